Source: an optimization exercise on an open RTL-to-GDS flow (aim: small area and a short achievable clock period). Production flows keep margins and buffers that such runs may drop.
RTL that was checked went through simulation tests only; none was proved equivalent to the original.
Order is by start time. A run may have started before the one above it ended, and the first run may already hold edits.
Some runs may be left out. An edit can pass the tests and still lose a function that they never use.
No functional check of the RTL was part of runs 2 to 14, 21 to 23, 29, 30, 35, 36, 39 and 42 to 45.
Power figures rest on the tool's default switching activity, not on a simulated workload.

===== flow/design.v =====
module array_multiplier_product_row #(
    parameter DATA_WIDTH = 32
) (
    input  logic [DATA_WIDTH - 1:0] and_product_i,
    input  logic [DATA_WIDTH - 2:0] partial_product_i,
    input  logic                    prev_carry_i,
    output logic [DATA_WIDTH - 2:0] result_o,
    output logic                    product_bit_o,
    output logic                    carry_o
);
    logic carry;
    assign {carry, result_o[DATA_WIDTH - 3:0], product_bit_o} = and_product_i[DATA_WIDTH - 2:0] + partial_product_i[DATA_WIDTH - 2:0];
    assign {carry_o, result_o[DATA_WIDTH - 2]} = prev_carry_i + carry + and_product_i[DATA_WIDTH - 1];
endmodule
module pipelined_array_multiplier_stage #(
    parameter DATA_WIDTH = 8,
    parameter PRODUCT_PER_STAGE = 4
) (
    input  logic  [DATA_WIDTH - 1:0]        operand_A_i,
    input  logic  [PRODUCT_PER_STAGE - 1:0] operand_B_i,
    input  logic  [DATA_WIDTH - 2:0]        last_partial_prod_i,
    input  logic                            carry_i,
    output logic                            carry_o,
    output logic [DATA_WIDTH - 2:0]         partial_product_o,
    output logic [PRODUCT_PER_STAGE - 1:0]  final_result_bits_o
);
    logic [PRODUCT_PER_STAGE - 1:0][DATA_WIDTH - 1:0] and_product;
        always_comb begin : and_product_generation
            for (int i = 0; i < PRODUCT_PER_STAGE; ++i) begin 
                for (int j = 0; j < DATA_WIDTH; ++j) begin
                    and_product[i][j] = operand_A_i[j] & operand_B_i[i];
                end              
            end
        end : and_product_generation
    logic [PRODUCT_PER_STAGE - 1:0][DATA_WIDTH - 1:0] partial_product;
    logic [PRODUCT_PER_STAGE - 1:0] carry_next;
    genvar i;
    generate
        for (i = 0; i < PRODUCT_PER_STAGE; ++i) begin 
            if (i == 0) begin
                array_multiplier_product_row #(DATA_WIDTH) multiplier_row (
                    .and_product_i     ( and_product[0][DATA_WIDTH - 1:0]     ),
                    .partial_product_i ( last_partial_prod_i                  ),
                    .prev_carry_i      ( carry_i                              ),
                    .result_o          ( partial_product[0][DATA_WIDTH - 1:1] ),
                    .product_bit_o     ( final_result_bits_o[0]               ),
                    .carry_o           ( carry_next[0]                        ) 
                );
            end else begin
                array_multiplier_product_row #(DATA_WIDTH) multiplier_row (
                    .and_product_i     ( and_product[i]                           ),
                    .partial_product_i ( partial_product[i - 1][DATA_WIDTH - 1:1] ),
                    .prev_carry_i      ( carry_next[i - 1]                        ),
                    .result_o          ( partial_product[i][DATA_WIDTH - 1:1]     ),
                    .product_bit_o     ( final_result_bits_o[i]                   ),
                    .carry_o           ( carry_next[i]                            ) 
                );      
            end
        end
    endgenerate
    assign carry_o = carry_next[PRODUCT_PER_STAGE - 1];
    assign partial_product_o = partial_product[PRODUCT_PER_STAGE - 1][DATA_WIDTH - 1:1];
endmodule
module pipelined_array_multiplier #(
    parameter DATA_WIDTH = 32,
    parameter PIPELINE_DEPTH = 8
) (
    input  logic                          clk_i,
    input  logic                          clk_en_i,
    input  logic                          rst_n_i,
    input  logic [DATA_WIDTH - 1:0]       multiplicand_i,
    input  logic [DATA_WIDTH - 1:0]       multiplier_i,
    input  logic                          data_valid_i,
    output logic [(2 * DATA_WIDTH) - 1:0] product_o,
    output logic                          data_valid_o
);
    localparam PRODUCT_PER_STAGE = DATA_WIDTH / PIPELINE_DEPTH;
    localparam PIPELINE_REG = PIPELINE_DEPTH - 1;
    localparam RESULT_WIDTH = 2 * DATA_WIDTH;
    logic [PIPELINE_REG - 1:0][DATA_WIDTH - 1:0] multiplicand_stage, multiplier_stage;
    logic [PIPELINE_REG - 1:0] data_valid_stage;
        always_ff @(posedge clk_i      ) begin : inputs_pipeline_registers
            if (!rst_n_i) begin
                for (int i = 0; i < PIPELINE_REG; ++i) begin 
                    multiplicand_stage[i] <= 'b0;
                    multiplier_stage[i] <= 'b0;
                    data_valid_stage[i] <= 1'b0;
                end
            end else if (clk_en_i) begin
                for (int i = 0; i < PIPELINE_REG; ++i) begin 
                    if (i == 0) begin 
                        multiplicand_stage[i] <= multiplicand_i;
                        multiplier_stage[i] <= multiplier_i;
                        data_valid_stage[i] <= data_valid_i;
                    end else begin 
                        multiplicand_stage[i] <= multiplicand_stage[i - 1];
                        multiplier_stage[i] <= multiplier_stage[i - 1];
                        data_valid_stage[i] <= data_valid_stage[i - 1];
                    end
                end  
            end
        end : inputs_pipeline_registers
    logic [PIPELINE_REG - 1:0] carry_stage_in, carry_stage_out;
    logic [PIPELINE_REG - 1:0][DATA_WIDTH - 2:0] partial_product_stage_in, partial_product_stage_out;
    logic [PIPELINE_REG - 1:0][PRODUCT_PER_STAGE - 1:0] result_bits; 
    logic [PIPELINE_REG - 1:0][PIPELINE_REG - 1:0][PRODUCT_PER_STAGE - 1:0] result_bits_stage;
        always_ff @(posedge clk_i      ) begin
            if (!rst_n_i) begin
                for (int i = 0; i < PIPELINE_REG; ++i) begin 
                    carry_stage_out[i] <= 1'b0;
                    partial_product_stage_out[i] <= 'b0;
                end
            end else if (clk_en_i) begin
                for (int i = 0; i < PIPELINE_REG; ++i) begin 
                    carry_stage_out[i] <= carry_stage_in[i];
                    partial_product_stage_out[i] <= partial_product_stage_in[i];
                end
            end
        end
        always_ff @(posedge clk_i      ) begin : final_bits_pipeline_network
            if (!rst_n_i) begin
                for (int i = 0; i < PIPELINE_REG; ++i) begin
                    for (int j = i; j < PIPELINE_REG; ++j) begin
                        result_bits_stage[i][j] <= 'b0;
                    end
                end
            end else if (clk_en_i) begin
                for (int i = 0; i < PIPELINE_REG; ++i) begin
                    for (int j = i; j < PIPELINE_REG; ++j) begin
                        if (i == j) begin 
                            result_bits_stage[i][j] <= result_bits[i];
                        end else begin 
                            result_bits_stage[i][j] <= result_bits_stage[i][j - 1];
                        end
                    end
                end
            end
        end : final_bits_pipeline_network
    genvar i;
    generate 
        for (i = 0; i < PIPELINE_DEPTH; ++i) begin
            if (i == 0) begin 
                pipelined_array_multiplier_stage #(DATA_WIDTH, PRODUCT_PER_STAGE) pipeline_stage (
                    .operand_A_i         ( multiplicand_i                        ),
                    .operand_B_i         ( multiplier_i[PRODUCT_PER_STAGE - 1:0] ),
                    .last_partial_prod_i ( 'b0                                   ),
                    .carry_i             ( 1'b0                                  ),
                    .carry_o             ( carry_stage_in[0]                     ),
                    .partial_product_o   ( partial_product_stage_in[0]           ),
                    .final_result_bits_o ( result_bits[0]                        )
                );
            end else if (i == (PIPELINE_DEPTH - 1)) begin
                pipelined_array_multiplier_stage #(DATA_WIDTH, PRODUCT_PER_STAGE) pipeline_stage (
                    .operand_A_i         ( multiplicand_stage[i - 1]                                             ),
                    .operand_B_i         ( multiplier_stage[i - 1][(PRODUCT_PER_STAGE * i) +: PRODUCT_PER_STAGE] ),
                    .last_partial_prod_i ( partial_product_stage_out[i - 1]                                      ),
                    .carry_i             ( carry_stage_out[i - 1]                                                ),
                    .carry_o             ( product_o[RESULT_WIDTH - 1]                                           ),
                    .partial_product_o   ( product_o[RESULT_WIDTH - 2:DATA_WIDTH]                                ),
                    .final_result_bits_o ( product_o[DATA_WIDTH - 1:DATA_WIDTH - PRODUCT_PER_STAGE]              )
                );     
            end else begin
                pipelined_array_multiplier_stage #(DATA_WIDTH, PRODUCT_PER_STAGE) pipeline_stage (
                    .operand_A_i         ( multiplicand_stage[i - 1]                                             ),
                    .operand_B_i         ( multiplier_stage[i - 1][(PRODUCT_PER_STAGE * i) +: PRODUCT_PER_STAGE] ),
                    .last_partial_prod_i ( partial_product_stage_out[i - 1]                                      ),
                    .carry_i             ( carry_stage_out[i - 1]                                                ),
                    .carry_o             ( carry_stage_in[i]                                                     ),
                    .partial_product_o   ( partial_product_stage_in[i]                                           ),
                    .final_result_bits_o ( result_bits[i]                                                        )
                );
            end
        end
    endgenerate
    assign data_valid_o = data_valid_stage[PIPELINE_REG - 1];
    logic [DATA_WIDTH - PRODUCT_PER_STAGE - 1:0] result;
        always_comb begin 
            for (int i = 0; i < PIPELINE_REG; ++i) begin 
                result[i * PRODUCT_PER_STAGE +: PRODUCT_PER_STAGE] = result_bits_stage[i][PIPELINE_REG - 1];
            end
        end
    assign product_o[DATA_WIDTH - PRODUCT_PER_STAGE - 1:0] = result;
endmodule

===== flow/constraint.sdc =====
create_clock -name core_clock -period 11.0 [get_ports {clk_i}]
set_input_delay 2.2000 -clock core_clock [delete_from_list [all_inputs] [get_ports {clk_i}]]
set_output_delay 2.2000 -clock core_clock [all_outputs]
set_load 0.01 [all_outputs]

===== flow/run.sh =====
#!/bin/bash
# synth_recipe.tcl (not shown) runs the flow's synth.tcl, then flattens the netlist and writes it again
# the make line also repeats each setting of config.mk as NAME=value (left out here)
make -C /OpenROAD-flow-scripts/flow DESIGN_CONFIG=/design/flow/config.mk WORK_HOME=/design/flow/orfs CLKGATE_MAP_FILE= SYNTH_SCRIPT=/design/flow/synth_recipe.tcl finish

===== flow/config.mk =====
export PLATFORM = sky130hd
export DESIGN_NAME = pipelined_array_multiplier
export DESIGN_NICKNAME = pipelined_array_multiplier
export VERILOG_FILES = /design/flow/design.v
export SDC_FILE = /design/flow/constraint.sdc
export NUM_CORES = 4
export LEC_CHECK = 0
export CAP_MARGIN = 20
export CORE_MARGIN = 2
export CORE_UTILIZATION = 40
export SLEW_MARGIN = 20

==> key figures, run 1 <==
Power
  • Power, Total: slightly above 0.007 W
  • Net Sw Frac: 0.308
  • Power Density: 87.3 mW/mm²
  • Power Internal: about 0.0050 W
  • Net switching power figure: 0.00221 W
  • Reg power frac: 0.366
  • Worst vdd ir: ~0.11 mV
  • Gate power share: 0.215
  • Clk network pwr share: 0.419
  • Pleak: 42.0 nW

Routing
  • Routed vias/inst: 5.44
  • Post-Route WL: 194000 µm
  • DRC viols: 0
  • Post-route ant nets: 0
  • Wire per inst: between 15 and 20 µm
  • Detailed Routing Iterations Pass 1: 6
  • DR vias: between 60000 and 70000
  • Initial DRC count: between 3000 and 4000

Cells and area
  • FF/Latch Area: around 0.014 mm²
  • Fillers: 18900
  • Share of cells above drive strength 1: 0.0363
  • Most common cell after layout, fill and taps aside: nor2_1
  • Final nets: between 10000 and 15000
  • Finished Core Util: 0.440
  • Final std cells w/o fill: 12100
  • Multi-input gate area: ~0.059 mm²
  • Commonest non-fill, non-tap cells in the layout: nor2_1, and2_1, ha_1, a21oi_1, dfxtp_1
  • Layout overhead on the synthesized area: 9.48%

CTS
  • Clock Latency Late Sink: approximately 0.74 ns
  • Cts hold-fix bufs: 0
  • CTS tree: yes
  • Max clock buf depth: 3
  • CTS Root Buffer Type: clkbuf_16
  • Clk pin slew, worst setup/hold paths: 0.06 ns
  • Htree depth: 3
  • CTS buffer count: 84
  • Clock sink count: 679

STA
  • Final WS setup: 0.354 ns
  • RSZ-0062 raised after global routing: yes
  • Clock skew: 0.0618 ns
  • Final Cycle Share: 0.968
  • Pins Over Slew Limit: 0
  • Hold WS: 0.463 ns
  • Final Hold Viols: 0
  • Slew headroom: 0.327
  • Fmax: 93.9 MHz
  • Setup-failing EPs final: 0
  • Fin crit period: 10.65 ns
  • Worst-Margin Slew: 1.01 ns

Yosys
  • Largest family of logic cells by synthesized area: simple AND/OR/NAND/NOR gates
  • Post-synth top flop: dfxtp_1
  • Post-synth top area cell: dfxtp_1
  • Simple-Gate Fraction of Synth Area: 0.225
  • Seq cells post-synth: 679
  • Complex-gate fraction of the synthesized area: 0.212
  • Synth unique cells: 80
  • Synth top area share: 0.181
  • Yosys warns: 2
  • Mux cell area share after synthesis: 0.0751
  • Post-synth EDFFs: 0
  • Synthesized-area fraction occupied by adder cells: 0.182
  • Cells after Synth: between 9000 and 10000
  • Seq/Total Area, Yosys: 0.181
  • Ys async rst share: 0
  • Synth Area per Inst: 7.88 µm²
  • Synth Area in XOR/XNOR: 0.0933
  • Mapped Area: around 0.075 mm²
  • Top cells by area, synth: dfxtp_1, ha_1, and2_1

Status
  • Status: timing/DRC/antenna clean

Floorplanning
  • # IOs: 133
  • Total die area: about 0.19 mm²
  • CORE AREA: between 0.15 and 0.2 mm²
  • Horiz. Die Dim: 437 µm
  • Starting Density: 0.401
  • # rows: 159
  • Die height: 437 µm

Placement
  • Port Buf Inserts: 132
  • Gpl congestion: 0.896
  • Post-DP HPWL: around 150000 µm
  • Post-place setup slack: -0.0185 ns
  • Placed Instances: 11900

Global route
  • Largest net degree at the start of global routing: 109
  • Grt ovf: 0
  • Initial antenna violation count: 9
  • Vias in the first global route: 62600
  • First-pass GRT wire length: between 300000 and 400000 µm
  • Tot GR Track Use: 0.196

Setup path
  • Depth of the worst register-to-register path: 36
  • Cell family with most CP delay: compound AO/OA/AOI/OAI gates
  • CP Max Fanout: 26
  • Worst setup path class: reg -> out
  • Critical path depth in cells: 40
  • CP max stage delay: ~0.53 ns
  • CP Capture Type: output pin
  • WP buf/inv: 3
  • Max stage delay cell, worst path: fa_1
  • Startpoint types: flop
  • CP Data Required Time: 8.80 ns
  • WP data arrival: 8.45 ns

Worst hold path
  • WHS Path Cells: 2
  • Min-Delay Path Class: reg -> reg

Flow run
  • MaxCap Viol Count: 0
-- layout make-up --
cell class / count / area share
multi-input cells: 8250 / 0.722
clock inverters: 51 / 0.00923
diodes: 5 / 0.000152
well taps: 2495 / 0.0379
repair buffers: 214 / 0.0241
clock buffers: 103 / 0.0279
flip-flops and latches: 679 / 0.165
inverters: 287 / 0.0132
-- repair_timing --
action / in CTS / in global routing
setup endpoints to repair: 7 / 9
pin swaps: 23 / 40
gates resized for setup: 37 / 48
hold endpoints to repair: 0 / 0
setup buffers: 16 / 10
-- final timing paths --
kind / startpoint / endpoint / slack [ns]
min reg2reg: partial_product_stage_out[183] / partial_product_stage_out[183] / 0.46
max: multiplier_stage[220] / product_o[62] / 0.35
min: partial_product_stage_out[183] / partial_product_stage_out[183] / 0.46
max reg2reg: multiplier_stage[76] / partial_product_stage_out[123] / 1.35
-- metal layers --
metal / global-route usage / up-vias / part of all wire
li1: - / 33800 / -
met1: 0.253 / 30800 / 0.46
met2: 0.342 / 947 / 0.47
met3: 0.0179 / 253 / 0.031
met4: 0.0662 / 2 / 0.033
met5: 0 / - / 0.000067
-- power groups by stage --
stage	Combinational, W	Clock (W)	Sequential [W]
after floorplan	0.00124	0	0.00264
after global placement	0.00152	0	0.00268
after detailed placement	0.00154	0	0.00269
after CTS	0.00155	0.00310	0.00263
after global routing	0.00174	0.00319	0.00264
final	0.00155	0.00301	0.00263
-- cell usage after synthesis (41+ instances only) --
cell type / number
ha_1: 997
o31ai_1: 46
o21bai_1: 90
xor2_1: 262
inv_1: 286
nand4_1: 73
buf_1: 55
nor2b_1: 116
a211oi_1: 84
nand2_1: 497
and3_1: 70
nand2b_1: 124
a21oi_1: 752
fa_1: 61
nor3_1: 112
nand3_1: 154
mux2i_1: 564
xnor2_1: 539
o21ai_0: 465
nor2_1: 1035
a21o_1: 484
and2_1: 1015
o21a_1: 113
dfxtp_1: 679
o211ai_1: 44
or3_1: 41
a31oi_1: 87
clkbuf_1: 229
-- per-stage QoR --
stage / TNS [ns] / area [µm²]
after floorplan: 0 / 75200
after detailed placement: -0.0185 / 78800
final: 0 / 82300
after global routing: -0.135 / 82300
after global placement: 0 / 78800
after CTS: 0 / 82000
-- flip-flops by register name, indices dropped and copies added, names as in the netlist --
signal / flops
carry_stage_out: 7
multiplicand_stage: 224
data_valid_stage: 7
multiplier_stage: 112
result_bits_stage: 112
partial_product_stage_out: 217
-- worst reg2reg max path: cells and delay by family, from the launching register on --
family | cells | cell delay (ns)
AND/OR/NAND/NOR | 9 | 1.60
buffers and inverters | 1 | 0.35
flip-flops | 1 | 0.49
adder cells (fa/ha/maj) | 5 | 2.03
AO/OA/AOI/OAI | 17 | 4.45
XOR/XNOR | 3 | 0.47
multiplexers | 1 | 0.14
-- kinds of logic (layout without fill, tap and decap cells) --
family | Yosys count | in the layout
muxes | 564 | 564
DFF | 679 | 679
other | 0 | 5
and+or+nand+nor | 3346 | 3346
adders and majority gates | 1058 | 1058
xor gates and xnor gates | 801 | 801
AOI/OAI and AO/OA | 2481 | 2481
buffers and inverters | 604 | 655
## Run 2: large edit since run 1, in outline
flow/design.v: 183 -> 2986 lines; modules unchanged: 0
  pipelined_array_multiplier: edited, 120 -> 2958 lines, shown in part
  mul_fa: new, 10 lines
  mul_ha: new, 9 lines
  mul_ha_n: new, 9 lines
  removed: array_multiplier_product_row, pipelined_array_multiplier_stage
==> module pipelined_array_multiplier, changes in run 2, first 25 of 3074 lines <==
@@ -1,120 +1,2958 @@
-module pipelined_array_multiplier #(
-    parameter DATA_WIDTH = 32,
-    parameter PIPELINE_DEPTH = 8
-) (
-    input  logic                          clk_i,
-    input  logic                          clk_en_i,
-    input  logic                          rst_n_i,
-    input  logic [DATA_WIDTH - 1:0]       multiplicand_i,
-    input  logic [DATA_WIDTH - 1:0]       multiplier_i,
-    input  logic                          data_valid_i,
-    output logic [(2 * DATA_WIDTH) - 1:0] product_o,
-    output logic                          data_valid_o
+module pipelined_array_multiplier (
+    input  logic        clk_i,
+    input  logic        clk_en_i,
+    input  logic        rst_n_i,
+    input  logic [31:0] multiplicand_i,
+    input  logic [31:0] multiplier_i,
+    input  logic        data_valid_i,
+    output logic [63:0] product_o,
+    output logic        data_valid_o
 );
-    localparam PRODUCT_PER_STAGE = DATA_WIDTH / PIPELINE_DEPTH;
-    localparam PIPELINE_REG = PIPELINE_DEPTH - 1;
==> module mul_fa as of run 2 <==
module mul_fa (
    input  logic a_i,
    input  logic b_i,
    input  logic c_i,
    output logic s_o,
    output logic c_o
);
    assign s_o = a_i ^ b_i ^ c_i;
    assign c_o = (a_i & b_i) | (a_i & c_i) | (b_i & c_i);
endmodule
==> module mul_ha as of run 2 <==
module mul_ha (
    input  logic a_i,
    input  logic b_i,
    output logic s_o,
    output logic c_o
);
    assign s_o = a_i ^ b_i;
    assign c_o = a_i & b_i;
endmodule
==> module mul_ha_n as of run 2 <==
module mul_ha_n (
    input  logic a_i,
    input  logic b_i,
    output logic s_o,
    output logic c_o
);
    assign s_o = ~(a_i ^ b_i);
    assign c_o = a_i | b_i;
endmodule
--- a/flow/config.mk
+++ b/flow/config.mk
@@ -9,3 +9,5 @@
 export CORE_MARGIN = 2
 export CORE_UTILIZATION = 40
 export SLEW_MARGIN = 20
+export SYNTH_HIERARCHICAL = 1
+export SYNTH_MINIMUM_KEEP_SIZE = 0
==> run 2 against run 1 <==
Still clean on timing, DRC and antenna. Register-to-register slack better by 4.2 ns. Clock skew down 0.023 ns. Flip-flop and latch count is 423 lower. Count of clock-buffer cells in the layout shrank 57.
==> key figures, run 2 <==
Setup path
  • CP Max Fanout: 32 (+23%)
  • CP Data Required Time: 11.32 ns (+2.52 ns)
  • CP max stage delay: 0.55 ns (+0.02 ns)
  • WP data arrival: 5.81 ns (-2.64 ns)
  • CP startpoint: b_q[20]
  • WP buf/inv: 1 (-2)
  • Crit Reg-Reg Startpoint: b_q[20]
  • Startpoint types: flop
  • Cell family with most CP delay: adder cells
  • Cells along the critical path: buf_4, nand2_1, fa_1, fa_1, fa_1, fa_1, fa_1, fa_1, fa_1, fa_1
  • Max stage delay cell, worst path: fa_1
  • Capturing point of the worst reg2reg path: y_q[36]
  • Worst path most repeated cell: fa_1
  • Worst setup path class: reg -> reg
  • CP Capture Type: flop
  • Crit path capture: y_q[36]
  • Depth of the worst register-to-register path: 10 (-72%)
  • Critical path depth in cells: 10 (-75%)
  • FF-to-FF setup slack: 5.51 ns (+4.16 ns)

CTS
  • CTS tree: yes
  • Clock Latency Late Sink: 0.58 ns (-0.16 ns)
  • Clk pin slew, worst setup/hold paths: 0.06 ns (about the same)
  • Post-CTS Setup Inserts: 0 (-16)
  • PostCTS Resize Cnt: 0 (-100%)
  • CTS buffer count: 34 (-60%)
  • Htree depth: 2 (-1)
  • Clock sink count: 256 (-62%)
  • Max clock buf depth: 3 (unchanged)
  • CTS Root Buffer Type: clkbuf_16
  • Cts hold-fix bufs: 0 (unchanged)

Routing
  • DR vias: 24300 (-63%)
  • DRC viols: 0 (unchanged)
  • Post-Route WL: 110000 µm (-43%)
  • Detailed Routing Iterations Pass 1: 5 (-1)
  • Post-route ant nets: 0 (unchanged)
  • Routed vias/inst: 5.68 (+4.4%)
  • Wire per inst: 25.7 µm (+60%)
  • Initial DRC count: 2615 (-29%)

Yosys
  • Mux cell area share after synthesis: 0.000864 (-0.0743)
  • Most common cell in the netlist: nand2_1
  • Synth unique cells: 55 (-31%)
  • Seq/Total Area, Yosys: 0.220 (+0.0394)
  • Cells after Synth: 3071 (-68%)
  • Mapped Area: 0.0348 mm² (-54%)
  • Synthesized-area fraction occupied by adder cells: 0.552 (+0.370)
  • Largest family of logic cells by synthesized area: adder cells
  • Seq cells post-synth: 256 (-62%)
  • Post-synth top area cell: fa_1
  • Synth Area in XOR/XNOR: 0.0144 (-0.0790)
  • Ys async rst share: 0 (unchanged)
  • Top post-synthesis cells by count: nand2_1, fa_1, edfxtp_1
  • Simple-Gate Fraction of Synth Area: 0.132 (-0.0928)
  • Top cells by area, synth: fa_1, edfxtp_1, nand2_1
  • Yosys warns: 7 (+5)
  • Synth top area share: 0.518 (+0.337)
  • Complex-gate fraction of the synthesized area: 0.0413 (-0.171)
  • Post-synth EDFFs: 253 (+253)
  • Synth Area per Inst: 11.3 µm² (+44%)
  • Post-synth top flop: edfxtp_1

STA
  • Pins Over Slew Limit: 0 (unchanged)
  • Fmax: 182 MHz (+94%)
  • RSZ-0062 raised after global routing: no
  • Final Hold Viols: 0 (unchanged)
  • Fin crit period: 5.49 ns (-5.16 ns)
  • Final Cycle Share: 0.499 (-0.469)
  • Worst-Margin Slew: 1.05 ns (+0.0441 ns)
  • Slew headroom: 0.298 (-0.0294)
  • Setup tns final: 0 ns (unchanged)
  • Clock skew: 0.0385 ns (-0.0233 ns)
  • Setup-failing EPs final: 0 (unchanged)

Floorplanning
  • # rows: 108 (-32%)
  • Total die area: 0.0893 mm² (-53%)
  • Horiz. Die Dim: 299 µm (-32%)
  • # IOs: 133 (unchanged)
  • Starting Density: 0.402 (+0.000437)
  • CORE AREA: 0.0865 mm² (-54%)
  • Die height: 299 µm (-32%)

Global route
  • First-pass GRT wire length: 165000 µm (-48%)
  • Initial antenna violation count: 0 (-9)
  • Largest net degree at the start of global routing: 83 (-24%)
  • Tot GR Track Use: 0.249 (+0.0527)
  • Grt ovf: 0 (unchanged)
  • Vias in the first global route: 26500 (-58%)

Cells and area
  • Max reg flops: 64 (-71%)
  • Most flop-heavy register: p_q
  • Share of cells above drive strength 1: 0.0414 (+0.00508)
  • Most common cell after layout, fill and taps aside: nand2_1
  • Layout overhead on the synthesized area: 10.5%
  • Commonest non-fill, non-tap cells in the layout: nand2_1, fa_1, edfxtp_1, inv_1, clkdlybuf4s50_1
  • Leading registers by flop count: p_q x64, x_q x63, y_q x62
  • Fillers: 8000 (-58%)
  • Final nets: 4152 (-61%)
  • Antenna diodes: 0 (-5)

Flow run
  • MaxCap Viol Count: 0 (unchanged)

Placement
  • Port Buf Inserts: 132 (unchanged)
  • Post-DP HPWL: 73000 µm (-52%)
  • Gpl congestion: 0.908 (+1.4%)

Status
  • Status: timing/DRC/antenna clean

Worst hold path
  • Min-Delay Path Class: reg -> reg
run 2: cell types whose count changed in the layout (fill, tap and decap cells not counted), moves of 581 or more:
cell / delta
fa_1: +840
nor2_1: -995
dfxtp_1: -674
ha_1: -895
a21oi_1: -670
nand2_1: +581
and2_1: -1011
run 2: metrics by stage:
step                      instance area (µm²)   util  cells  hold slack (ns)  setup slack, ns
after global routing                    38400  0.444   4272            0.551             5.51
after global placement                  37200  0.431   4210            0.501             5.70
after floorplan                         34800      -   3071            0.482             6.27
after detailed placement                37200  0.431   4210            0.510             5.72
final                                   38400  0.444   4272            0.520             5.51
after CTS                               38400  0.444   4272            0.526             5.69
run 2: worst reg2reg max path: cells and delay by family (launching register included):
kind,cells,cell delay [ns]
adders and majority gates,8,4.00
DFF,1,0.32
buffers and inverters,1,0.54
and+or+nand+nor,1,0.38
run 2: routing by layer:
layer,part of all wire,global-route usage,routed length (µm),up-vias
met4,0.039,0.0895,4280,0
li1,-,-,-,9679
met5,0,0,0,-
met3,0.12,0.0710,12800,286
met1,0.39,0.334,42600,12600
met2,0.46,0.388,50200,1649
run 2: worst min path at each step:
stage,start,end,cells past startpoint
6_report,v_q[2],v_q[2],2
5_1_grt,x_q[0],p_q[0],1
4_1_cts,v_q[2],v_q[2],2
3_5_place_dp,x_q[0],p_q[0],1
3_3_place_gp,v_q[2],v_q[2],2
2_1_floorplan,v_q[0],v_q[0],2
run 2: modules after synthesis, one instance, submodules excluded:
module / flops+latches / area [µm²]
pipelined_array_multiplier: 256 / 15900
mul_fa: 0 / 20.0
mul_ha_n: 0 / 27.5
run 2: cell families (layout without fill, tap and decap cells):
logic type | Yosys count | count (layout)
xor+xnor | 57 | 57
mux | 3 | 3
buf+inv | 363 | 409
fa+ha+maj | 993 | 993
simple gates | 1182 | 1182
compound gates | 217 | 217
flops | 256 | 256
run 2: layout make-up:
class	count	area [µm²]	area share
Clock inverter	16	228	0.00593
Sequential cell	256	7660	0.199
Multi-Input combinational cell	2452	25700	0.670
Inverter	145	544	0.0142
Clock buffer	46	937	0.0244
Tap cell	1155	1450	0.0376
Timing Repair Buffer	202	1850	0.0482
Power of run 2 is not shown: the default activity estimate is doubtful for this run.
## Run 3: large edit since run 2, in outline
flow/design.v: 2986 -> 1860 lines; modules unchanged: 2
  pipelined_array_multiplier: edited, 2958 -> 1817 lines, shown in part
  mul_bpp: new, 10 lines
  mul_xnor: new, 7 lines
  mul_or: new, 7 lines
  removed: mul_ha_n
==> module pipelined_array_multiplier, changes in run 3, first 40 of 2641 lines <==
@@ -8,27 +8,48 @@
     output logic [63:0] product_o,
     output logic        data_valid_o
 );
-    logic [31:0] a_q, b_q;
-    logic [63:0] x_q, y_q;
-    logic        v0_q, v1_q;
     logic [2:0] v_q;
     always_ff @(posedge clk_i) begin
         if (!rst_n_i) v_q <= '0;
         else if (clk_en_i) v_q <= {v_q[1:0], data_valid_i};
     end
     assign data_valid_o = v_q[2];
+    logic [31:0] a_q, b_q;
     always_ff @(posedge clk_i) begin
         if (clk_en_i) begin
             a_q <= multiplicand_i;
             b_q <= multiplier_i;
         end
     end
-    logic [31:0][31:0] pp;
-    for (genvar i = 0; i < 32; i++) begin : g_pp_row
-        for (genvar j = 0; j < 32; j++) begin : g_pp_bit
-            assign pp[i][j] = ~(a_q[j] & b_q[i]);
+    logic [33:0] bx;
+    assign bx = {2'b00, b_q};
+    logic [15:0] neg, one, two;
+    logic [32:0] ax;
+    assign ax = {a_q, 1'b0};
+    logic [15:0][32:0] ppn;   
+    for (genvar i = 0; i < 16; i++) begin : g_booth
+        logic b_lo;
+        if (i == 0) begin : g_first
+            assign b_lo = 1'b0;
+        end else begin : g_next
+            assign b_lo = bx[2*i-1];
+        end
+        assign neg[i] = bx[2*i+1];
+        assign one[i] = bx[2*i] ^ b_lo;
+        assign two[i] = (bx[2*i+1] & ~bx[2*i] & ~b_lo) | (~bx[2*i+1] & bx[2*i] & b_lo);
==> module mul_bpp as of run 3 <==
module mul_bpp (
    input  logic a_i,
    input  logic a1_i,
    input  logic one_i,
    input  logic two_i,
    input  logic neg_i,
    output logic ppn_o
);
    assign ppn_o = ~(((a_i & one_i) | (a1_i & two_i)) ^ neg_i);
endmodule
==> module mul_xnor as of run 3 <==
module mul_xnor (
    input  logic a_i,
    input  logic b_i,
    output logic y_o
);
    assign y_o = ~(a_i ^ b_i);
endmodule
==> module mul_or as of run 3 <==
module mul_or (
    input  logic a_i,
    input  logic b_i,
    output logic y_o
);
    assign y_o = a_i | b_i;
endmodule
==> run 3 against run 2 <==
Die area shrank 3.8%. Area after synthesis shrank 3.9%. Sequential share of layout area grew 0.16 points. Flip-flop and latch count grew 2. Core utilization grew 1.8 points. Critical path depth grew 4. Still clean. Worst hold slack gained 0.0040 ns. Fmax shrank 16%.
==> key figures, run 3 <==
Floorplanning
  • Starting Density: 0.402 (about the same)
  • # IOs: 133 (unchanged)
  • CORE AREA: 0.0832 mm² (-3.8%)
  • Horiz. Die Dim: 293 µm (-1.9%)
  • Total die area: 0.0859 mm² (-3.8%)
  • Die height: 293 µm (-1.9%)
  • # rows: 106 (-1.9%)

Routing
  • Wire per inst: 30.0 µm (+17%)
  • Post-Route WL: 118000 µm (+7.1%)
  • Routed vias/inst: 6.15 (+8.2%)
  • Detailed Routing Iterations Pass 1: 7 (+2)
  • Post-route ant nets: 0 (unchanged)
  • Initial DRC count: 1838 (-30%)
  • DR vias: 24100 (-0.59%)
  • DRC viols: 0 (unchanged)

CTS
  • Post-CTS Setup Inserts: 0 (unchanged)
  • Clock Latency Late Sink: 0.59 ns (about the same)
  • CTS tree: yes
  • Clk pin slew, worst setup/hold paths: 0.06 ns (about the same)
  • CTS Root Buffer Type: clkbuf_16
  • PostCTS Resize Cnt: 0 (unchanged)
  • Htree depth: 2 (unchanged)
  • Max clock buf depth: 3 (unchanged)
  • Clock sink count: 258 (+0.78%)
  • Cts hold-fix bufs: 0 (unchanged)
  • CTS buffer count: 37 (+8.8%)

Setup path
  • Depth of the worst register-to-register path: 14 (+4)
  • CP max stage delay: 0.91 ns (+0.36 ns)
  • Crit Reg-Reg Startpoint: b_q[29]
  • FF-to-FF setup slack: 4.46 ns (-1.05 ns)
  • CP Data Required Time: 11.31 ns (about the same)
  • WP data arrival: 6.85 ns (+1.04 ns)
  • Startpoint types: flop
  • Capturing point of the worst reg2reg path: cs_q[98]
  • Worst setup path class: reg -> reg
  • Max stage delay cell, worst path: edfxtp_1
  • Cells along the critical path: buf_4, inv_1, or3_1, o21ai_4, buf_4, a22oi_2, xor2_1, fa_1, fa_1, fa_1, fa_1, fa_1, fa_1, fa_1
  • Worst path most repeated cell: fa_1
  • CP Capture Type: flop
  • CP Max Fanout: 32 (unchanged)

STA
  • Setup-failing EPs final: 0 (unchanged)
  • Final Hold Viols: 0 (unchanged)
  • Setup tns final: 0 ns (unchanged)
  • Pins Over Slew Limit: 0 (unchanged)
  • Fmax: 153 MHz (-16%)
  • RSZ-0062 raised after global routing: no
  • Worst-Margin Slew: 1.13 ns (+0.0775 ns)
  • Slew headroom: 0.245 (-0.0529)
  • Final Cycle Share: 0.595 (+0.0958)
  • Fin crit period: 6.54 ns (+1.05 ns)
  • Clock skew: 0.0531 ns (+0.0145 ns)

Yosys
  • Synth Area per Inst: 13.0 µm² (+15%)
  • Top cells by area, synth: fa_1, edfxtp_1, a22oi_2
  • Post-synth top flop: edfxtp_1
  • Mapped Area: 0.0334 mm² (-3.9%)
  • Post-synth top area cell: fa_1
  • Cells after Synth: 2575 (-16%)
  • Ys async rst share: 0 (unchanged)
  • Synth top area share: 0.278 (-0.240)
  • Yosys warns: 7 (unchanged)
  • Post-synth EDFFs: 255 (+0.79%)
  • Seq/Total Area, Yosys: 0.231 (+0.0106)
  • Most common cell in the netlist: xor2_1
  • Seq cells post-synth: 258 (+0.78%)
  • Synth unique cells: 65 (+18%)
  • Top post-synthesis cells by count: xor2_1, a22oi_2, fa_1

Flow run
  • MaxCap Viol Count: 0 (unchanged)

Global route
  • Tot GR Track Use: 0.275 (+0.0264)
  • Grt ovf: 0 (unchanged)
  • Largest net degree at the start of global routing: 152 (+83%)
  • Vias in the first global route: 26100 (-1.4%)
  • First-pass GRT wire length: 175000 µm (+5.9%)
  • Initial antenna violation count: 1 (+1)

Cells and area
  • Antenna diodes: 0 (unchanged)
  • Most common cell after layout, fill and taps aside: xor2_1
  • Final nets: 3427 (-17%)
  • Layout overhead on the synthesized area: 14.9%
  • Leading registers by flop count: cs_q x127, p_q x64
  • Share of cells above drive strength 1: 0.250 (+0.209)
  • Max reg flops: 127 (+98%)
  • Most flop-heavy register: cs_q
  • Commonest non-fill, non-tap cells in the layout: xor2_1, a22oi_2, fa_1, edfxtp_1, clkdlybuf4s50_1

Worst hold path
  • WHS Path Cells: 2 (unchanged)
  • WHS Endpoint: v_q[2]
  • Min-Delay Path Class: reg -> reg
  • HP Start: v_q[2]

Placement
  • Post-DP HPWL: 78200 µm (+7.2%)
  • Port Buf Inserts: 132 (unchanged)
  • Gpl congestion: 0.929 (+2.3%)

Status
  • Status: timing/DRC/antenna clean
run 3: cell type report:
type	count	area, µm²
flip-flops and latches	258	7720
clock buffers	41	941
multi-input cells	2271	26000
repair buffers	217	2000
clock inverters	26	287
well taps	1080	1350
fillers	7451	44800
inverters	31	116
run 3: through the flow:
step                 util  hold slack (ns)  instances  setup WS, ns  area (µm²)
global placement    0.447            0.494       3856          4.54       37100
CTS                 0.462            0.537       3924          4.46       38400
global route        0.462            0.560       3924          4.28       38400
finish              0.462            0.524       3924          4.46       38400
detailed placement  0.447            0.521       3857          4.48       37200
floorplan               -            0.482       2590          2.69       33500
run 3: Yosys stat by module, one instance, submodules excluded:
module                      flip-flops and latches  times used  cell area [µm²]  cells
pipelined_array_multiplier                     258           1            12300    979
mul_bpp                                          0         512             21.3      2
mul_fa                                           0         464             20.0      1
mul_ha                                           0          16             12.5      1
mul_xnor                                         0          46             8.76      1
mul_or                                           0          46             6.26      1
run 3: per-layer routing:
layer	routed length, µm	vias to the layer above	global-route usage
met1	48700	12600	0.367
li1	-	9984	-
met3	9400	271	0.0526
met4	6040	2	0.128
met5	13	-	0
met2	53600	1241	0.434
run 3: cell families after synthesis:
logic type,Yosys count,synth area share
other cells,1,0.000112
mux,4,0.00120
fa+ha+maj,543,0.308
flops,258,0.231
compound gates,789,0.245
buf+inv,61,0.00700
xor+xnor,633,0.166
simple gates,286,0.0424
run 3: worst max path at each step:
stage	cells after the start	slack [ns]	start	to
2_1_floorplan	12	2.69	b_q[31]	cs_q[98]
3_3_place_gp	14	4.54	b_q[29]	cs_q[98]
3_5_place_dp	14	4.48	b_q[29]	cs_q[98]
4_1_cts	14	4.46	b_q[29]	cs_q[98]
5_1_grt	14	4.28	b_q[29]	cs_q[98]
6_report	14	4.46	b_q[29]	cs_q[98]
run 3: worst max-delay path, delay by kind of cell, from the launching register on:
family / cells / cell delay [ns]
DFF: 1 / 0.91
AOI/OAI and AO/OA: 2 / 0.17
xor gates and xnor gates: 1 / 0.19
adders and majority gates: 7 / 3.24
and+or+nand+nor: 1 / 0.45
buffers and inverters: 3 / 1.26
Power of run 3 is not shown: the default activity estimate is doubtful for this run.
==> run 4: too many edits to list; what changed since run 3 <==
flow/design.v: 1860 -> 3033 lines; modules unchanged: 5
  pipelined_array_multiplier: edited, 1817 -> 2990 lines, shown in part
==> module pipelined_array_multiplier, changes in run 4, first 49 of 2649 lines <==
@@ -21,35 +21,13 @@
             b_q <= multiplier_i;
         end
     end
-    logic [33:0] bx;
-    assign bx = {2'b00, b_q};
-    logic [15:0] neg, one, two;
-    logic [32:0] ax;
-    assign ax = {a_q, 1'b0};
-    logic [15:0][32:0] ppn;   
-    for (genvar i = 0; i < 16; i++) begin : g_booth
-        logic b_lo;
-        if (i == 0) begin : g_first
-            assign b_lo = 1'b0;
-        end else begin : g_next
-            assign b_lo = bx[2*i-1];
-        end
-        assign neg[i] = bx[2*i+1];
-        assign one[i] = bx[2*i] ^ b_lo;
-        assign two[i] = (bx[2*i+1] & ~bx[2*i] & ~b_lo) | (~bx[2*i+1] & bx[2*i] & b_lo);
-        for (genvar j = 0; j < 33; j++) begin : g_bit
-            if (j == 32) begin : g_top
-                assign ppn[i][j] = ~((ax[j] & two[i]) ^ neg[i]);
-            end else begin : g_mid
-                mul_bpp u_bpp (.a_i(a_q[j]), .a1_i(ax[j]), .one_i(one[i]), .two_i(two[i]), .neg_i(neg[i]), .ppn_o(ppn[i][j]));
-            end
+    logic [31:0][31:0] ppn;
+    for (genvar i = 0; i < 32; i++) begin : g_pp_row
+        for (genvar j = 0; j < 32; j++) begin : g_pp_bit
+            assign ppn[i][j] = ~(a_q[j] & b_q[i]);
         end
     end
-    logic [31:0] ppn16;
-    assign ppn16 = ~(a_q & {32{b_q[31]}});
-    logic [15:0] negn;
-    assign negn = ~neg;
-    logic [126:0] cs_q;
+    logic [124:0] cs_q;
     logic s1;
     logic c2;
     logic s3;
@@ -1102,712 +1080,1907 @@
     logic c1050;
     logic s1051;
     logic c1052;
-    mul_xnor u_hans1 (.a_i(negn[1]), .b_i(ppn[0][2]), .y_o(s1));
-    mul_or u_hanc1 (.a_i(negn[1]), .b_i(ppn[0][2]), .y_o(c2));
-    mul_xnor u_hans2 (.a_i(ppn[0][3]), .b_i(ppn[1][1]), .y_o(s3));
-    mul_or u_hanc2 (.a_i(ppn[0][3]), .b_i(ppn[1][1]), .y_o(c4));
==> run 4 against run 3 <==
Flip-flop and latch count fell by 2. Register-to-register slack improved by 1.3 ns. Die area rose by 2.8%. Critical endpoint is now cs_q[95]. Final cell count rose by 6.1%. Critical path type unchanged.
==> key figures, run 4 <==
Routing
  • Detailed Routing Iterations Pass 1: 6 (-1)
  • DRC viols: 0 (unchanged)
  • Post-route ant nets: 0 (unchanged)
  • Routed wl met2: 49200 µm (-8.3%)
  • Post-Route WL: 108000 µm (-8.1%)
  • Met3 wire len: 12500 µm (+33%)
  • Wire per inst: 26.0 µm (-13%)
  • Initial DRC count: 2478 (+35%)
  • Highest routed layer: met5
  • DRT met1 WL: 42300 µm (-13%)
  • DR vias: 24000 (-0.53%)
  • Routed vias/inst: 5.76 (-6.3%)

STA
  • Setup tns final: 0 ns (unchanged)
  • Clock skew: 0.0364 ns (-0.0167 ns)
  • Fin crit period: 5.20 ns (-1.34 ns)
  • Final Hold Viols: 0 (unchanged)
  • Final Cycle Share: 0.473 (-0.122)
  • RSZ-0062 raised after global routing: no
  • Worst-Margin Slew: 1.00 ns (-0.128 ns)
  • Slew headroom: 0.328 (+0.0826)
  • Fmax: 192 MHz (+26%)
  • Hold WS: 0.512 ns (-0.0119 ns)
  • Setup-failing EPs final: 0 (unchanged)
  • Pins Over Slew Limit: 0 (unchanged)

Worst hold path
  • WHS Path Cells: 2 (unchanged)
  • HP Start: v_q[2]
  • Min-Delay Path Class: reg -> reg
  • WHS Endpoint: v_q[2]

Setup path
  • CP Max Fanout: 32 (unchanged)
  • Capturing point of the worst reg2reg path: cs_q[95]
  • Crit Reg-Reg Startpoint: a_q[26]
  • CP startpoint: a_q[26]
  • CP Capture Type: flop
  • Startpoint types: flop
  • FF-to-FF setup slack: 5.80 ns (+1.34 ns)
  • CP Data Required Time: 11.28 ns (-0.03 ns)
  • Worst setup path class: reg -> reg
  • Depth of the worst register-to-register path: 10 (-4)
  • WP data arrival: 5.49 ns (-1.36 ns)

Global route
  • Vias in the first global route: 26100 (-0.18%)
  • Largest net degree at the start of global routing: 78 (-49%)
  • Grt ovf: 0 (unchanged)
  • Tot GR Track Use: 0.247 (-0.0287)
  • First-pass GRT wire length: 163000 µm (-6.9%)
  • Initial antenna violation count: 3 (+2)

CTS
  • CTS tree: yes
  • CTS Root Buffer Type: clkbuf_16
  • PostCTS Resize Cnt: 0 (unchanged)
  • Clock sink count: 256 (-0.78%)
  • Post-CTS Setup Inserts: 0 (unchanged)
  • Max clock buf depth: 3 (unchanged)
  • Clock Latency Late Sink: 0.58 ns (about the same)
  • CTS buffer count: 34 (-8.1%)
  • Htree depth: 2 (unchanged)
  • Clk pin slew, worst setup/hold paths: 0.06 ns (about the same)
  • Cts hold-fix bufs: 0 (unchanged)

Cells and area
  • Most common cell after layout, fill and taps aside: nand2_1
  • Most flop-heavy register: cs_q
  • Multi-input gate area: 0.0258 mm² (-0.65%)
  • Leading registers by flop count: cs_q x125, p_q x64
  • Commonest non-fill, non-tap cells in the layout: nand2_1, fa_1, edfxtp_1, clkdlybuf4s50_1
  • Final std cells w/o fill: 4165 (+6.1%)
  • Fillers: 7837 (+5.2%)
  • FF/Latch Area: 0.00766 mm² (-0.78%)
  • Final nets: 4027 (+18%)
  • Max reg flops: 125 (-1.6%)
  • Layout overhead on the synthesized area: 10.3%
  • Share of cells above drive strength 1: 0.0421 (-0.208)

Floorplanning
  • # IOs: 133 (unchanged)
  • # rows: 107 (+0.94%)
  • Die height: 297 µm (+1.4%)
  • Total die area: 0.0883 mm² (+2.8%)
  • CORE AREA: 0.0851 mm² (+2.4%)
  • Starting Density: 0.404 (+0.00179)
  • Horiz. Die Dim: 297 µm (+1.4%)

Yosys
  • Synth unique cells: 56 (-14%)
  • Seq/Total Area, Yosys: 0.223 (-0.00814)
  • Post-synth top area cell: fa_1
  • Synth top area share: 0.524 (+0.246)
  • Top post-synthesis cells by count: nand2_1, fa_1, edfxtp_1
  • Yosys warns: 7 (unchanged)
  • Most common cell in the netlist: nand2_1
  • Synth Area per Inst: 11.5 µm² (-11%)
  • Post-synth top flop: edfxtp_1
  • Cells after Synth: 2978 (+16%)
  • Ys async rst share: 0 (unchanged)
  • Mapped Area: 0.0344 mm² (+2.8%)
  • Top cells by area, synth: fa_1, edfxtp_1, nand2_1
  • Post-synth EDFFs: 253 (-0.78%)
  • Seq cells post-synth: 256 (-0.78%)

Placement
  • Post-DP HPWL: 71500 µm (-8.6%)
  • Placed Instances: 4105 (+6.4%)
  • Gpl congestion: 0.911 (-1.9%)
  • Port Buf Inserts: 132 (unchanged)

Status
  • Status: timing/DRC/antenna clean

Flow run
  • MaxCap Viol Count: 0 (unchanged)
run 4: cell count changes after synthesis, moves of 17 or more:
cell      previous run  this run
clkbuf_1            26       214
a22oi_2            512         0
xor2_1             553        24
ha_1                79        62
nand2_1             96      1075
o21ai_0             70        35
fa_1               464       900
a21oi_1             91        69
run 4: per-layer routing:
| metal | track usage | up-vias |
|---|---|---|
| met5 | 0 | - |
| met4 | 0.0853 | 4 |
| met3 | 0.0670 | 301 |
| met2 | 0.386 | 1587 |
| met1 | 0.333 | 12600 |
| li1 | - | 9483 |
run 4: final cells by class:
class                           instances  area share
Clock inverter                         18     0.00587
Clock buffer                           40      0.0230
Timing Repair Buffer                  201      0.0486
Sequential cell                       256       0.202
Tap cell                             1144      0.0377
Inverter                               21     0.00208
Antenna cell                            2    0.000132
Multi-Input combinational cell       2483       0.681
run 4: worst max path at each step:
stage,slack [ns],to
3_5_place_dp,5.88,cs_q[95]
5_1_grt,5.64,cs_q[95]
6_report,5.80,cs_q[95]
2_1_floorplan,6.31,cs_q[95]
3_3_place_gp,6.00,cs_q[98]
4_1_cts,5.82,cs_q[95]
run 4: modules after synthesis, one instance, submodules excluded:
module,area (µm²),flip-flops and latches
mul_fa,20.0,0
pipelined_array_multiplier,15900,256
mul_or,6.26,0
mul_xnor,8.76,0
run 4: cell families (layout without fill, tap and decap cells):
family,Yosys count,in the layout,share of synthesized area
and+or+nand+nor,1213,1213,0.139
adders and majority gates,962,962,0.547
DFF,256,256,0.223
buffers and inverters,239,280,0.0262
AOI/OAI and AO/OA,217,217,0.0418
xor gates and xnor gates,88,88,0.0224
muxes,3,3,0.000874
other,0,2,0
run 4: worst max-delay path, stage by stage, from the launching register on:
cell and delay [ns]:
edfxtp_1 0.33, buf_4 0.52, nand2_1 0.17, fa_1 0.53
fa_1 0.53, fa_1 0.48, fa_1 0.44, fa_1 0.45
fa_1 0.49, fa_1 0.47, fa_1 0.47
run 4: metrics by stage:
stage	setup WS [ns]	area [µm²]	util
after floorplan	6.31	34400	-
after global placement	6.00	36800	0.432
after detailed placement	5.88	36800	0.432
after CTS	5.82	37900	0.445
after global routing	5.64	37900	0.445
final	5.80	37900	0.445
Power of run 4 is not shown: the default activity estimate is doubtful for this run.
==> run 5: changes to the inputs <==
==> flow/design.v: back to that of run 3 <==
==> flow/flow/run.sh (new file) <==
#!/bin/bash
# Layout flow: the standard ORFS flow (standard.sh, unchanged synthesis),
# with timing repair asked to leave 7.0 ns of setup slack at the design's
# clock period, so that it sizes and buffers the critical paths.
set -euo pipefail
cd "$(dirname "$0")/.."
bash standard.sh synth > flow_synth.log 2>&1
bash standard.sh SETUP_SLACK_MARGIN=7.0  finish > flow_layout.log 2>&1
==> flow/standard.sh (new file) <==
#!/bin/bash
# synth_recipe.tcl (not shown) runs the flow's synth.tcl, then flattens the netlist and writes it again
# the make line also repeats each setting of config.mk as NAME=value (left out here)
make -C /OpenROAD-flow-scripts/flow DESIGN_CONFIG=/design/flow/config.mk WORK_HOME=/design/flow/orfs CLKGATE_MAP_FILE= SYNTH_SCRIPT=/design/flow/synth_recipe.tcl "${@:-finish}"
removed: flow/run.sh
==> run 5 against run 4 <==
Via count grew 9.2%. Die area is 2.7% lower. Count of clock-buffer cells in the layout down 1. Fmax up 4.0%. Sequential share of layout area shrank 2.6 points. Synthesized cell count down 14%. Global-route usage increased by 6.1 points. Critical path depth grew 5. Design area is 16% higher.
==> key figures, run 5 <==
CTS
  • CTS buffer count: 35 (+2.9%)
  • Clock Latency Late Sink: 0.58 ns (about the same)
  • Max clock buf depth: 3 (unchanged)
  • Clk pin slew, worst setup/hold paths: 0.06 ns (about the same)
  • Htree depth: 2 (unchanged)
  • CTS Root Buffer Type: clkbuf_16
  • Cts hold-fix bufs: 0 (unchanged)
  • Clock sink count: 258 (+0.78%)
  • CTS tree: yes

Cells and area
  • Most common cell after layout, fill and taps aside: a22oi_2
  • Share of cells above drive strength 1: 0.417 (+0.375)
  • Layout overhead on the synthesized area: 31.1%
  • Max reg flops: 127 (+1.6%)
  • Commonest non-fill, non-tap cells in the layout: a22oi_2, xor2_1, edfxtp_1, fa_1, fa_2
  • Final nets: 3716 (-7.7%)
  • Leading registers by flop count: cs_q x127, p_q x64
  • Fillers: 6923 (-12%)
  • Most flop-heavy register: cs_q
  • Final std cells w/o fill: 4211 (+1.1%)

Yosys
  • Synth Area in XOR/XNOR: 0.166 (+0.143)
  • Simple-Gate Fraction of Synth Area: 0.0424 (-0.0968)
  • Top post-synthesis cells by count: xor2_1, a22oi_2, fa_1
  • Yosys warns: 7 (unchanged)
  • Post-synth top flop: edfxtp_1
  • Mapped Area: 0.0334 mm² (-2.8%)
  • Complex-gate fraction of the synthesized area: 0.245 (+0.203)
  • Most common cell in the netlist: xor2_1
  • Seq cells post-synth: 258 (+0.78%)
  • Cells after Synth: 2575 (-14%)
  • Synth unique cells: 65 (+16%)
  • Ys async rst share: 0 (unchanged)
  • Post-synth top area cell: fa_1
  • Top cells by area, synth: fa_1, edfxtp_1, a22oi_2
  • Synth top area share: 0.278 (-0.246)
  • Seq/Total Area, Yosys: 0.231 (+0.00814)
  • Post-synth EDFFs: 255 (+0.79%)
  • Synthesized-area fraction occupied by adder cells: 0.308 (-0.239)
  • Largest family of logic cells by synthesized area: adder cells
  • Synth Area per Inst: 13.0 µm² (+12%)
  • Mux cell area share after synthesis: 0.00120 (+0.000324)

Global route
  • Vias in the first global route: 27500 (+5.5%)
  • Initial antenna violation count: 3 (unchanged)
  • First-pass GRT wire length: 193000 µm (+18%)
  • Grt ovf: 0 (unchanged)
  • Tot GR Track Use: 0.308 (+0.0615)
  • Largest net degree at the start of global routing: 135 (+73%)

Status
  • Status: timing/DRC/antenna clean

Routing
  • Routed vias/inst: 6.22 (+8.0%)
  • Detailed Routing Iterations Pass 1: 5 (-1)
  • DR vias: 26200 (+9.2%)
  • DRC viols: 0 (unchanged)
  • Post-Route WL: 133000 µm (+23%)
  • Wire per inst: 31.5 µm (+21%)
  • Post-route ant nets: 0 (unchanged)
  • Initial DRC count: 2840 (+15%)

Setup path
  • WP data arrival: 5.27 ns (-0.22 ns)
  • CP Data Required Time: 11.27 ns (about the same)
  • Worst path most repeated cell: fa_2
  • Cells along the critical path: buf_12, buf_12, or3_4, o21ai_4, buf_12, buf_16, a22oi_2, xor2_1, fa_2, fa_2, fa_2, fa_2, fa_1, fa_2, fa_2
  • Crit Reg-Reg Startpoint: b_q[27]
  • Max stage delay cell, worst path: fa_2
  • Worst setup path class: reg -> reg
  • FF-to-FF setup slack: 5.99 ns (+0.20 ns)
  • CP startpoint: b_q[27]
  • CP Capture Type: flop
  • CP Max Fanout: 7 (-78%)
  • Startpoint types: flop
  • CP max stage delay: 0.48 ns (-0.05 ns)

STA
  • Setup tns final: 0 ns (unchanged)
  • Final Hold Viols: 0 (unchanged)
  • RSZ-0062 raised after global routing: yes
  • Slew headroom: 0.405 (+0.0769)
  • Pins Over Slew Limit: 0 (unchanged)
  • Final Cycle Share: 0.455 (-0.0180)
  • Worst-Margin Slew: 0.893 ns (-0.109 ns)
  • Clock skew: 0.0404 ns (+0.00395 ns)
  • Setup-failing EPs final: 0 (unchanged)
  • Fmax: 200 MHz (+4.0%)
  • Fin crit period: 5.01 ns (-0.198 ns)

Worst hold path
  • Min-Delay Path Class: reg -> reg
  • HP Start: v_q[0]

Placement
  • Placed Instances: 3861 (-5.9%)
  • Gpl congestion: 0.922 (+1.2%)
  • Post-DP HPWL: 78400 µm (+9.7%)
  • Port Buf Inserts: 132 (unchanged)

Floorplanning
  • CORE AREA: 0.0832 mm² (-2.3%)
  • Horiz. Die Dim: 293 µm (-1.4%)
  • Total die area: 0.0859 mm² (-2.7%)
  • # IOs: 133 (unchanged)
  • Starting Density: 0.402 (-0.00179)
  • Die height: 293 µm (-1.4%)
  • # rows: 106 (-0.93%)

Flow run
  • MaxCap Viol Count: 0 (unchanged)
-- run 5: repair_timing --
action | CTS | global route
pin swaps | 133 | 103
buffers inserted | 181 | 56
setup endpoints to repair | 106 | 192
gates resized for setup | 277 | 98
cloned | 47 | 3
-- run 5: layer usage --
layer	wire length (µm)	track usage	up-vias	share of wire
li1	-	-	10600	-
met1	51900	0.401	13400	0.39
met2	56900	0.456	1739	0.43
met3	14400	0.0857	478	0.11
met4	9410	0.188	0	0.071
met5	0	0	-	0
-- run 5: cells by family after synthesis --
logic type | after synthesis
compound gates | 789
xor+xnor | 633
fa+ha+maj | 543
simple gates | 286
flops | 258
buf+inv | 61
mux | 4
other cells | 1
-- run 5: critical path, delay by kind of cell, from the launching register on --
kind | cells | cell delay, ns
XOR/XNOR | 1 | 0.21
buffers and inverters | 4 | 0.62
AO/OA/AOI/OAI | 2 | 0.18
adder cells (fa/ha/maj) | 7 | 2.89
AND/OR/NAND/NOR | 1 | 0.37
flip-flops | 1 | 0.43
-- run 5: final cells by class --
type                       count  area [µm²]  share of cell area
clock inverter                23         236             0.00540
timing repair buffer         508        6410               0.146
multi-input combinational   2271       27000               0.617
antenna                        1        2.50           0.0000571
clock buffer                  39         912              0.0208
tap                         1080        1350              0.0308
sequential                   258        7720               0.176
inverter                      31         145             0.00331
-- run 5: final timing paths --
kind / to / cells after the start
worst max-delay path: cs_q[101] / 15
worst min-delay path: v_q[1] / 2
worst max register to register: cs_q[101] / 15
worst min register to register: v_q[1] / 2
-- run 5: per-stage QoR --
| step | cell area (µm²) | utilization | hold WS (ns) | setup WS, ns |
|---|---|---|---|---|
| after floorplan | 33800 | - | 0.482 | 3.87 |
| after global placement | 37500 | 0.451 | 0.495 | 4.93 |
| after detailed placement | 37500 | 0.451 | 0.514 | 4.86 |
| after CTS | 42800 | 0.515 | 0.526 | 6.05 |
| after global routing | 43800 | 0.527 | 0.556 | 5.94 |
| final | 43800 | 0.527 | 0.516 | 5.99 |
-- run 5: Yosys stat by module (local to each module, per instance) --
module / flip-flops and latches / cells
mul_xnor: 0 / 1
mul_fa: 0 / 1
mul_bpp: 0 / 2
mul_or: 0 / 1
pipelined_array_multiplier: 258 / 979
mul_ha: 0 / 1
Power of run 5 is not shown: the default activity estimate is doubtful for this run.
==> run 6: changes to the inputs <==
==> flow/design.v: back to that of run 4 <==
==> run 6 against run 5 <==
Final cell count up 7.8%. Fmax rose by 5.5%. Core utilization rose by 0.080 points. Count of clock-buffer cells in the layout rose by 2. Register-to-register slack better by 0.26 ns. Die area is 2.8% higher. Critical path depth fell by 4. Critical path type unchanged.
==> key figures, run 6 <==
Routing
  • Post-Route WL: 138000 µm (+3.9%)
  • Wire per inst: 30.4 µm (-3.6%)
  • Post-route ant nets: 0 (unchanged)
  • Initial DRC count: 4059 (+43%)
  • Detailed Routing Iterations Pass 1: 8 (+3)
  • DR vias: 27300 (+4.3%)
  • Routed vias/inst: 6.02 (-3.2%)
  • DRC viols: 0 (unchanged)

STA
  • Final Cycle Share: 0.431 (-0.0238)
  • Setup tns final: 0 ns (unchanged)
  • Final Hold Viols: 0 (unchanged)
  • Slew headroom: 0.318 (-0.0861)
  • Setup-failing EPs final: 0 (unchanged)
  • Worst-Margin Slew: 1.02 ns (+0.129 ns)
  • Fmax: 211 MHz (+5.5%)
  • Fin crit period: 4.74 ns (-0.262 ns)
  • RSZ-0062 raised after global routing: yes
  • Clock skew: 0.0244 ns (-0.0159 ns)
  • Pins Over Slew Limit: 0 (unchanged)

Cells and area
  • Final nets: 4394 (+18%)
  • Leading registers by flop count: cs_q x125, p_q x64
  • Max reg flops: 125 (-1.6%)
  • Most flop-heavy register: cs_q
  • Commonest non-fill, non-tap cells in the layout: nand2_1, fa_1, fa_2, edfxtp_1, buf_4
  • Share of cells above drive strength 1: 0.268 (-0.150)
  • Layout overhead on the synthesized area: 30.7%
  • Most common cell after layout, fill and taps aside: nand2_1

CTS
  • Cts hold-fix bufs: 0 (unchanged)
  • Clock sink count: 256 (-0.78%)
  • Max clock buf depth: 3 (unchanged)
  • Clk pin slew, worst setup/hold paths: 0.06 ns (about the same)
  • CTS buffer count: 37 (+5.7%)
  • CTS tree: yes
  • Clock Latency Late Sink: 0.59 ns (about the same)
  • Htree depth: 2 (unchanged)
  • CTS Root Buffer Type: clkbuf_16

Setup path
  • Crit path capture: cs_q[28]
  • Capturing point of the worst reg2reg path: cs_q[28]
  • Max stage delay cell, worst path: fa_1
  • CP Data Required Time: 11.33 ns (+0.06 ns)
  • CP startpoint: a_q[15]
  • CP max stage delay: 0.56 ns (+0.08 ns)
  • Cell family with most CP delay: adder cells
  • WP buf/inv: 2 (-2)
  • CP Capture Type: flop
  • Cells along the critical path: buf_12, buf_12, nand2_1, fa_2, fa_1, fa_1, fa_2, fa_2, fa_2, fa_2, or2_1
  • FF-to-FF setup slack: 6.26 ns (+0.26 ns)
  • WP data arrival: 5.07 ns (-0.20 ns)
  • Startpoint types: flop
  • Worst path most repeated cell: fa_2
  • Worst setup path class: reg -> reg
  • CP Max Fanout: 9 (+2)
  • Critical path depth in cells: 11 (-4)
  • Crit Reg-Reg Startpoint: a_q[15]
  • Depth of the worst register-to-register path: 11 (-4)

Yosys
  • Synth Area in XOR/XNOR: 0.0224 (-0.143)
  • Synth unique cells: 56 (-14%)
  • Seq cells post-synth: 256 (-0.78%)
  • Synth top area share: 0.524 (+0.246)
  • Synthesized-area fraction occupied by adder cells: 0.547 (+0.239)
  • Ys async rst share: 0 (unchanged)
  • Seq/Total Area, Yosys: 0.223 (-0.00814)
  • Simple-Gate Fraction of Synth Area: 0.139 (+0.0968)
  • Complex-gate fraction of the synthesized area: 0.0418 (-0.203)
  • Post-synth top flop: edfxtp_1
  • Largest family of logic cells by synthesized area: adder cells
  • Yosys warns: 7 (unchanged)
  • Post-synth top area cell: fa_1
  • Mux cell area share after synthesis: 0.000874 (-0.000324)
  • Cells after Synth: 2978 (+16%)
  • Synth Area per Inst: 11.5 µm² (-11%)
  • Top post-synthesis cells by count: nand2_1, fa_1, edfxtp_1
  • Most common cell in the netlist: nand2_1
  • Mapped Area: 0.0344 mm² (+2.8%)
  • Post-synth EDFFs: 253 (-0.78%)
  • Top cells by area, synth: fa_1, edfxtp_1, nand2_1

Placement
  • Post-DP HPWL: 72200 µm (-7.9%)
  • Port Buf Inserts: 132 (unchanged)
  • Gpl congestion: 0.907 (-1.6%)

Global route
  • Tot GR Track Use: 0.304 (-0.00407)
  • Initial antenna violation count: 1 (-2)
  • Vias in the first global route: 29000 (+5.2%)
  • First-pass GRT wire length: 194000 µm (+0.58%)
  • Grt ovf: 0 (unchanged)
  • Largest net degree at the start of global routing: 74 (-45%)

Flow run
  • MaxCap Viol Count: 0 (unchanged)

Floorplanning
  • Starting Density: 0.404 (+0.00179)
  • # rows: 107 (+0.94%)
  • Horiz. Die Dim: 297 µm (+1.4%)
  • # IOs: 133 (unchanged)
  • Total die area: 0.0883 mm² (+2.8%)
  • CORE AREA: 0.0851 mm² (+2.4%)
  • Die height: 297 µm (+1.4%)

Worst hold path
  • Min-Delay Path Class: reg -> reg

Status
  • Status: timing/DRC/antenna clean
-- run 6: cell types whose count changed after synthesis, moves of 16 or more --
cell	previous run	this run
a21oi_1	91	69
or2_1	47	31
xor2_1	553	24
fa_1	464	900
nand2_1	96	1075
clkbuf_1	26	214
o21ai_0	70	35
a22oi_2	512	0
xnor2_1	80	64
ha_1	79	62
-- run 6: how the worst min path moves through the flow --
stage	start	endpoint	slack, ns	depth (start not counted)
floorplan	v_q[0]	v_q[0]	0.48	2
global placement	v_q[2]	v_q[2]	0.50	2
detailed placement	v_q[1]	v_q[1]	0.51	2
CTS	v_q[1]	v_q[1]	0.53	2
global route	v_q[1]	v_q[1]	0.56	2
finish	v_q[0]	v_q[0]	0.51	2
-- run 6: logic make-up after synthesis --
kind of cell             after synthesis
AND/OR/NAND/NOR                     1213
adder cells (fa/ha/maj)              962
flip-flops                           256
buffers and inverters                239
AO/OA/AOI/OAI                        217
XOR/XNOR                              88
multiplexers                           3
-- run 6: cell type report --
cell class                 instances  area, µm²
fill                            7157      40200
multi-input combinational       2483      27000
sequential                       256       7660
timing repair buffer             565       7550
tap                             1144       1430
clock buffer                      41        941
clock inverter                    27        269
inverter                          21       78.8
antenna                            2       5.00
-- run 6: metrics by stage --
step                      area (µm²)  setup WS, ns  instances  hold slack, ns  utilization
final                          44900          6.26       4539           0.515        0.528
after global routing           44900          6.23       4537           0.559        0.528
after CTS                      43600          6.32       4460           0.526        0.512
after detailed placement       37000          5.68       4104           0.509        0.434
after global placement         37000          5.73       4104           0.503        0.434
after floorplan                35200          6.56       2978           0.482            -
-- run 6: modules after synthesis (local to each module, per instance) --
module / cells inside / copies in the design
mul_xnor: 1 / 31
mul_fa: 1 / 899
pipelined_array_multiplier: 2017 / 1
mul_or: 1 / 31
-- run 6: what timing repair did --
action                     in CTS  in global routing
gates resized for setup       470                196
pin swaps                      83                121
setup endpoints to repair     167                 87
gates cloned                   62                  5
setup buffers                 226                 72
-- run 6: worst register-to-register path, cell delays in order, from the launching register on --
cell and delay [ns]:
edfxtp_1 0.45, buf_12 0.19, buf_12 0.16, nand2_1 0.14
fa_2 0.50, fa_1 0.56, fa_1 0.44, fa_2 0.36
fa_2 0.40, fa_2 0.56, fa_2 0.47, or2_1 0.25
-- run 6: metal layers --
layer	part of all wire	wire [µm]	global-route usage	up-vias
met5	0	0	0.00325	-
met4	0.082	11300	0.205	0
met3	0.15	20700	0.125	738
met2	0.43	58600	0.440	2495
met1	0.34	47200	0.373	13800
li1	-	-	-	10300
Power of run 6 is not shown: the default activity estimate is doubtful for this run.
## Run 7: large edit since run 6, in outline
flow/design.v: 3033 -> 1918 lines; modules unchanged: 5
  pipelined_array_multiplier: edited, 2990 -> 1867 lines, shown in part
  mul_bpp0: new, 8 lines
==> module pipelined_array_multiplier, changes in run 7, first 41 of 2710 lines <==
@@ -14,20 +14,47 @@
         else if (clk_en_i) v_q <= {v_q[1:0], data_valid_i};
     end
     assign data_valid_o = v_q[2];
-    logic [31:0] a_q, b_q;
+    logic [33:0] bx;
+    assign bx = {2'b00, multiplier_i};
+    logic [15:0] neg, one, two;
+    for (genvar i = 0; i < 16; i++) begin : g_enc
+        logic b_lo;
+        if (i == 0) begin : g_first
+            assign b_lo = 1'b0;
+        end else begin : g_next
+            assign b_lo = bx[2*i-1];
+        end
+        assign neg[i] = bx[2*i+1];
+        assign one[i] = bx[2*i] ^ b_lo;
+        assign two[i] = (bx[2*i+1] & ~bx[2*i] & ~b_lo) | (~bx[2*i+1] & bx[2*i] & b_lo);
+    end
+    logic [31:0] a_q;
+    logic [15:0] neg_q, one_q, two_q;
+    logic        b31_q;
     always_ff @(posedge clk_i) begin
         if (clk_en_i) begin
-            a_q <= multiplicand_i;
-            b_q <= multiplier_i;
+            a_q   <= multiplicand_i;
+            neg_q <= neg;
+            one_q <= one;
+            two_q <= two;
+            b31_q <= multiplier_i[31];
         end
     end
-    logic [31:0][31:0] ppn;
-    for (genvar i = 0; i < 32; i++) begin : g_pp_row
-        for (genvar j = 0; j < 32; j++) begin : g_pp_bit
-            assign ppn[i][j] = ~(a_q[j] & b_q[i]);
+    logic [32:0] ax;
+    assign ax = {a_q, 1'b0};
+    logic [15:0][32:0] ppn;
+    for (genvar i = 0; i < 16; i++) begin : g_booth
==> module mul_bpp0 as of run 7 <==
module mul_bpp0 (
    input  logic a_i,
    input  logic one_i,
    input  logic neg_i,
    output logic ppn_o
);
    assign ppn_o = ~((a_i & one_i) ^ neg_i);
endmodule
removed: flow/flow/run.sh
removed: flow/standard.sh
==> flow/run.sh (new file) <==
#!/bin/bash
# synth_recipe.tcl (not shown) runs the flow's synth.tcl, then flattens the netlist and writes it again
# the make line also repeats each setting of config.mk as NAME=value (left out here)
make -C /OpenROAD-flow-scripts/flow DESIGN_CONFIG=/design/flow/config.mk WORK_HOME=/design/flow/orfs CLKGATE_MAP_FILE= SYNTH_SCRIPT=/design/flow/synth_recipe.tcl finish
==> run 7 against run 6 <==
Still clean. Design area down 11%. Worst hold slack better by 0.020 ns. First-iteration DRC count is 47% lower. Sequential share of layout area grew 7.2 points. Synthesized cell count fell by 11%. Non-clock buffer count decreased by 348. Area after synthesis increased by 2.8%. Routed wire length is 12% lower.
==> key figures, run 7 <==
STA
  • Final Cycle Share: 0.451 (+0.0196)
  • Setup-failing EPs final: 0 (unchanged)
  • Setup tns final: 0 ns (unchanged)
  • Worst-Margin Slew: 1.00 ns (-0.0212 ns)
  • Fmax: 202 MHz (-4.3%)
  • Final Hold Viols: 0 (unchanged)
  • Slew headroom: 0.333 (+0.0141)
  • Fin crit period: 4.96 ns (+0.215 ns)
  • RSZ-0062 raised after global routing: no
  • Pins Over Slew Limit: 0 (unchanged)
  • Final WS setup: 6.04 ns (-0.215 ns)
  • Clock skew: 0.0386 ns (+0.0142 ns)

CTS
  • CTS Root Buffer Type: clkbuf_16
  • PostCTS Resize Cnt: 0 (-100%)
  • Htree depth: 2 (unchanged)
  • Clock sink count: 324 (+27%)
  • CTS tree: yes
  • CTS buffer count: 42 (+14%)
  • Clk pin slew, worst setup/hold paths: 0.06 ns (about the same)
  • Post-CTS Setup Inserts: 0 (-100%)
  • Max clock buf depth: 3 (unchanged)
  • Cts hold-fix bufs: 0 (unchanged)
  • Clock Latency Late Sink: 0.61 ns (+0.02 ns)

Routing
  • Initial DRC count: 2154 (-47%)
  • Detailed Routing Iterations Pass 1: 6 (-2)
  • Routed vias/inst: 6.19 (+2.8%)
  • DR vias: 25100 (-8.2%)
  • Post-route ant nets: 0 (unchanged)
  • DRC viols: 0 (unchanged)
  • Post-Route WL: 121000 µm (-12%)
  • Wire per inst: 29.9 µm (-1.4%)

Floorplanning
  • # rows: 108 (+0.93%)
  • CORE AREA: 0.0872 mm² (+2.4%)
  • Starting Density: 0.405 (+0.00169)
  • Horiz. Die Dim: 301 µm (+1.4%)
  • Die height: 301 µm (+1.4%)
  • Total die area: 0.0907 mm² (+2.8%)
  • # IOs: 133 (unchanged)

Worst hold path
  • Min-Delay Path Class: reg -> reg

Placement
  • Gpl congestion: 0.870 (-4.2%)
  • Post-place setup slack: 6.09 ns (+0.411 ns)
  • Port Buf Inserts: 132 (unchanged)
  • Post-DP HPWL: 72900 µm (+0.90%)

Yosys
  • Synth Area per Inst: 13.4 µm² (+16%)
  • Top cells by area, synth: edfxtp_1, fa_1, a22oi_2
  • Cells after Synth: 2636 (-11%)
  • Seq cells post-synth: 324 (+27%)
  • Ys async rst share: 0 (unchanged)
  • Seq/Total Area, Yosys: 0.275 (+0.0517)
  • Synth top area share: 0.273 (-0.251)
  • Post-synth top flop: edfxtp_1
  • Synth unique cells: 63 (+13%)
  • Yosys warns: 7 (unchanged)
  • Mapped Area: 0.0353 mm² (+2.8%)
  • Post-synth EDFFs: 321 (+27%)
  • Top post-synthesis cells by count: xor2_1, a22oi_2, fa_1
  • Post-synth top area cell: edfxtp_1
  • Most common cell in the netlist: xor2_1

Status
  • Status: timing/DRC/antenna clean

Cells and area
  • Max reg flops: 177 (+42%)
  • Fillers: 7820 (+9.3%)
  • Most flop-heavy register: r0_q
  • Leading registers by flop count: r0_q x177, p_q x64, a_q x32
  • Antenna diodes: 0 (-2)
  • Share of cells above drive strength 1: 0.230 (-0.0376)
  • Most common cell after layout, fill and taps aside: xor2_1
  • Commonest non-fill, non-tap cells in the layout: xor2_1, a22oi_2, fa_1, edfxtp_1, clkdlybuf4s50_1
  • Final nets: 3474 (-21%)
  • Layout overhead on the synthesized area: 13.4%

Global route
  • Largest net degree at the start of global routing: 78 (+5.4%)
  • Initial antenna violation count: 4 (+3)
  • Vias in the first global route: 27300 (-5.7%)
  • Grt ovf: 0 (unchanged)
  • Tot GR Track Use: 0.268 (-0.0364)
  • First-pass GRT wire length: 180000 µm (-7.0%)

Setup path
  • Max stage delay cell, worst path: a2111oi_0
  • WP buf/inv: 0 (-2)
  • CP Data Required Time: 11.32 ns (about the same)
  • Startpoint types: flop
  • CP max stage delay: 0.65 ns (+0.09 ns)
  • WP data arrival: 5.28 ns (+0.21 ns)
  • Worst setup path class: reg -> reg
  • CP Max Fanout: 7 (-2)
  • FF-to-FF setup slack: 6.04 ns (-0.22 ns)
  • CP Capture Type: flop
  • Cells along the critical path: fa_1, or2_1, or2_1, xnor2_1, ha_1, nand2_1, nor4_1, o311a_1, o21ai_0, a2111oi_0, o21ai_0, a21oi_1, a21boi_0, xor2_1
  • Cell family with most CP delay: compound AO/OA/AOI/OAI gates

Flow run
  • MaxCap Viol Count: 0 (unchanged)
run 7: cell types whose count changed in the layout (fill, tap and decap cells not counted), sizes merged, moves of 68 or more:
cell    before  now
nand2     1075  112
buf        418   86
fa         900  469
edfxtp     253  321
xor2        24  566
a22oi        2  496
run 7: layout make-up:
cell class | count | area (µm²) | share of cell area
clock buffers | 50 | 1100 | 0.0275
clock inverters | 27 | 354 | 0.00884
inverters | 34 | 128 | 0.00319
multi-input cells | 2244 | 25400 | 0.633
flip-flops and latches | 324 | 9700 | 0.242
well taps | 1155 | 1450 | 0.0361
repair buffers | 217 | 1960 | 0.0490
run 7: final timing paths:
check                 end  depth (start not counted)  startpoint
setup / recovery  p_q[54]                         14    r0_q[60]
hold / removal     v_q[1]                          2      v_q[1]
setup reg to reg  p_q[54]                         14    r0_q[60]
hold reg to reg    v_q[1]                          2      v_q[1]
run 7: cells by family (layout without fill, tap and decap cells):
logic type,after synthesis,after routing,share of synthesized area
mux,5,5,0.00142
buf+inv,68,328,0.00740
fa+ha+maj,543,543,0.292
flops,324,324,0.275
xor+xnor,643,643,0.159
simple gates,326,326,0.0475
compound gates,727,727,0.218
run 7: worst register-to-register path, delay by kind of cell (launching register included):
kind                       cells  cell delay (ns)
AOI/OAI and AO/OA              6             2.10
xor gates and xnor gates       2             0.32
adders and majority gates      2             0.91
DFF                            1             0.41
and+or+nand+nor                4             0.96
run 7: Yosys stat by module, one instance, submodules excluded:
module / times used / cell area, µm²
mul_xnor: 41 / 8.76
mul_bpp: 496 / 21.3
mul_fa: 469 / 20.0
mul_bpp0: 32 / 12.5
mul_or: 41 / 6.26
pipelined_array_multiplier: 1 / 14200
mul_ha: 16 / 12.5
run 7: routing by layer:
metal | global-route usage | routed length [µm] | part of all wire | vias up
li1 | - | - | - | 10200
met1 | 0.352 | 48800 | 0.40 | 13000
met2 | 0.418 | 54800 | 0.45 | 1506
met3 | 0.0707 | 12200 | 0.10 | 414
met4 | 0.113 | 5360 | 0.044 | 2
met5 | 0 | 13 | 0.00011 | -
run 7: per-stage QoR:
step / instances / hold WS, ns / area, µm² / util
after floorplan: 2636 / 0.482 / 35300 / -
after global placement: 3974 / 0.495 / 38600 / 0.443
after detailed placement: 3974 / 0.513 / 38600 / 0.443
after CTS: 4051 / 0.538 / 40100 / 0.460
after global routing: 4051 / 0.553 / 40100 / 0.460
final: 4051 / 0.535 / 40100 / 0.460
Power of run 7 is not shown: the default activity estimate is doubtful for this run.
## Run 8: large edit since run 7, in outline
flow/design.v: 1918 -> 1873 lines; modules unchanged: 6
  pipelined_array_multiplier: edited, 1867 -> 1822 lines, shown in part
==> module pipelined_array_multiplier as of run 8, first 50 of 1822 lines <==
module pipelined_array_multiplier (
    input  logic        clk_i,
    input  logic        clk_en_i,
    input  logic        rst_n_i,
    input  logic [31:0] multiplicand_i,
    input  logic [31:0] multiplier_i,
    input  logic        data_valid_i,
    output logic [63:0] product_o,
    output logic        data_valid_o
);
    logic [2:0] v_q;
    always_ff @(posedge clk_i) begin
        if (!rst_n_i) v_q <= '0;
        else if (clk_en_i) v_q <= {v_q[1:0], data_valid_i};
    end
    assign data_valid_o = v_q[2];
    logic [33:0] bx;
    assign bx = {2'b00, multiplier_i};
    logic [15:0] neg, one, two;
    for (genvar i = 0; i < 16; i++) begin : g_enc
        logic b_lo;
        if (i == 0) begin : g_first
            assign b_lo = 1'b0;
        end else begin : g_next
            assign b_lo = bx[2*i-1];
        end
        assign neg[i] = bx[2*i+1];
        assign one[i] = bx[2*i] ^ b_lo;
        assign two[i] = (bx[2*i+1] & ~bx[2*i] & ~b_lo) | (~bx[2*i+1] & bx[2*i] & b_lo);
    end
    logic [31:0] a_q;
    logic [15:0] neg_q, one_q, two_q;
    logic        b31_q;
    always_ff @(posedge clk_i) begin
        if (clk_en_i) begin
            a_q   <= multiplicand_i;
            neg_q <= neg;
            one_q <= one;
            two_q <= two;
            b31_q <= multiplier_i[31];
        end
    end
    logic [32:0] ax;
    assign ax = {a_q, 1'b0};
    logic [15:0][32:0] ppn;
    for (genvar i = 0; i < 16; i++) begin : g_booth
        mul_bpp0 u_bpp0 (.a_i(a_q[0]), .one_i(one_q[i]), .neg_i(neg_q[i]), .ppn_o(ppn[i][0]));
        for (genvar j = 1; j < 32; j++) begin : g_bit
            mul_bpp u_bpp (.a_i(a_q[j]), .a1_i(a_q[j-1]), .one_i(one_q[i]), .two_i(two_q[i]), .neg_i(neg_q[i]), .ppn_o(ppn[i][j]));
        end
==> run 8 against run 7 <==
Still clean on timing, DRC and antenna. Clock skew is 0.017 ns lower. Highest routed layer is now met4. Routed wire length is 7.5% lower. Global-route usage is 1.0 points lower. Critical endpoint is now cs_q[98]. Core utilization down 0.61 points. Die area decreased by 3.2%. Worst hold slack got worse by 0.0097 ns. Largest cell class unchanged.
==> key figures, run 8 <==
Status
  • Status: timing/DRC/antenna clean

Placement
  • Post-DP Area: 0.0374 mm² (-3.2%)
  • Port Buf Inserts: 132 (unchanged)
  • Gpl congestion: 0.908 (+4.4%)
  • Placed Instances: 3976 (+0.050%)
  • Post-DP HPWL: 72200 µm (-0.88%)

Yosys
  • Post-synth top area cell: fa_1
  • Cells after Synth: 2649 (+0.49%)
  • Most common cell in the netlist: xor2_1
  • Synth unique cells: 76 (+21%)
  • Ys async rst share: 0 (unchanged)
  • Synth top area share: 0.272 (-0.000972)
  • Post-synth top flop: edfxtp_1
  • Post-synth EDFFs: 271 (-16%)
  • Seq/Total Area, Yosys: 0.240 (-0.0346)
  • Seq cells post-synth: 274 (-15%)
  • Top post-synthesis cells by count: xor2_1, a22oi_2, fa_1
  • Synth Area per Inst: 12.9 µm² (-3.8%)
  • Top cells by area, synth: fa_1, edfxtp_1, a22oi_2
  • Yosys warns: 7 (unchanged)
  • Mapped Area: 0.0342 mm² (-3.3%)

STA
  • Clock skew: 0.0213 ns (-0.0173 ns)
  • RSZ-0062 raised after global routing: no
  • Pins Over Slew Limit: 0 (unchanged)
  • Slew headroom: 0.431 (+0.0983)
  • Fin crit period: 4.85 ns (-0.112 ns)
  • Setup-failing EPs final: 0 (unchanged)
  • Fmax: 206 MHz (+2.3%)
  • Setup tns final: 0 ns (unchanged)
  • Final Hold Viols: 0 (unchanged)
  • Final Cycle Share: 0.441 (-0.0102)
  • Worst-Margin Slew: 0.854 ns (-0.147 ns)

Setup path
  • CP max stage delay: 0.55 ns (-0.10 ns)
  • Capturing point of the worst reg2reg path: cs_q[98]
  • Max stage delay cell, worst path: buf_4
  • CP Capture Type: flop
  • Crit Reg-Reg Startpoint: b31_q
  • Startpoint types: flop
  • CP Data Required Time: 11.29 ns (-0.03 ns)
  • WP data arrival: 5.14 ns (-0.14 ns)
  • CP Max Fanout: 39 (+32)
  • Crit path capture: cs_q[98]
  • FF-to-FF setup slack: 6.15 ns (+0.11 ns)
  • CP startpoint: b31_q
  • Cells along the critical path: buf_4, buf_4, xor2_1, fa_1, fa_1, fa_1, fa_1, fa_1, fa_1, fa_1
  • Depth of the worst register-to-register path: 10 (-4)
  • Worst path most repeated cell: fa_1
  • Worst setup path class: reg -> reg

Floorplanning
  • CORE AREA: 0.0849 mm² (-2.6%)
  • Horiz. Die Dim: 296 µm (-1.6%)
  • Starting Density: 0.403 (-0.00281)
  • Die height: 296 µm (-1.6%)
  • Total die area: 0.0878 mm² (-3.2%)
  • # rows: 107 (-0.93%)
  • # IOs: 133 (unchanged)

Flow run
  • MaxCap Viol Count: 0 (unchanged)

Routing
  • DR vias: 24200 (-3.6%)
  • Routed vias/inst: 5.99 (-3.3%)
  • Wire per inst: 27.8 µm (-7.3%)
  • Initial DRC count: 2072 (-3.8%)
  • Post-Route WL: 112000 µm (-7.5%)
  • Detailed Routing Iterations Pass 1: 5 (-1)
  • DRC viols: 0 (unchanged)
  • Post-route ant nets: 0 (unchanged)

CTS
  • CTS tree: yes
  • Cts hold-fix bufs: 0 (unchanged)
  • CTS buffer count: 34 (-19%)
  • Post-CTS Setup Inserts: 0 (unchanged)
  • Htree depth: 2 (unchanged)
  • Clock sink count: 274 (-15%)
  • Clk pin slew, worst setup/hold paths: 0.06 ns (about the same)
  • CTS Root Buffer Type: clkbuf_16
  • PostCTS Resize Cnt: 0 (unchanged)
  • Max clock buf depth: 3 (unchanged)
  • Clock Latency Late Sink: 0.56 ns (-0.05 ns)

Worst hold path
  • HP Start: v_q[0]
  • Min-Delay Path Class: reg -> reg

Cells and area
  • Leading registers by flop count: cs_q x127, p_q x64, a_q x32
  • Commonest non-fill, non-tap cells in the layout: xor2_1, a22oi_2, fa_1, edfxtp_1, clkdlybuf4s50_1
  • Share of cells above drive strength 1: 0.225 (-0.00502)
  • Layout overhead on the synthesized area: 12.7%
  • Fillers: 7786 (-0.43%)
  • Max reg flops: 127 (-28%)
  • Fin area: 0.0385 mm² (-3.9%)
  • Final nets: 3479 (+0.14%)
  • Most common cell after layout, fill and taps aside: xor2_1
  • Finished Core Util: 0.454 (-0.00605)
  • Most flop-heavy register: cs_q
  • Final std cells w/o fill: 4039 (-0.30%)

Global route
  • Met2 Usage GRT: 0.410 (-0.00767)
  • Initial antenna violation count: 0 (-4)
  • Grt ovf: 0 (unchanged)
  • First-pass GRT wire length: 169000 µm (-6.2%)
  • Vias in the first global route: 26200 (-4.2%)
  • GR peak layer: met2
  • Met3 GRT Util: 0.0501 (-0.0206)
  • Met1 Usage GRT: 0.351 (-0.00133)
  • Tot GR Track Use: 0.258 (-0.0101)
  • Largest net degree at the start of global routing: 88 (+13%)
## run 8: changes by cell type in the layout (fill, tap and decap cells not counted), sizes merged, moves of 9 or more
cell    before  now
a21oi       76   87
clkbuf      50   40
edfxtp     321  271
nand2      112  129
nor2        39   50
o21ai       55   64
## run 8: layout make-up
| class | count | area (µm²) | share of cell area |
|---|---|---|---|
| Timing Repair Buffer | 217 | 1960 | 0.0510 |
| Clock inverter | 22 | 225 | 0.00585 |
| Inverter | 34 | 128 | 0.00331 |
| Clock buffer | 40 | 895 | 0.0232 |
| Multi-Input combinational cell | 2307 | 25700 | 0.666 |
| Sequential cell | 274 | 8200 | 0.213 |
| Antenna cell | 1 | 2.50 | 0.0000650 |
| Tap cell | 1144 | 1430 | 0.0372 |
## run 8: worst min path at each step
stage,to,cells past startpoint,slack (ns)
3_5_place_dp,v_q[0],2,0.52
3_3_place_gp,v_q[0],2,0.50
5_1_grt,v_q[0],2,0.54
4_1_cts,v_q[0],2,0.53
2_1_floorplan,v_q[0],2,0.48
6_report,v_q[0],2,0.53
## run 8: modules after synthesis (local to each module, per instance)
module                      flops+latches  times used  cell area, µm²  cells
pipelined_array_multiplier            274           1           13000   1021
mul_bpp0                                0          32            12.5      2
mul_or                                  0          46            6.26      1
mul_ha                                  0          16            12.5      1
mul_bpp                                 0         496            21.3      2
mul_xnor                                0          46            8.76      1
mul_fa                                  0         464            20.0      1
## run 8: metal layers
metal	share of wire	wire length, µm
met1	0.43	47800
met5	0	0
met2	0.46	51400
met3	0.080	9000
met4	0.034	3870
## run 8: cell families after synthesis
logic type               share of synthesized area
AO/OA/AOI/OAI                                0.229
XOR/XNOR                                     0.165
adder cells (fa/ha/maj)                      0.301
buffers and inverters                      0.00915
flip-flops                                   0.240
multiplexers                               0.00205
AND/OR/NAND/NOR                             0.0540
## run 8: worst max-delay path, delay by kind of cell, from the launching register on
family / cells / cell delay, ns
buffers and inverters: 2 / 0.95
flip-flops: 1 / 0.34
adder cells (fa/ha/maj): 7 / 3.10
XOR/XNOR: 1 / 0.17
## run 8: per-stage QoR
stage / setup WS (ns) / hold WS (ns)
3_3_place_gp: 6.17 / 0.496
6_report: 6.15 / 0.526
2_1_floorplan: 5.83 / 0.482
4_1_cts: 6.17 / 0.531
5_1_grt: 6.01 / 0.541
3_5_place_dp: 6.19 / 0.523
Power of run 8 is not shown: the default activity estimate is doubtful for this run.
==> run 9: changes to the inputs <==
==> flow/flow/run.sh (new file) <==
#!/bin/bash
# Layout flow: the standard ORFS flow (standard.sh) with the standard
# synthesis unchanged, plus
#  - after floorplan, combinational cells downsized to their smallest drive
#    strength (flow/downsize.tcl), so that area is only spent where timing
#    repair asks for it;
#  - optionally a chosen buffer cell for the port buffers.
# Settings are in flow/settings.sh. Each tool's output goes to a log here.
set -euo pipefail
cd "$(dirname "$0")/.."
W=$PWD
source flow/settings.sh
args=()
if [[ "$DOWNSIZE" != "none" ]]; then
  args+=("POST_FLOORPLAN_TCL=$W/flow/downsize.tcl" "DOWNSIZE_FAMILIES=$DOWNSIZE")
fi
args+=("SETUP_SLACK_MARGIN=$SETUP_MARGIN")
if [[ -n "$PORT_BUFFER" ]]; then
  args+=("BUFFER_PORTS_ARGS=-buffer_cell $PORT_BUFFER")
fi
args+=($EXTRA)
bash standard.sh synth > flow_synth.log 2>&1
bash standard.sh "${args[@]}" finish > flow_layout.log 2>&1
==> flow/flow/downsize.tcl (new file) <==
# Downsize combinational cells to the smallest drive strength of their
# family (same function and footprint). Timing repair later sizes the
# critical ones back up. Registers and clock cells are left alone.
# DOWNSIZE_FAMILIES: space-separated family names (e.g. a22oi), or "all".
set families [expr {[info exists ::env(DOWNSIZE_FAMILIES)] ? $::env(DOWNSIZE_FAMILIES) : "all"}]
set skip {^(dfxtp|dfxbp|dfrtp|dfrbp|dfstp|dfbbp|dfsbp|dfrtn|dfbbn|edfxtp|edfxbp|sdf.*|sedf.*|dl.*|clk.*|conb|tap.*|fill.*|decap.*|diode.*|probe.*|lpflow.*)$}
set smallest [dict create]
set count 0
foreach inst [get_cells *] {
  set ref [get_property $inst ref_name]
  if {![regexp {^sky130_fd_sc_hd__(.+)_(\d+)$} $ref -> fam drive]} { continue }
  if {[regexp $skip $fam]} { continue }
  if {$families ne "all" && [lsearch -exact $families $fam] < 0} { continue }
  if {![dict exists $smallest $fam]} {
    set best ""
    set best_area 1e9
    foreach lc [get_lib_cells sky130_fd_sc_hd__${fam}_*] {
      set name [get_property $lc name]
      if {![regexp "^sky130_fd_sc_hd__${fam}_\\d+\$" $name]} { continue }
      if {[get_property $lc dont_use]} { continue }
      set a [get_property $lc area]
      if {$a < $best_area} { set best $name; set best_area $a }
    }
    dict set smallest $fam $best
  }
  set to [dict get $smallest $fam]
  if {$to ne "" && $to ne $ref} {
    replace_cell $inst $to
    incr count
  }
}
puts "downsize: replaced $count cells"
==> flow/flow/settings.sh (new file) <==
SETUP_MARGIN=0
DOWNSIZE="a22oi"
PORT_BUFFER=
EXTRA=""
==> flow/standard.sh (new file) <==
#!/bin/bash
# synth_recipe.tcl (not shown) runs the flow's synth.tcl, then flattens the netlist and writes it again
# the make line also repeats each setting of config.mk as NAME=value (left out here)
make -C /OpenROAD-flow-scripts/flow DESIGN_CONFIG=/design/flow/config.mk WORK_HOME=/design/flow/orfs CLKGATE_MAP_FILE= SYNTH_SCRIPT=/design/flow/synth_recipe.tcl "${@:-finish}"
removed: flow/run.sh
==> run 9 against run 8 <==
Worst setup slack worse by 0.059 ns. Clock skew is 0.0024 ns lower. Final cell count is 0.20% lower. Critical endpoint unchanged. Non-clock buffer count is 1 lower. Count of clock-buffer cells in the layout stayed put. Register-to-register slack worse by 0.06 ns. Still clean on timing, DRC and antenna. Highest routed layer is now met5.
==> key figures, run 9 <==
Routing
  • Post-Route WL: 112000 µm (-0.33%)
  • Detailed Routing Iterations Pass 1: 7 (+2)
  • DR vias: 24600 (+1.7%)
  • Wire per inst: 27.7 µm (-0.13%)
  • DRC viols: 0 (unchanged)
  • Routed vias/inst: 6.10 (+1.9%)
  • Post-route ant nets: 0 (unchanged)
  • Initial DRC count: 2768 (+34%)

STA
  • Clock skew: 0.0189 ns (-0.00244 ns)
  • Final Cycle Share: 0.446 (+0.00533)
  • Setup tns final: 0 ns (unchanged)
  • RSZ-0062 raised after global routing: no
  • Worst-Margin Slew: 0.841 ns (-0.0129 ns)
  • Pins Over Slew Limit: 0 (unchanged)
  • Slew headroom: 0.432 (+0.000673)
  • Final Hold Viols: 0 (unchanged)
  • Fmax: 204 MHz (-1.2%)
  • Fin crit period: 4.91 ns (+0.0586 ns)
  • Setup-failing EPs final: 0 (unchanged)

Setup path
  • CP max stage delay: 0.56 ns (about the same)
  • Depth of the worst register-to-register path: 10 (unchanged)
  • Worst path most repeated cell: fa_1
  • WP data arrival: 5.24 ns (+0.10 ns)
  • FF-to-FF setup slack: 6.09 ns (-0.06 ns)
  • CP startpoint: b31_q
  • Cells along the critical path: buf_4, buf_4, nand2_1, fa_1, fa_1, fa_1, fa_1, fa_1, fa_1, fa_1
  • Capturing point of the worst reg2reg path: cs_q[98]
  • Worst setup path class: reg -> reg
  • CP Data Required Time: 11.33 ns (+0.04 ns)
  • Crit Reg-Reg Startpoint: b31_q
  • CP Capture Type: flop
  • Crit path capture: cs_q[98]
  • Startpoint types: flop
  • CP Max Fanout: 42 (+7.7%)
  • Max stage delay cell, worst path: buf_4

Cells and area
  • Layout overhead on the synthesized area: 4.99%
  • Antenna diodes: 0 (-1)
  • Most flop-heavy register: cs_q
  • FF/Latch Area: 0.00820 mm² (unchanged)
  • Most common cell after layout, fill and taps aside: xor2_1
  • Multi-input gate area: 0.0232 mm² (-9.7%)
  • Commonest non-fill, non-tap cells in the layout: xor2_1, a22oi_1, fa_1, edfxtp_1, clkdlybuf4s50_1
  • Final nets: 3475 (-0.11%)
  • Leading registers by flop count: cs_q x127, p_q x64, a_q x32
  • Share of cells above drive strength 1: 0.0513 (-0.174)
  • Max reg flops: 127 (unchanged)
  • Fillers: 8088 (+3.9%)

Yosys
  • Cells after Synth: 2649 (unchanged)
  • Top post-synthesis cells by count: xor2_1, a22oi_2, fa_1
  • Most common cell in the netlist: xor2_1
  • Top cells by area, synth: fa_1, edfxtp_1, a22oi_2
  • Seq/Total Area, Yosys: 0.240 (unchanged)
  • Synth unique cells: 76 (unchanged)
  • Post-synth top flop: edfxtp_1
  • Seq cells post-synth: 274 (unchanged)
  • Mapped Area: 0.0342 mm² (unchanged)
  • Synth top area share: 0.272 (unchanged)
  • Synth Area per Inst: 12.9 µm² (unchanged)
  • Post-synth top area cell: fa_1
  • Ys async rst share: 0 (unchanged)
  • Post-synth EDFFs: 271 (unchanged)
  • Yosys warns: 7 (unchanged)

Floorplanning
  • # IOs: 133 (unchanged)
  • CORE AREA: 0.0849 mm² (unchanged)
  • # rows: 107 (unchanged)
  • Die height: 296 µm (unchanged)
  • Total die area: 0.0878 mm² (unchanged)
  • Horiz. Die Dim: 296 µm (unchanged)
  • Starting Density: 0.403 (unchanged)

Worst hold path
  • WHS Path Cells: 2 (unchanged)
  • Min-Delay Path Class: reg -> reg

CTS
  • Clk pin slew, worst setup/hold paths: 0.07 ns (about the same)
  • Clock sink count: 274 (unchanged)
  • Clock Latency Late Sink: 0.61 ns (+0.05 ns)
  • CTS Root Buffer Type: clkbuf_16
  • Post-CTS Setup Inserts: 0 (unchanged)
  • CTS tree: yes
  • Htree depth: 1 (-1)
  • PostCTS Resize Cnt: 0 (unchanged)
  • Cts hold-fix bufs: 0 (unchanged)
  • Max clock buf depth: 3 (unchanged)
  • CTS buffer count: 31 (-8.8%)

Flow run
  • MaxCap Viol Count: 0 (unchanged)

Global route
  • Vias in the first global route: 26600 (+1.8%)
  • Largest net degree at the start of global routing: 91 (+3.4%)
  • First-pass GRT wire length: 169000 µm (+0.27%)
  • Tot GR Track Use: 0.256 (-0.00125)
  • Initial antenna violation count: 1 (+1)
  • Grt ovf: 0 (unchanged)

Status
  • Status: timing/DRC/antenna clean

Placement
  • Port Buf Inserts: 132 (unchanged)
  • Gpl congestion: 0.906 (-0.26%)
  • Post-DP HPWL: 70600 µm (-2.3%)
## run 9: cell counts after synthesis
No cell type changed its count.
## run 9: cell families after synthesis
logic type / share of synthesized area
buf+inv: 0.00915
flops: 0.240
simple gates: 0.0540
xor+xnor: 0.165
mux: 0.00205
fa+ha+maj: 0.301
compound gates: 0.229
## run 9: worst min path at each step
stage	start	slack (ns)	endpoint
after global routing	v_q[1]	0.55	v_q[1]
after detailed placement	v_q[1]	0.51	v_q[1]
after floorplan	v_q[0]	0.48	v_q[0]
after CTS	v_q[1]	0.52	v_q[1]
final	v_q[1]	0.52	v_q[1]
after global placement	v_q[1]	0.50	v_q[1]
## run 9: layer usage
metal,up-vias,global-route usage,part of all wire
met3,401,0.0806,0.12
met2,1706,0.404,0.45
li1,10200,-,-
met5,-,0,0.00012
met1,12300,0.327,0.38
met4,2,0.105,0.045
## run 9: metrics by stage
stage / utilization / worst slack (ns) / hold slack, ns / instances / instance area [µm²]
floorplan: - / 5.83 / 0.482 / 2649 / 34200
global placement: 0.411 / 6.11 / 0.497 / 3975 / 34900
detailed placement: 0.411 / 6.14 / 0.511 / 3975 / 34900
CTS: 0.423 / 6.12 / 0.525 / 4031 / 35900
global route: 0.423 / 5.91 / 0.545 / 4031 / 35900
finish: 0.423 / 6.09 / 0.520 / 4031 / 35900
## run 9: cell type report
cell class / count / share of cell area
Clock inverter: 16 / 0.00499
Timing Repair Buffer: 216 / 0.0546
Clock buffer: 40 / 0.0226
Sequential cell: 274 / 0.229
Multi-Input combinational cell: 2307 / 0.646
Tap cell: 1144 / 0.0399
Inverter: 34 / 0.00356
## run 9: critical path, delay by kind of cell (launching register included)
family	cells	cell delay (ns)
adders and majority gates	7	3.19
buffers and inverters	2	0.92
DFF	1	0.32
and+or+nand+nor	1	0.16
## run 9: per-module statistics from Yosys, one instance, submodules excluded
module / flops+latches / cells inside
pipelined_array_multiplier: 274 / 1021
mul_bpp: 0 / 2
mul_fa: 0 / 1
mul_bpp0: 0 / 2
mul_ha: 0 / 1
mul_xnor: 0 / 1
mul_or: 0 / 1
Power of run 9 is not shown: the default activity estimate is doubtful for this run.
==> run 10: changes to the inputs <==
==> flow/flow/settings.sh (replaced) <==
SETUP_MARGIN=6.6
DOWNSIZE="all"
PORT_BUFFER=
EXTRA=""
==> run 10 against run 9 <==
Final cell count grew 2.1%. Critical path type unchanged. Design area grew 7.9%. Count of clock-buffer cells in the layout grew 1. Die area is the same. Register-to-register slack gained 0.46 ns. Largest cell class unchanged.
==> key figures, run 10 <==
Status
  • Status: timing/DRC/antenna clean

Floorplanning
  • # IOs: 133 (unchanged)
  • CORE AREA: 0.0849 mm² (unchanged)
  • Horiz. Die Dim: 296 µm (unchanged)
  • Total die area: 0.0878 mm² (unchanged)
  • Die height: 296 µm (unchanged)
  • Starting Density: 0.403 (unchanged)
  • # rows: 107 (unchanged)

Setup path
  • Depth of the worst register-to-register path: 9 (-1)
  • Crit Reg-Reg Startpoint: a_q[8]
  • Worst setup path class: reg -> reg
  • CP startpoint: a_q[8]
  • Startpoint types: flop
  • Capturing point of the worst reg2reg path: cs_q[98]
  • FF-to-FF setup slack: 6.55 ns (+0.46 ns)
  • WP data arrival: 4.74 ns (-0.50 ns)
  • CP Max Fanout: 17 (-60%)
  • CP Capture Type: flop
  • CP Data Required Time: 11.29 ns (-0.04 ns)

Routing
  • Wire per inst: 30.5 µm (+10%)
  • DR vias: 25700 (+4.3%)
  • Post-Route WL: 126000 µm (+12%)
  • Routed vias/inst: 6.23 (+2.1%)
  • DRC viols: 0 (unchanged)
  • Post-route ant nets: 0 (unchanged)
  • Initial DRC count: 3302 (+19%)
  • Detailed Routing Iterations Pass 1: 7 (unchanged)

STA
  • Worst-Margin Slew: 1.07 ns (+0.224 ns)
  • Slew headroom: 0.290 (-0.142)
  • Clock skew: 0.0243 ns (+0.00545 ns)
  • Hold WS: 0.529 ns (+0.00953 ns)
  • Fin crit period: 4.45 ns (-0.456 ns)
  • Pins Over Slew Limit: 0 (unchanged)
  • Final Hold Viols: 0 (unchanged)
  • RSZ-0062 raised after global routing: yes
  • Setup-failing EPs final: 0 (unchanged)
  • Final Cycle Share: 0.405 (-0.0414)
  • Fmax: 225 MHz (+10%)
  • Setup tns final: 0 ns (unchanged)

Flow run
  • MaxCap Viol Count: 0 (unchanged)

CTS
  • Htree depth: 2 (+1)
  • CTS Root Buffer Type: clkbuf_16
  • Clock sink count: 274 (unchanged)
  • Clock Latency Late Sink: 0.56 ns (-0.05 ns)
  • CTS buffer count: 35 (+13%)
  • Clk pin slew, worst setup/hold paths: 0.06 ns (about the same)
  • Cts hold-fix bufs: 0 (unchanged)
  • Max clock buf depth: 3 (unchanged)
  • CTS tree: yes

Cells and area
  • Antenna diodes: 0 (unchanged)
  • Most common cell after layout, fill and taps aside: xor2_1
  • Fin area: 0.0387 mm² (+7.9%)
  • Layout overhead on the synthesized area: 13.2%
  • Final nets: 3557 (+2.4%)
  • Share of cells above drive strength 1: 0.124 (+0.0729)
  • Fillers: 7665 (-5.2%)
  • Commonest non-fill, non-tap cells in the layout: xor2_1, a22oi_1, fa_1, edfxtp_1, clkdlybuf4s50_1
  • Max reg flops: 127 (unchanged)
  • Finished Core Util: 0.456 (+0.0332)
  • Leading registers by flop count: cs_q x127, p_q x64, a_q x32
  • Most flop-heavy register: cs_q

Yosys
  • Ys async rst share: 0 (unchanged)
  • Most common cell in the netlist: xor2_1
  • Synth Area per Inst: 12.9 µm² (unchanged)
  • Seq cells post-synth: 274 (unchanged)
  • Yosys warns: 7 (unchanged)
  • Post-synth top area cell: fa_1
  • Synth unique cells: 76 (unchanged)
  • Synth top area share: 0.272 (unchanged)
  • Top cells by area, synth: fa_1, edfxtp_1, a22oi_2
  • Top post-synthesis cells by count: xor2_1, a22oi_2, fa_1
  • Seq/Total Area, Yosys: 0.240 (unchanged)
  • Post-synth top flop: edfxtp_1
  • Cells after Synth: 2649 (unchanged)
  • Post-synth EDFFs: 271 (unchanged)
  • Mapped Area: 0.0342 mm² (unchanged)

Global route
  • Initial antenna violation count: 2 (+1)
  • Grt ovf: 0 (unchanged)
  • Vias in the first global route: 27100 (+1.8%)
  • First-pass GRT wire length: 182000 µm (+7.6%)
  • Tot GR Track Use: 0.283 (+0.0267)
  • Largest net degree at the start of global routing: 82 (-9.9%)

Placement
  • Post-DP Area: 0.0348 mm² (-0.16%)
  • Port Buf Inserts: 132 (unchanged)
  • Post-DP HPWL: 72900 µm (+3.3%)
  • Gpl congestion: 0.939 (+3.7%)

Worst hold path
  • HP Start: v_q[1]
  • Min-Delay Path Class: reg -> reg
  • WHS Path Cells: 2 (unchanged)
  • WHS Endpoint: v_q[1]
-- run 10: cell counts after synthesis --
Identical to the previous run, type by type.
-- run 10: logic make-up after synthesis --
group,Yosys count,share of synthesized area
xor gates and xnor gates,642,0.165
and+or+nand+nor,359,0.0540
adders and majority gates,543,0.301
AOI/OAI and AO/OA,756,0.229
muxes,7,0.00205
DFF,274,0.240
buffers and inverters,68,0.00915
-- run 10: worst max-delay path by stage --
stage / to / cells after the start
final: cs_q[98] / 9
after global routing: cs_q[98] / 9
after CTS: cs_q[102] / 10
after detailed placement: cs_q[102] / 9
after global placement: cs_q[102] / 9
after floorplan: cs_q[98] / 9
-- run 10: stage by stage --
stage / instances / worst slack, ns
after floorplan: 2649 / 6.07
after global placement: 3975 / 6.21
after detailed placement: 3975 / 6.11
after CTS: 4093 / 6.56
after global routing: 4116 / 6.49
final: 4116 / 6.55
-- run 10: layer usage --
metal	GRT usage	vias up	wire length (µm)
li1	-	10400	-
met1	0.358	12800	46600
met2	0.427	1953	55000
met3	0.107	499	16700
met4	0.132	4	7180
met5	0.00443	-	27
-- run 10: area by class of cell --
| class | count | area (µm²) | area share |
|---|---|---|---|
| Tap cell | 1144 | 1430 | 0.0370 |
| Clock inverter | 22 | 246 | 0.00637 |
| Clock buffer | 41 | 920 | 0.0238 |
| Timing Repair Buffer | 294 | 4100 | 0.106 |
| Inverter | 34 | 128 | 0.00330 |
| Sequential cell | 274 | 8200 | 0.212 |
| Multi-Input combinational cell | 2307 | 23700 | 0.612 |
-- run 10: critical path, cell delays in order (launching register included) --
cell	delay (ns)
edfxtp_1	0.44
buf_12	0.20
a22oi_1	0.22
xor2_1	0.25
fa_2	0.49
fa_1	0.53
fa_1	0.45
fa_1	0.51
fa_2	0.62
fa_1	0.44
-- run 10: Yosys stat by module (local to each module, per instance) --
module                      flops+latches  cells
pipelined_array_multiplier            274   1021
mul_bpp                                 0      2
mul_fa                                  0      1
mul_bpp0                                0      2
mul_ha                                  0      1
mul_xnor                                0      1
mul_or                                  0      1
-- run 10: timing repair --
action,4_1_cts,5_1_grt
resized for setup,236,135
pin swaps,13,49
setup endpoints to repair,44,34
gates cloned,24,5
buffers inserted,31,18
Power of run 10 is not shown: the default activity estimate is doubtful for this run.
==> run 11: too many edits to list; what changed since run 10 <==
flow/design.v: 1873 -> 1863 lines; modules unchanged: 6
  pipelined_array_multiplier: edited, 1822 -> 1812 lines, shown in part
==> module pipelined_array_multiplier as of run 11, first 47 of 1812 lines <==
module pipelined_array_multiplier (
    input  logic        clk_i,
    input  logic        clk_en_i,
    input  logic        rst_n_i,
    input  logic [31:0] multiplicand_i,
    input  logic [31:0] multiplier_i,
    input  logic        data_valid_i,
    output logic [63:0] product_o,
    output logic        data_valid_o
);
    logic [2:0] v_q;
    always_ff @(posedge clk_i) begin
        if (!rst_n_i) v_q <= '0;
        else if (clk_en_i) v_q <= {v_q[1:0], data_valid_i};
    end
    assign data_valid_o = v_q[2];
    logic [33:0] bx;
    assign bx = {2'b00, multiplier_i};
    logic [15:0] neg, one, two;
    for (genvar i = 0; i < 16; i++) begin : g_enc
        logic b_lo;
        if (i == 0) begin : g_first
            assign b_lo = 1'b0;
        end else begin : g_next
            assign b_lo = bx[2*i-1];
        end
        assign neg[i] = bx[2*i+1];
        assign one[i] = bx[2*i] ^ b_lo;
        assign two[i] = (bx[2*i+1] & ~bx[2*i] & ~b_lo) | (~bx[2*i+1] & bx[2*i] & b_lo);
    end
    logic [31:0] a_q;
    logic [15:0] neg_q, one_q, two_q;
    logic        b31_q;
    always_ff @(posedge clk_i) begin
        if (clk_en_i) begin
            a_q   <= multiplicand_i;
            neg_q <= neg;
            one_q <= one;
            two_q <= two;
            b31_q <= multiplier_i[31];
        end
    end
    logic [32:0] ax;
    assign ax = {a_q, 1'b0};
    logic [15:0][32:0] ppn;
    for (genvar i = 0; i < 16; i++) begin : g_booth
        mul_bpp0 u_bpp0 (.a_i(a_q[0]), .one_i(one_q[i]), .neg_i(neg_q[i]), .ppn_o(ppn[i][0]));
removed: flow/flow/run.sh
removed: flow/flow/downsize.tcl
removed: flow/flow/settings.sh
removed: flow/standard.sh
==> flow/run.sh (new file) <==
#!/bin/bash
# synth_recipe.tcl (not shown) runs the flow's synth.tcl, then flattens the netlist and writes it again
# the make line also repeats each setting of config.mk as NAME=value (left out here)
make -C /OpenROAD-flow-scripts/flow DESIGN_CONFIG=/design/flow/config.mk WORK_HOME=/design/flow/orfs CLKGATE_MAP_FILE= SYNTH_SCRIPT=/design/flow/synth_recipe.tcl finish
==> run 11 against run 10 <==
Worst setup slack got worse by 0.18 ns. Fmax fell by 3.8%. Still clean. Worst hold slack improved by 0.0097 ns. Via count fell by 5.2%. First-iteration DRC count fell by 32%. Non-clock buffer count fell by 78.
==> key figures, run 11 <==
Routing
  • Initial DRC count: 2250 (-32%)
  • DR vias: 24300 (-5.2%)
  • DRC viols: 0 (unchanged)
  • Post-Route WL: 113000 µm (-9.7%)
  • Wire per inst: 28.1 µm (-7.8%)
  • Post-route ant nets: 0 (unchanged)
  • Detailed Routing Iterations Pass 1: 5 (-2)
  • Routed vias/inst: 6.04 (-3.1%)

Yosys
  • Seq cells post-synth: 274 (unchanged)
  • Post-synth top area cell: fa_1
  • Seq/Total Area, Yosys: 0.240 (about the same)
  • Synth unique cells: 76 (unchanged)
  • Ys async rst share: 0 (unchanged)
  • Synth top area share: 0.275 (+0.00305)
  • Cells after Synth: 2644 (-0.19%)
  • Top cells by area, synth: fa_1, edfxtp_1, a22oi_2
  • Synth Area per Inst: 12.9 µm² (+0.15%)
  • Most common cell in the netlist: xor2_1
  • Post-synth EDFFs: 271 (unchanged)
  • Yosys warns: 7 (unchanged)
  • Post-synth top flop: edfxtp_1
  • Top post-synthesis cells by count: xor2_1, a22oi_2, fa_1
  • Mapped Area: 0.0342 mm² (about the same)

Global route
  • Largest net degree at the start of global routing: 80 (-2.4%)
  • Initial antenna violation count: 1 (-1)
  • Vias in the first global route: 26200 (-3.3%)
  • Grt ovf: 0 (unchanged)
  • Tot GR Track Use: 0.260 (-0.0232)
  • First-pass GRT wire length: 170000 µm (-6.9%)

Flow run
  • MaxCap Viol Count: 0 (unchanged)

Cells and area
  • Leading registers by flop count: cs_q x127, p_q x64, a_q x32
  • Final nets: 3473 (-2.4%)
  • Max reg flops: 127 (unchanged)
  • Layout overhead on the synthesized area: 12.6%
  • Commonest non-fill, non-tap cells in the layout: xor2_1, a22oi_2, fa_1, edfxtp_1, clkdlybuf4s50_1
  • Share of cells above drive strength 1: 0.225 (+0.101)
  • Most flop-heavy register: cs_q
  • Most common cell after layout, fill and taps aside: xor2_1
  • Antenna diodes: 0 (unchanged)

Floorplanning
  • Starting Density: 0.402 (about the same)
  • Die height: 296 µm (about the same)
  • Total die area: 0.0877 mm² (about the same)
  • # IOs: 133 (unchanged)
  • Horiz. Die Dim: 296 µm (about the same)
  • # rows: 107 (unchanged)
  • CORE AREA: 0.0849 mm² (unchanged)

Setup path
  • Cells along the critical path: buf_4, a22oi_2, xor2_1, fa_1, fa_1, fa_1, fa_1, fa_1, fa_1
  • Worst path most repeated cell: fa_1
  • CP max stage delay: 0.61 ns (about the same)
  • CP Max Fanout: 33 (+16)
  • CP Data Required Time: 11.26 ns (-0.03 ns)
  • CP Capture Type: flop
  • Max stage delay cell, worst path: buf_4
  • Worst setup path class: reg -> reg
  • Startpoint types: flop
  • WP data arrival: 4.89 ns (+0.15 ns)

CTS
  • Clock Latency Late Sink: 0.58 ns (+0.02 ns)
  • Post-CTS Setup Inserts: 0 (-100%)
  • Clk pin slew, worst setup/hold paths: 0.06 ns (about the same)
  • CTS buffer count: 34 (-2.9%)
  • Cts hold-fix bufs: 0 (unchanged)
  • Htree depth: 2 (unchanged)
  • Clock sink count: 274 (unchanged)
  • PostCTS Resize Cnt: 0 (-100%)
  • CTS tree: yes
  • Max clock buf depth: 3 (unchanged)
  • CTS Root Buffer Type: clkbuf_16

STA
  • Clock skew: 0.0364 ns (+0.0121 ns)
  • Pins Over Slew Limit: 0 (unchanged)
  • Fin crit period: 4.63 ns (+0.177 ns)
  • Setup tns final: 0 ns (unchanged)
  • RSZ-0062 raised after global routing: no
  • Setup-failing EPs final: 0 (unchanged)
  • Final Hold Viols: 0 (unchanged)
  • Slew headroom: 0.330 (+0.0403)
  • Fmax: 216 MHz (-3.8%)
  • Final Cycle Share: 0.421 (+0.0161)
  • Worst-Margin Slew: 1.00 ns (-0.0605 ns)

Worst hold path
  • Min-Delay Path Class: reg -> reg

Placement
  • Port Buf Inserts: 132 (unchanged)
  • Gpl congestion: 0.916 (-2.5%)
  • Post-DP HPWL: 71600 µm (-1.8%)

Status
  • Status: timing/DRC/antenna clean
==> run 11: changes by cell type after synthesis, moves of 5 or more <==
cell     previous run  this run
xnor2_1            79        74
fa_1              464       469
or2_1              47        42
ha_1               79        74
inv_1              34        39
==> run 11: cell type report <==
class / instances / area [µm²]
clock inverters: 15 / 191
repair buffers: 216 / 1960
well taps: 1144 / 1430
clock buffers: 44 / 908
multi-input cells: 2297 / 25600
flip-flops and latches: 274 / 8200
fillers: 7747 / 46400
inverters: 39 / 146
==> run 11: cell families (layout without fill, tap and decap cells) <==
logic type,Yosys count,after routing,synth area share
buffers and inverters,73,314,0.00978
AOI/OAI and AO/OA,756,756,0.230
and+or+nand+nor,354,354,0.0532
DFF,274,274,0.240
muxes,7,7,0.00205
xor gates and xnor gates,637,637,0.163
adders and majority gates,543,543,0.302
==> run 11: Yosys stat by module, one instance, submodules excluded <==
module,flops+latches,copies in the design
mul_ha,0,11
mul_bpp,0,496
mul_fa,0,469
mul_xnor,0,41
mul_or,0,41
pipelined_array_multiplier,274,1
mul_bpp0,0,32
==> run 11: per-layer routing <==
metal | wire [µm] | GRT usage | up-vias
li1 | - | - | 10200
met5 | 12 | 0 | -
met2 | 50700 | 0.404 | 1266
met1 | 48200 | 0.357 | 12600
met3 | 10600 | 0.0617 | 259
met4 | 3780 | 0.0861 | 2
==> run 11: stage by stage <==
stage | hold WS (ns) | instances | instance area [µm²] | setup slack [ns] | utilization
final | 0.539 | 4029 | 38500 | 6.37 | 0.453
after global routing | 0.572 | 4029 | 38500 | 6.30 | 0.453
after CTS | 0.544 | 4029 | 38500 | 6.45 | 0.453
after detailed placement | 0.526 | 3970 | 37400 | 6.24 | 0.440
after global placement | 0.499 | 3970 | 37400 | 6.33 | 0.440
after floorplan | 0.482 | 2644 | 34200 | 6.03 | -
==> run 11: critical path: cells and delay by family (launching register included) <==
| kind | cells | cell delay, ns |
|---|---|---|
| flip-flops | 1 | 0.33 |
| adder cells (fa/ha/maj) | 6 | 2.96 |
| AO/OA/AOI/OAI | 1 | 0.18 |
| XOR/XNOR | 1 | 0.20 |
| buffers and inverters | 1 | 0.61 |
==> run 11: worst paths after layout <==
path	startpoint	end	slack (ns)	cells after the start
worst max register to register	a_q[8]	cs_q[101]	6.37	9
worst min-delay path	v_q[0]	v_q[0]	0.54	2
worst min register to register	v_q[0]	v_q[0]	0.54	2
worst max-delay path	a_q[8]	cs_q[101]	6.37	9
Power of run 11 is not shown: the default activity estimate is doubtful for this run.
==> run 12: changes to the inputs <==
==> flow/flow/run.sh (new file) <==
#!/bin/bash
# Layout flow: the standard ORFS flow (standard.sh) with the standard
# synthesis unchanged, plus
#  - after floorplan, combinational cells downsized to their smallest drive
#    strength (flow/downsize.tcl), so that area is only spent where timing
#    repair asks for it;
#  - optionally a chosen buffer cell for the port buffers.
# Settings are in flow/settings.sh. Each tool's output goes to a log here.
set -euo pipefail
cd "$(dirname "$0")/.."
W=$PWD
source flow/settings.sh
args=()
if [[ "$DOWNSIZE" != "none" ]]; then
  args+=("POST_FLOORPLAN_TCL=$W/flow/downsize.tcl" "DOWNSIZE_FAMILIES=$DOWNSIZE")
fi
args+=("SETUP_SLACK_MARGIN=$SETUP_MARGIN")
if [[ -n "$PORT_BUFFER" ]]; then
  args+=("BUFFER_PORTS_ARGS=-buffer_cell $PORT_BUFFER")
fi
args+=($EXTRA)
bash standard.sh synth > flow_synth.log 2>&1
bash standard.sh "${args[@]}" finish > flow_layout.log 2>&1
==> flow/flow/downsize.tcl (new file) <==
# Downsize combinational cells to the smallest drive strength of their
# family (same function and footprint). Timing repair later sizes the
# critical ones back up. Registers and clock cells are left alone.
# DOWNSIZE_FAMILIES: space-separated family names (e.g. a22oi), or "all".
set families [expr {[info exists ::env(DOWNSIZE_FAMILIES)] ? $::env(DOWNSIZE_FAMILIES) : "all"}]
set skip {^(dfxtp|dfxbp|dfrtp|dfrbp|dfstp|dfbbp|dfsbp|dfrtn|dfbbn|edfxtp|edfxbp|sdf.*|sedf.*|dl.*|clk.*|conb|tap.*|fill.*|decap.*|diode.*|probe.*|lpflow.*)$}
set smallest [dict create]
set count 0
foreach inst [get_cells *] {
  set ref [get_property $inst ref_name]
  if {![regexp {^sky130_fd_sc_hd__(.+)_(\d+)$} $ref -> fam drive]} { continue }
  if {[regexp $skip $fam]} { continue }
  if {$families ne "all" && [lsearch -exact $families $fam] < 0} { continue }
  if {![dict exists $smallest $fam]} {
    set best ""
    set best_area 1e9
    foreach lc [get_lib_cells sky130_fd_sc_hd__${fam}_*] {
      set name [get_property $lc name]
      if {![regexp "^sky130_fd_sc_hd__${fam}_\\d+\$" $name]} { continue }
      if {[get_property $lc dont_use]} { continue }
      set a [get_property $lc area]
      if {$a < $best_area} { set best $name; set best_area $a }
    }
    dict set smallest $fam $best
  }
  set to [dict get $smallest $fam]
  if {$to ne "" && $to ne $ref} {
    replace_cell $inst $to
    incr count
  }
}
puts "downsize: replaced $count cells"
==> flow/flow/settings.sh (new file) <==
SETUP_MARGIN=7.0
DOWNSIZE="all"
PORT_BUFFER=
EXTRA=""
==> flow/standard.sh (new file) <==
#!/bin/bash
# synth_recipe.tcl (not shown) runs the flow's synth.tcl, then flattens the netlist and writes it again
# the make line also repeats each setting of config.mk as NAME=value (left out here)
make -C /OpenROAD-flow-scripts/flow DESIGN_CONFIG=/design/flow/config.mk WORK_HOME=/design/flow/orfs CLKGATE_MAP_FILE= SYNTH_SCRIPT=/design/flow/synth_recipe.tcl "${@:-finish}"
removed: flow/run.sh
==> run 12 against run 11 <==
Clock skew shrank 0.015 ns. Count of clock-buffer cells in the layout shrank 6. Critical endpoint unchanged. Area after synthesis stayed put. Fmax grew 11%. Highest routed layer unchanged. Design area rose by 1.3%. Synthesized cell count unchanged. Worst setup slack improved by 0.47 ns. Largest cell class unchanged. Via count is 4.8% higher. Critical path depth unchanged.
==> key figures, run 12 <==
Routing
  • Wire per inst: 29.1 µm (+3.6%)
  • DRC viols: 0 (unchanged)
  • Post-route ant nets: 0 (unchanged)
  • Routed vias/inst: 6.17 (+2.2%)
  • Post-Route WL: 120000 µm (+6.2%)
  • Detailed Routing Iterations Pass 1: 6 (+1)
  • DR vias: 25500 (+4.8%)
  • Initial DRC count: 3312 (+47%)

Setup path
  • Max stage delay cell, worst path: fa_1
  • Worst path most repeated cell: fa_1
  • Worst setup path class: reg -> reg
  • CP max stage delay: 0.53 ns (-0.08 ns)
  • CP Max Fanout: 17 (-48%)
  • WP data arrival: 4.45 ns (-0.44 ns)
  • Cells along the critical path: buf_12, a22oi_1, xor2_1, fa_1, fa_1, fa_1, fa_1, fa_1, fa_1
  • WP buf/inv: 1 (unchanged)
  • Cell family with most CP delay: adder cells
  • Startpoint types: flop
  • CP Data Required Time: 11.30 ns (+0.04 ns)
  • CP Capture Type: flop

Cells and area
  • Final nets: 3570 (+2.8%)
  • Commonest non-fill, non-tap cells in the layout: xor2_1, a22oi_1, fa_1, edfxtp_1, clkdlybuf4s50_1
  • Share of cells above drive strength 1: 0.140 (-0.0857)
  • Leading registers by flop count: cs_q x127, p_q x64, a_q x32
  • Most flop-heavy register: cs_q
  • FF/Latch Area: 0.00820 mm² (unchanged)
  • Finished Core Util: 0.459 (+0.00578)
  • Multi-input gate area: 0.0239 mm² (-6.9%)
  • Layout overhead on the synthesized area: 14.0%
  • Fillers: 7642 (-1.4%)
  • Most common cell after layout, fill and taps aside: xor2_1
  • Max reg flops: 127 (unchanged)

Yosys
  • Yosys warns: 7 (unchanged)
  • Synth Area per Inst: 12.9 µm² (unchanged)
  • Ys async rst share: 0 (unchanged)
  • Mapped Area: 0.0342 mm² (unchanged)
  • Post-synth top area cell: fa_1
  • Top post-synthesis cells by count: xor2_1, a22oi_2, fa_1
  • Seq/Total Area, Yosys: 0.240 (unchanged)
  • Top cells by area, synth: fa_1, edfxtp_1, a22oi_2
  • Post-synth EDFFs: 271 (unchanged)
  • Cells after Synth: 2644 (unchanged)
  • Synth top area share: 0.275 (unchanged)
  • Synth unique cells: 76 (unchanged)
  • Most common cell in the netlist: xor2_1
  • Seq cells post-synth: 274 (unchanged)
  • Post-synth top flop: edfxtp_1

Placement
  • Post-DP HPWL: 70700 µm (-1.3%)
  • Port Buf Inserts: 132 (unchanged)
  • Gpl congestion: 0.912 (-0.35%)

Floorplanning
  • Die height: 296 µm (unchanged)
  • # IOs: 133 (unchanged)
  • # rows: 107 (unchanged)
  • Horiz. Die Dim: 296 µm (unchanged)
  • Total die area: 0.0877 mm² (unchanged)
  • Starting Density: 0.402 (unchanged)
  • CORE AREA: 0.0849 mm² (unchanged)

CTS
  • Clock sink count: 274 (unchanged)
  • CTS Root Buffer Type: clkbuf_16
  • Max clock buf depth: 3 (unchanged)
  • CTS buffer count: 35 (+2.9%)
  • Clk pin slew, worst setup/hold paths: 0.06 ns (about the same)
  • Clock Latency Late Sink: 0.57 ns (about the same)
  • Cts hold-fix bufs: 0 (unchanged)
  • CTS tree: yes
  • Htree depth: 2 (unchanged)

STA
  • Fmax: 241 MHz (+11%)
  • Final Hold Viols: 0 (unchanged)
  • RSZ-0062 raised after global routing: yes
  • Final Cycle Share: 0.378 (-0.0430)
  • Slew headroom: 0.303 (-0.0271)
  • Worst-Margin Slew: 1.05 ns (+0.0406 ns)
  • Pins Over Slew Limit: 0 (unchanged)
  • Clock skew: 0.0211 ns (-0.0153 ns)
  • Setup-failing EPs final: 0 (unchanged)
  • Setup tns final: 0 ns (unchanged)
  • Fin crit period: 4.15 ns (-0.474 ns)

Global route
  • Initial antenna violation count: 4 (+3)
  • First-pass GRT wire length: 178000 µm (+4.7%)
  • Largest net degree at the start of global routing: 83 (+3.8%)
  • Grt ovf: 0 (unchanged)
  • Tot GR Track Use: 0.274 (+0.0139)
  • Vias in the first global route: 27100 (+3.3%)

Flow run
  • MaxCap Viol Count: 0 (unchanged)

Worst hold path
  • Min-Delay Path Class: reg -> reg

Status
  • Status: timing/DRC/antenna clean
==> run 12: logic make-up (layout without fill, tap and decap cells) <==
| group | Yosys count | in the layout | share of synthesized area |
|---|---|---|---|
| flops | 274 | 274 | 0.240 |
| mux | 7 | 7 | 0.00205 |
| other cells | 0 | 2 | 0 |
| compound gates | 756 | 756 | 0.230 |
| fa+ha+maj | 543 | 543 | 0.302 |
| buf+inv | 73 | 415 | 0.00978 |
| xor+xnor | 637 | 637 | 0.163 |
| simple gates | 354 | 354 | 0.0532 |
==> run 12: Yosys stat by module (local to each module, per instance) <==
module,flops+latches,copies in the design,cells inside,cell area (µm²)
pipelined_array_multiplier,274,1,1026,13100
mul_bpp,0,496,2,21.3
mul_fa,0,469,1,20.0
mul_bpp0,0,32,2,12.5
mul_ha,0,11,1,12.5
mul_xnor,0,41,1,8.76
mul_or,0,41,1,6.26
==> run 12: worst paths after layout <==
kind	startpoint	endpoint	slack [ns]	depth (start not counted)
max	a_q[17]	cs_q[101]	6.85	9
min	v_q[0]	v_q[1]	0.54	2
max reg2reg	a_q[17]	cs_q[101]	6.85	9
min reg2reg	v_q[0]	v_q[1]	0.54	2
==> run 12: worst register-to-register path, cell delays in order (launching register included) <==
cell      delay [ns]
edfxtp_1        0.44
buf_12          0.21
a22oi_1         0.23
xor2_1          0.21
fa_1            0.46
fa_1            0.52
fa_1            0.45
fa_1            0.40
fa_1            0.53
fa_1            0.43
==> run 12: cell type report <==
class,count,area share
diodes,2,0.000129
clock inverters,26,0.00729
clock buffers,38,0.0233
multi-input cells,2297,0.613
inverters,39,0.00376
well taps,1144,0.0368
repair buffers,312,0.105
flip-flops and latches,274,0.211
==> run 12: metrics by stage <==
stage / area, µm² / hold slack, ns / instances / setup slack (ns)
final: 38900 / 0.539 / 4132 / 6.85
after global routing: 38900 / 0.567 / 4130 / 6.78
after CTS: 38200 / 0.539 / 4115 / 6.87
after global placement: 34800 / 0.499 / 3970 / 6.49
after floorplan: 34400 / 0.482 / 2644 / 6.21
after detailed placement: 34800 / 0.525 / 3970 / 6.47
==> run 12: routing by layer <==
layer	GRT usage	vias to the layer above	wire [µm]
met4	0.130	4	5790
met1	0.351	12800	46200
met5	0	-	80
li1	-	10400	-
met3	0.0827	411	14700
met2	0.423	1864	53700
==> run 12: repair_timing <==
item                                    CTS  global route
endpoints found under the setup margin   45            54
pin swaps                                55            58
buffers inserted                         57            12
gates cloned                             24             3
hold endpoints to repair                  0             0
gates resized for setup                 267           117
Power of run 12 is not shown: the default activity estimate is doubtful for this run.
==> run 13: changes to the inputs <==
--- a/flow/design.v
+++ b/flow/design.v
@@ -54,7 +54,7 @@
     assign ppn16 = ~(a_q & {32{b31_q}});
     logic [15:0] negn;
     assign negn = ~neg_q;
-    logic [126:0] cs_q;
+    logic [242:0] r0_q;
     logic s1;
     logic c2;
     logic s3;
@@ -1544,265 +1544,381 @@
     mul_or u_hanc37 (.a_i(ppn[14][30]), .b_i(ppn[15][28]), .y_o(c803));
     mul_fa u_fa353 (.a_i(neg_q[13]), .b_i(ppn16[27]), .c_i(ppn[14][31]), .s_o(s804), .c_o(c805));
     assign s806 = ~ppn16[28];
-    mul_xnor u_hans38 (.a_i(negn[2]), .b_i(ppn[0][4]), .y_o(s807));
-    mul_or u_hanc38 (.a_i(negn[2]), .b_i(ppn[0][4]), .y_o(c808));
-    mul_xnor u_hans39 (.a_i(ppn[0][5]), .b_i(ppn[1][3]), .y_o(s809));
-    mul_or u_hanc39 (.a_i(ppn[0][5]), .b_i(ppn[1][3]), .y_o(c810));
-    mul_fa u_fa354 (.a_i(ppn[1][4]), .b_i(ppn[2][2]), .c_i(ppn[3][0]), .s_o(s811), .c_o(c812));
-    mul_fa u_fa355 (.a_i(ppn[2][3]), .b_i(ppn[3][1]), .c_i(c597), .s_o(s813), .c_o(c814));
-    mul_fa u_fa356 (.a_i(ppn[4][0]), .b_i(c599), .c_i(s602), .s_o(s815), .c_o(c816));
-    mul_fa u_fa357 (.a_i(c603), .b_i(s606), .c_i(c601), .s_o(s817), .c_o(c818));
-    mul_fa u_fa358 (.a_i(c607), .b_i(c605), .c_i(s608), .s_o(s819), .c_o(c820));
-    mul_fa u_fa359 (.a_i(c609), .b_i(s612), .c_i(c611), .s_o(s821), .c_o(c822));
-    mul_fa u_fa360 (.a_i(c613), .b_i(s616), .c_i(c615), .s_o(s823), .c_o(c824));
-    mul_fa u_fa361 (.a_i(c617), .b_i(s620), .c_i(c619), .s_o(s825), .c_o(c826));
-    mul_fa u_fa362 (.a_i(c621), .b_i(s624), .c_i(c623), .s_o(s827), .c_o(c828));
-    mul_fa u_fa363 (.a_i(c625), .b_i(s628), .c_i(c627), .s_o(s829), .c_o(c830));
-    mul_fa u_fa364 (.a_i(c629), .b_i(s632), .c_i(c631), .s_o(s831), .c_o(c832));
-    mul_fa u_fa365 (.a_i(c633), .b_i(s636), .c_i(c635), .s_o(s833), .c_o(c834));
-    mul_fa u_fa366 (.a_i(c637), .b_i(s640), .c_i(c639), .s_o(s835), .c_o(c836));
-    mul_fa u_fa367 (.a_i(c641), .b_i(s644), .c_i(c643), .s_o(s837), .c_o(c838));
-    mul_fa u_fa368 (.a_i(c645), .b_i(s648), .c_i(c647), .s_o(s839), .c_o(c840));
-    mul_fa u_fa369 (.a_i(c649), .b_i(s652), .c_i(c651), .s_o(s841), .c_o(c842));
-    mul_fa u_fa370 (.a_i(c653), .b_i(s656), .c_i(c655), .s_o(s843), .c_o(c844));
-    mul_fa u_fa371 (.a_i(c657), .b_i(s660), .c_i(c659), .s_o(s845), .c_o(c846));
-    mul_fa u_fa372 (.a_i(c661), .b_i(s664), .c_i(c663), .s_o(s847), .c_o(c848));
-    mul_fa u_fa373 (.a_i(c665), .b_i(c667), .c_i(s668), .s_o(s849), .c_o(c850));
-    mul_fa u_fa374 (.a_i(c669), .b_i(s672), .c_i(c671), .s_o(s851), .c_o(c852));
-    mul_fa u_fa375 (.a_i(c673), .b_i(s676), .c_i(c675), .s_o(s853), .c_o(c854));
-    mul_fa u_fa376 (.a_i(c677), .b_i(s680), .c_i(c679), .s_o(s855), .c_o(c856));
-    mul_fa u_fa377 (.a_i(c681), .b_i(s684), .c_i(c683), .s_o(s857), .c_o(c858));
-    mul_fa u_fa378 (.a_i(c685), .b_i(s688), .c_i(c687), .s_o(s859), .c_o(c860));
-    mul_fa u_fa379 (.a_i(c689), .b_i(s692), .c_i(c691), .s_o(s861), .c_o(c862));
-    mul_fa u_fa380 (.a_i(c693), .b_i(s696), .c_i(c695), .s_o(s863), .c_o(c864));
-    mul_fa u_fa381 (.a_i(c697), .b_i(s700), .c_i(c699), .s_o(s865), .c_o(c866));
-    mul_fa u_fa382 (.a_i(c701), .b_i(s704), .c_i(c703), .s_o(s867), .c_o(c868));
-    mul_fa u_fa383 (.a_i(c705), .b_i(s708), .c_i(c707), .s_o(s869), .c_o(c870));
-    mul_fa u_fa384 (.a_i(c709), .b_i(s712), .c_i(c711), .s_o(s871), .c_o(c872));
-    mul_fa u_fa385 (.a_i(c713), .b_i(s716), .c_i(c715), .s_o(s873), .c_o(c874));
-    mul_fa u_fa386 (.a_i(c717), .b_i(s720), .c_i(c719), .s_o(s875), .c_o(c876));
-    mul_fa u_fa387 (.a_i(s724), .b_i(c721), .c_i(c723), .s_o(s877), .c_o(c878));
-    mul_fa u_fa388 (.a_i(s728), .b_i(c725), .c_i(c727), .s_o(s879), .c_o(c880));
-    mul_fa u_fa389 (.a_i(c729), .b_i(s732), .c_i(c731), .s_o(s881), .c_o(c882));
-    mul_fa u_fa390 (.a_i(c733), .b_i(s736), .c_i(s738), .s_o(s883), .c_o(c884));
-    mul_fa u_fa391 (.a_i(c737), .b_i(s740), .c_i(s742), .s_o(s885), .c_o(c886));
-    mul_fa u_fa392 (.a_i(c741), .b_i(s744), .c_i(s746), .s_o(s887), .c_o(c888));
-    mul_fa u_fa393 (.a_i(c745), .b_i(s748), .c_i(c747), .s_o(s889), .c_o(c890));
-    mul_fa u_fa394 (.a_i(c749), .b_i(s752), .c_i(c751), .s_o(s891), .c_o(c892));
-    mul_fa u_fa395 (.a_i(s756), .b_i(c753), .c_i(c755), .s_o(s893), .c_o(c894));
-    mul_fa u_fa396 (.a_i(s760), .b_i(c757), .c_i(c759), .s_o(s895), .c_o(c896));
-    mul_fa u_fa397 (.a_i(s764), .b_i(c761), .c_i(c763), .s_o(s897), .c_o(c898));
-    mul_fa u_fa398 (.a_i(c765), .b_i(s768), .c_i(c767), .s_o(s899), .c_o(c900));
-    mul_fa u_fa399 (.a_i(c769), .b_i(s772), .c_i(s774), .s_o(s901), .c_o(c902));
-    mul_fa u_fa400 (.a_i(s776), .b_i(c773), .c_i(s778), .s_o(s903), .c_o(c904));
-    mul_fa u_fa401 (.a_i(s780), .b_i(c777), .c_i(c779), .s_o(s905), .c_o(c906));
-    mul_fa u_fa402 (.a_i(c781), .b_i(s784), .c_i(s786), .s_o(s907), .c_o(c908));
-    mul_fa u_fa403 (.a_i(s788), .b_i(c785), .c_i(c787), .s_o(s909), .c_o(c910));
-    mul_fa u_fa404 (.a_i(c789), .b_i(s792), .c_i(s794), .s_o(s911), .c_o(c912));
-    mul_fa u_fa405 (.a_i(c793), .b_i(s796), .c_i(s798), .s_o(s913), .c_o(c914));
-    mul_fa u_fa406 (.a_i(s800), .b_i(s802), .c_i(c797), .s_o(s915), .c_o(c916));
-    mul_fa u_fa407 (.a_i(ppn[15][29]), .b_i(c801), .c_i(c803), .s_o(s917), .c_o(c918));
-    mul_fa u_fa408 (.a_i(ppn[14][32]), .b_i(ppn[15][30]), .c_i(s806), .s_o(s919), .c_o(c920));
-    mul_fa u_fa409 (.a_i(neg_q[14]), .b_i(ppn16[28]), .c_i(ppn16[29]), .s_o(s921), .c_o(c922));
-    assign s923 = ~ppn16[30];
-    mul_xnor u_hans40 (.a_i(negn[1]), .b_i(ppn[0][2]), .y_o(s924));
-    mul_or u_hanc40 (.a_i(negn[1]), .b_i(ppn[0][2]), .y_o(c925));
-    mul_xnor u_hans41 (.a_i(ppn[0][3]), .b_i(ppn[1][1]), .y_o(s926));
-    mul_or u_hanc41 (.a_i(ppn[0][3]), .b_i(ppn[1][1]), .y_o(c927));
-    mul_fa u_fa410 (.a_i(ppn[1][2]), .b_i(ppn[2][0]), .c_i(s807), .s_o(s928), .c_o(c929));
-    mul_fa u_fa411 (.a_i(ppn[2][1]), .b_i(c808), .c_i(s809), .s_o(s930), .c_o(c931));
-    mul_fa u_fa412 (.a_i(c810), .b_i(s596), .c_i(s811), .s_o(s932), .c_o(c933));
-    mul_fa u_fa413 (.a_i(s598), .b_i(c812), .c_i(s813), .s_o(s934), .c_o(c935));
-    mul_fa u_fa414 (.a_i(s600), .b_i(c814), .c_i(s815), .s_o(s936), .c_o(c937));
-    mul_fa u_fa415 (.a_i(s604), .b_i(c816), .c_i(s817), .s_o(s938), .c_o(c939));
-    mul_fa u_fa416 (.a_i(s610), .b_i(c818), .c_i(s819), .s_o(s940), .c_o(c941));
-    mul_fa u_fa417 (.a_i(s614), .b_i(c820), .c_i(s821), .s_o(s942), .c_o(c943));
-    mul_fa u_fa418 (.a_i(s618), .b_i(c822), .c_i(s823), .s_o(s944), .c_o(c945));
-    mul_fa u_fa419 (.a_i(s622), .b_i(c824), .c_i(s825), .s_o(s946), .c_o(c947));
-    mul_fa u_fa420 (.a_i(s626), .b_i(c826), .c_i(s827), .s_o(s948), .c_o(c949));
-    mul_fa u_fa421 (.a_i(s630), .b_i(c828), .c_i(s829), .s_o(s950), .c_o(c951));
-    mul_fa u_fa422 (.a_i(s634), .b_i(c830), .c_i(s831), .s_o(s952), .c_o(c953));
-    mul_fa u_fa423 (.a_i(s638), .b_i(c832), .c_i(s833), .s_o(s954), .c_o(c955));
-    mul_fa u_fa424 (.a_i(s642), .b_i(c834), .c_i(s835), .s_o(s956), .c_o(c957));
-    mul_fa u_fa425 (.a_i(s646), .b_i(c836), .c_i(s837), .s_o(s958), .c_o(c959));
-    mul_fa u_fa426 (.a_i(s650), .b_i(c838), .c_i(s839), .s_o(s960), .c_o(c961));
-    mul_fa u_fa427 (.a_i(s654), .b_i(c840), .c_i(s841), .s_o(s962), .c_o(c963));
-    mul_fa u_fa428 (.a_i(s658), .b_i(c842), .c_i(s843), .s_o(s964), .c_o(c965));
-    mul_fa u_fa429 (.a_i(s662), .b_i(c844), .c_i(s845), .s_o(s966), .c_o(c967));
-    mul_fa u_fa430 (.a_i(s666), .b_i(c846), .c_i(s847), .s_o(s968), .c_o(c969));
-    mul_fa u_fa431 (.a_i(s670), .b_i(c848), .c_i(s849), .s_o(s970), .c_o(c971));
-    mul_fa u_fa432 (.a_i(s674), .b_i(c850), .c_i(s851), .s_o(s972), .c_o(c973));
-    mul_fa u_fa433 (.a_i(s678), .b_i(c852), .c_i(s853), .s_o(s974), .c_o(c975));
-    mul_fa u_fa434 (.a_i(s682), .b_i(c854), .c_i(s855), .s_o(s976), .c_o(c977));
-    mul_fa u_fa435 (.a_i(s686), .b_i(c856), .c_i(s857), .s_o(s978), .c_o(c979));
-    mul_fa u_fa436 (.a_i(s690), .b_i(c858), .c_i(s859), .s_o(s980), .c_o(c981));
-    mul_fa u_fa437 (.a_i(s694), .b_i(c860), .c_i(s861), .s_o(s982), .c_o(c983));
-    mul_fa u_fa438 (.a_i(s698), .b_i(c862), .c_i(s863), .s_o(s984), .c_o(c985));
-    mul_fa u_fa439 (.a_i(s702), .b_i(c864), .c_i(s865), .s_o(s986), .c_o(c987));
-    mul_fa u_fa440 (.a_i(s706), .b_i(c866), .c_i(s867), .s_o(s988), .c_o(c989));
-    mul_fa u_fa441 (.a_i(s710), .b_i(c868), .c_i(s869), .s_o(s990), .c_o(c991));
-    mul_fa u_fa442 (.a_i(s714), .b_i(c870), .c_i(s871), .s_o(s992), .c_o(c993));
-    mul_fa u_fa443 (.a_i(s718), .b_i(c872), .c_i(s873), .s_o(s994), .c_o(c995));
-    mul_fa u_fa444 (.a_i(s722), .b_i(c874), .c_i(s875), .s_o(s996), .c_o(c997));
-    mul_fa u_fa445 (.a_i(s726), .b_i(c876), .c_i(s877), .s_o(s998), .c_o(c999));
-    mul_fa u_fa446 (.a_i(s730), .b_i(c878), .c_i(s879), .s_o(s1000), .c_o(c1001));
-    mul_fa u_fa447 (.a_i(s734), .b_i(c880), .c_i(s881), .s_o(s1002), .c_o(c1003));
-    mul_fa u_fa448 (.a_i(c735), .b_i(s883), .c_i(c882), .s_o(s1004), .c_o(c1005));
-    mul_fa u_fa449 (.a_i(c739), .b_i(s885), .c_i(c884), .s_o(s1006), .c_o(c1007));
-    mul_fa u_fa450 (.a_i(c743), .b_i(s887), .c_i(c886), .s_o(s1008), .c_o(c1009));
-    mul_fa u_fa451 (.a_i(s750), .b_i(c888), .c_i(s889), .s_o(s1010), .c_o(c1011));
-    mul_fa u_fa452 (.a_i(s754), .b_i(c890), .c_i(s891), .s_o(s1012), .c_o(c1013));
-    mul_fa u_fa453 (.a_i(s758), .b_i(c892), .c_i(s893), .s_o(s1014), .c_o(c1015));
-    mul_fa u_fa454 (.a_i(s762), .b_i(c894), .c_i(s895), .s_o(s1016), .c_o(c1017));
-    mul_fa u_fa455 (.a_i(s766), .b_i(c896), .c_i(s897), .s_o(s1018), .c_o(c1019));
-    mul_fa u_fa456 (.a_i(s770), .b_i(c898), .c_i(s899), .s_o(s1020), .c_o(c1021));
-    mul_fa u_fa457 (.a_i(c771), .b_i(s901), .c_i(c900), .s_o(s1022), .c_o(c1023));
-    mul_fa u_fa458 (.a_i(c775), .b_i(s903), .c_i(c902), .s_o(s1024), .c_o(c1025));
-    mul_fa u_fa459 (.a_i(s782), .b_i(c904), .c_i(s905), .s_o(s1026), .c_o(c1027));
-    mul_fa u_fa460 (.a_i(c783), .b_i(c906), .c_i(s907), .s_o(s1028), .c_o(c1029));
-    mul_fa u_fa461 (.a_i(s790), .b_i(c908), .c_i(s909), .s_o(s1030), .c_o(c1031));
-    mul_fa u_fa462 (.a_i(c791), .b_i(c910), .c_i(s911), .s_o(s1032), .c_o(c1033));
-    mul_fa u_fa463 (.a_i(c795), .b_i(s913), .c_i(c912), .s_o(s1034), .c_o(c1035));
-    mul_fa u_fa464 (.a_i(c799), .b_i(s915), .c_i(c914), .s_o(s1036), .c_o(c1037));
-    mul_fa u_fa465 (.a_i(s804), .b_i(s917), .c_i(c916), .s_o(s1038), .c_o(c1039));
-    mul_fa u_fa466 (.a_i(c805), .b_i(s919), .c_i(c918), .s_o(s1040), .c_o(c1041));
-    mul_fa u_fa467 (.a_i(ppn[15][31]), .b_i(c920), .c_i(s921), .s_o(s1042), .c_o(c1043));
-    mul_fa u_fa468 (.a_i(ppn[15][32]), .b_i(s923), .c_i(c922), .s_o(s1044), .c_o(c1045));
-    mul_fa u_fa469 (.a_i(neg_q[15]), .b_i(ppn16[30]), .c_i(ppn16[31]), .s_o(s1046), .c_o(c1047));
+    mul_xnor u_hans38 (.a_i(r0_q[10]), .b_i(r0_q[11]), .y_o(s807));
+    mul_or u_hanc38 (.a_i(r0_q[10]), .b_i(r0_q[11]), .y_o(c808));
+    mul_xnor u_hans39 (.a_i(r0_q[12]), .b_i(r0_q[13]), .y_o(s809));
+    mul_or u_hanc39 (.a_i(r0_q[12]), .b_i(r0_q[13]), .y_o(c810));
+    mul_fa u_fa354 (.a_i(r0_q[15]), .b_i(r0_q[16]), .c_i(r0_q[17]), .s_o(s811), .c_o(c812));
+    mul_fa u_fa355 (.a_i(r0_q[19]), .b_i(r0_q[20]), .c_i(r0_q[21]), .s_o(s813), .c_o(c814));
+    mul_fa u_fa356 (.a_i(r0_q[23]), .b_i(r0_q[24]), .c_i(r0_q[25]), .s_o(s815), .c_o(c816));
+    mul_fa u_fa357 (.a_i(r0_q[27]), .b_i(r0_q[28]), .c_i(r0_q[29]), .s_o(s817), .c_o(c818));
+    mul_fa u_fa358 (.a_i(r0_q[31]), .b_i(r0_q[32]), .c_i(r0_q[33]), .s_o(s819), .c_o(c820));
+    mul_fa u_fa359 (.a_i(r0_q[35]), .b_i(r0_q[36]), .c_i(r0_q[37]), .s_o(s821), .c_o(c822));
+    mul_fa u_fa360 (.a_i(r0_q[39]), .b_i(r0_q[40]), .c_i(r0_q[41]), .s_o(s823), .c_o(c824));
+    mul_fa u_fa361 (.a_i(r0_q[43]), .b_i(r0_q[44]), .c_i(r0_q[45]), .s_o(s825), .c_o(c826));
+    mul_fa u_fa362 (.a_i(r0_q[47]), .b_i(r0_q[48]), .c_i(r0_q[49]), .s_o(s827), .c_o(c828));
+    mul_fa u_fa363 (.a_i(r0_q[51]), .b_i(r0_q[52]), .c_i(r0_q[53]), .s_o(s829), .c_o(c830));
+    mul_fa u_fa364 (.a_i(r0_q[55]), .b_i(r0_q[56]), .c_i(r0_q[57]), .s_o(s831), .c_o(c832));
+    mul_fa u_fa365 (.a_i(r0_q[59]), .b_i(r0_q[60]), .c_i(r0_q[61]), .s_o(s833), .c_o(c834));
+    mul_fa u_fa366 (.a_i(r0_q[63]), .b_i(r0_q[64]), .c_i(r0_q[65]), .s_o(s835), .c_o(c836));
+    mul_fa u_fa367 (.a_i(r0_q[67]), .b_i(r0_q[68]), .c_i(r0_q[69]), .s_o(s837), .c_o(c838));
+    mul_fa u_fa368 (.a_i(r0_q[71]), .b_i(r0_q[72]), .c_i(r0_q[73]), .s_o(s839), .c_o(c840));
+    mul_fa u_fa369 (.a_i(r0_q[75]), .b_i(r0_q[76]), .c_i(r0_q[77]), .s_o(s841), .c_o(c842));
+    mul_fa u_fa370 (.a_i(r0_q[79]), .b_i(r0_q[80]), .c_i(r0_q[81]), .s_o(s843), .c_o(c844));
+    mul_fa u_fa371 (.a_i(r0_q[83]), .b_i(r0_q[84]), .c_i(r0_q[85]), .s_o(s845), .c_o(c846));
+    mul_fa u_fa372 (.a_i(r0_q[87]), .b_i(r0_q[88]), .c_i(r0_q[89]), .s_o(s847), .c_o(c848));
+    mul_fa u_fa373 (.a_i(r0_q[91]), .b_i(r0_q[92]), .c_i(r0_q[93]), .s_o(s849), .c_o(c850));
+    mul_fa u_fa374 (.a_i(r0_q[95]), .b_i(r0_q[96]), .c_i(r0_q[97]), .s_o(s851), .c_o(c852));
+    mul_fa u_fa375 (.a_i(r0_q[100]), .b_i(r0_q[101]), .c_i(r0_q[102]), .s_o(s853), .c_o(c854));
+    mul_fa u_fa376 (.a_i(r0_q[103]), .b_i(r0_q[104]), .c_i(r0_q[105]), .s_o(s855), .c_o(c856));
+    mul_fa u_fa377 (.a_i(r0_q[107]), .b_i(r0_q[108]), .c_i(r0_q[109]), .s_o(s857), .c_o(c858));
+    mul_fa u_fa378 (.a_i(r0_q[111]), .b_i(r0_q[112]), .c_i(r0_q[113]), .s_o(s859), .c_o(c860));
+    mul_fa u_fa379 (.a_i(r0_q[115]), .b_i(r0_q[116]), .c_i(r0_q[117]), .s_o(s861), .c_o(c862));
+    mul_fa u_fa380 (.a_i(r0_q[119]), .b_i(r0_q[120]), .c_i(r0_q[121]), .s_o(s863), .c_o(c864));
+    mul_fa u_fa381 (.a_i(r0_q[123]), .b_i(r0_q[124]), .c_i(r0_q[125]), .s_o(s865), .c_o(c866));
+    mul_fa u_fa382 (.a_i(r0_q[127]), .b_i(r0_q[128]), .c_i(r0_q[129]), .s_o(s867), .c_o(c868));
+    mul_fa u_fa383 (.a_i(r0_q[131]), .b_i(r0_q[132]), .c_i(r0_q[133]), .s_o(s869), .c_o(c870));
+    mul_fa u_fa384 (.a_i(r0_q[135]), .b_i(r0_q[136]), .c_i(r0_q[137]), .s_o(s871), .c_o(c872));
+    mul_fa u_fa385 (.a_i(r0_q[139]), .b_i(r0_q[140]), .c_i(r0_q[141]), .s_o(s873), .c_o(c874));
+    mul_fa u_fa386 (.a_i(r0_q[143]), .b_i(r0_q[144]), .c_i(r0_q[145]), .s_o(s875), .c_o(c876));
+    mul_fa u_fa387 (.a_i(r0_q[147]), .b_i(r0_q[148]), .c_i(r0_q[149]), .s_o(s877), .c_o(c878));
+    mul_fa u_fa388 (.a_i(r0_q[151]), .b_i(r0_q[152]), .c_i(r0_q[153]), .s_o(s879), .c_o(c880));
+    mul_fa u_fa389 (.a_i(r0_q[155]), .b_i(r0_q[156]), .c_i(r0_q[157]), .s_o(s881), .c_o(c882));
+    mul_fa u_fa390 (.a_i(r0_q[159]), .b_i(r0_q[160]), .c_i(r0_q[161]), .s_o(s883), .c_o(c884));
+    mul_fa u_fa391 (.a_i(r0_q[163]), .b_i(r0_q[164]), .c_i(r0_q[165]), .s_o(s885), .c_o(c886));
+    mul_fa u_fa392 (.a_i(r0_q[167]), .b_i(r0_q[168]), .c_i(r0_q[169]), .s_o(s887), .c_o(c888));
+    mul_fa u_fa393 (.a_i(r0_q[171]), .b_i(r0_q[172]), .c_i(r0_q[173]), .s_o(s889), .c_o(c890));
+    mul_fa u_fa394 (.a_i(r0_q[175]), .b_i(r0_q[176]), .c_i(r0_q[177]), .s_o(s891), .c_o(c892));
+    mul_fa u_fa395 (.a_i(r0_q[179]), .b_i(r0_q[180]), .c_i(r0_q[181]), .s_o(s893), .c_o(c894));
+    mul_fa u_fa396 (.a_i(r0_q[183]), .b_i(r0_q[184]), .c_i(r0_q[185]), .s_o(s895), .c_o(c896));
+    mul_fa u_fa397 (.a_i(r0_q[187]), .b_i(r0_q[188]), .c_i(r0_q[189]), .s_o(s897), .c_o(c898));
+    mul_fa u_fa398 (.a_i(r0_q[191]), .b_i(r0_q[192]), .c_i(r0_q[193]), .s_o(s899), .c_o(c900));
+    mul_fa u_fa399 (.a_i(r0_q[195]), .b_i(r0_q[196]), .c_i(r0_q[197]), .s_o(s901), .c_o(c902));
+    mul_fa u_fa400 (.a_i(r0_q[199]), .b_i(r0_q[200]), .c_i(r0_q[201]), .s_o(s903), .c_o(c904));
+    mul_fa u_fa401 (.a_i(r0_q[203]), .b_i(r0_q[204]), .c_i(r0_q[205]), .s_o(s905), .c_o(c906));
+    mul_fa u_fa402 (.a_i(r0_q[207]), .b_i(r0_q[208]), .c_i(r0_q[209]), .s_o(s907), .c_o(c908));
+    mul_fa u_fa403 (.a_i(r0_q[211]), .b_i(r0_q[212]), .c_i(r0_q[213]), .s_o(s909), .c_o(c910));
+    mul_fa u_fa404 (.a_i(r0_q[215]), .b_i(r0_q[216]), .c_i(r0_q[217]), .s_o(s911), .c_o(c912));
+    mul_fa u_fa405 (.a_i(r0_q[219]), .b_i(r0_q[220]), .c_i(r0_q[221]), .s_o(s913), .c_o(c914));
+    mul_fa u_fa406 (.a_i(r0_q[223]), .b_i(r0_q[224]), .c_i(r0_q[225]), .s_o(s915), .c_o(c916));
+    mul_fa u_fa407 (.a_i(r0_q[227]), .b_i(r0_q[228]), .c_i(r0_q[229]), .s_o(s917), .c_o(c918));
+    mul_fa u_fa408 (.a_i(r0_q[231]), .b_i(r0_q[232]), .c_i(r0_q[233]), .s_o(s919), .c_o(c920));
+    mul_fa u_fa409 (.a_i(r0_q[235]), .b_i(r0_q[236]), .c_i(r0_q[237]), .s_o(s921), .c_o(c922));
+    assign s923 = ~r0_q[239];
+    mul_xnor u_hans40 (.a_i(r0_q[3]), .b_i(r0_q[4]), .y_o(s924));
+    mul_or u_hanc40 (.a_i(r0_q[3]), .b_i(r0_q[4]), .y_o(c925));
+    mul_xnor u_hans41 (.a_i(r0_q[6]), .b_i(r0_q[7]), .y_o(s926));
+    mul_or u_hanc41 (.a_i(r0_q[6]), .b_i(r0_q[7]), .y_o(c927));
+    mul_fa u_fa410 (.a_i(r0_q[8]), .b_i(r0_q[9]), .c_i(s807), .s_o(s928), .c_o(c929));
+    mul_fa u_fa411 (.a_i(r0_q[14]), .b_i(c808), .c_i(s809), .s_o(s930), .c_o(c931));
+    mul_fa u_fa412 (.a_i(r0_q[18]), .b_i(c810), .c_i(s811), .s_o(s932), .c_o(c933));
+    mul_fa u_fa413 (.a_i(r0_q[22]), .b_i(c812), .c_i(s813), .s_o(s934), .c_o(c935));
+    mul_fa u_fa414 (.a_i(r0_q[26]), .b_i(c814), .c_i(s815), .s_o(s936), .c_o(c937));
+    mul_fa u_fa415 (.a_i(r0_q[30]), .b_i(c816), .c_i(s817), .s_o(s938), .c_o(c939));
+    mul_fa u_fa416 (.a_i(r0_q[34]), .b_i(c818), .c_i(s819), .s_o(s940), .c_o(c941));
+    mul_fa u_fa417 (.a_i(r0_q[38]), .b_i(c820), .c_i(s821), .s_o(s942), .c_o(c943));
+    mul_fa u_fa418 (.a_i(r0_q[42]), .b_i(c822), .c_i(s823), .s_o(s944), .c_o(c945));
+    mul_fa u_fa419 (.a_i(r0_q[46]), .b_i(c824), .c_i(s825), .s_o(s946), .c_o(c947));
+    mul_fa u_fa420 (.a_i(r0_q[50]), .b_i(c826), .c_i(s827), .s_o(s948), .c_o(c949));
+    mul_fa u_fa421 (.a_i(r0_q[54]), .b_i(c828), .c_i(s829), .s_o(s950), .c_o(c951));
+    mul_fa u_fa422 (.a_i(r0_q[58]), .b_i(c830), .c_i(s831), .s_o(s952), .c_o(c953));
+    mul_fa u_fa423 (.a_i(r0_q[62]), .b_i(c832), .c_i(s833), .s_o(s954), .c_o(c955));
+    mul_fa u_fa424 (.a_i(r0_q[66]), .b_i(c834), .c_i(s835), .s_o(s956), .c_o(c957));
+    mul_fa u_fa425 (.a_i(r0_q[70]), .b_i(c836), .c_i(s837), .s_o(s958), .c_o(c959));
+    mul_fa u_fa426 (.a_i(r0_q[74]), .b_i(c838), .c_i(s839), .s_o(s960), .c_o(c961));
+    mul_fa u_fa427 (.a_i(r0_q[78]), .b_i(c840), .c_i(s841), .s_o(s962), .c_o(c963));
+    mul_fa u_fa428 (.a_i(r0_q[82]), .b_i(c842), .c_i(s843), .s_o(s964), .c_o(c965));
+    mul_fa u_fa429 (.a_i(r0_q[86]), .b_i(c844), .c_i(s845), .s_o(s966), .c_o(c967));
+    mul_fa u_fa430 (.a_i(r0_q[90]), .b_i(c846), .c_i(s847), .s_o(s968), .c_o(c969));
+    mul_fa u_fa431 (.a_i(r0_q[94]), .b_i(c848), .c_i(s849), .s_o(s970), .c_o(c971));
+    mul_fa u_fa432 (.a_i(r0_q[98]), .b_i(c850), .c_i(s851), .s_o(s972), .c_o(c973));
+    mul_fa u_fa433 (.a_i(r0_q[99]), .b_i(c852), .c_i(s853), .s_o(s974), .c_o(c975));
+    mul_fa u_fa434 (.a_i(r0_q[106]), .b_i(c854), .c_i(s855), .s_o(s976), .c_o(c977));
+    mul_fa u_fa435 (.a_i(r0_q[110]), .b_i(c856), .c_i(s857), .s_o(s978), .c_o(c979));
+    mul_fa u_fa436 (.a_i(r0_q[114]), .b_i(c858), .c_i(s859), .s_o(s980), .c_o(c981));
+    mul_fa u_fa437 (.a_i(r0_q[118]), .b_i(c860), .c_i(s861), .s_o(s982), .c_o(c983));
+    mul_fa u_fa438 (.a_i(r0_q[122]), .b_i(c862), .c_i(s863), .s_o(s984), .c_o(c985));
+    mul_fa u_fa439 (.a_i(r0_q[126]), .b_i(c864), .c_i(s865), .s_o(s986), .c_o(c987));
+    mul_fa u_fa440 (.a_i(r0_q[130]), .b_i(c866), .c_i(s867), .s_o(s988), .c_o(c989));
+    mul_fa u_fa441 (.a_i(r0_q[134]), .b_i(c868), .c_i(s869), .s_o(s990), .c_o(c991));
+    mul_fa u_fa442 (.a_i(r0_q[138]), .b_i(c870), .c_i(s871), .s_o(s992), .c_o(c993));
+    mul_fa u_fa443 (.a_i(r0_q[142]), .b_i(c872), .c_i(s873), .s_o(s994), .c_o(c995));
+    mul_fa u_fa444 (.a_i(r0_q[146]), .b_i(c874), .c_i(s875), .s_o(s996), .c_o(c997));
+    mul_fa u_fa445 (.a_i(r0_q[150]), .b_i(c876), .c_i(s877), .s_o(s998), .c_o(c999));
+    mul_fa u_fa446 (.a_i(r0_q[154]), .b_i(c878), .c_i(s879), .s_o(s1000), .c_o(c1001));
+    mul_fa u_fa447 (.a_i(r0_q[158]), .b_i(c880), .c_i(s881), .s_o(s1002), .c_o(c1003));
+    mul_fa u_fa448 (.a_i(r0_q[162]), .b_i(c882), .c_i(s883), .s_o(s1004), .c_o(c1005));
+    mul_fa u_fa449 (.a_i(r0_q[166]), .b_i(c884), .c_i(s885), .s_o(s1006), .c_o(c1007));
+    mul_fa u_fa450 (.a_i(r0_q[170]), .b_i(c886), .c_i(s887), .s_o(s1008), .c_o(c1009));
+    mul_fa u_fa451 (.a_i(r0_q[174]), .b_i(c888), .c_i(s889), .s_o(s1010), .c_o(c1011));
+    mul_fa u_fa452 (.a_i(r0_q[178]), .b_i(c890), .c_i(s891), .s_o(s1012), .c_o(c1013));
+    mul_fa u_fa453 (.a_i(r0_q[182]), .b_i(c892), .c_i(s893), .s_o(s1014), .c_o(c1015));
+    mul_fa u_fa454 (.a_i(r0_q[186]), .b_i(c894), .c_i(s895), .s_o(s1016), .c_o(c1017));
+    mul_fa u_fa455 (.a_i(r0_q[190]), .b_i(c896), .c_i(s897), .s_o(s1018), .c_o(c1019));
+    mul_fa u_fa456 (.a_i(r0_q[194]), .b_i(c898), .c_i(s899), .s_o(s1020), .c_o(c1021));
+    mul_fa u_fa457 (.a_i(r0_q[198]), .b_i(c900), .c_i(s901), .s_o(s1022), .c_o(c1023));
+    mul_fa u_fa458 (.a_i(r0_q[202]), .b_i(c902), .c_i(s903), .s_o(s1024), .c_o(c1025));
+    mul_fa u_fa459 (.a_i(r0_q[206]), .b_i(c904), .c_i(s905), .s_o(s1026), .c_o(c1027));
+    mul_fa u_fa460 (.a_i(r0_q[210]), .b_i(c906), .c_i(s907), .s_o(s1028), .c_o(c1029));
+    mul_fa u_fa461 (.a_i(r0_q[214]), .b_i(c908), .c_i(s909), .s_o(s1030), .c_o(c1031));
+    mul_fa u_fa462 (.a_i(r0_q[218]), .b_i(c910), .c_i(s911), .s_o(s1032), .c_o(c1033));
+    mul_fa u_fa463 (.a_i(r0_q[222]), .b_i(c912), .c_i(s913), .s_o(s1034), .c_o(c1035));
+    mul_fa u_fa464 (.a_i(r0_q[226]), .b_i(c914), .c_i(s915), .s_o(s1036), .c_o(c1037));
+    mul_fa u_fa465 (.a_i(r0_q[230]), .b_i(c916), .c_i(s917), .s_o(s1038), .c_o(c1039));
+    mul_fa u_fa466 (.a_i(r0_q[234]), .b_i(c918), .c_i(s919), .s_o(s1040), .c_o(c1041));
+    mul_fa u_fa467 (.a_i(r0_q[238]), .b_i(c920), .c_i(s921), .s_o(s1042), .c_o(c1043));
+    mul_fa u_fa468 (.a_i(r0_q[240]), .b_i(s923), .c_i(c922), .s_o(s1044), .c_o(c1045));
+    mul_fa u_fa469 (.a_i(r0_q[239]), .b_i(r0_q[241]), .c_i(r0_q[242]), .s_o(s1046), .c_o(c1047));
     always_ff @(posedge clk_i) begin
         if (clk_en_i) begin
-            cs_q[0] <= negn[0];   
-            cs_q[1] <= ppn[0][1];   
-            cs_q[2] <= ppn[1][0];   
-            cs_q[3] <= c925;   
-            cs_q[4] <= c927;   
-            cs_q[5] <= c929;   
-            cs_q[6] <= c931;   
-            cs_q[7] <= c933;   
-            cs_q[8] <= c935;   
-            cs_q[9] <= c937;   
-            cs_q[10] <= c939;   
-            cs_q[11] <= c941;   
-            cs_q[12] <= c943;   
-            cs_q[13] <= c945;   
-            cs_q[14] <= c947;   
-            cs_q[15] <= c949;   
-            cs_q[16] <= c951;   
-            cs_q[17] <= c953;   
-            cs_q[18] <= c955;   
-            cs_q[19] <= c957;   
-            cs_q[20] <= c959;   
-            cs_q[21] <= c961;   
-            cs_q[22] <= c963;   
-            cs_q[23] <= c965;   
-            cs_q[24] <= c967;   
-            cs_q[25] <= c969;   
-            cs_q[26] <= c971;   
-            cs_q[27] <= c973;   
-            cs_q[28] <= c975;   
-            cs_q[29] <= c977;   
-            cs_q[30] <= c979;   
-            cs_q[31] <= c981;   
-            cs_q[32] <= c983;   
-            cs_q[33] <= c985;   
-            cs_q[34] <= c987;   
-            cs_q[35] <= c989;   
-            cs_q[36] <= c991;   
-            cs_q[37] <= c993;   
-            cs_q[38] <= c995;   
-            cs_q[39] <= c997;   
-            cs_q[40] <= c999;   
-            cs_q[41] <= c1001;   
-            cs_q[42] <= s1004;   
-            cs_q[43] <= s1006;   
-            cs_q[44] <= s1008;   
-            cs_q[45] <= s1010;   
-            cs_q[46] <= c1011;   
-            cs_q[47] <= c1013;   
-            cs_q[48] <= c1015;   
-            cs_q[49] <= s1018;   
-            cs_q[50] <= c1019;   
-            cs_q[51] <= s1022;   
-            cs_q[52] <= s1024;   
-            cs_q[53] <= s1026;   
-            cs_q[54] <= c1027;   
-            cs_q[55] <= s1030;   
-            cs_q[56] <= c1031;   
-            cs_q[57] <= s1034;   
-            cs_q[58] <= s1036;   
-            cs_q[59] <= s1038;   
-            cs_q[60] <= s1040;   
-            cs_q[61] <= s1042;   
-            cs_q[62] <= s1044;   
-            cs_q[63] <= s1046;   
-            cs_q[64] <= ppn[0][0];   
-            cs_q[65] <= s924;   
-            cs_q[66] <= s926;   
-            cs_q[67] <= s928;   
-            cs_q[68] <= s930;   
-            cs_q[69] <= s932;   
-            cs_q[70] <= s934;   
-            cs_q[71] <= s936;   
-            cs_q[72] <= s938;   
-            cs_q[73] <= s940;   
-            cs_q[74] <= s942;   
-            cs_q[75] <= s944;   
-            cs_q[76] <= s946;   
-            cs_q[77] <= s948;   
-            cs_q[78] <= s950;   
-            cs_q[79] <= s952;   
-            cs_q[80] <= s954;   
-            cs_q[81] <= s956;   
-            cs_q[82] <= s958;   
-            cs_q[83] <= s960;   
-            cs_q[84] <= s962;   
-            cs_q[85] <= s964;   
-            cs_q[86] <= s966;   
-            cs_q[87] <= s968;   
-            cs_q[88] <= s970;   
-            cs_q[89] <= s972;   
-            cs_q[90] <= s974;   
-            cs_q[91] <= s976;   
-            cs_q[92] <= s978;   
-            cs_q[93] <= s980;   
-            cs_q[94] <= s982;   
-            cs_q[95] <= s984;   
-            cs_q[96] <= s986;   
-            cs_q[97] <= s988;   
-            cs_q[98] <= s990;   
-            cs_q[99] <= s992;   
-            cs_q[100] <= s994;   
-            cs_q[101] <= s996;   
-            cs_q[102] <= s998;   
-            cs_q[103] <= s1000;   
-            cs_q[104] <= s1002;   
-            cs_q[105] <= c1003;   
-            cs_q[106] <= c1005;   
-            cs_q[107] <= c1007;   
-            cs_q[108] <= c1009;   
-            cs_q[109] <= s1012;   
-            cs_q[110] <= s1014;   
-            cs_q[111] <= s1016;   
-            cs_q[112] <= c1017;   
-            cs_q[113] <= s1020;   
-            cs_q[114] <= c1021;   
-            cs_q[115] <= c1023;   
-            cs_q[116] <= c1025;   
-            cs_q[117] <= s1028;   
-            cs_q[118] <= c1029;   
-            cs_q[119] <= s1032;   
-            cs_q[120] <= c1033;   
-            cs_q[121] <= c1035;   
-            cs_q[122] <= c1037;   
-            cs_q[123] <= c1039;   
-            cs_q[124] <= c1041;   
-            cs_q[125] <= c1043;   
-            cs_q[126] <= c1045;   
+            r0_q[0] <= negn[0];   
+            r0_q[1] <= ppn[0][0];   
+            r0_q[2] <= ppn[0][1];   
+            r0_q[3] <= negn[1];   
+            r0_q[4] <= ppn[0][2];   
+            r0_q[5] <= ppn[1][0];   
+            r0_q[6] <= ppn[0][3];   
+            r0_q[7] <= ppn[1][1];   
+            r0_q[8] <= negn[2];   
+            r0_q[9] <= ppn[0][4];   
+            r0_q[10] <= ppn[1][2];   
+            r0_q[11] <= ppn[2][0];   
+            r0_q[12] <= ppn[0][5];   
+            r0_q[13] <= ppn[1][3];   
+            r0_q[14] <= ppn[2][1];   
+            r0_q[15] <= s596;   
+            r0_q[16] <= ppn[1][4];   
+            r0_q[17] <= ppn[2][2];   
+            r0_q[18] <= ppn[3][0];   
+            r0_q[19] <= s598;   
+            r0_q[20] <= ppn[2][3];   
+            r0_q[21] <= ppn[3][1];   
+            r0_q[22] <= c597;   
+            r0_q[23] <= s600;   
+            r0_q[24] <= s602;   
+            r0_q[25] <= ppn[4][0];   
+            r0_q[26] <= c599;   
+            r0_q[27] <= s604;   
+            r0_q[28] <= s606;   
+            r0_q[29] <= c601;   
+            r0_q[30] <= c603;   
+            r0_q[31] <= s608;   
+            r0_q[32] <= s610;   
+            r0_q[33] <= c605;   
+            r0_q[34] <= c607;   
+            r0_q[35] <= s612;   
+            r0_q[36] <= s614;   
+            r0_q[37] <= c609;   
+            r0_q[38] <= c611;   
+            r0_q[39] <= s616;   
+            r0_q[40] <= s618;   
+            r0_q[41] <= c613;   
+            r0_q[42] <= c615;   
+            r0_q[43] <= s620;   
+            r0_q[44] <= s622;   
+            r0_q[45] <= c617;   
+            r0_q[46] <= c619;   
+            r0_q[47] <= s624;   
+            r0_q[48] <= s626;   
+            r0_q[49] <= c621;   
+            r0_q[50] <= c623;   
+            r0_q[51] <= s628;   
+            r0_q[52] <= s630;   
+            r0_q[53] <= c625;   
+            r0_q[54] <= c627;   
+            r0_q[55] <= s632;   
+            r0_q[56] <= s634;   
+            r0_q[57] <= c629;   
+            r0_q[58] <= c631;   
+            r0_q[59] <= s636;   
+            r0_q[60] <= s638;   
+            r0_q[61] <= c633;   
+            r0_q[62] <= c635;   
+            r0_q[63] <= s640;   
+            r0_q[64] <= s642;   
+            r0_q[65] <= c637;   
+            r0_q[66] <= c639;   
+            r0_q[67] <= s644;   
+            r0_q[68] <= s646;   
+            r0_q[69] <= c641;   
+            r0_q[70] <= c643;   
+            r0_q[71] <= s648;   
+            r0_q[72] <= s650;   
+            r0_q[73] <= c645;   
+            r0_q[74] <= c647;   
+            r0_q[75] <= s652;   
+            r0_q[76] <= s654;   
+            r0_q[77] <= c649;   
+            r0_q[78] <= c651;   
+            r0_q[79] <= s656;   
+            r0_q[80] <= s658;   
+            r0_q[81] <= c653;   
+            r0_q[82] <= c655;   
+            r0_q[83] <= s660;   
+            r0_q[84] <= s662;   
+            r0_q[85] <= c657;   
+            r0_q[86] <= c659;   
+            r0_q[87] <= s664;   
+            r0_q[88] <= s666;   
+            r0_q[89] <= c661;   
+            r0_q[90] <= c663;   
+            r0_q[91] <= s668;   
+            r0_q[92] <= s670;   
+            r0_q[93] <= c665;   
+            r0_q[94] <= c667;   
+            r0_q[95] <= s672;   
+            r0_q[96] <= s674;   
+            r0_q[97] <= c669;   
+            r0_q[98] <= c671;   
+            r0_q[99] <= s676;   
+            r0_q[100] <= s678;   
+            r0_q[101] <= c673;   
+            r0_q[102] <= c675;   
+            r0_q[103] <= s680;   
+            r0_q[104] <= s682;   
+            r0_q[105] <= c677;   
+            r0_q[106] <= c679;   
+            r0_q[107] <= s684;   
+            r0_q[108] <= s686;   
+            r0_q[109] <= c681;   
+            r0_q[110] <= c683;   
+            r0_q[111] <= s688;   
+            r0_q[112] <= s690;   
+            r0_q[113] <= c685;   
+            r0_q[114] <= c687;   
+            r0_q[115] <= s692;   
+            r0_q[116] <= s694;   
+            r0_q[117] <= c689;   
+            r0_q[118] <= c691;   
+            r0_q[119] <= s696;   
+            r0_q[120] <= s698;   
+            r0_q[121] <= c693;   
+            r0_q[122] <= c695;   
+            r0_q[123] <= s700;   
+            r0_q[124] <= s702;   
+            r0_q[125] <= c697;   
+            r0_q[126] <= c699;   
+            r0_q[127] <= s704;   
+            r0_q[128] <= s706;   
+            r0_q[129] <= c701;   
+            r0_q[130] <= c703;   
+            r0_q[131] <= s708;   
+            r0_q[132] <= s710;   
+            r0_q[133] <= c705;   
+            r0_q[134] <= c707;   
+            r0_q[135] <= s712;   
+            r0_q[136] <= s714;   
+            r0_q[137] <= c709;   
+            r0_q[138] <= c711;   
+            r0_q[139] <= s716;   
+            r0_q[140] <= s718;   
+            r0_q[141] <= c713;   
+            r0_q[142] <= c715;   
+            r0_q[143] <= s720;   
+            r0_q[144] <= s722;   
+            r0_q[145] <= c717;   
+            r0_q[146] <= c719;   
+            r0_q[147] <= s724;   
+            r0_q[148] <= s726;   
+            r0_q[149] <= c721;   
+            r0_q[150] <= c723;   
+            r0_q[151] <= s728;   
+            r0_q[152] <= s730;   
+            r0_q[153] <= c725;   
+            r0_q[154] <= c727;   
+            r0_q[155] <= s732;   
+            r0_q[156] <= s734;   
+            r0_q[157] <= c729;   
+            r0_q[158] <= c731;   
+            r0_q[159] <= s736;   
+            r0_q[160] <= s738;   
+            r0_q[161] <= c733;   
+            r0_q[162] <= c735;   
+            r0_q[163] <= s740;   
+            r0_q[164] <= s742;   
+            r0_q[165] <= c737;   
+            r0_q[166] <= c739;   
+            r0_q[167] <= s744;   
+            r0_q[168] <= s746;   
+            r0_q[169] <= c741;   
+            r0_q[170] <= c743;   
+            r0_q[171] <= s748;   
+            r0_q[172] <= s750;   
+            r0_q[173] <= c745;   
+            r0_q[174] <= c747;   
+            r0_q[175] <= s752;   
+            r0_q[176] <= s754;   
+            r0_q[177] <= c749;   
+            r0_q[178] <= c751;   
+            r0_q[179] <= s756;   
+            r0_q[180] <= s758;   
+            r0_q[181] <= c753;   
+            r0_q[182] <= c755;   
+            r0_q[183] <= s760;   
+            r0_q[184] <= s762;   
+            r0_q[185] <= c757;   
+            r0_q[186] <= c759;   
+            r0_q[187] <= s764;   
+            r0_q[188] <= s766;   
+            r0_q[189] <= c761;   
+            r0_q[190] <= c763;   
+            r0_q[191] <= s768;   
+            r0_q[192] <= s770;   
+            r0_q[193] <= c765;   
+            r0_q[194] <= c767;   
+            r0_q[195] <= s772;   
+            r0_q[196] <= s774;   
+            r0_q[197] <= c769;   
+            r0_q[198] <= c771;   
+            r0_q[199] <= s776;   
+            r0_q[200] <= s778;   
+            r0_q[201] <= c773;   
+            r0_q[202] <= c775;   
+            r0_q[203] <= s780;   
+            r0_q[204] <= s782;   
+            r0_q[205] <= c777;   
+            r0_q[206] <= c779;   
+            r0_q[207] <= s784;   
+            r0_q[208] <= s786;   
+            r0_q[209] <= c781;   
+            r0_q[210] <= c783;   
+            r0_q[211] <= s788;   
+            r0_q[212] <= s790;   
+            r0_q[213] <= c785;   
+            r0_q[214] <= c787;   
+            r0_q[215] <= s792;   
+            r0_q[216] <= s794;   
+            r0_q[217] <= c789;   
+            r0_q[218] <= c791;   
+            r0_q[219] <= s796;   
+            r0_q[220] <= s798;   
+            r0_q[221] <= c793;   
+            r0_q[222] <= c795;   
+            r0_q[223] <= s800;   
+            r0_q[224] <= s802;   
+            r0_q[225] <= c797;   
+            r0_q[226] <= c799;   
+            r0_q[227] <= s804;   
+            r0_q[228] <= ppn[15][29];   
+            r0_q[229] <= c801;   
+            r0_q[230] <= c803;   
+            r0_q[231] <= s806;   
+            r0_q[232] <= ppn[14][32];   
+            r0_q[233] <= ppn[15][30];   
+            r0_q[234] <= c805;   
+            r0_q[235] <= neg_q[14];   
+            r0_q[236] <= ppn16[29];   
+            r0_q[237] <= ppn[15][31];   
+            r0_q[238] <= ppn16[28];   
+            r0_q[239] <= ppn16[30];   
+            r0_q[240] <= ppn[15][32];   
+            r0_q[241] <= neg_q[15];   
+            r0_q[242] <= ppn16[31];   
         end
     end
     logic [63:0] xn, yn, sum;
-    assign xn = {cs_q[63], cs_q[62], cs_q[61], cs_q[60], cs_q[59], cs_q[58], cs_q[57], cs_q[56], cs_q[55], cs_q[54], cs_q[53], cs_q[52], cs_q[51], cs_q[50], cs_q[49], cs_q[48], cs_q[47], cs_q[46], cs_q[45], cs_q[44], cs_q[43], cs_q[42], cs_q[41], cs_q[40], cs_q[39], cs_q[38], cs_q[37], cs_q[36], cs_q[35], cs_q[34], cs_q[33], cs_q[32], cs_q[31], cs_q[30], cs_q[29], cs_q[28], cs_q[27], cs_q[26], cs_q[25], cs_q[24], cs_q[23], cs_q[22], cs_q[21], cs_q[20], cs_q[19], cs_q[18], cs_q[17], cs_q[16], cs_q[15], cs_q[14], cs_q[13], cs_q[12], cs_q[11], cs_q[10], cs_q[9], cs_q[8], cs_q[7], cs_q[6], cs_q[5], cs_q[4], cs_q[3], cs_q[2], cs_q[1], cs_q[0]};
-    assign yn = {cs_q[126], cs_q[125], cs_q[124], cs_q[123], cs_q[122], cs_q[121], cs_q[120], cs_q[119], cs_q[118], cs_q[117], cs_q[116], cs_q[115], cs_q[114], cs_q[113], cs_q[112], cs_q[111], cs_q[110], cs_q[109], cs_q[108], cs_q[107], cs_q[106], cs_q[105], cs_q[104], cs_q[103], cs_q[102], cs_q[101], cs_q[100], cs_q[99], cs_q[98], cs_q[97], cs_q[96], cs_q[95], cs_q[94], cs_q[93], cs_q[92], cs_q[91], cs_q[90], cs_q[89], cs_q[88], cs_q[87], cs_q[86], cs_q[85], cs_q[84], cs_q[83], cs_q[82], cs_q[81], cs_q[80], cs_q[79], cs_q[78], cs_q[77], cs_q[76], cs_q[75], cs_q[74], cs_q[73], cs_q[72], cs_q[71], cs_q[70], cs_q[69], cs_q[68], cs_q[67], cs_q[66], cs_q[65], 1'b1, cs_q[64]};
+    assign xn = {s1046, s1044, c1041, c1039, c1037, c1035, c1033, c1031, c1029, c1027, c1025, c1023, c1021, c1019, c1017, c1015, c1013, c1011, c1009, c1007, c1005, c1003, c1001, c999, c997, c995, c993, c991, c989, c987, c985, c983, c981, c979, c977, c975, c973, c971, c969, c967, c965, c963, c961, c959, c957, c955, c953, c951, c949, c947, c945, c943, c941, c939, c937, c935, c933, c931, c929, c927, c925, r0_q[5], r0_q[2], r0_q[0]};
+    assign yn = {c1045, c1043, s1042, s1040, s1038, s1036, s1034, s1032, s1030, s1028, s1026, s1024, s1022, s1020, s1018, s1016, s1014, s1012, s1010, s1008, s1006, s1004, s1002, s1000, s998, s996, s994, s992, s990, s988, s986, s984, s982, s980, s978, s976, s974, s972, s970, s968, s966, s964, s962, s960, s958, s956, s954, s952, s950, s948, s946, s944, s942, s940, s938, s936, s934, s932, s930, s928, s926, s924, 1'b1, r0_q[1]};
     assign sum = ~(xn + yn + 64'd1);
     logic [63:0] p_q;
     always_ff @(posedge clk_i) begin
==> flow/flow/settings.sh (replaced) <==
SETUP_MARGIN=7.3
DOWNSIZE="all"
PORT_BUFFER=
EXTRA=""
==> run 13 against run 12 <==
Die area is 10% higher. Final cell count is 4.9% higher. Worst setup slack improved by 0.24 ns. Fmax up 6.2%. Via count grew 1.7%. Non-clock buffer count fell by 41. Area after synthesis rose by 10%. Critical path depth is 2 higher. Highest routed layer unchanged. Design area increased by 6.0%. Sequential share of layout area up 7.3 points. Core utilization is 1.7 points lower. Routed wire length grew 0.38%.
==> key figures, run 13 <==
STA
  • Fin crit period: 3.91 ns (-0.241 ns)
  • Final Cycle Share: 0.356 (-0.0219)
  • Worst-Margin Slew: 0.885 ns (-0.160 ns)
  • Fmax: 256 MHz (+6.2%)
  • RSZ-0062 raised after global routing: yes
  • Pins Over Slew Limit: 0 (unchanged)
  • Setup-failing EPs final: 0 (unchanged)
  • Clock skew: 0.0188 ns (-0.00224 ns)
  • Slew headroom: 0.410 (+0.107)
  • Setup tns final: 0 ns (unchanged)
  • Final Hold Viols: 0 (unchanged)

CTS
  • CTS tree: yes
  • Cts hold-fix bufs: 0 (unchanged)
  • Htree depth: 2 (unchanged)
  • CTS buffer count: 45 (+29%)
  • Max clock buf depth: 3 (unchanged)
  • Clock sink count: 390 (+42%)
  • Clock Latency Late Sink: 0.60 ns (+0.03 ns)
  • Clk pin slew, worst setup/hold paths: 0.06 ns (about the same)
  • CTS Root Buffer Type: clkbuf_16

Cells and area
  • Commonest non-fill, non-tap cells in the layout: xor2_1, a22oi_1, fa_1, edfxtp_1, buf_4
  • Layout overhead on the synthesized area: 9.69%
  • Max reg flops: 243 (+91%)
  • Final nets: 3655 (+2.4%)
  • Share of cells above drive strength 1: 0.110 (-0.0296)
  • Most flop-heavy register: r0_q
  • Most common cell after layout, fill and taps aside: xor2_1
  • Leading registers by flop count: r0_q x243, p_q x64, a_q x32
  • Fillers: 8592 (+12%)
  • Antenna diodes: 0 (-2)

Setup path
  • CP Capture Type: flop
  • CP Data Required Time: 11.34 ns (+0.04 ns)
  • Worst setup path class: reg -> reg
  • Startpoint types: flop
  • CP Max Fanout: 3 (-14)
  • WP data arrival: 4.25 ns (-0.20 ns)

Yosys
  • Synth top area share: 0.309 (+0.0339)
  • Cells after Synth: 2762 (+4.5%)
  • Post-synth EDFFs: 387 (+43%)
  • Seq cells post-synth: 390 (+42%)
  • Synth Area per Inst: 13.6 µm² (+5.5%)
  • Top cells by area, synth: edfxtp_1, fa_1, a22oi_2
  • Most common cell in the netlist: xor2_1
  • Yosys warns: 7 (unchanged)
  • Top post-synthesis cells by count: xor2_1, a22oi_2, fa_1
  • Mapped Area: 0.0376 mm² (+10%)
  • Post-synth top flop: edfxtp_1
  • Synth unique cells: 71 (-6.6%)
  • Ys async rst share: 0 (unchanged)
  • Post-synth top area cell: edfxtp_1
  • Seq/Total Area, Yosys: 0.310 (+0.0704)

Floorplanning
  • # IOs: 133 (unchanged)
  • CORE AREA: 0.0933 mm² (+10%)
  • Total die area: 0.0965 mm² (+10%)
  • Die height: 311 µm (+4.9%)
  • # rows: 112 (+4.7%)
  • Starting Density: 0.403 (+0.000783)
  • Horiz. Die Dim: 311 µm (+4.9%)

Placement
  • Post-DP HPWL: 73900 µm (+4.5%)
  • Gpl congestion: 0.867 (-4.9%)
  • Port Buf Inserts: 132 (unchanged)

Global route
  • Grt ovf: 0 (unchanged)
  • Tot GR Track Use: 0.248 (-0.0256)
  • First-pass GRT wire length: 181000 µm (+1.9%)
  • Vias in the first global route: 27400 (+1.2%)
  • Largest net degree at the start of global routing: 121 (+46%)
  • Initial antenna violation count: 2 (-2)

Routing
  • DRC viols: 0 (unchanged)
  • Post-Route WL: 121000 µm (+0.38%)
  • Detailed Routing Iterations Pass 1: 6 (unchanged)
  • Routed vias/inst: 5.99 (-3.0%)
  • Post-route ant nets: 0 (unchanged)
  • Initial DRC count: 2902 (-12%)
  • DR vias: 25900 (+1.7%)
  • Wire per inst: 27.9 µm (-4.3%)

Flow run
  • MaxCap Viol Count: 0 (unchanged)

Status
  • Status: timing/DRC/antenna clean

Worst hold path
  • Min-Delay Path Class: reg -> reg
## run 13: cells by family (layout without fill, tap and decap cells)
family	Yosys count	after routing	share of synthesized area
compound gates	762	762	0.210
xor+xnor	637	637	0.148
fa+ha+maj	543	543	0.274
buf+inv	76	393	0.00878
flops	390	390	0.310
mux	6	6	0.00160
simple gates	348	348	0.0472
## run 13: what timing repair did
item                       CTS  global route
resized for setup          164           125
setup endpoints to repair  243           110
gates cloned                 0             0
buffers inserted            24            26
pin swaps                   33            43
## run 13: metrics by stage
stage | hold WS [ns] | cell area, µm² | worst slack (ns) | instances | utilization
final | 0.520 | 41300 | 7.09 | 4333 | 0.442
after global routing | 0.550 | 41300 | 7.02 | 4333 | 0.442
after CTS | 0.526 | 40600 | 7.12 | 4306 | 0.435
after detailed placement | 0.513 | 38500 | 6.07 | 4200 | 0.412
after global placement | 0.504 | 38500 | 6.09 | 4200 | 0.412
after floorplan | 0.482 | 37700 | 7.07 | 2762 | -
## run 13: routing by layer
metal / GRT usage / vias up / part of all wire
met4: 0.0988 / 4 / 0.042
met2: 0.378 / 1636 / 0.45
met1: 0.328 / 13100 / 0.40
li1: - / 10800 / -
met3: 0.0800 / 369 / 0.12
met5: 0 / - / 0.00026
## run 13: Yosys stat by module (local to each module, per instance)
module                      flip-flops and latches  cells inside
mul_bpp0                                         0             2
mul_xnor                                         0             1
mul_bpp                                          0             2
mul_ha                                           0             1
pipelined_array_multiplier                     390          1144
mul_fa                                           0             1
mul_or                                           0             1
## run 13: final timing paths
kind / from / to / slack (ns) / cells past startpoint
hold / removal: v_q[1] / v_q[1] / 0.52 / 2
setup reg to reg: r0_q[139] / p_q[63] / 7.09 / 11
hold reg to reg: v_q[1] / v_q[1] / 0.52 / 2
setup / recovery: r0_q[139] / p_q[63] / 7.09 / 11
## run 13: worst max-delay path, cell delays in order, from the launching register on
cell and delay (ns):
edfxtp_1 0.40, fa_1 0.52, fa_1 0.54, ha_4 0.31
nand2_4 0.05, or4_4 0.54, or4_4 0.49, nor4_4 0.21
a22oi_2 0.17, a211oi_2 0.22, nor2_1 0.07, xnor2_1 0.14
## run 13: area by class of cell
class,instances,area (µm²),share of cell area
Clock inverter,25,219,0.00531
Inverter,40,150,0.00364
Multi-Input combinational cell,2296,24000,0.582
Tap cell,1254,1570,0.0380
Clock buffer,57,1210,0.0294
Timing Repair Buffer,271,2430,0.0588
Sequential cell,390,11700,0.283
Power of run 13 is not shown: default switching activity piles up to over one toggle a cycle in this logic, so the estimate is an artifact.
--- run 14: outline of the changes from run 13 ---
flow/design.v: 1979 -> 3678 lines; modules unchanged: 6
  pipelined_array_multiplier: edited, 1928 -> 3584 lines, shown in part
  mul_inv: new, 6 lines
  mul_nand2: new, 7 lines
  mul_nor2: new, 7 lines
  mul_xor2: new, 7 lines
  mul_aoi21: new, 8 lines
  mul_oai21: new, 8 lines, not shown
==> module pipelined_array_multiplier as of run 14, first 28 of 3584 lines <==
module pipelined_array_multiplier (
    input  logic        clk_i,
    input  logic        clk_en_i,
    input  logic        rst_n_i,
    input  logic [31:0] multiplicand_i,
    input  logic [31:0] multiplier_i,
    input  logic        data_valid_i,
    output logic [63:0] product_o,
    output logic        data_valid_o
);
    logic [2:0] v_q;
    always_ff @(posedge clk_i) begin
        if (!rst_n_i) v_q <= '0;
        else if (clk_en_i) v_q <= {v_q[1:0], data_valid_i};
    end
    assign data_valid_o = v_q[2];
    logic [33:0] bx;
    assign bx = {2'b00, multiplier_i};
    logic [15:0] neg, one, two;
    for (genvar i = 0; i < 16; i++) begin : g_enc
        logic b_lo;
        if (i == 0) begin : g_first
            assign b_lo = 1'b0;
        end else begin : g_next
            assign b_lo = bx[2*i-1];
        end
        assign neg[i] = bx[2*i+1];
        assign one[i] = bx[2*i] ^ b_lo;
==> module mul_inv as of run 14 <==
module mul_inv (
    input  logic a_i,
    output logic y_o
);
    assign y_o = ~a_i;
endmodule
==> module mul_nand2 as of run 14 <==
module mul_nand2 (
    input  logic a_i,
    input  logic b_i,
    output logic y_o
);
    assign y_o = ~(a_i & b_i);
endmodule
==> module mul_nor2 as of run 14 <==
module mul_nor2 (
    input  logic a_i,
    input  logic b_i,
    output logic y_o
);
    assign y_o = ~(a_i | b_i);
endmodule
==> module mul_xor2 as of run 14 <==
module mul_xor2 (
    input  logic a_i,
    input  logic b_i,
    output logic y_o
);
    assign y_o = a_i ^ b_i;
endmodule
==> module mul_aoi21 as of run 14 <==
module mul_aoi21 (
    input  logic a1_i,
    input  logic a2_i,
    input  logic b1_i,
    output logic y_o
);
    assign y_o = ~((a1_i & a2_i) | b1_i);
endmodule
==> flow/flow/settings.sh (replaced) <==
SETUP_MARGIN=7.6
DOWNSIZE="all"
PORT_BUFFER=sky130_fd_sc_hd__buf_2
EXTRA=""
==> run 14 against run 13 <==
Still clean. Die area fell by 0.54%. Critical path depth unchanged. Area after synthesis is 0.55% lower. Via count grew 4.5%. First-iteration DRC count increased by 15%. Design area decreased by 0.40%. Largest cell class unchanged.
==> key figures, run 14 <==
Status
  • Status: timing/DRC/antenna clean

CTS
  • CTS tree: yes
  • Htree depth: 2 (unchanged)
  • CTS Root Buffer Type: clkbuf_16
  • Max clock buf depth: 3 (unchanged)
  • Clock Latency Late Sink: 0.61 ns (about the same)
  • Clk pin slew, worst setup/hold paths: 0.06 ns (about the same)
  • Clock sink count: 368 (-5.6%)
  • Cts hold-fix bufs: 0 (unchanged)
  • CTS buffer count: 45 (unchanged)

Worst hold path
  • HP Start: v_q[0]
  • Min-Delay Path Class: reg -> reg

Cells and area
  • Final nets: 3766 (+3.0%)
  • Leading registers by flop count: r0_q x221, p_q x64, a_q x32
  • Most flop-heavy register: r0_q
  • Fillers: 8589 (-0.035%)
  • Layout overhead on the synthesized area: 9.84%
  • Most common cell after layout, fill and taps aside: xor2_1
  • Max reg flops: 221 (-9.1%)
  • Share of cells above drive strength 1: 0.205 (+0.0952)
  • Commonest non-fill, non-tap cells in the layout: xor2_1, a22oi_1, fa_1, edfxtp_1, nand2_1

Global route
  • Largest net degree at the start of global routing: 105 (-13%)
  • Tot GR Track Use: 0.267 (+0.0188)
  • First-pass GRT wire length: 188000 µm (+3.7%)
  • Grt ovf: 0 (unchanged)
  • Vias in the first global route: 28700 (+4.7%)
  • Initial antenna violation count: 3 (+1)

Routing
  • Wire per inst: 28.5 µm (+2.3%)
  • DR vias: 27100 (+4.5%)
  • Initial DRC count: 3326 (+15%)
  • Post-Route WL: 129000 µm (+6.3%)
  • Detailed Routing Iterations Pass 1: 6 (unchanged)
  • DRC viols: 0 (unchanged)
  • Routed vias/inst: 6.02 (+0.58%)
  • Post-route ant nets: 0 (unchanged)

STA
  • RSZ-0062 raised after global routing: yes
  • Pins Over Slew Limit: 0 (unchanged)
  • Fin crit period: 3.68 ns (-0.228 ns)
  • Worst-Margin Slew: 1.04 ns (+0.158 ns)
  • Final WS setup: 7.32 ns (+0.228 ns)
  • Setup tns final: 0 ns (unchanged)
  • Setup-failing EPs final: 0 (unchanged)
  • Final Hold Viols: 0 (unchanged)
  • Slew headroom: 0.297 (-0.113)
  • Fmax: 271 MHz (+6.2%)
  • Clock skew: 0.0365 ns (+0.0177 ns)
  • Final Cycle Share: 0.335 (-0.0207)
  • Hold WS: 0.524 ns (+0.00396 ns)

Yosys
  • Mapped Area: 0.0374 mm² (-0.55%)
  • Seq/Total Area, Yosys: 0.295 (-0.0160)
  • Post-synth EDFFs: 365 (-5.7%)
  • Most common cell in the netlist: xor2_1
  • Yosys warns: 7 (unchanged)
  • Cells after Synth: 2905 (+5.2%)
  • Top post-synthesis cells by count: xor2_1, a22oi_2, fa_1
  • Post-synth top area cell: edfxtp_1
  • Top cells by area, synth: edfxtp_1, fa_1, a22oi_2
  • Ys async rst share: 0 (unchanged)
  • Synth Area per Inst: 12.9 µm² (-5.4%)
  • Synth unique cells: 20 (-72%)
  • Post-synth top flop: edfxtp_1
  • Seq cells post-synth: 368 (-5.6%)
  • Synth top area share: 0.293 (-0.0160)

Floorplanning
  • # rows: 112 (unchanged)
  • Total die area: 0.0960 mm² (-0.54%)
  • Starting Density: 0.402 (-0.000991)
  • Horiz. Die Dim: 310 µm (-0.27%)
  • CORE AREA: 0.0930 mm² (-0.30%)
  • # IOs: 133 (unchanged)
  • Die height: 310 µm (-0.27%)

Setup path
  • Startpoint types: flop
  • Crit path capture: p_q[48]
  • Worst setup path class: reg -> reg
  • Cells along the critical path: fa_2, fa_1, fa_2, xor2_4, nand2_4, nor2_4, nand2_2, nor2_2, nand2_1, o21ai_4, xor2_2
  • Critical path depth in cells: 11 (unchanged)
  • Depth of the worst register-to-register path: 11 (unchanged)
  • Capturing point of the worst reg2reg path: p_q[48]
  • Crit Reg-Reg Startpoint: r0_q[129]
  • CP Data Required Time: 11.30 ns (-0.04 ns)
  • CP startpoint: r0_q[129]
  • Max stage delay cell, worst path: fa_2
  • CP Max Fanout: 4 (+1)
  • Cell family with most CP delay: adder cells
  • WP buf/inv: 0 (unchanged)
  • CP Capture Type: flop
  • CP max stage delay: 0.65 ns (+0.11 ns)
  • Worst path most repeated cell: fa_2
  • FF-to-FF setup slack: 7.32 ns (+0.23 ns)
  • WP data arrival: 3.98 ns (-0.27 ns)

Placement
  • Port Buf Inserts: 132 (unchanged)
  • Post-place setup slack: 6.16 ns (+0.0860 ns)
  • Post-DP HPWL: 77500 µm (+4.8%)
  • Gpl congestion: 0.938 (+8.2%)

Flow run
  • MaxCap Viol Count: 0 (unchanged)
-- run 14: final cells by class --
cell class                      instances  area (µm²)  area share
Timing Repair Buffer                  267        1780      0.0433
Clock inverter                         31         339     0.00825
Antenna cell                            1        2.50   0.0000609
Sequential cell                       368       11000       0.268
Tap cell                             1254        1570      0.0382
Clock buffer                           50        1140      0.0279
Multi-Input combinational cell       2466       25000       0.608
Inverter                               67         251     0.00612
-- run 14: through the flow --
| step | std cells | utilization | instance area (µm²) |
|---|---|---|---|
| final | 4504 | 0.442 | 41100 |
| after global placement | 4373 | 0.400 | 37200 |
| after floorplan | 2905 | - | 37500 |
| after global routing | 4503 | 0.442 | 41100 |
| after CTS | 4483 | 0.431 | 40100 |
| after detailed placement | 4373 | 0.400 | 37200 |
-- run 14: cells by family (layout without fill, tap and decap cells) --
group	after synthesis	count (layout)	share of synthesized area
xor+xnor	709	709	0.166
buf+inv	71	415	0.00746
other cells	0	1	0
fa+ha+maj	483	483	0.255
compound gates	814	814	0.225
simple gates	457	457	0.0515
flops	368	368	0.295
mux	3	3	0.000802
-- run 14: timing repair --
item	in CTS	in global routing
setup endpoints to repair	311	265
pin swaps	45	61
resized for setup	345	204
setup buffers	29	20
endpoints found under the hold margin	0	0
-- run 14: tightest hold or removal path: cells and delay by family (launching register included) --
family / cells / cell delay (ns)
flops: 1 / 0.33
simple gates: 1 / 0.09
mux: 1 / 0.07
-- run 14: per-module statistics from Yosys (local to each module, per instance) --
module / area (µm²) / cells
mul_fa: 20.0 / 1
mul_nor2: 3.75 / 1
mul_or: 6.26 / 1
pipelined_array_multiplier: 11700 / 487
mul_bpp0: 12.5 / 2
mul_ha: 12.5 / 1
mul_aoi21: 8.76 / 1
mul_bpp: 21.3 / 2
mul_oai21: 5.00 / 1
mul_inv: 3.75 / 1
mul_nand2: 3.75 / 1
mul_xnor: 8.76 / 1
mul_xor2: 8.76 / 1
-- run 14: per-layer routing --
layer,global-route usage,wire [µm],up-vias
li1,-,-,11000
met1,0.342,48200,13500
met2,0.411,56900,2034
met3,0.0889,16700,509
met4,0.120,6720,4
met5,0.00202,20,-
-- run 14: how the worst min path moves through the flow --
stage                  end  slack, ns  cells past startpoint
floorplan           v_q[0]       0.48                      2
global placement    v_q[0]       0.50                      2
detailed placement  v_q[2]       0.51                      2
CTS                 v_q[0]       0.53                      2
global route        v_q[0]       0.54                      2
finish              v_q[0]       0.52                      2
Power of run 14 is left out for the same reason.
==> run 15: too many edits to list; what changed since run 14 <==
flow/design.v: 3678 -> 3636 lines; modules unchanged: 12
  pipelined_array_multiplier: edited, 3584 -> 3542 lines, shown in part
==> module pipelined_array_multiplier as of run 15, first 50 of 3542 lines <==
module pipelined_array_multiplier (
    input  logic        clk_i,
    input  logic        clk_en_i,
    input  logic        rst_n_i,
    input  logic [31:0] multiplicand_i,
    input  logic [31:0] multiplier_i,
    input  logic        data_valid_i,
    output logic [63:0] product_o,
    output logic        data_valid_o
);
    logic [2:0] v_q;
    always_ff @(posedge clk_i) begin
        if (!rst_n_i) v_q <= '0;
        else if (clk_en_i) v_q <= {v_q[1:0], data_valid_i};
    end
    assign data_valid_o = v_q[2];
    logic [33:0] bx;
    assign bx = {2'b00, multiplier_i};
    logic [15:0] neg, one, two;
    for (genvar i = 0; i < 16; i++) begin : g_enc
        logic b_lo;
        if (i == 0) begin : g_first
            assign b_lo = 1'b0;
        end else begin : g_next
            assign b_lo = bx[2*i-1];
        end
        assign neg[i] = bx[2*i+1];
        assign one[i] = bx[2*i] ^ b_lo;
        assign two[i] = (bx[2*i+1] & ~bx[2*i] & ~b_lo) | (~bx[2*i+1] & bx[2*i] & b_lo);
    end
    logic [31:0] a_q;
    logic [15:0] neg_q, one_q, two_q;
    logic        b31_q;
    always_ff @(posedge clk_i) begin
        if (clk_en_i) begin
            a_q   <= multiplicand_i;
            neg_q <= neg;
            one_q <= one;
            two_q <= two;
            b31_q <= multiplier_i[31];
        end
    end
    logic [32:0] ax;
    assign ax = {a_q, 1'b0};
    logic [15:0][32:0] ppn;
    for (genvar i = 0; i < 16; i++) begin : g_booth
        mul_bpp0 u_bpp0 (.a_i(a_q[0]), .one_i(one_q[i]), .neg_i(neg_q[i]), .ppn_o(ppn[i][0]));
        for (genvar j = 1; j < 32; j++) begin : g_bit
            mul_bpp u_bpp (.a_i(a_q[j]), .a1_i(a_q[j-1]), .one_i(one_q[i]), .two_i(two_q[i]), .neg_i(neg_q[i]), .ppn_o(ppn[i][j]));
        end
==> flow/flow/settings.sh (replaced) <==
SETUP_MARGIN=7.35
DOWNSIZE="all"
PORT_BUFFER=sky130_fd_sc_hd__buf_2
EXTRA=""
==> run 15 against run 14 <==
Still clean on timing, DRC and antenna. Area after synthesis shrank 3.6%. Die area shrank 3.6%. First-iteration DRC count shrank 11%. Clock skew is essentially flat. Flip-flop and latch count shrank 44. Sequential share of layout area shrank 0.99 points. Count of clock-buffer cells in the layout shrank 1. Register-to-register slack gained 0.03 ns. Worst setup slack gained 0.031 ns. Synthesized cell count shrank 1.6%. Final cell count shrank 4.0%. Highest routed layer unchanged.
==> key figures, run 15 <==
Yosys
  • Seq cells post-synth: 324 (-12%)
  • Seq/Total Area, Yosys: 0.269 (-0.0256)
  • Post-synth top area cell: edfxtp_1
  • Top cells by area, synth: edfxtp_1, fa_1, a22oi_2
  • Synth top area share: 0.267 (-0.0257)
  • Mapped Area: 0.0361 mm² (-3.6%)
  • Post-synth EDFFs: 321 (-12%)
  • Ys async rst share: 0 (unchanged)
  • Cells after Synth: 2858 (-1.6%)
  • Synth unique cells: 20 (unchanged)
  • Yosys warns: 7 (unchanged)
  • Post-synth top flop: edfxtp_1
  • Most common cell in the netlist: xor2_1
  • Top post-synthesis cells by count: xor2_1, a22oi_2, fa_1
  • Synth Area per Inst: 12.6 µm² (-2.0%)

CTS
  • CTS tree: yes
  • CTS buffer count: 41 (-8.9%)
  • Max clock buf depth: 3 (unchanged)
  • Htree depth: 2 (unchanged)
  • Clock sink count: 324 (-12%)
  • Clk pin slew, worst setup/hold paths: 0.06 ns (about the same)
  • CTS Root Buffer Type: clkbuf_16
  • Clock Latency Late Sink: 0.60 ns (about the same)
  • Cts hold-fix bufs: 0 (unchanged)

Routing
  • Routed vias/inst: 6.03 (+0.22%)
  • Initial DRC count: 2970 (-11%)
  • DR vias: 26100 (-3.8%)
  • DRC viols: 0 (unchanged)
  • Highest routed layer: met5
  • Detailed Routing Iterations Pass 1: 6 (unchanged)
  • Met3 wire len: 15200 µm (-8.7%)
  • Wire per inst: 28.8 µm (+1.1%)
  • Post-route ant nets: 0 (unchanged)
  • Post-Route WL: 125000 µm (-2.9%)
  • DRT met1 WL: 48300 µm (+0.27%)
  • Routed wl met2: 55400 µm (-2.6%)

Setup path
  • Worst setup path class: reg -> reg
  • CP Data Required Time: 11.27 ns (-0.03 ns)
  • Crit Reg-Reg Startpoint: a_q[12]
  • CP Max Fanout: 33 (+29)
  • FF-to-FF setup slack: 7.35 ns (+0.03 ns)
  • CP Capture Type: flop
  • Startpoint types: flop
  • Depth of the worst register-to-register path: 7 (-4)
  • WP data arrival: 3.92 ns (-0.06 ns)
  • Capturing point of the worst reg2reg path: r0_q[121]

STA
  • Setup-failing EPs final: 0 (unchanged)
  • Final Cycle Share: 0.332 (-0.00284)
  • Fmax: 274 MHz (+0.86%)
  • Fin crit period: 3.65 ns (-0.0312 ns)
  • Worst-Margin Slew: 0.937 ns (-0.106 ns)
  • Slew headroom: 0.375 (+0.0780)
  • RSZ-0062 raised after global routing: yes
  • Final Hold Viols: 0 (unchanged)
  • Pins Over Slew Limit: 0 (unchanged)
  • Clock skew: 0.0368 ns (+0.000291 ns)
  • Setup tns final: 0 ns (unchanged)

Flow run
  • MaxCap Viol Count: 0 (unchanged)

Cells and area
  • Commonest non-fill, non-tap cells in the layout: xor2_1, a22oi_1, fa_1, edfxtp_1, nand2_1
  • Fillers: 8553 (-0.42%)
  • Share of cells above drive strength 1: 0.105 (-0.0998)
  • Layout overhead on the synthesized area: 4.12%
  • Most common cell after layout, fill and taps aside: xor2_1
  • Most flop-heavy register: r0_q
  • Leading registers by flop count: r0_q x177, p_q x64, a_q x32
  • Max reg flops: 177 (-20%)
  • Final nets: 3670 (-2.5%)

Worst hold path
  • Min-Delay Path Class: reg -> reg
  • WHS Path Cells: 2 (unchanged)
  • WHS Endpoint: v_q[1]
  • HP Start: v_q[1]

Floorplanning
  • Starting Density: 0.402 (about the same)
  • # rows: 110 (-1.8%)
  • # IOs: 133 (unchanged)
  • CORE AREA: 0.0897 mm² (-3.6%)
  • Die height: 304 µm (-1.8%)
  • Horiz. Die Dim: 304 µm (-1.8%)
  • Total die area: 0.0926 mm² (-3.6%)

Global route
  • Initial antenna violation count: 3 (unchanged)
  • First-pass GRT wire length: 184000 µm (-1.7%)
  • Largest net degree at the start of global routing: 119 (+13%)
  • Grt ovf: 0 (unchanged)
  • Vias in the first global route: 27700 (-3.3%)
  • Tot GR Track Use: 0.268 (+0.000710)

Placement
  • Gpl congestion: 0.950 (+1.2%)
  • Post-DP HPWL: 77400 µm (-0.11%)
  • Port Buf Inserts: 132 (unchanged)

Status
  • Status: timing/DRC/antenna clean
-- run 15: stage by stage --
| stage | utilization | instance area [µm²] | hold WS, ns | setup WS, ns | instances |
|---|---|---|---|---|---|
| after floorplan | - | 36400 | 0.482 | 7.25 | 2858 |
| after global placement | 0.399 | 35800 | 0.521 | 6.73 | 4249 |
| after detailed placement | 0.399 | 35800 | 0.519 | 6.69 | 4249 |
| after CTS | 0.415 | 37200 | 0.531 | 7.36 | 4322 |
| after global routing | 0.419 | 37600 | 0.562 | 7.28 | 4323 |
| final | 0.419 | 37600 | 0.523 | 7.35 | 4325 |
-- run 15: cells by family after synthesis --
kind of cell | share of synthesized area
simple gates | 0.0531
xor+xnor | 0.171
flops | 0.269
buf+inv | 0.00836
compound gates | 0.232
fa+ha+maj | 0.266
mux | 0.000832
-- run 15: layout make-up --
| type | instances | area, µm² | share of cell area |
|---|---|---|---|
| timing repair buffer | 220 | 1400 | 0.0371 |
| inverter | 73 | 274 | 0.00730 |
| sequential | 324 | 9700 | 0.258 |
| tap | 1176 | 1470 | 0.0392 |
| antenna | 2 | 5.00 | 0.000133 |
| clock buffer | 49 | 1100 | 0.0292 |
| multi-input combinational | 2457 | 23300 | 0.621 |
| clock inverter | 24 | 292 | 0.00776 |
-- run 15: timing repair --
action / CTS / global route
resized for setup: 14 / 81
gates cloned: 0 / 0
endpoints found under the hold margin: 0 / 0
buffers inserted: 0 / 1
setup endpoints to repair: 31 / 48
pin swaps: 0 / 2
-- run 15: per-module statistics from Yosys, one instance, submodules excluded, excerpt --
| module | flip-flops and latches | cells inside | times used | cell area (µm²) |
|---|---|---|---|---|
| mul_bpp0 | 0 | 2 | 32 | 12.5 |
| mul_fa | 0 | 1 | 469 | 20.0 |
| mul_oai21 | 0 | 1 | 140 | 5.00 |
| mul_inv | 0 | 1 | 57 | 3.75 |
| mul_nand2 | 0 | 1 | 143 | 3.75 |
| mul_or | 0 | 1 | 41 | 6.26 |
| mul_xor2 | 0 | 1 | 121 | 8.76 |
| mul_nor2 | 0 | 1 | 173 | 3.75 |
| mul_ha | 0 | 1 | 16 | 12.5 |
| mul_xnor | 0 | 1 | 41 | 8.76 |
| pipelined_array_multiplier | 324 | 443 | 1 | 10400 |
| mul_aoi21 | 0 | 1 | 158 | 8.76 |
-- run 15: layer usage --
layer / GRT usage / up-vias
li1: - / 10700
met1: 0.345 / 13100
met2: 0.406 / 1864
met3: 0.0935 / 430
met4: 0.120 / 4
met5: 0 / -
-- run 15: worst max-delay path, cell delays in order (launching register included) --
cell      delay [ns]
edfxtp_1        0.32
buf_4           0.55
a22oi_1         0.21
xor2_1          0.20
fa_1            0.44
fa_1            0.47
fa_1            0.48
fa_1            0.60
-- run 15: worst max-delay path by stage --
stage / endpoint / cells after the start / start / slack (ns)
6_report: r0_q[121] / 7 / a_q[12] / 7.35
4_1_cts: p_q[54] / 10 / r0_q[111] / 7.36
3_5_place_dp: v_q[2] / 4 / clk_en_i / 6.69
2_1_floorplan: r0_q[79] / 6 / a_q[28] / 7.25
3_3_place_gp: v_q[0] / 4 / clk_en_i / 6.73
5_1_grt: p_q[62] / 12 / r0_q[64] / 7.28
Power of run 15 is left out for the same reason.
==> run 16: changes to the inputs <==
==> flow/flow/settings.sh (replaced) <==
SETUP_MARGIN=7.45
DOWNSIZE="all"
PORT_BUFFER=sky130_fd_sc_hd__buf_2
EXTRA=""
==> run 16 against run 15 <==
Fmax grew 3.6%. Critical path type unchanged. Synthesized cell count is the same. Worst setup slack gained 0.13 ns. Highest routed layer unchanged.
==> key figures, run 16 <==
Routing
  • Detailed Routing Iterations Pass 1: 8 (+2)
  • DR vias: 26000 (-0.38%)
  • Post-route ant nets: 0 (unchanged)
  • Routed vias/inst: 6.01 (-0.31%)
  • DRC viols: 0 (unchanged)
  • Post-Route WL: 123000 µm (-1.8%)
  • Initial DRC count: 3108 (+4.6%)
  • Wire per inst: 28.4 µm (-1.7%)

Yosys
  • Seq cells post-synth: 324 (unchanged)
  • Seq/Total Area, Yosys: 0.269 (unchanged)
  • Synth top area share: 0.267 (unchanged)
  • Top post-synthesis cells by count: xor2_1, a22oi_2, fa_1
  • Most common cell in the netlist: xor2_1
  • Post-synth EDFFs: 321 (unchanged)
  • Mapped Area: 0.0361 mm² (unchanged)
  • Synth unique cells: 20 (unchanged)
  • Post-synth top area cell: edfxtp_1
  • Cells after Synth: 2858 (unchanged)
  • Top cells by area, synth: edfxtp_1, fa_1, a22oi_2
  • Post-synth top flop: edfxtp_1
  • Ys async rst share: 0 (unchanged)
  • Synth Area per Inst: 12.6 µm² (unchanged)
  • Yosys warns: 7 (unchanged)

Global route
  • Grt ovf: 0 (unchanged)
  • Largest net degree at the start of global routing: 118 (-0.84%)
  • Tot GR Track Use: 0.262 (-0.00534)
  • Initial antenna violation count: 5 (+2)
  • First-pass GRT wire length: 181000 µm (-1.9%)
  • Vias in the first global route: 27600 (-0.60%)

STA
  • Worst-Margin Slew: 1.07 ns (+0.133 ns)
  • Setup-failing EPs final: 0 (unchanged)
  • Clock skew: 0.0233 ns (-0.0135 ns)
  • Slew headroom: 0.279 (-0.0960)
  • Setup tns final: 0 ns (unchanged)
  • RSZ-0062 raised after global routing: yes
  • Fmax: 284 MHz (+3.6%)
  • Final Hold Viols: 0 (unchanged)
  • Fin crit period: 3.52 ns (-0.128 ns)
  • Final Cycle Share: 0.320 (-0.0117)
  • Pins Over Slew Limit: 0 (unchanged)

Cells and area
  • Final nets: 3668 (-0.054%)
  • Commonest non-fill, non-tap cells in the layout: xor2_1, a22oi_1, fa_1, edfxtp_1, nand2_1
  • Fillers: 8592 (+0.46%)
  • Layout overhead on the synthesized area: 4.76%
  • Leading registers by flop count: r0_q x177, p_q x64, a_q x32
  • Max reg flops: 177 (unchanged)
  • Most common cell after layout, fill and taps aside: xor2_1
  • Share of cells above drive strength 1: 0.112 (+0.00678)
  • FF/Latch Area: 0.00970 mm² (unchanged)
  • Most flop-heavy register: r0_q
  • Multi-input gate area: 0.0234 mm² (+0.53%)

Setup path
  • Cells along the critical path: buf_4, a22oi_1, xor2_1, fa_1, fa_1, fa_1, fa_1
  • WP data arrival: 3.83 ns (-0.09 ns)
  • Max stage delay cell, worst path: fa_1
  • Startpoint types: flop
  • Worst setup path class: reg -> reg
  • Worst path most repeated cell: fa_1
  • CP max stage delay: 0.66 ns (+0.06 ns)
  • CP Max Fanout: 33 (unchanged)
  • WP buf/inv: 1 (unchanged)
  • CP Data Required Time: 11.31 ns (+0.04 ns)
  • Depth of the worst register-to-register path: 7 (unchanged)
  • Capturing point of the worst reg2reg path: r0_q[75]
  • Crit Reg-Reg Startpoint: a_q[26]
  • FF-to-FF setup slack: 7.48 ns (+0.13 ns)
  • Cell family with most CP delay: adder cells
  • CP startpoint: a_q[26]
  • CP Capture Type: flop

Status
  • Status: timing/DRC/antenna clean

Worst hold path
  • WHS Endpoint: v_q[2]
  • Min-Delay Path Class: reg -> reg
  • HP Start: v_q[2]
  • WHS Path Cells: 2 (unchanged)

Floorplanning
  • # IOs: 133 (unchanged)
  • Die height: 304 µm (unchanged)
  • Starting Density: 0.402 (unchanged)
  • Horiz. Die Dim: 304 µm (unchanged)
  • # rows: 110 (unchanged)
  • CORE AREA: 0.0897 mm² (unchanged)
  • Total die area: 0.0926 mm² (unchanged)

CTS
  • CTS buffer count: 38 (-7.3%)
  • Max clock buf depth: 3 (unchanged)
  • CTS Root Buffer Type: clkbuf_16
  • Htree depth: 2 (unchanged)
  • CTS tree: yes
  • Clk pin slew, worst setup/hold paths: 0.06 ns (about the same)
  • Clock Latency Late Sink: 0.59 ns (about the same)
  • Clock sink count: 324 (unchanged)
  • Cts hold-fix bufs: 0 (unchanged)

Placement
  • Port Buf Inserts: 132 (unchanged)
  • Post-DP HPWL: 76900 µm (-0.64%)
  • Gpl congestion: 0.985 (+3.8%)

Flow run
  • MaxCap Viol Count: 0 (unchanged)
run 16: stage by stage:
stage                     setup slack (ns)  area [µm²]   util  std cells  hold slack [ns]
after global routing                  7.36       37800  0.421       4320            0.554
final                                 7.48       37800  0.421       4322            0.516
after global placement                6.67       35800  0.399       4249            0.531
after floorplan                       7.25       36500      -       2858            0.482
after CTS                             7.40       37200  0.415       4320            0.529
after detailed placement              6.66       35800  0.399       4249            0.511
run 16: routing by layer:
metal	wire (µm)	vias to the layer above	global-route usage
li1	-	10700	-
met1	47400	12900	0.342
met2	53500	1911	0.396
met3	16200	449	0.0954
met4	5460	8	0.109
met5	54	-	0
run 16: kinds of logic after synthesis:
family          after synthesis  share of synthesized area
simple gates                455                     0.0531
buf+inv                      77                    0.00836
flops                       324                      0.269
xor+xnor                    705                      0.171
compound gates              809                      0.232
fa+ha+maj                   485                      0.266
mux                           3                   0.000832
run 16: what timing repair did:
action / 4_1_cts / 5_1_grt
gates resized for setup: 46 / 173
setup endpoints to repair: 233 / 147
setup buffers: 2 / 0
cloned: 0 / 0
pin swaps: 1 / 10
run 16: modules after synthesis, one instance, submodules excluded:
module	cell area, µm²	flip-flops and latches	copies in the design
mul_ha	12.5	0	16
mul_nand2	3.75	0	143
mul_or	6.26	0	41
mul_bpp0	12.5	0	32
mul_inv	3.75	0	57
pipelined_array_multiplier	10400	324	1
mul_nor2	3.75	0	173
mul_bpp	21.3	0	496
mul_xnor	8.76	0	41
mul_fa	20.0	0	469
mul_oai21	5.00	0	140
mul_xor2	8.76	0	121
mul_aoi21	8.76	0	158
run 16: cell type report:
type	count	share of cell area
multi-input cells	2457	0.620
flip-flops and latches	324	0.257
repair buffers	221	0.0430
well taps	1176	0.0389
clock buffers	46	0.0260
clock inverters	23	0.00761
inverters	73	0.00725
diodes	2	0.000132
run 16: worst max-delay path by stage:
stage                            to  cells after the start  slack (ns)
after floorplan            r0_q[79]                      6        7.25
after global placement    r0_q[158]                      2        6.67
after detailed placement  r0_q[158]                      2        6.66
after CTS                   p_q[61]                     10        7.40
after global routing        p_q[48]                     11        7.36
final                      r0_q[75]                      7        7.48
run 16: tightest hold or removal path: stages (launching register included):
cell     delay (ns)
dfxtp_1        0.32
mux2i_1        0.06
nor2b_1        0.09
Power of run 16 is left out for the same reason.
==> run 17: changes to the inputs <==
--- a/flow/flow/run.sh
+++ b/flow/flow/run.sh
@@ -4,6 +4,8 @@
 #  - after floorplan, combinational cells downsized to their smallest drive
 #    strength (flow/downsize.tcl), so that area is only spent where timing
 #    repair asks for it;
+#  - optionally, timing repair also right after detailed placement
+#    (flow/place_repair.tcl);
 #  - optionally a chosen buffer cell for the port buffers.
 # Settings are in flow/settings.sh. Each tool's output goes to a log here.
 set -euo pipefail
@@ -15,6 +17,9 @@
   args+=("POST_FLOORPLAN_TCL=$W/flow/downsize.tcl" "DOWNSIZE_FAMILIES=$DOWNSIZE")
 fi
 args+=("SETUP_SLACK_MARGIN=$SETUP_MARGIN")
+if [[ "${PLACE_REPAIR:-0}" == 1 ]]; then
+  args+=("POST_DETAIL_PLACE_TCL=$W/flow/place_repair.tcl")
+fi
 if [[ -n "$PORT_BUFFER" ]]; then
   args+=("BUFFER_PORTS_ARGS=-buffer_cell $PORT_BUFFER")
 fi
==> flow/flow/place_repair.tcl (new file) <==
log_cmd estimate_parasitics -placement
repair_timing_helper -setup
detailed_placement
optimize_mirroring
log_cmd estimate_parasitics -placement
==> flow/flow/settings.sh (replaced) <==
SETUP_MARGIN=7.55
DOWNSIZE="all"
PORT_BUFFER=sky130_fd_sc_hd__buf_2
PLACE_REPAIR=1
EXTRA=""
==> run 17 against run 16 <==
Still clean on timing, DRC and antenna. Global-route usage increased by 0.065 points. Critical path depth increased by 5. Worst hold slack improved by 0.0032 ns. First-iteration DRC count increased by 1.1%. Count of clock-buffer cells in the layout increased by 3. Flip-flop and latch count unchanged. Largest cell class unchanged.
==> key figures, run 17 <==
STA
  • Setup tns final: 0 ns (unchanged)
  • Clock skew: 0.0287 ns (+0.00541 ns)
  • Slew headroom: 0.333 (+0.0535)
  • RSZ-0062 raised after global routing: yes
  • Worst-Margin Slew: 0.990 ns (-0.0794 ns)
  • Fmax: 288 MHz (+1.5%)
  • Final Hold Viols: 0 (unchanged)
  • Pins Over Slew Limit: 0 (unchanged)
  • Fin crit period: 3.47 ns (-0.0509 ns)
  • Setup-failing EPs final: 0 (unchanged)
  • Final Cycle Share: 0.316 (-0.00463)

Floorplanning
  • Total die area: 0.0926 mm² (unchanged)
  • # rows: 110 (unchanged)
  • CORE AREA: 0.0897 mm² (unchanged)
  • Horiz. Die Dim: 304 µm (unchanged)
  • # IOs: 133 (unchanged)
  • Die height: 304 µm (unchanged)
  • Starting Density: 0.402 (unchanged)

CTS
  • Clock Latency Late Sink: 0.58 ns (about the same)
  • CTS tree: yes
  • Clock sink count: 324 (unchanged)
  • Max clock buf depth: 3 (unchanged)
  • CTS Root Buffer Type: clkbuf_16
  • Cts hold-fix bufs: 0 (unchanged)
  • Htree depth: 2 (unchanged)
  • Clk pin slew, worst setup/hold paths: 0.06 ns (about the same)
  • CTS buffer count: 42 (+11%)

Routing
  • Routed vias/inst: 6.06 (+0.68%)
  • Initial DRC count: 3141 (+1.1%)
  • DRC viols: 0 (unchanged)
  • Detailed Routing Iterations Pass 1: 7 (-1)
  • Post-route ant nets: 0 (unchanged)
  • Wire per inst: 28.4 µm (+0.21%)
  • DR vias: 26200 (+0.84%)
  • Post-Route WL: 123000 µm (+0.38%)

Cells and area
  • Antenna diodes: 0 (-2)
  • Most flop-heavy register: r0_q
  • Final std cells w/o fill: 4329 (+0.16%)
  • Max reg flops: 177 (unchanged)
  • Final nets: 3676 (+0.22%)
  • Leading registers by flop count: r0_q x177, p_q x64, a_q x32
  • Share of cells above drive strength 1: 0.145 (+0.0330)
  • Layout overhead on the synthesized area: 6.99%
  • Commonest non-fill, non-tap cells in the layout: xor2_1, a22oi_1, fa_1, edfxtp_1, nand2_1
  • Fillers: 8460 (-1.5%)
  • Most common cell after layout, fill and taps aside: xor2_1

Yosys
  • Most common cell in the netlist: xor2_1
  • Top post-synthesis cells by count: xor2_1, a22oi_2, fa_1
  • Ys async rst share: 0 (unchanged)
  • Synth Area per Inst: 12.6 µm² (unchanged)
  • Post-synth top area cell: edfxtp_1
  • Seq/Total Area, Yosys: 0.269 (unchanged)
  • Top cells by area, synth: edfxtp_1, fa_1, a22oi_2
  • Yosys warns: 7 (unchanged)
  • Seq cells post-synth: 324 (unchanged)
  • Post-synth top flop: edfxtp_1
  • Synth top area share: 0.267 (unchanged)
  • Post-synth EDFFs: 321 (unchanged)
  • Cells after Synth: 2858 (unchanged)
  • Mapped Area: 0.0361 mm² (unchanged)
  • Synth unique cells: 20 (unchanged)

Setup path
  • CP Data Required Time: 11.32 ns (about the same)
  • Startpoint types: flop
  • CP Max Fanout: 2 (-94%)
  • WP data arrival: 3.80 ns (-0.03 ns)
  • CP Capture Type: flop
  • Worst setup path class: reg -> reg

Status
  • Status: timing/DRC/antenna clean

Placement
  • Gpl congestion: 0.979 (-0.64%)
  • Port Buf Inserts: 132 (unchanged)
  • Post-DP HPWL: 76100 µm (-1.1%)
  • Placed Instances: 4247 (-0.047%)

Global route
  • Grt ovf: 0 (unchanged)
  • Tot GR Track Use: 0.263 (+0.000653)
  • Largest net degree at the start of global routing: 87 (-26%)
  • First-pass GRT wire length: 183000 µm (+1.1%)
  • Initial antenna violation count: 0 (-5)
  • Vias in the first global route: 28300 (+2.5%)

Worst hold path
  • Min-Delay Path Class: reg -> reg

Flow run
  • MaxCap Viol Count: 0 (unchanged)
run 17: cell counts after synthesis:
No cell type changed its count.
run 17: path summary, 6_finish.rpt:
path              to  slack, ns  depth (start not counted)      from
min reg2reg   v_q[0]       0.52                          2    v_q[0]
max          p_q[62]       7.53                         12  r0_q[69]
max reg2reg  p_q[62]       7.53                         12  r0_q[69]
min           v_q[0]       0.52                          2    v_q[0]
run 17: cell families after synthesis:
logic type / Yosys count / share of synthesized area
AOI/OAI and AO/OA: 809 / 0.232
muxes: 3 / 0.000832
buffers and inverters: 77 / 0.00836
adders and majority gates: 485 / 0.266
and+or+nand+nor: 455 / 0.0531
xor gates and xnor gates: 705 / 0.171
DFF: 324 / 0.269
run 17: final cells by class:
cell class	instances	area (µm²)	area share
repair buffers	225	1840	0.0477
multi-input cells	2457	23900	0.620
inverters	73	274	0.00710
flip-flops and latches	324	9700	0.251
clock buffers	49	1100	0.0285
clock inverters	25	287	0.00742
well taps	1176	1470	0.0381
run 17: worst max-delay path: stages, from the launching register on:
cell	delay, ns
edfxtp_1	0.40
or2_0	0.27
fa_1	0.51
fa_2	0.49
nor2_1	0.36
a21oi_2	0.16
o21ai_2	0.23
a21oi_1	0.15
o21ai_1	0.24
a21oi_1	0.09
o21ai_1	0.10
xor2_1	0.15
inv_1	0.06
run 17: Yosys stat by module, one instance, submodules excluded:
module,cells,copies in the design,flip-flops and latches
mul_bpp0,2,32,0
mul_oai21,1,140,0
mul_xor2,1,121,0
mul_fa,1,469,0
mul_aoi21,1,158,0
pipelined_array_multiplier,443,1,324
mul_bpp,2,496,0
mul_nand2,1,143,0
mul_nor2,1,173,0
mul_or,1,41,0
mul_xnor,1,41,0
mul_inv,1,57,0
mul_ha,1,16,0
run 17: metrics by stage:
step	hold slack (ns)	util	cell area, µm²	setup WS (ns)
floorplan	0.482	-	36500	7.25
global placement	0.522	0.398	35800	6.35
detailed placement	0.509	0.398	35800	6.33
CTS	0.529	0.420	37700	7.47
global route	0.545	0.430	38600	7.40
finish	0.519	0.430	38600	7.53
run 17: what timing repair did:
action / 4_1_cts / 5_1_grt
cloned: 0 / 0
setup buffers: 4 / 4
resized for setup: 149 / 268
endpoints found under the setup margin: 138 / 83
pin swaps: 7 / 16
run 17: per-layer routing:
layer / share of wire / up-vias / track usage
met2: 0.44 / 1961 / 0.407
met5: 0 / - / 0.00103
met4: 0.047 / 0 / 0.115
li1: - / 10700 / -
met3: 0.12 / 452 / 0.0841
met1: 0.38 / 13100 / 0.339
Power of run 17 is left out for the same reason.
==> run 18: changes to the inputs <==
==> flow/flow/settings.sh (replaced) <==
SETUP_MARGIN=7.65
DOWNSIZE="all"
PORT_BUFFER=sky130_fd_sc_hd__buf_2
PLACE_REPAIR=0
EXTRA="CTS_CLUSTER_SIZE=30 CTS_CLUSTER_DIAMETER=100 CORE_UTILIZATION=55"
==> run 18 against run 17 <==
Via count grew 3.0%. Sequential share of layout area shrank 0.73 points. Critical path type unchanged. Non-clock buffer count grew 48. Highest routed layer is now met5. Final cell count shrank 7.1%. Design area grew 3.0%.
==> key figures, run 18 <==
Yosys
  • Yosys warns: 7 (unchanged)
  • Synth unique cells: 20 (unchanged)
  • Synth top area share: 0.267 (unchanged)
  • Post-synth top area cell: edfxtp_1
  • Post-synth EDFFs: 321 (unchanged)
  • Cells after Synth: 2858 (unchanged)
  • Mapped Area: 0.0361 mm² (unchanged)
  • Synth Area per Inst: 12.6 µm² (unchanged)
  • Ys async rst share: 0 (unchanged)
  • Post-synth top flop: edfxtp_1
  • Seq/Total Area, Yosys: 0.269 (unchanged)
  • Top post-synthesis cells by count: xor2_1, a22oi_2, fa_1
  • Most common cell in the netlist: xor2_1
  • Seq cells post-synth: 324 (unchanged)
  • Top cells by area, synth: edfxtp_1, fa_1, a22oi_2

STA
  • Final WS setup: 7.54 ns (+0.0104 ns)
  • Final Cycle Share: 0.315 (-0.000945)
  • Setup-failing EPs final: 0 (unchanged)
  • Pins Over Slew Limit: 0 (unchanged)
  • RSZ-0062 raised after global routing: yes
  • Final Hold Viols: 0 (unchanged)
  • Slew headroom: 0.230 (-0.103)
  • Fmax: 289 MHz (+0.30%)
  • Fin crit period: 3.46 ns (-0.0104 ns)
  • Worst-Margin Slew: 1.14 ns (+0.153 ns)
  • Setup tns final: 0 ns (unchanged)
  • Clock skew: 0.0342 ns (+0.00553 ns)

Routing
  • Initial DRC count: 3713 (+18%)
  • Post-route ant nets: 0 (unchanged)
  • Post-Route WL: 129000 µm (+5.2%)
  • DR vias: 27000 (+3.0%)
  • Wire per inst: 32.2 µm (+13%)
  • Routed vias/inst: 6.72 (+11%)
  • DRC viols: 0 (unchanged)
  • Detailed Routing Iterations Pass 1: 8 (+1)

Global route
  • Largest net degree at the start of global routing: 148 (+70%)
  • First-pass GRT wire length: 184000 µm (+0.77%)
  • Grt ovf: 0 (unchanged)
  • Tot GR Track Use: 0.372 (+0.109)
  • Initial antenna violation count: 2 (+2)
  • Vias in the first global route: 28700 (+1.6%)

Cells and area
  • Commonest non-fill, non-tap cells in the layout: xor2_1, a22oi_1, fa_1, edfxtp_1, nand2_1
  • Leading registers by flop count: r0_q x177, p_q x64, a_q x32
  • Fillers: 5338 (-37%)
  • Share of cells above drive strength 1: 0.221 (+0.0762)
  • Most flop-heavy register: r0_q
  • Most common cell after layout, fill and taps aside: xor2_1
  • Fin area: 0.0398 mm² (+3.0%)
  • Layout overhead on the synthesized area: 10.2%
  • Antenna diodes: 0 (unchanged)
  • Max reg flops: 177 (unchanged)
  • Final nets: 3704 (+0.76%)

Setup path
  • Worst setup path class: reg -> reg
  • Cells along the critical path: buf_4, buf_12, a22oi_1, xor2_1, fa_1, fa_2, fa_2, fa_1
  • CP max stage delay: 0.65 ns (+0.14 ns)
  • WP buf/inv: 2 (+1)
  • CP Max Fanout: 17 (+15)
  • CP Data Required Time: 11.34 ns (+0.02 ns)
  • Startpoint types: flop
  • WP data arrival: 3.80 ns (about the same)
  • CP Capture Type: flop
  • Max stage delay cell, worst path: fa_2
  • Cell family with most CP delay: adder cells

Floorplanning
  • Total die area: 0.0677 mm² (-27%)
  • CORE AREA: 0.0647 mm² (-28%)
  • # rows: 93 (-15%)
  • Die height: 260 µm (-15%)
  • # IOs: 133 (unchanged)
  • Horiz. Die Dim: 260 µm (-15%)
  • Starting Density: 0.558 (+0.156)

CTS
  • CTS tree: yes
  • Clk pin slew, worst setup/hold paths: 0.11 ns (+0.05 ns)
  • Max clock buf depth: 3 (unchanged)
  • Clock sink count: 324 (unchanged)
  • Htree depth: 1 (-1)
  • Clock Latency Late Sink: 0.60 ns (+0.02 ns)
  • CTS buffer count: 22 (-48%)
  • Cts hold-fix bufs: 0 (unchanged)
  • CTS Root Buffer Type: clkbuf_16

Placement
  • Post-DP HPWL: 79300 µm (+4.2%)
  • Post-place setup slack: 6.86 ns (+0.527 ns)
  • Post-DP Area: 0.0353 mm² (-1.1%)
  • Gpl congestion: 0.985 (+0.57%)
  • Port Buf Inserts: 132 (unchanged)

Worst hold path
  • Min-Delay Path Class: reg -> reg

Status
  • Status: timing/DRC/antenna clean

Flow run
  • MaxCap Viol Count: 0 (unchanged)
==> run 18: layout make-up <==
cell class,instances,area [µm²],share of cell area
multi-input combinational,2457,25000,0.628
sequential,324,9700,0.244
timing repair buffer,273,2920,0.0736
tap,855,1070,0.0269
clock buffer,23,576,0.0145
inverter,73,274,0.00689
clock inverter,16,251,0.00633
==> run 18: cell families (layout without fill, tap and decap cells) <==
kind of cell / count (synthesis) / after routing / synth area share
multiplexers: 3 / 3 / 0.000832
flip-flops: 324 / 324 / 0.269
AND/OR/NAND/NOR: 455 / 455 / 0.0531
buffers and inverters: 77 / 385 / 0.00836
XOR/XNOR: 705 / 705 / 0.171
adder cells (fa/ha/maj): 485 / 485 / 0.266
AO/OA/AOI/OAI: 809 / 809 / 0.232
==> run 18: through the flow <==
step / utilization / hold WS, ns / cells
global placement: 0.546 / 0.497 / 3924
global route: 0.614 / 0.559 / 4021
CTS: 0.577 / 0.528 / 3975
floorplan: - / 0.482 / 2858
detailed placement: 0.546 / 0.511 / 3924
finish: 0.614 / 0.526 / 4021
==> run 18: what timing repair did <==
item / in CTS / in global routing
cloned: 1 / 15
setup buffers: 11 / 31
pin swaps: 16 / 65
gates resized for setup: 283 / 504
endpoints found under the setup margin: 223 / 283
==> run 18: worst reg2reg max path: stages, from the launching register on <==
cell and delay [ns]:
edfxtp_1 0.41, buf_4 0.16, buf_12 0.17, a22oi_1 0.24, xor2_1 0.22, fa_1 0.49, fa_2 0.39, fa_2 0.65
fa_1 0.47
==> run 18: final timing paths <==
check                           cells after the start  endpoint    start  slack (ns)
worst max-delay path                                8  r0_q[31]  a_q[10]        7.54
worst min-delay path                                2    v_q[1]   v_q[1]        0.53
worst max register to register                      8  r0_q[31]  a_q[10]        7.54
worst min register to register                      2    v_q[1]   v_q[1]        0.53
==> run 18: per-module statistics from Yosys, one instance, submodules excluded, excerpt <==
module	copies in the design	cell area, µm²	cells
mul_bpp	496	21.3	2
mul_fa	469	20.0	1
mul_bpp0	32	12.5	2
mul_aoi21	158	8.76	1
mul_xor2	121	8.76	1
mul_xnor	41	8.76	1
mul_or	41	6.26	1
mul_oai21	140	5.00	1
mul_nand2	143	3.75	1
mul_inv	57	3.75	1
mul_nor2	173	3.75	1
==> run 18: metal layers <==
metal	track usage	vias to the layer above	routed length (µm)
met1	0.477	13500	47300
met4	0.180	2	7500
li1	-	10800	-
met3	0.113	515	17200
met5	0	-	18
met2	0.577	2153	57400
Power of run 18 is left out for the same reason.
==> run 19: changes to the inputs <==
==> flow/flow/settings.sh (replaced) <==
SETUP_MARGIN=7.55
DOWNSIZE="all"
PORT_BUFFER=sky130_fd_sc_hd__buf_2
PLACE_REPAIR=0
EXTRA="CTS_CLUSTER_SIZE=30 CTS_CLUSTER_DIAMETER=100 CORE_UTILIZATION=65"
==> run 19 against run 18 <==
Worst hold slack gained 0.0028 ns. Fmax grew 0.51%. Routed wire length shrank 6.9%. Flip-flop and latch count is the same. First-iteration DRC count grew 11%. Design area shrank 6.4%. Die area shrank 15%. Synthesized cell count is the same. Global-route usage grew 5.2 points.
==> key figures, run 19 <==
Routing
  • DR vias: 27400 (+1.3%)
  • Initial DRC count: 4129 (+11%)
  • DRC viols: 0 (unchanged)
  • Post-route ant nets: 0 (unchanged)
  • Routed vias/inst: 7.08 (+5.4%)
  • Post-Route WL: 121000 µm (-6.9%)
  • Detailed Routing Iterations Pass 1: 9 (+1)
  • Wire per inst: 31.2 µm (-3.1%)

Setup path
  • WP data arrival: 3.76 ns (-0.04 ns)
  • CP Max Fanout: 33 (+16)
  • Worst setup path class: reg -> reg
  • CP Capture Type: flop
  • Startpoint types: flop
  • CP Data Required Time: 11.32 ns (-0.02 ns)

CTS
  • Clk pin slew, worst setup/hold paths: 0.11 ns (about the same)
  • Max clock buf depth: 3 (unchanged)
  • Clock Latency Late Sink: 0.58 ns (-0.02 ns)
  • Htree depth: 1 (unchanged)
  • CTS buffer count: 17 (-23%)
  • CTS Root Buffer Type: clkbuf_16
  • Clock sink count: 324 (unchanged)
  • CTS tree: yes
  • Cts hold-fix bufs: 0 (unchanged)

Yosys
  • Top cells by area, synth: edfxtp_1, fa_1, a22oi_2
  • Seq/Total Area, Yosys: 0.269 (unchanged)
  • Mapped Area: 0.0361 mm² (unchanged)
  • Synth top area share: 0.267 (unchanged)
  • Post-synth top area cell: edfxtp_1
  • Most common cell in the netlist: xor2_1
  • Yosys warns: 7 (unchanged)
  • Seq cells post-synth: 324 (unchanged)
  • Synth Area per Inst: 12.6 µm² (unchanged)
  • Cells after Synth: 2858 (unchanged)
  • Top post-synthesis cells by count: xor2_1, a22oi_2, fa_1
  • Ys async rst share: 0 (unchanged)
  • Post-synth top flop: edfxtp_1
  • Synth unique cells: 20 (unchanged)
  • Post-synth EDFFs: 321 (unchanged)

STA
  • Final Hold Viols: 0 (unchanged)
  • RSZ-0062 raised after global routing: yes
  • Worst-Margin Slew: 0.763 ns (-0.381 ns)
  • Fmax: 290 MHz (+0.51%)
  • Slew headroom: 0.492 (+0.262)
  • Setup tns final: 0 ns (unchanged)
  • Setup-failing EPs final: 0 (unchanged)
  • Final Cycle Share: 0.313 (-0.00160)
  • Fin crit period: 3.45 ns (-0.0176 ns)
  • Pins Over Slew Limit: 0 (unchanged)
  • Clock skew: 0.0173 ns (-0.0170 ns)

Status
  • Status: timing/DRC/antenna clean

Floorplanning
  • CORE AREA: 0.0550 mm² (-15%)
  • Starting Density: 0.656 (+0.0985)
  • # rows: 86 (-7.5%)
  • Horiz. Die Dim: 240 µm (-7.9%)
  • Total die area: 0.0574 mm² (-15%)
  • # IOs: 133 (unchanged)
  • Die height: 240 µm (-7.9%)

Flow run
  • MaxCap Viol Count: 0 (unchanged)

Placement
  • Port Buf Inserts: 132 (unchanged)
  • Post-DP HPWL: 76200 µm (-3.9%)
  • Gpl congestion: 1.05 (+6.2%)

Cells and area
  • Fillers: 4204 (-21%)
  • Most flop-heavy register: r0_q
  • Commonest non-fill, non-tap cells in the layout: xor2_1, a22oi_1, fa_1, edfxtp_1, nand2_1
  • Share of cells above drive strength 1: 0.138 (-0.0836)
  • Final nets: 3656 (-1.3%)
  • Most common cell after layout, fill and taps aside: xor2_1
  • Max reg flops: 177 (unchanged)
  • Layout overhead on the synthesized area: 3.11%
  • Leading registers by flop count: r0_q x177, p_q x64, a_q x32

Global route
  • Largest net degree at the start of global routing: 91 (-39%)
  • Vias in the first global route: 28700 (-0.11%)
  • Initial antenna violation count: 4 (+2)
  • Grt ovf: 0 (unchanged)
  • Tot GR Track Use: 0.424 (+0.0517)
  • First-pass GRT wire length: 177000 µm (-3.8%)

Worst hold path
  • Min-Delay Path Class: reg -> reg
==> run 19: cell counts after synthesis <==
Identical to the previous run, type by type.
==> run 19: modules after synthesis, one instance, submodules excluded, excerpt <==
| module | cells inside | cell area [µm²] |
|---|---|---|
| mul_nand2 | 1 | 3.75 |
| mul_bpp0 | 2 | 12.5 |
| mul_oai21 | 1 | 5.00 |
| mul_ha | 1 | 12.5 |
| mul_xnor | 1 | 8.76 |
| mul_xor2 | 1 | 8.76 |
| mul_nor2 | 1 | 3.75 |
| mul_aoi21 | 1 | 8.76 |
==> run 19: layer usage <==
metal | share of wire | vias to the layer above | GRT usage
li1 | - | 10700 | -
met1 | 0.34 | 13400 | 0.524
met4 | 0.068 | 8 | 0.232
met3 | 0.15 | 697 | 0.171
met2 | 0.43 | 2598 | 0.636
met5 | 0.0011 | - | 0
==> run 19: worst max-delay path: stages (launching register included) <==
cell	delay (ns)
edfxtp_1	0.35
buf_6	0.40
a22oi_2	0.18
xor2_2	0.18
fa_1	0.52
fa_1	0.48
fa_2	0.63
fa_1	0.45
==> run 19: kinds of logic after synthesis <==
family	synth area share
xor+xnor	0.171
compound gates	0.232
buf+inv	0.00836
mux	0.000832
fa+ha+maj	0.266
simple gates	0.0531
flops	0.269
==> run 19: cell type report <==
type	count	area [µm²]	area share
repair buffers	230	1760	0.0474
well taps	748	936	0.0252
clock inverters	11	140	0.00377
clock buffers	17	425	0.0114
diodes	4	10.0	0.000269
flip-flops and latches	324	9700	0.261
inverters	73	274	0.00737
multi-input cells	2457	23900	0.644
==> run 19: path summary, 6_finish.rpt <==
kind | startpoint | to | slack [ns] | cells after the start
setup / recovery | a_q[16] | r0_q[31] | 7.55 | 7
hold / removal | v_q[2] | v_q[2] | 0.53 | 2
setup reg to reg | a_q[16] | r0_q[31] | 7.55 | 7
hold reg to reg | v_q[2] | v_q[2] | 0.53 | 2
==> run 19: repair_timing <==
item / in CTS / in global routing
buffers inserted: 3 / 11
pin swaps: 7 / 15
cloned: 0 / 0
gates resized for setup: 150 / 219
setup endpoints to repair: 234 / 156
==> run 19: through the flow <==
| stage | setup slack [ns] | utilization | hold slack (ns) | cell area (µm²) | std cells |
|---|---|---|---|---|---|
| after floorplan | 7.25 | - | 0.482 | 36500 | 2858 |
| after global placement | 6.79 | 0.640 | 0.495 | 35200 | 3818 |
| after detailed placement | 6.85 | 0.640 | 0.508 | 35200 | 3818 |
| after CTS | 7.45 | 0.661 | 0.531 | 36400 | 3849 |
| after global routing | 7.42 | 0.676 | 0.567 | 37200 | 3860 |
| final | 7.55 | 0.676 | 0.529 | 37200 | 3864 |
Power of run 19 is left out for the same reason.
==> run 20: changes to the inputs <==
==> flow/flow/settings.sh (replaced) <==
SETUP_MARGIN=7.55
DOWNSIZE="all"
PORT_BUFFER=sky130_fd_sc_hd__buf_2
PLACE_REPAIR=0
EXTRA="CTS_CLUSTER_SIZE=25 CTS_CLUSTER_DIAMETER=80 CORE_UTILIZATION=55"
==> run 20 against run 19 <==
Global-route usage is 5.8 points lower. Worst hold slack better by 0.0054 ns. Highest routed layer is now met4. Design area is 1.9% higher. Clock skew is 0.0068 ns higher. Flip-flop and latch count stayed put. Synthesized cell count stayed put. Sequential share of layout area is 0.50 points lower. Worst setup slack worse by 0.071 ns. Area after synthesis stayed put. Register-to-register slack worse by 0.07 ns. Critical path type unchanged. Final cell count is 3.1% higher. First-iteration DRC count is 10% lower.
==> key figures, run 20 <==
Yosys
  • Yosys warns: 7 (unchanged)
  • Post-synth EDFFs: 321 (unchanged)
  • Mapped Area: 0.0361 mm² (unchanged)
  • Cells after Synth: 2858 (unchanged)
  • Synth Area per Inst: 12.6 µm² (unchanged)
  • Top post-synthesis cells by count: xor2_1, a22oi_2, fa_1
  • Post-synth top flop: edfxtp_1
  • Seq cells post-synth: 324 (unchanged)
  • Top cells by area, synth: edfxtp_1, fa_1, a22oi_2
  • Post-synth top area cell: edfxtp_1
  • Seq/Total Area, Yosys: 0.269 (unchanged)
  • Synth unique cells: 20 (unchanged)
  • Synth top area share: 0.267 (unchanged)
  • Most common cell in the netlist: xor2_1
  • Ys async rst share: 0 (unchanged)

Setup path
  • WP buf/inv: 0 (-1)
  • CP Max Fanout: 4 (-88%)
  • Startpoint types: flop
  • Max stage delay cell, worst path: fa_1
  • Cell family with most CP delay: compound AO/OA/AOI/OAI gates
  • CP max stage delay: 0.50 ns (-0.13 ns)
  • Cells along the critical path: or2_0, fa_1, xor2_1, a21oi_1, o21ai_0, a21oi_1, o21ai_1, a21oi_2, o21ai_2, xor2_1
  • CP Capture Type: flop
  • CP Data Required Time: 11.33 ns (about the same)
  • WP data arrival: 3.85 ns (+0.09 ns)
  • Worst setup path class: reg -> reg

Global route
  • Grt ovf: 0 (unchanged)
  • Tot GR Track Use: 0.366 (-0.0582)
  • Largest net degree at the start of global routing: 76 (-16%)
  • Initial antenna violation count: 1 (-3)
  • Vias in the first global route: 28800 (+0.60%)
  • Met1 Usage GRT: 0.468 (-0.0565)
  • Met2 Usage GRT: 0.557 (-0.0794)
  • GR peak layer: met2
  • First-pass GRT wire length: 181000 µm (+2.2%)
  • Met3 GRT Util: 0.122 (-0.0484)

STA
  • Slew headroom: 0.481 (-0.0107)
  • Worst-Margin Slew: 0.770 ns (+0.00789 ns)
  • Setup tns final: 0 ns (unchanged)
  • Setup-failing EPs final: 0 (unchanged)
  • RSZ-0062 raised after global routing: yes
  • Pins Over Slew Limit: 0 (unchanged)
  • Final Hold Viols: 0 (unchanged)
  • Fin crit period: 3.52 ns (+0.0706 ns)
  • Final Cycle Share: 0.320 (+0.00642)
  • Clock skew: 0.0241 ns (+0.00679 ns)
  • Fmax: 284 MHz (-2.0%)

Flow run
  • MaxCap Viol Count: 0 (unchanged)

CTS
  • CTS tree: yes
  • CTS buffer count: 26 (+9)
  • Clock sink count: 324 (unchanged)
  • CTS Root Buffer Type: clkbuf_16
  • Clk pin slew, worst setup/hold paths: 0.09 ns (-0.02 ns)
  • Max clock buf depth: 3 (unchanged)
  • Clock Latency Late Sink: 0.60 ns (+0.02 ns)
  • Htree depth: 1 (unchanged)

Worst hold path
  • Min-Delay Path Class: reg -> reg

Floorplanning
  • Starting Density: 0.558 (-0.0985)
  • Horiz. Die Dim: 260 µm (+8.6%)
  • # IOs: 133 (unchanged)
  • Total die area: 0.0677 mm² (+18%)
  • CORE AREA: 0.0647 mm² (+18%)
  • Die height: 260 µm (+8.6%)
  • # rows: 93 (+8.1%)

Cells and area
  • Commonest non-fill, non-tap cells in the layout: xor2_1, a22oi_1, fa_1, edfxtp_1, nand2_1
  • Fillers: 5525 (+31%)
  • Max reg flops: 177 (unchanged)
  • Most flop-heavy register: r0_q
  • FF/Latch Area: 0.00970 mm² (unchanged)
  • Multi-input gate area: 0.0240 mm² (+0.32%)
  • Share of cells above drive strength 1: 0.147 (+0.00943)
  • Antenna diodes: 0 (-4)
  • Most common cell after layout, fill and taps aside: xor2_1
  • Layout overhead on the synthesized area: 5.11%
  • Leading registers by flop count: r0_q x177, p_q x64, a_q x32
  • Final nets: 3665 (+0.25%)

Routing
  • DRC viols: 0 (unchanged)
  • DR vias: 26700 (-2.5%)
  • Initial DRC count: 3701 (-10%)
  • Post-route ant nets: 0 (unchanged)
  • Routed vias/inst: 6.69 (-5.5%)
  • Wire per inst: 30.7 µm (-1.4%)
  • Post-Route WL: 123000 µm (+1.6%)
  • Detailed Routing Iterations Pass 1: 6 (-3)

Placement
  • Port Buf Inserts: 132 (unchanged)
  • Post-DP HPWL: 77400 µm (+1.5%)
  • Gpl congestion: 1.01 (-3.4%)

Status
  • Status: timing/DRC/antenna clean
-- run 20: cell counts after synthesis --
Identical to the previous run, type by type.
-- run 20: stage by stage --
step	hold slack (ns)	util	area [µm²]	std cells	setup WS [ns]
final	0.534	0.586	37900	3985	7.48
after floorplan	0.482	-	36500	2858	7.25
after global routing	0.583	0.586	37900	3985	7.44
after global placement	0.498	0.546	35400	3926	6.37
after detailed placement	0.527	0.546	35400	3926	6.26
after CTS	0.541	0.571	36900	3977	7.53
-- run 20: final cells by class --
type,instances,share of cell area
clock buffers,28,0.0179
repair buffers,230,0.0501
multi-input cells,2457,0.634
well taps,855,0.0282
inverters,73,0.00723
flip-flops and latches,324,0.256
clock inverters,18,0.00709
-- run 20: what timing repair did --
item	4_1_cts	5_1_grt
resized for setup	163	285
gates cloned	0	0
buffers inserted	5	8
pin swaps	10	22
endpoints found under the hold margin	0	0
setup endpoints to repair	238	178
hold buffers	0	0
-- run 20: cell families after synthesis --
logic type | share of synthesized area
compound gates | 0.232
flops | 0.269
simple gates | 0.0531
fa+ha+maj | 0.266
mux | 0.000832
buf+inv | 0.00836
xor+xnor | 0.171
-- run 20: Yosys stat by module (local to each module, per instance) --
module                      copies in the design  cell area [µm²]
mul_inv                                       57             3.75
mul_xor2                                     121             8.76
mul_nand2                                    143             3.75
mul_oai21                                    140             5.00
mul_nor2                                     173             3.75
pipelined_array_multiplier                     1            10400
mul_xnor                                      41             8.76
mul_ha                                        16             12.5
mul_aoi21                                    158             8.76
mul_bpp                                      496             21.3
mul_or                                        41             6.26
mul_fa                                       469             20.0
mul_bpp0                                      32             12.5
-- run 20: final timing paths --
path | start | end | slack, ns | depth (start not counted)
max | r0_q[37] | p_q[55] | 7.48 | 10
min | v_q[2] | v_q[2] | 0.53 | 2
max reg2reg | r0_q[37] | p_q[55] | 7.48 | 10
min reg2reg | v_q[2] | v_q[2] | 0.53 | 2
-- run 20: worst min-delay path, cell delays in order (launching register included) --
cell and delay (ns):
dfxtp_1 0.32, mux2i_1 0.12, nor2b_1 0.06
-- run 20: routing by layer --
layer / up-vias / part of all wire
met1: 13300 / 0.36
met5: - / 0
li1: 10700 / -
met3: 540 / 0.13
met4: 0 / 0.056
met2: 2151 / 0.45
Power of run 20 is left out for the same reason.
## Run 21: large edit since run 20, in outline
flow/design.v: 3636 -> 3434 lines; modules unchanged: 12
  pipelined_array_multiplier: edited, 3542 -> 3340 lines, not shown
==> flow/flow/settings.sh (replaced) <==
SETUP_MARGIN=7.55
DOWNSIZE="all"
PORT_BUFFER=sky130_fd_sc_hd__buf_2
PLACE_REPAIR=0
EXTRA="CTS_CLUSTER_SIZE=30 CTS_CLUSTER_DIAMETER=100 CORE_UTILIZATION=55"
==> run 21 against run 20 <==
Worst setup slack improved by 0.050 ns. Fmax is 1.4% higher. Still clean. Non-clock buffer count is 17 higher. Synthesized cell count is 3.5% lower. Sequential share of layout area about the same.
==> key figures, run 21 <==
CTS
  • Clock sink count: 324 (unchanged)
  • CTS tree: yes
  • Htree depth: 1 (unchanged)
  • Clk pin slew, worst setup/hold paths: 0.11 ns (+0.02 ns)
  • Max clock buf depth: 3 (unchanged)
  • CTS Root Buffer Type: clkbuf_16
  • CTS buffer count: 23 (-12%)
  • Clock Latency Late Sink: 0.63 ns (+0.03 ns)

Global route
  • Largest net degree at the start of global routing: 137 (+80%)
  • Initial antenna violation count: 2 (+1)
  • Grt ovf: 0 (unchanged)
  • First-pass GRT wire length: 179000 µm (-1.2%)
  • Met2 Usage GRT: 0.559 (+0.00270)
  • Vias in the first global route: 28000 (-2.8%)
  • Met3 GRT Util: 0.111 (-0.0116)
  • Tot GR Track Use: 0.363 (-0.00238)
  • GR peak layer: met2
  • Met1 Usage GRT: 0.475 (+0.00739)

Status
  • Status: timing/DRC/antenna clean

Worst hold path
  • Min-Delay Path Class: reg -> reg
  • WHS Path Cells: 2 (unchanged)
  • HP Start: v_q[2]

STA
  • Slew headroom: 0.457 (-0.0236)
  • Final Cycle Share: 0.315 (-0.00453)
  • RSZ-0062 raised after global routing: yes
  • Pins Over Slew Limit: 0 (unchanged)
  • Setup-failing EPs final: 0 (unchanged)
  • Setup tns final: 0 ns (unchanged)
  • Fin crit period: 3.47 ns (-0.0498 ns)
  • Clock skew: 0.0441 ns (+0.0200 ns)
  • Worst-Margin Slew: 0.814 ns (+0.0436 ns)
  • Fmax: 288 MHz (+1.4%)
  • Final Hold Viols: 0 (unchanged)

Yosys
  • Synth unique cells: 20 (unchanged)
  • Most common cell in the netlist: xor2_1
  • Mapped Area: 0.0356 mm² (-1.4%)
  • Largest family of logic cells by synthesized area: adder cells
  • Synth Area per Inst: 12.9 µm² (+2.2%)
  • Top post-synthesis cells by count: xor2_1, a22oi_2, fa_1
  • Simple-Gate Fraction of Synth Area: 0.0477 (-0.00534)
  • Complex-gate fraction of the synthesized area: 0.226 (-0.00599)
  • Cells after Synth: 2757 (-3.5%)
  • Top cells by area, synth: edfxtp_1, fa_1, a22oi_2
  • Post-synth EDFFs: 321 (unchanged)
  • Synth top area share: 0.271 (+0.00392)
  • Ys async rst share: 0 (unchanged)
  • Seq cells post-synth: 324 (unchanged)
  • Synth Area in XOR/XNOR: 0.174 (+0.00251)
  • Synthesized-area fraction occupied by adder cells: 0.270 (+0.00390)
  • Post-synth top area cell: edfxtp_1
  • Mux cell area share after synthesis: 0.000845 (+0.0000122)
  • Seq/Total Area, Yosys: 0.273 (+0.00395)
  • Post-synth top flop: edfxtp_1
  • Yosys warns: 7 (unchanged)

Setup path
  • Worst setup path class: reg -> reg
  • Crit Reg-Reg Startpoint: two_q[13]
  • CP Data Required Time: 11.36 ns (+0.03 ns)
  • WP data arrival: 3.83 ns (-0.02 ns)
  • Depth of the worst register-to-register path: 7 (-3)
  • CP Max Fanout: 32 (+28)
  • Startpoint types: flop
  • CP startpoint: two_q[13]
  • CP Capture Type: flop

Floorplanning
  • CORE AREA: 0.0642 mm² (-0.72%)
  • # IOs: 133 (unchanged)
  • Horiz. Die Dim: 258 µm (-0.72%)
  • Die height: 258 µm (-0.72%)
  • Total die area: 0.0667 mm² (-1.4%)
  • # rows: 93 (unchanged)
  • Starting Density: 0.554 (-0.00408)

Cells and area
  • Final nets: 3578 (-2.4%)
  • Finished Core Util: 0.590 (+0.00368)
  • Commonest non-fill, non-tap cells in the layout: xor2_1, a22oi_1, fa_1, edfxtp_1, nand2_1
  • Most common cell after layout, fill and taps aside: xor2_1
  • Share of cells above drive strength 1: 0.164 (+0.0168)
  • Layout overhead on the synthesized area: 6.55%
  • Max reg flops: 177 (unchanged)
  • Most flop-heavy register: r0_q
  • Leading registers by flop count: r0_q x177, p_q x64, a_q x32

Placement
  • Port Buf Inserts: 132 (unchanged)
  • Gpl congestion: 0.996 (-1.4%)
  • Post-DP HPWL: 73900 µm (-4.4%)

Routing
  • Post-route ant nets: 0 (unchanged)
  • DR vias: 25900 (-3.0%)
  • DRC viols: 0 (unchanged)
  • Detailed Routing Iterations Pass 1: 10 (+4)
  • Initial DRC count: 3271 (-12%)
  • Wire per inst: 30.9 µm (+0.39%)
  • Routed vias/inst: 6.64 (-0.84%)
  • Post-Route WL: 120000 µm (-1.8%)

Flow run
  • MaxCap Viol Count: 0 (unchanged)
-- run 21: final timing paths --
kind | endpoint | slack, ns
max | r0_q[75] | 7.53
max reg2reg | r0_q[75] | 7.53
min | v_q[2] | 0.52
min reg2reg | v_q[2] | 0.52
-- run 21: cell families (layout without fill, tap and decap cells) --
family | count (synthesis) | count (layout)
adder cells (fa/ha/maj) | 485 | 485
flip-flops | 324 | 324
buffers and inverters | 85 | 370
AND/OR/NAND/NOR | 397 | 397
multiplexers | 3 | 3
XOR/XNOR | 705 | 705
other | 0 | 1
AO/OA/AOI/OAI | 758 | 758
-- run 21: critical path, cell delays in order (launching register included) --
cell	delay (ns)
edfxtp_1	0.33
buf_4	0.47
a22oi_1	0.18
xor2_1	0.21
fa_1	0.45
fa_1	0.52
fa_2	0.59
fa_1	0.46
-- run 21: per-stage QoR --
| step | std cells | worst slack [ns] | hold slack (ns) | instance area (µm²) |
|---|---|---|---|---|
| 6_report | 3898 | 7.53 | 0.521 | 37900 |
| 5_1_grt | 3897 | 7.45 | 0.580 | 37900 |
| 4_1_cts | 3880 | 7.44 | 0.525 | 36600 |
| 3_5_place_dp | 3823 | 6.28 | 0.508 | 34900 |
| 3_3_place_gp | 3823 | 6.40 | 0.499 | 34900 |
| 2_1_floorplan | 2757 | 7.25 | 0.482 | 36000 |
-- run 21: per-module statistics from Yosys (local to each module, per instance) --
module,cells,cell area (µm²),flops+latches,times used
mul_or,1,6.26,0,41
mul_nand2,1,3.75,0,111
mul_xnor,1,8.76,0,41
mul_ha,1,12.5,0,16
pipelined_array_multiplier,443,10400,324,1
mul_fa,1,20.0,0,469
mul_inv,1,3.75,0,65
mul_bpp0,2,12.5,0,32
mul_nor2,1,3.75,0,147
mul_oai21,1,5.00,0,110
mul_xor2,1,8.76,0,121
mul_aoi21,1,8.76,0,137
mul_bpp,2,21.3,0,496
-- run 21: layer usage --
metal  wire [µm]  vias to the layer above
met1       44600                    13000
met3       15700                      466
met5           9                        -
met4        5670                        2
met2       54300                     1972
li1            -                    10400
-- run 21: final cells by class --
class / instances / area [µm²]
Sequential cell: 324 / 9700
Tap cell: 855 / 1070
Clock inverter: 19 / 352
Inverter: 81 / 304
Multi-Input combinational cell: 2348 / 23800
Clock buffer: 23 / 576
Timing Repair Buffer: 247 / 2100
Fill cell: 5318 / 26400
Antenna cell: 1 / 2.50
-- run 21: what timing repair did --
item,CTS,global route
gates cloned,0,2
endpoints found under the setup margin,219,223
gates resized for setup,164,312
pin swaps,10,33
setup buffers,15,15
hold buffers,0,0
Power of run 21 is left out for the same reason.
## Run 22: large edit since run 21, in outline
flow/design.v: 3434 -> 3400 lines; modules unchanged: 12
  pipelined_array_multiplier: edited, 3340 -> 3306 lines, shown in part
==> module pipelined_array_multiplier, changes in run 22, first 39 of 1840 lines <==
@@ -2117,1221 +2117,1187 @@
     logic ad259;
     mul_nand2 u_ad260 (.a_i(ad41), .b_i(ad37), .y_o(ad259));
     logic ad261;
-    mul_inv u_ad262 (.a_i(ad235), .y_o(ad261));
+    mul_aoi21 u_ad262 (.a1_i(ad49), .a2_i(ad47), .b1_i(ad51), .y_o(ad261));
     logic ad263;
-    mul_nor2 u_ad264 (.a_i(r0_q[3]), .b_i(ad261), .y_o(ad263));
+    mul_nand2 u_ad264 (.a_i(ad49), .b_i(ad45), .y_o(ad263));
     logic ad265;
-    mul_nand2 u_ad266 (.a_i(ad237), .b_i(ad235), .y_o(ad265));
+    mul_inv u_ad266 (.a_i(ad235), .y_o(ad265));
     logic ad267;
-    mul_nand2 u_ad268 (.a_i(ad5), .b_i(ad239), .y_o(ad267));
+    mul_nor2 u_ad268 (.a_i(r0_q[3]), .b_i(ad265), .y_o(ad267));
     logic ad269;
-    mul_inv u_ad270 (.a_i(ad239), .y_o(ad269));
+    mul_nand2 u_ad270 (.a_i(ad237), .b_i(ad235), .y_o(ad269));
     logic ad271;
-    mul_nor2 u_ad272 (.a_i(ad243), .b_i(ad269), .y_o(ad271));
+    mul_nand2 u_ad272 (.a_i(ad5), .b_i(ad239), .y_o(ad271));
     logic ad273;
-    mul_inv u_ad274 (.a_i(ad245), .y_o(ad273));
+    mul_inv u_ad274 (.a_i(ad239), .y_o(ad273));
     logic ad275;
-    mul_aoi21 u_ad276 (.a1_i(ad21), .a2_i(ad273), .b1_i(ad23), .y_o(ad275));
+    mul_nor2 u_ad276 (.a_i(ad243), .b_i(ad273), .y_o(ad275));
     logic ad277;
-    mul_inv u_ad278 (.a_i(ad21), .y_o(ad277));
+    mul_inv u_ad278 (.a_i(ad245), .y_o(ad277));
     logic ad279;
-    mul_nor2 u_ad280 (.a_i(ad277), .b_i(ad247), .y_o(ad279));
+    mul_aoi21 u_ad280 (.a1_i(ad21), .a2_i(ad277), .b1_i(ad23), .y_o(ad279));
     logic ad281;
-    mul_oai21 u_ad282 (.a1_i(ad251), .a2_i(ad245), .b1_i(ad249), .y_o(ad281));
+    mul_inv u_ad282 (.a_i(ad21), .y_o(ad281));
     logic ad283;
-    mul_nor2 u_ad284 (.a_i(ad251), .b_i(ad247), .y_o(ad283));
+    mul_nor2 u_ad284 (.a_i(ad281), .b_i(ad247), .y_o(ad283));
==> run 22 against run 21 <==
Routed wire length decreased by 1.7%. Fmax up 0.25%. Worst setup slack improved by 0.0086 ns. Register-to-register slack about the same. Count of clock-buffer cells in the layout fell by 2. Final cell count down 0.44%. Critical path depth unchanged. Synthesized cell count down 0.65%. Clock skew is essentially flat.
==> key figures, run 22 <==
Floorplanning
  • CORE AREA: 0.0641 mm² (-0.18%)
  • Total die area: 0.0665 mm² (-0.26%)
  • # rows: 93 (unchanged)
  • Starting Density: 0.553 (about the same)
  • # IOs: 133 (unchanged)
  • Horiz. Die Dim: 258 µm (-0.13%)
  • Die height: 258 µm (-0.13%)

STA
  • Slew headroom: 0.403 (-0.0542)
  • Setup tns final: 0 ns (unchanged)
  • Final Hold Viols: 0 (unchanged)
  • Final WS setup: 7.54 ns (+0.00856 ns)
  • RSZ-0062 raised after global routing: yes
  • Worst-Margin Slew: 0.895 ns (+0.0812 ns)
  • Clock skew: 0.0445 ns (+0.000423 ns)
  • Fmax: 289 MHz (+0.25%)
  • Fin crit period: 3.46 ns (-0.00856 ns)
  • Final Cycle Share: 0.314 (-0.000778)
  • Pins Over Slew Limit: 0 (unchanged)
  • Setup-failing EPs final: 0 (unchanged)

Cells and area
  • Final nets: 3563 (-0.42%)
  • Layout overhead on the synthesized area: 6.02%
  • Finished Core Util: 0.586 (-0.00340)
  • Leading registers by flop count: r0_q x177, p_q x64, a_q x32
  • Commonest non-fill, non-tap cells in the layout: xor2_1, a22oi_1, fa_1, edfxtp_1, nand2_1
  • Most flop-heavy register: r0_q
  • Max reg flops: 177 (unchanged)
  • Share of cells above drive strength 1: 0.159 (-0.00531)
  • Most common cell after layout, fill and taps aside: xor2_1

Routing
  • Routed vias/inst: 6.54 (-1.4%)
  • DRT met1 WL: 44100 µm (-1.0%)
  • Highest routed layer: met5
  • Detailed Routing Iterations Pass 1: 6 (-4)
  • DRC viols: 0 (unchanged)
  • Initial DRC count: 2991 (-8.6%)
  • Post-Route WL: 118000 µm (-1.7%)
  • Post-route ant nets: 0 (unchanged)
  • DR vias: 25400 (-1.8%)
  • Met3 wire len: 15300 µm (-2.8%)
  • Wire per inst: 30.5 µm (-1.2%)
  • Routed wl met2: 53200 µm (-2.0%)

Setup path
  • CP Max Fanout: 33 (+3.1%)
  • CP startpoint: a_q[11]
  • Startpoint types: flop
  • WP data arrival: 3.78 ns (-0.05 ns)
  • Worst setup path class: reg -> reg
  • CP Capture Type: flop
  • CP Data Required Time: 11.32 ns (-0.04 ns)
  • Crit Reg-Reg Startpoint: a_q[11]

CTS
  • CTS buffer count: 20 (-13%)
  • Clock Latency Late Sink: 0.61 ns (-0.02 ns)
  • Clock sink count: 324 (unchanged)
  • Clk pin slew, worst setup/hold paths: 0.11 ns (about the same)
  • Max clock buf depth: 3 (unchanged)
  • CTS tree: yes
  • CTS Root Buffer Type: clkbuf_16
  • Htree depth: 1 (unchanged)
  • Cts hold-fix bufs: 0 (unchanged)

Worst hold path
  • HP Start: v_q[1]
  • Min-Delay Path Class: reg -> reg

Global route
  • First-pass GRT wire length: 176000 µm (-1.9%)
  • Largest net degree at the start of global routing: 103 (-25%)
  • Grt ovf: 0 (unchanged)
  • Initial antenna violation count: 2 (unchanged)
  • Vias in the first global route: 27400 (-2.3%)
  • Tot GR Track Use: 0.355 (-0.00769)

Yosys
  • Synth top area share: 0.272 (+0.000718)
  • Synth unique cells: 20 (unchanged)
  • Most common cell in the netlist: xor2_1
  • Post-synth top area cell: edfxtp_1
  • Top post-synthesis cells by count: xor2_1, a22oi_2, fa_1
  • Mapped Area: 0.0355 mm² (-0.26%)
  • Post-synth EDFFs: 321 (unchanged)
  • Ys async rst share: 0 (unchanged)
  • Top cells by area, synth: edfxtp_1, fa_1, a22oi_2
  • Synth Area per Inst: 12.9 µm² (+0.39%)
  • Seq/Total Area, Yosys: 0.274 (+0.000722)
  • Post-synth top flop: edfxtp_1
  • Seq cells post-synth: 324 (unchanged)
  • Cells after Synth: 2739 (-0.65%)
  • Yosys warns: 7 (unchanged)

Placement
  • Gpl congestion: 0.916 (-8.0%)
  • Post-place setup slack: 5.77 ns (-0.511 ns)
  • Post-DP HPWL: 72900 µm (-1.3%)
  • Port Buf Inserts: 132 (unchanged)

Flow run
  • MaxCap Viol Count: 0 (unchanged)

Status
  • Status: timing/DRC/antenna clean
## run 22: changes by cell type in the layout (fill, tap and decap cells not counted), sizes merged, moves of 4 or more
cell / delta
a21oi: -4
buf: +5
nand2: -5
nor2: -4
o21ai: -5
## run 22: worst max-delay path: stages, from the launching register on
cell and delay, ns:
edfxtp_1 0.36, buf_6 0.38, a22oi_1 0.18, xor2_1 0.19, fa_1 0.47, fa_1 0.47, fa_1 0.56, fa_2 0.54
## run 22: layout make-up
type / count / area (µm²)
inverters: 81 / 304
fillers: 5328 / 26500
repair buffers: 253 / 2160
multi-input cells: 2330 / 23600
well taps: 855 / 1070
clock buffers: 21 / 504
diodes: 2 / 5.00
clock inverters: 15 / 254
flip-flops and latches: 324 / 9700
## run 22: final timing paths
kind | endpoint | slack [ns] | cells past startpoint
max | r0_q[62] | 7.54 | 7
min | v_q[2] | 0.54 | 2
max reg2reg | r0_q[62] | 7.54 | 7
min reg2reg | v_q[2] | 0.54 | 2
## run 22: logic make-up after synthesis
| group | after synthesis | synth area share |
|---|---|---|
| multiplexers | 3 | 0.000847 |
| XOR/XNOR | 705 | 0.174 |
| flip-flops | 324 | 0.274 |
| AND/OR/NAND/NOR | 388 | 0.0469 |
| buffers and inverters | 85 | 0.00935 |
| adder cells (fa/ha/maj) | 485 | 0.270 |
| AO/OA/AOI/OAI | 749 | 0.225 |
## run 22: what timing repair did
item | in CTS | in global routing
cloned | 0 | 4
setup buffers | 14 | 19
setup endpoints to repair | 389 | 108
gates resized for setup | 182 | 284
pin swaps | 11 | 40
## run 22: routing by layer
metal  vias to the layer above  GRT usage
met5                         -          0
met4                         4      0.156
met3                       414      0.112
met1                     12700      0.464
met2                      1943      0.548
li1                      10300          -
## run 22: modules after synthesis, one instance, submodules excluded
module | times used | area, µm²
mul_xnor | 41 | 8.76
mul_bpp | 496 | 21.3
mul_ha | 16 | 12.5
pipelined_array_multiplier | 1 | 10400
mul_fa | 469 | 20.0
mul_inv | 65 | 3.75
mul_aoi21 | 133 | 8.76
mul_nor2 | 143 | 3.75
mul_or | 41 | 6.26
mul_bpp0 | 32 | 12.5
mul_xor2 | 121 | 8.76
mul_oai21 | 105 | 5.00
mul_nand2 | 106 | 3.75
## run 22: through the flow
| step | hold slack, ns | std cells | instance area (µm²) |
|---|---|---|---|
| after detailed placement | 0.523 | 3806 | 34800 |
| after global placement | 0.499 | 3806 | 34800 |
| after CTS | 0.544 | 3856 | 36400 |
| after global routing | 0.579 | 3879 | 37600 |
| after floorplan | 0.482 | 2739 | 35900 |
| final | 0.540 | 3881 | 37600 |
Power of run 22 is left out for the same reason.
==> run 23: changes to the inputs <==
==> flow/design.v: back to that of run 21 <==
==> flow/flow/settings.sh (replaced) <==
SETUP_MARGIN=7.55
DOWNSIZE="all"
PORT_BUFFER=sky130_fd_sc_hd__buf_1
PLACE_REPAIR=0
EXTRA="CTS_CLUSTER_SIZE=30 CTS_CLUSTER_DIAMETER=100 CORE_UTILIZATION=55"
==> run 23 against run 22 <==
Final cell count increased by 0.52%. First-iteration DRC count increased by 13%. Worst hold slack worse by 0.013 ns. Routed wire length rose by 0.86%. Non-clock buffer count down 7. Via count up 2.0%. Clock skew fell by 0.016 ns. Critical path depth is 4 higher. Flip-flop and latch count did not move. Highest routed layer is now met4.
==> key figures, run 23 <==
Status
  • Status: timing/DRC/antenna clean

Yosys
  • Synth unique cells: 20 (unchanged)
  • Top post-synthesis cells by count: xor2_1, a22oi_2, fa_1
  • Top cells by area, synth: edfxtp_1, fa_1, a22oi_2
  • Synth Area per Inst: 12.9 µm² (-0.39%)
  • Yosys warns: 7 (unchanged)
  • Synthesized-area fraction occupied by adder cells: 0.270 (-0.000714)
  • Post-synth top area cell: edfxtp_1
  • Synth top area share: 0.271 (-0.000718)
  • Most common cell in the netlist: xor2_1
  • Simple-Gate Fraction of Synth Area: 0.0477 (+0.000826)
  • Seq/Total Area, Yosys: 0.273 (-0.000722)
  • Complex-gate fraction of the synthesized area: 0.226 (+0.00110)
  • Seq cells post-synth: 324 (unchanged)
  • Mux cell area share after synthesis: 0.000845 (-0.00000224)
  • Mapped Area: 0.0356 mm² (+0.26%)
  • Largest family of logic cells by synthesized area: adder cells
  • Synth Area in XOR/XNOR: 0.174 (-0.000460)
  • Post-synth EDFFs: 321 (unchanged)
  • Ys async rst share: 0 (unchanged)
  • Cells after Synth: 2757 (+0.66%)
  • Post-synth top flop: edfxtp_1

STA
  • Setup tns final: 0 ns (unchanged)
  • Final Hold Viols: 0 (unchanged)
  • Slew headroom: 0.561 (+0.158)
  • RSZ-0062 raised after global routing: yes
  • Pins Over Slew Limit: 0 (unchanged)
  • Fin crit period: 3.47 ns (+0.00895 ns)
  • Worst-Margin Slew: 0.659 ns (-0.237 ns)
  • Clock skew: 0.0288 ns (-0.0158 ns)
  • Hold WS: 0.527 ns (-0.0130 ns)
  • Final Cycle Share: 0.315 (+0.000814)
  • Fmax: 288 MHz (-0.26%)
  • Setup-failing EPs final: 0 (unchanged)

Worst hold path
  • HP Start: v_q[2]
  • Min-Delay Path Class: reg -> reg

Setup path
  • WP data arrival: 3.83 ns (+0.05 ns)
  • Crit Reg-Reg Startpoint: r0_q[63]
  • CP Max Fanout: 4 (-88%)
  • Worst setup path class: reg -> reg
  • CP Capture Type: flop
  • CP startpoint: r0_q[63]
  • Startpoint types: flop
  • CP Data Required Time: 11.36 ns (+0.04 ns)

Floorplanning
  • Total die area: 0.0667 mm² (+0.26%)
  • CORE AREA: 0.0642 mm² (+0.18%)
  • Starting Density: 0.554 (about the same)
  • # rows: 93 (unchanged)
  • Horiz. Die Dim: 258 µm (+0.13%)
  • Die height: 258 µm (+0.13%)
  • # IOs: 133 (unchanged)

CTS
  • Clk pin slew, worst setup/hold paths: 0.10 ns (about the same)
  • Cts hold-fix bufs: 0 (unchanged)
  • Clock Latency Late Sink: 0.63 ns (+0.02 ns)
  • CTS buffer count: 25 (+25%)
  • Clock sink count: 324 (unchanged)
  • CTS tree: yes
  • Htree depth: 1 (unchanged)
  • CTS Root Buffer Type: clkbuf_16
  • Max clock buf depth: 3 (unchanged)

Cells and area
  • Layout overhead on the synthesized area: 5.49%
  • Final nets: 3579 (+0.45%)
  • Commonest non-fill, non-tap cells in the layout: xor2_1, a22oi_1, fa_1, edfxtp_1, nand2_1
  • Max reg flops: 177 (unchanged)
  • Share of cells above drive strength 1: 0.110 (-0.0487)
  • Most flop-heavy register: r0_q
  • Final std cells w/o fill: 3901 (+0.52%)
  • Leading registers by flop count: r0_q x177, p_q x64, a_q x32
  • FF/Latch Area: 0.00970 mm² (unchanged)
  • Most common cell after layout, fill and taps aside: xor2_1
  • Multi-input gate area: 0.0236 mm² (about the same)
  • Fillers: 5393 (+1.2%)

Global route
  • Initial antenna violation count: 4 (+2)
  • Grt ovf: 0 (unchanged)
  • First-pass GRT wire length: 177000 µm (+0.61%)
  • Vias in the first global route: 27800 (+1.3%)
  • Largest net degree at the start of global routing: 81 (-21%)
  • Tot GR Track Use: 0.358 (+0.00271)

Placement
  • Post-DP HPWL: 72800 µm (-0.13%)
  • Port Buf Inserts: 132 (unchanged)
  • Gpl congestion: 0.938 (+2.4%)
  • Placed Instances: 3825 (+0.50%)

Flow run
  • MaxCap Viol Count: 0 (unchanged)

Routing
  • Initial DRC count: 3394 (+13%)
  • Routed vias/inst: 6.64 (+1.5%)
  • Detailed Routing Iterations Pass 1: 6 (unchanged)
  • Post-route ant nets: 0 (unchanged)
  • Wire per inst: 30.6 µm (+0.35%)
  • DRC viols: 0 (unchanged)
  • DR vias: 25900 (+2.0%)
  • Post-Route WL: 119000 µm (+0.86%)
[run 23: per-stage QoR]
stage          area [µm²]  setup slack, ns  utilization
2_1_floorplan       36000             7.25            -
3_3_place_gp        34700             6.49        0.541
3_5_place_dp        34700             6.42        0.541
4_1_cts             36400             7.51        0.567
5_1_grt             37500             7.45        0.584
6_report            37500             7.53        0.584
[run 23: critical path, cell delays in order, from the launching register on]
cell,delay [ns]
edfxtp_1,0.42
or2_1,0.25
fa_1,0.48
fa_2,0.69
xor2_4,0.30
nand2_4,0.13
nor2_4,0.17
nand2_1,0.20
nor2_2,0.17
nand2_1,0.11
o21ai_4,0.19
xor2_1,0.09
[run 23: final cells by class]
class                      instances  share of cell area
inverter                          81             0.00811
timing repair buffer             246              0.0497
clock buffer                      25              0.0167
tap                              855              0.0285
antenna                            1           0.0000667
clock inverter                    21             0.00951
sequential                       324               0.259
multi-input combinational       2348               0.629
[run 23: what timing repair did]
action,in CTS,in global routing
endpoints found under the setup margin,289,74
pin swaps,8,32
setup buffers,9,19
endpoints found under the hold margin,0,0
cloned,1,0
resized for setup,161,274
[run 23: per-layer routing]
metal / routed length, µm / global-route usage / up-vias
met1: 44800 / 0.470 / 13000
li1: - / - / 10400
met4: 5600 / 0.156 / 0
met2: 52900 / 0.544 / 2069
met3: 16100 / 0.120 / 479
met5: 0 / 0 / -
[run 23: logic make-up after synthesis]
logic type,count (synthesis)
buffers and inverters,85
AO/OA/AOI/OAI,758
adder cells (fa/ha/maj),485
flip-flops,324
AND/OR/NAND/NOR,397
multiplexers,3
XOR/XNOR,705
[run 23: final timing paths]
| check | to | slack [ns] | depth (start not counted) |
|---|---|---|---|
| worst max-delay path | p_q[50] | 7.53 | 11 |
| worst min-delay path | v_q[2] | 0.53 | 2 |
| worst max register to register | p_q[50] | 7.53 | 11 |
| worst min register to register | v_q[2] | 0.53 | 2 |
[run 23: Yosys stat by module, one instance, submodules excluded]
module / copies in the design / cells inside
mul_nor2: 147 / 1
mul_bpp: 496 / 2
mul_xor2: 121 / 1
mul_fa: 469 / 1
pipelined_array_multiplier: 1 / 443
mul_nand2: 111 / 1
mul_or: 41 / 1
mul_inv: 65 / 1
mul_bpp0: 32 / 2
mul_ha: 16 / 1
mul_aoi21: 137 / 1
mul_oai21: 110 / 1
mul_xnor: 41 / 1
Power of run 23 is left out for the same reason.
==> run 24: changes to the inputs <==
==> flow/design.v: back to that of run 15 <==
==> flow/flow/settings.sh (replaced) <==
SETUP_MARGIN=7.55
DOWNSIZE="all"
PORT_BUFFER=sky130_fd_sc_hd__buf_2
PLACE_REPAIR=0
EXTRA="CTS_CLUSTER_SIZE=30 CTS_CLUSTER_DIAMETER=100 CORE_UTILIZATION=55"
==> run 24 against run 23 <==
Synthesized cell count up 3.7%. Die area up 1.4%. Critical path depth fell by 4. Area after synthesis up 1.5%. Routed wire length grew 2.6%. Flip-flop and latch count did not move. Non-clock buffer count down 17. Sequential share of layout area hardly changed. Design area up 0.16%. Critical path type unchanged.
==> key figures, run 24 <==
Cells and area
  • Layout overhead on the synthesized area: 4.12%
  • Final nets: 3658 (+2.2%)
  • Max reg flops: 177 (unchanged)
  • Most common cell after layout, fill and taps aside: xor2_1
  • Leading registers by flop count: r0_q x177, p_q x64, a_q x32
  • Antenna diodes: 0 (-1)
  • Most flop-heavy register: r0_q
  • Share of cells above drive strength 1: 0.143 (+0.0330)
  • Commonest non-fill, non-tap cells in the layout: xor2_1, a22oi_1, fa_1, edfxtp_1, nand2_1

Floorplanning
  • Starting Density: 0.558 (+0.00408)
  • Die height: 260 µm (+0.72%)
  • # rows: 93 (unchanged)
  • Horiz. Die Dim: 260 µm (+0.72%)
  • # IOs: 133 (unchanged)
  • Total die area: 0.0677 mm² (+1.4%)
  • CORE AREA: 0.0647 mm² (+0.72%)

STA
  • Setup tns final: 0 ns (unchanged)
  • Pins Over Slew Limit: 0 (unchanged)
  • RSZ-0062 raised after global routing: yes
  • Final Cycle Share: 0.312 (-0.00353)
  • Slew headroom: 0.460 (-0.101)
  • Worst-Margin Slew: 0.805 ns (+0.146 ns)
  • Fin crit period: 3.43 ns (-0.0388 ns)
  • Fmax: 292 MHz (+1.1%)
  • Clock skew: 0.0448 ns (+0.0160 ns)
  • Setup-failing EPs final: 0 (unchanged)
  • Final Hold Viols: 0 (unchanged)

CTS
  • CTS buffer count: 20 (-20%)
  • Htree depth: 1 (unchanged)
  • CTS Root Buffer Type: clkbuf_16
  • CTS tree: yes
  • Max clock buf depth: 3 (unchanged)
  • Clock sink count: 324 (unchanged)
  • Clk pin slew, worst setup/hold paths: 0.11 ns (about the same)
  • Clock Latency Late Sink: 0.60 ns (-0.03 ns)
  • Cts hold-fix bufs: 0 (unchanged)

Yosys
  • Mapped Area: 0.0361 mm² (+1.5%)
  • Seq cells post-synth: 324 (unchanged)
  • Cells after Synth: 2858 (+3.7%)
  • Synth Area per Inst: 12.6 µm² (-2.1%)
  • Yosys warns: 7 (unchanged)
  • Synth unique cells: 20 (unchanged)
  • Seq/Total Area, Yosys: 0.269 (-0.00395)
  • Top cells by area, synth: edfxtp_1, fa_1, a22oi_2
  • Top post-synthesis cells by count: xor2_1, a22oi_2, fa_1
  • Post-synth top area cell: edfxtp_1
  • Synth top area share: 0.267 (-0.00392)
  • Post-synth EDFFs: 321 (unchanged)
  • Most common cell in the netlist: xor2_1
  • Post-synth top flop: edfxtp_1
  • Ys async rst share: 0 (unchanged)

Routing
  • DR vias: 26500 (+2.2%)
  • Post-route ant nets: 0 (unchanged)
  • Initial DRC count: 3458 (+1.9%)
  • Post-Route WL: 122000 µm (+2.6%)
  • Routed vias/inst: 6.67 (+0.38%)
  • Detailed Routing Iterations Pass 1: 8 (+2)
  • DRC viols: 0 (unchanged)
  • Wire per inst: 30.8 µm (+0.71%)

Global route
  • Tot GR Track Use: 0.365 (+0.00704)
  • Vias in the first global route: 28700 (+3.5%)
  • Largest net degree at the start of global routing: 76 (-6.2%)
  • Grt ovf: 0 (unchanged)
  • First-pass GRT wire length: 181000 µm (+2.4%)
  • Initial antenna violation count: 1 (-3)

Setup path
  • CP Capture Type: flop
  • Capturing point of the worst reg2reg path: r0_q[31]
  • CP startpoint: one_q[6]
  • CP Max Fanout: 32 (+28)
  • Startpoint types: flop
  • Crit path capture: r0_q[31]
  • CP Data Required Time: 11.34 ns (-0.02 ns)
  • Depth of the worst register-to-register path: 7 (-4)
  • Crit Reg-Reg Startpoint: one_q[6]
  • WP data arrival: 3.77 ns (-0.06 ns)
  • Worst setup path class: reg -> reg
  • FF-to-FF setup slack: 7.57 ns (+0.04 ns)

Status
  • Status: timing/DRC/antenna clean

Placement
  • Port Buf Inserts: 132 (unchanged)
  • Post-DP HPWL: 77400 µm (+6.2%)
  • Gpl congestion: 1.01 (+7.7%)

Worst hold path
  • Min-Delay Path Class: reg -> reg

Flow run
  • MaxCap Viol Count: 0 (unchanged)
run 24: repair_timing:
item | 4_1_cts | 5_1_grt
gates resized for setup | 146 | 284
setup buffers | 4 | 8
setup endpoints to repair | 233 | 192
pin swaps | 8 | 27
run 24: how the worst min path moves through the flow:
stage / startpoint / endpoint / slack (ns) / cells past startpoint
after floorplan: v_q[0] / v_q[0] / 0.48 / 2
after global placement: v_q[1] / v_q[1] / 0.50 / 2
after detailed placement: v_q[2] / v_q[2] / 0.53 / 2
after CTS: v_q[2] / v_q[2] / 0.54 / 2
after global routing: v_q[0] / v_q[0] / 0.58 / 2
final: v_q[2] / v_q[2] / 0.54 / 2
run 24: worst max-delay path, cell delays in order, from the launching register on:
cell and delay [ns]:
edfxtp_1 0.35, buf_6 0.38, a22oi_1 0.19, xor2_1 0.19, fa_1 0.45, fa_1 0.54, fa_2 0.63, fa_1 0.45
run 24: final cells by class:
cell class / instances / area (µm²)
tap: 855 / 1070
fill: 5569 / 27100
clock buffer: 22 / 529
multi-input combinational: 2457 / 24000
sequential: 324 / 9700
clock inverter: 13 / 143
timing repair buffer: 229 / 1840
inverter: 73 / 274
run 24: kinds of logic after synthesis:
logic type / after synthesis / synth area share
muxes: 3 / 0.000832
DFF: 324 / 0.269
and+or+nand+nor: 455 / 0.0531
AOI/OAI and AO/OA: 809 / 0.232
buffers and inverters: 77 / 0.00836
xor gates and xnor gates: 705 / 0.171
adders and majority gates: 485 / 0.266
run 24: per-layer routing:
metal / vias to the layer above / GRT usage / wire length [µm]
met1: 13200 / 0.470 / 44600
met2: 2105 / 0.556 / 54400
met5: - / 0 / 0
li1: 10700 / - / -
met3: 528 / 0.124 / 16500
met4: 0 / 0.175 / 6870
run 24: per-module statistics from Yosys (local to each module, per instance), a selection:
module / flops+latches / copies in the design
mul_aoi21: 0 / 158
mul_bpp: 0 / 496
mul_bpp0: 0 / 32
mul_fa: 0 / 469
mul_nand2: 0 / 143
mul_nor2: 0 / 173
mul_oai21: 0 / 140
mul_or: 0 / 41
mul_xnor: 0 / 41
run 24: per-stage QoR:
| stage | setup WS [ns] | hold slack (ns) | utilization | area (µm²) | instances |
|---|---|---|---|---|---|
| floorplan | 7.25 | 0.482 | - | 36500 | 2858 |
| global placement | 6.37 | 0.498 | 0.546 | 35400 | 3926 |
| detailed placement | 6.26 | 0.527 | 0.546 | 35400 | 3926 |
| CTS | 7.48 | 0.540 | 0.565 | 36600 | 3965 |
| global route | 7.45 | 0.582 | 0.581 | 37600 | 3973 |
| finish | 7.57 | 0.536 | 0.581 | 37600 | 3973 |
Power of run 24 is left out for the same reason.
==> run 25: changes to the inputs <==
==> flow/flow/settings.sh (replaced) <==
SETUP_MARGIN=7.55
DOWNSIZE="all"
PORT_BUFFER=sky130_fd_sc_hd__buf_2
PLACE_REPAIR=0
EXTRA="CTS_CLUSTER_SIZE=30 CTS_CLUSTER_DIAMETER=100 CORE_UTILIZATION=60 PLACE_DENSITY=0.75"
==> run 25 against run 24 <==
Still clean. Worst hold slack worse by 0.0042 ns. Design area is 0.94% lower. Synthesized cell count stayed put. Sequential share of layout area is 0.24 points higher. Area after synthesis stayed put. Count of clock-buffer cells in the layout is 1 lower. Routed wire length is 1.1% lower. Register-to-register slack worse by 0.05 ns. Largest cell class unchanged.
==> key figures, run 25 <==
Status
  • Status: timing/DRC/antenna clean

STA
  • Hold WS: 0.532 ns (-0.00419 ns)
  • Final Hold Viols: 0 (unchanged)
  • Worst-Margin Slew: 1.02 ns (+0.218 ns)
  • Setup-failing EPs final: 0 (unchanged)
  • Final Cycle Share: 0.316 (+0.00449)
  • RSZ-0062 raised after global routing: yes
  • Clock skew: 0.0444 ns (-0.000363 ns)
  • Slew headroom: 0.311 (-0.149)
  • Pins Over Slew Limit: 0 (unchanged)
  • Fmax: 288 MHz (-1.4%)
  • Setup tns final: 0 ns (unchanged)
  • Fin crit period: 3.48 ns (+0.0494 ns)

Floorplanning
  • # rows: 89 (-4.3%)
  • Die height: 249 µm (-4.2%)
  • Horiz. Die Dim: 249 µm (-4.2%)
  • CORE AREA: 0.0592 mm² (-8.4%)
  • Starting Density: 0.609 (+0.0513)
  • Total die area: 0.0621 mm² (-8.2%)
  • # IOs: 133 (unchanged)

CTS
  • CTS Root Buffer Type: clkbuf_16
  • Cts hold-fix bufs: 0 (unchanged)
  • Htree depth: 1 (unchanged)
  • Clk pin slew, worst setup/hold paths: 0.10 ns (about the same)
  • CTS tree: yes
  • Clock Latency Late Sink: 0.59 ns (about the same)
  • Max clock buf depth: 3 (unchanged)
  • Clock sink count: 324 (unchanged)
  • CTS buffer count: 20 (unchanged)

Yosys
  • Post-synth EDFFs: 321 (unchanged)
  • Seq cells post-synth: 324 (unchanged)
  • Most common cell in the netlist: xor2_1
  • Synth unique cells: 20 (unchanged)
  • Cells after Synth: 2858 (unchanged)
  • Synth top area share: 0.267 (unchanged)
  • Yosys warns: 7 (unchanged)
  • Mapped Area: 0.0361 mm² (unchanged)
  • Post-synth top flop: edfxtp_1
  • Post-synth top area cell: edfxtp_1
  • Seq/Total Area, Yosys: 0.269 (unchanged)
  • Top post-synthesis cells by count: xor2_1, a22oi_2, fa_1
  • Synth Area per Inst: 12.6 µm² (unchanged)
  • Ys async rst share: 0 (unchanged)
  • Top cells by area, synth: edfxtp_1, fa_1, a22oi_2

Cells and area
  • Fin area: 0.0372 mm² (-0.94%)
  • Max reg flops: 177 (unchanged)
  • Layout overhead on the synthesized area: 3.15%
  • Most flop-heavy register: r0_q
  • Leading registers by flop count: r0_q x177, p_q x64, a_q x32
  • Most common cell after layout, fill and taps aside: xor2_1
  • Antenna diodes: 0 (unchanged)
  • Final nets: 3658 (unchanged)
  • Fillers: 4708 (-15%)
  • Commonest non-fill, non-tap cells in the layout: xor2_1, a22oi_1, fa_1, edfxtp_1, nand2_1
  • Share of cells above drive strength 1: 0.132 (-0.0109)

Routing
  • Initial DRC count: 4225 (+22%)
  • DRC viols: 0 (unchanged)
  • Routed wl met2: 53400 µm (-1.8%)
  • Wire per inst: 31.1 µm (+1.0%)
  • Post-Route WL: 121000 µm (-1.1%)
  • Highest routed layer: met4
  • Detailed Routing Iterations Pass 1: 13 (+5)
  • Routed vias/inst: 7.03 (+5.4%)
  • DR vias: 27400 (+3.2%)
  • Post-route ant nets: 0 (unchanged)
  • DRT met1 WL: 40100 µm (-10%)
  • Met3 wire len: 19300 µm (+17%)

Setup path
  • CP Data Required Time: 11.32 ns (-0.02 ns)
  • Startpoint types: flop
  • Max stage delay cell, worst path: buf_4
  • Worst path most repeated cell: fa_1
  • CP Max Fanout: 35 (+9.4%)
  • CP max stage delay: 0.64 ns (about the same)
  • WP data arrival: 3.80 ns (+0.03 ns)
  • Worst setup path class: reg -> reg
  • Cells along the critical path: buf_4, xor2_1, fa_1, fa_1, fa_1, fa_1
  • CP Capture Type: flop

Placement
  • Gpl congestion: 1.02 (+0.58%)
  • Post-DP Area: 0.0352 mm² (-0.29%)
  • Post-DP HPWL: 75300 µm (-2.7%)
  • Port Buf Inserts: 132 (unchanged)

Worst hold path
  • Min-Delay Path Class: reg -> reg

Flow run
  • MaxCap Viol Count: 0 (unchanged)

Global route
  • Vias in the first global route: 29300 (+2.1%)
  • Largest net degree at the start of global routing: 101 (+33%)
  • First-pass GRT wire length: 179000 µm (-1.1%)
  • Initial antenna violation count: 1 (unchanged)
  • Tot GR Track Use: 0.386 (+0.0208)
  • Grt ovf: 0 (unchanged)
## run 25: cell counts after synthesis
No cell type changed its count.
## run 25: per-module statistics from Yosys, one instance, submodules excluded
module | cells | copies in the design | area [µm²]
mul_aoi21 | 1 | 158 | 8.76
mul_oai21 | 1 | 140 | 5.00
mul_nor2 | 1 | 173 | 3.75
mul_bpp0 | 2 | 32 | 12.5
mul_ha | 1 | 16 | 12.5
mul_xor2 | 1 | 121 | 8.76
pipelined_array_multiplier | 443 | 1 | 10400
mul_fa | 1 | 469 | 20.0
mul_xnor | 1 | 41 | 8.76
mul_or | 1 | 41 | 6.26
mul_inv | 1 | 57 | 3.75
mul_nand2 | 1 | 143 | 3.75
mul_bpp | 2 | 496 | 21.3
## run 25: stage by stage
stage	instances	worst slack [ns]	utilization
2_1_floorplan	2858	7.25	-
3_3_place_gp	3844	6.83	0.595
5_1_grt	3892	7.45	0.628
4_1_cts	3882	7.48	0.615
6_report	3892	7.52	0.628
3_5_place_dp	3844	6.79	0.595
## run 25: critical path, delay by kind of cell, from the launching register on
family | cells | cell delay, ns
xor+xnor | 1 | 0.21
fa+ha+maj | 4 | 1.99
buf+inv | 1 | 0.64
flops | 1 | 0.33
## run 25: routing by layer
metal	vias to the layer above	global-route usage
met2	2675	0.589
li1	10700	-
met4	0	0.217
met3	680	0.162
met1	13300	0.462
met5	-	0
## run 25: path summary, 6_finish.rpt
kind | startpoint | to | slack (ns) | cells after the start
min reg2reg | v_q[1] | v_q[1] | 0.53 | 2
max | neg_q[9] | r0_q[149] | 7.52 | 6
max reg2reg | neg_q[9] | r0_q[149] | 7.52 | 6
min | v_q[1] | v_q[1] | 0.53 | 2
## run 25: timing repair
action | CTS | global route
pin swaps | 6 | 16
hold endpoints to repair | 0 | 0
buffers inserted | 2 | 10
setup endpoints to repair | 231 | 180
gates resized for setup | 115 | 215
## run 25: logic make-up (layout without fill, tap and decap cells)
group                      count (synthesis)  in the layout  share of synthesized area
AOI/OAI and AO/OA                        809            809                      0.232
xor gates and xnor gates                 705            705                      0.171
adders and majority gates                485            485                      0.266
and+or+nand+nor                          455            455                     0.0531
DFF                                      324            324                      0.269
buffers and inverters                     77            338                    0.00836
muxes                                      3              3                   0.000832
## run 25: final cells by class
class | count | area, µm² | share of cell area
clock buffers | 21 | 526 | 0.0141
multi-input cells | 2457 | 23800 | 0.640
well taps | 773 | 967 | 0.0260
clock inverters | 15 | 213 | 0.00572
inverters | 73 | 274 | 0.00736
flip-flops and latches | 324 | 9700 | 0.261
repair buffers | 229 | 1720 | 0.0462
Power of run 25 is left out for the same reason.
==> run 26: changes to the inputs <==
==> flow/flow/settings.sh (replaced) <==
SETUP_MARGIN=7.6
DOWNSIZE="all"
PORT_BUFFER=sky130_fd_sc_hd__buf_2
PLACE_REPAIR=0
EXTRA="CTS_CLUSTER_SIZE=30 CTS_CLUSTER_DIAMETER=100 CORE_UTILIZATION=65"
==> run 26 against run 25 <==
Area after synthesis is the same. Worst hold slack gained 0.0057 ns. Final cell count shrank 0.26%. Synthesized cell count is the same. Register-to-register slack gained 0.02 ns.
==> key figures, run 26 <==
Setup path
  • Cell family with most CP delay: compound AO/OA/AOI/OAI gates
  • CP max stage delay: 0.58 ns (-0.06 ns)
  • CP Capture Type: flop
  • Startpoint types: flop
  • CP Data Required Time: 11.33 ns (about the same)
  • Crit Reg-Reg Startpoint: r0_q[108]
  • Worst setup path class: reg -> reg
  • Critical path depth in cells: 11 (+5)
  • Capturing point of the worst reg2reg path: p_q[43]
  • Cells along the critical path: xnor2_1, fa_1, fa_1, xor2_4, a21oi_2, o21ai_1, a21oi_2, o21ai_2, a21oi_1, o21ai_4, xor2_2
  • WP buf/inv: 0 (-1)
  • CP Max Fanout: 4 (-89%)
  • WP data arrival: 3.78 ns (-0.02 ns)
  • Depth of the worst register-to-register path: 11 (+5)
  • FF-to-FF setup slack: 7.55 ns (+0.02 ns)
  • Max stage delay cell, worst path: fa_1

Yosys
  • Mapped Area: 0.0361 mm² (unchanged)
  • Synth unique cells: 20 (unchanged)
  • Most common cell in the netlist: xor2_1
  • Post-synth EDFFs: 321 (unchanged)
  • Synth Area per Inst: 12.6 µm² (unchanged)
  • Seq/Total Area, Yosys: 0.269 (unchanged)
  • Synth top area share: 0.267 (unchanged)
  • Post-synth top area cell: edfxtp_1
  • Top cells by area, synth: edfxtp_1, fa_1, a22oi_2
  • Top post-synthesis cells by count: xor2_1, a22oi_2, fa_1
  • Seq cells post-synth: 324 (unchanged)
  • Post-synth top flop: edfxtp_1
  • Cells after Synth: 2858 (unchanged)
  • Ys async rst share: 0 (unchanged)
  • Yosys warns: 7 (unchanged)

CTS
  • CTS tree: yes
  • Clk pin slew, worst setup/hold paths: 0.11 ns (about the same)
  • Max clock buf depth: 3 (unchanged)
  • Cts hold-fix bufs: 0 (unchanged)
  • Clock sink count: 324 (unchanged)
  • Htree depth: 1 (unchanged)
  • CTS Root Buffer Type: clkbuf_16
  • Clock Latency Late Sink: 0.58 ns (about the same)
  • CTS buffer count: 21 (+5.0%)

Placement
  • Gpl congestion: 1.08 (+6.6%)
  • Port Buf Inserts: 132 (unchanged)
  • Post-DP HPWL: 76500 µm (+1.7%)

Worst hold path
  • WHS Path Cells: 2 (unchanged)
  • HP Start: v_q[2]
  • Min-Delay Path Class: reg -> reg
  • WHS Endpoint: v_q[2]

Flow run
  • MaxCap Viol Count: 0 (unchanged)

Cells and area
  • Share of cells above drive strength 1: 0.159 (+0.0267)
  • FF/Latch Area: 0.00970 mm² (unchanged)
  • Layout overhead on the synthesized area: 5.21%
  • Leading registers by flop count: r0_q x177, p_q x64, a_q x32
  • Fillers: 4061 (-14%)
  • Multi-input gate area: 0.0242 mm² (+1.7%)
  • Most flop-heavy register: r0_q
  • Most common cell after layout, fill and taps aside: xor2_1
  • Final nets: 3670 (+0.33%)
  • Commonest non-fill, non-tap cells in the layout: xor2_1, a22oi_1, fa_1, edfxtp_1, nand2_1
  • Max reg flops: 177 (unchanged)

Routing
  • Wire per inst: 31.0 µm (-0.26%)
  • Post-route ant nets: 0 (unchanged)
  • DR vias: 27300 (-0.18%)
  • Detailed Routing Iterations Pass 1: 7 (-6)
  • Routed vias/inst: 7.03 (about the same)
  • DRC viols: 0 (unchanged)
  • Initial DRC count: 4113 (-2.7%)
  • Post-Route WL: 120000 µm (-0.52%)

Global route
  • Grt ovf: 0 (unchanged)
  • Met1 Usage GRT: 0.524 (+0.0615)
  • Met3 GRT Util: 0.172 (+0.0100)
  • Tot GR Track Use: 0.425 (+0.0388)
  • GR peak layer: met2
  • Met2 Usage GRT: 0.642 (+0.0528)
  • Initial antenna violation count: 1 (unchanged)
  • First-pass GRT wire length: 178000 µm (-0.46%)
  • Vias in the first global route: 28900 (-1.4%)
  • Largest net degree at the start of global routing: 99 (-2.0%)

Status
  • Status: timing/DRC/antenna clean

STA
  • Setup-failing EPs final: 0 (unchanged)
  • Final Cycle Share: 0.314 (-0.00219)
  • Clock skew: 0.0264 ns (-0.0180 ns)
  • Fin crit period: 3.45 ns (-0.0241 ns)
  • RSZ-0062 raised after global routing: yes
  • Final Hold Viols: 0 (unchanged)
  • Slew headroom: 0.463 (+0.152)
  • Pins Over Slew Limit: 0 (unchanged)
  • Setup tns final: 0 ns (unchanged)
  • Worst-Margin Slew: 0.805 ns (-0.218 ns)
  • Fmax: 290 MHz (+0.70%)

Floorplanning
  • CORE AREA: 0.0550 mm² (-7.2%)
  • # rows: 86 (-3.4%)
  • Horiz. Die Dim: 240 µm (-3.9%)
  • Starting Density: 0.656 (+0.0471)
  • # IOs: 133 (unchanged)
  • Total die area: 0.0574 mm² (-7.6%)
  • Die height: 240 µm (-3.9%)
==> run 26: cell counts after synthesis <==
Identical to the previous run, type by type.
==> run 26: layout make-up <==
cell class	count	area share
Clock inverter	15	0.00574
Antenna cell	4	0.000264
Sequential cell	324	0.256
Multi-Input combinational cell	2457	0.638
Clock buffer	21	0.0138
Tap cell	748	0.0247
Timing Repair Buffer	240	0.0549
Inverter	73	0.00722
==> run 26: layer usage <==
| layer | vias up | share of wire |
|---|---|---|
| li1 | 10700 | - |
| met5 | - | 0 |
| met3 | 675 | 0.15 |
| met2 | 2475 | 0.44 |
| met4 | 0 | 0.065 |
| met1 | 13400 | 0.34 |
==> run 26: worst max path at each step <==
stage	startpoint	slack [ns]	endpoint
6_report	r0_q[108]	7.55	p_q[43]
5_1_grt	r0_q[72]	7.47	p_q[60]
4_1_cts	r0_q[101]	7.50	p_q[43]
3_5_place_dp	r0_q[108]	6.74	p_q[43]
3_3_place_gp	r0_q[101]	6.83	p_q[43]
2_1_floorplan	a_q[28]	7.25	r0_q[79]
==> run 26: kinds of logic after synthesis <==
group,Yosys count,synth area share
compound gates,809,0.232
xor+xnor,705,0.171
fa+ha+maj,485,0.266
buf+inv,77,0.00836
flops,324,0.269
mux,3,0.000832
simple gates,455,0.0531
==> run 26: per-stage QoR <==
step / setup slack, ns / std cells / area [µm²] / utilization / hold slack, ns
floorplan: 7.25 / 2858 / 36600 / - / 0.482
global placement: 6.83 / 3818 / 35200 / 0.640 / 0.496
detailed placement: 6.74 / 3818 / 35200 / 0.640 / 0.529
CTS: 7.50 / 3864 / 36700 / 0.668 / 0.542
global route: 7.47 / 3878 / 37900 / 0.690 / 0.567
finish: 7.55 / 3882 / 38000 / 0.690 / 0.538
==> run 26: per-module statistics from Yosys, one instance, submodules excluded, excerpt <==
| module | cell area, µm² | flip-flops and latches | times used |
|---|---|---|---|
| mul_oai21 | 5.00 | 0 | 140 |
| mul_bpp0 | 12.5 | 0 | 32 |
| mul_xnor | 8.76 | 0 | 41 |
| mul_nand2 | 3.75 | 0 | 143 |
| mul_bpp | 21.3 | 0 | 496 |
| mul_or | 6.26 | 0 | 41 |
==> run 26: tightest hold or removal path, delay by kind of cell (launching register included) <==
family,cells,cell delay [ns]
DFF,1,0.33
muxes,1,0.12
and+or+nand+nor,1,0.06
==> run 26: timing repair <==
item | CTS | global route
setup endpoints to repair | 275 | 160
buffers inserted | 10 | 14
pin swaps | 11 | 36
gates resized for setup | 179 | 354
Power of run 26 is left out for the same reason.
==> run 27: changes to the inputs <==
==> flow/flow/settings.sh (replaced) <==
SETUP_MARGIN=7.55
DOWNSIZE="all"
PORT_BUFFER=sky130_fd_sc_hd__buf_2
PLACE_REPAIR=0
EXTRA="CTS_CLUSTER_SIZE=30 CTS_CLUSTER_DIAMETER=100 CORE_UTILIZATION=55 TNS_END_PERCENT=0"
==> run 27 against run 26 <==
Critical path type unchanged. Sequential share of layout area is 0.72 points higher. Still clean. Routed wire length up 2.8%. Fmax fell by 3.9%. Highest routed layer unchanged. Area after synthesis unchanged. Largest cell class unchanged.
==> key figures, run 27 <==
CTS
  • Clock sink count: 324 (unchanged)
  • Clk pin slew, worst setup/hold paths: 0.11 ns (about the same)
  • Max clock buf depth: 3 (unchanged)
  • Htree depth: 1 (unchanged)
  • CTS tree: yes
  • Clock Latency Late Sink: 0.58 ns (about the same)
  • CTS buffer count: 19 (-9.5%)
  • CTS Root Buffer Type: clkbuf_16

Setup path
  • Capturing point of the worst reg2reg path: r0_q[149]
  • WP data arrival: 3.90 ns (+0.12 ns)
  • FF-to-FF setup slack: 7.41 ns (-0.14 ns)
  • CP Max Fanout: 33 (+29)
  • Cells along the critical path: buf_4, a22oi_1, xor2_1, fa_1, fa_1, fa_1, fa_1
  • Depth of the worst register-to-register path: 7 (-4)
  • CP max stage delay: 0.59 ns (about the same)
  • Worst path most repeated cell: fa_1
  • WP buf/inv: 1 (+1)
  • Startpoint types: flop
  • Crit Reg-Reg Startpoint: a_q[27]
  • Worst setup path class: reg -> reg
  • CP Capture Type: flop
  • CP Data Required Time: 11.31 ns (-0.02 ns)
  • Cell family with most CP delay: adder cells
  • Max stage delay cell, worst path: fa_1

Yosys
  • Post-synth top area cell: edfxtp_1
  • Synth unique cells: 20 (unchanged)
  • Ys async rst share: 0 (unchanged)
  • Synth Area per Inst: 12.6 µm² (unchanged)
  • Cells after Synth: 2858 (unchanged)
  • Top post-synthesis cells by count: xor2_1, a22oi_2, fa_1
  • Post-synth top flop: edfxtp_1
  • Most common cell in the netlist: xor2_1
  • Seq cells post-synth: 324 (unchanged)
  • Synth top area share: 0.267 (unchanged)
  • Seq/Total Area, Yosys: 0.269 (unchanged)
  • Post-synth EDFFs: 321 (unchanged)
  • Top cells by area, synth: edfxtp_1, fa_1, a22oi_2
  • Yosys warns: 7 (unchanged)
  • Mapped Area: 0.0361 mm² (unchanged)

Routing
  • Wire per inst: 31.2 µm (+0.53%)
  • Post-route ant nets: 0 (unchanged)
  • DRC viols: 0 (unchanged)
  • Post-Route WL: 124000 µm (+2.8%)
  • Detailed Routing Iterations Pass 1: 5 (-2)
  • Initial DRC count: 3793 (-7.8%)
  • Routed vias/inst: 6.72 (-4.5%)
  • DR vias: 26700 (-2.3%)

STA
  • RSZ-0062 raised after global routing: yes
  • Fin crit period: 3.59 ns (+0.138 ns)
  • Worst-Margin Slew: 1.18 ns (+0.376 ns)
  • Final Hold Viols: 0 (unchanged)
  • Final Cycle Share: 0.327 (+0.0126)
  • Slew headroom: 0.204 (-0.259)
  • Fmax: 278 MHz (-3.9%)
  • Clock skew: 0.0227 ns (-0.00373 ns)
  • Setup-failing EPs final: 0 (unchanged)
  • Setup tns final: 0 ns (unchanged)
  • Pins Over Slew Limit: 0 (unchanged)

Cells and area
  • Fillers: 5577 (+37%)
  • Final nets: 3659 (-0.30%)
  • Most flop-heavy register: r0_q
  • Leading registers by flop count: r0_q x177, p_q x64, a_q x32
  • Antenna diodes: 0 (-4)
  • Multi-input gate area: 0.0237 mm² (-2.3%)
  • Most common cell after layout, fill and taps aside: xor2_1
  • Max reg flops: 177 (unchanged)
  • Share of cells above drive strength 1: 0.120 (-0.0391)
  • Layout overhead on the synthesized area: 2.31%
  • Commonest non-fill, non-tap cells in the layout: xor2_1, a22oi_1, fa_1, edfxtp_1, nand2_1
  • FF/Latch Area: 0.00970 mm² (unchanged)

Floorplanning
  • # rows: 93 (+8.1%)
  • CORE AREA: 0.0647 mm² (+18%)
  • # IOs: 133 (unchanged)
  • Total die area: 0.0677 mm² (+18%)
  • Horiz. Die Dim: 260 µm (+8.6%)
  • Die height: 260 µm (+8.6%)
  • Starting Density: 0.558 (-0.0985)

Placement
  • Port Buf Inserts: 132 (unchanged)
  • Gpl congestion: 1.01 (-6.8%)
  • Post-DP HPWL: 77900 µm (+1.9%)

Global route
  • Initial antenna violation count: 3 (+2)
  • Largest net degree at the start of global routing: 87 (-12%)
  • Tot GR Track Use: 0.368 (-0.0568)
  • Vias in the first global route: 28400 (-1.9%)
  • Grt ovf: 0 (unchanged)
  • First-pass GRT wire length: 183000 µm (+2.5%)

Worst hold path
  • Min-Delay Path Class: reg -> reg
  • WHS Endpoint: v_q[2]
  • HP Start: v_q[2]
  • WHS Path Cells: 2 (unchanged)

Flow run
  • MaxCap Viol Count: 0 (unchanged)

Status
  • Status: timing/DRC/antenna clean
## run 27: changes by cell type in the layout (fill, tap and decap cells not counted), sizes merged
cell    before  now
buf        239  231
clkbuf      22   19
clkinv       5    4
diode        4    0
inv         81   79
## run 27: worst max-delay path by stage
stage	startpoint	to	slack, ns	depth (start not counted)
2_1_floorplan	a_q[11]	r0_q[124]	7.25	6
3_3_place_gp	clk_en_i	p_q[2]	6.85	2
3_5_place_dp	clk_en_i	p_q[4]	6.81	2
4_1_cts	r0_q[101]	p_q[48]	7.42	11
5_1_grt	r0_q[101]	p_q[47]	7.40	12
6_report	a_q[27]	r0_q[149]	7.41	7
## run 27: Yosys stat by module (local to each module, per instance), a selection
module | copies in the design | area [µm²] | flops+latches | cells
mul_bpp | 496 | 21.3 | 0 | 2
mul_inv | 57 | 3.75 | 0 | 1
mul_xnor | 41 | 8.76 | 0 | 1
mul_ha | 16 | 12.5 | 0 | 1
mul_fa | 469 | 20.0 | 0 | 1
mul_bpp0 | 32 | 12.5 | 0 | 2
mul_aoi21 | 158 | 8.76 | 0 | 1
pipelined_array_multiplier | 1 | 10400 | 324 | 443
mul_nor2 | 173 | 3.75 | 0 | 1
mul_xor2 | 121 | 8.76 | 0 | 1
mul_oai21 | 140 | 5.00 | 0 | 1
## run 27: layer usage
metal  share of wire  track usage  vias to the layer above
li1                -            -                    10700
met1            0.37        0.475                    13300
met2            0.45        0.563                     2205
met3            0.13        0.121                      500
met4           0.054        0.171                        0
met5               0            0                        -
## run 27: kinds of logic (layout without fill, tap and decap cells)
group	after synthesis	after routing	share of synthesized area
AO/OA/AOI/OAI	809	809	0.232
XOR/XNOR	705	705	0.171
adder cells (fa/ha/maj)	485	485	0.266
AND/OR/NAND/NOR	455	455	0.0531
flip-flops	324	324	0.269
buffers and inverters	77	335	0.00836
multiplexers	3	3	0.000832
## run 27: final cells by class
type	instances	area share
clock buffers	19	0.0129
clock inverters	12	0.00437
inverters	73	0.00742
multi-input cells	2457	0.641
flip-flops and latches	324	0.263
well taps	855	0.0290
repair buffers	231	0.0428
## run 27: through the flow
step	hold slack, ns	area [µm²]	std cells	utilization	setup slack, ns
2_1_floorplan	0.482	36200	2858	-	7.25
3_3_place_gp	0.497	35400	3926	0.546	6.85
3_5_place_dp	0.514	35400	3926	0.546	6.81
4_1_cts	0.535	36200	3958	0.560	7.42
5_1_grt	0.559	36900	3971	0.570	7.40
6_report	0.533	36900	3971	0.570	7.41
## run 27: timing repair
| action | CTS | global route |
|---|---|---|
| gates resized for setup | 47 | 180 |
| cloned | 0 | 0 |
| endpoints found under the hold margin | 0 | 0 |
| pin swaps | 1 | 16 |
| buffers inserted | 1 | 13 |
| endpoints found under the setup margin | 275 | 264 |
| hold buffers | 0 | 0 |
## run 27: tightest hold or removal path: cells and delay by family (launching register included)
| family | cells | cell delay (ns) |
|---|---|---|
| flops | 1 | 0.33 |
| mux | 1 | 0.12 |
| simple gates | 1 | 0.06 |
Power of run 27 is left out for the same reason.
==> run 28: changes to the inputs <==
==> flow/flow/settings.sh (replaced) <==
SETUP_MARGIN=7.55
DOWNSIZE="all"
PORT_BUFFER=sky130_fd_sc_hd__buf_2
PLACE_REPAIR=0
EXTRA="CTS_CLUSTER_SIZE=30 CTS_CLUSTER_DIAMETER=100 CORE_UTILIZATION=55 TNS_END_PERCENT=20"
==> run 28 against run 27 <==
Routed wire length shrank 0.13%. Non-clock buffer count shrank 6. Synthesized cell count is the same. Final cell count grew 0.13%. Worst hold slack lost 0.0046 ns.
==> key figures, run 28 <==
Global route
  • Vias in the first global route: 28800 (+1.3%)
  • Tot GR Track Use: 0.368 (about the same)
  • Initial antenna violation count: 6 (+3)
  • First-pass GRT wire length: 183000 µm (about the same)
  • Largest net degree at the start of global routing: 108 (+24%)
  • Grt ovf: 0 (unchanged)

Cells and area
  • Most common cell after layout, fill and taps aside: xor2_1
  • Layout overhead on the synthesized area: 2.41% (about the same)
  • Most flop-heavy register: r0_q
  • Commonest non-fill, non-tap cells in the layout: xor2_1, a22oi_1, fa_1, edfxtp_1, nand2_1
  • Leading registers by flop count: r0_q x177, p_q x64, a_q x32
  • Max reg flops: 177 (unchanged)
  • Final std cells w/o fill: 3976 (+0.13%)
  • Final nets: 3656 (-0.082%)
  • Share of cells above drive strength 1: 0.111 (-0.00842)
  • Fillers: 5509 (-1.2%)

Routing
  • Post-route ant nets: 0 (unchanged)
  • Detailed Routing Iterations Pass 1: 7 (+2)
  • DRC viols: 0 (unchanged)
  • Wire per inst: 31.1 µm (-0.25%)
  • Post-Route WL: 124000 µm (-0.13%)
  • DR vias: 26600 (-0.37%)
  • Initial DRC count: 3502 (-7.7%)
  • Routed vias/inst: 6.69 (-0.50%)

Setup path
  • Depth of the worst register-to-register path: 7 (unchanged)
  • Worst setup path class: reg -> reg
  • Startpoint types: flop
  • CP Capture Type: flop
  • Capturing point of the worst reg2reg path: r0_q[92]
  • FF-to-FF setup slack: 7.44 ns (+0.04 ns)
  • Crit path capture: r0_q[92]
  • CP Max Fanout: 33 (unchanged)
  • Crit Reg-Reg Startpoint: a_q[27]
  • CP Data Required Time: 11.32 ns (about the same)
  • WP data arrival: 3.87 ns (-0.03 ns)
  • CP startpoint: a_q[27]

CTS
  • CTS Root Buffer Type: clkbuf_16
  • Clk pin slew, worst setup/hold paths: 0.10 ns (about the same)
  • Clock sink count: 324 (unchanged)
  • Cts hold-fix bufs: 0 (unchanged)
  • Max clock buf depth: 3 (unchanged)
  • CTS buffer count: 22 (+3)
  • Htree depth: 1 (unchanged)
  • Clock Latency Late Sink: 0.59 ns (about the same)
  • CTS tree: yes

Yosys
  • Top cells by area, synth: edfxtp_1, fa_1, a22oi_2
  • Post-synth top flop: edfxtp_1
  • Post-synth EDFFs: 321 (unchanged)
  • Seq/Total Area, Yosys: 0.269 (unchanged)
  • Seq cells post-synth: 324 (unchanged)
  • Ys async rst share: 0 (unchanged)
  • Most common cell in the netlist: xor2_1
  • Synth Area per Inst: 12.6 µm² (unchanged)
  • Mapped Area: 0.0361 mm² (unchanged)
  • Yosys warns: 7 (unchanged)
  • Synth unique cells: 20 (unchanged)
  • Post-synth top area cell: edfxtp_1
  • Top post-synthesis cells by count: xor2_1, a22oi_2, fa_1
  • Synth top area share: 0.267 (unchanged)
  • Cells after Synth: 2858 (unchanged)

STA
  • Final Cycle Share: 0.323 (-0.00331)
  • Fmax: 281 MHz (+1.0%)
  • RSZ-0062 raised after global routing: yes
  • Setup tns final: 0 ns (unchanged)
  • Final WS setup: 7.44 ns (+0.0365 ns)
  • Slew headroom: 0.189 (-0.0157)
  • Clock skew: 0.0349 ns (+0.0122 ns)
  • Setup-failing EPs final: 0 (unchanged)
  • Final Hold Viols: 0 (unchanged)
  • Pins Over Slew Limit: 0 (unchanged)
  • Fin crit period: 3.56 ns (-0.0365 ns)
  • Worst-Margin Slew: 1.20 ns (+0.0233 ns)

Placement
  • Post-place setup slack: 6.74 ns (-0.0705 ns)
  • Gpl congestion: 1.04 (+2.7%)
  • Port Buf Inserts: 132 (unchanged)
  • Placed Instances: 3926 (unchanged)
  • Post-DP HPWL: 79500 µm (+2.0%)

Floorplanning
  • Total die area: 0.0677 mm² (unchanged)
  • Starting Density: 0.558 (unchanged)
  • # IOs: 133 (unchanged)
  • Horiz. Die Dim: 260 µm (unchanged)
  • CORE AREA: 0.0647 mm² (unchanged)
  • Die height: 260 µm (unchanged)
  • # rows: 93 (unchanged)

Flow run
  • MaxCap Viol Count: 0 (unchanged)

Status
  • Status: timing/DRC/antenna clean

Worst hold path
  • Min-Delay Path Class: reg -> reg
run 28: cell counts after synthesis:
No cell type changed its count.
run 28: worst min path at each step:
stage | from | to | slack (ns) | cells past startpoint
4_1_cts | v_q[2] | v_q[2] | 0.53 | 2
2_1_floorplan | v_q[0] | v_q[0] | 0.48 | 2
3_5_place_dp | v_q[2] | v_q[2] | 0.51 | 2
3_3_place_gp | v_q[2] | v_q[2] | 0.50 | 2
6_report | v_q[0] | v_q[0] | 0.53 | 2
5_1_grt | v_q[1] | v_q[2] | 0.56 | 2
run 28: layout make-up:
cell class / instances / area [µm²] / area share
multi-input cells: 2457 / 23500 / 0.635
flip-flops and latches: 324 / 9700 / 0.263
repair buffers: 225 / 1570 / 0.0425
well taps: 855 / 1070 / 0.0290
clock buffers: 25 / 583 / 0.0158
inverters: 73 / 274 / 0.00742
clock inverters: 14 / 268 / 0.00725
diodes: 3 / 7.51 / 0.000203
run 28: worst max-delay path, cell delays in order (launching register included):
cell and delay, ns:
edfxtp_1 0.33, buf_4 0.53, a22oi_1 0.22, xor2_1 0.19, fa_1 0.42, fa_1 0.53, fa_1 0.56, fa_1 0.47
run 28: cell families (layout without fill, tap and decap cells):
family	count (synthesis)	count (layout)	share of synthesized area
other	0	3	0
flip-flops	324	324	0.269
AO/OA/AOI/OAI	809	809	0.232
XOR/XNOR	705	705	0.171
buffers and inverters	77	337	0.00836
adder cells (fa/ha/maj)	485	485	0.266
multiplexers	3	3	0.000832
AND/OR/NAND/NOR	455	455	0.0531
run 28: per-layer routing:
layer  share of wire  wire [µm]  vias to the layer above  global-route usage
met5         0.00027         34                        -                   0
met4           0.054       6660                        4               0.168
met3            0.13      15800                      511               0.112
met2            0.45      55400                     2108               0.569
met1            0.37      45800                    13300               0.478
li1                -          -                    10700                   -
run 28: timing repair:
action                                  in CTS  in global routing
hold endpoints to repair                     0                  0
pin swaps                                    5                  4
setup buffers                                6                  2
resized for setup                          101                102
endpoints found under the setup margin     320                266
run 28: Yosys stat by module (local to each module, per instance), a selection:
module                      cell area [µm²]  cells inside
mul_aoi21                              8.76             1
mul_bpp                                21.3             2
mul_fa                                 20.0             1
mul_nand2                              3.75             1
mul_nor2                               3.75             1
mul_oai21                              5.00             1
mul_xnor                               8.76             1
mul_xor2                               8.76             1
pipelined_array_multiplier            10400           443
run 28: metrics by stage:
stage | hold slack [ns] | util | cell area, µm²
finish | 0.528 | 0.571 | 36900
global route | 0.558 | 0.571 | 36900
CTS | 0.533 | 0.566 | 36600
detailed placement | 0.510 | 0.546 | 35400
global placement | 0.503 | 0.546 | 35400
floorplan | 0.482 | - | 36300
Power of run 28 is left out for the same reason.
==> run 29: too many edits to list; what changed since run 28 <==
flow/design.v: 3636 -> 3632 lines; modules unchanged: 12
  pipelined_array_multiplier: edited, 3542 -> 3538 lines, shown in part
==> module pipelined_array_multiplier as of run 29, first 48 of 3538 lines <==
module pipelined_array_multiplier (
    input  logic        clk_i,
    input  logic        clk_en_i,
    input  logic        rst_n_i,
    input  logic [31:0] multiplicand_i,
    input  logic [31:0] multiplier_i,
    input  logic        data_valid_i,
    output logic [63:0] product_o,
    output logic        data_valid_o
);
    logic [2:0] v_q;
    always_ff @(posedge clk_i) begin
        if (!rst_n_i) v_q <= '0;
        else if (clk_en_i) v_q <= {v_q[1:0], data_valid_i};
    end
    assign data_valid_o = v_q[2];
    logic [33:0] bx;
    assign bx = {2'b00, multiplier_i};
    logic [15:0] neg, one, two;
    for (genvar i = 0; i < 16; i++) begin : g_enc
        logic b_lo;
        if (i == 0) begin : g_first
            assign b_lo = 1'b0;
        end else begin : g_next
            assign b_lo = bx[2*i-1];
        end
        assign neg[i] = bx[2*i+1];
        assign one[i] = bx[2*i] ^ b_lo;
        assign two[i] = (bx[2*i+1] & ~bx[2*i] & ~b_lo) | (~bx[2*i+1] & bx[2*i] & b_lo);
    end
    logic [31:0] a_q;
    logic [15:0] neg_q, one_q, two_q;
    logic        b31_q;
    always_ff @(posedge clk_i) begin
        if (clk_en_i) begin
            a_q   <= multiplicand_i;
            neg_q <= neg;
            one_q <= one;
            two_q <= two;
            b31_q <= multiplier_i[31];
        end
    end
    logic [32:0] ax;
    assign ax = {a_q, 1'b0};
    logic [15:0][32:0] ppn;
    for (genvar i = 0; i < 16; i++) begin : g_booth
        mul_bpp0 u_bpp0 (.a_i(a_q[0]), .one_i(one_q[i]), .neg_i(neg_q[i]), .ppn_o(ppn[i][0]));
        for (genvar j = 1; j < 32; j++) begin : g_bit
==> flow/flow/settings.sh (replaced) <==
SETUP_MARGIN=7.55
DOWNSIZE="all"
PORT_BUFFER=sky130_fd_sc_hd__buf_2
PLACE_REPAIR=0
EXTRA="CTS_CLUSTER_SIZE=30 CTS_CLUSTER_DIAMETER=100 CORE_UTILIZATION=55"
==> run 29 against run 28 <==
Critical endpoint is now r0_q[60]. Design area up 0.79%. Global-route usage fell by 0.24 points. Sequential share of layout area shrank 0.53 points. Non-clock buffer count stayed put. Critical path depth did not move. Flip-flop and latch count down 4. Worst setup slack better by 0.10 ns. Highest routed layer unchanged. Final cell count decreased by 0.25%. Synthesized cell count down 0.14%. Still clean on timing, DRC and antenna. Critical path type unchanged. First-iteration DRC count shrank 1.5%.
==> key figures, run 29 <==
Yosys
  • Seq cells post-synth: 320 (-1.2%)
  • Post-synth EDFFs: 317 (-1.2%)
  • Post-synth top area cell: edfxtp_1
  • Seq/Total Area, Yosys: 0.266 (-0.00244)
  • Mapped Area: 0.0360 mm² (-0.33%)
  • Synth unique cells: 20 (unchanged)
  • Most common cell in the netlist: xor2_1
  • Ys async rst share: 0 (unchanged)
  • Top post-synthesis cells by count: xor2_1, a22oi_2, fa_1
  • Synth Area per Inst: 12.6 µm² (-0.19%)
  • Cells after Synth: 2854 (-0.14%)
  • Yosys warns: 7 (unchanged)
  • Post-synth top flop: edfxtp_1
  • Top cells by area, synth: edfxtp_1, fa_1, a22oi_2
  • Synth top area share: 0.265 (-0.00245)

Cells and area
  • FF/Latch Area: 0.00958 mm² (-1.2%)
  • Layout overhead on the synthesized area: 3.56%
  • Antenna diodes: 0 (-3)
  • Most flop-heavy register: r0_q
  • Max reg flops: 173 (-2.3%)
  • Share of cells above drive strength 1: 0.127 (+0.0157)
  • Multi-input gate area: 0.0238 mm² (+1.4%)
  • Final nets: 3651 (-0.14%)
  • Commonest non-fill, non-tap cells in the layout: xor2_1, a22oi_1, fa_1, edfxtp_1, nand2_1
  • Most common cell after layout, fill and taps aside: xor2_1
  • Leading registers by flop count: r0_q x173, p_q x64, a_q x32
  • Fillers: 5496 (-0.24%)

STA
  • Pins Over Slew Limit: 0 (unchanged)
  • Setup tns final: 0 ns (unchanged)
  • Slew headroom: 0.393 (+0.204)
  • RSZ-0062 raised after global routing: yes
  • Final Hold Viols: 0 (unchanged)
  • Final Cycle Share: 0.314 (-0.00910)
  • Worst-Margin Slew: 0.902 ns (-0.303 ns)
  • Clock skew: 0.0242 ns (-0.0107 ns)
  • Hold WS: 0.522 ns (-0.00565 ns)
  • Setup-failing EPs final: 0 (unchanged)
  • Fmax: 289 MHz (+2.9%)
  • Fin crit period: 3.46 ns (-0.100 ns)

Global route
  • Vias in the first global route: 28700 (-0.17%)
  • Initial antenna violation count: 1 (-5)
  • First-pass GRT wire length: 182000 µm (-0.37%)
  • Largest net degree at the start of global routing: 155 (+44%)
  • Tot GR Track Use: 0.366 (-0.00243)
  • Grt ovf: 0 (unchanged)

CTS
  • Max clock buf depth: 3 (unchanged)
  • CTS tree: yes
  • Clock sink count: 320 (-1.2%)
  • Clock Latency Late Sink: 0.58 ns (about the same)
  • CTS Root Buffer Type: clkbuf_16
  • Clk pin slew, worst setup/hold paths: 0.11 ns (about the same)
  • CTS buffer count: 21 (-4.5%)
  • Htree depth: 1 (unchanged)
  • Cts hold-fix bufs: 0 (unchanged)

Flow run
  • MaxCap Viol Count: 0 (unchanged)

Floorplanning
  • Die height: 260 µm (-0.16%)
  • # IOs: 133 (unchanged)
  • CORE AREA: 0.0646 mm² (-0.18%)
  • # rows: 93 (unchanged)
  • Starting Density: 0.557 (-0.000855)
  • Total die area: 0.0674 mm² (-0.33%)
  • Horiz. Die Dim: 260 µm (-0.16%)

Routing
  • Post-Route WL: 123000 µm (-0.44%)
  • DR vias: 26700 (+0.48%)
  • DRC viols: 0 (unchanged)
  • Initial DRC count: 3450 (-1.5%)
  • Wire per inst: 31.1 µm (-0.19%)
  • Routed vias/inst: 6.73 (+0.73%)
  • Detailed Routing Iterations Pass 1: 7 (unchanged)
  • Post-route ant nets: 0 (unchanged)

Worst hold path
  • WHS Path Cells: 2 (unchanged)
  • Min-Delay Path Class: reg -> reg

Setup path
  • Worst setup path class: reg -> reg
  • Startpoint types: flop
  • CP Max Fanout: 33 (unchanged)
  • CP Capture Type: flop
  • Max stage delay cell, worst path: fa_1
  • CP Data Required Time: 11.30 ns (-0.02 ns)
  • WP data arrival: 3.75 ns (-0.12 ns)
  • Depth of the worst register-to-register path: 7 (unchanged)
  • Cells along the critical path: buf_6, a22oi_1, xor2_1, fa_1, fa_1, fa_1, fa_1
  • CP max stage delay: 0.53 ns (-0.03 ns)
  • Worst path most repeated cell: fa_1

Placement
  • Port Buf Inserts: 132 (unchanged)
  • Post-DP HPWL: 78400 µm (-1.3%)
  • Gpl congestion: 0.978 (-5.6%)

Status
  • Status: timing/DRC/antenna clean
==> run 29: cell count changes after synthesis <==
cell / change
edfxtp_1: -4
==> run 29: layout make-up <==
type                            instances  area share
Multi-Input combinational cell       2457       0.639
Tap cell                              855      0.0287
Clock buffer                           22      0.0142
Inverter                               73     0.00736
Timing Repair Buffer                  225      0.0485
Sequential cell                       320       0.257
Clock inverter                         14     0.00491
==> run 29: path summary, 6_finish.rpt <==
kind | start | to | slack, ns
setup / recovery | a_q[17] | r0_q[60] | 7.55
hold / removal | v_q[2] | v_q[2] | 0.52
setup reg to reg | a_q[17] | r0_q[60] | 7.55
hold reg to reg | v_q[2] | v_q[2] | 0.52
==> run 29: critical path, delay by kind of cell (launching register included) <==
| family | cells | cell delay [ns] |
|---|---|---|
| xor+xnor | 1 | 0.25 |
| compound gates | 1 | 0.18 |
| buf+inv | 1 | 0.41 |
| fa+ha+maj | 4 | 1.98 |
| flops | 1 | 0.35 |
==> run 29: timing repair <==
action                                 4_1_cts  5_1_grt
buffers inserted                             5        5
resized for setup                          117      234
setup endpoints to repair                  159      197
gates cloned                                 0        1
pin swaps                                    2       19
endpoints found under the hold margin        0        0
==> run 29: logic make-up (layout without fill, tap and decap cells) <==
| kind of cell | Yosys count | in the layout | share of synthesized area |
|---|---|---|---|
| muxes | 3 | 3 | 0.000835 |
| adders and majority gates | 485 | 485 | 0.267 |
| and+or+nand+nor | 455 | 455 | 0.0532 |
| buffers and inverters | 77 | 334 | 0.00839 |
| DFF | 320 | 320 | 0.266 |
| AOI/OAI and AO/OA | 809 | 809 | 0.233 |
| xor gates and xnor gates | 705 | 705 | 0.172 |
==> run 29: layer usage <==
metal  GRT usage  wire length [µm]
met4       0.170              6630
met2       0.570             56000
met5           0                16
met1       0.472             45200
met3       0.108             15400
==> run 29: stage by stage <==
step / util / cell area (µm²) / cells / setup slack, ns
2_1_floorplan: - / 36500 / 2854 / 7.18
3_3_place_gp: 0.545 / 35200 / 3919 / 6.84
3_5_place_dp: 0.545 / 35200 / 3919 / 6.83
4_1_cts: 0.564 / 36400 / 3960 / 7.50
5_1_grt: 0.577 / 37200 / 3966 / 7.47
6_report: 0.577 / 37200 / 3966 / 7.55
==> run 29: Yosys stat by module, one instance, submodules excluded, a selection <==
module	copies in the design	flip-flops and latches
mul_aoi21	158	0
mul_bpp	496	0
mul_bpp0	32	0
mul_fa	469	0
mul_inv	57	0
mul_oai21	140	0
mul_xnor	41	0
Power of run 29 is left out for the same reason.
## Run 30: large edit since run 29, in outline
flow/design.v: 3632 -> 3673 lines; modules unchanged: 12
  pipelined_array_multiplier: edited, 3538 -> 3579 lines, shown in part
==> module pipelined_array_multiplier as of run 30, first 50 of 3579 lines <==
module pipelined_array_multiplier (
    input  logic        clk_i,
    input  logic        clk_en_i,
    input  logic        rst_n_i,
    input  logic [31:0] multiplicand_i,
    input  logic [31:0] multiplier_i,
    input  logic        data_valid_i,
    output logic [63:0] product_o,
    output logic        data_valid_o
);
    logic [2:0] v_q;
    always_ff @(posedge clk_i) begin
        if (!rst_n_i) v_q <= '0;
        else if (clk_en_i) v_q <= {v_q[1:0], data_valid_i};
    end
    assign data_valid_o = v_q[2];
    logic [33:0] bx;
    assign bx = {2'b00, multiplier_i};
    logic [15:0] neg, one, two;
    for (genvar i = 0; i < 16; i++) begin : g_enc
        logic b_lo;
        if (i == 0) begin : g_first
            assign b_lo = 1'b0;
        end else begin : g_next
            assign b_lo = bx[2*i-1];
        end
        assign neg[i] = bx[2*i+1];
        assign one[i] = bx[2*i] ^ b_lo;
        assign two[i] = (bx[2*i+1] & ~bx[2*i] & ~b_lo) | (~bx[2*i+1] & bx[2*i] & b_lo);
    end
    logic [31:0] a_q;
    logic [15:0] neg_q, one_q, two_q;
    logic        b31_q;
    always_ff @(posedge clk_i) begin
        if (clk_en_i) begin
            a_q   <= multiplicand_i;
            neg_q <= neg;
            one_q <= one;
            two_q <= two;
            b31_q <= multiplier_i[31];
        end
    end
    logic [32:0] ax;
    assign ax = {a_q, 1'b0};
    logic [15:0][32:0] ppn;
    for (genvar i = 0; i < 16; i++) begin : g_booth
        mul_bpp0 u_bpp0 (.a_i(a_q[0]), .one_i(one_q[i]), .neg_i(neg_q[i]), .ppn_o(ppn[i][0]));
        for (genvar j = 1; j < 32; j++) begin : g_bit
            mul_bpp u_bpp (.a_i(a_q[j]), .a1_i(a_q[j-1]), .one_i(one_q[i]), .two_i(two_q[i]), .neg_i(neg_q[i]), .ppn_o(ppn[i][j]));
        end
==> run 30 against run 29 <==
Sequential share of layout area is 1.6 points higher. Global-route usage is 1.3 points higher. Critical endpoint is now p_q[44]. Clock skew is 0.013 ns higher. Critical path depth is 4 higher. Critical path type unchanged. Worst hold slack better by 0.024 ns. Final cell count is 2.6% higher.
==> key figures, run 30 <==
STA
  • Final Hold Viols: 0 (unchanged)
  • Final Cycle Share: 0.336 (+0.0223)
  • Slew headroom: 0.159 (-0.234)
  • RSZ-0062 raised after global routing: yes
  • Worst-Margin Slew: 1.26 ns (+0.360 ns)
  • Fmax: 270 MHz (-6.6%)
  • Fin crit period: 3.70 ns (+0.245 ns)
  • Setup tns final: 0 ns (unchanged)
  • Pins Over Slew Limit: 0 (unchanged)
  • Setup-failing EPs final: 0 (unchanged)
  • Clock skew: 0.0368 ns (+0.0126 ns)

Flow run
  • MaxCap Viol Count: 0 (unchanged)

Yosys
  • Synth top area share: 0.289 (+0.0243)
  • Mapped Area: 0.0372 mm² (+3.4%)
  • Seq cells post-synth: 361 (+13%)
  • Synth Area per Inst: 12.8 µm² (+2.0%)
  • Ys async rst share: 0 (unchanged)
  • Seq/Total Area, Yosys: 0.291 (+0.0243)
  • Most common cell in the netlist: xor2_1
  • Post-synth top flop: edfxtp_1
  • Yosys warns: 7 (unchanged)
  • Cells after Synth: 2895 (+1.4%)
  • Post-synth top area cell: edfxtp_1
  • Post-synth EDFFs: 358 (+13%)
  • Top post-synthesis cells by count: xor2_1, a22oi_2, fa_1
  • Synth unique cells: 20 (unchanged)
  • Top cells by area, synth: edfxtp_1, fa_1, a22oi_2

Cells and area
  • Layout overhead on the synthesized area: 6.48%
  • Multi-input gate area: 0.0249 mm² (+4.6%)
  • FF/Latch Area: 0.0108 mm² (+13%)
  • Most flop-heavy register: r0_q
  • Most common cell after layout, fill and taps aside: xor2_1
  • Max reg flops: 214 (+24%)
  • Antenna diodes: 0 (unchanged)
  • Fillers: 5625 (+2.3%)
  • Leading registers by flop count: r0_q x214, p_q x64, a_q x32
  • Commonest non-fill, non-tap cells in the layout: xor2_1, a22oi_1, fa_1, edfxtp_1, nand2_1
  • Final nets: 3735 (+2.3%)
  • Share of cells above drive strength 1: 0.195 (+0.0680)

Placement
  • Post-DP HPWL: 80900 µm (+3.2%)
  • Gpl congestion: 0.973 (-0.51%)
  • Port Buf Inserts: 132 (unchanged)

Setup path
  • CP Capture Type: flop
  • Capturing point of the worst reg2reg path: p_q[44]
  • FF-to-FF setup slack: 7.30 ns (-0.25 ns)
  • WP data arrival: 4.03 ns (+0.28 ns)
  • CP startpoint: r0_q[126]
  • Crit Reg-Reg Startpoint: r0_q[126]
  • Depth of the worst register-to-register path: 11 (+4)
  • Crit path capture: p_q[44]
  • CP Max Fanout: 4 (-88%)
  • Startpoint types: flop
  • CP Data Required Time: 11.33 ns (+0.03 ns)
  • Worst setup path class: reg -> reg

CTS
  • CTS tree: yes
  • Clk pin slew, worst setup/hold paths: 0.11 ns (about the same)
  • Clock Latency Late Sink: 0.60 ns (+0.02 ns)
  • CTS Root Buffer Type: clkbuf_16
  • Htree depth: 1 (unchanged)
  • Max clock buf depth: 3 (unchanged)
  • Clock sink count: 361 (+13%)
  • CTS buffer count: 21 (unchanged)

Global route
  • First-pass GRT wire length: 194000 µm (+6.5%)
  • Vias in the first global route: 29800 (+3.8%)
  • Largest net degree at the start of global routing: 167 (+7.7%)
  • Grt ovf: 0 (unchanged)
  • Initial antenna violation count: 3 (+2)
  • Tot GR Track Use: 0.379 (+0.0131)

Routing
  • DRC viols: 0 (unchanged)
  • DR vias: 27700 (+3.7%)
  • Initial DRC count: 3820 (+11%)
  • Post-route ant nets: 0 (unchanged)
  • Routed vias/inst: 6.80 (+1.0%)
  • Post-Route WL: 132000 µm (+7.4%)
  • Detailed Routing Iterations Pass 1: 6 (-1)
  • Wire per inst: 32.5 µm (+4.7%)

Floorplanning
  • Starting Density: 0.555 (-0.00205)
  • Total die area: 0.0697 mm² (+3.4%)
  • # rows: 95 (+2.2%)
  • Horiz. Die Dim: 264 µm (+1.7%)
  • # IOs: 133 (unchanged)
  • CORE AREA: 0.0670 mm² (+3.8%)
  • Die height: 264 µm (+1.7%)

Worst hold path
  • Min-Delay Path Class: reg -> reg
  • WHS Path Cells: 2 (unchanged)

Status
  • Status: timing/DRC/antenna clean
-- run 30: cell families after synthesis --
logic type | after synthesis | synth area share
mux | 3 | 0.000808
simple gates | 455 | 0.0515
compound gates | 809 | 0.225
fa+ha+maj | 485 | 0.258
buf+inv | 77 | 0.00811
xor+xnor | 705 | 0.166
flops | 361 | 0.291
-- run 30: layout make-up --
| type | instances | area share |
|---|---|---|
| Clock buffer | 23 | 0.0135 |
| Clock inverter | 14 | 0.00512 |
| Inverter | 73 | 0.00692 |
| Multi-Input combinational cell | 2457 | 0.628 |
| Sequential cell | 361 | 0.273 |
| Tap cell | 873 | 0.0276 |
| Timing Repair Buffer | 268 | 0.0456 |
-- run 30: worst min path at each step --
| stage | from | end |
|---|---|---|
| after floorplan | v_q[0] | v_q[0] |
| after global placement | v_q[2] | v_q[2] |
| after detailed placement | v_q[2] | v_q[2] |
| after CTS | v_q[2] | v_q[2] |
| after global routing | v_q[1] | v_q[1] |
| final | v_q[2] | v_q[2] |
-- run 30: modules after synthesis, one instance, submodules excluded --
module                      copies in the design  flops+latches  area, µm²  cells
mul_aoi21                                    158              0       8.76      1
mul_bpp                                      496              0       21.3      2
mul_bpp0                                      32              0       12.5      2
mul_fa                                       469              0       20.0      1
mul_ha                                        16              0       12.5      1
mul_inv                                       57              0       3.75      1
mul_nand2                                    143              0       3.75      1
mul_nor2                                     173              0       3.75      1
mul_oai21                                    140              0       5.00      1
mul_or                                        41              0       6.26      1
mul_xnor                                      41              0       8.76      1
mul_xor2                                     121              0       8.76      1
pipelined_array_multiplier                     1            361      11500    480
-- run 30: stage by stage --
| step | cell area (µm²) | cells | util | hold slack (ns) | worst slack, ns |
|---|---|---|---|---|---|
| after global routing | 39600 | 4069 | 0.591 | 0.593 | 7.23 |
| after CTS | 38400 | 4041 | 0.573 | 0.547 | 7.40 |
| after global placement | 36500 | 3981 | 0.544 | 0.492 | 6.59 |
| after detailed placement | 36500 | 3981 | 0.544 | 0.522 | 6.59 |
| after floorplan | 37300 | 2895 | - | 0.482 | 7.43 |
| final | 39600 | 4069 | 0.591 | 0.547 | 7.30 |
-- run 30: routing by layer --
metal / track usage / wire, µm
met5: 0.00139 / 37
met4: 0.188 / 8050
met3: 0.106 / 16500
met2: 0.593 / 59900
met1: 0.486 / 47700
-- run 30: what timing repair did --
item | in CTS | in global routing
endpoints found under the hold margin | 0 | 0
pin swaps | 28 | 64
hold buffers | 0 | 0
setup endpoints to repair | 47 | 53
buffers inserted | 23 | 28
gates resized for setup | 298 | 221
cloned | 0 | 0
-- run 30: critical path: stages (launching register included) --
cell	delay, ns
edfxtp_1	0.42
fa_1	0.59
fa_1	0.45
fa_2	0.62
xor2_4	0.13
a21oi_2	0.25
o21ai_4	0.10
a21oi_4	0.24
o21ai_1	0.13
a21oi_1	0.17
o21ai_2	0.13
xor2_1	0.19
Power of run 30 is left out for the same reason.
==> run 31: changes to the inputs <==
==> flow/design.v: back to that of run 15 <==
==> flow/flow/settings.sh (replaced) <==
SETUP_MARGIN=7.55
DOWNSIZE="all"
PORT_BUFFER=sky130_fd_sc_hd__buf_2
PLACE_REPAIR=0
EXTRA="CORE_UTILIZATION=55"
==> run 31 against run 30 <==
Flip-flop and latch count shrank 37. Synthesized cell count decreased by 1.3%. Final cell count down 1.5%. Critical path depth down 4. Critical path type unchanged. Highest routed layer is now met4.
==> key figures, run 31 <==
Yosys
  • Post-synth top flop: edfxtp_1
  • Yosys warns: 7 (unchanged)
  • Seq/Total Area, Yosys: 0.269 (-0.0218)
  • Mux cell area share after synthesis: 0.000832 (+0.0000249)
  • Ys async rst share: 0 (unchanged)
  • Complex-gate fraction of the synthesized area: 0.232 (+0.00693)
  • Top post-synthesis cells by count: xor2_1, a22oi_2, fa_1
  • Largest family of logic cells by synthesized area: adder cells
  • Synth Area per Inst: 12.6 µm² (-1.7%)
  • Synth unique cells: 20 (unchanged)
  • Cells after Synth: 2858 (-1.3%)
  • Synth Area in XOR/XNOR: 0.171 (+0.00511)
  • Top cells by area, synth: edfxtp_1, fa_1, a22oi_2
  • Post-synth top area cell: edfxtp_1
  • Synth top area share: 0.267 (-0.0219)
  • Mapped Area: 0.0361 mm² (-3.0%)
  • Seq cells post-synth: 324 (-10%)
  • Post-synth EDFFs: 321 (-10%)
  • Most common cell in the netlist: xor2_1
  • Synthesized-area fraction occupied by adder cells: 0.266 (+0.00794)
  • Simple-Gate Fraction of Synth Area: 0.0531 (+0.00159)

Global route
  • GR peak layer: met2
  • Met1 Usage GRT: 0.470 (-0.0160)
  • Met3 GRT Util: 0.129 (+0.0228)
  • Tot GR Track Use: 0.369 (-0.0101)
  • Vias in the first global route: 28900 (-3.1%)
  • Grt ovf: 0 (unchanged)
  • First-pass GRT wire length: 182000 µm (-6.2%)
  • Largest net degree at the start of global routing: 76 (-54%)
  • Initial antenna violation count: 1 (-2)
  • Met2 Usage GRT: 0.557 (-0.0358)

Floorplanning
  • Horiz. Die Dim: 260 µm (-1.5%)
  • CORE AREA: 0.0647 mm² (-3.5%)
  • Total die area: 0.0677 mm² (-2.9%)
  • Die height: 260 µm (-1.5%)
  • Starting Density: 0.558 (+0.00291)
  • # IOs: 133 (unchanged)
  • # rows: 93 (-2.1%)

STA
  • Slew headroom: 0.465 (+0.306)
  • Setup tns final: 0 ns (unchanged)
  • Clock skew: 0.0191 ns (-0.0177 ns)
  • Final Hold Viols: 0 (unchanged)
  • Final WS setup: 7.53 ns (+0.226 ns)
  • Worst-Margin Slew: 0.797 ns (-0.465 ns)
  • Final Cycle Share: 0.316 (-0.0205)
  • Setup-failing EPs final: 0 (unchanged)
  • Fmax: 288 MHz (+6.5%)
  • Fin crit period: 3.47 ns (-0.226 ns)
  • RSZ-0062 raised after global routing: yes
  • Pins Over Slew Limit: 0 (unchanged)

Cells and area
  • Multi-input gate area: 0.0240 mm² (-3.5%)
  • Share of cells above drive strength 1: 0.151 (-0.0442)
  • Final nets: 3676 (-1.6%)
  • FF/Latch Area: 0.00970 mm² (-10%)
  • Finished Core Util: 0.590 (-0.00105)
  • Fillers: 5516 (-1.9%)
  • Most flop-heavy register: r0_q
  • Leading registers by flop count: r0_q x177, p_q x64, a_q x32
  • Most common cell after layout, fill and taps aside: xor2_1
  • Layout overhead on the synthesized area: 5.73%
  • Max reg flops: 177 (-17%)
  • Commonest non-fill, non-tap cells in the layout: xor2_1, a22oi_1, fa_1, edfxtp_1, nand2_1

Setup path
  • Crit path capture: r0_q[53]
  • Worst setup path class: reg -> reg
  • Capturing point of the worst reg2reg path: r0_q[53]
  • Crit Reg-Reg Startpoint: a_q[2]
  • FF-to-FF setup slack: 7.53 ns (+0.23 ns)
  • CP Max Fanout: 33 (+29)
  • CP Data Required Time: 11.28 ns (-0.05 ns)
  • WP data arrival: 3.75 ns (-0.28 ns)
  • Startpoint types: flop
  • CP startpoint: a_q[2]
  • CP Capture Type: flop
  • Depth of the worst register-to-register path: 7 (-4)

CTS
  • Cts hold-fix bufs: 0 (unchanged)
  • Clk pin slew, worst setup/hold paths: 0.06 ns (-0.05 ns)
  • CTS buffer count: 39 (+86%)
  • Clock sink count: 324 (-10%)
  • CTS Root Buffer Type: clkbuf_16
  • Max clock buf depth: 3 (unchanged)
  • Clock Latency Late Sink: 0.59 ns (about the same)
  • Htree depth: 2 (+1)
  • CTS tree: yes

Placement
  • Port Buf Inserts: 132 (unchanged)
  • Gpl congestion: 1.01 (+3.8%)
  • Post-DP HPWL: 77400 µm (-4.4%)
  • Post-place setup slack: 6.26 ns (-0.329 ns)

Routing
  • Initial DRC count: 3514 (-8.0%)
  • Post-Route WL: 124000 µm (-6.6%)
  • Wire per inst: 30.8 µm (-5.2%)
  • DR vias: 26700 (-3.6%)
  • DRC viols: 0 (unchanged)
  • Routed vias/inst: 6.66 (-2.1%)
  • Detailed Routing Iterations Pass 1: 6 (unchanged)
  • Post-route ant nets: 0 (unchanged)

Flow run
  • MaxCap Viol Count: 0 (unchanged)

Status
  • Status: timing/DRC/antenna clean

Worst hold path
  • Min-Delay Path Class: reg -> reg
[run 31: changes by cell type in the layout (fill, tap and decap cells not counted), moves of 21 or more]
| cell | previous run | this run |
|---|---|---|
| edfxtp_1 | 358 | 321 |
| o21ai_2 | 56 | 35 |
| nor2_4 | 39 | 15 |
| buf_4 | 122 | 10 |
| a21oi_2 | 64 | 42 |
| nor2_1 | 109 | 137 |
| a21oi_1 | 80 | 113 |
| buf_6 | 7 | 64 |
| nand2_1 | 167 | 190 |
[run 31: cell families after synthesis]
family / after synthesis
compound gates: 809
xor+xnor: 705
fa+ha+maj: 485
buf+inv: 77
flops: 324
mux: 3
simple gates: 455
[run 31: critical path, stage by stage, from the launching register on]
cell      delay [ns]
edfxtp_1        0.37
clkbuf_8        0.30
a22oi_1         0.30
xor2_1          0.24
fa_1            0.50
fa_1            0.44
fa_1            0.43
fa_1            0.57
[run 31: layer usage]
layer	part of all wire	vias to the layer above
met5	0	-
met3	0.13	551
met4	0.059	0
li1	-	10700
met2	0.44	2130
met1	0.36	13300
[run 31: Yosys stat by module (local to each module, per instance), a selection]
module,cells inside,cell area (µm²),times used,flip-flops and latches
mul_inv,1,3.75,57,0
mul_nand2,1,3.75,143,0
mul_ha,1,12.5,16,0
mul_fa,1,20.0,469,0
mul_or,1,6.26,41,0
mul_xnor,1,8.76,41,0
mul_bpp,2,21.3,496,0
mul_aoi21,1,8.76,158,0
mul_xor2,1,8.76,121,0
pipelined_array_multiplier,443,10400,1,324
[run 31: worst min-delay path by stage]
stage	from	end	slack (ns)	depth (start not counted)
3_3_place_gp	v_q[1]	v_q[1]	0.50	2
4_1_cts	v_q[2]	v_q[2]	0.54	2
6_report	v_q[2]	v_q[2]	0.53	2
5_1_grt	v_q[0]	v_q[0]	0.58	2
2_1_floorplan	v_q[0]	v_q[0]	0.48	2
3_5_place_dp	v_q[2]	v_q[2]	0.53	2
[run 31: timing repair]
item / CTS / global route
setup buffers: 4 / 7
setup endpoints to repair: 234 / 202
pin swaps: 10 / 26
resized for setup: 165 / 259
[run 31: final cells by class]
cell class / count / area share
tap: 855 / 0.0280
clock inverter: 23 / 0.00659
multi-input combinational: 2457 / 0.629
sequential: 324 / 0.254
inverter: 73 / 0.00718
timing repair buffer: 228 / 0.0478
clock buffer: 46 / 0.0268
antenna: 2 / 0.000131
[run 31: stage by stage]
stage	hold WS, ns	instances	instance area [µm²]
after global routing	0.578	4006	38100
after detailed placement	0.527	3926	35400
after floorplan	0.482	2858	36500
after global placement	0.498	3926	35400
after CTS	0.536	3999	37300
final	0.531	4008	38100
Power of run 31 is left out for the same reason.
==> run 32: changes to the inputs <==
==> flow/flow/settings.sh (replaced) <==
SETUP_MARGIN=7.55
DOWNSIZE="all"
PORT_BUFFER=sky130_fd_sc_hd__buf_2
PLACE_REPAIR=0
EXTRA="CTS_CLUSTER_SIZE=20 CTS_CLUSTER_DIAMETER=60 CORE_UTILIZATION=55"
==> run 32 against run 31 <==
Core utilization hardly changed. Critical path type unchanged. Critical endpoint is now p_q[57]. Clock skew is 0.0018 ns higher. Worst setup slack worse by 0.014 ns. Die area stayed put. First-iteration DRC count is 1.5% higher. Fmax is 0.41% lower. Design area hardly changed. Critical path depth is 5 higher. Count of clock-buffer cells in the layout is 9 lower. Final cell count hardly changed. Global-route usage is 0.11 points lower. Highest routed layer unchanged.
==> key figures, run 32 <==
Yosys
  • Synth top area share: 0.267 (unchanged)
  • Top cells by area, synth: edfxtp_1, fa_1, a22oi_2
  • Synthesized-area fraction occupied by adder cells: 0.266 (unchanged)
  • Simple-Gate Fraction of Synth Area: 0.0531 (unchanged)
  • Cells after Synth: 2858 (unchanged)
  • Post-synth top flop: edfxtp_1
  • Yosys warns: 7 (unchanged)
  • Synth Area per Inst: 12.6 µm² (unchanged)
  • Top post-synthesis cells by count: xor2_1, a22oi_2, fa_1
  • Complex-gate fraction of the synthesized area: 0.232 (unchanged)
  • Seq/Total Area, Yosys: 0.269 (unchanged)
  • Post-synth EDFFs: 321 (unchanged)
  • Seq cells post-synth: 324 (unchanged)
  • Ys async rst share: 0 (unchanged)
  • Synth unique cells: 20 (unchanged)
  • Post-synth top area cell: edfxtp_1
  • Mux cell area share after synthesis: 0.000832 (unchanged)
  • Mapped Area: 0.0361 mm² (unchanged)
  • Largest family of logic cells by synthesized area: adder cells
  • Synth Area in XOR/XNOR: 0.171 (unchanged)
  • Most common cell in the netlist: xor2_1

Setup path
  • WP data arrival: 3.79 ns (+0.04 ns)
  • Max stage delay cell, worst path: fa_2
  • Cells along the critical path: xnor2_2, fa_2, fa_2, xor2_4, a21oi_2, o21ai_2, a21oi_2, buf_4, o21ai_4, a21oi_1, o21ai_1, xor2_1
  • CP max stage delay: 0.59 ns (+0.02 ns)
  • CP Data Required Time: 11.30 ns (+0.02 ns)
  • FF-to-FF setup slack: 7.51 ns (about the same)
  • CP Capture Type: flop
  • Depth of the worst register-to-register path: 12 (+5)
  • CP Max Fanout: 4 (-88%)
  • Startpoint types: flop
  • Worst setup path class: reg -> reg

STA
  • Setup-failing EPs final: 0 (unchanged)
  • Worst-Margin Slew: 0.738 ns (-0.0594 ns)
  • Final Hold Viols: 0 (unchanged)
  • Clock skew: 0.0209 ns (+0.00178 ns)
  • RSZ-0062 raised after global routing: yes
  • Setup tns final: 0 ns (unchanged)
  • Final Cycle Share: 0.317 (+0.00131)
  • Pins Over Slew Limit: 0 (unchanged)
  • Slew headroom: 0.503 (+0.0380)
  • Fin crit period: 3.49 ns (+0.0144 ns)
  • Fmax: 287 MHz (-0.41%)

Routing
  • Detailed Routing Iterations Pass 1: 6 (unchanged)
  • Wire per inst: 30.7 µm (-0.32%)
  • DRC viols: 0 (unchanged)
  • Post-route ant nets: 0 (unchanged)
  • Initial DRC count: 3566 (+1.5%)
  • Routed vias/inst: 6.69 (+0.43%)
  • DR vias: 26800 (+0.33%)
  • Post-Route WL: 123000 µm (-0.42%)

Cells and area
  • Max reg flops: 177 (unchanged)
  • Fin area: 0.0382 mm² (about the same)
  • Leading registers by flop count: r0_q x177, p_q x64, a_q x32
  • Final nets: 3675 (-0.027%)
  • Most flop-heavy register: r0_q
  • Most common cell after layout, fill and taps aside: xor2_1
  • Finished Core Util: 0.590 (about the same)
  • Commonest non-fill, non-tap cells in the layout: xor2_1, a22oi_1, fa_1, edfxtp_1, nand2_1
  • Layout overhead on the synthesized area: 5.77% (about the same)
  • Share of cells above drive strength 1: 0.152 (+0.00173)

Global route
  • Grt ovf: 0 (unchanged)
  • Tot GR Track Use: 0.368 (-0.00113)
  • Initial antenna violation count: 1 (unchanged)
  • Largest net degree at the start of global routing: 76 (unchanged)
  • First-pass GRT wire length: 182000 µm (-0.25%)
  • Vias in the first global route: 28900 (unchanged)

Floorplanning
  • Horiz. Die Dim: 260 µm (unchanged)
  • Die height: 260 µm (unchanged)
  • # IOs: 133 (unchanged)
  • CORE AREA: 0.0647 mm² (unchanged)
  • Starting Density: 0.558 (unchanged)
  • Total die area: 0.0677 mm² (unchanged)
  • # rows: 93 (unchanged)

CTS
  • Clock Latency Late Sink: 0.57 ns (-0.02 ns)
  • CTS buffer count: 35 (-10%)
  • Clock sink count: 324 (unchanged)
  • CTS tree: yes
  • Htree depth: 2 (unchanged)
  • Max clock buf depth: 3 (unchanged)
  • Clk pin slew, worst setup/hold paths: 0.08 ns (+0.02 ns)
  • CTS Root Buffer Type: clkbuf_16
  • Cts hold-fix bufs: 0 (unchanged)

Status
  • Status: timing/DRC/antenna clean

Placement
  • Post-DP Area: 0.0354 mm² (unchanged)
  • Gpl congestion: 1.01 (unchanged)
  • Post-DP HPWL: 77400 µm (unchanged)
  • Port Buf Inserts: 132 (unchanged)

Flow run
  • MaxCap Viol Count: 0 (unchanged)

Worst hold path
  • Min-Delay Path Class: reg -> reg
  • WHS Path Cells: 2 (unchanged)
==> run 32: cell counts after synthesis <==
Identical to the previous run, type by type.
==> run 32: layer usage <==
layer,wire (µm),global-route usage,up-vias,part of all wire
li1,-,-,10700,-
met1,44600,0.468,13300,0.36
met2,54300,0.552,2157,0.44
met3,16600,0.130,554,0.13
met4,7480,0.196,0,0.061
met5,0,0.000712,-,0
==> run 32: cell type report <==
type	instances	area (µm²)
antenna	1	2.50
clock buffer	37	926
clock inverter	26	303
fill	5521	26500
inverter	73	274
multi-input combinational	2457	24000
sequential	324	9700
tap	855	1070
timing repair buffer	231	1870
==> run 32: what timing repair did <==
item                                    CTS  global route
buffers inserted                          2            12
endpoints found under the setup margin  232           213
gates resized for setup                 159           280
pin swaps                                 9            29
==> run 32: worst paths after layout <==
path / from / endpoint
max: r0_q[108] / p_q[57]
max reg2reg: r0_q[108] / p_q[57]
min reg2reg: v_q[2] / v_q[2]
min: v_q[2] / v_q[2]
==> run 32: modules after synthesis, one instance, submodules excluded, excerpt <==
module | copies in the design | flip-flops and latches | cells inside
mul_inv | 57 | 0 | 1
pipelined_array_multiplier | 1 | 324 | 443
mul_or | 41 | 0 | 1
mul_bpp0 | 32 | 0 | 2
mul_ha | 16 | 0 | 1
mul_xor2 | 121 | 0 | 1
mul_fa | 469 | 0 | 1
mul_xnor | 41 | 0 | 1
mul_oai21 | 140 | 0 | 1
mul_nor2 | 173 | 0 | 1
mul_nand2 | 143 | 0 | 1
mul_bpp | 496 | 0 | 2
==> run 32: per-stage QoR <==
stage | instances | hold WS, ns | setup slack, ns
after floorplan | 2858 | 0.482 | 7.25
after global placement | 3926 | 0.498 | 6.37
after detailed placement | 3926 | 0.527 | 6.26
after CTS | 3991 | 0.538 | 7.52
after global routing | 4003 | 0.580 | 7.46
final | 4004 | 0.531 | 7.51
==> run 32: logic make-up after synthesis <==
logic type / Yosys count
XOR/XNOR: 705
buffers and inverters: 77
AO/OA/AOI/OAI: 809
multiplexers: 3
AND/OR/NAND/NOR: 455
flip-flops: 324
adder cells (fa/ha/maj): 485
==> run 32: worst max-delay path: cells and delay by family, from the launching register on <==
kind	cells	cell delay [ns]
XOR/XNOR	3	0.61
buffers and inverters	1	0.15
flip-flops	1	0.42
AO/OA/AOI/OAI	6	0.90
adder cells (fa/ha/maj)	2	1.13
Power of run 32 is left out for the same reason.
==> run 33: changes to the inputs <==
==> flow/flow/settings.sh (replaced) <==
SETUP_MARGIN=7.5
DOWNSIZE="all"
PORT_BUFFER=sky130_fd_sc_hd__buf_2
PLACE_REPAIR=0
EXTRA="CTS_CLUSTER_SIZE=30 CTS_CLUSTER_DIAMETER=100 CORE_UTILIZATION=55"
==> run 33 against run 32 <==
Via count down 0.53%. Still clean on timing, DRC and antenna. Fmax increased by 0.34%. Flip-flop and latch count is the same. Critical path type unchanged. Final cell count down 0.80%.
==> key figures, run 33 <==
Placement
  • Port Buf Inserts: 132 (unchanged)
  • Gpl congestion: 0.997 (-1.3%)
  • Post-DP HPWL: 79200 µm (+2.4%)

Cells and area
  • Share of cells above drive strength 1: 0.124 (-0.0286)
  • Most common cell after layout, fill and taps aside: xor2_1
  • Most flop-heavy register: r0_q
  • Final nets: 3656 (-0.52%)
  • Leading registers by flop count: r0_q x177, p_q x64, a_q x32
  • Max reg flops: 177 (unchanged)
  • Fillers: 5571 (+0.91%)
  • Antenna diodes: 0 (-1)
  • Layout overhead on the synthesized area: 3.17%
  • Commonest non-fill, non-tap cells in the layout: xor2_1, a22oi_1, fa_1, edfxtp_1, nand2_1

Global route
  • Met3 GRT Util: 0.115 (-0.0153)
  • Vias in the first global route: 28600 (-0.96%)
  • First-pass GRT wire length: 185000 µm (+1.7%)
  • GR peak layer: met2
  • Tot GR Track Use: 0.372 (+0.00461)
  • Grt ovf: 0 (unchanged)
  • Met2 Usage GRT: 0.567 (+0.0146)
  • Met1 Usage GRT: 0.493 (+0.0255)
  • Initial antenna violation count: 1 (unchanged)
  • Largest net degree at the start of global routing: 89 (+17%)

Routing
  • Routed vias/inst: 6.70 (+0.27%)
  • Post-Route WL: 125000 µm (+1.7%)
  • Post-route ant nets: 0 (unchanged)
  • DRC viols: 0 (unchanged)
  • Initial DRC count: 3777 (+5.9%)
  • DR vias: 26600 (-0.53%)
  • Wire per inst: 31.5 µm (+2.5%)
  • Detailed Routing Iterations Pass 1: 6 (unchanged)

Floorplanning
  • Die height: 260 µm (unchanged)
  • CORE AREA: 0.0647 mm² (unchanged)
  • Starting Density: 0.558 (unchanged)
  • Horiz. Die Dim: 260 µm (unchanged)
  • # rows: 93 (unchanged)
  • Total die area: 0.0677 mm² (unchanged)
  • # IOs: 133 (unchanged)

Yosys
  • Top cells by area, synth: edfxtp_1, fa_1, a22oi_2
  • Seq/Total Area, Yosys: 0.269 (unchanged)
  • Ys async rst share: 0 (unchanged)
  • Mapped Area: 0.0361 mm² (unchanged)
  • Post-synth top area cell: edfxtp_1
  • Synth unique cells: 20 (unchanged)
  • Yosys warns: 7 (unchanged)
  • Synth top area share: 0.267 (unchanged)
  • Seq cells post-synth: 324 (unchanged)
  • Synth Area per Inst: 12.6 µm² (unchanged)
  • Post-synth EDFFs: 321 (unchanged)
  • Top post-synthesis cells by count: xor2_1, a22oi_2, fa_1
  • Cells after Synth: 2858 (unchanged)
  • Post-synth top flop: edfxtp_1
  • Most common cell in the netlist: xor2_1

Setup path
  • Worst setup path class: reg -> reg
  • WP data arrival: 3.79 ns (about the same)
  • CP Max Fanout: 32 (+28)
  • Capturing point of the worst reg2reg path: r0_q[62]
  • Depth of the worst register-to-register path: 7 (-5)
  • CP Capture Type: flop
  • Startpoint types: flop
  • CP Data Required Time: 11.31 ns (about the same)
  • Crit Reg-Reg Startpoint: one_q[2]
  • FF-to-FF setup slack: 7.52 ns (about the same)

Worst hold path
  • Min-Delay Path Class: reg -> reg
  • WHS Endpoint: v_q[2]
  • WHS Path Cells: 2 (unchanged)
  • HP Start: v_q[2]

STA
  • Pins Over Slew Limit: 0 (unchanged)
  • Worst-Margin Slew: 0.902 ns (+0.164 ns)
  • Setup-failing EPs final: 0 (unchanged)
  • Fin crit period: 3.48 ns (-0.0117 ns)
  • Final Hold Viols: 0 (unchanged)
  • Final Cycle Share: 0.316 (-0.00106)
  • Setup tns final: 0 ns (unchanged)
  • RSZ-0062 raised after global routing: yes
  • Slew headroom: 0.392 (-0.111)
  • Clock skew: 0.0423 ns (+0.0214 ns)
  • Fmax: 288 MHz (+0.34%)

CTS
  • Htree depth: 1 (-1)
  • Clock sink count: 324 (unchanged)
  • Clock Latency Late Sink: 0.60 ns (+0.03 ns)
  • CTS tree: yes
  • CTS buffer count: 20 (-43%)
  • Clk pin slew, worst setup/hold paths: 0.10 ns (+0.02 ns)
  • CTS Root Buffer Type: clkbuf_16
  • Cts hold-fix bufs: 0 (unchanged)
  • Max clock buf depth: 3 (unchanged)

Flow run
  • MaxCap Viol Count: 0 (unchanged)

Status
  • Status: timing/DRC/antenna clean
-- run 33: area by class of cell --
| class | instances | area (µm²) | share of cell area |
|---|---|---|---|
| clock buffers | 22 | 529 | 0.0142 |
| clock inverters | 14 | 225 | 0.00605 |
| inverters | 73 | 274 | 0.00736 |
| multi-input cells | 2457 | 23700 | 0.638 |
| flip-flops and latches | 324 | 9700 | 0.261 |
| well taps | 855 | 1070 | 0.0287 |
| repair buffers | 227 | 1690 | 0.0453 |
-- run 33: through the flow --
stage	cells	util	area (µm²)	worst slack, ns	hold WS, ns
2_1_floorplan	2858	-	36500	7.25	0.482
3_3_place_gp	3924	0.546	35300	6.85	0.495
3_5_place_dp	3924	0.546	35300	6.79	0.517
4_1_cts	3961	0.563	36400	7.38	0.535
5_1_grt	3972	0.575	37200	7.39	0.567
6_report	3972	0.575	37200	7.52	0.528
-- run 33: what timing repair did --
| item | 4_1_cts | 5_1_grt |
|---|---|---|
| setup endpoints to repair | 156 | 227 |
| pin swaps | 3 | 15 |
| setup buffers | 1 | 11 |
| resized for setup | 86 | 198 |
-- run 33: layer usage --
layer / share of wire / up-vias
li1: - / 10700
met1: 0.37 / 13300
met2: 0.45 / 2182
met3: 0.13 / 430
met4: 0.050 / 2
met5: 0.000088 / -
-- run 33: worst max-delay path by stage --
stage,from,cells after the start,slack (ns),endpoint
5_1_grt,r0_q[64],11,7.39,p_q[45]
3_5_place_dp,clk_en_i,2,6.79,r0_q[10]
4_1_cts,r0_q[69],11,7.38,p_q[34]
2_1_floorplan,a_q[28],6,7.25,r0_q[79]
3_3_place_gp,clk_en_i,2,6.85,p_q[8]
6_report,one_q[2],7,7.52,r0_q[62]
-- run 33: kinds of logic (layout without fill, tap and decap cells) --
family                   count (synthesis)  in the layout  synth area share
AO/OA/AOI/OAI                          809            809             0.232
XOR/XNOR                               705            705             0.171
adder cells (fa/ha/maj)                485            485             0.266
buffers and inverters                   77            336           0.00836
flip-flops                             324            324             0.269
multiplexers                             3              3          0.000832
AND/OR/NAND/NOR                        455            455            0.0531
-- run 33: modules after synthesis, one instance, submodules excluded, excerpt --
module                      cell area [µm²]  cells  flops+latches  times used
mul_oai21                              5.00      1              0         140
mul_nand2                              3.75      1              0         143
mul_bpp0                               12.5      2              0          32
mul_or                                 6.26      1              0          41
mul_xor2                               8.76      1              0         121
mul_ha                                 12.5      1              0          16
pipelined_array_multiplier            10400    443            324           1
mul_fa                                 20.0      1              0         469
-- run 33: worst max-delay path: stages, from the launching register on --
cell,delay (ns)
edfxtp_1,0.36
buf_6,0.36
a22oi_1,0.19
xor2_1,0.20
fa_1,0.50
fa_1,0.52
fa_1,0.47
fa_1,0.58
Power of run 33 is left out for the same reason.
==> run 34: changes to the inputs <==
==> flow/flow/settings.sh (replaced) <==
SETUP_MARGIN=7.6
DOWNSIZE="all"
PORT_BUFFER=sky130_fd_sc_hd__buf_2
PLACE_REPAIR=0
EXTRA="CTS_CLUSTER_SIZE=30 CTS_CLUSTER_DIAMETER=100 CORE_UTILIZATION=55"
==> run 34 against run 33 <==
Area after synthesis stayed put. Fmax increased by 1.7%. Routed wire length is 3.6% lower. Still clean on timing, DRC and antenna. Highest routed layer is now met4. Register-to-register slack gained 0.06 ns. Design area is 2.9% higher.
==> key figures, run 34 <==
Status
  • Status: timing/DRC/antenna clean

Setup path
  • CP Capture Type: flop
  • CP Data Required Time: 11.33 ns (+0.02 ns)
  • Crit path capture: p_q[55]
  • CP max stage delay: 0.67 ns (+0.09 ns)
  • CP Max Fanout: 3 (-91%)
  • Worst path most repeated cell: nand2_1
  • Cell family with most CP delay: adder cells
  • Max stage delay cell, worst path: fa_2
  • Capturing point of the worst reg2reg path: p_q[55]
  • FF-to-FF setup slack: 7.58 ns (+0.06 ns)
  • Depth of the worst register-to-register path: 12 (+5)
  • WP data arrival: 3.75 ns (-0.04 ns)
  • CP startpoint: r0_q[101]
  • WP buf/inv: 1 (unchanged)
  • Cells along the critical path: or2_0, fa_1, fa_2, xor2_4, buf_12, nand2_4, nor2_4, nand2_1, nor2_2, nand2_1, o21ai_2, xor2_1
  • Worst setup path class: reg -> reg
  • Critical path depth in cells: 12 (+5)
  • Startpoint types: flop
  • Crit Reg-Reg Startpoint: r0_q[101]

STA
  • Pins Over Slew Limit: 0 (unchanged)
  • Fin crit period: 3.42 ns (-0.0565 ns)
  • RSZ-0062 raised after global routing: yes
  • Fmax: 292 MHz (+1.7%)
  • Clock skew: 0.0592 ns (+0.0169 ns)
  • Setup-failing EPs final: 0 (unchanged)
  • Worst-Margin Slew: 0.811 ns (-0.0916 ns)
  • Slew headroom: 0.454 (+0.0617)
  • Final Cycle Share: 0.311 (-0.00514)
  • Setup tns final: 0 ns (unchanged)
  • Final Hold Viols: 0 (unchanged)

Cells and area
  • Most common cell after layout, fill and taps aside: xor2_1
  • FF/Latch Area: 0.00970 mm² (unchanged)
  • Antenna diodes: 0 (unchanged)
  • Max reg flops: 177 (unchanged)
  • Share of cells above drive strength 1: 0.174 (+0.0501)
  • Final nets: 3669 (+0.36%)
  • Commonest non-fill, non-tap cells in the layout: xor2_1, a22oi_1, fa_1, edfxtp_1, nand2_1
  • Layout overhead on the synthesized area: 6.20%
  • Most flop-heavy register: r0_q
  • Multi-input gate area: 0.0246 mm² (+3.5%)
  • Leading registers by flop count: r0_q x177, p_q x64, a_q x32
  • Fillers: 5550 (-0.38%)

Routing
  • DR vias: 26400 (-0.97%)
  • Post-Route WL: 121000 µm (-3.6%)
  • Detailed Routing Iterations Pass 1: 9 (+3)
  • Routed vias/inst: 6.62 (-1.2%)
  • Wire per inst: 30.3 µm (-3.8%)
  • Initial DRC count: 3255 (-14%)
  • DRC viols: 0 (unchanged)
  • Post-route ant nets: 0 (unchanged)

Yosys
  • Complex-gate fraction of the synthesized area: 0.232 (unchanged)
  • Top post-synthesis cells by count: xor2_1, a22oi_2, fa_1
  • Largest family of logic cells by synthesized area: adder cells
  • Cells after Synth: 2858 (unchanged)
  • Ys async rst share: 0 (unchanged)
  • Simple-Gate Fraction of Synth Area: 0.0531 (unchanged)
  • Synth Area in XOR/XNOR: 0.171 (unchanged)
  • Seq/Total Area, Yosys: 0.269 (unchanged)
  • Synth Area per Inst: 12.6 µm² (unchanged)
  • Most common cell in the netlist: xor2_1
  • Synth unique cells: 20 (unchanged)
  • Mapped Area: 0.0361 mm² (unchanged)
  • Post-synth top area cell: edfxtp_1
  • Seq cells post-synth: 324 (unchanged)
  • Top cells by area, synth: edfxtp_1, fa_1, a22oi_2
  • Post-synth top flop: edfxtp_1
  • Post-synth EDFFs: 321 (unchanged)
  • Synthesized-area fraction occupied by adder cells: 0.266 (unchanged)
  • Yosys warns: 7 (unchanged)
  • Mux cell area share after synthesis: 0.000832 (unchanged)
  • Synth top area share: 0.267 (unchanged)

Floorplanning
  • Horiz. Die Dim: 260 µm (unchanged)
  • Total die area: 0.0677 mm² (unchanged)
  • # IOs: 133 (unchanged)
  • Starting Density: 0.558 (unchanged)
  • CORE AREA: 0.0647 mm² (unchanged)
  • Die height: 260 µm (unchanged)
  • # rows: 93 (unchanged)

CTS
  • CTS tree: yes
  • CTS buffer count: 19 (-5.0%)
  • Clock Latency Late Sink: 0.59 ns (about the same)
  • CTS Root Buffer Type: clkbuf_16
  • Max clock buf depth: 3 (unchanged)
  • Htree depth: 1 (unchanged)
  • Clock sink count: 324 (unchanged)
  • Clk pin slew, worst setup/hold paths: 0.11 ns (about the same)
  • Cts hold-fix bufs: 0 (unchanged)

Global route
  • Initial antenna violation count: 0 (-1)
  • Vias in the first global route: 28400 (-0.73%)
  • Grt ovf: 0 (unchanged)
  • Tot GR Track Use: 0.359 (-0.0137)
  • First-pass GRT wire length: 179000 µm (-3.3%)
  • Largest net degree at the start of global routing: 80 (-10%)

Placement
  • Gpl congestion: 1.03 (+3.7%)
  • Post-DP HPWL: 76800 µm (-3.1%)
  • Port Buf Inserts: 132 (unchanged)

Flow run
  • MaxCap Viol Count: 0 (unchanged)

Worst hold path
  • Min-Delay Path Class: reg -> reg
-- run 34: cell count changes in the layout (fill, tap and decap cells not counted), moves of 13 or more --
cell and delta:
a21oi_1 -25, a21oi_2 +21, a22oi_1 -13, a22oi_2 +13
buf_12 +14, buf_6 -22, buf_8 +19, nand2_1 -29
nand2_2 +18, nor2_1 -23, nor2_4 +26, o21ai_0 -31
o21ai_2 +33
-- run 34: cell type report --
class / count / share of cell area
Timing Repair Buffer: 241 / 0.0531
Tap cell: 855 / 0.0279
Sequential cell: 324 / 0.253
Clock inverter: 13 / 0.00496
Multi-Input combinational cell: 2457 / 0.641
Clock buffer: 19 / 0.0124
Inverter: 73 / 0.00715
-- run 34: cell families after synthesis --
| family | count (synthesis) |
|---|---|
| AO/OA/AOI/OAI | 809 |
| XOR/XNOR | 705 |
| adder cells (fa/ha/maj) | 485 |
| AND/OR/NAND/NOR | 455 |
| flip-flops | 324 |
| buffers and inverters | 77 |
| multiplexers | 3 |
-- run 34: what timing repair did --
action	in CTS	in global routing
endpoints found under the hold margin	0	0
pin swaps	13	58
gates resized for setup	200	397
endpoints found under the setup margin	253	176
setup buffers	9	15
-- run 34: stage by stage --
| stage | cell area [µm²] | utilization | std cells | setup WS, ns | hold slack (ns) |
|---|---|---|---|---|---|
| floorplan | 36600 | - | 2858 | 7.25 | 0.482 |
| CTS | 36800 | 0.568 | 3967 | 7.53 | 0.542 |
| detailed placement | 35400 | 0.546 | 3926 | 6.35 | 0.521 |
| global placement | 35400 | 0.546 | 3926 | 6.43 | 0.497 |
| finish | 38300 | 0.592 | 3982 | 7.58 | 0.532 |
| global route | 38300 | 0.592 | 3982 | 7.48 | 0.558 |
-- run 34: worst min path at each step --
stage / cells past startpoint / slack (ns) / end / start
3_3_place_gp: 2 / 0.50 / v_q[0] / v_q[0]
5_1_grt: 2 / 0.56 / v_q[2] / v_q[2]
2_1_floorplan: 2 / 0.48 / v_q[0] / v_q[0]
6_report: 2 / 0.53 / v_q[2] / v_q[2]
3_5_place_dp: 2 / 0.52 / v_q[1] / v_q[1]
4_1_cts: 2 / 0.54 / v_q[2] / v_q[2]
-- run 34: metal layers --
metal	share of wire	global-route usage	wire, µm
met3	0.13	0.120	15100
met2	0.44	0.542	53100
met1	0.38	0.466	45600
met4	0.056	0.171	6780
met5	0	0	0
-- run 34: worst register-to-register path, stage by stage (launching register included) --
cell and delay (ns):
edfxtp_1 0.45, or2_0 0.26, fa_1 0.47, fa_2 0.67, xor2_4 0.25, buf_12 0.14, nand2_4 0.07, nor2_4 0.13
nand2_1 0.17, nor2_2 0.19, nand2_1 0.08, o21ai_2 0.20, xor2_1 0.12
-- run 34: per-module statistics from Yosys (local to each module, per instance), a selection --
module                      cell area [µm²]  copies in the design
mul_bpp                                21.3                   496
mul_xnor                               8.76                    41
mul_bpp0                               12.5                    32
mul_inv                                3.75                    57
mul_xor2                               8.76                   121
pipelined_array_multiplier            10400                     1
mul_ha                                 12.5                    16
Power of run 34 is left out for the same reason.
==> run 35: changes to the inputs <==
==> flow/design.v: back to that of run 22 <==
==> flow/flow/settings.sh (replaced) <==
SETUP_MARGIN=7.55
DOWNSIZE="all"
PORT_BUFFER=sky130_fd_sc_hd__buf_2
PLACE_REPAIR=0
EXTRA="CTS_CLUSTER_SIZE=30 CTS_CLUSTER_DIAMETER=100 CORE_UTILIZATION=65"
==> run 35 against run 34 <==
Still clean. Fmax is 1.5% lower. Count of clock-buffer cells in the layout unchanged. Via count decreased by 1.0%. Critical path type unchanged. Highest routed layer is now met5.
==> key figures, run 35 <==
Status
  • Status: timing/DRC/antenna clean

CTS
  • CTS tree: yes
  • CTS buffer count: 18 (-1)
  • Cts hold-fix bufs: 0 (unchanged)
  • Htree depth: 1 (unchanged)
  • CTS Root Buffer Type: clkbuf_16
  • Max clock buf depth: 3 (unchanged)
  • Clock Latency Late Sink: 0.57 ns (-0.02 ns)
  • Clock sink count: 324 (unchanged)
  • Clk pin slew, worst setup/hold paths: 0.10 ns (about the same)

Global route
  • First-pass GRT wire length: 170000 µm (-5.1%)
  • Vias in the first global route: 27600 (-2.8%)
  • Grt ovf: 0 (unchanged)
  • Tot GR Track Use: 0.408 (+0.0497)
  • Largest net degree at the start of global routing: 102 (+28%)
  • Initial antenna violation count: 2 (+2)

STA
  • Final Cycle Share: 0.316 (+0.00461)
  • Pins Over Slew Limit: 0 (unchanged)
  • RSZ-0062 raised after global routing: yes
  • Slew headroom: 0.420 (-0.0342)
  • Setup tns final: 0 ns (unchanged)
  • Setup-failing EPs final: 0 (unchanged)
  • Final WS setup: 7.53 ns (-0.0507 ns)
  • Fin crit period: 3.47 ns (+0.0507 ns)
  • Fmax: 288 MHz (-1.5%)
  • Final Hold Viols: 0 (unchanged)
  • Worst-Margin Slew: 0.871 ns (+0.0599 ns)
  • Clock skew: 0.0349 ns (-0.0243 ns)

Yosys
  • Synth unique cells: 20 (unchanged)
  • Cells after Synth: 2739 (-4.2%)
  • Mux cell area share after synthesis: 0.000847 (+0.0000145)
  • Post-synth EDFFs: 321 (unchanged)
  • Seq/Total Area, Yosys: 0.274 (+0.00467)
  • Top post-synthesis cells by count: xor2_1, a22oi_2, fa_1
  • Top cells by area, synth: edfxtp_1, fa_1, a22oi_2
  • Synth Area in XOR/XNOR: 0.174 (+0.00297)
  • Synthesized-area fraction occupied by adder cells: 0.270 (+0.00461)
  • Synth Area per Inst: 12.9 µm² (+2.6%)
  • Largest family of logic cells by synthesized area: adder cells
  • Synth top area share: 0.272 (+0.00464)
  • Ys async rst share: 0 (unchanged)
  • Post-synth top flop: edfxtp_1
  • Complex-gate fraction of the synthesized area: 0.225 (-0.00709)
  • Most common cell in the netlist: xor2_1
  • Seq cells post-synth: 324 (unchanged)
  • Mapped Area: 0.0355 mm² (-1.7%)
  • Post-synth top area cell: edfxtp_1
  • Yosys warns: 7 (unchanged)
  • Simple-Gate Fraction of Synth Area: 0.0469 (-0.00617)

Routing
  • Post-Route WL: 115000 µm (-4.3%)
  • DR vias: 26100 (-1.0%)
  • Detailed Routing Iterations Pass 1: 8 (-1)
  • Post-route ant nets: 0 (unchanged)
  • Wire per inst: 30.9 µm (+2.1%)
  • Initial DRC count: 3692 (+13%)
  • Routed vias/inst: 7.00 (+5.6%)
  • DRC viols: 0 (unchanged)

Worst hold path
  • WHS Endpoint: v_q[0]
  • Min-Delay Path Class: reg -> reg
  • WHS Path Cells: 2 (unchanged)
  • HP Start: v_q[0]

Setup path
  • Depth of the worst register-to-register path: 7 (-5)
  • CP Capture Type: flop
  • CP max stage delay: 0.55 ns (-0.12 ns)
  • Startpoint types: flop
  • CP Max Fanout: 33 (+30)
  • WP data arrival: 3.73 ns (-0.02 ns)
  • Max stage delay cell, worst path: fa_1
  • Capturing point of the worst reg2reg path: r0_q[60]
  • FF-to-FF setup slack: 7.53 ns (-0.05 ns)
  • Cells along the critical path: buf_8, a22oi_1, xor2_1, fa_1, fa_1, fa_1, fa_1
  • Worst setup path class: reg -> reg
  • CP Data Required Time: 11.26 ns (-0.07 ns)
  • Worst path most repeated cell: fa_1
  • Crit Reg-Reg Startpoint: a_q[21]

Placement
  • Gpl congestion: 0.974 (-5.8%)
  • Placed Instances: 3647 (-7.1%)
  • Post-place setup slack: 5.26 ns (-1.09 ns)
  • Post-DP HPWL: 70700 µm (-7.9%)
  • Port Buf Inserts: 132 (unchanged)

Floorplanning
  • Horiz. Die Dim: 238 µm (-8.7%)
  • Die height: 238 µm (-8.7%)
  • # IOs: 133 (unchanged)
  • Starting Density: 0.658 (+0.100)
  • CORE AREA: 0.0539 mm² (-17%)
  • # rows: 85 (-8.6%)
  • Total die area: 0.0564 mm² (-17%)

Flow run
  • MaxCap Viol Count: 0 (unchanged)

Cells and area
  • Most flop-heavy register: r0_q
  • Commonest non-fill, non-tap cells in the layout: xor2_1, a22oi_1, fa_1, edfxtp_1, nand2_1
  • Leading registers by flop count: r0_q x177, p_q x64, a_q x32
  • Fillers: 3971 (-28%)
  • Most common cell after layout, fill and taps aside: xor2_1
  • Max reg flops: 177 (unchanged)
  • Layout overhead on the synthesized area: 5.22%
  • Share of cells above drive strength 1: 0.159 (-0.0151)
  • Final std cells w/o fill: 3731 (-6.3%)
  • Final nets: 3576 (-2.5%)
==> run 35: cell types whose count changed after synthesis <==
| cell | delta |
|---|---|
| a21oi_2 | -25 |
| nor2_1 | -30 |
| o21ai_1 | -35 |
| nand2_1 | -37 |
| inv_1 | +8 |
==> run 35: worst max path at each step <==
stage	startpoint	to	slack (ns)	depth (start not counted)
floorplan	a_q[28]	r0_q[79]	7.25	6
global placement	r0_q[11]	p_q[49]	5.37	17
detailed placement	r0_q[11]	p_q[49]	5.26	17
CTS	a_q[22]	r0_q[59]	7.54	7
global route	r0_q[69]	p_q[59]	7.46	11
finish	a_q[21]	r0_q[60]	7.53	7
==> run 35: routing by layer <==
metal	part of all wire	GRT usage	wire length, µm
met1	0.35	0.513	39900
met5	0.00069	0	80
met3	0.15	0.162	17700
met2	0.44	0.613	50800
met4	0.060	0.214	6920
==> run 35: timing repair <==
item | 4_1_cts | 5_1_grt
hold endpoints to repair | 0 | 0
setup endpoints to repair | 379 | 69
setup buffers | 27 | 22
cloned | 0 | 3
pin swaps | 12 | 48
resized for setup | 159 | 269
==> run 35: kinds of logic after synthesis <==
kind of cell | count (synthesis)
xor gates and xnor gates | 705
muxes | 3
buffers and inverters | 85
DFF | 324
adders and majority gates | 485
and+or+nand+nor | 388
AOI/OAI and AO/OA | 749
==> run 35: final cells by class <==
class,count,area [µm²],area share
Clock inverter,12,195,0.00523
Inverter,81,304,0.00815
Sequential cell,324,9700,0.260
Timing Repair Buffer,268,2250,0.0602
Multi-Input combinational cell,2330,23500,0.630
Tap cell,696,871,0.0233
Antenna cell,1,2.50,0.0000671
Clock buffer,19,475,0.0127
==> run 35: critical path: cells and delay by family (launching register included) <==
kind                     cells  cell delay [ns]
AO/OA/AOI/OAI                1             0.17
flip-flops                   1             0.37
buffers and inverters        1             0.37
adder cells (fa/ha/maj)      4             2.06
XOR/XNOR                     1             0.19
==> run 35: per-stage QoR <==
| step | cell area [µm²] | hold slack (ns) | util |
|---|---|---|---|
| after floorplan | 35900 | 0.482 | - |
| after global placement | 34600 | 0.495 | 0.642 |
| after detailed placement | 34600 | 0.518 | 0.642 |
| after CTS | 36100 | 0.547 | 0.670 |
| after global routing | 37300 | 0.567 | 0.692 |
| final | 37300 | 0.549 | 0.692 |
==> run 35: modules after synthesis (local to each module, per instance) <==
module	cell area (µm²)	times used	cells inside	flops+latches
mul_oai21	5.00	105	1	0
mul_ha	12.5	16	1	0
mul_bpp0	12.5	32	2	0
mul_xnor	8.76	41	1	0
mul_aoi21	8.76	133	1	0
mul_fa	20.0	469	1	0
mul_nor2	3.75	143	1	0
mul_bpp	21.3	496	2	0
pipelined_array_multiplier	10400	1	443	324
mul_nand2	3.75	106	1	0
mul_xor2	8.76	121	1	0
mul_inv	3.75	65	1	0
mul_or	6.26	41	1	0
Power of run 35 is left out for the same reason.
==> run 36: changes to the inputs <==
==> flow/design.v: back to that of run 29 <==
==> run 36 against run 35 <==
Fmax decreased by 0.16%. Routed wire length increased by 4.4%. Global-route usage increased by 1.9 points. Critical endpoint is now r0_q[61].
==> key figures, run 36 <==
Cells and area
  • Layout overhead on the synthesized area: 3.60%
  • Most common cell after layout, fill and taps aside: xor2_1
  • Share of cells above drive strength 1: 0.144 (-0.0145)
  • Leading registers by flop count: r0_q x173, p_q x64, a_q x32
  • Commonest non-fill, non-tap cells in the layout: xor2_1, a22oi_1, fa_1, edfxtp_1, nand2_1
  • Most flop-heavy register: r0_q
  • Fillers: 4180 (+5.3%)
  • Max reg flops: 173 (-2.3%)
  • Final nets: 3660 (+2.3%)
  • Final std cells w/o fill: 3823 (+2.5%)

CTS
  • Clock Latency Late Sink: 0.58 ns (about the same)
  • Clock sink count: 320 (-1.2%)
  • CTS buffer count: 18 (unchanged)
  • Clk pin slew, worst setup/hold paths: 0.11 ns (about the same)
  • Max clock buf depth: 3 (unchanged)
  • Htree depth: 1 (unchanged)
  • CTS Root Buffer Type: clkbuf_16
  • CTS tree: yes

Flow run
  • MaxCap Viol Count: 0 (unchanged)

Yosys
  • Top post-synthesis cells by count: xor2_1, a22oi_2, fa_1
  • Post-synth top area cell: edfxtp_1
  • Yosys warns: 7 (unchanged)
  • Most common cell in the netlist: xor2_1
  • Seq cells post-synth: 320 (-1.2%)
  • Post-synth top flop: edfxtp_1
  • Ys async rst share: 0 (unchanged)
  • Mapped Area: 0.0360 mm² (+1.4%)
  • Top cells by area, synth: edfxtp_1, fa_1, a22oi_2
  • Seq/Total Area, Yosys: 0.266 (-0.00711)
  • Synth top area share: 0.265 (-0.00709)
  • Post-synth EDFFs: 317 (-1.2%)
  • Cells after Synth: 2854 (+4.2%)
  • Synth unique cells: 20 (unchanged)
  • Synth Area per Inst: 12.6 µm² (-2.7%)

Floorplanning
  • Horiz. Die Dim: 239 µm (+0.68%)
  • # IOs: 133 (unchanged)
  • Starting Density: 0.655 (-0.00244)
  • Die height: 239 µm (+0.68%)
  • Total die area: 0.0572 mm² (+1.4%)
  • CORE AREA: 0.0549 mm² (+1.8%)
  • # rows: 86 (+1.2%)

Global route
  • Initial antenna violation count: 3 (+1)
  • Grt ovf: 0 (unchanged)
  • Largest net degree at the start of global routing: 113 (+11%)
  • Vias in the first global route: 28800 (+4.3%)
  • First-pass GRT wire length: 178000 µm (+5.2%)
  • Tot GR Track Use: 0.427 (+0.0186)

Setup path
  • Depth of the worst register-to-register path: 7 (unchanged)
  • Worst setup path class: reg -> reg
  • Startpoint types: flop
  • WP data arrival: 3.77 ns (+0.04 ns)
  • CP Data Required Time: 11.29 ns (+0.03 ns)
  • CP Max Fanout: 32 (-3.0%)
  • FF-to-FF setup slack: 7.52 ns (about the same)
  • CP Capture Type: flop

STA
  • RSZ-0062 raised after global routing: yes
  • Clock skew: 0.0357 ns (+0.000867 ns)
  • Fin crit period: 3.48 ns (+0.00573 ns)
  • Final Hold Viols: 0 (unchanged)
  • Setup-failing EPs final: 0 (unchanged)
  • Setup tns final: 0 ns (unchanged)
  • Slew headroom: 0.388 (-0.0318)
  • Final Cycle Share: 0.316 (+0.000521)
  • Pins Over Slew Limit: 0 (unchanged)
  • Fmax: 288 MHz (-0.16%)
  • Worst-Margin Slew: 0.918 ns (+0.0477 ns)

Routing
  • Detailed Routing Iterations Pass 1: 8 (unchanged)
  • DRC viols: 0 (unchanged)
  • Post-route ant nets: 0 (unchanged)
  • Routed vias/inst: 7.10 (+1.4%)
  • DR vias: 27100 (+3.9%)
  • Post-Route WL: 120000 µm (+4.4%)
  • Wire per inst: 31.5 µm (+1.9%)
  • Initial DRC count: 3897 (+5.6%)

Worst hold path
  • WHS Path Cells: 2 (unchanged)
  • Min-Delay Path Class: reg -> reg

Placement
  • Port Buf Inserts: 132 (unchanged)
  • Post-DP HPWL: 76300 µm (+7.9%)
  • Placed Instances: 3771 (+3.4%)
  • Gpl congestion: 0.969 (-0.52%)

Status
  • Status: timing/DRC/antenna clean
## run 36: cell types whose count changed after synthesis, sizes merged
cell	delta
nor2	+30
inv	-8
edfxtp	-4
nand2	+37
a21oi	+25
o21ai	+35
## run 36: repair_timing
| action | CTS | global route |
|---|---|---|
| hold buffers | 0 | 0 |
| pin swaps | 9 | 26 |
| resized for setup | 121 | 292 |
| endpoints found under the setup margin | 235 | 267 |
| setup buffers | 8 | 12 |
## run 36: final timing paths
check                start  endpoint
setup reg to reg  one_q[9]  r0_q[61]
hold reg to reg     v_q[2]    v_q[2]
hold / removal      v_q[2]    v_q[2]
setup / recovery  one_q[9]  r0_q[61]
## run 36: cells by family after synthesis
family / Yosys count / share of synthesized area
mux: 3 / 0.000835
simple gates: 455 / 0.0532
flops: 320 / 0.266
xor+xnor: 705 / 0.172
compound gates: 809 / 0.233
buf+inv: 77 / 0.00839
fa+ha+maj: 485 / 0.267
## run 36: layout make-up
type	count	area, µm²	area share
Antenna cell	2	5.00	0.000134
Clock buffer	20	479	0.0129
Clock inverter	10	160	0.00430
Inverter	73	274	0.00736
Multi-Input combinational cell	2457	24000	0.644
Sequential cell	320	9580	0.257
Tap cell	704	881	0.0236
Timing Repair Buffer	237	1870	0.0502
## run 36: Yosys stat by module, one instance, submodules excluded, excerpt
module	flops+latches	cells	times used
mul_xor2	0	1	121
mul_xnor	0	1	41
mul_fa	0	1	469
pipelined_array_multiplier	320	439	1
mul_bpp	0	2	496
mul_nor2	0	1	173
## run 36: routing by layer
metal | share of wire | track usage
met4 | 0.067 | 0.223
met5 | 0.00081 | 0.00433
met2 | 0.44 | 0.638
met1 | 0.34 | 0.534
met3 | 0.15 | 0.176
## run 36: worst max-delay path, stage by stage, from the launching register on
cell,delay (ns)
edfxtp_1,0.34
buf_4,0.50
a22oi_1,0.20
xor2_1,0.20
fa_1,0.55
fa_1,0.46
fa_1,0.42
fa_1,0.51
## run 36: per-stage QoR
| stage | setup WS (ns) | hold slack, ns | instance area (µm²) | util |
|---|---|---|---|---|
| floorplan | 7.18 | 0.482 | 36500 | - |
| global placement | 6.51 | 0.496 | 35000 | 0.639 |
| detailed placement | 6.60 | 0.510 | 35000 | 0.639 |
| CTS | 7.45 | 0.537 | 36200 | 0.659 |
| global route | 7.42 | 0.567 | 37200 | 0.679 |
| finish | 7.52 | 0.533 | 37200 | 0.679 |
Power of run 36 is left out for the same reason.
==> run 37: changes to the inputs <==
==> flow/design.v: back to that of run 15 <==
==> flow/flow/settings.sh (replaced) <==
SETUP_MARGIN=7.55
DOWNSIZE="all"
PORT_BUFFER=sky130_fd_sc_hd__buf_2
PLACE_REPAIR=0
EXTRA="CTS_CLUSTER_SIZE=30 CTS_CLUSTER_DIAMETER=100 CORE_UTILIZATION=55 GPL_ROUTABILITY_DRIVEN=0"
==> run 37 against run 36 <==
Area after synthesis is 0.33% higher. Worst setup slack better by 0.0082 ns. Fmax is 0.24% higher. Critical endpoint is now p_q[60]. Via count is 1.2% lower. Global-route usage is 6.7 points lower. Still clean on timing, DRC and antenna. Flip-flop and latch count is 4 higher.
==> key figures, run 37 <==
Floorplanning
  • Starting Density: 0.558 (-0.0976)
  • CORE AREA: 0.0647 mm² (+18%)
  • Total die area: 0.0677 mm² (+18%)
  • Die height: 260 µm (+8.7%)
  • # IOs: 133 (unchanged)
  • Horiz. Die Dim: 260 µm (+8.7%)
  • # rows: 93 (+8.1%)

Setup path
  • Cells along the critical path: fa_1, fa_1, xor2_2, a21oi_1, o21ai_0, a21oi_2, o21ai_1, a21oi_1, o21ai_2, xor2_1
  • CP Capture Type: flop
  • CP max stage delay: 0.58 ns (+0.03 ns)
  • Startpoint types: flop
  • CP Max Fanout: 4 (-88%)
  • CP Data Required Time: 11.34 ns (+0.05 ns)
  • Max stage delay cell, worst path: fa_1
  • Worst setup path class: reg -> reg
  • Depth of the worst register-to-register path: 10 (+3)
  • Capturing point of the worst reg2reg path: p_q[60]
  • Crit Reg-Reg Startpoint: r0_q[139]
  • Cell family with most CP delay: compound AO/OA/AOI/OAI gates
  • FF-to-FF setup slack: 7.53 ns (about the same)
  • WP data arrival: 3.80 ns (+0.03 ns)
  • WP buf/inv: 0 (-1)

STA
  • Pins Over Slew Limit: 0 (unchanged)
  • Setup-failing EPs final: 0 (unchanged)
  • Fmax: 288 MHz (+0.24%)
  • Fin crit period: 3.47 ns (-0.00819 ns)
  • Slew headroom: 0.256 (-0.132)
  • Final Hold Viols: 0 (unchanged)
  • Clock skew: 0.0453 ns (+0.00958 ns)
  • Setup tns final: 0 ns (unchanged)
  • Worst-Margin Slew: 1.10 ns (+0.186 ns)
  • RSZ-0062 raised after global routing: yes
  • Final Cycle Share: 0.315 (-0.000745)

Global route
  • Grt ovf: 0 (unchanged)
  • Vias in the first global route: 28200 (-2.1%)
  • First-pass GRT wire length: 179000 µm (+0.49%)
  • Largest net degree at the start of global routing: 97 (-14%)
  • Initial antenna violation count: 0 (-3)
  • Tot GR Track Use: 0.360 (-0.0672)

Yosys
  • Synth Area per Inst: 12.6 µm² (+0.19%)
  • Mapped Area: 0.0361 mm² (+0.33%)
  • Top cells by area, synth: edfxtp_1, fa_1, a22oi_2
  • Post-synth EDFFs: 321 (+1.3%)
  • Synth unique cells: 20 (unchanged)
  • Post-synth top area cell: edfxtp_1
  • Most common cell in the netlist: xor2_1
  • Cells after Synth: 2858 (+0.14%)
  • Post-synth top flop: edfxtp_1
  • Top post-synthesis cells by count: xor2_1, a22oi_2, fa_1
  • Seq/Total Area, Yosys: 0.269 (+0.00244)
  • Seq cells post-synth: 324 (+1.3%)
  • Yosys warns: 7 (unchanged)
  • Synth top area share: 0.267 (+0.00245)
  • Ys async rst share: 0 (unchanged)

CTS
  • Clock Latency Late Sink: 0.59 ns (about the same)
  • Clock sink count: 324 (+1.3%)
  • Max clock buf depth: 3 (unchanged)
  • Clk pin slew, worst setup/hold paths: 0.11 ns (about the same)
  • CTS tree: yes
  • Cts hold-fix bufs: 0 (unchanged)
  • CTS buffer count: 19 (+1)
  • Htree depth: 1 (unchanged)
  • CTS Root Buffer Type: clkbuf_16

Routing
  • Wire per inst: 30.5 µm (-3.3%)
  • DRC viols: 0 (unchanged)
  • Met3 wire len: 16500 µm (-9.6%)
  • Post-Route WL: 121000 µm (+0.46%)
  • Highest routed layer: met4
  • Routed wl met2: 53100 µm (+1.2%)
  • Initial DRC count: 3340 (-14%)
  • DR vias: 26800 (-1.2%)
  • Post-route ant nets: 0 (unchanged)
  • DRT met1 WL: 44100 µm (+6.3%)
  • Detailed Routing Iterations Pass 1: 6 (-2)
  • Routed vias/inst: 6.75 (-4.9%)

Worst hold path
  • WHS Endpoint: v_q[2]
  • Min-Delay Path Class: reg -> reg
  • HP Start: v_q[2]
  • WHS Path Cells: 2 (unchanged)

Status
  • Status: timing/DRC/antenna clean

Cells and area
  • Antenna diodes: 0 (-2)
  • Share of cells above drive strength 1: 0.124 (-0.0202)
  • Most flop-heavy register: r0_q
  • Max reg flops: 177 (+2.3%)
  • Final nets: 3658 (-0.055%)
  • Layout overhead on the synthesized area: 2.81%
  • Most common cell after layout, fill and taps aside: xor2_1
  • Commonest non-fill, non-tap cells in the layout: xor2_1, a22oi_1, fa_1, edfxtp_1, nand2_1
  • Leading registers by flop count: r0_q x177, p_q x64, a_q x32

Placement
  • Port Buf Inserts: 132 (unchanged)
  • Post-DP HPWL: 73700 µm (-3.4%)

Flow run
  • MaxCap Viol Count: 0 (unchanged)
## run 37: area by class of cell
class | count | area, µm²
fillers | 5525 | 27600
well taps | 855 | 1070
inverters | 73 | 274
clock inverters | 12 | 188
multi-input cells | 2457 | 23600
repair buffers | 230 | 1740
clock buffers | 20 | 479
flip-flops and latches | 324 | 9700
## run 37: worst max path at each step
stage / from / end / slack [ns] / cells past startpoint
2_1_floorplan: a_q[28] / r0_q[79] / 7.25 / 6
5_1_grt: r0_q[64] / p_q[62] / 7.40 / 12
6_report: r0_q[139] / p_q[60] / 7.53 / 10
3_3_place_gp: clk_en_i / p_q[10] / 6.86 / 2
4_1_cts: r0_q[69] / p_q[34] / 7.44 / 11
3_5_place_dp: clk_en_i / p_q[10] / 6.78 / 2
## run 37: routing by layer
metal	GRT usage	vias to the layer above
li1	-	10700
met1	0.473	13200
met2	0.548	2336
met3	0.111	581
met4	0.164	0
met5	0	-
## run 37: stage by stage
step                      instances  setup slack, ns  utilization  hold slack, ns  cell area [µm²]
after detailed placement       3925             6.78        0.546           0.512            35300
final                          3971             7.53        0.573           0.527            37100
after global routing           3971             7.40        0.573           0.563            37100
after floorplan                2858             7.25            -           0.482            36500
after CTS                      3961             7.44        0.562           0.534            36400
after global placement         3925             6.86        0.546           0.494            35300
## run 37: per-module statistics from Yosys, one instance, submodules excluded, excerpt
module                      cells inside  cell area (µm²)  flops+latches
mul_aoi21                              1             8.76              0
mul_bpp                                2             21.3              0
mul_fa                                 1             20.0              0
mul_ha                                 1             12.5              0
mul_nand2                              1             3.75              0
mul_nor2                               1             3.75              0
mul_oai21                              1             5.00              0
mul_or                                 1             6.26              0
mul_xnor                               1             8.76              0
mul_xor2                               1             8.76              0
pipelined_array_multiplier           443            10400            324
## run 37: timing repair
item / in CTS / in global routing
gates resized for setup: 84 / 218
pin swaps: 5 / 18
setup endpoints to repair: 222 / 159
buffers inserted: 4 / 10
## run 37: cell families (layout without fill, tap and decap cells)
group,count (synthesis),in the layout,synth area share
muxes,3,3,0.000832
buffers and inverters,77,335,0.00836
DFF,324,324,0.269
AOI/OAI and AO/OA,809,809,0.232
and+or+nand+nor,455,455,0.0531
xor gates and xnor gates,705,705,0.171
adders and majority gates,485,485,0.266
## run 37: tightest hold or removal path: stages (launching register included)
cell and delay, ns:
dfxtp_1 0.34, mux2i_1 0.06, nor2b_1 0.10
Power of run 37 is left out for the same reason.
==> run 38: changes to the inputs <==
==> flow/flow/settings.sh (replaced) <==
SETUP_MARGIN=7.55
DOWNSIZE="all"
PORT_BUFFER=sky130_fd_sc_hd__buf_1
PLACE_REPAIR=0
EXTRA="CTS_CLUSTER_SIZE=30 CTS_CLUSTER_DIAMETER=100 CORE_UTILIZATION=55"
==> run 38 against run 37 <==
Clock skew shrank 0.013 ns. Worst setup slack lost 0.0011 ns. Via count shrank 0.46%. Count of clock-buffer cells in the layout is the same. Global-route usage grew 0.35 points. Flip-flop and latch count is the same. Critical path type unchanged. Critical path depth shrank 3.
==> key figures, run 38 <==
Status
  • Status: timing/DRC/antenna clean

Worst hold path
  • WHS Path Cells: 2 (unchanged)
  • WHS Endpoint: v_q[0]
  • Min-Delay Path Class: reg -> reg
  • HP Start: v_q[0]

STA
  • Setup-failing EPs final: 0 (unchanged)
  • Slew headroom: 0.357 (+0.101)
  • RSZ-0062 raised after global routing: yes
  • Setup tns final: 0 ns (unchanged)
  • Worst-Margin Slew: 0.954 ns (-0.150 ns)
  • Final Hold Viols: 0 (unchanged)
  • Final Cycle Share: 0.315 (about the same)
  • Fmax: 288 MHz (about the same)
  • Fin crit period: 3.47 ns (+0.00109 ns)
  • Clock skew: 0.0323 ns (-0.0131 ns)
  • Pins Over Slew Limit: 0 (unchanged)

Cells and area
  • Max reg flops: 177 (unchanged)
  • Share of cells above drive strength 1: 0.106 (-0.0179)
  • Leading registers by flop count: r0_q x177, p_q x64, a_q x32
  • Final nets: 3657 (-0.027%)
  • Most common cell after layout, fill and taps aside: xor2_1
  • Most flop-heavy register: r0_q
  • Commonest non-fill, non-tap cells in the layout: xor2_1, a22oi_1, fa_1, edfxtp_1, nand2_1
  • Layout overhead on the synthesized area: 4.02%

Setup path
  • Depth of the worst register-to-register path: 7 (-3)
  • Startpoint types: flop
  • WP data arrival: 3.76 ns (-0.04 ns)
  • CP Capture Type: flop
  • CP Max Fanout: 33 (+29)
  • Crit Reg-Reg Startpoint: a_q[26]
  • CP Data Required Time: 11.29 ns (-0.05 ns)
  • Worst setup path class: reg -> reg
  • FF-to-FF setup slack: 7.53 ns (about the same)
  • Capturing point of the worst reg2reg path: r0_q[62]

Floorplanning
  • Starting Density: 0.558 (unchanged)
  • # rows: 93 (unchanged)
  • # IOs: 133 (unchanged)
  • Die height: 260 µm (unchanged)
  • Horiz. Die Dim: 260 µm (unchanged)
  • CORE AREA: 0.0647 mm² (unchanged)
  • Total die area: 0.0677 mm² (unchanged)

Global route
  • Tot GR Track Use: 0.363 (+0.00348)
  • Initial antenna violation count: 5 (+5)
  • Vias in the first global route: 29000 (+2.8%)
  • First-pass GRT wire length: 181000 µm (+1.1%)
  • Largest net degree at the start of global routing: 82 (-15%)
  • Grt ovf: 0 (unchanged)

Yosys
  • Post-synth EDFFs: 321 (unchanged)
  • Synth Area per Inst: 12.6 µm² (unchanged)
  • Synth unique cells: 20 (unchanged)
  • Seq cells post-synth: 324 (unchanged)
  • Top post-synthesis cells by count: xor2_1, a22oi_2, fa_1
  • Post-synth top area cell: edfxtp_1
  • Post-synth top flop: edfxtp_1
  • Top cells by area, synth: edfxtp_1, fa_1, a22oi_2
  • Mapped Area: 0.0361 mm² (unchanged)
  • Seq/Total Area, Yosys: 0.269 (unchanged)
  • Ys async rst share: 0 (unchanged)
  • Synth top area share: 0.267 (unchanged)
  • Cells after Synth: 2858 (unchanged)
  • Most common cell in the netlist: xor2_1
  • Yosys warns: 7 (unchanged)

CTS
  • CTS tree: yes
  • CTS Root Buffer Type: clkbuf_16
  • Max clock buf depth: 3 (unchanged)
  • Htree depth: 1 (unchanged)
  • CTS buffer count: 18 (-1)
  • Clock sink count: 324 (unchanged)
  • Clk pin slew, worst setup/hold paths: 0.11 ns (about the same)
  • Clock Latency Late Sink: 0.58 ns (about the same)

Routing
  • Post-Route WL: 122000 µm (+0.65%)
  • Initial DRC count: 3342 (+0.060%)
  • Wire per inst: 30.6 µm (+0.57%)
  • Detailed Routing Iterations Pass 1: 6 (unchanged)
  • DR vias: 26700 (-0.46%)
  • DRC viols: 0 (unchanged)
  • Routed vias/inst: 6.71 (-0.54%)
  • Post-route ant nets: 0 (unchanged)

Flow run
  • MaxCap Viol Count: 0 (unchanged)

Placement
  • Gpl congestion: 0.954
  • Port Buf Inserts: 132 (unchanged)
  • Post-DP HPWL: 78300 µm (+6.1%)
[run 38: cell counts after synthesis]
No cell type changed its count.
[run 38: modules after synthesis (local to each module, per instance)]
module                      flops+latches  cells inside  times used  cell area (µm²)
mul_or                                  0             1          41             6.26
mul_fa                                  0             1         469             20.0
mul_aoi21                               0             1         158             8.76
mul_bpp                                 0             2         496             21.3
mul_xnor                                0             1          41             8.76
pipelined_array_multiplier            324           443           1            10400
mul_inv                                 0             1          57             3.75
mul_nor2                                0             1         173             3.75
mul_nand2                               0             1         143             3.75
mul_xor2                                0             1         121             8.76
mul_ha                                  0             1          16             12.5
mul_oai21                               0             1         140             5.00
mul_bpp0                                0             2          32             12.5
[run 38: cell families after synthesis]
logic type,Yosys count,share of synthesized area
XOR/XNOR,705,0.171
adder cells (fa/ha/maj),485,0.266
multiplexers,3,0.000832
buffers and inverters,77,0.00836
AO/OA/AOI/OAI,809,0.232
flip-flops,324,0.269
AND/OR/NAND/NOR,455,0.0531
[run 38: how the worst max path moves through the flow]
stage | from | to | slack (ns) | depth (start not counted)
4_1_cts | one_q[13] | r0_q[62] | 7.55 | 7
6_report | a_q[26] | r0_q[62] | 7.53 | 7
3_3_place_gp | clk_en_i | p_q[12] | 6.08 | 3
3_5_place_dp | clk_en_i | p_q[7] | 5.99 | 3
5_1_grt | r0_q[72] | p_q[52] | 7.44 | 11
2_1_floorplan | a_q[28] | r0_q[79] | 7.25 | 6
[run 38: per-layer routing]
metal | global-route usage | wire, µm | up-vias
li1 | - | - | 10700
met1 | 0.455 | 43900 | 13300
met2 | 0.560 | 54700 | 2134
met3 | 0.123 | 15900 | 549
met4 | 0.189 | 7260 | 2
met5 | 0 | 13 | -
[run 38: layout make-up]
| cell class | count | area (µm²) |
|---|---|---|
| diodes | 4 | 10.0 |
| clock buffers | 20 | 479 |
| clock inverters | 11 | 143 |
| fillers | 5550 | 27200 |
| inverters | 73 | 274 |
| multi-input cells | 2457 | 24200 |
| flip-flops and latches | 324 | 9700 |
| well taps | 855 | 1070 |
| repair buffers | 230 | 1680 |
[run 38: repair_timing]
| action | 4_1_cts | 5_1_grt |
|---|---|---|
| pin swaps | 8 | 39 |
| buffers inserted | 4 | 9 |
| gates resized for setup | 157 | 309 |
| endpoints found under the setup margin | 309 | 222 |
| hold buffers | 0 | 0 |
[run 38: critical path, stage by stage (launching register included)]
cell and delay, ns:
edfxtp_1 0.35, buf_6 0.40, a22oi_2 0.17, xor2_2 0.19, fa_1 0.43, fa_1 0.51, fa_1 0.60, fa_2 0.51
[run 38: through the flow]
| step | cell area [µm²] | utilization | worst slack, ns | hold WS [ns] | cells |
|---|---|---|---|---|---|
| floorplan | 36500 | - | 7.25 | 0.482 | 2858 |
| global placement | 35200 | 0.544 | 6.08 | 0.496 | 3926 |
| detailed placement | 35200 | 0.544 | 5.99 | 0.509 | 3926 |
| CTS | 36400 | 0.563 | 7.55 | 0.536 | 3961 |
| global route | 37500 | 0.580 | 7.44 | 0.568 | 3970 |
| finish | 37500 | 0.580 | 7.53 | 0.541 | 3974 |
Power of run 38 is left out for the same reason.
## Run 39: large edit since run 38, in outline
flow/design.v: 3636 -> 3248 lines; modules unchanged: 12
  pipelined_array_multiplier: edited, 3542 -> 3154 lines, not shown
==> flow/flow/settings.sh (replaced) <==
SETUP_MARGIN=7.55
DOWNSIZE="all"
PORT_BUFFER=sky130_fd_sc_hd__buf_2
PLACE_REPAIR=0
EXTRA="CTS_CLUSTER_SIZE=30 CTS_CLUSTER_DIAMETER=100 CORE_UTILIZATION=55"
==> run 39 against run 38 <==
Count of clock-buffer cells in the layout is 1 lower. Sequential share of layout area grew 0.68 points. Worst setup slack got worse by 0.14 ns. Worst hold slack worse by 0.018 ns. Core utilization up 0.059 points. Final cell count shrank 4.3%. Fmax is 3.8% lower.
==> key figures, run 39 <==
CTS
  • Max clock buf depth: 3 (unchanged)
  • Cts hold-fix bufs: 0 (unchanged)
  • Clock sink count: 324 (unchanged)
  • Clk pin slew, worst setup/hold paths: 0.11 ns (about the same)
  • Htree depth: 1 (unchanged)
  • CTS Root Buffer Type: clkbuf_16
  • CTS tree: yes
  • Clock Latency Late Sink: 0.59 ns (about the same)
  • CTS buffer count: 19 (+1)

Floorplanning
  • CORE AREA: 0.0630 mm² (-2.7%)
  • Starting Density: 0.556 (-0.00158)
  • # IOs: 133 (unchanged)
  • Die height: 256 µm (-1.5%)
  • Total die area: 0.0657 mm² (-2.9%)
  • Horiz. Die Dim: 256 µm (-1.5%)
  • # rows: 92 (-1.1%)

Yosys
  • Top post-synthesis cells by count: xor2_1, a22oi_2, fa_1
  • Mapped Area: 0.0350 mm² (-3.0%)
  • Synth top area share: 0.275 (+0.00813)
  • Seq/Total Area, Yosys: 0.277 (+0.00818)
  • Ys async rst share: 0 (unchanged)
  • Most common cell in the netlist: xor2_1
  • Post-synth EDFFs: 321 (unchanged)
  • Post-synth top area cell: edfxtp_1
  • Top cells by area, synth: edfxtp_1, fa_1, a22oi_2
  • Cells after Synth: 2664 (-6.8%)
  • Synth unique cells: 20 (unchanged)
  • Post-synth top flop: edfxtp_1
  • Yosys warns: 7 (unchanged)
  • Synth Area per Inst: 13.1 µm² (+4.1%)
  • Seq cells post-synth: 324 (unchanged)

Routing
  • DR vias: 24400 (-8.3%)
  • Wire per inst: 27.1 µm (-12%)
  • Initial DRC count: 2826 (-15%)
  • Routed vias/inst: 6.42 (-4.3%)
  • Post-Route WL: 103000 µm (-15%)
  • Detailed Routing Iterations Pass 1: 6 (unchanged)
  • DRC viols: 0 (unchanged)
  • Post-route ant nets: 0 (unchanged)

STA
  • Fmax: 277 MHz (-3.8%)
  • Hold WS: 0.523 ns (-0.0183 ns)
  • Slew headroom: 0.433 (+0.0760)
  • RSZ-0062 raised after global routing: yes
  • Fin crit period: 3.61 ns (+0.138 ns)
  • Pins Over Slew Limit: 0 (unchanged)
  • Setup-failing EPs final: 0 (unchanged)
  • Clock skew: 0.0252 ns (-0.00708 ns)
  • Final Hold Viols: 0 (unchanged)
  • Setup tns final: 0 ns (unchanged)
  • Final Cycle Share: 0.328 (+0.0125)
  • Worst-Margin Slew: 0.850 ns (-0.104 ns)

Cells and area
  • Most flop-heavy register: r0_q
  • Commonest non-fill, non-tap cells in the layout: xor2_1, a22oi_1, fa_1, edfxtp_1, buf_2
  • Most common cell after layout, fill and taps aside: xor2_1
  • Leading registers by flop count: r0_q x177, p_q x64, a_q x32
  • Final nets: 3499 (-4.3%)
  • Antenna diodes: 0 (-4)
  • Share of cells above drive strength 1: 0.132 (+0.0262)
  • Max reg flops: 177 (unchanged)
  • Layout overhead on the synthesized area: 4.42%

Global route
  • Initial antenna violation count: 0 (-5)
  • Tot GR Track Use: 0.313 (-0.0504)
  • Largest net degree at the start of global routing: 154 (+88%)
  • Grt ovf: 0 (unchanged)
  • Met2 Usage GRT: 0.493 (-0.0671)
  • Met3 GRT Util: 0.0893 (-0.0334)
  • First-pass GRT wire length: 158000 µm (-13%)
  • Vias in the first global route: 26600 (-8.2%)
  • GR peak layer: met2
  • Met1 Usage GRT: 0.401 (-0.0532)

Worst hold path
  • Min-Delay Path Class: reg -> reg

Setup path
  • Max stage delay cell, worst path: fa_2
  • Worst setup path class: reg -> reg
  • CP Capture Type: flop
  • Startpoint types: flop
  • WP data arrival: 3.97 ns (+0.21 ns)
  • Cells along the critical path: or2_1, fa_1, fa_2, xor2_4, nand2_2, nor2_4, nand2_2, o21ai_2, a21oi_2, buf_12, buf_4, buf_12, o21ai_1, xor2_1, inv_1
  • CP Max Fanout: 10 (-70%)
  • Cell family with most CP delay: adder cells
  • CP Data Required Time: 11.36 ns (+0.07 ns)
  • CP max stage delay: 0.63 ns (+0.03 ns)
  • WP buf/inv: 4 (+3)

Placement
  • Post-DP HPWL: 59400 µm (-24%)
  • Gpl congestion: 0.918 (-3.7%)
  • Port Buf Inserts: 132 (unchanged)

Status
  • Status: timing/DRC/antenna clean

Flow run
  • MaxCap Viol Count: 0 (unchanged)
==> run 39: cell count changes after synthesis, sizes merged <==
cell / delta
nand2: -82
a21oi: -49
o21ai: -73
inv: +57
nor2: -47
==> run 39: area by class of cell <==
type / count / area [µm²]
clock inverter: 15 / 224
multi-input combinational: 2208 / 22500
sequential: 324 / 9700
fill: 5308 / 26400
tap: 846 / 1060
timing repair buffer: 263 / 2110
clock buffer: 19 / 475
inverter: 130 / 494
==> run 39: cells by family (layout without fill, tap and decap cells) <==
family / Yosys count / after routing / synth area share
compound gates: 687 / 687 / 0.216
xor+xnor: 705 / 705 / 0.176
buf+inv: 134 / 427 / 0.0147
flops: 324 / 324 / 0.277
mux: 3 / 3 / 0.000858
fa+ha+maj: 485 / 485 / 0.274
simple gates: 326 / 328 / 0.0408
==> run 39: worst min-delay path, delay by kind of cell, from the launching register on <==
kind / cells / cell delay (ns)
AND/OR/NAND/NOR: 1 / 0.09
flip-flops: 1 / 0.34
multiplexers: 1 / 0.06
==> run 39: layer usage <==
layer | wire (µm) | share of wire
met3 | 12500 | 0.12
met5 | 0 | 0
met1 | 38600 | 0.37
met4 | 5250 | 0.051
met2 | 46800 | 0.45
==> run 39: worst paths after layout <==
check	slack, ns	to	cells after the start	startpoint
worst max register to register	7.39	p_q[62]	15	r0_q[63]
worst min-delay path	0.52	v_q[2]	2	v_q[2]
worst max-delay path	7.39	p_q[62]	15	r0_q[63]
worst min register to register	0.52	v_q[2]	2	v_q[2]
==> run 39: metrics by stage <==
step | instance area [µm²] | std cells | setup slack [ns] | utilization
6_report | 36600 | 3805 | 7.39 | 0.581
5_1_grt | 36600 | 3805 | 7.23 | 0.581
4_1_cts | 35800 | 3781 | 7.45 | 0.568
3_5_place_dp | 34500 | 3724 | 6.43 | 0.548
3_3_place_gp | 34500 | 3724 | 6.55 | 0.548
2_1_floorplan | 35500 | 2664 | 7.25 | -
==> run 39: modules after synthesis (local to each module, per instance), excerpt <==
module                      cell area, µm²  cells  flip-flops and latches  times used
mul_nor2                              3.75      1                       0         126
mul_xor2                              8.76      1                       0         121
mul_bpp                               21.3      2                       0         496
mul_or                                6.26      1                       0          41
pipelined_array_multiplier           10400    443                     324           1
mul_xnor                              8.76      1                       0          41
mul_bpp0                              12.5      2                       0          32
mul_nand2                             3.75      1                       0          61
mul_ha                                12.5      1                       0          16
mul_aoi21                             8.76      1                       0         109
==> run 39: what timing repair did <==
action / in CTS / in global routing
gates resized for setup: 113 / 151
buffers inserted: 20 / 22
pin swaps: 29 / 34
endpoints found under the setup margin: 62 / 247
cloned: 3 / 2
Power of run 39 is not shown: the default activity estimate is doubtful for this run.
==> run 40: changes to the inputs <==
==> flow/design.v: back to that of run 15 <==
==> flow/flow/settings.sh (replaced) <==
SETUP_MARGIN=7.55
DOWNSIZE="all"
PORT_BUFFER=sky130_fd_sc_hd__buf_2
PLACE_REPAIR=0
EXTRA="CTS_CLUSTER_SIZE=30 CTS_CLUSTER_DIAMETER=100 CORE_UTILIZATION=55 SLEW_MARGIN=0 CAP_MARGIN=0"
==> run 40 against run 39 <==
Global-route usage rose by 5.2 points. Count of clock-buffer cells in the layout is 3 higher. Still clean on timing, DRC and antenna. Routed wire length rose by 19%. Critical endpoint is now r0_q[31]. Die area is 3.0% higher. Area after synthesis is 3.0% higher. Core utilization hardly changed.
==> key figures, run 40 <==
Yosys
  • Synth unique cells: 20 (unchanged)
  • Synth Area per Inst: 12.6 µm² (-4.0%)
  • Post-synth top flop: edfxtp_1
  • Mapped Area: 0.0361 mm² (+3.0%)
  • Top cells by area, synth: edfxtp_1, fa_1, a22oi_2
  • Yosys warns: 7 (unchanged)
  • Top post-synthesis cells by count: xor2_1, a22oi_2, fa_1
  • Seq cells post-synth: 324 (unchanged)
  • Most common cell in the netlist: xor2_1
  • Post-synth top area cell: edfxtp_1
  • Ys async rst share: 0 (unchanged)
  • Cells after Synth: 2858 (+7.3%)
  • Seq/Total Area, Yosys: 0.269 (-0.00818)
  • Synth top area share: 0.267 (-0.00813)
  • Post-synth EDFFs: 321 (unchanged)

Floorplanning
  • Starting Density: 0.558 (+0.00158)
  • # IOs: 133 (unchanged)
  • Die height: 260 µm (+1.5%)
  • Total die area: 0.0677 mm² (+3.0%)
  • # rows: 93 (+1.1%)
  • Horiz. Die Dim: 260 µm (+1.5%)
  • CORE AREA: 0.0647 mm² (+2.8%)

CTS
  • CTS tree: yes
  • Clock sink count: 324 (unchanged)
  • Cts hold-fix bufs: 0 (unchanged)
  • CTS Root Buffer Type: clkbuf_16
  • Htree depth: 1 (unchanged)
  • Max clock buf depth: 3 (unchanged)
  • CTS buffer count: 20 (+1)
  • Clk pin slew, worst setup/hold paths: 0.11 ns (about the same)
  • Clock Latency Late Sink: 0.60 ns (about the same)

STA
  • Setup tns final: 0 ns (unchanged)
  • Worst-Margin Slew: 0.805 ns (-0.0457 ns)
  • Final Cycle Share: 0.312 (-0.0163)
  • Clock skew: 0.0448 ns (+0.0196 ns)
  • Setup-failing EPs final: 0 (unchanged)
  • Final WS setup: 7.57 ns (+0.180 ns)
  • RSZ-0062 raised after global routing: yes
  • Fin crit period: 3.43 ns (-0.180 ns)
  • Final Hold Viols: 0 (unchanged)
  • Pins Over Slew Limit: 0 (unchanged)
  • Slew headroom: 0.460 (+0.0269)
  • Fmax: 292 MHz (+5.2%)

Cells and area
  • Most common cell after layout, fill and taps aside: xor2_1
  • Most flop-heavy register: r0_q
  • Leading registers by flop count: r0_q x177, p_q x64, a_q x32
  • Final std cells w/o fill: 3973 (+4.4%)
  • Layout overhead on the synthesized area: 4.12%
  • Max reg flops: 177 (unchanged)
  • Share of cells above drive strength 1: 0.143 (+0.0106)
  • Final nets: 3658 (+4.5%)
  • Antenna diodes: 0 (unchanged)
  • Commonest non-fill, non-tap cells in the layout: xor2_1, a22oi_1, fa_1, edfxtp_1, nand2_1

Routing
  • Post-Route WL: 122000 µm (+19%)
  • Routed vias/inst: 6.67 (+3.8%)
  • DR vias: 26500 (+8.4%)
  • Post-route ant nets: 0 (unchanged)
  • Wire per inst: 30.8 µm (+14%)
  • Initial DRC count: 3458 (+22%)
  • Detailed Routing Iterations Pass 1: 8 (+2)
  • DRC viols: 0 (unchanged)

Setup path
  • WP data arrival: 3.77 ns (-0.20 ns)
  • Cells along the critical path: buf_6, a22oi_1, xor2_1, fa_1, fa_1, fa_2, fa_1
  • Worst path most repeated cell: fa_1
  • Worst setup path class: reg -> reg
  • CP Max Fanout: 32 (+22)
  • CP Capture Type: flop
  • CP Data Required Time: 11.34 ns (-0.02 ns)
  • CP max stage delay: 0.63 ns (about the same)
  • Startpoint types: flop
  • Max stage delay cell, worst path: fa_2

Flow run
  • MaxCap Viol Count: 0 (unchanged)

Worst hold path
  • Min-Delay Path Class: reg -> reg

Global route
  • Grt ovf: 0 (unchanged)
  • First-pass GRT wire length: 181000 µm (+15%)
  • Initial antenna violation count: 1 (+1)
  • Tot GR Track Use: 0.365 (+0.0525)
  • Vias in the first global route: 28700 (+8.1%)
  • Largest net degree at the start of global routing: 76 (-51%)

Placement
  • Placed Instances: 3926 (+5.4%)
  • Port Buf Inserts: 132 (unchanged)
  • Post-place setup slack: 6.26 ns (-0.170 ns)
  • Gpl congestion: 1.01 (+10%)
  • Post-DP HPWL: 77400 µm (+30%)

Status
  • Status: timing/DRC/antenna clean
-- run 40: changes by cell type after synthesis --
cell,previous run,this run
a21oi_2,109,158
nor2_1,126,173
o21ai_1,67,140
inv_1,130,73
nand2_1,125,207
-- run 40: what timing repair did --
item,4_1_cts,5_1_grt
buffers inserted,4,8
gates resized for setup,146,284
pin swaps,8,27
gates cloned,0,0
setup endpoints to repair,233,192
endpoints found under the hold margin,0,0
-- run 40: path summary, 6_finish.rpt --
kind              startpoint        to  slack [ns]  cells past startpoint
setup reg to reg    one_q[6]  r0_q[31]        7.57                      7
hold reg to reg       v_q[2]    v_q[2]        0.54                      2
hold / removal        v_q[2]    v_q[2]        0.54                      2
setup / recovery    one_q[6]  r0_q[31]        7.57                      7
-- run 40: modules after synthesis (local to each module, per instance), excerpt --
module / copies in the design / cells inside / flops+latches / area [µm²]
pipelined_array_multiplier: 1 / 443 / 324 / 10400
mul_nor2: 173 / 1 / 0 / 3.75
mul_nand2: 143 / 1 / 0 / 3.75
mul_fa: 469 / 1 / 0 / 20.0
mul_xnor: 41 / 1 / 0 / 8.76
mul_xor2: 121 / 1 / 0 / 8.76
mul_bpp: 496 / 2 / 0 / 21.3
mul_aoi21: 158 / 1 / 0 / 8.76
-- run 40: worst max-delay path: cells and delay by family (launching register included) --
family	cells	cell delay, ns
XOR/XNOR	1	0.19
buffers and inverters	1	0.38
flip-flops	1	0.35
adder cells (fa/ha/maj)	4	2.07
AO/OA/AOI/OAI	1	0.19
-- run 40: metal layers --
layer / track usage / vias to the layer above / part of all wire
met5: 0 / - / 0
met4: 0.175 / 0 / 0.056
met3: 0.124 / 528 / 0.13
met2: 0.556 / 2105 / 0.44
met1: 0.470 / 13200 / 0.36
li1: - / 10700 / -
-- run 40: logic make-up after synthesis --
family                   count (synthesis)  share of synthesized area
AO/OA/AOI/OAI                          809                      0.232
XOR/XNOR                               705                      0.171
adder cells (fa/ha/maj)                485                      0.266
AND/OR/NAND/NOR                        455                     0.0531
flip-flops                             324                      0.269
buffers and inverters                   77                    0.00836
multiplexers                             3                   0.000832
-- run 40: metrics by stage --
| step | util | instance area (µm²) | hold WS, ns |
|---|---|---|---|
| global placement | 0.546 | 35400 | 0.498 |
| global route | 0.581 | 37600 | 0.582 |
| floorplan | - | 36500 | 0.482 |
| detailed placement | 0.546 | 35400 | 0.527 |
| finish | 0.581 | 37600 | 0.536 |
| CTS | 0.565 | 36600 | 0.540 |
-- run 40: cell type report --
cell class | instances | area [µm²]
Fill cell | 5569 | 27100
Sequential cell | 324 | 9700
Multi-Input combinational cell | 2457 | 24000
Inverter | 73 | 274
Clock inverter | 13 | 143
Tap cell | 855 | 1070
Timing Repair Buffer | 229 | 1840
Clock buffer | 22 | 529
Power of run 40 is not shown: default switching activity piles up to over one toggle a cycle in this logic, so the estimate is an artifact.
==> run 41: changes to the inputs <==
==> flow/flow/settings.sh (replaced) <==
SETUP_MARGIN=7.55
DOWNSIZE="all"
PORT_BUFFER=sky130_fd_sc_hd__buf_2
PLACE_REPAIR=0
EXTRA="CTS_CLUSTER_SIZE=35 CTS_CLUSTER_DIAMETER=100 CORE_UTILIZATION=55"
==> run 41 against run 40 <==
Global-route usage grew 0.075 points. Fmax fell by 1.7%. Via count up 0.68%. Synthesized cell count stayed put.
==> key figures, run 41 <==
Status
  • Status: timing/DRC/antenna clean

Setup path
  • Cells along the critical path: or2_0, fa_1, fa_2, xor2_4, nand2_1, nor2_2, nand2_1, nor2_4, nand2_1, o21ai_2, xor2_1
  • Crit Reg-Reg Startpoint: r0_q[90]
  • Worst setup path class: reg -> reg
  • CP Data Required Time: 11.32 ns (-0.02 ns)
  • Max stage delay cell, worst path: fa_2
  • Cell family with most CP delay: simple AND/OR/NAND/NOR gates
  • WP data arrival: 3.81 ns (+0.04 ns)
  • CP Capture Type: flop
  • CP max stage delay: 0.62 ns (about the same)
  • Capturing point of the worst reg2reg path: p_q[45]
  • Worst path most repeated cell: nand2_1
  • CP Max Fanout: 4 (-88%)
  • Startpoint types: flop
  • FF-to-FF setup slack: 7.51 ns (-0.06 ns)
  • WP buf/inv: 0 (-1)
  • Depth of the worst register-to-register path: 11 (+4)

Yosys
  • Cells after Synth: 2858 (unchanged)
  • Seq/Total Area, Yosys: 0.269 (unchanged)
  • Post-synth top flop: edfxtp_1
  • Most common cell in the netlist: xor2_1
  • Top post-synthesis cells by count: xor2_1, a22oi_2, fa_1
  • Synth top area share: 0.267 (unchanged)
  • Synth Area per Inst: 12.6 µm² (unchanged)
  • Post-synth EDFFs: 321 (unchanged)
  • Ys async rst share: 0 (unchanged)
  • Yosys warns: 7 (unchanged)
  • Synth unique cells: 20 (unchanged)
  • Top cells by area, synth: edfxtp_1, fa_1, a22oi_2
  • Post-synth top area cell: edfxtp_1
  • Mapped Area: 0.0361 mm² (unchanged)
  • Seq cells post-synth: 324 (unchanged)

STA
  • Clock skew: 0.0373 ns (-0.00752 ns)
  • Final Hold Viols: 0 (unchanged)
  • Fmax: 287 MHz (-1.7%)
  • Slew headroom: 0.487 (+0.0274)
  • Worst-Margin Slew: 0.761 ns (-0.0437 ns)
  • Setup-failing EPs final: 0 (unchanged)
  • Fin crit period: 3.49 ns (+0.0593 ns)
  • Setup tns final: 0 ns (unchanged)
  • RSZ-0062 raised after global routing: yes
  • Pins Over Slew Limit: 0 (unchanged)
  • Final Cycle Share: 0.317 (+0.00539)

Worst hold path
  • WHS Path Cells: 2 (unchanged)
  • WHS Endpoint: v_q[2]
  • Min-Delay Path Class: reg -> reg
  • HP Start: v_q[2]

CTS
  • CTS buffer count: 21 (+5.0%)
  • Clock Latency Late Sink: 0.61 ns (about the same)
  • Max clock buf depth: 3 (unchanged)
  • Clock sink count: 324 (unchanged)
  • CTS Root Buffer Type: clkbuf_16
  • Clk pin slew, worst setup/hold paths: 0.10 ns (about the same)
  • CTS tree: yes
  • Htree depth: 1 (unchanged)

Floorplanning
  • Die height: 260 µm (unchanged)
  • CORE AREA: 0.0647 mm² (unchanged)
  • Horiz. Die Dim: 260 µm (unchanged)
  • Total die area: 0.0677 mm² (unchanged)
  • Starting Density: 0.558 (unchanged)
  • # rows: 93 (unchanged)
  • # IOs: 133 (unchanged)

Global route
  • Tot GR Track Use: 0.366 (+0.000747)
  • Initial antenna violation count: 1 (unchanged)
  • Vias in the first global route: 28800 (+0.22%)
  • Largest net degree at the start of global routing: 76 (unchanged)
  • Grt ovf: 0 (unchanged)
  • First-pass GRT wire length: 181000 µm (+0.21%)

Routing
  • Post-route ant nets: 0 (unchanged)
  • Wire per inst: 30.9 µm (+0.18%)
  • Detailed Routing Iterations Pass 1: 8 (unchanged)
  • Post-Route WL: 123000 µm (+0.18%)
  • DRC viols: 0 (unchanged)
  • Routed vias/inst: 6.71 (+0.68%)
  • DR vias: 26700 (+0.68%)
  • Initial DRC count: 3579 (+3.5%)

Cells and area
  • Antenna diodes: 0 (unchanged)
  • Most flop-heavy register: r0_q
  • Layout overhead on the synthesized area: 4.52%
  • Commonest non-fill, non-tap cells in the layout: xor2_1, a22oi_1, fa_1, edfxtp_1, nand2_1
  • Max reg flops: 177 (unchanged)
  • Fillers: 5543 (-0.47%)
  • Most common cell after layout, fill and taps aside: xor2_1
  • Final nets: 3656 (-0.055%)
  • Leading registers by flop count: r0_q x177, p_q x64, a_q x32
  • Share of cells above drive strength 1: 0.143 (+0.000321)

Placement
  • Gpl congestion: 1.01 (unchanged)
  • Post-DP HPWL: 77400 µm (unchanged)
  • Port Buf Inserts: 132 (unchanged)

Flow run
  • MaxCap Viol Count: 0 (unchanged)
run 41: cell counts after synthesis:
Identical to the previous run, type by type.
run 41: worst max-delay path by stage:
stage / startpoint / endpoint / slack (ns) / depth (start not counted)
floorplan: a_q[28] / r0_q[79] / 7.25 / 6
CTS: r0_q[1] / p_q[48] / 7.48 / 10
finish: r0_q[90] / p_q[45] / 7.51 / 11
detailed placement: clk_en_i / p_q[4] / 6.26 / 3
global placement: clk_en_i / p_q[2] / 6.37 / 3
global route: r0_q[86] / p_q[45] / 7.46 / 11
run 41: area by class of cell:
type / instances / area (µm²) / area share
Clock buffer: 21 / 526 / 0.0139
Clock inverter: 17 / 295 / 0.00783
Inverter: 73 / 274 / 0.00727
Multi-Input combinational cell: 2457 / 24000 / 0.636
Sequential cell: 324 / 9700 / 0.257
Tap cell: 855 / 1070 / 0.0284
Timing Repair Buffer: 226 / 1860 / 0.0494
run 41: layer usage:
layer  track usage  share of wire
met4         0.177          0.055
met2         0.557           0.44
met5             0              0
met3         0.125           0.13
met1         0.469           0.37
run 41: per-stage QoR:
stage	utilization	worst slack, ns	instances	hold slack (ns)	cell area, µm²
after floorplan	-	7.25	2858	0.482	36500
after global placement	0.546	6.37	3926	0.498	35400
after detailed placement	0.546	6.26	3926	0.527	35400
after CTS	0.568	7.48	3967	0.541	36800
after global routing	0.583	7.46	3973	0.583	37700
final	0.583	7.51	3973	0.536	37700
run 41: cells by family (layout without fill, tap and decap cells):
family / Yosys count / count (layout) / share of synthesized area
xor+xnor: 705 / 705 / 0.171
compound gates: 809 / 809 / 0.232
simple gates: 455 / 455 / 0.0531
buf+inv: 77 / 337 / 0.00836
fa+ha+maj: 485 / 485 / 0.266
mux: 3 / 3 / 0.000832
flops: 324 / 324 / 0.269
run 41: worst reg2reg max path: cells and delay by family (launching register included):
kind / cells / cell delay, ns
flops: 1 / 0.41
compound gates: 1 / 0.21
simple gates: 6 / 1.11
xor+xnor: 2 / 0.38
fa+ha+maj: 2 / 1.11
run 41: per-module statistics from Yosys, one instance, submodules excluded:
| module | flip-flops and latches | cells |
|---|---|---|
| pipelined_array_multiplier | 324 | 443 |
| mul_bpp | 0 | 2 |
| mul_fa | 0 | 1 |
| mul_bpp0 | 0 | 2 |
| mul_ha | 0 | 1 |
| mul_aoi21 | 0 | 1 |
| mul_xnor | 0 | 1 |
| mul_xor2 | 0 | 1 |
| mul_or | 0 | 1 |
| mul_oai21 | 0 | 1 |
| mul_inv | 0 | 1 |
| mul_nand2 | 0 | 1 |
| mul_nor2 | 0 | 1 |
run 41: timing repair:
| action | in CTS | in global routing |
|---|---|---|
| hold buffers | 0 | 0 |
| setup buffers | 3 | 6 |
| pin swaps | 10 | 26 |
| endpoints found under the setup margin | 232 | 197 |
| resized for setup | 153 | 284 |
Power of run 41 is left out for the same reason.
--- run 42: outline of the changes from run 41 ---
flow/design.v: 3636 -> 3628 lines; modules unchanged: 12
  pipelined_array_multiplier: edited, 3542 -> 3534 lines, shown in part
==> module pipelined_array_multiplier as of run 42, first 48 of 3534 lines <==
module pipelined_array_multiplier (
    input  logic        clk_i,
    input  logic        clk_en_i,
    input  logic        rst_n_i,
    input  logic [31:0] multiplicand_i,
    input  logic [31:0] multiplier_i,
    input  logic        data_valid_i,
    output logic [63:0] product_o,
    output logic        data_valid_o
);
    logic [2:0] v_q;
    always_ff @(posedge clk_i) begin
        if (!rst_n_i) v_q <= '0;
        else if (clk_en_i) v_q <= {v_q[1:0], data_valid_i};
    end
    assign data_valid_o = v_q[2];
    logic [33:0] bx;
    assign bx = {2'b00, multiplier_i};
    logic [15:0] neg, one, two;
    for (genvar i = 0; i < 16; i++) begin : g_enc
        logic b_lo;
        if (i == 0) begin : g_first
            assign b_lo = 1'b0;
        end else begin : g_next
            assign b_lo = bx[2*i-1];
        end
        assign neg[i] = bx[2*i+1];
        assign one[i] = bx[2*i] ^ b_lo;
        assign two[i] = (bx[2*i+1] & ~bx[2*i] & ~b_lo) | (~bx[2*i+1] & bx[2*i] & b_lo);
    end
    logic [31:0] a_q;
    logic [15:0] neg_q, one_q, two_q;
    logic        b31_q;
    always_ff @(posedge clk_i) begin
        if (clk_en_i) begin
            a_q   <= multiplicand_i;
            neg_q <= neg;
            one_q <= one;
            two_q <= two;
            b31_q <= multiplier_i[31];
        end
    end
    logic [32:0] ax;
    assign ax = {a_q, 1'b0};
    logic [15:0][32:0] ppn;
    for (genvar i = 0; i < 16; i++) begin : g_booth
        mul_bpp0 u_bpp0 (.a_i(a_q[0]), .one_i(one_q[i]), .neg_i(neg_q[i]), .ppn_o(ppn[i][0]));
        for (genvar j = 1; j < 32; j++) begin : g_bit
==> flow/flow/settings.sh (replaced) <==
SETUP_MARGIN=7.55
DOWNSIZE="all"
PORT_BUFFER=sky130_fd_sc_hd__buf_2
PLACE_REPAIR=0
EXTRA="CTS_CLUSTER_SIZE=30 CTS_CLUSTER_DIAMETER=100 CORE_UTILIZATION=55"
==> run 42 against run 41 <==
Still clean. Synthesized cell count down 0.87%. Via count rose by 6.2%. Sequential share of layout area down 4.9 points. First-iteration DRC count rose by 8.7%. Non-clock buffer count rose by 217. Worst hold slack lost 0.013 ns. Global-route usage grew 5.6 points. Critical path type unchanged. Critical endpoint is now r0_q[50]. Highest routed layer is now met5.
==> key figures, run 42 <==
Cells and area
  • Most flop-heavy register: r0_q
  • Leading registers by flop count: r0_q x140, p_q x64, a_q x32
  • Layout overhead on the synthesized area: 17.9%
  • Max reg flops: 140 (-21%)
  • Commonest non-fill, non-tap cells in the layout: xor2_1, a22oi_1, edfxtp_1, fa_2, fa_1
  • Final nets: 3847 (+5.2%)
  • Most common cell after layout, fill and taps aside: xor2_1
  • Share of cells above drive strength 1: 0.313 (+0.170)

CTS
  • Clk pin slew, worst setup/hold paths: 0.09 ns (about the same)
  • Clock Latency Late Sink: 0.58 ns (-0.03 ns)
  • Htree depth: 1 (unchanged)
  • Max clock buf depth: 3 (unchanged)
  • Clock sink count: 287 (-11%)
  • CTS Root Buffer Type: clkbuf_16
  • CTS buffer count: 17 (-19%)
  • CTS tree: yes

Setup path
  • CP Capture Type: flop
  • Cells along the critical path: buf_12, a22oi_1, xor2_1, fa_1, fa_1, fa_2, fa_1, fa_1
  • Cell family with most CP delay: adder cells
  • CP startpoint: a_q[12]
  • Crit path capture: r0_q[50]
  • Startpoint types: flop
  • CP Max Fanout: 17 (+13)
  • CP max stage delay: 0.56 ns (-0.06 ns)
  • Depth of the worst register-to-register path: 8 (-3)
  • Capturing point of the worst reg2reg path: r0_q[50]
  • Crit Reg-Reg Startpoint: a_q[12]
  • Max stage delay cell, worst path: fa_1
  • CP Data Required Time: 11.32 ns (about the same)
  • Critical path depth in cells: 8 (-3)
  • WP buf/inv: 1 (+1)
  • FF-to-FF setup slack: 7.20 ns (-0.31 ns)
  • Worst path most repeated cell: fa_1
  • Worst setup path class: reg -> reg
  • WP data arrival: 4.12 ns (+0.31 ns)

STA
  • Fin crit period: 3.80 ns (+0.314 ns)
  • Worst-Margin Slew: 0.991 ns (+0.230 ns)
  • Pins Over Slew Limit: 0 (unchanged)
  • RSZ-0062 raised after global routing: yes
  • Clock skew: 0.0346 ns (-0.00264 ns)
  • Fmax: 263 MHz (-8.3%)
  • Slew headroom: 0.332 (-0.155)
  • Setup-failing EPs final: 0 (unchanged)
  • Final Hold Viols: 0 (unchanged)
  • Final Cycle Share: 0.346 (+0.0285)
  • Setup tns final: 0 ns (unchanged)

Yosys
  • Top post-synthesis cells by count: xor2_1, a22oi_2, fa_1
  • Top cells by area, synth: fa_1, edfxtp_1, a22oi_2
  • Synth top area share: 0.270 (+0.00272)
  • Cells after Synth: 2833 (-0.87%)
  • Post-synth EDFFs: 284 (-12%)
  • Synth Area per Inst: 12.4 µm² (-2.1%)
  • Mapped Area: 0.0350 mm² (-3.0%)
  • Seq/Total Area, Yosys: 0.245 (-0.0235)
  • Ys async rst share: 0 (unchanged)
  • Post-synth top area cell: fa_1
  • Post-synth top flop: edfxtp_1
  • Seq cells post-synth: 287 (-11%)
  • Yosys warns: 7 (unchanged)
  • Most common cell in the netlist: xor2_1
  • Synth unique cells: 20 (unchanged)

Routing
  • DR vias: 28300 (+6.2%)
  • Routed vias/inst: 6.83 (+1.7%)
  • Detailed Routing Iterations Pass 1: 9 (+1)
  • DRC viols: 0 (unchanged)
  • Post-Route WL: 142000 µm (+16%)
  • Initial DRC count: 3891 (+8.7%)
  • Post-route ant nets: 0 (unchanged)
  • Wire per inst: 34.2 µm (+11%)

Flow run
  • MaxCap Viol Count: 0 (unchanged)

Floorplanning
  • Starting Density: 0.556 (-0.00164)
  • # IOs: 133 (unchanged)
  • Total die area: 0.0657 mm² (-2.9%)
  • CORE AREA: 0.0630 mm² (-2.7%)
  • Horiz. Die Dim: 256 µm (-1.5%)
  • # rows: 92 (-1.1%)
  • Die height: 256 µm (-1.5%)

Worst hold path
  • WHS Path Cells: 2 (unchanged)
  • Min-Delay Path Class: reg -> reg

Placement
  • Port Buf Inserts: 132 (unchanged)
  • Gpl congestion: 0.967 (-4.3%)
  • Post-DP HPWL: 78000 µm (+0.85%)

Global route
  • Tot GR Track Use: 0.422 (+0.0565)
  • Largest net degree at the start of global routing: 100 (+32%)
  • Vias in the first global route: 29800 (+3.3%)
  • Grt ovf: 0 (unchanged)
  • Initial antenna violation count: 4 (+3)
  • First-pass GRT wire length: 201000 µm (+11%)

Status
  • Status: timing/DRC/antenna clean
[run 42: cell count changes after synthesis, moves of 5 or more]
cell      before  now
edfxtp_1     321  284
inv_1         73   99
o21ai_1      140  133
nand2_1      207  202
nor2_1       173  178
[run 42: modules after synthesis, one instance, submodules excluded, excerpt]
module / cells / flip-flops and latches / times used
mul_or: 1 / 0 / 38
mul_nand2: 1 / 0 / 138
mul_aoi21: 1 / 0 / 157
mul_bpp0: 2 / 0 / 32
mul_ha: 1 / 0 / 16
mul_oai21: 1 / 0 / 133
mul_nor2: 1 / 0 / 178
[run 42: timing repair]
action                                  CTS  global route
gates cloned                             49             7
pin swaps                               160           141
endpoints found under the setup margin  288           174
resized for setup                       659           266
hold endpoints to repair                  0             0
setup buffers                           135            34
hold buffers                              0             0
[run 42: through the flow]
step	hold WS (ns)	instance area [µm²]	setup slack, ns	util	cells
after detailed placement	0.506	34300	6.18	0.544	3893
after CTS	0.527	39800	7.30	0.631	4106
after floorplan	0.482	35600	6.78	-	2833
after global placement	0.493	34300	6.30	0.544	3893
after global routing	0.576	41300	7.16	0.655	4147
final	0.523	41300	7.20	0.656	4149
[run 42: worst reg2reg max path: cells and delay by family, from the launching register on]
family | cells | cell delay (ns)
AO/OA/AOI/OAI | 1 | 0.26
buffers and inverters | 1 | 0.21
XOR/XNOR | 1 | 0.22
adder cells (fa/ha/maj) | 5 | 2.38
flip-flops | 1 | 0.47
[run 42: how the worst min path moves through the flow]
stage / slack, ns / to / from
6_report: 0.52 / v_q[2] / v_q[2]
2_1_floorplan: 0.48 / v_q[0] / v_q[0]
3_5_place_dp: 0.51 / v_q[2] / v_q[2]
5_1_grt: 0.58 / v_q[2] / v_q[2]
3_3_place_gp: 0.49 / v_q[2] / v_q[2]
4_1_cts: 0.53 / v_q[2] / v_q[2]
[run 42: layer usage]
layer,share of wire,global-route usage
met4,0.089,0.290
met2,0.43,0.633
met5,0.0023,0
met1,0.33,0.498
met3,0.15,0.171
[run 42: final cells by class]
type / count / area (µm²)
Clock buffer: 17 / 425
Antenna cell: 2 / 5.00
Multi-Input combinational cell: 2443 / 25200
Fill cell: 4772 / 21700
Inverter: 99 / 372
Timing Repair Buffer: 443 / 5490
Sequential cell: 287 / 8590
Clock inverter: 12 / 125
Tap cell: 846 / 1060
[run 42: kinds of logic (layout without fill, tap and decap cells)]
kind of cell | Yosys count | count (layout) | share of synthesized area
other | 0 | 2 | 0
xor gates and xnor gates | 699 | 699 | 0.175
buffers and inverters | 103 | 571 | 0.0114
AOI/OAI and AO/OA | 801 | 801 | 0.238
and+or+nand+nor | 452 | 452 | 0.0541
adders and majority gates | 488 | 488 | 0.276
DFF | 287 | 287 | 0.245
muxes | 3 | 3 | 0.000858
Power of run 42 is not shown: the default activity estimate is doubtful for this run.
==> run 43: changes to the inputs <==
==> flow/flow/settings.sh (replaced) <==
SETUP_MARGIN=7.45
DOWNSIZE="all"
PORT_BUFFER=sky130_fd_sc_hd__buf_2
PLACE_REPAIR=0
EXTRA="CTS_CLUSTER_SIZE=30 CTS_CLUSTER_DIAMETER=100 CORE_UTILIZATION=55"
==> run 43 against run 42 <==
Still clean. Critical path depth unchanged. Final cell count shrank 0.96%. Routed wire length shrank 3.7%. Worst hold slack lost 0.0048 ns. Core utilization decreased by 1.6 points. Die area unchanged. Worst setup slack got worse by 0.014 ns. Clock skew fell by 0.0049 ns.
==> key figures, run 43 <==
Global route
  • Tot GR Track Use: 0.403 (-0.0192)
  • Grt ovf: 0 (unchanged)
  • Initial antenna violation count: 2 (-2)
  • Largest net degree at the start of global routing: 100 (unchanged)
  • First-pass GRT wire length: 193000 µm (-3.7%)
  • Vias in the first global route: 28800 (-3.2%)

STA
  • Clock skew: 0.0297 ns (-0.00489 ns)
  • Worst-Margin Slew: 0.939 ns (-0.0518 ns)
  • Pins Over Slew Limit: 0 (unchanged)
  • Fin crit period: 3.82 ns (+0.0144 ns)
  • Slew headroom: 0.367 (+0.0349)
  • Setup-failing EPs final: 0 (unchanged)
  • RSZ-0062 raised after global routing: yes
  • Final Cycle Share: 0.347 (+0.00130)
  • Fmax: 262 MHz (-0.38%)
  • Setup tns final: 0 ns (unchanged)
  • Final Hold Viols: 0 (unchanged)

CTS
  • Clock sink count: 287 (unchanged)
  • CTS Root Buffer Type: clkbuf_16
  • Clock Latency Late Sink: 0.58 ns (about the same)
  • CTS buffer count: 17 (unchanged)
  • CTS tree: yes
  • Clk pin slew, worst setup/hold paths: 0.10 ns (about the same)
  • Htree depth: 1 (unchanged)
  • Max clock buf depth: 3 (unchanged)
  • Cts hold-fix bufs: 0 (unchanged)

Worst hold path
  • HP Start: v_q[2]
  • Min-Delay Path Class: reg -> reg
  • WHS Path Cells: 2 (unchanged)
  • WHS Endpoint: v_q[2]

Routing
  • Met3 wire len: 19400 µm (-7.5%)
  • Routed wl met2: 60300 µm (-0.83%)
  • DR vias: 27700 (-2.3%)
  • Routed vias/inst: 6.74 (-1.3%)
  • Initial DRC count: 3696 (-5.0%)
  • DRC viols: 0 (unchanged)
  • Highest routed layer: met5
  • Wire per inst: 33.3 µm (-2.7%)
  • Detailed Routing Iterations Pass 1: 7 (-2)
  • Post-route ant nets: 0 (unchanged)
  • Post-Route WL: 137000 µm (-3.7%)
  • DRT met1 WL: 47100 µm (-0.55%)

Yosys
  • Post-synth top area cell: fa_1
  • Most common cell in the netlist: xor2_1
  • Synth unique cells: 20 (unchanged)
  • Mapped Area: 0.0350 mm² (unchanged)
  • Post-synth top flop: edfxtp_1
  • Synth Area per Inst: 12.4 µm² (unchanged)
  • Top cells by area, synth: fa_1, edfxtp_1, a22oi_2
  • Top post-synthesis cells by count: xor2_1, a22oi_2, fa_1
  • Seq cells post-synth: 287 (unchanged)
  • Post-synth EDFFs: 284 (unchanged)
  • Seq/Total Area, Yosys: 0.245 (unchanged)
  • Ys async rst share: 0 (unchanged)
  • Synth top area share: 0.270 (unchanged)
  • Cells after Synth: 2833 (unchanged)
  • Yosys warns: 7 (unchanged)

Setup path
  • Worst setup path class: reg -> reg
  • Worst path most repeated cell: fa_2
  • CP Data Required Time: 11.30 ns (-0.02 ns)
  • CP Capture Type: flop
  • FF-to-FF setup slack: 7.18 ns (about the same)
  • WP data arrival: 4.12 ns (about the same)
  • Crit Reg-Reg Startpoint: a_q[24]
  • CP max stage delay: 0.57 ns (about the same)
  • Startpoint types: flop
  • WP buf/inv: 1 (unchanged)
  • Cell family with most CP delay: adder cells
  • Capturing point of the worst reg2reg path: r0_q[49]
  • Max stage delay cell, worst path: fa_2
  • Depth of the worst register-to-register path: 8 (unchanged)
  • CP Max Fanout: 17 (unchanged)
  • Cells along the critical path: buf_12, a22oi_1, xor2_1, fa_2, fa_2, fa_2, fa_1, fa_2

Placement
  • Gpl congestion: 0.967 (unchanged)
  • Port Buf Inserts: 132 (unchanged)
  • Post-DP HPWL: 78000 µm (unchanged)

Floorplanning
  • # IOs: 133 (unchanged)
  • Starting Density: 0.556 (unchanged)
  • Die height: 256 µm (unchanged)
  • CORE AREA: 0.0630 mm² (unchanged)
  • # rows: 92 (unchanged)
  • Horiz. Die Dim: 256 µm (unchanged)
  • Total die area: 0.0657 mm² (unchanged)

Cells and area
  • Finished Core Util: 0.640 (-0.0158)
  • Most common cell after layout, fill and taps aside: xor2_1
  • Final nets: 3809 (-0.99%)
  • Fillers: 4886 (+2.4%)
  • Leading registers by flop count: r0_q x140, p_q x64, a_q x32
  • Most flop-heavy register: r0_q
  • Commonest non-fill, non-tap cells in the layout: xor2_1, a22oi_1, edfxtp_1, fa_1, fa_2
  • Antenna diodes: 0 (-2)
  • Share of cells above drive strength 1: 0.274 (-0.0396)
  • Layout overhead on the synthesized area: 15.1%
  • Max reg flops: 140 (unchanged)

Flow run
  • MaxCap Viol Count: 0 (unchanged)

Status
  • Status: timing/DRC/antenna clean
-- run 43: cell count changes in the layout (fill, tap and decap cells not counted), moves of 13 or more --
cell | before | now
xor2_2 | 59 | 46
fa_1 | 213 | 265
a22oi_2 | 189 | 174
xor2_1 | 602 | 615
buf_16 | 37 | 21
a22oi_1 | 307 | 322
fa_2 | 259 | 207
-- run 43: area by class of cell --
cell class / instances / area [µm²] / share of cell area
well taps: 846 / 1060 / 0.0263
repair buffers: 405 / 4910 / 0.122
clock inverters: 12 / 125 / 0.00311
clock buffers: 17 / 425 / 0.0106
flip-flops and latches: 287 / 8590 / 0.213
multi-input cells: 2443 / 24800 / 0.616
inverters: 99 / 372 / 0.00922
-- run 43: how the worst max path moves through the flow --
stage              start         to  slack, ns  cells past startpoint
2_1_floorplan      b31_q   r0_q[97]       6.78                      8
3_3_place_gp    clk_en_i  r0_q[127]       6.30                      3
3_5_place_dp    clk_en_i  r0_q[129]       6.18                      3
4_1_cts        one_q[12]   r0_q[50]       7.29                      8
5_1_grt          a_q[24]   r0_q[48]       7.17                      8
6_report         a_q[24]   r0_q[49]       7.18                      8
-- run 43: per-stage QoR --
| stage | cell area, µm² | setup WS, ns | hold slack (ns) | instances |
|---|---|---|---|---|
| 6_report | 40300 | 7.18 | 0.518 | 4109 |
| 5_1_grt | 40300 | 7.17 | 0.576 | 4109 |
| 3_3_place_gp | 34300 | 6.30 | 0.493 | 3893 |
| 2_1_floorplan | 35500 | 6.78 | 0.482 | 2833 |
| 3_5_place_dp | 34300 | 6.18 | 0.506 | 3893 |
| 4_1_cts | 38100 | 7.29 | 0.527 | 4023 |
-- run 43: cells by family after synthesis --
family                   count (synthesis)  share of synthesized area
XOR/XNOR                               699                      0.175
AO/OA/AOI/OAI                          801                      0.238
multiplexers                             3                   0.000858
buffers and inverters                  103                     0.0114
AND/OR/NAND/NOR                        452                     0.0541
adder cells (fa/ha/maj)                488                      0.276
flip-flops                             287                      0.245
-- run 43: what timing repair did --
| item | 4_1_cts | 5_1_grt |
|---|---|---|
| setup endpoints to repair | 196 | 229 |
| cloned | 36 | 11 |
| buffers inserted | 65 | 75 |
| pin swaps | 104 | 122 |
| gates resized for setup | 479 | 288 |
-- run 43: worst reg2reg max path: stages, from the launching register on --
cell,delay (ns)
edfxtp_1,0.46
buf_12,0.22
a22oi_1,0.23
xor2_1,0.26
fa_2,0.51
fa_2,0.36
fa_2,0.57
fa_1,0.45
fa_2,0.49
-- run 43: Yosys stat by module (local to each module, per instance), a selection --
module                      times used  flops+latches  area (µm²)
mul_bpp                            496              0        21.3
mul_bpp0                            32              0        12.5
mul_aoi21                          157              0        8.76
mul_nand2                          138              0        3.75
mul_nor2                           178              0        3.75
mul_or                              38              0        6.26
mul_oai21                          133              0        5.00
mul_xor2                           118              0        8.76
pipelined_array_multiplier           1            287        9260
mul_ha                              16              0        12.5
-- run 43: metal layers --
| layer | up-vias | track usage |
|---|---|---|
| met2 | 2373 | 0.619 |
| met3 | 661 | 0.156 |
| met5 | - | 0 |
| met1 | 13800 | 0.484 |
| li1 | 10900 | - |
| met4 | 4 | 0.237 |
Power of run 43 is not shown: the default activity estimate is doubtful for this run.
==> run 44: too many edits to list; what changed since run 43 <==
flow/design.v: 3628 -> 3659 lines; modules unchanged: 12
  pipelined_array_multiplier: edited, 3534 -> 3542 lines, shown in part
  mul_a21o: new, 8 lines
  mul_o21a: new, 8 lines
  mul_and2: new, 7 lines
==> module pipelined_array_multiplier as of run 44, first 34 of 3542 lines <==
module pipelined_array_multiplier (
    input  logic        clk_i,
    input  logic        clk_en_i,
    input  logic        rst_n_i,
    input  logic [31:0] multiplicand_i,
    input  logic [31:0] multiplier_i,
    input  logic        data_valid_i,
    output logic [63:0] product_o,
    output logic        data_valid_o
);
    logic [2:0] v_q;
    always_ff @(posedge clk_i) begin
        if (!rst_n_i) v_q <= '0;
        else if (clk_en_i) v_q <= {v_q[1:0], data_valid_i};
    end
    assign data_valid_o = v_q[2];
    logic [33:0] bx;
    assign bx = {2'b00, multiplier_i};
    logic [15:0] neg, one, two;
    for (genvar i = 0; i < 16; i++) begin : g_enc
        logic b_lo;
        if (i == 0) begin : g_first
            assign b_lo = 1'b0;
        end else begin : g_next
            assign b_lo = bx[2*i-1];
        end
        assign neg[i] = bx[2*i+1];
        assign one[i] = bx[2*i] ^ b_lo;
        assign two[i] = (bx[2*i+1] & ~bx[2*i] & ~b_lo) | (~bx[2*i+1] & bx[2*i] & b_lo);
    end
    logic [31:0] a_q;
    logic [15:0] neg_q, one_q, two_q;
    logic        b31_q;
    always_ff @(posedge clk_i) begin
==> module mul_a21o as of run 44 <==
module mul_a21o (
    input  logic a1_i,
    input  logic a2_i,
    input  logic b1_i,
    output logic y_o
);
    assign y_o = (a1_i & a2_i) | b1_i;
endmodule
==> module mul_o21a as of run 44 <==
module mul_o21a (
    input  logic a1_i,
    input  logic a2_i,
    input  logic b1_i,
    output logic y_o
);
    assign y_o = (a1_i | a2_i) & b1_i;
endmodule
==> module mul_and2 as of run 44 <==
module mul_and2 (
    input  logic a_i,
    input  logic b_i,
    output logic y_o
);
    assign y_o = a_i & b_i;
endmodule
==> flow/flow/settings.sh (replaced) <==
SETUP_MARGIN=7.55
DOWNSIZE="all"
PORT_BUFFER=sky130_fd_sc_hd__buf_2
PLACE_REPAIR=0
EXTRA="CTS_CLUSTER_SIZE=30 CTS_CLUSTER_DIAMETER=100 CORE_UTILIZATION=55"
==> run 44 against run 43 <==
Final cell count decreased by 3.8%. Core utilization fell by 5.6 points. Worst setup slack improved by 0.35 ns. Flip-flop and latch count rose by 37. Global-route usage fell by 3.4 points. First-iteration DRC count is 1.1% lower. Area after synthesis increased by 3.1%. Non-clock buffer count is 171 lower. Die area is 3.1% higher. Clock skew rose by 0.018 ns. Critical path depth rose by 3. Worst hold slack better by 0.013 ns.
==> key figures, run 44 <==
Status
  • Status: timing/DRC/antenna clean

STA
  • Final Hold Viols: 0 (unchanged)
  • Fin crit period: 3.46 ns (-0.354 ns)
  • Pins Over Slew Limit: 0 (unchanged)
  • RSZ-0062 raised after global routing: yes
  • Setup-failing EPs final: 0 (unchanged)
  • Clock skew: 0.0479 ns (+0.0182 ns)
  • Setup tns final: 0 ns (unchanged)
  • Final Cycle Share: 0.315 (-0.0322)
  • Slew headroom: 0.460 (+0.0923)
  • Worst-Margin Slew: 0.802 ns (-0.137 ns)
  • Fmax: 289 MHz (+10%)

Yosys
  • Top post-synthesis cells by count: xor2_1, a22oi_2, fa_1
  • Synth Area per Inst: 12.7 µm² (+3.1%)
  • Ys async rst share: 0 (unchanged)
  • Post-synth top area cell: edfxtp_1
  • Post-synth top flop: edfxtp_1
  • Cells after Synth: 2834 (+0.035%)
  • Post-synth EDFFs: 321 (+13%)
  • Synth unique cells: 23 (+15%)
  • Yosys warns: 7 (unchanged)
  • Most common cell in the netlist: xor2_1
  • Seq/Total Area, Yosys: 0.269 (+0.0234)
  • Synth top area share: 0.267 (-0.00284)
  • Mapped Area: 0.0361 mm² (+3.1%)
  • Seq cells post-synth: 324 (+13%)
  • Top cells by area, synth: edfxtp_1, fa_1, a22oi_2

Global route
  • Tot GR Track Use: 0.370 (-0.0336)
  • Vias in the first global route: 28900 (+0.31%)
  • Grt ovf: 0 (unchanged)
  • Largest net degree at the start of global routing: 75 (-25%)
  • Initial antenna violation count: 0 (-2)
  • First-pass GRT wire length: 184000 µm (-5.1%)

Setup path
  • CP startpoint: r0_q[77]
  • CP Capture Type: flop
  • Crit path capture: p_q[39]
  • FF-to-FF setup slack: 7.54 ns (+0.35 ns)
  • Capturing point of the worst reg2reg path: p_q[39]
  • Worst setup path class: reg -> reg
  • Crit Reg-Reg Startpoint: r0_q[77]
  • CP Data Required Time: 11.30 ns (about the same)
  • Depth of the worst register-to-register path: 11 (+3)
  • CP Max Fanout: 4 (-13)
  • Startpoint types: flop
  • WP data arrival: 3.77 ns (-0.35 ns)

Floorplanning
  • CORE AREA: 0.0647 mm² (+2.8%)
  • # IOs: 133 (unchanged)
  • Starting Density: 0.558 (+0.00189)
  • Horiz. Die Dim: 260 µm (+1.5%)
  • # rows: 93 (+1.1%)
  • Die height: 260 µm (+1.5%)
  • Total die area: 0.0677 mm² (+3.1%)

Routing
  • Initial DRC count: 3655 (-1.1%)
  • Routed vias/inst: 6.81 (+1.1%)
  • Post-route ant nets: 0 (unchanged)
  • DRC viols: 0 (unchanged)
  • Detailed Routing Iterations Pass 1: 6 (-1)
  • Post-Route WL: 125000 µm (-8.9%)
  • Wire per inst: 31.5 µm (-5.3%)
  • DR vias: 26900 (-2.8%)

Worst hold path
  • Min-Delay Path Class: reg -> reg
  • HP Start: v_q[1]

Cells and area
  • Final nets: 3638 (-4.5%)
  • Antenna diodes: 0 (unchanged)
  • Multi-input gate area: 0.0245 mm² (-1.4%)
  • Commonest non-fill, non-tap cells in the layout: xor2_1, a22oi_1, fa_1, edfxtp_1, nand2_1
  • Fillers: 5493 (+12%)
  • Share of cells above drive strength 1: 0.152 (-0.122)
  • Most flop-heavy register: r0_q
  • FF/Latch Area: 0.00970 mm² (+13%)
  • Most common cell after layout, fill and taps aside: xor2_1
  • Leading registers by flop count: r0_q x177, p_q x64, a_q x32
  • Layout overhead on the synthesized area: 4.63%
  • Max reg flops: 177 (+26%)

CTS
  • Clock sink count: 324 (+13%)
  • CTS buffer count: 19 (+2)
  • Clk pin slew, worst setup/hold paths: 0.11 ns (about the same)
  • CTS Root Buffer Type: clkbuf_16
  • Max clock buf depth: 3 (unchanged)
  • Htree depth: 1 (unchanged)
  • Cts hold-fix bufs: 0 (unchanged)
  • CTS tree: yes
  • Clock Latency Late Sink: 0.60 ns (+0.02 ns)

Flow run
  • MaxCap Viol Count: 0 (unchanged)

Placement
  • Post-DP HPWL: 77400 µm (-0.76%)
  • Port Buf Inserts: 132 (unchanged)
  • Gpl congestion: 1.06 (+10%)
run 44: cell types whose count changed in the layout (fill, tap and decap cells not counted), sizes merged, moves of 6 or more:
cell,previous run,this run
bufbuf,15,0
xor2,661,642
buf,378,229
edfxtp,284,321
xnor2,38,65
clkinv,7,1
inv,104,28
o21a,0,10
nor2,178,172
o21ai,148,155
or2,38,57
run 44: stage by stage:
stage / hold slack [ns] / setup WS (ns) / std cells / util / instance area, µm²
floorplan: 0.482 / 7.25 / 2834 / - / 36600
global placement: 0.501 / 6.31 / 3901 / 0.547 / 35400
detailed placement: 0.510 / 6.23 / 3901 / 0.547 / 35400
CTS: 0.531 / 7.51 / 3941 / 0.566 / 36700
global route: 0.575 / 7.42 / 3952 / 0.584 / 37800
finish: 0.531 / 7.54 / 3952 / 0.584 / 37800
run 44: area by class of cell:
class | count | area share
well taps | 855 | 0.0283
multi-input cells | 2490 | 0.648
flip-flops and latches | 324 | 0.257
repair buffers | 234 | 0.0478
inverters | 16 | 0.00159
clock buffers | 20 | 0.0127
clock inverters | 13 | 0.00500
run 44: cells by family after synthesis:
kind of cell / share of synthesized area
mux: 0.000832
simple gates: 0.0561
flops: 0.269
fa+ha+maj: 0.266
xor+xnor: 0.172
compound gates: 0.235
buf+inv: 0.00243
run 44: critical path, stage by stage, from the launching register on:
cell	delay (ns)
edfxtp_1	0.42
or2_0	0.26
fa_1	0.51
fa_2	0.51
xor2_4	0.23
a21oi_2	0.24
o21ai_2	0.12
a21oi_2	0.29
o21ai_4	0.13
a21oi_1	0.16
o21ai_2	0.11
xor2_1	0.17
run 44: per-module statistics from Yosys (local to each module, per instance):
module / copies in the design / cell area (µm²) / flops+latches
mul_or: 57 / 6.26 / 0
mul_xor2: 99 / 8.76 / 0
mul_bpp: 496 / 21.3 / 0
mul_nand2: 143 / 3.75 / 0
pipelined_array_multiplier: 1 / 10400 / 324
mul_a21o: 5 / 7.51 / 0
mul_ha: 16 / 12.5 / 0
mul_bpp0: 32 / 12.5 / 0
mul_aoi21: 157 / 8.76 / 0
mul_o21a: 10 / 7.51 / 0
mul_nor2: 172 / 3.75 / 0
mul_xnor: 65 / 8.76 / 0
mul_fa: 469 / 20.0 / 0
mul_oai21: 140 / 5.00 / 0
mul_and2: 2 / 6.26 / 0
run 44: worst min path at each step:
stage	to	cells past startpoint
finish	v_q[1]	2
global placement	v_q[0]	2
CTS	v_q[1]	2
global route	v_q[2]	2
floorplan	v_q[0]	2
detailed placement	v_q[1]	2
run 44: timing repair:
action / 4_1_cts / 5_1_grt
gates resized for setup: 161 / 284
setup endpoints to repair: 189 / 160
pin swaps: 11 / 25
buffers inserted: 7 / 11
run 44: layer usage:
metal / share of wire / global-route usage
met5: 0 / 0.00427
met4: 0.065 / 0.181
met3: 0.12 / 0.116
met2: 0.45 / 0.577
met1: 0.36 / 0.467
Power of run 44 is left out: the tool's default activity adds up to more than one toggle a clock period on the data nets, which glitch-free logic cannot reach.
==> run 45: changes to the inputs <==
==> flow/flow/settings.sh (replaced) <==
SETUP_MARGIN=7.5
DOWNSIZE="all"
PORT_BUFFER=sky130_fd_sc_hd__buf_2
PLACE_REPAIR=0
EXTRA="CTS_CLUSTER_SIZE=30 CTS_CLUSTER_DIAMETER=100 CORE_UTILIZATION=60"
==> run 45 against run 44 <==
Routed wire length fell by 0.98%. Final cell count fell by 2.1%. Via count barely moved. Flip-flop and latch count did not move. Non-clock buffer count fell by 2. Largest cell class unchanged.
==> key figures, run 45 <==
Setup path
  • Depth of the worst register-to-register path: 11 (unchanged)
  • Worst setup path class: reg -> reg
  • Startpoint types: flop
  • CP Max Fanout: 4 (unchanged)
  • Capturing point of the worst reg2reg path: p_q[38]
  • WP data arrival: 3.84 ns (+0.07 ns)
  • FF-to-FF setup slack: 7.50 ns (-0.04 ns)
  • Worst path most repeated cell: nand2_2
  • Crit Reg-Reg Startpoint: r0_q[101]
  • Cells along the critical path: or2_0, fa_1, fa_2, xor2_4, nand2_2, nor2_2, nand2_2, nor2_4, nand2_1, o21ai_2, xor2_2
  • CP Data Required Time: 11.34 ns (+0.04 ns)
  • CP max stage delay: 0.62 ns (+0.11 ns)
  • CP Capture Type: flop
  • Max stage delay cell, worst path: fa_2

Worst hold path
  • WHS Path Cells: 2 (unchanged)
  • Min-Delay Path Class: reg -> reg
  • HP Start: v_q[2]
  • WHS Endpoint: v_q[2]

Yosys
  • Post-synth top area cell: edfxtp_1
  • Mapped Area: 0.0361 mm² (unchanged)
  • Ys async rst share: 0 (unchanged)
  • Cells after Synth: 2834 (unchanged)
  • Synth top area share: 0.267 (unchanged)
  • Post-synth EDFFs: 321 (unchanged)
  • Seq cells post-synth: 324 (unchanged)
  • Top post-synthesis cells by count: xor2_1, a22oi_2, fa_1
  • Synth unique cells: 23 (unchanged)
  • Yosys warns: 7 (unchanged)
  • Post-synth top flop: edfxtp_1
  • Most common cell in the netlist: xor2_1
  • Synth Area per Inst: 12.7 µm² (unchanged)
  • Top cells by area, synth: edfxtp_1, fa_1, a22oi_2
  • Seq/Total Area, Yosys: 0.269 (unchanged)

Floorplanning
  • CORE AREA: 0.0592 mm² (-8.4%)
  • Horiz. Die Dim: 249 µm (-4.2%)
  • # rows: 89 (-4.3%)
  • # IOs: 133 (unchanged)
  • Die height: 249 µm (-4.2%)
  • Total die area: 0.0621 mm² (-8.2%)
  • Starting Density: 0.609 (+0.0514)

Routing
  • DR vias: 26900 (-0.093%)
  • DRC viols: 0 (unchanged)
  • Detailed Routing Iterations Pass 1: 8 (+2)
  • Wire per inst: 31.9 µm (+1.2%)
  • Routed vias/inst: 6.95 (+2.1%)
  • Initial DRC count: 3382 (-7.5%)
  • Post-route ant nets: 0 (unchanged)
  • Post-Route WL: 123000 µm (-0.98%)

CTS
  • Clock Latency Late Sink: 0.60 ns (about the same)
  • Htree depth: 1 (unchanged)
  • CTS Root Buffer Type: clkbuf_16
  • Clock sink count: 324 (unchanged)
  • CTS tree: yes
  • CTS buffer count: 19 (unchanged)
  • Clk pin slew, worst setup/hold paths: 0.11 ns (about the same)
  • Max clock buf depth: 3 (unchanged)

STA
  • Final WS setup: 7.50 ns (-0.0387 ns)
  • Final Hold Viols: 0 (unchanged)
  • Clock skew: 0.0198 ns (-0.0282 ns)
  • Setup-failing EPs final: 0 (unchanged)
  • Pins Over Slew Limit: 0 (unchanged)
  • RSZ-0062 raised after global routing: yes
  • Final Cycle Share: 0.318 (+0.00352)
  • Worst-Margin Slew: 0.873 ns (+0.0714 ns)
  • Fmax: 286 MHz (-1.1%)
  • Fin crit period: 3.50 ns (+0.0387 ns)
  • Slew headroom: 0.418 (-0.0420)
  • Setup tns final: 0 ns (unchanged)

Cells and area
  • Max reg flops: 177 (unchanged)
  • Commonest non-fill, non-tap cells in the layout: xor2_1, a22oi_1, fa_1, edfxtp_1, nand2_1
  • Share of cells above drive strength 1: 0.143 (-0.00927)
  • Finished Core Util: 0.630 (+0.0463)
  • Fillers: 4734 (-14%)
  • Leading registers by flop count: r0_q x177, p_q x64, a_q x32
  • Final std cells w/o fill: 3868 (-2.1%)
  • Layout overhead on the synthesized area: 3.40%
  • Most flop-heavy register: r0_q
  • Most common cell after layout, fill and taps aside: xor2_1
  • Antenna diodes: 0 (unchanged)
  • Final nets: 3636 (-0.055%)

Global route
  • Grt ovf: 0 (unchanged)
  • Largest net degree at the start of global routing: 101 (+35%)
  • Vias in the first global route: 28900 (-0.15%)
  • Initial antenna violation count: 1 (+1)
  • First-pass GRT wire length: 183000 µm (-0.22%)
  • Tot GR Track Use: 0.396 (+0.0268)

Flow run
  • MaxCap Viol Count: 0 (unchanged)

Placement
  • Post-DP HPWL: 78100 µm (+0.90%)
  • Post-place setup slack: 6.79 ns (+0.557 ns)
  • Port Buf Inserts: 132 (unchanged)
  • Placed Instances: 3818 (-2.1%)
  • Gpl congestion: 0.995 (-6.4%)

Status
  • Status: timing/DRC/antenna clean
## run 45: cell counts after synthesis
Identical to the previous run, type by type.
## run 45: worst max-delay path by stage
stage          startpoint       end  slack, ns  cells after the start
6_report        r0_q[101]   p_q[38]       7.50                     11
3_5_place_dp     clk_en_i    p_q[3]       6.79                      2
4_1_cts         r0_q[101]   p_q[39]       7.42                     11
3_3_place_gp    r0_q[101]   p_q[39]       6.71                     11
2_1_floorplan     a_q[28]  r0_q[79]       7.25                      6
5_1_grt          r0_q[64]   p_q[48]       7.38                     11
## run 45: cells by family after synthesis
family,synth area share
mux,0.000832
flops,0.269
buf+inv,0.00243
xor+xnor,0.172
fa+ha+maj,0.266
simple gates,0.0561
compound gates,0.235
## run 45: metrics by stage
stage / hold WS [ns] / instance area (µm²)
after floorplan: 0.482 / 36500
after global placement: 0.496 / 35300
after detailed placement: 0.509 / 35300
after CTS: 0.534 / 36300
after global routing: 0.575 / 37300
final: 0.529 / 37300
## run 45: timing repair
item,in CTS,in global routing
hold buffers,0,0
buffers inserted,1,16
resized for setup,109,238
endpoints found under the hold margin,0,0
setup endpoints to repair,157,148
pin swaps,3,19
cloned,0,0
## run 45: area by class of cell
| class | count | area, µm² | area share |
|---|---|---|---|
| Clock buffer | 20 | 479 | 0.0128 |
| Sequential cell | 324 | 9700 | 0.260 |
| Tap cell | 773 | 967 | 0.0259 |
| Timing Repair Buffer | 232 | 1680 | 0.0449 |
| Inverter | 16 | 60.1 | 0.00161 |
| Multi-Input combinational cell | 2490 | 24200 | 0.649 |
| Clock inverter | 13 | 206 | 0.00553 |
## run 45: routing by layer
| layer | track usage | part of all wire | wire, µm |
|---|---|---|---|
| met4 | 0.203 | 0.064 | 7880 |
| met5 | 0 | 0.00028 | 34 |
| met1 | 0.508 | 0.36 | 44600 |
| met3 | 0.138 | 0.13 | 16400 |
| met2 | 0.600 | 0.44 | 54400 |
## run 45: worst max-delay path: cells and delay by family, from the launching register on
family	cells	cell delay, ns
and+or+nand+nor	6	1.11
adders and majority gates	2	1.11
DFF	1	0.43
xor gates and xnor gates	2	0.39
AOI/OAI and AO/OA	1	0.20
## run 45: Yosys stat by module (local to each module, per instance), excerpt
module	cells	flops+latches	times used
mul_nor2	1	0	172
mul_and2	1	0	2
mul_nand2	1	0	143
pipelined_array_multiplier	443	324	1
mul_xnor	1	0	65
mul_aoi21	1	0	157
mul_bpp	2	0	496
mul_fa	1	0	469
mul_a21o	1	0	5
mul_xor2	1	0	99
mul_o21a	1	0	10
Power of run 45 is left out for the same reason.

## separate check: timing with driven ports
In the flow no input, the clock included, has a driving cell. The finished layouts below were timed again as built, in two steps.
Step 1 (the two cells are an assumption about what drives the block):
set clk [get_ports {clk_i}]
set_driving_cell -lib_cell sky130_fd_sc_hd__clkbuf_16 $clk
set_driving_cell -lib_cell sky130_fd_sc_hd__buf_2 [delete_from_list [all_inputs] $clk]
Step 2, shift: input delay + t, output delay - t, t = (earliest + latest rising clock arrival at the registers) / 2. This alone moves slack from input paths to output paths.
a / b / c = ideal / step 1 / step 2; a / b = the first two.
| run | t, ns | slack for setup (ns) | latest minus earliest clock arrival (ns) |
|---|---|---|---|
| run 1 | 0.787 | 0.354 / 0.273 / 1.048 | 0.065 / 0.065 |
| run 2 | 0.625 | 5.511 / 5.511 / 5.511 | 0.039 / 0.039 |
| run 3 | 0.626 | 4.458 / 4.458 / 4.458 | 0.053 / 0.054 |
| run 4 | 0.635 | 5.796 / 5.796 / 5.796 | 0.036 / 0.037 |
| run 5 | 0.623 | 5.994 / 5.994 / 5.994 | 0.040 / 0.040 |
| run 6 | 0.645 | 6.256 / 6.256 / 6.256 | 0.025 / 0.026 |
| run 7 | 0.655 | 6.041 / 6.041 / 6.041 | 0.039 / 0.039 |
| run 8 | 0.609 | 6.153 / 6.153 / 6.153 | 0.022 / 0.022 |
| run 9 | 0.661 | 6.094 / 6.094 / 6.094 | 0.020 / 0.020 |
| run 10 | 0.607 | 6.550 / 6.550 / 6.550 | 0.026 / 0.026 |
| run 11 | 0.622 | 6.373 / 6.373 / 6.221 | 0.036 / 0.036 |
| run 12 | 0.617 | 6.847 / 6.847 / 6.847 | 0.021 / 0.021 |
| run 13 | 0.657 | 7.088 / 7.088 / 6.781 | 0.018 / 0.019 |
| run 14 | 0.663 | 7.316 / 7.316 / 6.985 | 0.036 / 0.037 |
| run 15 | 0.653 | 7.347 / 7.347 / 6.870 | 0.037 / 0.037 |
| run 16 | 0.645 | 7.476 / 7.476 / 7.057 | 0.024 / 0.024 |
| run 17 | 0.635 | 7.527 / 7.527 / 7.049 | 0.029 / 0.029 |
| run 18 | 0.646 | 7.537 / 7.478 / 7.159 | 0.034 / 0.034 |
| run 19 | 0.635 | 7.555 / 7.532 / 7.033 | 0.018 / 0.017 |
| run 20 | 0.651 | 7.484 / 7.484 / 7.030 | 0.024 / 0.024 |
| run 21 | 0.669 | 7.534 / 7.501 / 7.054 | 0.045 / 0.045 |
| run 22 | 0.653 | 7.542 / 7.490 / 6.993 | 0.047 / 0.046 |
| run 23 | 0.685 | 7.533 / 7.494 / 7.056 | 0.033 / 0.033 |
| run 24 | 0.645 | 7.572 / 7.536 / 7.022 | 0.045 / 0.044 |
| run 25 | 0.631 | 7.523 / 7.517 / 6.998 | 0.047 / 0.047 |
| run 26 | 0.627 | 7.547 / 7.503 / 7.136 | 0.027 / 0.028 |
| run 27 | 0.633 | 7.408 / 7.408 / 6.954 | 0.023 / 0.023 |
| run 28 | 0.638 | 7.445 / 7.445 / 6.934 | 0.037 / 0.038 |
| run 29 | 0.637 | 7.545 / 7.487 / 7.028 | 0.024 / 0.025 |
| run 30 | 0.653 | 7.300 / 7.300 / 6.964 | 0.037 / 0.037 |
| run 31 | 0.637 | 7.526 / 7.526 / 7.069 | 0.019 / 0.019 |
| run 32 | 0.627 | 7.511 / 7.511 / 7.093 | 0.021 / 0.021 |
| run 33 | 0.642 | 7.523 / 7.494 / 7.020 | 0.043 / 0.044 |
| run 34 | 0.630 | 7.580 / 7.568 / 7.176 | 0.060 / 0.060 |
| run 35 | 0.621 | 7.529 / 7.529 / 7.014 | 0.035 / 0.035 |
| run 36 | 0.626 | 7.523 / 7.518 / 7.059 | 0.036 / 0.036 |
| run 37 | 0.633 | 7.531 / 7.527 / 7.132 | 0.046 / 0.046 |
| run 38 | 0.628 | 7.530 / 7.530 / 7.047 | 0.033 / 0.032 |
| run 39 | 0.647 | 7.393 / 7.393 / 7.123 | 0.028 / 0.028 |
| run 40 | 0.645 | 7.572 / 7.536 / 7.022 | 0.045 / 0.044 |
| run 41 | 0.655 | 7.513 / 7.513 / 7.007 | 0.039 / 0.039 |
| run 42 | 0.629 | 7.199 / 7.199 / 6.993 | 0.034 / 0.034 |
| run 43 | 0.635 | 7.185 / 7.185 / 6.946 | 0.030 / 0.030 |
| run 44 | 0.641 | 7.539 / 7.539 / 6.996 | 0.048 / 0.048 |
| run 45 | 0.652 | 7.500 / 7.500 / 6.969 | 0.020 / 0.020 |
After both steps every run listed still meets setup and hold.
